What follows belongs to an exercise in optimizing a design on an open flow for small area and a short achievable clock period; a production flow would make more cautious choices. At most, simulation tests tie the RTL to the original design; equivalence was not proved. Order is by start time. A run may have started before the one above it ended, and the first run may already hold edits. The series may have gaps, and a smaller design here may also do less where the tests do not look. Only the layout flow was run in runs 2 to 5, 10, 12 to 14, 29, 30 and 32 to 36; the RTL was not checked for function there. In runs 29 to 35, 37, 38 and 42 the design's own scripts or RTL, not TritonCTS, make the clock network. No driver is modelled on the clock port, so clock power and skew are understated where the tree is cut down; a real chip needs a root buffer or a tree. Power and IR drop assume default switching activity.

<file path="flow/run.sh">
#!/bin/bash
# synth_recipe.tcl (not shown) runs the flow's synth.tcl, then flattens the netlist and writes it again
# the make line also repeats each setting of config.mk as NAME=value (left out here)
make -C /OpenROAD-flow-scripts/flow DESIGN_CONFIG=/design/flow/config.mk WORK_HOME=/design/flow/orfs CLKGATE_MAP_FILE= SYNTH_SCRIPT=/design/flow/synth_recipe.tcl finish
</file>
<file path="flow/config.mk">
export PLATFORM = sky130hd
export DESIGN_NAME = dr_core
export DESIGN_NICKNAME = dr_core
export VERILOG_FILES = /design/flow/design.v
export SDC_FILE = /design/flow/constraint.sdc
export NUM_CORES = 4
export LEC_CHECK = 0
export CAP_MARGIN = 20
export CORE_MARGIN = 2
export CORE_UTILIZATION = 40
export PLACE_DENSITY = 0.6
export SLEW_MARGIN = 20
</file>
<file path="flow/constraint.sdc">
create_clock -name core_clock -period 3.3 [get_ports {clock_480}]
set_input_delay 0.6600 -clock core_clock [delete_from_list [all_inputs] [get_ports {clock_480}]]
set_output_delay 0.6600 -clock core_clock [all_outputs]
set_load 0.01 [all_outputs]
</file>
<file path="flow/design.v">
module CRD(
    input clock,
    input reset,
    input [4:0] data,
    output CRD,
    output ADD,
    output DROP
);
reg [4:0] data_r, data_w, data_2_r, data_2_w;
reg [4:0] flag_r, flag_w;
reg [2:0] ctrl_r, ctrl_w;
reg ADD_r, ADD_w, DROP_r, DROP_w;
assign CRD = data_2_r[ctrl_r];
assign ADD = ADD_r;
assign DROP = DROP_r;
always @(*) begin  
    data_w = data;
    data_2_w = data_r;
    flag_w = (data_w == data_r) ? flag_r: data_w ^ {5{data_r[4]}};
end
always @(*) begin  
    if (flag_r[0] == 1'b1) ctrl_w = 3'b010;  
    else if (flag_r[1] == 1'b1) ctrl_w = 3'b011;  
    else if (flag_r[2] == 1'b1) ctrl_w = 3'b100;  
    else if (flag_r[3] == 1'b1) ctrl_w = 3'b000;  
    else if (flag_r[4] == 1'b1) ctrl_w = 3'b001;  
    else ctrl_w = ctrl_r;   
end
always @(*) begin  
    if( (ctrl_r[1] == ctrl_w[1]) && (ctrl_r[0] == ctrl_w[0]) && (ctrl_r[2] != ctrl_w[2]) ) begin
        ADD_w = !ctrl_r[2];
        DROP_w = ctrl_r[2];
    end
    else begin
        ADD_w = 1'b0;
        DROP_w = 1'b0;
    end
end
always @(posedge clock) begin
    if(reset) begin
        data_r <= 5'b0;
        data_2_r <= 5'b0;
        flag_r <= 5'b0;
        ctrl_r <= 3'b0;
        ADD_r  <= 1'b0;
        DROP_r <= 1'b0;
    end
    else begin
        data_r <= data_w;
        data_2_r <= data_2_w;
        flag_r <= flag_w;
        ctrl_r <= ctrl_w;
        ADD_r  <= ADD_w;
        DROP_r <= DROP_w;
    end
end
endmodule
module token_control
(
    input clk, reset, add_left, drop_left, ptr_left, ptl_right,
    output reg add_right, drop_right, ptr_right, ptl_left, token,
    input has_token_rst
);
reg add_d, add_q;
reg drop_d, drop_q;
reg ptr_d, ptr_q;
reg ptl_d, ptl_q;
reg has_token_d, has_token_q;
assign add_d = add_left;
assign add_right = add_q;
assign drop_d = drop_left;
assign drop_right = drop_q;
assign ptr_right = ptr_q;
assign token = has_token_q | ptr_q;
always @* begin
    if ((has_token_q | ptl_right) & add_left) begin
        ptr_d = 1'b1;
    end else begin
        ptr_d = 1'b0;
    end
end
always @* begin
    if (has_token_q & drop_left) begin
        ptl_left = 1'b1;
    end else begin
        ptl_left = 1'b0;
    end
end
always @* begin
    if ((has_token_q & !add_left & !drop_left) | (ptl_right & !add_d) | ptr_left) begin
        has_token_d = 1'b1;
    end else begin
        has_token_d = 1'b0;
    end
end
always @(posedge clk) begin
    if (reset) begin
        add_q <= 0;
        drop_q <= 0;
        ptr_q <= 0;
        has_token_q <= has_token_rst;
    end else begin
        add_q <= add_d;
        drop_q <= drop_d;
        ptr_q <= ptr_d;
        has_token_q <= has_token_d;
    end
end
endmodule
module ad_fifo_cell
(
    input crd_left, add_left, drop_left, ptr_left, ptl_right, clk, reset,
    output crd_right, add_right, drop_right, ptr_right, ptl_left, token_out,
    output reg cell_output,
    input has_token_rst
);
wire token;
reg crd_d, crd_q;
assign crd_d = crd_left;
assign crd_right = crd_q;
assign token_out = token;
token_control TC(
    .clk(clk),
    .reset(reset),
    .add_left(add_left),
    .drop_left(drop_left),
    .ptr_left(ptr_left),
    .ptl_right(ptl_right),
    .add_right(add_right),
    .drop_right(drop_right),
    .ptr_right(ptr_right),
    .ptl_left(ptl_left),
    .token(token),
    .has_token_rst(has_token_rst)
);
always @* begin
    if (token == 1'b1) begin         
        if (ptr_right == 1'b0) begin
            cell_output = crd_q;     
        end else begin
            cell_output = !crd_q;    
        end
    end else begin                   
        cell_output = 1'b0;
    end
end
always @(posedge clk) begin
    if (reset) begin
        crd_q <= 0;
    end else begin
        crd_q <= crd_d;
    end
end
endmodule
module ad_fifo #(parameter N = 41)  
(
    input CRD, Add, Drop, Clock, Reset,
    output Underflow, Overflow, Data
);
wire [N:0] crd, add, drop, ptr, ptl;
wire clk, reset;
wire [N-1:0] cell_output;
wire [N-1:0] has_token_rst, token_out;
assign crd[0] = CRD;
assign add[0] = Add;
assign drop[0] = Drop;
assign clk = Clock;
assign reset = Reset;
assign Underflow = ptl[0];
assign Overflow = ptr[N];
assign Data = |cell_output;      
assign ptl[N] = 1'b0;             
assign ptr[0] = 1'b0;             
assign has_token_rst = {{(N/2){1'b0}}, 1'b1, {(N/2){1'b0}}};
genvar i;
generate
    for (i=0; i<N; i=i+1) begin : cell_instance
        ad_fifo_cell cell_inst (
            .crd_left(crd[i]),
            .add_left(add[i]),
            .drop_left(drop[i]),
            .ptr_left(ptr[i]),
            .ptl_right(ptl[i+1]),
            .clk(clk),
            .reset(reset),
            .crd_right(crd[i+1]),
            .add_right(add[i+1]),
            .drop_right(drop[i+1]),
            .ptr_right(ptr[i+1]),
            .ptl_left(ptl[i]),
            .cell_output(cell_output[i]),
            .has_token_rst(has_token_rst[i]),
            .token_out(token_out[i])
        );
    end
endgenerate
endmodule
module dr_core
(
    input        clock_480,
    input        reset,
    input  [4:0] data_in,
    output       data_out,
    output       underflow,
    output       overflow
);
wire dout_crd, add_crd, drop_crd;
CRD crd(
    .clock(clock_480),
    .reset(reset),
    .data(data_in),
    .CRD(dout_crd),
    .ADD(add_crd),
    .DROP(drop_crd)
);
ad_fifo #(.N(41)) fifo
(
    .CRD(dout_crd),
    .Add(add_crd),
    .Drop(drop_crd),
    .Clock(clock_480),
    .Reset(reset),
    .Underflow(underflow),
    .Overflow(overflow),
    .Data(data_out)
);
endmodule
</file>
==> implementation parameters, run 1 <==
Parameter                              Value

Routing
  First-iteration detailed-routing DRC count    209
  Number of iterations in the first detailed-routing pass    4
  Routed wire per std cell    14.1 um
  Length of routed wiring on met1    7740 um
  Number of remaining DRC errors    0
  Met2 layer wire length in the routed design    6740 um
  Antenna Violating Nets Remaining    0
  Total wirelength of the detailed-routed design    15500 um
  Met3 wire length    599 um
  Number of vias per cell    4.71
  Top routing layer used    met4
  Vias after detailed routing    5195

Worst setup path
  Worst stage delay on the critical path    580 ps
  Category of the most critical setup path    reg -> out
  Required time reported for the critical path endpoint    2640 ps
  Arrival time at the worst endpoint    2540 ps
  Largest delay share family, worst path    simple AND/OR/NAND/NOR gates
  Critical Path, Cell by Cell    and3b_1 -> a31oi_1 -> and4_1 -> nand4_1 -> or4_1 -> dlygate4sd2_1
  Worst path slowest cell    sky130_fd_sc_hd__or4_1
  Kind of start point of the critical path    flip-flop
  Maximum fanout along the worst path    3
  Sort of element at the end of the critical path    primary output
  Combined buffer and inverter count along the critical path    1

Floorplan
  # rows    50
  Core Footprint    18800 um^2
  Height of the chip    143 um
  Horiz. Die Dim    143 um
  Die Footprint    20400 um^2
  Initial core utilization    40.9%
  Top Ports    10

CTS
  Clock Root Buffer    sky130_fd_sc_hd__clkbuf_16
  CTS sink cnt    223
  Post-CTS setup buffers    0
  CTS Buf Count    23
  Insertion delay to the later sink of the worst-skew pair    500 ps
  CTS Hold Buffers Added    0
  CTS tree    yes
  Number of gates resized after cts    2
  Clock-pin slew on the worst setup and hold paths    60 ps
  Number of buffers between clock root and the deepest sink    3
  CTS H-tree depth    1

Yosys
  Count of cell types in the netlist    43
  FF+latch count, synth    223
  Area share of the leading cell type in the synthesized netlist    57.9%
  Proportion of synthesized chip area in sequential cells    57.9%
  Mapped Nets    819
  Top_reg_cell synth    sky130_fd_sc_hd__dfxtp_1
  Number of synthesized flops with an enable pin    0
  Mean area per synthesized cell    9.49 um^2
  Yosys top cell by area    sky130_fd_sc_hd__dfxtp_1
  Yosys synthesis warning count    10
  Leading cell types by total area after synthesis    sky130_fd_sc_hd__dfxtp_1 (58%), sky130_fd_sc_hd__nor2b_1 (13%), sky130_fd_sc_hd__a21oi_1 (5.2%)
  Post-Syn Instances    812
  Share of async-settable or async-resettable flops after synthesis    0%
  Post-synth design cell area    7710 um^2

Timing
  Max frequency    313 MHz
  Worst slew margin    63.7%
  Post-layout min period    3200 ps
  Number of endpoints with negative hold slack in the final report    0
  Final critical-path setup slack    100 ps
  Setup Viol. Count Final    0
  Unrepaired setup endpoints after global routing    false
  Post-route setup TNS    0 ps
  Maximum clock skew at final layout    10.6 ps
  Number of max-slew violations in the final report    0
  Share of the cycle needed by the critical path after routing    97.0%
  Worst-margin pin slew    544 ps

Layout
  Total inserted antenna cells    0
  # nets final    838
  Summed area of non-filler cells in the final layout    8830 um^2
  Layout-stage area growth over the synthesis result    14.6%
  Number of fill cells    1776
  Non-filler cells, final    1104
  Share of cells above drive strength 1    4.98%

Place
  Post-placement worst setup slack    368 ps
  Cell area after placement    8100 um^2
  Detailed placement HPWL    11000 um
  Count of port buffers added during placement    9
  GPL Wtd Cong    0.880
  Cell total after placement    1066

Global routing
  Total global-route track usage    15.5%
  Total overflow reported by the global router    0
  Initial antenna violation count    0
  Via count of the first global-routing pass    5001
  Maximum number of pins on one net before global-route repair    67
  First-pass GRT wire length    25300 um

Power
  Pwr Density    603 nW/um^2
  Switching portion of total power    20.0%
  Portion of total power attributed to the clock network    47.0%
  Leak    3.15 nW
  Switching Power    1.07 mW
  Gate power share    1.8%
  Fraction of power consumed by sequential logic    51.2%
  Internal power consumption    4.26 mW
  Total power of the final layout    5.32 mW
  Worst vdd rail ir drop    456 uV

Status
  Status    finished clean

Worst hold path
  Tightest Hold Check Type    reg -> reg

Run
  Count of max-cap constraint violations    0
==> layer usage <==
layer,track usage (%),up-vias
met5,0,-
met4,5.37,0
li1,-,2706
met3,2.52,36
met2,24.1,66
met1,21.9,2387
==> area by class of cell <==
| cell class | count | area (um^2) | area share, % |
|---|---|---|---|
| Clock buffer | 35 | 691 | 7.82 |
| Clock inverter | 3 | 43.8 | 0.496 |
| Inverter | 37 | 139 | 1.57 |
| Multi-Input combinational cell | 531 | 3020 | 34.2 |
| Sequential cell | 223 | 4460 | 50.5 |
| Tap cell | 260 | 325 | 3.68 |
| Timing Repair Buffer | 15 | 148 | 1.67 |
==> layout by cell type (no fill, tap or decap), drive strengths merged, types with 2 or more instances in the layout <==
cell	netlist	routed
nand2b	44	44
o21ai	2	2
nor3b	3	3
a31oi	12	12
nand3b	5	5
and4b	2	2
o22ai	12	12
clkdlybuf4s50	0	7
a32o	4	4
nor3	3	3
a21oi	80	80
a221oi	2	2
nand2	39	39
nor2	101	101
a311oi	2	2
dfxtp	223	223
a22oi	2	2
nor2b	165	165
nand4	5	5
and4	2	2
nand3	3	3
and3b	12	12
clkbuf	17	35
inv	37	38
xnor2	7	7
a211oi	4	4
buf	4	7
xor2	3	3
o2111ai	2	2
nor4	3	3
==> power by group through the flow <==
| stage | Combinational [mW] | Sequential (mW) | Clock (mW) |
|---|---|---|---|
| CTS | 0.0966 | 2.73 | 2.57 |
| detailed placement | 0.0963 | 2.79 | 0 |
| floorplan | 0.0699 | 2.78 | 0 |
| global route | 0.106 | 2.73 | 2.66 |
| global placement | 0.0969 | 2.79 | 0 |
| finish | 0.0950 | 2.73 | 2.50 |
==> cells in the mapped netlist (all sizes together) (2+ instances only) <==
| library cell | number |
|---|---|
| xnor2 | 7 |
| buf | 4 |
| nor2 | 101 |
| nor2b | 165 |
| nand2b | 44 |
| a31oi | 12 |
| a211oi | 4 |
| nand4 | 5 |
| a221oi | 2 |
| clkbuf | 17 |
| a311oi | 2 |
| nand3 | 3 |
| xor2 | 3 |
| nor3 | 3 |
| nand3b | 5 |
| a22oi | 2 |
| nor3b | 3 |
| and4 | 2 |
| a32o | 4 |
| a21oi | 80 |
| nand2 | 39 |
| o2111ai | 2 |
| nor4 | 3 |
| dfxtp | 223 |
| inv | 37 |
| o22ai | 12 |
| o21ai | 2 |
| and3b | 12 |
| and4b | 2 |
==> metrics by stage <==
| step | util [%] | hold WS (ps) |
|---|---|---|
| final | 46.9 | 414 |
| after global routing | 46.9 | 450 |
| after CTS | 46.9 | 423 |
| after detailed placement | 43.0 | 410 |
| after global placement | 43.0 | 405 |
| after floorplan | - | 393 |
==> kinds of logic (layout without fill, tap and decap cells) <==
| family | Yosys count | after routing | share of synthesized area [%] |
|---|---|---|---|
| xor+xnor | 10 | 10 | 1.14 |
| buf+inv | 58 | 90 | 2.84 |
| simple gates | 392 | 392 | 28.1 |
| flops | 223 | 223 | 57.9 |
| compound gates | 127 | 127 | 9.60 |
| mux | 2 | 2 | 0.422 |
==> flip-flops by register name, summed over array words and instances, names as in the netlist <==
register,count
fifo.cell_instance.cell_inst.TC.has_token_q,41
fifo.cell_instance.cell_inst.TC.add_q,40
fifo.cell_instance.cell_inst.TC.ptr_q,41
crd.ADD_r,1
crd.data_r,5
fifo.cell_instance.cell_inst.crd_q,41
crd.flag_r,5
crd.data_2_r,5
crd.DROP_r,1
fifo.cell_instance.cell_inst.TC.drop_q,40
crd.ctrl_r,3
==> worst reg2reg max path: cells and delay by family (launching register included) <==
family,cells,cell delay [ps]
simple gates,2,390
xor+xnor,1,190
compound gates,1,280
flops,1,480
==> path summary, 6_finish.rpt <==
check                                                 start                                              to  slack [ps]  cells after the start
setup reg to reg                              crd.data_r[4]                                   crd.flag_r[4]        1910                      4
setup / recovery  fifo.cell_instance[27].cell_inst.TC.ptr_q                                        data_out         100                      6
hold reg to reg                                   crd.ADD_r  fifo.cell_instance[0].cell_inst.TC.has_token_q         410                      1
hold / removal                                    crd.ADD_r  fifo.cell_instance[0].cell_inst.TC.has_token_q         410                      1
==> run 2: changes to the inputs <==
==> flow/design.v (replaced) <==
module CRD(
    input clock,
    input reset,
    input [4:0] data,
    output reg CRD,
    output reg ADD,
    output reg DROP,
    output DROP_w
);
reg [4:0] data_r, flag_r;
reg [2:0] ctrl_r;
reg [2:0] ctrl_w;
wire [4:0] flag_w = (data == data_r) ? flag_r : data ^ {5{data_r[4]}};
always @(*) begin
    if (flag_r[0]) ctrl_w = 3'd2;
    else if (flag_r[1]) ctrl_w = 3'd3;
    else if (flag_r[2]) ctrl_w = 3'd4;
    else if (flag_r[3]) ctrl_w = 3'd0;
    else if (flag_r[4]) ctrl_w = 3'd1;
    else ctrl_w = ctrl_r;
end
wire wrap = (ctrl_r[1:0] == ctrl_w[1:0]) && (ctrl_r[2] != ctrl_w[2]);
wire ADD_w = wrap & !ctrl_r[2];
assign DROP_w = wrap & ctrl_r[2];
always @(posedge clock) begin
    if (reset) begin
        data_r <= 5'b0;
        flag_r <= 5'b0;
        ctrl_r <= 3'b0;
        CRD <= 1'b0;
        ADD <= 1'b0;
        DROP <= 1'b0;
    end else begin
        data_r <= data;
        flag_r <= flag_w;
        ctrl_r <= ctrl_w;
        CRD <= data_r[ctrl_w];
        ADD <= ADD_w;
        DROP <= DROP_w;
    end
end
endmodule
module ad_fifo #(parameter N = 41)
(
    input  Clock, Reset,
    input  CRD, Add, Drop, DropNext,
    output reg Underflow, Overflow, Data
);
localparam M = N / 2;           
reg [N-1:0] c;                  
reg [N-1:1] a_q, d_q;           
reg [N-1:0] h;                  
reg T;                          
reg [4:0] cnt;
reg go;                         
wire [N-1:0] a = {a_q, Add};
wire [N-1:0] d0 = {d_q, Drop};
wire [N-1:0] d = d0 & ~({{(N-1){1'b0}}, ~go} << M);
wire [N-1:0] ag = a & ~({{(N-1){1'b0}}, ~go} << M);
wire [N:0] hx = {1'b0, h};                     
wire [N:0] dx = {1'b0, d};
wire [N-1:0] cp = {c[N-2:0], CRD};             
wire [N-1:0] h_n;
wire [N-1:0] add_hit;
genvar i;
generate
    for (i = 0; i < N; i = i + 1) begin : g_cell
        if (i == 0)
            assign h_n[i] = T ? 1'b0 : (h[i] & ~d[i]) | (hx[i+1] & dx[i+1]);
        else
            assign h_n[i] = T ? h[i-1] : (h[i] & ~d[i]) | (hx[i+1] & dx[i+1]);
        assign add_hit[i] = ag[i] & (h[i] | (hx[i+1] & dx[i+1]));
    end
endgenerate
wire T_n = ~T & (|add_hit);
wire data_n = go & (T_n ^ (|(h_n & cp)));
wire under_n = h_n[0] & DropNext & ~(~T & add_hit[0]);
wire over_n = ~T & h[N-1] & ag[N-1];
always @(posedge Clock) begin
    c <= cp;
    a_q <= a[N-2:0];
    d_q <= d0[N-2:0];
    if (Reset) begin
        h <= {{(N-1){1'b0}}, 1'b1} << M;
        T <= 1'b0;
        cnt <= 5'd0;
        go <= 1'b0;
        Data <= 1'b0;
        Underflow <= 1'b0;
        Overflow <= 1'b0;
    end else begin
        h <= h_n;
        T <= T_n;
        if (!go) cnt <= cnt + 5'd1;
        go <= go | (cnt == 5'd21);
        Data <= data_n;
        Underflow <= under_n;
        Overflow <= over_n;
    end
end
endmodule
module dr_core
(
    input        clock_480,
    input        reset,
    input  [4:0] data_in,
    output       data_out,
    output       underflow,
    output       overflow
);
wire dout_crd, add_crd, drop_crd, drop_next;
CRD crd(
    .clock(clock_480),
    .reset(reset),
    .data(data_in),
    .CRD(dout_crd),
    .ADD(add_crd),
    .DROP(drop_crd),
    .DROP_w(drop_next)
);
ad_fifo #(.N(41)) fifo
(
    .Clock(clock_480),
    .Reset(reset),
    .CRD(dout_crd),
    .Add(add_crd),
    .Drop(drop_crd),
    .DropNext(drop_next),
    .Underflow(underflow),
    .Overflow(overflow),
    .Data(data_out)
);
endmodule
==> run 2 against run 1 <==
  * Clock skew fell by 5.9 ps
  * Still clean on timing, DRC and antenna
  * Synthesized area fell by 19%
  * Highest routed layer unchanged
  * Final cell count is 24% lower
  * Sequential power is 7% lower
  * Maximum frequency up 20%
  * Worst hold slack got worse by 70 ps
  * Sequential share of layout area up 1.4 points
  * Register-to-register slack lost 1300 ps
  * Largest power group unchanged
==> implementation parameters, run 2 <==
Parameter                              Value

Yosys
  Number of synthesized flops with an enable pin    0 (unchanged)
  Commonest cells in the synthesized netlist    sky130_fd_sc_hd__dfxtp_1 (187), sky130_fd_sc_hd__nor2_1 (45), sky130_fd_sc_hd__nor2b_1 (42), sky130_fd_sc_hd__nand2b_1 (34), sky130_fd_sc_hd__inv_1 (32)
  Most frequent cell after synthesis    sky130_fd_sc_hd__dfxtp_1
  Share of async-settable or async-resettable flops after synthesis    0% (unchanged)
  Post-Syn Instances    605 (-25%)
  Proportion of synthesized chip area in sequential cells    59.6% (+1.7 points)
  Mean area per synthesized cell    10.4 um^2 (+9.3%)
  Top_reg_cell synth    sky130_fd_sc_hd__dfxtp_1
  Count of cell types in the netlist    50 (+16%)
  Yosys top cell by area    sky130_fd_sc_hd__dfxtp_1
  Post-synth design cell area    6280 um^2 (-19%)
  Yosys synthesis warning count    2 (-8)
  Leading cell types by total area after synthesis    sky130_fd_sc_hd__dfxtp_1 (60%), sky130_fd_sc_hd__nor2b_1 (4.2%), sky130_fd_sc_hd__nand2b_1 (3.4%)
  FF+latch count, synth    187 (-16%)
  Area share of the leading cell type in the synthesized netlist    59.6% (+1.7 points)
  Mapped Nets    614 (-25%)

Power
  Switching Power    1.12 mW (+5.0%)
  Fraction of power consumed by sequential logic    50.8% (-0.4 points)
  Pwr Density    690 nW/um^2 (+15%)
  Leak    2.68 nW (-15%)
  Switching portion of total power    22.5% (+2.5 points)
  Gate power share    6.1% (+4.3 points)
  Worst vdd rail ir drop    366 uV (-20%)
  Portion of total power attributed to the clock network    43.1% (-3.9 points)
  Internal power consumption    3.86 mW (-9.4%)

Worst setup path
  Category of the most critical setup path    reg -> reg
  Maximum fanout along the worst path    33 (+30)
  Worst path slowest cell    sky130_fd_sc_hd__dfxtp_2
  Arrival time at the worst endpoint    3010 ps (+470 ps)
  Worst stage delay on the critical path    750 ps (+170 ps)
  Sort of element at the end of the critical path    flip-flop
  Kind of start point of the critical path    flip-flop
  Critical Path, Cell by Cell    clkinv_1 -> o21ai_0 -> o22ai_1 -> nor4_1 -> nand4_1 -> xnor2_1 -> nor3b_1
  Required time reported for the critical path endpoint    3650 ps (+1010 ps)

Place
  Detailed placement HPWL    10500 um (-4.9%)
  GPL Wtd Cong    0.844 (-4.1%)
  Count of port buffers added during placement    9 (unchanged)
  Post-placement worst setup slack    668 ps (+300 ps)

Timing
  Unrepaired setup endpoints after global routing    false
  Worst slew margin    49.4% (-14 points)
  Post-layout min period    2660 ps (-540 ps)
  Setup Viol. Count Final    0 (unchanged)
  Post-route setup TNS    0 ps (unchanged)
  Worst-margin pin slew    749 ps (+205 ps)
  Maximum clock skew at final layout    4.62 ps (-5.94 ps)
  Final critical-path setup slack    640 ps (+540 ps)
  Share of the cycle needed by the critical path after routing    80.6% (-16 points)
  Number of endpoints with negative hold slack in the final report    0 (unchanged)
  Max frequency    376 MHz (+20%)
  Number of max-slew violations in the final report    0 (unchanged)

Routing
  Total wirelength of the detailed-routed design    14300 um (-7.8%)
  First-iteration detailed-routing DRC count    348 (+67%)
  Antenna Violating Nets Remaining    0 (unchanged)
  Routed wire per std cell    17.0 um (+21%)
  Number of remaining DRC errors    0 (unchanged)
  Number of vias per cell    5.20 (+11%)
  Vias after detailed routing    4391 (-15%)
  Number of iterations in the first detailed-routing pass    4 (unchanged)

Run
  Count of max-cap constraint violations    0 (unchanged)

Status
  Status    finished clean

Global routing
  Total global-route track usage    18.2% (+2.7 points)
  Via count of the first global-routing pass    4334 (-13%)
  Total overflow reported by the global router    0 (unchanged)
  First-pass GRT wire length    22800 um (-9.9%)
  Initial antenna violation count    0 (unchanged)
  Maximum number of pins on one net before global-route repair    38 (-43%)

CTS
  Post-CTS setup buffers    0 (unchanged)
  Number of buffers between clock root and the deepest sink    2 (-1)
  CTS H-tree depth    4 (+3)
  CTS Hold Buffers Added    0 (unchanged)
  CTS sink cnt    187 (-16%)
  Clock-pin slew on the worst setup and hold paths    60 ps (about the same)
  Number of gates resized after cts    0 (-2)
  CTS tree    yes
  Insertion delay to the later sink of the worst-skew pair    430 ps (-70 ps)
  CTS Buf Count    17 (-26%)
  Clock Root Buffer    sky130_fd_sc_hd__clkbuf_16

Floorplan
  Horiz. Die Dim    129 um (-9.5%)
  # rows    45 (-10%)
  Initial core utilization    41.1% (+0.22 points)
  Die Footprint    16700 um^2 (-18%)
  Top Ports    10 (unchanged)
  Core Footprint    15300 um^2 (-19%)
  Height of the chip    129 um (-9.5%)

Layout
  Largest register by flop count    fifo.h
  Layout-stage area growth over the synthesis result    14.9%
  Share of cells above drive strength 1    6.79% (+1.8 points)
  Total inserted antenna cells    0 (unchanged)
  Most frequent cells in the layout    sky130_fd_sc_hd__dfxtp_1 (186), sky130_fd_sc_hd__nor2_1 (45), sky130_fd_sc_hd__nor2b_1 (42)
  # nets final    629 (-25%)
  Number of flip-flops in the largest register    41
  Most common cell after layout, fill and taps aside    sky130_fd_sc_hd__dfxtp_1

Worst hold path
  Tightest Hold Check Type    reg -> reg
run 2: cell types whose count changed after synthesis, moves of 20 or more:
cell,before,now
sky130_fd_sc_hd__a21oi_1,80,17
sky130_fd_sc_hd__and2_1,1,24
sky130_fd_sc_hd__dfxtp_1,223,187
sky130_fd_sc_hd__nand2_1,39,18
sky130_fd_sc_hd__nor2_1,101,45
sky130_fd_sc_hd__nor2b_1,165,42
sky130_fd_sc_hd__o21ai_0,2,30
sky130_fd_sc_hd__o31ai_1,1,21
run 2: final timing paths:
| check | start | end | slack, ps | cells past startpoint |
|---|---|---|---|---|
| max | fifo.T | fifo.Data | 640 | 7 |
| min | crd.DROP | fifo.d_q[1] | 340 | 0 |
| max reg2reg | fifo.T | fifo.Data | 640 | 7 |
| min reg2reg | crd.DROP | fifo.d_q[1] | 340 | 0 |
run 2: logic make-up after synthesis:
group	after synthesis	synth area share [%]
and+or+nand+nor	206	18.0
xor gates and xnor gates	14	1.95
buffers and inverters	53	3.47
adders and majority gates	2	0.399
muxes	2	0.518
AOI/OAI and AO/OA	141	16.0
DFF	187	59.6
run 2: area by class of cell:
type,instances,area [um^2]
Fill cell,1399,8050
Clock buffer,21,460
Clock inverter,11,166
Inverter,33,124
Multi-Input combinational cell,365,2320
Sequential cell,187,3740
Tap cell,211,264
Timing Repair Buffer,16,138
run 2: per-stage QoR:
step / power (mW) / instance area [um^2] / std cells / util (%) / hold slack, ps
floorplan: 2.77 / 6280 / 605 / - / 322
global placement: 2.87 / 6590 / 812 / 43.2 / 328
detailed placement: 2.88 / 6590 / 812 / 43.2 / 330
CTS: 5.01 / 7210 / 844 / 47.3 / 345
global route: 5.16 / 7210 / 844 / 47.3 / 355
finish: 4.98 / 7210 / 844 / 47.3 / 345
run 2: critical path, delay by kind of cell (launching register included):
family | cells | cell delay [ps]
XOR/XNOR | 1 | 150
flip-flops | 1 | 750
buffers and inverters | 1 | 620
AO/OA/AOI/OAI | 2 | 430
AND/OR/NAND/NOR | 3 | 620
run 2: per-layer routing:
metal | routed length (um) | GRT usage (%) | part of all wire (%)
met1 | 6610 | 23.1 | 46
met2 | 6590 | 28.9 | 46
met3 | 727 | 4.79 | 5.1
met4 | 388 | 8.50 | 2.7
met5 | 0 | 0 | 0
run 2: power by group through the flow:
stage	Sequential [mW]	Combinational [mW]	Clock, mW
floorplan	2.52	0.247	0
global placement	2.57	0.299	0
detailed placement	2.58	0.304	0
CTS	2.53	0.306	2.18
global route	2.55	0.341	2.27
finish	2.53	0.305	2.14
==> run 3: changes to the inputs <==
--- a/flow/config.mk
+++ b/flow/config.mk
@@ -9,4 +9,6 @@
 export CORE_MARGIN = 2
 export CORE_UTILIZATION = 40
+export CTS_BUF_LIST = sky130_fd_sc_hd__clkbuf_8
 export PLACE_DENSITY = 0.6
+export SETUP_SLACK_MARGIN = 1.6
 export SLEW_MARGIN = 20
==> run 3 against run 2 <==
  * Sequential share of layout area fell by 1.2 points
  * Flip-flop and latch count stayed put
  * Cell area increased by 2.7%
  * Final cell count up 1.1%
  * Global-route usage rose by 1.3 points
  * Clock-buffer cell count rose by 1
  * Wire length rose by 9.4%
  * Maximum frequency grew 23%
  * Clock skew rose by 7.2 ps
  * Critical path depth increased by 2
  * Combinational power rose by 26%
  * Register-to-register slack improved by 490 ps
==> implementation parameters, run 3 <==
Parameter                              Value

Layout
  Layout-stage area growth over the synthesis result    18.0%
  Share of cells above drive strength 1    14.0% (+7.2 points)
  Summed area of non-filler cells in the final layout    7400 um^2 (+2.7%)
  Reg area    3760 um^2 (+0.30%)
  # nets final    638 (+1.4%)
  Number of fill cells    1420 (+1.5%)
  Most common cell after layout, fill and taps aside    sky130_fd_sc_hd__dfxtp_1
  Footprint of the multi-input gates    2540 um^2 (+9.5%)
  Total inserted antenna cells    0 (unchanged)
  Largest register by flop count    fifo.h
  Number of flip-flops in the largest register    41 (unchanged)
  Most frequent cells in the layout    sky130_fd_sc_hd__dfxtp_1 (183), sky130_fd_sc_hd__nor2_1 (44), sky130_fd_sc_hd__nor2b_1 (39)

Timing
  Final critical-path setup slack    1130 ps (+493 ps)
  Share of the cycle needed by the critical path after routing    65.7% (-15 points)
  Post-layout min period    2170 ps (-493 ps)
  Setup Viol. Count Final    0 (unchanged)
  Worst slew margin    58.2% (+8.8 points)
  Unrepaired setup endpoints after global routing    true
  Maximum clock skew at final layout    11.8 ps (+7.20 ps)
  Max frequency    462 MHz (+23%)
  Worst-margin pin slew    627 ps (-123 ps)
  Post-Route Hold Slack    347 ps (+1.79 ps)
  Post-route setup TNS    0 ps (unchanged)
  Number of endpoints with negative hold slack in the final report    0 (unchanged)
  Number of max-slew violations in the final report    0 (unchanged)

CTS
  CTS Hold Buffers Added    0 (unchanged)
  Insertion delay to the later sink of the worst-skew pair    460 ps (+30 ps)
  Clock-pin slew on the worst setup and hold paths    90 ps (+30 ps)
  Clock Root Buffer    sky130_fd_sc_hd__clkbuf_8
  CTS H-tree depth    4 (unchanged)
  CTS tree    yes
  Number of buffers between clock root and the deepest sink    2 (unchanged)
  CTS sink cnt    187 (unchanged)
  CTS Buf Count    17 (unchanged)

Worst setup path
  Category of the most critical setup path    reg -> reg
  Sort of element at the end of the critical path    flip-flop
  Required time reported for the critical path endpoint    3690 ps (+40 ps)
  Combined buffer and inverter count along the critical path    2 (+1)
  Maximum fanout along the worst path    9 (-73%)
  Critical Path, Cell by Cell    buf_16 -> buf_4 -> nor2b_1 -> a31oi_1 -> a32o_2 -> nor4_2 -> nand4_1 -> xnor2_1 -> nor3b_1
  Worst path slowest cell    sky130_fd_sc_hd__dfxtp_4
  Largest delay share family, worst path    simple AND/OR/NAND/NOR gates
  Arrival time at the worst endpoint    2560 ps (-450 ps)
  Worst stage delay on the critical path    500 ps (-250 ps)
  Kind of start point of the critical path    flip-flop

Yosys
  Mean area per synthesized cell    10.4 um^2 (unchanged)
  Post-Syn Instances    605 (unchanged)
  Commonest cells in the synthesized netlist    sky130_fd_sc_hd__dfxtp_1 (187), sky130_fd_sc_hd__nor2_1 (45), sky130_fd_sc_hd__nor2b_1 (42), sky130_fd_sc_hd__nand2b_1 (34), sky130_fd_sc_hd__inv_1 (32)
  FF+latch count, synth    187 (unchanged)
  Number of synthesized flops with an enable pin    0 (unchanged)
  Proportion of synthesized chip area in sequential cells    59.6% (unchanged)
  Most frequent cell after synthesis    sky130_fd_sc_hd__dfxtp_1
  Yosys synthesis warning count    2 (unchanged)
  Mapped Nets    614 (unchanged)
  Area share of the leading cell type in the synthesized netlist    59.6% (unchanged)
  Share of the synthesized netlist area taken by xor and xnor gates    1.95% (unchanged)
  Count of cell types in the netlist    50 (unchanged)
  Combinational family with the most area after synthesis    simple AND/OR/NAND/NOR gates
  Synthesized-area fraction occupied by ao, oa, aoi and oai cells    16.0% (unchanged)
  Post-synth design cell area    6280 um^2 (unchanged)
  Fraction of synthesized area in multiplexers    0.518% (unchanged)
  Yosys top cell by area    sky130_fd_sc_hd__dfxtp_1
  Share of synthesized cell area in full adder, half adder and majority cells    0.399% (unchanged)
  Top_reg_cell synth    sky130_fd_sc_hd__dfxtp_1
  Share of synthesized cell area in and, or, nand and nor gates    18.0% (unchanged)
  Leading cell types by total area after synthesis    sky130_fd_sc_hd__dfxtp_1 (60%), sky130_fd_sc_hd__nor2b_1 (4.2%), sky130_fd_sc_hd__nand2b_1 (3.4%)
  Share of async-settable or async-resettable flops after synthesis    0% (unchanged)

Routing
  Routed wire per std cell    18.3 um (+8.2%)
  Number of iterations in the first detailed-routing pass    5 (+1)
  Number of vias per cell    5.33 (+2.5%)
  Antenna Violating Nets Remaining    0 (unchanged)
  Total wirelength of the detailed-routed design    15600 um (+9.4%)
  Vias after detailed routing    4550 (+3.6%)
  Number of remaining DRC errors    0 (unchanged)
  First-iteration detailed-routing DRC count    311 (-11%)

Worst hold path
  Tightest Hold Check Type    reg -> reg

Floorplan
  Die Footprint    16700 um^2 (unchanged)
  Height of the chip    129 um (unchanged)
  Core Footprint    15300 um^2 (unchanged)
  Horiz. Die Dim    129 um (unchanged)
  Initial core utilization    41.1% (unchanged)
  # rows    45 (unchanged)
  Top Ports    10 (unchanged)

Global routing
  Maximum number of pins on one net before global-route repair    38 (unchanged)
  First-pass GRT wire length    24500 um (+7.5%)
  Via count of the first global-routing pass    4470 (+3.1%)
  Initial antenna violation count    0 (unchanged)
  Total overflow reported by the global router    0 (unchanged)
  Total global-route track usage    19.5% (+1.3 points)

Power
  Worst vdd rail ir drop    274 uV (-25%)
  Total power of the final layout    4.48 mW (-10%)
  Leak    2.71 nW (+1.2%)
  Pwr Density    605 nW/um^2 (-12%)

Status
  Status    finished clean

Place
  Detailed placement HPWL    10600 um (+0.88%)
  GPL Wtd Cong    0.911 (+8.0%)
  Count of port buffers added during placement    9 (unchanged)
  Post-placement worst setup slack    718 ps (+49.9 ps)
  Cell area after placement    6590 um^2 (about the same)

Run
  Count of max-cap constraint violations    0 (unchanged)
-- run 3: changes by cell type in the layout (fill, tap and decap cells not counted), sizes merged --
cell,before,now
clkinvlp,3,4
bufinv,4,2
clkbuf,21,24
bufbuf,0,1
buf,8,16
clkdlybuf4s15,0,1
inv,33,35
clkdlybuf4s50,8,5
clkinv,4,2
-- run 3: layer usage --
layer	up-vias	track usage [%]	part of all wire (%)
met5	-	0	0
met4	0	8.25	2.9
met3	34	4.42	5.1
met2	141	30.0	45
met1	2197	26.4	47
li1	2178	-	-
-- run 3: layout make-up --
class                   count  share of cell area [%]
clock buffers              22                    4.09
clock inverters            10                    1.55
inverters                  33                    1.69
multi-input cells         365                    34.3
flip-flops and latches    187                    50.7
well taps                 211                    3.57
repair buffers             25                    4.12
-- run 3: final timing paths --
check | endpoint | slack [ps] | start | depth (start not counted)
worst max register to register | fifo.Data | 1130 | fifo.T | 9
worst max-delay path | fifo.Data | 1130 | fifo.T | 9
worst min-delay path | fifo.c[1] | 350 | fifo.c[0] | 0
worst min register to register | fifo.c[1] | 350 | fifo.c[0] | 0
-- run 3: worst reg2reg max path: cells and delay by family (launching register included) --
family | cells | cell delay [ps]
compound gates | 2 | 350
buf+inv | 2 | 340
xor+xnor | 1 | 160
flops | 1 | 500
simple gates | 4 | 750
-- run 3: per-stage QoR --
stage	util, %	instances
after detailed placement	43.2	809
after global placement	43.2	809
final	48.5	853
after floorplan	-	605
after global routing	48.5	853
after CTS	47.6	850
-- run 3: cells by family after synthesis --
family | after synthesis
AO/OA/AOI/OAI | 141
XOR/XNOR | 14
adder cells (fa/ha/maj) | 2
buffers and inverters | 53
flip-flops | 187
multiplexers | 2
AND/OR/NAND/NOR | 206
-- run 3: timing repair --
action | in CTS | in global routing
gates resized for setup | 41 | 35
setup buffers | 6 | 3
pin swaps | 5 | 9
gates cloned | 3 | 0
endpoints found under the hold margin | 0 | 0
endpoints found under the setup margin | 6 | 12
-- run 3: power breakdown --
group / internal, mW / switching (mW)
clock: 0.773 / 0.786
sequential: 2.40 / 0.134
combinational: 0.188 / 0.195
==> run 4: changes to the inputs <==
==> flow/design.v (replaced) <==
module CRD(
    input clock,
    input reset,
    input [4:0] data,
    output reg Z,
    output reg ADD,
    output reg DROP,
    output DROP_w
);
reg [4:0] data_r, flag_r;
reg [2:0] ctrl_r;
reg [2:0] ctrl_w;
wire [4:0] flag_w = (data == data_r) ? flag_r : data ^ {5{data_r[4]}};
always @(*) begin
    if (flag_r[0]) ctrl_w = 3'd2;
    else if (flag_r[1]) ctrl_w = 3'd3;
    else if (flag_r[2]) ctrl_w = 3'd4;
    else if (flag_r[3]) ctrl_w = 3'd0;
    else if (flag_r[4]) ctrl_w = 3'd1;
    else ctrl_w = ctrl_r;
end
wire wrap = (ctrl_r[1:0] == ctrl_w[1:0]) && (ctrl_r[2] != ctrl_w[2]);
wire ADD_w = wrap & !ctrl_r[2];
assign DROP_w = wrap & ctrl_r[2];
always @(posedge clock) begin
    if (reset) begin
        data_r <= 5'b0;
        flag_r <= 5'b0;
        ctrl_r <= 3'b0;
    end else begin
        data_r <= data;
        flag_r <= flag_w;
        ctrl_r <= ctrl_w;
    end
    Z <= ADD_w ^ data_r[ctrl_w];
    ADD <= ADD_w;
    DROP <= DROP_w;
end
endmodule
module ad_fifo #(parameter N = 41)
(
    input  Clock, Reset,
    input  Z, Add, Drop, DropNext,
    output reg Underflow, Overflow, Data
);
localparam M = N / 2;           
reg [N-1:1] z_q;
reg [N-1:1] a_q, d_q;           
reg [N-1:0] h;                  
reg T;                          
reg [4:0] lf;                   
reg go;                         
wire [N-1:0] mask = ~({{(N-1){1'b0}}, ~go} << M);
wire [N-1:0] a = {a_q, Add} & mask;
wire [N-1:0] d = {d_q, Drop} & mask;
wire [N-1:0] z = {z_q, Z};
wire [N-1:0] hs = (h & ~d) | ({1'b0, h[N-1:1]} & {1'b0, d[N-1:1]});
wire [N-1:0] h_n = T ? {h[N-2:0], 1'b0} : hs;
wire T_n = ~T & (|(a & hs));
wire data_n = T ? ~Data & ~Overflow : go & (|(z & hs));
wire under_n = ~T & hs[0] & ~a[0] & DropNext;
wire over_n = ~T & h[N-1] & a[N-1];
always @(posedge Clock) begin
    z_q <= z[N-2:0];
    a_q <= {a_q[N-2:1], Add};
    d_q <= {d_q[N-2:1], Drop};
    if (Reset) begin
        h <= {{(N-1){1'b0}}, 1'b1} << M;
        T <= 1'b0;
        lf <= 5'b00001;
        go <= 1'b0;
        Data <= 1'b0;
        Underflow <= 1'b0;
        Overflow <= 1'b0;
    end else begin
        h <= h_n;
        T <= T_n;
        lf <= {lf[3:0], lf[4] ^ lf[2]};
        go <= go | (lf == LF21);
        Data <= data_n;
        Underflow <= under_n;
        Overflow <= over_n;
    end
end
localparam [4:0] LF21 = 5'b11011;
endmodule
module dr_core
(
    input        clock_480,
    input        reset,
    input  [4:0] data_in,
    output       data_out,
    output       underflow,
    output       overflow
);
wire z_crd, add_crd, drop_crd, drop_next;
CRD crd(
    .clock(clock_480),
    .reset(reset),
    .data(data_in),
    .Z(z_crd),
    .ADD(add_crd),
    .DROP(drop_crd),
    .DROP_w(drop_next)
);
ad_fifo #(.N(41)) fifo
(
    .Clock(clock_480),
    .Reset(reset),
    .Z(z_crd),
    .Add(add_crd),
    .Drop(drop_crd),
    .DropNext(drop_next),
    .Underflow(underflow),
    .Overflow(overflow),
    .Data(data_out)
);
endmodule
--- a/flow/config.mk
+++ b/flow/config.mk
@@ -11,4 +11,4 @@
 export CTS_BUF_LIST = sky130_fd_sc_hd__clkbuf_8
 export PLACE_DENSITY = 0.6
-export SETUP_SLACK_MARGIN = 1.6
+export SETUP_SLACK_MARGIN = 1.7
 export SLEW_MARGIN = 20
==> run 4 against run 3 <==
  * Still clean
  * Flip-flop and latch count unchanged
  * Sequential share of layout area increased by 4.2 points
  * Sequential power increased by 2%
  * Die area decreased by 4.1%
  * Global-route usage decreased by 2.6 points
  * Largest cell class unchanged
  * Combinational power decreased by 66%
  * Clock power decreased by 5%
  * Setup slack improved by 430 ps
==> implementation parameters, run 4 <==
Parameter                              Value

CTS
  CTS H-tree depth    4 (unchanged)
  CTS Hold Buffers Added    0 (unchanged)
  CTS sink cnt    187 (unchanged)
  Clock-pin slew on the worst setup and hold paths    90 ps (about the same)
  Insertion delay to the later sink of the worst-skew pair    470 ps (about the same)
  CTS tree    yes
  Number of buffers between clock root and the deepest sink    2 (unchanged)
  Clock Root Buffer    sky130_fd_sc_hd__clkbuf_8
  CTS Buf Count    17 (unchanged)

Global routing
  Via count of the first global-routing pass    4140 (-7.4%)
  Maximum number of pins on one net before global-route repair    49 (+29%)
  Total overflow reported by the global router    0 (unchanged)
  First-pass GRT wire length    20800 um (-15%)
  Total global-route track usage    16.8% (-2.6 points)
  Initial antenna violation count    0 (unchanged)

Yosys
  Post-synth design cell area    6010 um^2 (-4.2%)
  Fraction of synthesized area in multiplexers    0.562% (+0.044 points)
  Synthesized-area fraction occupied by ao, oa, aoi and oai cells    17.0% (+1.0 points)
  Number of synthesized flops with an enable pin    0 (unchanged)
  Area share of the leading cell type in the synthesized netlist    62.3% (+2.6 points)
  Yosys synthesis warning count    2 (unchanged)
  Commonest cells in the synthesized netlist    sky130_fd_sc_hd__dfxtp_1 (187), sky130_fd_sc_hd__o21ai_0 (69), sky130_fd_sc_hd__nor2b_1 (47), sky130_fd_sc_hd__nand2_1 (37)
  Mean area per synthesized cell    10.3 um^2 (-0.25%)
  Proportion of synthesized chip area in sequential cells    62.3% (+2.6 points)
  Share of synthesized cell area in and, or, nand and nor gates    16.4% (-1.6 points)
  Combinational family with the most area after synthesis    compound AO/OA/AOI/OAI gates
  Post-Syn Instances    581 (-4.0%)
  Count of cell types in the netlist    43 (-14%)
  Most frequent cell after synthesis    sky130_fd_sc_hd__dfxtp_1
  Share of async-settable or async-resettable flops after synthesis    0% (unchanged)
  Share of the synthesized netlist area taken by xor and xnor gates    1.60% (-0.35 points)
  Yosys top cell by area    sky130_fd_sc_hd__dfxtp_1
  Mapped Nets    588 (-4.2%)
  Share of synthesized cell area in full adder, half adder and majority cells    0% (-0.40 points)
  FF+latch count, synth    187 (unchanged)
  Leading cell types by total area after synthesis    sky130_fd_sc_hd__dfxtp_1 (62%), sky130_fd_sc_hd__o21ai_0 (5.7%), sky130_fd_sc_hd__nor2b_1 (4.9%)
  Top_reg_cell synth    sky130_fd_sc_hd__dfxtp_1

Worst setup path
  Worst path slowest cell    sky130_fd_sc_hd__or4b_4
  Largest delay share family, worst path    simple AND/OR/NAND/NOR gates
  Critical Path, Cell by Cell    or2_4 -> or4b_4 -> a31oi_4 -> xnor2_1 -> mux2_2
  Required time reported for the critical path endpoint    3660 ps (-30 ps)
  Category of the most critical setup path    reg -> reg
  Maximum fanout along the worst path    3 (-6)
  Depth of the worst register-to-register path    5 (-4)
  Kind of start point of the critical path    flip-flop
  Worst stage delay on the critical path    540 ps (+40 ps)
  Arrival time at the worst endpoint    2090 ps (-470 ps)
  Path length in cells of the critical path    5 (-4)
  Sort of element at the end of the critical path    flip-flop
  Combined buffer and inverter count along the critical path    0 (-2)

Timing
  Unrepaired setup endpoints after global routing    true
  Post-layout min period    1730 ps (-433 ps)
  Number of max-slew violations in the final report    0 (unchanged)
  Worst slew margin    68.5% (+10 points)
  Number of endpoints with negative hold slack in the final report    0 (unchanged)
  Max frequency    577 MHz (+25%)
  Share of the cycle needed by the critical path after routing    52.5% (-13 points)
  Setup Viol. Count Final    0 (unchanged)
  Worst-margin pin slew    473 ps (-154 ps)
  Final critical-path setup slack    1570 ps (+433 ps)
  Post-Route Hold Slack    344 ps (-2.44 ps)
  Maximum clock skew at final layout    9.98 ps (-1.84 ps)
  Post-route setup TNS    0 ps (unchanged)

Routing
  Number of vias per cell    5.09 (-4.6%)
  First-iteration detailed-routing DRC count    276 (-11%)
  Antenna Violating Nets Remaining    0 (unchanged)
  Routed wire per std cell    16.3 um (-11%)
  Number of remaining DRC errors    0 (unchanged)
  Total wirelength of the detailed-routed design    13100 um (-16%)
  Length of routed wiring on met1    6390 um (-12%)
  Vias after detailed routing    4091 (-10%)
  Top routing layer used    met4
  Met3 wire length    579 um (-28%)
  Met2 layer wire length in the routed design    5880 um (-17%)
  Number of iterations in the first detailed-routing pass    5 (unchanged)

Place
  Cell area after placement    6290 um^2 (-4.6%)
  Cell total after placement    760 (-6.1%)
  Detailed placement HPWL    9080 um (-14%)
  Post-placement worst setup slack    1100 ps (+381 ps)
  Count of port buffers added during placement    9 (unchanged)
  GPL Wtd Cong    0.831 (-8.8%)

Layout
  Summed area of non-filler cells in the final layout    6840 um^2 (-7.6%)
  Share of cells above drive strength 1    11.5% (-2.6 points)
  Number of flip-flops in the largest register    41 (unchanged)
  Most common cell after layout, fill and taps aside    sky130_fd_sc_hd__dfxtp_1
  Total inserted antenna cells    0 (unchanged)
  Post-layout util    46.9% (-1.6 points)
  Largest register by flop count    fifo.h
  Layout-stage area growth over the synthesis result    13.8%
  Non-filler cells, final    804 (-5.7%)
  # nets final    614 (-3.8%)
  Most frequent cells in the layout    sky130_fd_sc_hd__dfxtp_1 (179), sky130_fd_sc_hd__o21ai_0 (53), sky130_fd_sc_hd__nor2b_1 (47)

Floorplan
  Initial core utilization    41.2% (+0.078 points)
  # rows    44 (-2.2%)
  Top Ports    10 (unchanged)
  Height of the chip    127 um (-2.1%)
  Die Footprint    16000 um^2 (-4.1%)
  Horiz. Die Dim    127 um (-2.1%)
  Core Footprint    14600 um^2 (-4.4%)

Run
  Count of max-cap constraint violations    0 (unchanged)

Power
  Leak    2.60 nW (-4.4%)
  Pwr Density    612 nW/um^2 (+1.2%)
  Worst vdd rail ir drop    409 uV (+49%)
  Total power of the final layout    4.19 mW (-6.4%)

Worst hold path
  Tightest Hold Check Type    reg -> reg
  Number of cells on the worst hold path    0 (unchanged)

Status
  Status    finished clean
## run 4: changes by cell type in the layout (fill, tap and decap cells not counted), sizes merged, moves of 6 or more
| cell | change |
|---|---|
| nor2 | -26 |
| inv | -14 |
| a21o | -6 |
| nand2 | +19 |
| a221oi | -6 |
| nand4 | +8 |
| o21bai | +29 |
| o31ai | -21 |
| a21oi | +18 |
| o21ai | +43 |
| o311ai | -15 |
| and2 | +11 |
| nand2b | -32 |
## run 4: cells by family after synthesis
family	count (synthesis)
muxes	2
and+or+nand+nor	178
AOI/OAI and AO/OA	168
buffers and inverters	35
DFF	187
xor gates and xnor gates	11
## run 4: repair_timing
action	CTS	global route
resized for setup	24	29
endpoints found under the setup margin	33	21
buffers inserted	3	9
pin swaps	2	4
## run 4: final cells by class
type | count | area [um^2]
Timing Repair Buffer | 23 | 213
Fill cell | 1349 | 7740
Clock buffer | 19 | 262
Tap cell | 184 | 230
Inverter | 19 | 71.3
Clock inverter | 13 | 125
Sequential cell | 187 | 3760
Multi-Input combinational cell | 359 | 2180
## run 4: worst register-to-register path: cells and delay by family, from the launching register on
kind / cells / cell delay (ps)
XOR/XNOR: 1 / 70
multiplexers: 1 / 250
AND/OR/NAND/NOR: 2 / 790
flip-flops: 1 / 330
AO/OA/AOI/OAI: 1 / 190
## run 4: worst paths after layout
check / end / startpoint / slack, ps
worst max register to register: crd.Z / crd.flag_r[1] / 1570
worst min-delay path: fifo.a_q[33] / fifo.a_q[32] / 340
worst max-delay path: crd.Z / crd.flag_r[1] / 1570
worst min register to register: fifo.a_q[33] / fifo.a_q[32] / 340
## run 4: layer usage
metal  up-vias  global-route usage (%)
li1       2064                       -
met2        72                    26.2
met3        27                    4.85
met1      1928                    22.4
met4         0                    6.14
met5         -                       0
## run 4: report_power, final
group	switching [mW]	total, mW	leakage [nW]	internal, mW
registers	0.111	2.58	1.53	2.46
logic	0.0628	0.131	0.865	0.0684
clock network	0.782	1.48	0.199	0.703
total	0.956	4.19	2.60	3.24
==> run 5: changes to the inputs <==
--- a/flow/config.mk
+++ b/flow/config.mk
@@ -9,5 +9,6 @@
 export CORE_MARGIN = 2
 export CORE_UTILIZATION = 40
-export CTS_BUF_LIST = sky130_fd_sc_hd__clkbuf_8
+export CTS_BUF_LIST = sky130_fd_sc_hd__clkbuf_8 sky130_fd_sc_hd__clkbuf_4
+export CTS_CLUSTER_SIZE = 20
 export PLACE_DENSITY = 0.6
 export SETUP_SLACK_MARGIN = 1.7
==> run 5 against run 4 <==
  * Still clean
  * Worst hold slack worse by 0.68 ps
  * First-iteration DRC count is 0.36% higher
  * Die area stayed put
  * Maximum frequency hardly changed
  * Final cell count stayed put
  * Highest routed layer unchanged
==> implementation parameters, run 5 <==
Parameter                              Value

Worst setup path
  Critical Path, Cell by Cell    or2_4 -> or4b_4 -> a31oi_4 -> xnor2_1 -> mux2_2
  Category of the most critical setup path    reg -> reg
  Maximum fanout along the worst path    3 (unchanged)
  Arrival time at the worst endpoint    2090 ps (about the same)
  Worst path slowest cell    sky130_fd_sc_hd__or4b_4
  Worst stage delay on the critical path    540 ps (about the same)
  Kind of start point of the critical path    flip-flop
  Sort of element at the end of the critical path    flip-flop
  Required time reported for the critical path endpoint    3660 ps (about the same)

Global routing
  Total global-route track usage    16.8% (unchanged)
  Total overflow reported by the global router    0 (unchanged)
  First-pass GRT wire length    20800 um (unchanged)
  Maximum number of pins on one net before global-route repair    49 (unchanged)
  Via count of the first global-routing pass    4140 (unchanged)
  Initial antenna violation count    0 (unchanged)

Yosys
  Post-Syn Instances    581 (unchanged)
  Combinational family with the most area after synthesis    compound AO/OA/AOI/OAI gates
  Area share of the leading cell type in the synthesized netlist    62.3% (unchanged)
  Commonest cells in the synthesized netlist    sky130_fd_sc_hd__dfxtp_1 (187), sky130_fd_sc_hd__o21ai_0 (69), sky130_fd_sc_hd__nor2b_1 (47), sky130_fd_sc_hd__nand2_1 (37)
  Post-synth design cell area    6010 um^2 (unchanged)
  Share of async-settable or async-resettable flops after synthesis    0% (unchanged)
  Proportion of synthesized chip area in sequential cells    62.3% (unchanged)
  Synthesized-area fraction occupied by ao, oa, aoi and oai cells    17.0% (unchanged)
  Mapped Nets    588 (unchanged)
  Yosys synthesis warning count    2 (unchanged)
  Yosys top cell by area    sky130_fd_sc_hd__dfxtp_1
  Top_reg_cell synth    sky130_fd_sc_hd__dfxtp_1
  Share of the synthesized netlist area taken by xor and xnor gates    1.60% (unchanged)
  FF+latch count, synth    187 (unchanged)
  Share of synthesized cell area in and, or, nand and nor gates    16.4% (unchanged)
  Fraction of synthesized area in multiplexers    0.562% (unchanged)
  Mean area per synthesized cell    10.3 um^2 (unchanged)
  Share of synthesized cell area in full adder, half adder and majority cells    0% (unchanged)
  Leading cell types by total area after synthesis    sky130_fd_sc_hd__dfxtp_1 (62%), sky130_fd_sc_hd__o21ai_0 (5.7%), sky130_fd_sc_hd__nor2b_1 (4.9%)
  Number of synthesized flops with an enable pin    0 (unchanged)
  Most frequent cell after synthesis    sky130_fd_sc_hd__dfxtp_1
  Count of cell types in the netlist    43 (unchanged)

Place
  Detailed placement HPWL    9080 um (unchanged)
  Cell total after placement    760 (unchanged)
  GPL Wtd Cong    0.831 (unchanged)
  Count of port buffers added during placement    9 (unchanged)

CTS
  CTS sink cnt    187 (unchanged)
  Insertion delay to the later sink of the worst-skew pair    470 ps (about the same)
  CTS tree    yes
  Clock Root Buffer    sky130_fd_sc_hd__clkbuf_8
  CTS Buf Count    17 (unchanged)
  Number of buffers between clock root and the deepest sink    2 (unchanged)
  CTS Hold Buffers Added    0 (unchanged)
  Clock-pin slew on the worst setup and hold paths    90 ps (about the same)
  CTS H-tree depth    4 (unchanged)

Timing
  Maximum clock skew at final layout    11.0 ps (+0.989 ps)
  Number of endpoints with negative hold slack in the final report    0 (unchanged)
  Worst slew margin    68.6% (+0.087 points)
  Setup Viol. Count Final    0 (unchanged)
  Unrepaired setup endpoints after global routing    true
  Post-layout min period    1730 ps (-0.0100 ps)
  Post-Route Hold Slack    343 ps (-0.679 ps)
  Post-route setup TNS    0 ps (unchanged)
  Number of max-slew violations in the final report    0 (unchanged)
  Share of the cycle needed by the critical path after routing    52.5% (about the same)
  Worst-margin pin slew    472 ps (-1.30 ps)
  Max frequency    577 MHz (about the same)

Floorplan
  Die Footprint    16000 um^2 (unchanged)
  Height of the chip    127 um (unchanged)
  # rows    44 (unchanged)
  Horiz. Die Dim    127 um (unchanged)
  Core Footprint    14600 um^2 (unchanged)
  Top Ports    10 (unchanged)
  Initial core utilization    41.2% (unchanged)

Worst hold path
  Tightest Hold Check Type    reg -> reg

Power
  Pwr Density    614 nW/um^2 (+0.25%)
  Worst vdd rail ir drop    409 uV (about the same)
  Leak    2.59 nW (about the same)

Layout
  Most frequent cells in the layout    sky130_fd_sc_hd__dfxtp_1 (179), sky130_fd_sc_hd__o21ai_0 (53), sky130_fd_sc_hd__nor2b_1 (47)
  Share of cells above drive strength 1    11.6% (+0.16 points)
  # nets final    614 (unchanged)
  Largest register by flop count    fifo.h
  Most common cell after layout, fill and taps aside    sky130_fd_sc_hd__dfxtp_1
  Layout-stage area growth over the synthesis result    13.9% (about the same)
  Non-filler cells, final    804 (unchanged)
  Total inserted antenna cells    0 (unchanged)
  Number of flip-flops in the largest register    41 (unchanged)

Status
  Status    finished clean

Routing
  Total wirelength of the detailed-routed design    13100 um (-0.11%)
  Vias after detailed routing    4097 (+0.15%)
  Number of iterations in the first detailed-routing pass    5 (unchanged)
  First-iteration detailed-routing DRC count    277 (+0.36%)
  Routed wire per std cell    16.3 um (-0.11%)
  Number of vias per cell    5.10 (+0.15%)
  Antenna Violating Nets Remaining    0 (unchanged)
  Number of remaining DRC errors    0 (unchanged)

Run
  Count of max-cap constraint violations    0 (unchanged)
run 5: cell counts after synthesis:
Identical to the previous run, type by type.
run 5: metal layers:
layer  part of all wire [%]  global-route usage (%)  up-vias
li1                       -                       -     2064
met1                     49                    22.4     1930
met2                     45                    26.2       78
met3                    4.3                    4.85       25
met4                    1.9                    6.14        0
met5                      0                       0        -
run 5: logic make-up (layout without fill, tap and decap cells):
family,after synthesis,in the layout
buffers and inverters,35,74
and+or+nand+nor,178,178
AOI/OAI and AO/OA,168,168
xor gates and xnor gates,11,11
DFF,187,187
muxes,2,2
run 5: metrics by stage:
stage                     cell area (um^2)  utilization [%]  total power [mW]  setup WS (ps)
after floorplan                       6020                -              2.67           1590
after global placement                6290             43.1              2.73           1160
after detailed placement              6290             43.1              2.74           1100
after CTS                             6730             46.1              4.22           1540
after global routing                  6850             46.9              4.37           1500
final                                 6850             46.9              4.20           1570
run 5: critical path, delay by kind of cell, from the launching register on:
family,cells,cell delay (ps)
compound gates,1,190
xor+xnor,1,70
simple gates,2,790
mux,1,250
flops,1,330
run 5: what timing repair did:
action	4_1_cts	5_1_grt
setup buffers	3	9
setup endpoints to repair	33	21
resized for setup	24	29
pin swaps	2	4
gates cloned	0	0
run 5: area by class of cell:
class	instances	area (um^2)
Clock buffer	20	269
Clock inverter	12	121
Fill cell	1347	7740
Inverter	19	71.3
Multi-Input combinational cell	359	2180
Sequential cell	187	3760
Tap cell	184	230
Timing Repair Buffer	23	213
run 5: path summary, 6_finish.rpt:
kind | startpoint | to | slack [ps] | cells past startpoint
setup / recovery | crd.flag_r[1] | crd.Z | 1570 | 5
hold / removal | fifo.a_q[32] | fifo.a_q[33] | 340 | 0
setup reg to reg | crd.flag_r[1] | crd.Z | 1570 | 5
hold reg to reg | fifo.a_q[32] | fifo.a_q[33] | 340 | 0
run 5: power by group:
| group | switching, mW | internal [mW] |
|---|---|---|
| sequential | 0.111 | 2.46 |
| combinational | 0.0628 | 0.0684 |
| clock | 0.783 | 0.714 |
==> run 6: changes to the inputs <==
--- a/flow/design.v
+++ b/flow/design.v
@@ -8,30 +8,28 @@
     output DROP_w
 );
-reg [4:0] data_r, flag_r;
-reg [2:0] ctrl_r;
-reg [2:0] ctrl_w;
-wire [4:0] flag_w = (data == data_r) ? flag_r : data ^ {5{data_r[4]}};
-always @(*) begin
-    if (flag_r[0]) ctrl_w = 3'd2;
-    else if (flag_r[1]) ctrl_w = 3'd3;
-    else if (flag_r[2]) ctrl_w = 3'd4;
-    else if (flag_r[3]) ctrl_w = 3'd0;
-    else if (flag_r[4]) ctrl_w = 3'd1;
-    else ctrl_w = ctrl_r;
-end
-wire wrap = (ctrl_r[1:0] == ctrl_w[1:0]) && (ctrl_r[2] != ctrl_w[2]);
-wire ADD_w = wrap & !ctrl_r[2];
-assign DROP_w = wrap & ctrl_r[2];
+reg [4:0] data_r;
+reg [4:0] P;                    
+reg [4:0] ph;                   
+wire [4:0] flag_w = data ^ {5{data_r[4]}};
+wire [4:0] pick = {flag_w[2] & ~flag_w[1] & ~flag_w[0],
+                   flag_w[1] & ~flag_w[0],
+                   flag_w[0],
+                   flag_w[4] & ~flag_w[3] & ~flag_w[2] & ~flag_w[1] & ~flag_w[0],
+                   flag_w[3] & ~flag_w[2] & ~flag_w[1] & ~flag_w[0]};
+wire [4:0] P_w = (data == data_r) ? P : pick;
+wire [4:0] ph_w = (|P) ? P : ph;
+wire ADD_w = ph[0] & P[4];
+assign DROP_w = ph[4] & P[0];
 always @(posedge clock) begin
     if (reset) begin
         data_r <= 5'b0;
-        flag_r <= 5'b0;
-        ctrl_r <= 3'b0;
+        P <= 5'b0;
+        ph <= 5'b00001;
     end else begin
         data_r <= data;
-        flag_r <= flag_w;
-        ctrl_r <= ctrl_w;
+        P <= P_w;
+        ph <= ph_w;
     end
-    Z <= ADD_w ^ data_r[ctrl_w];
+    Z <= ADD_w ^ (|(data_r & ph_w));
     ADD <= ADD_w;
     DROP <= DROP_w;
--- a/flow/config.mk
+++ b/flow/config.mk
@@ -9,7 +9,6 @@
 export CORE_MARGIN = 2
 export CORE_UTILIZATION = 40
-export CTS_BUF_LIST = sky130_fd_sc_hd__clkbuf_8 sky130_fd_sc_hd__clkbuf_4
-export CTS_CLUSTER_SIZE = 20
+export CTS_BUF_LIST = sky130_fd_sc_hd__clkbuf_8
 export PLACE_DENSITY = 0.6
-export SETUP_SLACK_MARGIN = 1.7
+export SETUP_SLACK_MARGIN = 1.9
 export SLEW_MARGIN = 20
==> run 6 against run 5 <==
  * Core utilization up 0.44 points
  * Final cell count up 1.1%
  * Sequential share of layout area down 1.2 points
  * Via count down 0.22%
  * Critical path depth down 4
  * Cell area up 4.0%
  * Total power down 5.0%
  * Largest power group unchanged
  * Critical path type is now reg -> out
  * Flip-flop and latch count up 2
==> implementation parameters, run 6 <==
Parameter                              Value

Timing
  Post-route setup TNS    0 ps (unchanged)
  Max frequency    639 MHz (+11%)
  Maximum clock skew at final layout    11.7 ps (+0.715 ps)
  Share of the cycle needed by the critical path after routing    47.4% (-5.1 points)
  Number of max-slew violations in the final report    0 (unchanged)
  Worst-margin pin slew    497 ps (+24.9 ps)
  Worst slew margin    66.9% (-1.7 points)
  Unrepaired setup endpoints after global routing    true
  Setup Viol. Count Final    0 (unchanged)
  Post-Route Hold Slack    344 ps (+0.926 ps)
  Post-layout min period    1570 ps (-168 ps)
  Number of endpoints with negative hold slack in the final report    0 (unchanged)

CTS
  CTS sink cnt    189 (+1.1%)
  Clock-pin slew on the worst setup and hold paths    90 ps (about the same)
  CTS H-tree depth    4 (unchanged)
  Clock Root Buffer    sky130_fd_sc_hd__clkbuf_8
  CTS tree    yes
  Number of buffers between clock root and the deepest sink    2 (unchanged)
  CTS Buf Count    17 (unchanged)
  Insertion delay to the later sink of the worst-skew pair    460 ps (about the same)

Yosys
  Post-synth design cell area    6070 um^2 (+0.96%)
  Mapped Nets    599 (+1.9%)
  Number of synthesized flops with an enable pin    0 (unchanged)
  Yosys top cell by area    sky130_fd_sc_hd__dfxtp_1
  Commonest cells in the synthesized netlist    sky130_fd_sc_hd__dfxtp_1 (189), sky130_fd_sc_hd__o21ai_0 (73), sky130_fd_sc_hd__nor2b_1 (52), sky130_fd_sc_hd__nand2_1 (43), sky130_fd_sc_hd__a21oi_1 (34)
  Top_reg_cell synth    sky130_fd_sc_hd__dfxtp_1
  Proportion of synthesized chip area in sequential cells    62.3% (+0.069 points)
  Post-Syn Instances    592 (+1.9%)
  Most frequent cell after synthesis    sky130_fd_sc_hd__dfxtp_1
  Yosys synthesis warning count    2 (unchanged)
  Mean area per synthesized cell    10.3 um^2 (-0.92%)
  Share of async-settable or async-resettable flops after synthesis    0% (unchanged)
  Count of cell types in the netlist    44 (+2.3%)
  FF+latch count, synth    189 (+1.1%)
  Leading cell types by total area after synthesis    sky130_fd_sc_hd__dfxtp_1 (62%), sky130_fd_sc_hd__o21ai_0 (6.0%), sky130_fd_sc_hd__nor2b_1 (5.4%)
  Area share of the leading cell type in the synthesized netlist    62.3% (+0.069 points)

Floorplan
  Core Footprint    15000 um^2 (+3.0%)
  Horiz. Die Dim    127 um (+0.46%)
  Die Footprint    16200 um^2 (+0.93%)
  Initial core utilization    40.4% (-0.83 points)
  Top Ports    10 (unchanged)
  # rows    45 (+2.3%)
  Height of the chip    127 um (+0.46%)

Layout
  Number of fill cells    1405 (+4.3%)
  Most common cell after layout, fill and taps aside    sky130_fd_sc_hd__dfxtp_1
  Total inserted antenna cells    0 (unchanged)
  Most frequent cells in the layout    sky130_fd_sc_hd__dfxtp_1 (171), sky130_fd_sc_hd__nor2b_1 (49), sky130_fd_sc_hd__nand2_1 (42)
  Number of flip-flops in the largest register    41 (unchanged)
  Largest register by flop count    fifo.h
  Layout-stage area growth over the synthesis result    17.3%
  Non-filler cells, final    813 (+1.1%)
  Share of cells above drive strength 1    21.9% (+10 points)
  # nets final    619 (+0.81%)

Worst setup path
  Maximum fanout along the worst path    2 (-1)
  Worst stage delay on the critical path    340 ps (-200 ps)
  Category of the most critical setup path    reg -> out
  Kind of start point of the critical path    flip-flop
  Arrival time at the worst endpoint    910 ps (-1180 ps)
  Required time reported for the critical path endpoint    2640 ps (-1020 ps)
  Critical Path, Cell by Cell    buf_6
  Combined buffer and inverter count along the critical path    1 (+1)
  Sort of element at the end of the critical path    primary output
  Worst path slowest cell    sky130_fd_sc_hd__dfxtp_2
  Largest delay share family, worst path    flip-flops

Power
  Worst vdd rail ir drop    249 uV (-39%)
  Pwr Density    561 nW/um^2 (-8.7%)
  Leak    2.64 nW (+1.7%)
  Total power of the final layout    3.99 mW (-5.0%)

Global routing
  Initial antenna violation count    0 (unchanged)
  Maximum number of pins on one net before global-route repair    57 (+16%)
  Total global-route track usage    16.7% (-0.19 points)
  Via count of the first global-routing pass    4018 (-2.9%)
  Total overflow reported by the global router    0 (unchanged)
  First-pass GRT wire length    20700 um (-0.90%)

Routing
  Antenna Violating Nets Remaining    0 (unchanged)
  First-iteration detailed-routing DRC count    254 (-8.3%)
  Number of remaining DRC errors    0 (unchanged)
  Number of iterations in the first detailed-routing pass    5 (unchanged)
  Met2 layer wire length in the routed design    5900 um (+0.14%)
  Vias after detailed routing    4088 (-0.22%)
  Length of routed wiring on met1    6180 um (-3.2%)
  Top routing layer used    met4
  Met3 wire length    461 um (-18%)
  Number of vias per cell    5.03 (-1.3%)
  Total wirelength of the detailed-routed design    12700 um (-2.7%)
  Routed wire per std cell    15.7 um (-3.8%)

Place
  Cell total after placement    773 (+1.7%)
  Detailed placement HPWL    8850 um (-2.6%)
  GPL Wtd Cong    0.822 (-1.1%)
  Count of port buffers added during placement    9 (unchanged)

Run
  Count of max-cap constraint violations    0 (unchanged)

Worst hold path
  Tightest Hold Check Type    reg -> reg

Status
  Status    finished clean
-- run 6: stage by stage --
step / worst slack (ps) / util, % / area [um^2]
floorplan: 1780 / - / 6080
global placement: 1190 / 42.2 / 6340
detailed placement: 1130 / 42.2 / 6340
CTS: 1700 / 46.4 / 6970
global route: 1680 / 47.4 / 7120
finish: 1730 / 47.4 / 7120
-- run 6: logic make-up (layout without fill, tap and decap cells) --
group | after synthesis | after routing | share of synthesized area, %
AOI/OAI and AO/OA | 171 | 171 | 17.1
xor gates and xnor gates | 8 | 8 | 1.15
buffers and inverters | 44 | 77 | 2.82
DFF | 189 | 189 | 62.3
muxes | 2 | 2 | 0.330
and+or+nand+nor | 178 | 178 | 16.3
-- run 6: final timing paths --
check,start,to,slack [ps],depth (start not counted)
worst max register to register,fifo.h[31],fifo.T,1870,5
worst min-delay path,fifo.a_q[15],fifo.a_q[16],340,0
worst min register to register,fifo.a_q[15],fifo.a_q[16],340,0
worst max-delay path,fifo.Data,data_out,1730,1
-- run 6: where the power goes --
group          leakage, nW  switching (mW)  internal (mW)  total, mW
combinational        0.878          0.0545         0.0461      0.101
clock                0.212           0.738          0.660       1.40
sequential            1.55          0.0789           2.41       2.49
-- run 6: timing repair --
| action | in CTS | in global routing |
|---|---|---|
| buffers inserted | 4 | 4 |
| setup endpoints to repair | 40 | 27 |
| hold buffers | 0 | 0 |
| resized for setup | 121 | 60 |
| pin swaps | 22 | 25 |
-- run 6: per-layer routing --
layer / track usage, % / up-vias
li1: - / 2090
met2: 26.0 / 56
met4: 6.79 / 0
met1: 22.2 / 1925
met3: 4.23 / 17
met5: 0 / -
-- run 6: layout make-up --
cell class / count / area (um^2) / area share [%]
multi-input combinational: 359 / 2450 / 34.4
inverter: 25 / 93.8 / 1.32
sequential: 189 / 3820 / 53.6
clock buffer: 21 / 289 / 4.06
timing repair buffer: 20 / 156 / 2.20
tap: 188 / 235 / 3.30
clock inverter: 11 / 77.6 / 1.09
==> run 7: changes to the inputs <==
--- a/flow/config.mk
+++ b/flow/config.mk
@@ -8,7 +8,7 @@
 export CAP_MARGIN = 20
 export CORE_MARGIN = 2
-export CORE_UTILIZATION = 40
+export CORE_UTILIZATION = 60
 export CTS_BUF_LIST = sky130_fd_sc_hd__clkbuf_8
-export PLACE_DENSITY = 0.6
+export PLACE_DENSITY = 0.75
 export SETUP_SLACK_MARGIN = 1.9
 export SLEW_MARGIN = 20
==> run 7 against run 6 <==
  * Synthesized cell count did not move
  * Worst hold slack worse by 1.6 ps
  * Synthesized area stayed put
  * Register-to-register slack worse by 40 ps
  * Wire length decreased by 2.9%
  * Still clean on timing, DRC and antenna
  * Sequential power is essentially flat
==> implementation parameters, run 7 <==
Parameter                              Value

Status
  Status    finished clean

Global routing
  Initial antenna violation count    0 (unchanged)
  Total global-route track usage    23.4% (+6.7 points)
  First-pass GRT wire length    19900 um (-3.8%)
  Total overflow reported by the global router    0 (unchanged)
  Maximum number of pins on one net before global-route repair    40 (-30%)
  Via count of the first global-routing pass    4070 (+1.3%)

Worst hold path
  Tightest Hold Check Type    reg -> reg

Yosys
  Area share of the leading cell type in the synthesized netlist    62.3% (unchanged)
  Proportion of synthesized chip area in sequential cells    62.3% (unchanged)
  Count of cell types in the netlist    44 (unchanged)
  Commonest cells in the synthesized netlist    sky130_fd_sc_hd__dfxtp_1 (189), sky130_fd_sc_hd__o21ai_0 (73), sky130_fd_sc_hd__nor2b_1 (52), sky130_fd_sc_hd__nand2_1 (43), sky130_fd_sc_hd__a21oi_1 (34)
  Mean area per synthesized cell    10.3 um^2 (unchanged)
  Number of synthesized flops with an enable pin    0 (unchanged)
  Post-synth design cell area    6070 um^2 (unchanged)
  Top_reg_cell synth    sky130_fd_sc_hd__dfxtp_1
  Yosys synthesis warning count    2 (unchanged)
  Leading cell types by total area after synthesis    sky130_fd_sc_hd__dfxtp_1 (62%), sky130_fd_sc_hd__o21ai_0 (6.0%), sky130_fd_sc_hd__nor2b_1 (5.4%)
  Share of async-settable or async-resettable flops after synthesis    0% (unchanged)
  Yosys top cell by area    sky130_fd_sc_hd__dfxtp_1
  FF+latch count, synth    189 (unchanged)
  Most frequent cell after synthesis    sky130_fd_sc_hd__dfxtp_1
  Mapped Nets    599 (unchanged)
  Post-Syn Instances    592 (unchanged)

Timing
  Post-route setup TNS    0 ps (unchanged)
  Post-layout min period    1560 ps (-8.80 ps)
  Number of max-slew violations in the final report    0 (unchanged)
  Max frequency    642 MHz (+0.56%)
  Number of endpoints with negative hold slack in the final report    0 (unchanged)
  Worst slew margin    63.9% (-3.0 points)
  Share of the cycle needed by the critical path after routing    47.2% (-0.27 points)
  Unrepaired setup endpoints after global routing    true
  Setup Viol. Count Final    0 (unchanged)
  Worst-margin pin slew    541 ps (+44.4 ps)
  Maximum clock skew at final layout    10.3 ps (-1.39 ps)

Worst setup path
  RR Startpoint    fifo.d_q[11]
  Worst stage delay on the critical path    350 ps (about the same)
  Arrival time at the worst endpoint    900 ps (about the same)
  Category of the most critical setup path    reg -> out
  Crit path from    fifo.Data
  Path length in cells of the critical path    1 (unchanged)
  Sort of element at the end of the critical path    primary output
  Critical Path, Cell by Cell    buf_6
  Slack of the worst reg-to-reg path    1830 ps (-40 ps)
  Last element of the critical path    data_out
  Depth of the worst register-to-register path    5 (unchanged)
  Combined buffer and inverter count along the critical path    1 (unchanged)
  Kind of start point of the critical path    flip-flop
  Maximum fanout along the worst path    2 (unchanged)
  Largest delay share family, worst path    flip-flops
  Endpoint of the most critical register-to-register path    fifo.T
  Required time reported for the critical path endpoint    2640 ps (about the same)
  Worst path slowest cell    sky130_fd_sc_hd__dfxtp_2

Floorplan
  Core Footprint    9820 um^2 (-35%)
  # rows    36 (-20%)
  Die Footprint    10900 um^2 (-32%)
  Height of the chip    105 um (-18%)
  Horiz. Die Dim    105 um (-18%)
  Initial core utilization    61.8% (+21 points)
  Top Ports    10 (unchanged)

Routing
  Vias after detailed routing    4075 (-0.32%)
  Total wirelength of the detailed-routed design    12400 um (-2.9%)
  Routed wire per std cell    16.4 um (+5.0%)
  Number of vias per cell    5.42 (+7.8%)
  Number of iterations in the first detailed-routing pass    5 (unchanged)
  Number of remaining DRC errors    0 (unchanged)
  First-iteration detailed-routing DRC count    220 (-13%)
  Antenna Violating Nets Remaining    0 (unchanged)

CTS
  CTS H-tree depth    4 (unchanged)
  Clock-pin slew on the worst setup and hold paths    90 ps (about the same)
  Number of buffers between clock root and the deepest sink    2 (unchanged)
  CTS tree    yes
  CTS Hold Buffers Added    0 (unchanged)
  CTS Buf Count    17 (unchanged)
  Insertion delay to the later sink of the worst-skew pair    440 ps (-20 ps)
  Clock Root Buffer    sky130_fd_sc_hd__clkbuf_8
  CTS sink cnt    189 (unchanged)

Power
  Internal power consumption    3.20 mW (+2.4%)
  Gate power share    2.4% (about the same)
  Switching portion of total power    21.1% (-0.70 points)
  Total power of the final layout    4.05 mW (+1.5%)
  Worst vdd rail ir drop    451 uV (+81%)
  Switching Power    856 uW (-1.8%)
  Portion of total power attributed to the clock network    36.0% (+1.0 points)
  Pwr Density    584 nW/um^2 (+4.1%)
  Fraction of power consumed by sequential logic    61.6% (-0.9 points)
  Leak    2.59 nW (-2.1%)

Layout
  Non-filler cells, final    752 (-7.5%)
  Number of flip-flops in the largest register    41 (unchanged)
  Share of cells above drive strength 1    17.9% (-4.0 points)
  Layout-stage area growth over the synthesis result    14.3%
  Total inserted antenna cells    0 (unchanged)
  # nets final    615 (-0.65%)
  Most common cell after layout, fill and taps aside    sky130_fd_sc_hd__dfxtp_1
  Largest register by flop count    fifo.h
  Most frequent cells in the layout    sky130_fd_sc_hd__dfxtp_1 (172), sky130_fd_sc_hd__nor2b_1 (49), sky130_fd_sc_hd__nand2_1 (42)

Place
  Count of port buffers added during placement    9 (unchanged)
  Cell total after placement    718 (-7.1%)
  GPL Wtd Cong    0.900 (+9.5%)
  Detailed placement HPWL    8410 um (-5.0%)

Run
  Count of max-cap constraint violations    0 (unchanged)
-- run 7: cell counts after synthesis --
Identical to the previous run, type by type.
-- run 7: worst min path at each step --
stage / from / endpoint / slack (ps) / cells past startpoint
5_1_grt: fifo.z_q[3] / fifo.z_q[4] / 350 / 0
3_3_place_gp: fifo.a_q[28] / fifo.a_q[29] / 330 / 0
4_1_cts: fifo.a_q[12] / fifo.a_q[13] / 340 / 0
3_5_place_dp: fifo.a_q[32] / fifo.a_q[33] / 330 / 0
6_report: fifo.a_q[32] / fifo.a_q[33] / 340 / 0
2_1_floorplan: fifo.a_q[9] / fifo.a_q[10] / 320 / 0
-- run 7: power groups by stage --
stage | clock [mW] | combinational [mW] | sequential [mW]
3_5_place_dp | 0 | 0.0869 | 2.53
3_3_place_gp | 0 | 0.0830 | 2.53
5_1_grt | 1.59 | 0.107 | 2.51
4_1_cts | 1.49 | 0.0894 | 2.49
6_report | 1.46 | 0.0965 | 2.50
2_1_floorplan | 0 | 0.0657 | 2.51
-- run 7: kinds of logic after synthesis --
| logic type | after synthesis | share of synthesized area, % |
|---|---|---|
| compound gates | 171 | 17.1 |
| mux | 2 | 0.330 |
| buf+inv | 44 | 2.82 |
| simple gates | 178 | 16.3 |
| flops | 189 | 62.3 |
| xor+xnor | 8 | 1.15 |
-- run 7: stage by stage --
stage	worst slack [ps]	hold slack, ps	cell area (um^2)	util [%]
global placement	1220	327	6280	64.0
CTS	1730	344	6780	69.1
finish	1740	343	6940	70.7
floorplan	1780	325	6080	-
global route	1700	352	6940	70.7
detailed placement	1160	330	6280	64.0
-- run 7: what timing repair did --
action,in CTS,in global routing
buffers inserted,2,2
endpoints found under the setup margin,13,12
pin swaps,10,27
gates resized for setup,83,56
-- run 7: layout make-up --
type,count,area (um^2)
timing repair buffer,16,144
tap,133,166
inverter,25,93.8
multi-input combinational,359,2340
clock inverter,9,95.1
clock buffer,21,289
fill,764,2880
sequential,189,3820
-- run 7: per-layer routing --
| layer | track usage (%) | part of all wire [%] | wire length (um) |
|---|---|---|---|
| met1 | 31.6 | 48 | 5880 |
| met2 | 35.3 | 46 | 5710 |
| met3 | 6.30 | 4.5 | 551 |
| met4 | 10.4 | 1.8 | 227 |
| met5 | 0 | 0 | 0 |
==> run 8: changes to the inputs <==
--- a/flow/config.mk
+++ b/flow/config.mk
@@ -6,4 +6,5 @@
 export NUM_CORES = 4
 export LEC_CHECK = 0
+export ABC_AREA = 1
 export CAP_MARGIN = 20
 export CORE_MARGIN = 2
@@ -11,4 +12,4 @@
 export CTS_BUF_LIST = sky130_fd_sc_hd__clkbuf_8
 export PLACE_DENSITY = 0.75
-export SETUP_SLACK_MARGIN = 1.9
+export SETUP_SLACK_MARGIN = 1.8
 export SLEW_MARGIN = 20
==> run 8 against run 7 <==
  * Still clean on timing, DRC and antenna
  * Register-to-register slack better by 70 ps
  * Worst hold slack gained 6.5 ps
  * Maximum frequency shrank 0.60%
==> implementation parameters, run 8 <==
Parameter                              Value

Status
  Status    finished clean

Floorplan
  Core Footprint    9860 um^2 (+0.46%)
  Horiz. Die Dim    105 um (+0.47%)
  Top Ports    10 (unchanged)
  Height of the chip    105 um (+0.47%)
  # rows    36 (unchanged)
  Die Footprint    11000 um^2 (+0.95%)
  Initial core utilization    62.2% (+0.33 points)

Layout
  Non-filler cells, final    920 (+22%)
  Total inserted antenna cells    0 (unchanged)
  Reg area    3790 um^2 (-0.66%)
  Number of flip-flops in the largest register    41 (unchanged)
  Most common cell after layout, fill and taps aside    sky130_fd_sc_hd__nand2_1
  Share of cells above drive strength 1    8.01% (-9.9 points)
  Number of fill cells    786 (+2.9%)
  Footprint of the multi-input gates    1880 um^2 (-20%)
  # nets final    781 (+27%)
  Post-layout util    69.6% (-1.1 points)
  Largest register by flop count    fifo.h
  Most frequent cells in the layout    sky130_fd_sc_hd__nand2_1 (228), sky130_fd_sc_hd__dfxtp_1 (182), sky130_fd_sc_hd__inv_1 (112)
  Layout-stage area growth over the synthesis result    11.9%

Worst setup path
  Critical Path, Cell by Cell    buf_6
  Sort of element at the end of the critical path    primary output
  Category of the most critical setup path    reg -> out
  Kind of start point of the critical path    flip-flop
  Worst path slowest cell    sky130_fd_sc_hd__dfxtp_2
  Maximum fanout along the worst path    2 (unchanged)
  Crit path from    fifo.Overflow
  Depth of the worst register-to-register path    5 (unchanged)
  Slack of the worst reg-to-reg path    1900 ps (+70 ps)
  Largest delay share family, worst path    flip-flops
  Combined buffer and inverter count along the critical path    1 (unchanged)
  RR Startpoint    crd.data_r[4]
  Arrival time at the worst endpoint    910 ps (about the same)
  Worst stage delay on the critical path    340 ps (about the same)
  Endpoint of the most critical register-to-register path    crd.P[1]
  Required time reported for the critical path endpoint    2640 ps (about the same)

Yosys
  Top_reg_cell synth    sky130_fd_sc_hd__dfxtp_1
  Commonest cells in the synthesized netlist    sky130_fd_sc_hd__nand2_1 (228), sky130_fd_sc_hd__dfxtp_1 (189), sky130_fd_sc_hd__inv_1 (113), sky130_fd_sc_hd__nor2_1 (86), sky130_fd_sc_hd__o21ai_0 (56)
  Count of cell types in the netlist    20 (-55%)
  Proportion of synthesized chip area in sequential cells    61.7% (-0.61 points)
  Mapped Nets    763 (+27%)
  Area share of the leading cell type in the synthesized netlist    61.7% (-0.61 points)
  Yosys synthesis warning count    2 (unchanged)
  Share of synthesized cell area in and, or, nand and nor gates    22.0% (+5.7 points)
  Fraction of synthesized area in multiplexers    0% (-0.33 points)
  Post-synth design cell area    6130 um^2 (+0.99%)
  Number of synthesized flops with an enable pin    0 (unchanged)
  Combinational family with the most area after synthesis    simple AND/OR/NAND/NOR gates
  Yosys top cell by area    sky130_fd_sc_hd__dfxtp_1
  FF+latch count, synth    189 (unchanged)
  Leading cell types by total area after synthesis    sky130_fd_sc_hd__dfxtp_1 (62%), sky130_fd_sc_hd__nand2_1 (14%), sky130_fd_sc_hd__inv_1 (6.9%)
  Most frequent cell after synthesis    sky130_fd_sc_hd__nand2_1
  Mean area per synthesized cell    8.11 um^2 (-21%)
  Share of the synthesized netlist area taken by xor and xnor gates    1.00% (-0.15 points)
  Share of synthesized cell area in full adder, half adder and majority cells    0% (unchanged)
  Synthesized-area fraction occupied by ao, oa, aoi and oai cells    7.04% (-10 points)
  Share of async-settable or async-resettable flops after synthesis    0% (unchanged)
  Post-Syn Instances    756 (+28%)

Timing
  Number of max-slew violations in the final report    0 (unchanged)
  Post-route setup TNS    0 ps (unchanged)
  Maximum clock skew at final layout    8.81 ps (-1.48 ps)
  Final critical-path setup slack    1730 ps (-9.44 ps)
  Max frequency    638 MHz (-0.60%)
  Number of endpoints with negative hold slack in the final report    0 (unchanged)
  Worst-margin pin slew    528 ps (-12.4 ps)
  Share of the cycle needed by the critical path after routing    47.5% (+0.29 points)
  Unrepaired setup endpoints after global routing    true
  Worst slew margin    64.8% (+0.83 points)
  Setup Viol. Count Final    0 (unchanged)
  Post-layout min period    1570 ps (+9.44 ps)

Worst hold path
  Hold Crit Endpoint    fifo.z_q[25]
  Startpoint of the worst hold path    fifo.z_q[24]
  Number of cells on the worst hold path    0 (unchanged)
  Tightest Hold Check Type    reg -> reg

Power
  Worst vdd rail ir drop    364 uV (-19%)
  Pwr Density    626 nW/um^2 (+7.3%)
  Portion of total power attributed to the clock network    39.2% (+3.2 points)
  Gate power share    2.5% (about the same)
  Leak    3.38 nW (+31%)
  Internal power consumption    3.37 mW (+5.6%)
  Fraction of power consumed by sequential logic    58.3% (-3.3 points)
  Total power of the final layout    4.30 mW (+6.1%)
  Switching portion of total power    21.5% (+0.41 points)
  Switching Power    926 uW (+8.1%)

Global routing
  First-pass GRT wire length    19400 um (-2.4%)
  Initial antenna violation count    0 (unchanged)
  Total overflow reported by the global router    0 (unchanged)
  Maximum number of pins on one net before global-route repair    60 (+50%)
  Total global-route track usage    22.6% (-0.77 points)
  Via count of the first global-routing pass    4257 (+4.6%)

Place
  Post-placement worst setup slack    1240 ps (+86.5 ps)
  Count of port buffers added during placement    9 (unchanged)
  Detailed placement HPWL    8130 um (-3.3%)
  GPL Wtd Cong    0.877 (-2.5%)
  Cell total after placement    885 (+23%)

Routing
  Total wirelength of the detailed-routed design    11700 um (-5.8%)
  Vias after detailed routing    4488 (+10%)
  Routed wire per std cell    12.7 um (-23%)
  Met2 layer wire length in the routed design    5650 um (-0.96%)
  Top routing layer used    met4
  Length of routed wiring on met1    5310 um (-9.8%)
  Antenna Violating Nets Remaining    0 (unchanged)
  Number of vias per cell    4.88 (-10%)
  Met3 wire length    539 um (-2.2%)
  First-iteration detailed-routing DRC count    176 (-20%)
  Number of iterations in the first detailed-routing pass    5 (unchanged)
  Number of remaining DRC errors    0 (unchanged)

CTS
  CTS sink cnt    189 (unchanged)
  CTS Buf Count    17 (unchanged)
  CTS tree    yes
  Clock-pin slew on the worst setup and hold paths    90 ps (about the same)
  Clock Root Buffer    sky130_fd_sc_hd__clkbuf_8
  CTS Hold Buffers Added    0 (unchanged)
  Insertion delay to the later sink of the worst-skew pair    460 ps (+20 ps)
  CTS H-tree depth    4 (unchanged)
  Number of buffers between clock root and the deepest sink    2 (unchanged)

Run
  Count of max-cap constraint violations    0 (unchanged)
[run 8: cell types whose count changed after synthesis, moves of 31 or more]
cell                       previous run  this run
sky130_fd_sc_hd__nor2b_1             52         0
sky130_fd_sc_hd__nand2_1             43       228
sky130_fd_sc_hd__inv_1               25       113
sky130_fd_sc_hd__o21bai_1            31         0
sky130_fd_sc_hd__and2_1              32         0
sky130_fd_sc_hd__nor2_1              14        86
[run 8: worst max-delay path by stage]
stage	depth (start not counted)	end
detailed placement	8	crd.P[3]
finish	1	overflow
global placement	8	crd.P[3]
global route	1	overflow
floorplan	5	fifo.h[1]
CTS	1	data_out
[run 8: per-stage QoR]
stage | instance area, um^2 | hold WS, ps
after detailed placement | 6330 | 336
final | 6860 | 349
after CTS | 6810 | 352
after global placement | 6330 | 332
after floorplan | 6130 | 331
after global routing | 6860 | 358
[run 8: area by class of cell]
class	instances	share of cell area (%)
clock buffer	17	3.41
clock inverter	15	3.23
inverter	115	6.38
multi-input combinational	436	27.3
sequential	189	55.3
tap	133	2.42
timing repair buffer	15	1.97
[run 8: timing repair]
| action | CTS | global route |
|---|---|---|
| gates resized for setup | 20 | 27 |
| setup endpoints to repair | 7 | 30 |
| pin swaps | 2 | 3 |
| buffers inserted | 3 | 0 |
[run 8: routing by layer]
metal	vias to the layer above	global-route usage (%)
met1	2061	27.7
li1	2332	-
met2	83	37.5
met4	0	8.29
met3	12	6.99
met5	-	0
[run 8: cells by family after synthesis]
family,after synthesis
compound gates,85
xor+xnor,7
buf+inv,131
flops,189
simple gates,344
[run 8: power groups by stage]
stage / logic, mW / clock network, mW / registers (mW)
floorplan: 0.0777 / 0 / 2.53
global placement: 0.0979 / 0 / 2.55
detailed placement: 0.102 / 0 / 2.56
CTS: 0.104 / 1.72 / 2.51
global route: 0.124 / 1.81 / 2.52
finish: 0.109 / 1.69 / 2.50
==> run 9: changes to the inputs <==
--- a/flow/config.mk
+++ b/flow/config.mk
@@ -6,9 +6,10 @@
 export NUM_CORES = 4
 export LEC_CHECK = 0
-export ABC_AREA = 1
 export CAP_MARGIN = 20
 export CORE_MARGIN = 2
 export CORE_UTILIZATION = 60
-export CTS_BUF_LIST = sky130_fd_sc_hd__clkbuf_8
+export CTS_BUF_LIST = sky130_fd_sc_hd__clkbuf_16 sky130_fd_sc_hd__clkbuf_8
+export CTS_CLUSTER_DIAMETER = 60
+export CTS_CLUSTER_SIZE = 40
 export PLACE_DENSITY = 0.75
 export SETUP_SLACK_MARGIN = 1.8
==> run 9 against run 8 <==
  * Synthesized cell count fell by 22%
  * Combinational power is 15% lower
  * Non-clock buffer count down 1
  * Wire length up 8.6%
  * Synthesized area decreased by 0.98%
  * Sequential share of layout area fell by 1.9 points
  * Maximum frequency fell by 4.8%
  * Die area shrank 0.94%
  * Clock-buffer cell count up 3
  * Still clean
  * Clock power increased by about 30%
==> implementation parameters, run 9 <==
Parameter                              Value

Global routing
  Initial antenna violation count    0 (unchanged)
  Total global-route track usage    24.6% (+2.0 points)
  Maximum number of pins on one net before global-route repair    40 (-33%)
  Via count of the first global-routing pass    4081 (-4.1%)
  First-pass GRT wire length    20500 um (+5.9%)
  Total overflow reported by the global router    0 (unchanged)

Layout
  Most frequent cells in the layout    sky130_fd_sc_hd__dfxtp_1 (179), sky130_fd_sc_hd__nor2b_1 (51), sky130_fd_sc_hd__nand2_1 (43)
  Number of fill cells    744 (-5.3%)
  Layout-stage area growth over the synthesis result    17.3%
  Number of flip-flops in the largest register    41 (unchanged)
  Largest register by flop count    fifo.h
  Total inserted antenna cells    0 (unchanged)
  # nets final    613 (-22%)
  Most common cell after layout, fill and taps aside    sky130_fd_sc_hd__dfxtp_1
  Share of cells above drive strength 1    14.5% (+6.5 points)

CTS
  CTS Buf Count    17 (unchanged)
  Clock Root Buffer    sky130_fd_sc_hd__clkbuf_8
  CTS H-tree depth    4 (unchanged)
  CTS sink cnt    189 (unchanged)
  CTS tree    yes
  Clock-pin slew on the worst setup and hold paths    70 ps (-20 ps)
  Insertion delay to the later sink of the worst-skew pair    540 ps (+80 ps)
  CTS Hold Buffers Added    0 (unchanged)
  Number of buffers between clock root and the deepest sink    2 (unchanged)

Power
  Pwr Density    672 nW/um^2 (+7.3%)
  Portion of total power attributed to the clock network    45.9% (+6.7 points)
  Worst vdd rail ir drop    479 uV (+32%)
  Switching Power    963 uW (+4.0%)
  Switching portion of total power    20.1% (-1.4 points)
  Gate power share    1.9% (-0.6 points)
  Internal power consumption    3.82 mW (+13%)
  Leak    2.69 nW (-20%)
  Total power of the final layout    4.79 mW (+11%)
  Fraction of power consumed by sequential logic    52.2% (-6.1 points)

Routing
  Number of iterations in the first detailed-routing pass    4 (-1)
  Routed wire per std cell    16.8 um (+33%)
  Number of vias per cell    5.49 (+12%)
  First-iteration detailed-routing DRC count    270 (+53%)
  Number of remaining DRC errors    0 (unchanged)
  Antenna Violating Nets Remaining    0 (unchanged)
  Vias after detailed routing    4127 (-8.0%)
  Total wirelength of the detailed-routed design    12700 um (+8.6%)

Yosys
  Share of async-settable or async-resettable flops after synthesis    0% (unchanged)
  Mean area per synthesized cell    10.3 um^2 (+26%)
  Yosys top cell by area    sky130_fd_sc_hd__dfxtp_1
  Combinational family with the most area after synthesis    compound AO/OA/AOI/OAI gates
  Proportion of synthesized chip area in sequential cells    62.3% (+0.61 points)
  Number of synthesized flops with an enable pin    0 (unchanged)
  Share of the synthesized netlist area taken by xor and xnor gates    1.15% (+0.15 points)
  Post-synth design cell area    6070 um^2 (-0.98%)
  Fraction of synthesized area in multiplexers    0.330% (+0.33 points)
  Count of cell types in the netlist    44 (+120%)
  Commonest cells in the synthesized netlist    sky130_fd_sc_hd__dfxtp_1 (189), sky130_fd_sc_hd__o21ai_0 (73), sky130_fd_sc_hd__nor2b_1 (52), sky130_fd_sc_hd__nand2_1 (43), sky130_fd_sc_hd__a21oi_1 (34)
  Post-Syn Instances    592 (-22%)
  Top_reg_cell synth    sky130_fd_sc_hd__dfxtp_1
  Share of synthesized cell area in and, or, nand and nor gates    16.3% (-5.7 points)
  Most frequent cell after synthesis    sky130_fd_sc_hd__dfxtp_1
  Share of synthesized cell area in full adder, half adder and majority cells    0% (unchanged)
  Yosys synthesis warning count    2 (unchanged)
  Mapped Nets    599 (-21%)
  Area share of the leading cell type in the synthesized netlist    62.3% (+0.61 points)
  Leading cell types by total area after synthesis    sky130_fd_sc_hd__dfxtp_1 (62%), sky130_fd_sc_hd__o21ai_0 (6.0%), sky130_fd_sc_hd__nor2b_1 (5.4%)
  Synthesized-area fraction occupied by ao, oa, aoi and oai cells    17.1% (+10 points)
  FF+latch count, synth    189 (unchanged)

Worst setup path
  Depth of the worst register-to-register path    5 (unchanged)
  Critical Path, Cell by Cell    buf_6
  Endpoint of the most critical register-to-register path    fifo.T
  Last element of the critical path    data_out
  Worst path slowest cell    sky130_fd_sc_hd__dfxtp_2
  Required time reported for the critical path endpoint    2640 ps (about the same)
  Slack of the worst reg-to-reg path    1870 ps (-30 ps)
  RR Startpoint    fifo.d_q[3]
  Sort of element at the end of the critical path    primary output
  Worst stage delay on the critical path    330 ps (about the same)
  Kind of start point of the critical path    flip-flop
  Crit path from    fifo.Data
  Combined buffer and inverter count along the critical path    1 (unchanged)
  Arrival time at the worst endpoint    990 ps (+80 ps)
  Path length in cells of the critical path    1 (unchanged)
  Maximum fanout along the worst path    2 (unchanged)
  Largest delay share family, worst path    flip-flops
  Category of the most critical setup path    reg -> out

Timing
  Worst slew margin    63.9% (-0.83 points)
  Number of endpoints with negative hold slack in the final report    0 (unchanged)
  Post-route setup TNS    0 ps (unchanged)
  Post-Route Hold Slack    346 ps (-3.18 ps)
  Setup Viol. Count Final    0 (unchanged)
  Max frequency    607 MHz (-4.8%)
  Maximum clock skew at final layout    5.92 ps (-2.89 ps)
  Unrepaired setup endpoints after global routing    true
  Final critical-path setup slack    1650 ps (-79.8 ps)
  Number of max-slew violations in the final report    0 (unchanged)
  Post-layout min period    1650 ps (+79.8 ps)
  Worst-margin pin slew    541 ps (+12.5 ps)
  Share of the cycle needed by the critical path after routing    49.9% (+2.4 points)

Floorplan
  # rows    36 (unchanged)
  Horiz. Die Dim    105 um (-0.47%)
  Initial core utilization    61.8% (-0.33 points)
  Die Footprint    10900 um^2 (-0.94%)
  Core Footprint    9820 um^2 (-0.46%)
  Top Ports    10 (unchanged)
  Height of the chip    105 um (-0.47%)

Place
  Detailed placement HPWL    8380 um (+3.1%)
  Post-placement worst setup slack    1170 ps (-68.6 ps)
  Count of port buffers added during placement    9 (unchanged)
  GPL Wtd Cong    0.900 (+2.7%)

Status
  Status    finished clean

Run
  Count of max-cap constraint violations    0 (unchanged)

Worst hold path
  Tightest Hold Check Type    reg -> reg
-- run 9: cell types whose count changed after synthesis, moves of 5 or more --
cell / change
sky130_fd_sc_hd__nand2_1: -185
sky130_fd_sc_hd__nor2b_1: +52
sky130_fd_sc_hd__inv_1: -88
sky130_fd_sc_hd__and2_1: +32
sky130_fd_sc_hd__nor2_1: -72
sky130_fd_sc_hd__o21bai_1: +31
sky130_fd_sc_hd__nand3_1: -14
sky130_fd_sc_hd__nor4_1: +6
sky130_fd_sc_hd__o21ai_0: +17
sky130_fd_sc_hd__o2111ai_1: +8
sky130_fd_sc_hd__clkbuf_1: +5
sky130_fd_sc_hd__a21oi_1: +8
sky130_fd_sc_hd__a22oi_1: +7
-- run 9: worst min path at each step --
stage	to	cells past startpoint	slack [ps]	from
after floorplan	fifo.a_q[10]	0	320	fifo.a_q[9]
after global placement	fifo.a_q[29]	0	330	fifo.a_q[28]
after detailed placement	fifo.a_q[33]	0	330	fifo.a_q[32]
after CTS	fifo.a_q[33]	0	350	fifo.a_q[32]
after global routing	fifo.a_q[34]	0	350	fifo.a_q[33]
final	fifo.a_q[33]	0	350	fifo.a_q[32]
-- run 9: metal layers --
| metal | vias to the layer above | track usage [%] | routed length, um |
|---|---|---|---|
| met2 | 72 | 37.8 | 6030 |
| met1 | 1971 | 32.8 | 6010 |
| li1 | 2070 | - | - |
| met3 | 14 | 7.61 | 518 |
| met4 | 0 | 9.14 | 105 |
| met5 | - | 0 | 0 |
-- run 9: kinds of logic after synthesis --
family	Yosys count
XOR/XNOR	8
AND/OR/NAND/NOR	178
multiplexers	2
buffers and inverters	44
flip-flops	189
AO/OA/AOI/OAI	171
-- run 9: what timing repair did --
action                     in CTS  in global routing
setup endpoints to repair      11                 12
buffers inserted                1                  1
pin swaps                       1                 16
resized for setup              39                 62
-- run 9: cell type report --
cell class	instances	area [um^2]	share of cell area (%)
Inverter	25	93.8	1.32
Timing Repair Buffer	14	151	2.13
Clock inverter	12	190	2.67
Sequential cell	189	3800	53.4
Tap cell	133	166	2.34
Clock buffer	20	455	6.40
Multi-Input combinational cell	359	2260	31.8
-- run 9: power by group through the flow --
stage	sequential [mW]	combinational, mW	clock, mW
after floorplan	2.51	0.0657	0
after global placement	2.53	0.0830	0
after detailed placement	2.53	0.0868	0
after CTS	2.49	0.0875	2.21
after global routing	2.51	0.103	2.32
final	2.50	0.0929	2.20
-- run 9: stage by stage --
| stage | cells | instance area [um^2] | util, % |
|---|---|---|---|
| floorplan | 592 | 6080 | - |
| global placement | 718 | 6280 | 64.0 |
| detailed placement | 718 | 6280 | 64.0 |
| CTS | 751 | 6970 | 71.0 |
| global route | 752 | 7120 | 72.5 |
| finish | 752 | 7120 | 72.5 |
==> run 10: changes to the inputs <==
--- a/flow/design.v
+++ b/flow/design.v
@@ -43,8 +43,9 @@
 );
 localparam M = N / 2;           
-reg [N-1:1] z_q;
-reg [N-1:1] a_q, d_q;           
-reg [N-1:0] h;                  
-reg T;                          
+localparam NG = (N + 6) / 7;    
+reg [N-1:1] z_q, a_q, d_q;      
+reg [NG-1:0] G;
+reg [6:0] J;
+reg T;
 reg [4:0] lf;                   
 reg go;                         
@@ -53,10 +54,32 @@
 wire [N-1:0] d = {d_q, Drop} & mask;
 wire [N-1:0] z = {z_q, Z};
-wire [N-1:0] hs = (h & ~d) | ({1'b0, h[N-1:1]} & {1'b0, d[N-1:1]});
-wire [N-1:0] h_n = T ? {h[N-2:0], 1'b0} : hs;
-wire T_n = ~T & (|(a & hs));
-wire data_n = T ? ~Data & ~Overflow : go & (|(z & hs));
-wire under_n = ~T & hs[0] & ~a[0] & DropNext;
-wire over_n = ~T & h[N-1] & a[N-1];
+wire [N-1:0] e = a | ({a[N-2:0], 1'b0} & d);       
+wire [N-1:0] f = (d & {z[N-2:0], 1'b0}) | (~d & z);  
+function sel;
+    input [NG*7-1:0] v;
+    input [NG-1:0] g;
+    input [6:0] jj;
+    integer k;
+    reg [NG-1:0] s;
+    begin
+        for (k = 0; k < NG; k = k + 1)
+            s[k] = g[k] & (|(jj & v[7*k +: 7]));
+        sel = |s;
+    end
+endfunction
+wire [NG*7-1:0] ex = e, fx = f, dx = d;
+wire add_hit = sel(ex, G, J);
+wire drop_hit = sel(dx, G, J);
+wire out_bit = sel(fx, G, J);
+wire h0 = G[0] & J[0], h1 = G[0] & J[1];
+wire h40 = G[(N-1)/7] & J[(N-1)%7];
+wire T_n = ~T & add_hit;
+wire data_n = T ? ~Data & ~Overflow : go & out_bit;
+wire under_n = ~T & ((h0 & ~d[0]) | (h1 & d[1])) & ~a[0] & DropNext;
+wire over_n = ~T & h40 & a[N-1];
+wire right = T, left = ~T & drop_hit;
+wire [6:0] J_n = right ? {J[5:0], J[6]} : left ? {J[0], J[6:1]} : J;
+wire [NG-1:0] G_n = (right & J[6]) ? {G[NG-2:0], 1'b0} :
+                    (left & J[0]) ? {1'b0, G[NG-1:1]} : G;
 always @(posedge Clock) begin
     z_q <= z[N-2:0];
@@ -64,5 +87,6 @@
     d_q <= {d_q[N-2:1], Drop};
     if (Reset) begin
-        h <= {{(N-1){1'b0}}, 1'b1} << M;
+        G <= {{(NG-1){1'b0}}, 1'b1} << (M / 7);
+        J <= 7'b1 << (M % 7);
         T <= 1'b0;
         lf <= 5'b00001;
@@ -72,5 +96,6 @@
         Overflow <= 1'b0;
     end else begin
-        h <= h_n;
+        G <= G_n;
+        J <= J_n;
         T <= T_n;
         lf <= {lf[3:0], lf[4] ^ lf[2]};
--- a/flow/config.mk
+++ b/flow/config.mk
@@ -9,8 +9,6 @@
 export CORE_MARGIN = 2
 export CORE_UTILIZATION = 60
-export CTS_BUF_LIST = sky130_fd_sc_hd__clkbuf_16 sky130_fd_sc_hd__clkbuf_8
-export CTS_CLUSTER_DIAMETER = 60
-export CTS_CLUSTER_SIZE = 40
+export CTS_BUF_LIST = sky130_fd_sc_hd__clkbuf_8
 export PLACE_DENSITY = 0.75
-export SETUP_SLACK_MARGIN = 1.8
+export SETUP_SLACK_MARGIN = 1.9
 export SLEW_MARGIN = 20
==> run 10 against run 9 <==
  * Total power shrank 17%
  * Combinational power grew 89%
  * Sequential power shrank 12%
  * First-iteration DRC count grew 100%
  * Die area shrank 9.7%
==> implementation parameters, run 10 <==
Parameter                              Value

Status
  Status    finished clean

Worst setup path
  Worst path slowest cell    sky130_fd_sc_hd__a222oi_1
  Depth of the worst register-to-register path    7 (+2)
  Most common cell type on the critical path    sky130_fd_sc_hd__a222oi_1
  Category of the most critical setup path    reg -> reg
  Arrival time at the worst endpoint    2450 ps (+1460 ps)
  Slack of the worst reg-to-reg path    1190 ps (-680 ps)
  Worst stage delay on the critical path    460 ps (+130 ps)
  Sort of element at the end of the critical path    flip-flop
  Crit path from    fifo.J[1]
  RR Startpoint    fifo.J[1]
  Path length in cells of the critical path    7 (+6)
  Required time reported for the critical path endpoint    3650 ps (+1010 ps)
  Last element of the critical path    fifo.J[4]
  Combined buffer and inverter count along the critical path    2 (+1)
  Largest delay share family, worst path    compound AO/OA/AOI/OAI gates
  Endpoint of the most critical register-to-register path    fifo.J[4]
  Maximum fanout along the worst path    17 (+15)
  Critical Path, Cell by Cell    a222oi_1 -> nand4_1 -> a222oi_1 -> nand3_2 -> buf_6 -> buf_4 -> a2111oi_2
  Kind of start point of the critical path    flip-flop

Routing
  Total wirelength of the detailed-routed design    13600 um (+7.0%)
  Number of vias per cell    6.47 (+18%)
  Number of iterations in the first detailed-routing pass    8 (+4)
  Vias after detailed routing    4319 (+4.7%)
  Antenna Violating Nets Remaining    0 (unchanged)
  Routed wire per std cell    20.3 um (+20%)
  First-iteration detailed-routing DRC count    546 (+100%)
  Number of remaining DRC errors    0 (unchanged)

Place
  Detailed placement HPWL    8620 um (+2.8%)
  Count of port buffers added during placement    9 (unchanged)
  Post-placement worst setup slack    765 ps (-409 ps)
  Cell area after placement    5650 um^2 (-10%)
  GPL Wtd Cong    0.959 (+6.5%)

Timing
  Share of the cycle needed by the critical path after routing    63.8% (+14 points)
  Post-layout min period    2110 ps (+461 ps)
  Post-route setup TNS    0 ps (unchanged)
  Number of endpoints with negative hold slack in the final report    0 (unchanged)
  Unrepaired setup endpoints after global routing    true
  Worst-margin pin slew    429 ps (-112 ps)
  Maximum clock skew at final layout    12.4 ps (+6.49 ps)
  Worst slew margin    71.4% (+7.5 points)
  Setup Viol. Count Final    0 (unchanged)
  Max frequency    475 MHz (-22%)
  Number of max-slew violations in the final report    0 (unchanged)
  Final critical-path setup slack    1190 ps (-461 ps)

Floorplan
  Top Ports    10 (unchanged)
  Die Footprint    9880 um^2 (-9.7%)
  Horiz. Die Dim    99.4 um (-5.0%)
  # rows    34 (-5.6%)
  Height of the chip    99.4 um (-5.0%)
  Core Footprint    8760 um^2 (-11%)
  Initial core utilization    62.3% (+0.45 points)

Power
  Gate power share    4.4% (+2.5 points)
  Leak    2.44 nW (-9.6%)
  Fraction of power consumed by sequential logic    55.0% (+2.8 points)
  Worst vdd rail ir drop    481 uV (+0.35%)
  Pwr Density    613 nW/um^2 (-8.9%)
  Switching Power    968 uW (+0.59%)
  Internal power consumption    3.02 mW (-21%)
  Switching portion of total power    24.3% (+4.2 points)
  Portion of total power attributed to the clock network    40.6% (-5.3 points)

CTS
  Number of buffers between clock root and the deepest sink    2 (unchanged)
  Clock Root Buffer    sky130_fd_sc_hd__clkbuf_8
  Clock-pin slew on the worst setup and hold paths    90 ps (+20 ps)
  Insertion delay to the later sink of the worst-skew pair    450 ps (-90 ps)
  CTS tree    yes
  CTS sink cnt    161 (-15%)
  CTS Hold Buffers Added    0 (unchanged)
  CTS H-tree depth    4 (unchanged)
  CTS Buf Count    17 (unchanged)

Layout
  Reg area    3270 um^2 (-14%)
  # nets final    554 (-9.6%)
  Most common cell after layout, fill and taps aside    sky130_fd_sc_hd__dfxtp_1
  Layout-stage area growth over the synthesis result    19.2%
  Most frequent cells in the layout    sky130_fd_sc_hd__dfxtp_1 (142), sky130_fd_sc_hd__mux2i_1 (34), sky130_fd_sc_hd__nand2_1 (32)
  Summed area of non-filler cells in the final layout    6500 um^2 (-8.6%)
  Share of cells above drive strength 1    22.3% (+7.8 points)
  Number of fill cells    599 (-19%)
  Total inserted antenna cells    0 (unchanged)
  Largest registers in the final layout    fifo.a_q: 40 flops, fifo.d_q: 40 flops, fifo.z_q: 40 flops
  Footprint of the multi-input gates    2200 um^2 (-2.8%)

Yosys
  Yosys top cell by area    sky130_fd_sc_hd__dfxtp_1
  FF+latch count, synth    161 (-15%)
  Mean area per synthesized cell    10.6 um^2 (+3.7%)
  Top_reg_cell synth    sky130_fd_sc_hd__dfxtp_1
  Count of cell types in the netlist    51 (+16%)
  Post-synth design cell area    5460 um^2 (-10%)
  Post-Syn Instances    513 (-13%)
  Leading cell types by total area after synthesis    sky130_fd_sc_hd__dfxtp_1 (59%), sky130_fd_sc_hd__mux2i_1 (6.2%), sky130_fd_sc_hd__o22ai_1 (2.5%)
  Area share of the leading cell type in the synthesized netlist    59.1% (-3.3 points)
  Share of async-settable or async-resettable flops after synthesis    0% (unchanged)
  Most frequent cell after synthesis    sky130_fd_sc_hd__dfxtp_1
  Number of synthesized flops with an enable pin    0 (unchanged)
  Proportion of synthesized chip area in sequential cells    59.1% (-3.3 points)
  Commonest cells in the synthesized netlist    sky130_fd_sc_hd__dfxtp_1 (161), sky130_fd_sc_hd__mux2i_1 (34), sky130_fd_sc_hd__nand2_1 (33), sky130_fd_sc_hd__nor2_1 (32), sky130_fd_sc_hd__a21oi_1 (27)
  Mapped Nets    520 (-13%)
  Yosys synthesis warning count    2 (unchanged)

Run
  Count of max-cap constraint violations    0 (unchanged)

Global routing
  Total global-route track usage    28.1% (+3.6 points)
  Maximum number of pins on one net before global-route repair    19 (-53%)
  First-pass GRT wire length    21400 um (+4.1%)
  Initial antenna violation count    0 (unchanged)
  Via count of the first global-routing pass    4101 (+0.49%)
  Total overflow reported by the global router    0 (unchanged)

Worst hold path
  Tightest Hold Check Type    reg -> reg
[run 10: changes by cell type in the layout (fill, tap and decap cells not counted), moves of 16 or more]
| cell | previous run | this run |
|---|---|---|
| sky130_fd_sc_hd__nor2b_1 | 51 | 10 |
| sky130_fd_sc_hd__dfxtp_1 | 179 | 142 |
| sky130_fd_sc_hd__mux2i_1 | 2 | 34 |
| sky130_fd_sc_hd__o21bai_1 | 31 | 0 |
| sky130_fd_sc_hd__o21ai_0 | 37 | 9 |
| sky130_fd_sc_hd__and2_1 | 30 | 5 |
| sky130_fd_sc_hd__o22ai_1 | 0 | 22 |
| sky130_fd_sc_hd__buf_4 | 3 | 23 |
| sky130_fd_sc_hd__o21ai_1 | 22 | 2 |
| sky130_fd_sc_hd__clkbuf_16 | 16 | 0 |
| sky130_fd_sc_hd__nor2_1 | 13 | 29 |
[run 10: power by group through the flow]
| stage | Sequential, mW | Combinational (mW) | Clock [mW] |
|---|---|---|---|
| 2_1_floorplan | 2.20 | 0.124 | 0 |
| 3_3_place_gp | 2.23 | 0.155 | 0 |
| 3_5_place_dp | 2.24 | 0.157 | 0 |
| 4_1_cts | 2.19 | 0.169 | 1.63 |
| 5_1_grt | 2.21 | 0.191 | 1.72 |
| 6_report | 2.19 | 0.176 | 1.62 |
[run 10: through the flow]
step	power, mW	std cells	util (%)	hold WS, ps
after floorplan	2.32	513	-	325
after global placement	2.39	613	64.5	336
after detailed placement	2.39	613	64.5	335
after CTS	3.99	660	72.7	352
after global routing	4.12	668	74.2	355
final	3.98	668	74.2	352
[run 10: logic make-up after synthesis]
| group | after synthesis | share of synthesized area, % |
|---|---|---|
| buffers and inverters | 43 | 3.26 |
| AND/OR/NAND/NOR | 137 | 12.5 |
| multiplexers | 35 | 6.44 |
| flip-flops | 161 | 59.1 |
| XOR/XNOR | 8 | 1.28 |
| AO/OA/AOI/OAI | 129 | 17.4 |
[run 10: how the worst min path moves through the flow]
stage	startpoint	end	slack [ps]	cells past startpoint
2_1_floorplan	fifo.a_q[19]	fifo.a_q[20]	320	0
3_3_place_gp	fifo.a_q[29]	fifo.a_q[30]	340	0
3_5_place_dp	fifo.a_q[19]	fifo.a_q[20]	330	0
4_1_cts	fifo.a_q[37]	fifo.a_q[38]	350	0
5_1_grt	fifo.a_q[8]	fifo.a_q[9]	350	0
6_report	fifo.a_q[37]	fifo.a_q[38]	350	0
[run 10: layout make-up]
class | count | share of cell area [%]
clock inverters | 15 | 3.42
clock buffers | 17 | 3.60
repair buffers | 37 | 5.31
inverters | 20 | 1.58
well taps | 108 | 2.08
flip-flops and latches | 161 | 50.2
multi-input cells | 310 | 33.8
[run 10: what timing repair did]
action                                  CTS  global route
buffers inserted                         13             8
resized for setup                        62            24
endpoints found under the setup margin   30            27
gates cloned                              2             0
endpoints found under the hold margin     0             0
pin swaps                                 7            10
[run 10: metal layers]
| layer | up-vias | GRT usage [%] | wire, um | part of all wire [%] |
|---|---|---|---|---|
| met4 | 0 | 9.38 | 214 | 1.6 |
| met2 | 242 | 45.5 | 6580 | 49 |
| li1 | 1977 | - | - | - |
| met3 | 30 | 8.43 | 1230 | 9.1 |
| met5 | - | 0 | 0 | 0 |
| met1 | 2070 | 36.2 | 5530 | 41 |
==> run 11: changes to the inputs <==
--- a/flow/design.v
+++ b/flow/design.v
@@ -43,9 +43,8 @@
 );
 localparam M = N / 2;           
-localparam NG = (N + 6) / 7;    
-reg [N-1:1] z_q, a_q, d_q;      
-reg [NG-1:0] G;
-reg [6:0] J;
-reg T;
+reg [N-1:1] z_q;
+reg [N-1:1] a_q, d_q;           
+reg [N-1:0] h;                  
+reg T;                          
 reg [4:0] lf;                   
 reg go;                         
@@ -54,32 +53,10 @@
 wire [N-1:0] d = {d_q, Drop} & mask;
 wire [N-1:0] z = {z_q, Z};
-wire [N-1:0] e = a | ({a[N-2:0], 1'b0} & d);       
-wire [N-1:0] f = (d & {z[N-2:0], 1'b0}) | (~d & z);  
-function sel;
-    input [NG*7-1:0] v;
-    input [NG-1:0] g;
-    input [6:0] jj;
-    integer k;
-    reg [NG-1:0] s;
-    begin
-        for (k = 0; k < NG; k = k + 1)
-            s[k] = g[k] & (|(jj & v[7*k +: 7]));
-        sel = |s;
-    end
-endfunction
-wire [NG*7-1:0] ex = e, fx = f, dx = d;
-wire add_hit = sel(ex, G, J);
-wire drop_hit = sel(dx, G, J);
-wire out_bit = sel(fx, G, J);
-wire h0 = G[0] & J[0], h1 = G[0] & J[1];
-wire h40 = G[(N-1)/7] & J[(N-1)%7];
-wire T_n = ~T & add_hit;
-wire data_n = T ? ~Data & ~Overflow : go & out_bit;
-wire under_n = ~T & ((h0 & ~d[0]) | (h1 & d[1])) & ~a[0] & DropNext;
-wire over_n = ~T & h40 & a[N-1];
-wire right = T, left = ~T & drop_hit;
-wire [6:0] J_n = right ? {J[5:0], J[6]} : left ? {J[0], J[6:1]} : J;
-wire [NG-1:0] G_n = (right & J[6]) ? {G[NG-2:0], 1'b0} :
-                    (left & J[0]) ? {1'b0, G[NG-1:1]} : G;
+wire [N-1:0] hs = (h & ~d) | ({1'b0, h[N-1:1]} & {1'b0, d[N-1:1]});
+wire [N-1:0] h_n = T ? {h[N-2:0], 1'b0} : hs;
+wire T_n = ~T & (|(a & hs));
+wire data_n = T ? ~Data & ~Overflow : go & (|(z & hs));
+wire under_n = ~T & hs[0] & ~a[0] & DropNext;
+wire over_n = ~T & h[N-1] & a[N-1];
 always @(posedge Clock) begin
     z_q <= z[N-2:0];
@@ -87,6 +64,5 @@
     d_q <= {d_q[N-2:1], Drop};
     if (Reset) begin
-        G <= {{(NG-1){1'b0}}, 1'b1} << (M / 7);
-        J <= 7'b1 << (M % 7);
+        h <= {{(N-1){1'b0}}, 1'b1} << M;
         T <= 1'b0;
         lf <= 5'b00001;
@@ -96,6 +72,5 @@
         Overflow <= 1'b0;
     end else begin
-        G <= G_n;
-        J <= J_n;
+        h <= h_n;
         T <= T_n;
         lf <= {lf[3:0], lf[4] ^ lf[2]};
--- a/flow/config.mk
+++ b/flow/config.mk
@@ -11,4 +11,4 @@
 export CTS_BUF_LIST = sky130_fd_sc_hd__clkbuf_8
 export PLACE_DENSITY = 0.75
-export SETUP_SLACK_MARGIN = 1.9
+export SETUP_SLACK_MARGIN = 1.65
 export SLEW_MARGIN = 20
==> run 11 against run 10 <==
  * Synthesized area is 11% higher
  * Total power up 2.3%
  * Synthesized cell count is 15% higher
  * Flip-flop and latch count increased by 28
  * Clock-buffer cell count is 1 higher
  * Clock skew down 5.8 ps
  * Combinational power fell by 51%
  * Via count fell by 6.9%
  * Worst hold slack worse by 10 ps
  * Critical path type unchanged
==> implementation parameters, run 11 <==
Parameter                              Value

Status
  Status    finished clean

Worst setup path
  Depth of the worst register-to-register path    5 (-2)
  Arrival time at the worst endpoint    1980 ps (-470 ps)
  Required time reported for the critical path endpoint    3590 ps (-60 ps)
  Endpoint of the most critical register-to-register path    fifo.T
  Combined buffer and inverter count along the critical path    0 (-2)
  Slack of the worst reg-to-reg path    1610 ps (+420 ps)
  Largest delay share family, worst path    compound AO/OA/AOI/OAI gates
  Category of the most critical setup path    reg -> reg
  RR Startpoint    fifo.d_q[22]
  Critical Path, Cell by Cell    and2_1 -> o21ai_0 -> o2111ai_1 -> nor4_2 -> a311oi_1
  Worst path slowest cell    sky130_fd_sc_hd__nor4_2
  Maximum fanout along the worst path    3 (-14)
  Worst stage delay on the critical path    370 ps (-90 ps)
  Kind of start point of the critical path    flip-flop
  Sort of element at the end of the critical path    flip-flop

Layout
  Non-filler cells, final    750 (+12%)
  Share of cells above drive strength 1    8.43% (-14 points)
  Most frequent cells in the layout    sky130_fd_sc_hd__dfxtp_1 (185), sky130_fd_sc_hd__o21ai_0 (66), sky130_fd_sc_hd__nor2b_1 (52)
  Layout-stage area growth over the synthesis result    10.1%
  Largest register by flop count    fifo.h
  Total inserted antenna cells    0 (unchanged)
  Number of flip-flops in the largest register    41
  Most common cell after layout, fill and taps aside    sky130_fd_sc_hd__dfxtp_1
  # nets final    611 (+10%)

Routing
  Total wirelength of the detailed-routed design    11900 um (-12%)
  Number of iterations in the first detailed-routing pass    5 (-3)
  Number of remaining DRC errors    0 (unchanged)
  Vias after detailed routing    4022 (-6.9%)
  First-iteration detailed-routing DRC count    203 (-63%)
  Antenna Violating Nets Remaining    0 (unchanged)
  Number of vias per cell    5.36 (-17%)
  Routed wire per std cell    15.9 um (-22%)

Yosys
  Proportion of synthesized chip area in sequential cells    62.3% (+3.3 points)
  Area share of the leading cell type in the synthesized netlist    62.3% (+3.3 points)
  Post-Syn Instances    592 (+15%)
  Count of cell types in the netlist    44 (-14%)
  Mapped Nets    599 (+15%)
  Share of async-settable or async-resettable flops after synthesis    0% (unchanged)
  FF+latch count, synth    189 (+17%)
  Most frequent cell after synthesis    sky130_fd_sc_hd__dfxtp_1
  Yosys top cell by area    sky130_fd_sc_hd__dfxtp_1
  Post-synth design cell area    6070 um^2 (+11%)
  Fraction of synthesized area in multiplexers    0.330% (-6.1 points)
  Top_reg_cell synth    sky130_fd_sc_hd__dfxtp_1
  Leading cell types by total area after synthesis    sky130_fd_sc_hd__dfxtp_1 (62%), sky130_fd_sc_hd__o21ai_0 (6.0%), sky130_fd_sc_hd__nor2b_1 (5.4%)
  Number of synthesized flops with an enable pin    0 (unchanged)
  Yosys synthesis warning count    2 (unchanged)
  Mean area per synthesized cell    10.3 um^2 (-3.6%)
  Share of the synthesized netlist area taken by xor and xnor gates    1.15% (-0.13 points)
  Synthesized-area fraction occupied by ao, oa, aoi and oai cells    17.1% (-0.34 points)
  Share of synthesized cell area in and, or, nand and nor gates    16.3% (+3.7 points)
  Share of synthesized cell area in full adder, half adder and majority cells    0% (unchanged)
  Combinational family with the most area after synthesis    compound AO/OA/AOI/OAI gates
  Commonest cells in the synthesized netlist    sky130_fd_sc_hd__dfxtp_1 (189), sky130_fd_sc_hd__o21ai_0 (73), sky130_fd_sc_hd__nor2b_1 (52), sky130_fd_sc_hd__nand2_1 (43), sky130_fd_sc_hd__a21oi_1 (34)

Worst hold path
  Hold Crit Endpoint    fifo.z_q[26]
  Startpoint of the worst hold path    fifo.z_q[25]
  Tightest Hold Check Type    reg -> reg
  Number of cells on the worst hold path    0 (unchanged)

Power
  Fraction of power consumed by sequential logic    61.0% (+6.0 points)
  Worst vdd rail ir drop    360 uV (-25%)
  Gate power share    2.1% (-2.3 points)
  Internal power consumption    3.21 mW (+6.5%)
  Portion of total power attributed to the clock network    36.9% (-3.7 points)
  Pwr Density    610 nW/um^2 (-0.49%)
  Switching portion of total power    21.2% (-3.1 points)
  Switching Power    865 uW (-11%)
  Leak    2.50 nW (+2.7%)

Floorplan
  Horiz. Die Dim    105 um (+5.2%)
  Die Footprint    10900 um^2 (+11%)
  Height of the chip    105 um (+5.2%)
  Initial core utilization    61.8% (-0.45 points)
  Top Ports    10 (unchanged)
  Core Footprint    9820 um^2 (+12%)
  # rows    36 (+5.9%)

CTS
  Insertion delay to the later sink of the worst-skew pair    440 ps (about the same)
  CTS Buf Count    17 (unchanged)
  Clock Root Buffer    sky130_fd_sc_hd__clkbuf_8
  CTS tree    yes
  CTS H-tree depth    4 (unchanged)
  CTS sink cnt    189 (+17%)
  Clock-pin slew on the worst setup and hold paths    90 ps (about the same)
  Number of buffers between clock root and the deepest sink    2 (unchanged)
  CTS Hold Buffers Added    0 (unchanged)

Timing
  Worst-margin pin slew    772 ps (+343 ps)
  Worst slew margin    48.6% (-23 points)
  Post-route setup TNS    0 ps (unchanged)
  Unrepaired setup endpoints after global routing    true
  Setup Viol. Count Final    0 (unchanged)
  Post-layout min period    1690 ps (-419 ps)
  Number of endpoints with negative hold slack in the final report    0 (unchanged)
  Share of the cycle needed by the critical path after routing    51.1% (-13 points)
  Max frequency    593 MHz (+25%)
  Maximum clock skew at final layout    6.62 ps (-5.79 ps)
  Number of max-slew violations in the final report    0 (unchanged)

Global routing
  Total overflow reported by the global router    0 (unchanged)
  Via count of the first global-routing pass    3987 (-2.8%)
  Initial antenna violation count    0 (unchanged)
  Maximum number of pins on one net before global-route repair    51 (+32)
  Total global-route track usage    23.0% (-5.1 points)
  First-pass GRT wire length    19400 um (-9.1%)

Run
  Count of max-cap constraint violations    0 (unchanged)

Place
  Count of port buffers added during placement    9 (unchanged)
  Cell total after placement    718 (+17%)
  GPL Wtd Cong    0.883 (-7.9%)
  Detailed placement HPWL    8470 um (-1.7%)
run 11: cell types whose count changed after synthesis, moves of 10 or more:
cell / delta
sky130_fd_sc_hd__dfxtp_1: +28
sky130_fd_sc_hd__and2_1: +27
sky130_fd_sc_hd__o22ai_1: -22
sky130_fd_sc_hd__mux2i_1: -32
sky130_fd_sc_hd__nor2b_1: +42
sky130_fd_sc_hd__o21bai_1: +31
sky130_fd_sc_hd__nand3_1: -16
sky130_fd_sc_hd__nand2_1: +10
sky130_fd_sc_hd__nor2_1: -18
sky130_fd_sc_hd__o21ai_0: +62
run 11: kinds of logic after synthesis:
family / after synthesis
simple gates: 178
xor+xnor: 8
compound gates: 171
flops: 189
mux: 2
buf+inv: 44
run 11: layout make-up:
type                            count  area [um^2]
Sequential cell                   189         3790
Multi-Input combinational cell    359         2140
Clock inverter                     14          153
Timing Repair Buffer               12         97.6
Clock buffer                       18          248
Tap cell                          133          166
Fill cell                         809         3130
Inverter                           25         93.8
run 11: timing repair:
item / in CTS / in global routing
pin swaps: 0 / 2
buffers inserted: 0 / 0
endpoints found under the setup margin: 11 / 6
gates resized for setup: 18 / 12
run 11: how the worst max path moves through the flow:
stage / from / to / cells past startpoint
floorplan: data_in[0] / crd.P[0] / 6
global placement: data_in[0] / crd.P[0] / 6
detailed placement: data_in[0] / crd.P[0] / 6
CTS: fifo.Overflow / overflow / 1
global route: fifo.d_q[32] / fifo.T / 5
finish: fifo.d_q[22] / fifo.T / 5
run 11: power groups by stage:
| stage | logic (mW) | registers [mW] | clock network [mW] |
|---|---|---|---|
| 2_1_floorplan | 0.0642 | 2.51 | 0 |
| 3_3_place_gp | 0.0836 | 2.53 | 0 |
| 3_5_place_dp | 0.0857 | 2.54 | 0 |
| 4_1_cts | 0.0859 | 2.48 | 1.53 |
| 5_1_grt | 0.0945 | 2.50 | 1.63 |
| 6_report | 0.0862 | 2.48 | 1.51 |
run 11: through the flow:
step / setup slack (ps) / hold WS [ps] / utilization (%) / total power [mW] / cell area (um^2)
4_1_cts: 1580 / 344 / 67.9 / 4.10 / 6670
3_3_place_gp: 1180 / 326 / 63.8 / 2.61 / 6270
5_1_grt: 1570 / 355 / 68.1 / 4.23 / 6690
2_1_floorplan: 1660 / 325 / - / 2.57 / 6070
3_5_place_dp: 1140 / 329 / 63.8 / 2.62 / 6270
6_report: 1610 / 342 / 68.1 / 4.08 / 6690
run 11: per-layer routing:
metal | track usage [%] | vias to the layer above | wire, um
met5 | 0 | - | 0
met2 | 35.9 | 77 | 5390
met1 | 30.9 | 1857 | 5670
met4 | 9.24 | 0 | 300
li1 | - | 2066 | -
met3 | 5.55 | 22 | 574
==> run 12: changes to the inputs <==
--- a/flow/design.v
+++ b/flow/design.v
@@ -6,5 +6,7 @@
     output reg ADD,
     output reg DROP,
-    output DROP_w
+    output DROP_w,
+    output ADD_w,
+    output Z_w
 );
 reg [4:0] data_r;
@@ -19,5 +21,6 @@
 wire [4:0] P_w = (data == data_r) ? P : pick;
 wire [4:0] ph_w = (|P) ? P : ph;
-wire ADD_w = ph[0] & P[4];
+assign ADD_w = ph[0] & P[4];
+assign Z_w = ADD_w ^ (|(data_r & ph_w));
 assign DROP_w = ph[4] & P[0];
 always @(posedge clock) begin
@@ -31,5 +34,5 @@
         ph <= ph_w;
     end
-    Z <= ADD_w ^ (|(data_r & ph_w));
+    Z <= Z_w;
     ADD <= ADD_w;
     DROP <= DROP_w;
@@ -39,10 +42,9 @@
 (
     input  Clock, Reset,
-    input  Z, Add, Drop, DropNext,
+    input  Z, Add, Drop, DropNext, AddNext, ZNext,
     output reg Underflow, Overflow, Data
 );
 localparam M = N / 2;           
-reg [N-1:1] z_q;
-reg [N-1:1] a_q, d_q;           
+reg [N-1:1] e_q, f_q, d_q;      
 reg [N-1:0] h;                  
 reg T;                          
@@ -50,16 +52,18 @@
 reg go;                         
 wire [N-1:0] mask = ~({{(N-1){1'b0}}, ~go} << M);
-wire [N-1:0] a = {a_q, Add} & mask;
 wire [N-1:0] d = {d_q, Drop} & mask;
-wire [N-1:0] z = {z_q, Z};
+wire [N-1:0] e = {e_q, Add};            
+wire [N-1:0] f = {f_q, ~Drop & Z};      
+wire e0 = Add | (AddNext & Drop);       
+wire f0 = Drop ? ZNext : Z;             
 wire [N-1:0] hs = (h & ~d) | ({1'b0, h[N-1:1]} & {1'b0, d[N-1:1]});
 wire [N-1:0] h_n = T ? {h[N-2:0], 1'b0} : hs;
-wire T_n = ~T & (|(a & hs));
-wire data_n = T ? ~Data & ~Overflow : go & (|(z & hs));
-wire under_n = ~T & hs[0] & ~a[0] & DropNext;
-wire over_n = ~T & h[N-1] & a[N-1];
+wire T_n = go & ~T & (|(h & e));
+wire data_n = T ? ~Data & ~Overflow : go & (|(h & f));
+wire under_n = ~T & hs[0] & ~Add & DropNext;
+wire over_n = ~T & h[N-1] & e[N-1] & ~d[N-1];
 always @(posedge Clock) begin
-    z_q <= z[N-2:0];
-    a_q <= {a_q[N-2:1], Add};
+    e_q <= {e_q[N-2:1], e0};
+    f_q <= {f_q[N-2:1], f0};
     d_q <= {d_q[N-2:1], Drop};
     if (Reset) begin
@@ -92,5 +96,5 @@
     output       overflow
 );
-wire z_crd, add_crd, drop_crd, drop_next;
+wire z_crd, add_crd, drop_crd, drop_next, add_next, z_next;
 CRD crd(
     .clock(clock_480),
@@ -100,5 +104,7 @@
     .ADD(add_crd),
     .DROP(drop_crd),
-    .DROP_w(drop_next)
+    .DROP_w(drop_next),
+    .ADD_w(add_next),
+    .Z_w(z_next)
 );
 ad_fifo #(.N(41)) fifo
@@ -110,4 +116,6 @@
     .Drop(drop_crd),
     .DropNext(drop_next),
+    .AddNext(add_next),
+    .ZNext(z_next),
     .Underflow(underflow),
     .Overflow(overflow),
--- a/flow/config.mk
+++ b/flow/config.mk
@@ -11,4 +11,4 @@
 export CTS_BUF_LIST = sky130_fd_sc_hd__clkbuf_8
 export PLACE_DENSITY = 0.75
-export SETUP_SLACK_MARGIN = 1.65
+export SETUP_SLACK_MARGIN = 1.75
 export SLEW_MARGIN = 20
==> run 12 against run 11 <==
  * Still clean
  * Critical path depth shrank 4
  * Via count shrank 0.57%
  * Clock-buffer cell count shrank 1
  * Sequential share of layout area grew 2.1 points
  * Cell area shrank 2.7%
  * Critical endpoint is now overflow
  * Highest routed layer unchanged
==> implementation parameters, run 12 <==
Parameter                              Value

Timing
  Maximum clock skew at final layout    11.0 ps (+4.39 ps)
  Setup Viol. Count Final    0 (unchanged)
  Post-route setup TNS    0 ps (unchanged)
  Post-Route Hold Slack    348 ps (+6.13 ps)
  Unrepaired setup endpoints after global routing    true
  Number of max-slew violations in the final report    0 (unchanged)
  Worst slew margin    57.5% (+8.9 points)
  Number of endpoints with negative hold slack in the final report    0 (unchanged)
  Post-layout min period    1600 ps (-84.2 ps)
  Worst-margin pin slew    638 ps (-133 ps)
  Share of the cycle needed by the critical path after routing    48.6% (-2.6 points)
  Max frequency    624 MHz (+5.2%)

Layout
  Reg area    3820 um^2 (+0.89%)
  # nets final    570 (-6.7%)
  Number of fill cells    714 (-12%)
  Total inserted antenna cells    0 (unchanged)
  Footprint of the multi-input gates    1950 um^2 (-8.5%)
  Largest register by flop count    fifo.h
  Non-filler cells, final    705 (-6.0%)
  Share of cells above drive strength 1    15.3% (+6.8 points)
  Most frequent cells in the layout    sky130_fd_sc_hd__dfxtp_1 (168), sky130_fd_sc_hd__a21oi_1 (80), sky130_fd_sc_hd__nor2_1 (54)
  Layout-stage area growth over the synthesis result    13.6%
  Number of flip-flops in the largest register    41 (unchanged)
  Post-layout util    70.4% (+2.3 points)
  Most common cell after layout, fill and taps aside    sky130_fd_sc_hd__dfxtp_1

Place
  Detailed placement HPWL    8290 um (-2.1%)
  Count of port buffers added during placement    9 (unchanged)
  Cell total after placement    664 (-7.5%)
  GPL Wtd Cong    0.901 (+2.0%)

Yosys
  Count of cell types in the netlist    44 (unchanged)
  Mean area per synthesized cell    10.6 um^2 (+2.9%)
  Leading cell types by total area after synthesis    sky130_fd_sc_hd__dfxtp_1 (66%), sky130_fd_sc_hd__a21oi_1 (7.0%), sky130_fd_sc_hd__nand2b_1 (4.4%)
  Yosys synthesis warning count    2 (unchanged)
  Proportion of synthesized chip area in sequential cells    66.0% (+3.7 points)
  Mapped Nets    550 (-8.2%)
  Commonest cells in the synthesized netlist    sky130_fd_sc_hd__dfxtp_1 (189), sky130_fd_sc_hd__a21oi_1 (80), sky130_fd_sc_hd__nor2_1 (54), sky130_fd_sc_hd__nand2_1 (45), sky130_fd_sc_hd__nand2b_1 (40)
  Share of async-settable or async-resettable flops after synthesis    0% (unchanged)
  Share of synthesized cell area in and, or, nand and nor gates    15.7% (-0.58 points)
  Combinational family with the most area after synthesis    simple AND/OR/NAND/NOR gates
  FF+latch count, synth    189 (unchanged)
  Fraction of synthesized area in multiplexers    0.175% (-0.16 points)
  Share of the synthesized netlist area taken by xor and xnor gates    1.07% (-0.084 points)
  Area share of the leading cell type in the synthesized netlist    66.0% (+3.7 points)
  Yosys top cell by area    sky130_fd_sc_hd__dfxtp_1
  Number of synthesized flops with an enable pin    0 (unchanged)
  Most frequent cell after synthesis    sky130_fd_sc_hd__dfxtp_1
  Top_reg_cell synth    sky130_fd_sc_hd__dfxtp_1
  Post-synth design cell area    5730 um^2 (-5.6%)
  Synthesized-area fraction occupied by ao, oa, aoi and oai cells    15.4% (-1.7 points)
  Post-Syn Instances    543 (-8.3%)
  Share of synthesized cell area in full adder, half adder and majority cells    0% (unchanged)

Power
  Switching portion of total power    25.1% (+3.9 points)
  Total power of the final layout    4.02 mW (-1.3%)
  Switching Power    1.01 mW (+17%)
  Fraction of power consumed by sequential logic    61.9% (+0.9 points)
  Pwr Density    618 nW/um^2 (+1.4%)
  Leak    2.46 nW (-1.9%)
  Portion of total power attributed to the clock network    35.7% (-1.2 points)
  Worst vdd rail ir drop    383 uV (+6.4%)
  Internal power consumption    3.01 mW (-6.2%)
  Gate power share    2.3% (+0.2 points)

CTS
  CTS sink cnt    189 (unchanged)
  CTS Buf Count    17 (unchanged)
  Clock Root Buffer    sky130_fd_sc_hd__clkbuf_8
  Clock-pin slew on the worst setup and hold paths    110 ps (+20 ps)
  Insertion delay to the later sink of the worst-skew pair    450 ps (about the same)
  Number of buffers between clock root and the deepest sink    2 (unchanged)
  CTS tree    yes
  CTS H-tree depth    4 (unchanged)

Routing
  Number of remaining DRC errors    0 (unchanged)
  First-iteration detailed-routing DRC count    226 (+11%)
  Routed wire per std cell    17.6 um (+10%)
  Number of iterations in the first detailed-routing pass    6 (+1)
  Antenna Violating Nets Remaining    0 (unchanged)
  Total wirelength of the detailed-routed design    12400 um (+3.7%)
  Number of vias per cell    5.67 (+5.8%)
  Vias after detailed routing    3999 (-0.57%)

Floorplan
  Core Footprint    9240 um^2 (-5.9%)
  Top Ports    10 (unchanged)
  Height of the chip    102 um (-2.7%)
  Die Footprint    10300 um^2 (-5.4%)
  # rows    35 (-2.8%)
  Initial core utilization    62.0% (+0.19 points)
  Horiz. Die Dim    102 um (-2.7%)

Worst setup path
  Worst path slowest cell    sky130_fd_sc_hd__dfxtp_2
  Sort of element at the end of the critical path    primary output
  Required time reported for the critical path endpoint    2640 ps (-950 ps)
  Critical Path, Cell by Cell    clkbuf_2
  Maximum fanout along the worst path    2 (-1)
  Worst stage delay on the critical path    360 ps (about the same)
  Depth of the worst register-to-register path    5 (unchanged)
  Combined buffer and inverter count along the critical path    1 (+1)
  Category of the most critical setup path    reg -> out
  Kind of start point of the critical path    flip-flop
  Arrival time at the worst endpoint    940 ps (-1040 ps)
  Slack of the worst reg-to-reg path    1730 ps (+120 ps)
  RR Startpoint    crd.P[2]
  Largest delay share family, worst path    flip-flops
  Endpoint of the most critical register-to-register path    fifo.f_q[1]

Worst hold path
  Number of cells on the worst hold path    0 (unchanged)
  Tightest Hold Check Type    reg -> reg
  Hold Crit Endpoint    fifo.e_q[15]
  Startpoint of the worst hold path    fifo.e_q[14]

Global routing
  Via count of the first global-routing pass    3707 (-7.0%)
  Total global-route track usage    24.9% (+1.9 points)
  First-pass GRT wire length    19300 um (-0.78%)
  Total overflow reported by the global router    0 (unchanged)
  Initial antenna violation count    0 (unchanged)
  Maximum number of pins on one net before global-route repair    55 (+7.8%)

Run
  Count of max-cap constraint violations    0 (unchanged)

Status
  Status    finished clean
run 12: kinds of logic (layout without fill, tap and decap cells):
family	count (synthesis)	in the layout
AOI/OAI and AO/OA	140	140
xor gates and xnor gates	7	7
buffers and inverters	24	57
DFF	189	189
muxes	1	1
and+or+nand+nor	182	182
run 12: metrics by stage:
stage / cell area (um^2) / setup WS [ps]
2_1_floorplan: 5750 / 1730
3_3_place_gp: 5920 / 1170
3_5_place_dp: 5920 / 1120
4_1_cts: 6400 / 1540
5_1_grt: 6510 / 1650
6_report: 6510 / 1700
run 12: cell type report:
cell class / instances / area share (%)
Sequential cell: 189 / 58.8
Multi-Input combinational cell: 330 / 30.0
Clock buffer: 17 / 3.60
Timing Repair Buffer: 20 / 2.60
Tap cell: 129 / 2.48
Clock inverter: 15 / 2.23
Inverter: 5 / 0.288
run 12: power groups by stage:
stage | clock [mW] | sequential [mW] | combinational [mW]
after detailed placement | 0 | 2.54 | 0.0830
after CTS | 1.46 | 2.49 | 0.0909
after global placement | 0 | 2.54 | 0.0812
after floorplan | 0 | 2.51 | 0.0651
final | 1.44 | 2.49 | 0.0939
after global routing | 1.54 | 2.51 | 0.103
run 12: worst max path at each step:
stage	from	to	slack (ps)	cells after the start
after global routing	fifo.Overflow	overflow	1650	1
after floorplan	data_in[0]	crd.P[0]	1730	6
after CTS	fifo.Overflow	overflow	1540	1
after global placement	data_in[0]	crd.P[0]	1170	6
after detailed placement	data_in[0]	crd.P[0]	1120	6
final	fifo.Overflow	overflow	1700	1
run 12: what timing repair did:
item,in CTS,in global routing
pin swaps,9,6
setup buffers,5,4
hold buffers,0,0
resized for setup,37,25
endpoints found under the setup margin,28,27
run 12: per-layer routing:
metal	share of wire (%)	global-route usage, %	vias up
li1	-	-	1940
met1	45	33.5	1941
met2	49	40.6	111
met3	5.4	6.21	7
met4	0.56	6.34	0
met5	0	0	-
==> run 13: changes to the inputs <==
--- a/flow/config.mk
+++ b/flow/config.mk
@@ -11,4 +11,4 @@
 export CTS_BUF_LIST = sky130_fd_sc_hd__clkbuf_8
 export PLACE_DENSITY = 0.75
-export SETUP_SLACK_MARGIN = 1.75
+export SETUP_SLACK_MARGIN = 1.9
 export SLEW_MARGIN = 20
==> run 13 against run 12 <==
  * Clock-buffer cell count increased by 1
  * Global-route usage shrank 0.28 points
  * Via count decreased by 2.3%
  * Core utilization fell by 0.16 points
  * Flip-flop and latch count is the same
  * Worst hold slack gained 6.3 ps
  * Sequential power about the same
  * Register-to-register slack lost 40 ps
  * Synthesized cell count unchanged
  * First-iteration DRC count increased by 27%
  * Non-clock buffer count down 1
  * Critical endpoint is now fifo.f_q[1]
  * Largest power group unchanged
==> implementation parameters, run 13 <==
Parameter                              Value

Yosys
  Mean area per synthesized cell    10.6 um^2 (unchanged)
  Post-synth design cell area    5730 um^2 (unchanged)
  Area share of the leading cell type in the synthesized netlist    66.0% (unchanged)
  Post-Syn Instances    543 (unchanged)
  Commonest cells in the synthesized netlist    sky130_fd_sc_hd__dfxtp_1 (189), sky130_fd_sc_hd__a21oi_1 (80), sky130_fd_sc_hd__nor2_1 (54), sky130_fd_sc_hd__nand2_1 (45), sky130_fd_sc_hd__nand2b_1 (40)
  Share of async-settable or async-resettable flops after synthesis    0% (unchanged)
  Leading cell types by total area after synthesis    sky130_fd_sc_hd__dfxtp_1 (66%), sky130_fd_sc_hd__a21oi_1 (7.0%), sky130_fd_sc_hd__nand2b_1 (4.4%)
  FF+latch count, synth    189 (unchanged)
  Most frequent cell after synthesis    sky130_fd_sc_hd__dfxtp_1
  Number of synthesized flops with an enable pin    0 (unchanged)
  Proportion of synthesized chip area in sequential cells    66.0% (unchanged)
  Mapped Nets    550 (unchanged)
  Top_reg_cell synth    sky130_fd_sc_hd__dfxtp_1
  Count of cell types in the netlist    44 (unchanged)
  Yosys top cell by area    sky130_fd_sc_hd__dfxtp_1
  Yosys synthesis warning count    2 (unchanged)

Layout
  Most common cell after layout, fill and taps aside    sky130_fd_sc_hd__dfxtp_1
  Summed area of non-filler cells in the final layout    6490 um^2 (-0.23%)
  # nets final    569 (-0.18%)
  Largest register by flop count    fifo.h
  Total inserted antenna cells    0 (unchanged)
  Share of cells above drive strength 1    15.1% (-0.15 points)
  Number of flip-flops in the largest register    41 (unchanged)
  Layout-stage area growth over the synthesis result    13.3%
  Number of fill cells    687 (-3.8%)
  Most frequent cells in the layout    sky130_fd_sc_hd__dfxtp_1 (168), sky130_fd_sc_hd__a21oi_1 (80), sky130_fd_sc_hd__nor2_1 (54)

Floorplan
  Initial core utilization    62.0% (unchanged)
  Die Footprint    10300 um^2 (unchanged)
  # rows    35 (unchanged)
  Horiz. Die Dim    102 um (unchanged)
  Height of the chip    102 um (unchanged)
  Core Footprint    9240 um^2 (unchanged)
  Top Ports    10 (unchanged)

Global routing
  Total overflow reported by the global router    0 (unchanged)
  Initial antenna violation count    0 (unchanged)
  First-pass GRT wire length    19100 um (-1.1%)
  Maximum number of pins on one net before global-route repair    46 (-16%)
  Via count of the first global-routing pass    3786 (+2.1%)
  Total global-route track usage    24.7% (-0.28 points)

Power
  Fraction of power consumed by sequential logic    62.6% (+0.7 points)
  Leak    2.44 nW (-0.66%)
  Pwr Density    613 nW/um^2 (-0.82%)
  Internal power consumption    3.07 mW (+1.9%)
  Switching Power    911 uW (-9.8%)
  Portion of total power attributed to the clock network    35.0% (-0.7 points)
  Switching portion of total power    22.9% (-2.2 points)
  Worst vdd rail ir drop    336 uV (-12%)
  Gate power share    2.4% (about the same)
  Total power of the final layout    3.98 mW (-1.0%)

Place
  GPL Wtd Cong    0.887 (-1.5%)
  Count of port buffers added during placement    9 (unchanged)
  Cell area after placement    5930 um^2 (about the same)
  Detailed placement HPWL    8060 um (-2.8%)

CTS
  Clock-pin slew on the worst setup and hold paths    90 ps (-20 ps)
  Number of buffers between clock root and the deepest sink    2 (unchanged)
  CTS Buf Count    17 (unchanged)
  CTS sink cnt    189 (unchanged)
  CTS tree    yes
  CTS H-tree depth    4 (unchanged)
  Clock Root Buffer    sky130_fd_sc_hd__clkbuf_8
  Insertion delay to the later sink of the worst-skew pair    450 ps (about the same)

Routing
  Routed wire per std cell    16.9 um (-3.9%)
  Total wirelength of the detailed-routed design    11900 um (-4.0%)
  Antenna Violating Nets Remaining    0 (unchanged)
  First-iteration detailed-routing DRC count    287 (+27%)
  Number of remaining DRC errors    0 (unchanged)
  Number of iterations in the first detailed-routing pass    5 (-1)
  Vias after detailed routing    3908 (-2.3%)
  Number of vias per cell    5.55 (-2.1%)

Worst setup path
  RR Startpoint    crd.P[4]
  Crit path from    crd.P[4]
  Arrival time at the worst endpoint    1960 ps (+1020 ps)
  Most common cell type on the critical path    sky130_fd_sc_hd__a31o_1
  Maximum fanout along the worst path    5 (+3)
  Kind of start point of the critical path    flip-flop
  Sort of element at the end of the critical path    flip-flop
  Worst path slowest cell    sky130_fd_sc_hd__a222oi_1
  Category of the most critical setup path    reg -> reg
  Worst stage delay on the critical path    450 ps (+90 ps)
  Critical Path, Cell by Cell    nor2_4 -> a31o_1 -> a222oi_1 -> nand3_1 -> a31o_1
  Required time reported for the critical path endpoint    3640 ps (+1000 ps)

Timing
  Unrepaired setup endpoints after global routing    true
  Worst slew margin    69.5% (+12 points)
  Maximum clock skew at final layout    15.1 ps (+4.09 ps)
  Worst-margin pin slew    457 ps (-181 ps)
  Max frequency    620 MHz (-0.64%)
  Number of endpoints with negative hold slack in the final report    0 (unchanged)
  Share of the cycle needed by the critical path after routing    48.9% (+0.31 points)
  Post-Route Hold Slack    354 ps (+6.26 ps)
  Setup Viol. Count Final    0 (unchanged)
  Number of max-slew violations in the final report    0 (unchanged)
  Post-route setup TNS    0 ps (unchanged)
  Post-layout min period    1610 ps (+10.3 ps)

Worst hold path
  Startpoint of the worst hold path    fifo.f_q[26]
  Tightest Hold Check Type    reg -> reg

Status
  Status    finished clean

Run
  Count of max-cap constraint violations    0 (unchanged)
[run 13: cell counts after synthesis]
No cell type changed its count.
[run 13: path summary, 6_finish.rpt]
check | endpoint | slack (ps) | cells after the start
worst max-delay path | fifo.f_q[1] | 1690 | 5
worst min-delay path | fifo.f_q[27] | 350 | 0
worst max register to register | fifo.f_q[1] | 1690 | 5
worst min register to register | fifo.f_q[27] | 350 | 0
[run 13: routing by layer]
metal	vias up	track usage [%]	part of all wire, %
met5	-	0	0
met4	0	9.25	1.6
met3	17	6.35	5.4
met2	102	37.9	46
met1	1853	33.7	47
li1	1936	-	-
[run 13: logic make-up (layout without fill, tap and decap cells)]
group           Yosys count  count (layout)  synth area share (%)
simple gates            182             182                  15.7
compound gates          140             140                  15.4
buf+inv                  24              56                  1.62
flops                   189             189                  66.0
xor+xnor                  7               7                  1.07
mux                       1               1                 0.175
[run 13: area by class of cell]
| class | instances | area (um^2) | area share, % |
|---|---|---|---|
| Timing Repair Buffer | 19 | 158 | 2.43 |
| Clock buffer | 18 | 248 | 3.82 |
| Inverter | 5 | 18.8 | 0.289 |
| Sequential cell | 189 | 3830 | 59.0 |
| Clock inverter | 14 | 119 | 1.83 |
| Tap cell | 129 | 161 | 2.49 |
| Multi-Input combinational cell | 330 | 1960 | 30.2 |
[run 13: power by group through the flow]
| stage | Combinational (mW) | Sequential, mW | Clock [mW] |
|---|---|---|---|
| 2_1_floorplan | 0.0664 | 2.51 | 0 |
| 3_3_place_gp | 0.0814 | 2.54 | 0 |
| 3_5_place_dp | 0.0835 | 2.54 | 0 |
| 4_1_cts | 0.0874 | 2.49 | 1.42 |
| 5_1_grt | 0.104 | 2.50 | 1.52 |
| 6_report | 0.0941 | 2.49 | 1.39 |
[run 13: worst max-delay path, delay by kind of cell (launching register included)]
kind	cells	cell delay (ps)
AOI/OAI and AO/OA	3	900
DFF	1	390
and+or+nand+nor	2	220
[run 13: metrics by stage]
| stage | utilization (%) | setup slack, ps | instances |
|---|---|---|---|
| floorplan | - | 1730 | 543 |
| global placement | 64.1 | 1170 | 664 |
| detailed placement | 64.1 | 1120 | 664 |
| CTS | 69.4 | 1710 | 700 |
| global route | 70.3 | 1650 | 704 |
| finish | 70.3 | 1690 | 704 |
[run 13: repair_timing]
action	CTS	global route
buffers inserted	4	4
setup endpoints to repair	36	56
pin swaps	16	15
hold buffers	0	0
resized for setup	57	18
==> run 14: changes to the inputs <==
--- a/flow/design.v
+++ b/flow/design.v
@@ -46,21 +46,40 @@
 );
 localparam M = N / 2;           
+localparam NG = (N + 6) / 7;    
 reg [N-1:1] e_q, f_q, d_q;      
-reg [N-1:0] h;                  
+reg [NG-1:0] G;
+reg [6:0] J;
 reg T;                          
+reg dn;                         
 reg [4:0] lf;                   
 reg go;                         
-wire [N-1:0] mask = ~({{(N-1){1'b0}}, ~go} << M);
-wire [N-1:0] d = {d_q, Drop} & mask;
+wire [N-1:0] d = {d_q, Drop};
 wire [N-1:0] e = {e_q, Add};            
 wire [N-1:0] f = {f_q, ~Drop & Z};      
 wire e0 = Add | (AddNext & Drop);       
 wire f0 = Drop ? ZNext : Z;             
-wire [N-1:0] hs = (h & ~d) | ({1'b0, h[N-1:1]} & {1'b0, d[N-1:1]});
-wire [N-1:0] h_n = T ? {h[N-2:0], 1'b0} : hs;
-wire T_n = go & ~T & (|(h & e));
-wire data_n = T ? ~Data & ~Overflow : go & (|(h & f));
-wire under_n = ~T & hs[0] & ~Add & DropNext;
-wire over_n = ~T & h[N-1] & e[N-1] & ~d[N-1];
+wire [N-1:0] D;
+genvar i;
+generate
+    for (i = 0; i < N; i = i + 1) begin : g_dec
+        assign D[i] = G[i / 7] & J[i % 7];
+    end
+endgenerate
+wire go_n = go | (lf == LF21);
+wire add_hit = |(D & e);
+wire out_bit = |(D & f);
+wire d0 = |(D & d);                           
+wire d1 = |(D & {d[N-2:0], DropNext});             
+wire d2 = |(D[N-1:1] & {d[N-3:0], DropNext});       
+wire right = T, left = ~T & dn;
+wire T_n = go & ~T & add_hit;
+wire data_n = T ? ~Data & ~Overflow : go & out_bit;
+wire dn_n = go_n & (T ? d0 : dn ? d2 : d1);
+wire under_n = ~T & ((D[0] & ~dn) | (D[1] & dn)) & ~Add & DropNext;
+wire over_n = ~T & D[N-1] & add_hit & ~dn;
+wire [6:0] J_n = right ? {J[5:0], J[6]} : left ? {J[0], J[6:1]} : J;
+wire [NG-1:0] G_n = (right & D[N-1]) ? {NG{1'b0}} :
+                    (right & J[6]) ? {G[NG-2:0], 1'b0} :
+                    (left & J[0]) ? {1'b0, G[NG-1:1]} : G;
 always @(posedge Clock) begin
     e_q <= {e_q[N-2:1], e0};
@@ -68,6 +87,8 @@
     d_q <= {d_q[N-2:1], Drop};
     if (Reset) begin
-        h <= {{(N-1){1'b0}}, 1'b1} << M;
+        G <= {{(NG-1){1'b0}}, 1'b1} << (M / 7);
+        J <= 7'b1 << (M % 7);
         T <= 1'b0;
+        dn <= 1'b0;
         lf <= 5'b00001;
         go <= 1'b0;
@@ -76,8 +97,10 @@
         Overflow <= 1'b0;
     end else begin
-        h <= h_n;
+        G <= G_n;
+        J <= J_n;
         T <= T_n;
+        dn <= dn_n;
         lf <= {lf[3:0], lf[4] ^ lf[2]};
-        go <= go | (lf == LF21);
+        go <= go_n;
         Data <= data_n;
         Underflow <= under_n;
==> run 14 against run 13 <==
  * Total power is 4.3% lower
  * Clock power is 12% higher
  * Worst hold slack worse by 8.5 ps
  * Setup slack worse by 120 ps
  * Final cell count is 5.0% lower
  * First-iteration DRC count is 42% higher
  * Critical path depth is 1 higher
  * Sequential share of layout area is 9.2 points lower
  * Highest routed layer unchanged
  * Still clean on timing, DRC and antenna
  * Critical path type unchanged
==> implementation parameters, run 14 <==
Parameter                              Value

Place
  Detailed placement HPWL    8140 um (+1.1%)
  GPL Wtd Cong    0.936 (+5.5%)
  Cell area after placement    5610 um^2 (-5.4%)
  Cell total after placement    593 (-11%)
  Count of port buffers added during placement    9 (unchanged)

Worst setup path
  Sort of element at the end of the critical path    flip-flop
  Slack of the worst reg-to-reg path    1570 ps (-120 ps)
  Crit path from    fifo.J[6]
  Category of the most critical setup path    reg -> reg
  Maximum fanout along the worst path    13 (+8)
  Arrival time at the worst endpoint    2050 ps (+90 ps)
  Depth of the worst register-to-register path    6 (+1)
  Critical Path, Cell by Cell    buf_12 -> a22oi_1 -> nand2_1 -> a2111oi_4 -> nand4_1 -> and4_1
  Required time reported for the critical path endpoint    3620 ps (-20 ps)
  Worst path slowest cell    sky130_fd_sc_hd__a2111oi_4
  RR Startpoint    fifo.J[6]
  Worst stage delay on the critical path    400 ps (-50 ps)
  Kind of start point of the critical path    flip-flop

Yosys
  Top_reg_cell synth    sky130_fd_sc_hd__dfxtp_1
  Number of synthesized flops with an enable pin    0 (unchanged)
  Area share of the leading cell type in the synthesized netlist    58.9% (-7.1 points)
  Leading cell types by total area after synthesis    sky130_fd_sc_hd__dfxtp_1 (59%), sky130_fd_sc_hd__a22oi_1 (6.8%), sky130_fd_sc_hd__a22o_1 (4.8%)
  Yosys synthesis warning count    2 (unchanged)
  Share of async-settable or async-resettable flops after synthesis    0% (unchanged)
  Mapped Nets    518 (-5.8%)
  Post-Syn Instances    511 (-5.9%)
  Commonest cells in the synthesized netlist    sky130_fd_sc_hd__dfxtp_1 (162), sky130_fd_sc_hd__a22oi_1 (50), sky130_fd_sc_hd__a22o_1 (30), sky130_fd_sc_hd__nand3_1 (27), sky130_fd_sc_hd__nor2_1 (24)
  Post-synth design cell area    5510 um^2 (-3.9%)
  Yosys top cell by area    sky130_fd_sc_hd__dfxtp_1
  Proportion of synthesized chip area in sequential cells    58.9% (-7.1 points)
  Count of cell types in the netlist    54 (+23%)
  Most frequent cell after synthesis    sky130_fd_sc_hd__dfxtp_1
  FF+latch count, synth    162 (-14%)
  Mean area per synthesized cell    10.8 um^2 (+2.1%)

Layout
  Largest registers in the final layout    fifo.d_q: 40 flops, fifo.e_q: 40 flops, fifo.f_q: 40 flops
  Non-filler cells, final    669 (-5.0%)
  Most frequent cells in the layout    sky130_fd_sc_hd__dfxtp_1 (140), sky130_fd_sc_hd__a22oi_1 (48), sky130_fd_sc_hd__buf_4 (43)
  Most common cell after layout, fill and taps aside    sky130_fd_sc_hd__dfxtp_1
  Number of fill cells    555 (-19%)
  Layout-stage area growth over the synthesis result    20.9%
  Summed area of non-filler cells in the final layout    6660 um^2 (+2.5%)
  # nets final    555 (-2.5%)
  Share of cells above drive strength 1    25.3% (+10 points)
  Reg area    3320 um^2 (-13%)
  Footprint of the multi-input gates    2200 um^2 (+13%)
  Total inserted antenna cells    0 (unchanged)

Timing
  Unrepaired setup endpoints after global routing    true
  Number of endpoints with negative hold slack in the final report    0 (unchanged)
  Number of max-slew violations in the final report    0 (unchanged)
  Maximum clock skew at final layout    13.8 ps (-1.31 ps)
  Worst-margin pin slew    526 ps (+68.5 ps)
  Post-route setup TNS    0 ps (unchanged)
  Post-layout min period    1730 ps (+118 ps)
  Setup Viol. Count Final    0 (unchanged)
  Max frequency    577 MHz (-6.8%)
  Worst slew margin    65.0% (-4.6 points)
  Share of the cycle needed by the critical path after routing    52.5% (+3.6 points)

Routing
  Total wirelength of the detailed-routed design    15100 um (+27%)
  Antenna Violating Nets Remaining    0 (unchanged)
  Length of routed wiring on met1    5770 um (+3.8%)
  Top routing layer used    met4
  First-iteration detailed-routing DRC count    407 (+42%)
  Met3 wire length    1400 um (+120%)
  Number of remaining DRC errors    0 (unchanged)
  Routed wire per std cell    22.5 um (+33%)
  Vias after detailed routing    4550 (+16%)
  Number of vias per cell    6.80 (+23%)
  Met2 layer wire length in the routed design    6920 um (+26%)
  Number of iterations in the first detailed-routing pass    7 (+2)

Floorplan
  Core Footprint    8810 um^2 (-4.7%)
  Height of the chip    99.8 um (-1.9%)
  # rows    34 (-2.9%)
  Initial core utilization    62.5% (+0.53 points)
  Die Footprint    9960 um^2 (-3.7%)
  Horiz. Die Dim    99.8 um (-1.9%)
  Top Ports    10 (unchanged)

CTS
  CTS sink cnt    162 (-14%)
  Clock-pin slew on the worst setup and hold paths    90 ps (about the same)
  CTS Buf Count    17 (unchanged)
  Insertion delay to the later sink of the worst-skew pair    440 ps (about the same)
  CTS Hold Buffers Added    0 (unchanged)
  CTS tree    yes
  CTS H-tree depth    4 (unchanged)
  Clock Root Buffer    sky130_fd_sc_hd__clkbuf_8
  Number of buffers between clock root and the deepest sink    2 (unchanged)

Power
  Pwr Density    572 nW/um^2 (-6.7%)
  Total power of the final layout    3.81 mW (-4.3%)
  Leak    2.56 nW (+5.1%)
  Worst vdd rail ir drop    349 uV (+3.8%)

Global routing
  Maximum number of pins on one net before global-route repair    26 (-43%)
  First-pass GRT wire length    23200 um (+22%)
  Initial antenna violation count    0 (unchanged)
  Total global-route track usage    30.5% (+5.8 points)
  Total overflow reported by the global router    0 (unchanged)
  Via count of the first global-routing pass    4397 (+16%)

Worst hold path
  Startpoint of the worst hold path    fifo.f_q[39]
  Tightest Hold Check Type    reg -> reg
  Number of cells on the worst hold path    0 (unchanged)

Status
  Status    finished clean

Run
  Count of max-cap constraint violations    0 (unchanged)
run 14: kinds of logic after synthesis:
family,count (synthesis),synth area share (%)
AND/OR/NAND/NOR,123,11.4
multiplexers,13,2.39
XOR/XNOR,7,1.11
buffers and inverters,51,4.16
AO/OA/AOI/OAI,155,22.1
flip-flops,162,58.9
run 14: timing repair:
item,4_1_cts,5_1_grt
setup buffers,31,13
gates resized for setup,83,28
setup endpoints to repair,43,17
pin swaps,14,11
run 14: final cells by class:
type	instances	share of cell area (%)
clock buffer	18	3.72
clock inverter	14	2.89
inverter	10	0.564
multi-input combinational	298	33.1
sequential	162	49.8
tap	108	2.03
timing repair buffer	59	7.86
run 14: worst paths after layout:
path	end
max	fifo.dn
max reg2reg	fifo.dn
min reg2reg	fifo.f_q[40]
min	fifo.f_q[40]
run 14: power breakdown:
group	leakage, nW	total (mW)	switching, mW	internal, mW
sequential	1.34	2.15	0.0739	2.07
combinational	1.01	0.109	0.0536	0.0549
clock	0.217	1.55	0.760	0.794
total	2.56	3.81	0.887	2.92
run 14: stage by stage:
| step | util (%) | hold slack [ps] | setup WS, ps |
|---|---|---|---|
| after floorplan | - | 324 | 1730 |
| after global placement | 63.7 | 330 | 1190 |
| after detailed placement | 63.7 | 330 | 1080 |
| after CTS | 73.2 | 340 | 1640 |
| after global routing | 75.6 | 352 | 1430 |
| final | 75.6 | 346 | 1570 |
run 14: worst max-delay path: cells and delay by family (launching register included):
kind	cells	cell delay (ps)
AOI/OAI and AO/OA	2	600
buffers and inverters	1	150
DFF	1	370
and+or+nand+nor	3	510
run 14: routing by layer:
| layer | global-route usage (%) | up-vias |
|---|---|---|
| met1 | 38.2 | 2124 |
| met5 | 0 | - |
| li1 | - | 2000 |
| met2 | 48.3 | 328 |
| met3 | 6.75 | 98 |
| met4 | 18.4 | 0 |
==> run 15: changes to the inputs <==
==> flow/design.v (replaced) <==
module CRD(
    input clock,
    input reset,
    input [4:0] data,
    output reg Z,
    output reg ADD,
    output reg DROP,
    output DROP_w
);
reg [4:0] data_r;
reg [4:0] P;                    
reg [4:0] ph;                   
wire [4:0] flag_w = data ^ {5{data_r[4]}};
wire [4:0] pick = {flag_w[2] & ~flag_w[1] & ~flag_w[0],
                   flag_w[1] & ~flag_w[0],
                   flag_w[0],
                   flag_w[4] & ~flag_w[3] & ~flag_w[2] & ~flag_w[1] & ~flag_w[0],
                   flag_w[3] & ~flag_w[2] & ~flag_w[1] & ~flag_w[0]};
wire [4:0] P_w = (data == data_r) ? P : pick;
wire [4:0] ph_w = (|P) ? P : ph;
wire ADD_w = ph[0] & P[4];
assign DROP_w = ph[4] & P[0];
always @(posedge clock) begin
    if (reset) begin
        data_r <= 5'b0;
        P <= 5'b0;
        ph <= 5'b00001;
    end else begin
        data_r <= data;
        P <= P_w;
        ph <= ph_w;
    end
    Z <= ADD_w ^ (|(data_r & ph_w));
    ADD <= ADD_w;
    DROP <= DROP_w;
end
endmodule
module ad_fifo #(parameter N = 41)
(
    input  Clock, Reset,
    input  Z, Add, Drop, DropNext,
    output reg Underflow, Overflow, Data
);
localparam M = N / 2;           
reg [N-1:2] e_q, f_q;           
reg [N-1:1] d_q;
reg a1, z1;                     
reg [N-1:0] h;                  
reg T;                          
reg [4:0] lf;                   
reg go;                         
wire [N-1:0] mask = ~({{(N-1){1'b0}}, ~go} << M);
wire [N-1:0] d = {d_q, Drop} & mask;
wire [N-1:0] e = {e_q, a1 | (Add & d_q[1]), Add};
wire [N-1:0] f = {f_q, d_q[1] ? Z : z1, ~Drop & Z};
wire [N-1:0] hs = (h & ~d) | ({1'b0, h[N-1:1]} & {1'b0, d[N-1:1]});
wire [N-1:0] h_n = T ? {h[N-2:0], 1'b0} : hs;
wire T_n = go & ~T & (|(h & e));
wire data_n = T ? ~Data & ~Overflow : go & (|(h & f));
wire under_n = ~T & hs[0] & ~Add & DropNext;
wire over_n = ~T & h[N-1] & e[N-1] & ~d[N-1];
always @(posedge Clock) begin
    e_q <= e[N-2:1];
    f_q <= f[N-2:1];
    a1 <= Add;
    z1 <= Z;
    d_q <= {d_q[N-2:1], Drop};
    if (Reset) begin
        h <= {{(N-1){1'b0}}, 1'b1} << M;
        T <= 1'b0;
        lf <= 5'b00001;
        go <= 1'b0;
        Data <= 1'b0;
        Underflow <= 1'b0;
        Overflow <= 1'b0;
    end else begin
        h <= h_n;
        T <= T_n;
        lf <= {lf[3:0], lf[4] ^ lf[2]};
        go <= go | (lf == LF21);
        Data <= data_n;
        Underflow <= under_n;
        Overflow <= over_n;
    end
end
localparam [4:0] LF21 = 5'b11011;
endmodule
module dr_core
(
    input        clock_480,
    input        reset,
    input  [4:0] data_in,
    output       data_out,
    output       underflow,
    output       overflow
);
wire z_crd, add_crd, drop_crd, drop_next;
CRD crd(
    .clock(clock_480),
    .reset(reset),
    .data(data_in),
    .Z(z_crd),
    .ADD(add_crd),
    .DROP(drop_crd),
    .DROP_w(drop_next)
);
ad_fifo #(.N(41)) fifo
(
    .Clock(clock_480),
    .Reset(reset),
    .Z(z_crd),
    .Add(add_crd),
    .Drop(drop_crd),
    .DropNext(drop_next),
    .Underflow(underflow),
    .Overflow(overflow),
    .Data(data_out)
);
endmodule
--- a/flow/config.mk
+++ b/flow/config.mk
@@ -11,4 +11,4 @@
 export CTS_BUF_LIST = sky130_fd_sc_hd__clkbuf_8
 export PLACE_DENSITY = 0.75
-export SETUP_SLACK_MARGIN = 1.9
+export SETUP_SLACK_MARGIN = 1.75
 export SLEW_MARGIN = 20
==> run 15 against run 14 <==
  * Still clean
  * Synthesized area grew 4.5%
  * Wire length fell by 21%
  * Flip-flop and latch count is 27 higher
  * Largest power group unchanged
  * Highest routed layer unchanged
==> implementation parameters, run 15 <==
Parameter                              Value

Status
  Status    finished clean

Routing
  Antenna Violating Nets Remaining    0 (unchanged)
  Met2 layer wire length in the routed design    5570 um (-20%)
  Number of remaining DRC errors    0 (unchanged)
  Number of iterations in the first detailed-routing pass    5 (-2)
  Number of vias per cell    5.60 (-18%)
  Top routing layer used    met4
  Total wirelength of the detailed-routed design    11900 um (-21%)
  First-iteration detailed-routing DRC count    254 (-38%)
  Vias after detailed routing    3900 (-14%)
  Routed wire per std cell    17.0 um (-24%)
  Met3 wire length    590 um (-58%)
  Length of routed wiring on met1    5450 um (-5.4%)

Worst setup path
  Arrival time at the worst endpoint    900 ps (-1150 ps)
  Critical Path, Cell by Cell    buf_6
  Kind of start point of the critical path    flip-flop
  Combined buffer and inverter count along the critical path    1 (unchanged)
  Slack of the worst reg-to-reg path    1860 ps (+290 ps)
  Required time reported for the critical path endpoint    2640 ps (-980 ps)
  Maximum fanout along the worst path    2 (-11)
  Worst path slowest cell    sky130_fd_sc_hd__dfxtp_2
  Depth of the worst register-to-register path    3 (-3)
  RR Startpoint    fifo.T
  Largest delay share family, worst path    flip-flops
  Endpoint of the most critical register-to-register path    fifo.Data
  Worst stage delay on the critical path    350 ps (-50 ps)
  Sort of element at the end of the critical path    primary output
  Category of the most critical setup path    reg -> out

Timing
  Share of the cycle needed by the critical path after routing    47.4% (-5.1 points)
  Max frequency    640 MHz (+11%)
  Post-route setup TNS    0 ps (unchanged)
  Worst-margin pin slew    506 ps (-19.6 ps)
  Setup Viol. Count Final    0 (unchanged)
  Unrepaired setup endpoints after global routing    true
  Worst slew margin    66.3% (+1.3 points)
  Number of endpoints with negative hold slack in the final report    0 (unchanged)
  Maximum clock skew at final layout    14.2 ps (+0.402 ps)
  Number of max-slew violations in the final report    0 (unchanged)
  Post-layout min period    1560 ps (-168 ps)

CTS
  Number of buffers between clock root and the deepest sink    2 (unchanged)
  CTS tree    yes
  Clock Root Buffer    sky130_fd_sc_hd__clkbuf_8
  Clock-pin slew on the worst setup and hold paths    90 ps (about the same)
  Insertion delay to the later sink of the worst-skew pair    460 ps (+20 ps)
  CTS Buf Count    17 (unchanged)
  CTS H-tree depth    4 (unchanged)
  CTS sink cnt    189 (+17%)

Worst hold path
  Tightest Hold Check Type    reg -> reg
  Number of cells on the worst hold path    0 (unchanged)
  Hold Crit Endpoint    fifo.d_q[1]
  Startpoint of the worst hold path    crd.DROP

Floorplan
  Horiz. Die Dim    102 um (+2.1%)
  Top Ports    10 (unchanged)
  Initial core utilization    62.0% (-0.57 points)
  # rows    35 (+2.9%)
  Die Footprint    10400 um^2 (+4.3%)
  Core Footprint    9280 um^2 (+5.4%)
  Height of the chip    102 um (+2.1%)

Yosys
  FF+latch count, synth    189 (+17%)
  Post-synth design cell area    5750 um^2 (+4.5%)
  Commonest cells in the synthesized netlist    sky130_fd_sc_hd__dfxtp_1 (189), sky130_fd_sc_hd__a21oi_1 (86), sky130_fd_sc_hd__nand2_1 (50), sky130_fd_sc_hd__nor2_1 (50), sky130_fd_sc_hd__nand2b_1 (40)
  Area share of the leading cell type in the synthesized netlist    65.8% (+6.9 points)
  Most frequent cell after synthesis    sky130_fd_sc_hd__dfxtp_1
  Mapped Nets    549 (+6.0%)
  Yosys top cell by area    sky130_fd_sc_hd__dfxtp_1
  Number of synthesized flops with an enable pin    0 (unchanged)
  Share of async-settable or async-resettable flops after synthesis    0% (unchanged)
  Count of cell types in the netlist    38 (-30%)
  Mean area per synthesized cell    10.6 um^2 (-1.5%)
  Top_reg_cell synth    sky130_fd_sc_hd__dfxtp_1
  Post-Syn Instances    542 (+6.1%)
  Yosys synthesis warning count    2 (unchanged)
  Leading cell types by total area after synthesis    sky130_fd_sc_hd__dfxtp_1 (66%), sky130_fd_sc_hd__a21oi_1 (7.5%), sky130_fd_sc_hd__nand2b_1 (4.3%)
  Proportion of synthesized chip area in sequential cells    65.8% (+6.9 points)

Place
  Count of port buffers added during placement    9 (unchanged)
  GPL Wtd Cong    0.887 (-5.3%)
  Detailed placement HPWL    8130 um (-0.17%)

Global routing
  Total overflow reported by the global router    0 (unchanged)
  First-pass GRT wire length    18500 um (-20%)
  Maximum number of pins on one net before global-route repair    50 (+92%)
  Via count of the first global-routing pass    3600 (-18%)
  Total global-route track usage    23.8% (-6.6 points)
  Initial antenna violation count    0 (unchanged)

Layout
  Total inserted antenna cells    0 (unchanged)
  # nets final    561 (+1.1%)
  Reg area    3790 um^2 (+14%)
  Largest registers in the final layout    fifo.h: 41 flops, fifo.d_q: 40 flops
  Number of flip-flops in the largest register    41
  Largest register by flop count    fifo.h
  Most common cell after layout, fill and taps aside    sky130_fd_sc_hd__dfxtp_1
  Footprint of the multi-input gates    1900 um^2 (-14%)
  Share of cells above drive strength 1    9.17% (-16 points)
  Number of fill cells    717 (+29%)
  Post-layout util    69.2% (-6.4 points)
  Layout-stage area growth over the synthesis result    11.6%
  Most frequent cells in the layout    sky130_fd_sc_hd__dfxtp_1 (186), sky130_fd_sc_hd__a21oi_1 (86), sky130_fd_sc_hd__nor2_1 (50)

Power
  Worst vdd rail ir drop    410 uV (+18%)
  Leak    2.35 nW (-8.5%)
  Pwr Density    657 nW/um^2 (+15%)

Run
  Count of max-cap constraint violations    0 (unchanged)
## run 15: power by group
group | leakage, nW | total (mW) | internal [mW] | switching [mW]
combinational | 0.589 | 0.0869 | 0.0385 | 0.0484
sequential | 1.54 | 2.52 | 2.43 | 0.0920
clock | 0.215 | 1.61 | 0.808 | 0.803
## run 15: worst reg2reg max path, cell delays in order (launching register included)
cell and delay [ps]:
sky130_fd_sc_hd__dfxtp_4 570, sky130_fd_sc_hd__nor4b_1 460, sky130_fd_sc_hd__nor4_1 120, sky130_fd_sc_hd__a31oi_1 200
## run 15: area by class of cell
type                            count  share of cell area, %
Clock inverter                     13                   2.73
Multi-Input combinational cell    332                   29.6
Tap cell                          129                   2.51
Clock buffer                       19                   4.07
Timing Repair Buffer               12                   1.93
Inverter                            2                  0.117
Sequential cell                   189                   59.0
## run 15: logic make-up (layout without fill, tap and decap cells)
kind of cell	count (synthesis)	count (layout)	share of synthesized area, %
flip-flops	189	189	65.8
AND/OR/NAND/NOR	181	181	15.7
AO/OA/AOI/OAI	142	142	15.5
buffers and inverters	21	46	1.72
XOR/XNOR	8	8	1.22
multiplexers	1	1	0.196
## run 15: per-layer routing
layer  global-route usage, %  up-vias
met1                    32.0     1841
met2                    36.8      112
met3                    6.50       24
met4                    9.64        0
met5                       0        -
li1                        -     1923
## run 15: repair_timing
| item | 4_1_cts | 5_1_grt |
|---|---|---|
| gates cloned | 0 | 0 |
| hold buffers | 0 | 0 |
| endpoints found under the hold margin | 0 | 0 |
| buffers inserted | 0 | 1 |
| endpoints found under the setup margin | 27 | 25 |
| resized for setup | 15 | 12 |
## run 15: how the worst max path moves through the flow
stage / start / slack (ps) / endpoint / cells after the start
global route: fifo.Overflow / 1690 / overflow / 1
global placement: data_in[0] / 1200 / crd.P[4] / 3
finish: fifo.Overflow / 1740 / overflow / 1
floorplan: data_in[0] / 1700 / crd.P[4] / 3
detailed placement: data_in[0] / 1180 / crd.P[4] / 3
CTS: fifo.Overflow / 1520 / overflow / 1
## run 15: stage by stage
stage | hold slack, ps | power (mW) | cells | cell area (um^2) | setup WS [ps]
after detailed placement | 337 | 2.65 | 663 | 5930 | 1180
after floorplan | 323 | 2.60 | 542 | 5750 | 1700
after global routing | 354 | 4.36 | 696 | 6420 | 1690
final | 353 | 4.22 | 696 | 6420 | 1740
after global placement | 331 | 2.64 | 663 | 5930 | 1200
after CTS | 352 | 4.24 | 695 | 6360 | 1520
==> run 16: changes to the inputs <==
--- a/flow/design.v
+++ b/flow/design.v
@@ -26,12 +26,15 @@
         P <= 5'b0;
         ph <= 5'b00001;
+        Z <= 1'b0;
+        ADD <= 1'b0;
+        DROP <= 1'b0;
     end else begin
         data_r <= data;
         P <= P_w;
         ph <= ph_w;
+        Z <= ADD_w ^ (|(data_r & ph_w));
+        ADD <= ADD_w;
+        DROP <= DROP_w;
     end
-    Z <= ADD_w ^ (|(data_r & ph_w));
-    ADD <= ADD_w;
-    DROP <= DROP_w;
 end
 endmodule
@@ -48,15 +51,13 @@
 reg [N-1:0] h;                  
 reg T;                          
-reg [4:0] lf;                   
 reg go;                         
-wire [N-1:0] mask = ~({{(N-1){1'b0}}, ~go} << M);
-wire [N-1:0] d = {d_q, Drop} & mask;
+wire [N-1:0] d = {d_q, Drop};
 wire [N-1:0] e = {e_q, a1 | (Add & d_q[1]), Add};
 wire [N-1:0] f = {f_q, d_q[1] ? Z : z1, ~Drop & Z};
 wire [N-1:0] hs = (h & ~d) | ({1'b0, h[N-1:1]} & {1'b0, d[N-1:1]});
-wire [N-1:0] h_n = T ? {h[N-2:0], 1'b0} : hs;
+wire [N-1:0] h_n = (T | ~go) ? {h[N-2:0], 1'b0} : hs;
 wire T_n = go & ~T & (|(h & e));
 wire data_n = T ? ~Data & ~Overflow : go & (|(h & f));
-wire under_n = ~T & hs[0] & ~Add & DropNext;
+wire under_n = go & ~T & hs[0] & ~Add & DropNext;
 wire over_n = ~T & h[N-1] & e[N-1] & ~d[N-1];
 always @(posedge Clock) begin
@@ -67,7 +68,6 @@
     d_q <= {d_q[N-2:1], Drop};
     if (Reset) begin
-        h <= {{(N-1){1'b0}}, 1'b1} << M;
+        h <= {{(N-1){1'b0}}, 1'b1};
         T <= 1'b0;
-        lf <= 5'b00001;
         go <= 1'b0;
         Data <= 1'b0;
@@ -77,6 +77,5 @@
         h <= h_n;
         T <= T_n;
-        lf <= {lf[3:0], lf[4] ^ lf[2]};
-        go <= go | (lf == LF21);
+        go <= go | h[M-1];
         Data <= data_n;
         Underflow <= under_n;
@@ -84,5 +83,4 @@
     end
 end
-localparam [4:0] LF21 = 5'b11011;
 endmodule
 module dr_core
==> run 16 against run 15 <==
  * Largest power group unchanged
  * Final cell count decreased by 8.9%
  * Sequential power is essentially flat
  * Still clean
  * Cell area is 1.4% lower
==> implementation parameters, run 16 <==
Parameter                              Value

Global routing
  Via count of the first global-routing pass    3627 (+0.75%)
  Total global-route track usage    25.2% (+1.4 points)
  Total overflow reported by the global router    0 (unchanged)
  Initial antenna violation count    0 (unchanged)
  Maximum number of pins on one net before global-route repair    46 (-8.0%)
  First-pass GRT wire length    19100 um (+3.3%)

CTS
  CTS tree    yes
  CTS H-tree depth    4 (unchanged)
  Clock-pin slew on the worst setup and hold paths    90 ps (about the same)
  CTS sink cnt    184 (-2.6%)
  CTS Hold Buffers Added    0 (unchanged)
  Insertion delay to the later sink of the worst-skew pair    430 ps (-30 ps)
  CTS Buf Count    17 (unchanged)
  Number of buffers between clock root and the deepest sink    2 (unchanged)
  Clock Root Buffer    sky130_fd_sc_hd__clkbuf_8

Yosys
  Mean area per synthesized cell    11.0 um^2 (+3.6%)
  Mapped Nets    506 (-7.8%)
  Area share of the leading cell type in the synthesized netlist    67.1% (+1.3 points)
  Post-synth design cell area    5490 um^2 (-4.6%)
  Most frequent cell after synthesis    sky130_fd_sc_hd__dfxtp_1
  Top_reg_cell synth    sky130_fd_sc_hd__dfxtp_1
  Yosys top cell by area    sky130_fd_sc_hd__dfxtp_1
  Leading cell types by total area after synthesis    sky130_fd_sc_hd__dfxtp_1 (67%), sky130_fd_sc_hd__a221oi_1 (7.8%), sky130_fd_sc_hd__nor3_1 (3.9%)
  Commonest cells in the synthesized netlist    sky130_fd_sc_hd__dfxtp_1 (184), sky130_fd_sc_hd__nor2_1 (56), sky130_fd_sc_hd__a221oi_1 (49), sky130_fd_sc_hd__inv_1 (48), sky130_fd_sc_hd__nor3_1 (43)
  Post-Syn Instances    499 (-7.9%)
  Number of synthesized flops with an enable pin    0 (unchanged)
  Yosys synthesis warning count    2 (unchanged)
  Share of async-settable or async-resettable flops after synthesis    0% (unchanged)
  Proportion of synthesized chip area in sequential cells    67.1% (+1.3 points)
  Count of cell types in the netlist    41 (+7.9%)
  FF+latch count, synth    184 (-2.6%)

Layout
  Number of fill cells    609 (-15%)
  Largest registers in the final layout    fifo.h: 41 flops, fifo.d_q: 40 flops
  Total inserted antenna cells    0 (unchanged)
  Layout-stage area growth over the synthesis result    15.2%
  Most common cell after layout, fill and taps aside    sky130_fd_sc_hd__dfxtp_1
  Footprint of the multi-input gates    1720 um^2 (-9.3%)
  Post-layout util    71.9% (+2.7 points)
  Largest register by flop count    fifo.h
  # nets final    522 (-7.0%)
  Most frequent cells in the layout    sky130_fd_sc_hd__dfxtp_1 (152), sky130_fd_sc_hd__nor2_1 (56), sky130_fd_sc_hd__inv_1 (49)
  Number of flip-flops in the largest register    41 (unchanged)
  Share of cells above drive strength 1    20.2% (+11 points)
  Reg area    3750 um^2 (-1.0%)
  Non-filler cells, final    634 (-8.9%)

Timing
  Post-route setup TNS    0 ps (unchanged)
  Number of endpoints with negative hold slack in the final report    0 (unchanged)
  Worst slew margin    65.0% (-1.3 points)
  Number of max-slew violations in the final report    0 (unchanged)
  Maximum clock skew at final layout    11.8 ps (-2.37 ps)
  Share of the cycle needed by the critical path after routing    48.9% (+1.5 points)
  Post-layout min period    1610 ps (+48.6 ps)
  Max frequency    620 MHz (-3.0%)
  Unrepaired setup endpoints after global routing    true
  Worst-margin pin slew    525 ps (+18.8 ps)
  Setup Viol. Count Final    0 (unchanged)

Worst hold path
  Tightest Hold Check Type    reg -> reg

Worst setup path
  Category of the most critical setup path    reg -> reg
  Sort of element at the end of the critical path    flip-flop
  Worst stage delay on the critical path    540 ps (+190 ps)
  Critical Path, Cell by Cell    a22oi_2 -> nand4_1 -> or4_1 -> o21ai_2 -> a21oi_2
  Worst path slowest cell    sky130_fd_sc_hd__or4_1
  Maximum fanout along the worst path    5 (+3)
  Kind of start point of the critical path    flip-flop
  Required time reported for the critical path endpoint    3600 ps (+960 ps)
  Arrival time at the worst endpoint    1910 ps (+1010 ps)
  Combined buffer and inverter count along the critical path    0 (-1)
  Largest delay share family, worst path    simple AND/OR/NAND/NOR gates

Run
  Count of max-cap constraint violations    0 (unchanged)

Floorplan
  # rows    34 (-2.9%)
  Height of the chip    99.7 um (-2.2%)
  Core Footprint    8810 um^2 (-5.1%)
  Horiz. Die Dim    99.7 um (-2.2%)
  Initial core utilization    62.3% (+0.37 points)
  Die Footprint    9930 um^2 (-4.4%)
  Top Ports    10 (unchanged)

Power
  Leak    2.31 nW (-1.4%)
  Worst vdd rail ir drop    585 uV (+43%)
  Pwr Density    670 nW/um^2 (+2.1%)

Routing
  Number of vias per cell    5.94 (+6.1%)
  First-iteration detailed-routing DRC count    198 (-22%)
  Total wirelength of the detailed-routed design    11700 um (-1.1%)
  Vias after detailed routing    3768 (-3.4%)
  Number of remaining DRC errors    0 (unchanged)
  Routed wire per std cell    18.5 um (+8.6%)
  Number of iterations in the first detailed-routing pass    4 (-1)
  Antenna Violating Nets Remaining    0 (unchanged)

Place
  Count of port buffers added during placement    9 (unchanged)
  Cell total after placement    599 (-9.7%)
  Detailed placement HPWL    7850 um (-3.5%)
  GPL Wtd Cong    0.856 (-3.5%)

Status
  Status    finished clean
[run 16: cell types whose count changed after synthesis, sizes merged, moves of 38 or more]
cell,before,now
nor3,5,44
a221oi,10,49
inv,2,48
nand2b,40,2
nand2,50,11
a21oi,86,5
[run 16: path summary, 6_finish.rpt]
kind	slack [ps]	from	cells after the start	endpoint
worst min-delay path	340	fifo.e_q[18]	0	fifo.e_q[19]
worst max register to register	1690	fifo.h[12]	5	fifo.Data
worst max-delay path	1690	fifo.h[12]	5	fifo.Data
worst min register to register	340	fifo.e_q[18]	0	fifo.e_q[19]
[run 16: area by class of cell]
cell class / instances / share of cell area, %
repair buffers: 17 / 2.16
clock buffers: 18 / 3.92
multi-input cells: 247 / 27.2
flip-flops and latches: 184 / 59.3
well taps: 108 / 2.14
inverters: 48 / 2.85
clock inverters: 12 / 2.41
[run 16: repair_timing]
action | CTS | global route
gates resized for setup | 54 | 43
setup endpoints to repair | 51 | 11
pin swaps | 11 | 17
buffers inserted | 3 | 2
[run 16: power breakdown]
group          total [mW]  leakage, nW  internal, mW  switching [mW]
combinational       0.242        0.590         0.114           0.128
clock                1.50        0.210         0.762           0.743
sequential           2.49         1.51          2.35           0.144
[run 16: logic make-up (layout without fill, tap and decap cells)]
logic type,count (synthesis),count (layout),synth area share (%)
DFF,184,184,67.1
and+or+nand+nor,139,139,12.1
AOI/OAI and AO/OA,99,99,14.5
buffers and inverters,68,95,4.69
xor gates and xnor gates,6,6,0.957
muxes,3,3,0.661
[run 16: metrics by stage]
stage	total power, mW	hold slack (ps)	worst slack [ps]	instance area (um^2)
6_report	4.24	344	1690	6330
5_1_grt	4.41	341	1630	6330
4_1_cts	4.24	345	1660	6160
3_5_place_dp	2.74	335	1140	5660
3_3_place_gp	2.73	336	1150	5660
2_1_floorplan	2.64	323	1730	5500
[run 16: layer usage]
layer	vias to the layer above	routed length, um	track usage, %
met4	0	139	7.48
li1	1818	-	-
met2	80	5460	38.4
met1	1855	5570	35.8
met3	15	548	6.32
met5	-	0	0
==> run 17: changes to the inputs <==
--- a/flow/design.v
+++ b/flow/design.v
@@ -9,6 +9,6 @@
 );
 reg [4:0] data_r;
-reg [4:0] P;                    
-reg [4:0] ph;                   
+reg [4:0] Q;
+reg p0, p4;
 wire [4:0] flag_w = data ^ {5{data_r[4]}};
 wire [4:0] pick = {flag_w[2] & ~flag_w[1] & ~flag_w[0],
@@ -17,13 +17,13 @@
                    flag_w[4] & ~flag_w[3] & ~flag_w[2] & ~flag_w[1] & ~flag_w[0],
                    flag_w[3] & ~flag_w[2] & ~flag_w[1] & ~flag_w[0]};
-wire [4:0] P_w = (data == data_r) ? P : pick;
-wire [4:0] ph_w = (|P) ? P : ph;
-wire ADD_w = ph[0] & P[4];
-assign DROP_w = ph[4] & P[0];
+wire [4:0] Q_w = ((data != data_r) && (|pick)) ? pick : Q;
+wire ADD_w = p0 & Q[4];
+assign DROP_w = p4 & Q[0];
 always @(posedge clock) begin
     if (reset) begin
         data_r <= 5'b0;
-        P <= 5'b0;
-        ph <= 5'b00001;
+        Q <= 5'b00001;
+        p0 <= 1'b1;
+        p4 <= 1'b0;
         Z <= 1'b0;
         ADD <= 1'b0;
@@ -31,7 +31,8 @@
     end else begin
         data_r <= data;
-        P <= P_w;
-        ph <= ph_w;
-        Z <= ADD_w ^ (|(data_r & ph_w));
+        Q <= Q_w;
+        p0 <= Q[0];
+        p4 <= Q[4];
+        Z <= ADD_w ^ (|(data_r & Q));
         ADD <= ADD_w;
         DROP <= DROP_w;
==> run 17 against run 16 <==
  * Worst hold slack lost 0.50 ps
  * Maximum frequency shrank 11%
  * Synthesized cell count shrank 1.0%
  * Cell area grew 0.63%
  * Total power shrank 2.3%
  * Clock skew shrank 0.56 ps
  * Combinational power grew 2%
  * Final cell count grew 1.1%
  * Via count grew 0.11%
  * Largest cell class unchanged
  * Highest routed layer unchanged
==> implementation parameters, run 17 <==
Parameter                              Value

Status
  Status    finished clean

Routing
  Total wirelength of the detailed-routed design    11700 um (about the same)
  Routed wire per std cell    18.3 um (-1.1%)
  Antenna Violating Nets Remaining    0 (unchanged)
  First-iteration detailed-routing DRC count    186 (-6.1%)
  Number of remaining DRC errors    0 (unchanged)
  Number of vias per cell    5.88 (-0.99%)
  Number of iterations in the first detailed-routing pass    5 (+1)
  Vias after detailed routing    3772 (+0.11%)

Run
  Count of max-cap constraint violations    0 (unchanged)

Yosys
  Mapped Nets    501 (-0.99%)
  Yosys synthesis warning count    2 (unchanged)
  Share of async-settable or async-resettable flops after synthesis    0% (unchanged)
  Post-synth design cell area    5460 um^2 (-0.64%)
  Leading cell types by total area after synthesis    sky130_fd_sc_hd__dfxtp_1 (66%), sky130_fd_sc_hd__a221oi_1 (7.9%), sky130_fd_sc_hd__nor3_1 (3.9%)
  Most frequent cell after synthesis    sky130_fd_sc_hd__dfxtp_1
  Post-Syn Instances    494 (-1.0%)
  Proportion of synthesized chip area in sequential cells    66.4% (-0.67 points)
  FF+latch count, synth    181 (-1.6%)
  Number of synthesized flops with an enable pin    0 (unchanged)
  Mean area per synthesized cell    11.0 um^2 (+0.37%)
  Yosys top cell by area    sky130_fd_sc_hd__dfxtp_1
  Area share of the leading cell type in the synthesized netlist    66.4% (-0.67 points)
  Top_reg_cell synth    sky130_fd_sc_hd__dfxtp_1
  Count of cell types in the netlist    44 (+7.3%)
  Commonest cells in the synthesized netlist    sky130_fd_sc_hd__dfxtp_1 (181), sky130_fd_sc_hd__nor2_1 (52), sky130_fd_sc_hd__a221oi_1 (49), sky130_fd_sc_hd__inv_1 (42), sky130_fd_sc_hd__nor3_1 (42)

Timing
  Max frequency    550 MHz (-11%)
  Post-route setup TNS    0 ps (unchanged)
  Number of max-slew violations in the final report    0 (unchanged)
  Number of endpoints with negative hold slack in the final report    0 (unchanged)
  Setup Viol. Count Final    0 (unchanged)
  Worst-margin pin slew    679 ps (+154 ps)
  Share of the cycle needed by the critical path after routing    55.1% (+6.2 points)
  Post-layout min period    1820 ps (+205 ps)
  Unrepaired setup endpoints after global routing    true
  Maximum clock skew at final layout    11.3 ps (-0.558 ps)
  Worst slew margin    54.7% (-10 points)

Worst setup path
  Required time reported for the critical path endpoint    3620 ps (+20 ps)
  Sort of element at the end of the critical path    flip-flop
  Arrival time at the worst endpoint    2140 ps (+230 ps)
  Category of the most critical setup path    in -> reg
  Maximum fanout along the worst path    8 (+3)
  Kind of start point of the critical path    primary input

Global routing
  First-pass GRT wire length    18600 um (-2.6%)
  Via count of the first global-routing pass    3578 (-1.4%)
  Total global-route track usage    24.6% (-0.65 points)
  Maximum number of pins on one net before global-route repair    61 (+33%)
  Total overflow reported by the global router    0 (unchanged)
  Initial antenna violation count    0 (unchanged)

Layout
  Layout-stage area growth over the synthesis result    16.7%
  Number of flip-flops in the largest register    41 (unchanged)
  # nets final    527 (+0.96%)
  Total inserted antenna cells    0 (unchanged)
  Largest register by flop count    fifo.h
  Summed area of non-filler cells in the final layout    6370 um^2 (+0.63%)
  Share of cells above drive strength 1    23.8% (+3.7 points)
  Post-layout util    72.7% (+0.81 points)
  Largest registers in the final layout    fifo.h: 41 flops, fifo.d_q: 40 flops
  Most common cell after layout, fill and taps aside    sky130_fd_sc_hd__dfxtp_1
  Most frequent cells in the layout    sky130_fd_sc_hd__dfxtp_1 (148), sky130_fd_sc_hd__nor2_1 (52), sky130_fd_sc_hd__inv_1 (42), sky130_fd_sc_hd__nor3_1 (42), sky130_fd_sc_hd__a221oi_1 (41)

CTS
  CTS H-tree depth    4 (unchanged)
  Insertion delay to the later sink of the worst-skew pair    440 ps (about the same)
  CTS Buf Count    17 (unchanged)
  Clock-pin slew on the worst setup and hold paths    90 ps (about the same)
  CTS tree    yes
  Number of buffers between clock root and the deepest sink    2 (unchanged)
  CTS Hold Buffers Added    0 (unchanged)
  CTS sink cnt    181 (-1.6%)
  Clock Root Buffer    sky130_fd_sc_hd__clkbuf_8

Place
  Cell area after placement    5610 um^2 (-0.93%)
  GPL Wtd Cong    0.865 (+1.1%)
  Count of port buffers added during placement    9 (unchanged)
  Detailed placement HPWL    7720 um (-1.6%)

Floorplan
  Horiz. Die Dim    99.4 um (-0.31%)
  Core Footprint    8760 um^2 (-0.48%)
  # rows    34 (unchanged)
  Initial core utilization    62.3% (-0.097 points)
  Die Footprint    9870 um^2 (-0.61%)
  Height of the chip    99.4 um (-0.31%)
  Top Ports    10 (unchanged)

Power
  Pwr Density    651 nW/um^2 (-2.9%)
  Worst vdd rail ir drop    357 uV (-39%)
  Leak    2.36 nW (+1.8%)

Worst hold path
  Tightest Hold Check Type    reg -> reg
==> run 17: final cells by class <==
cell class / count / area (um^2)
inverter: 42 / 158
clock buffer: 18 / 248
timing repair buffer: 28 / 231
multi-input combinational: 250 / 1760
clock inverter: 14 / 151
fill: 612 / 2400
sequential: 181 / 3680
tap: 108 / 135
==> run 17: final timing paths <==
kind / cells past startpoint / slack (ps) / end / start
worst max-delay path: 6 / 1480 / crd.Q[3] / data_in[1]
worst min-delay path: 0 / 340 / fifo.e_q[25] / fifo.e_q[24]
worst max register to register: 5 / 1490 / crd.Q[3] / crd.data_r[4]
worst min register to register: 0 / 340 / fifo.e_q[25] / fifo.e_q[24]
==> run 17: routing by layer <==
layer / vias up / part of all wire [%] / track usage [%]
met1: 1855 / 45 / 34.3
li1: 1818 / - / -
met4: 0 / 1.6 / 7.17
met2: 84 / 48 / 38.7
met5: - / 0 / 0
met3: 15 / 5.1 / 5.41
==> run 17: kinds of logic after synthesis <==
group	share of synthesized area (%)
XOR/XNOR	0.963
flip-flops	66.4
multiplexers	0.665
buffers and inverters	4.66
AND/OR/NAND/NOR	12.3
AO/OA/AOI/OAI	15.0
==> run 17: critical path, cell delays in order <==
cell	delay, ps
sky130_fd_sc_hd__buf_6	110
sky130_fd_sc_hd__or4_4	570
sky130_fd_sc_hd__a21boi_2	180
sky130_fd_sc_hd__o21ba_4	170
sky130_fd_sc_hd__or2_4	140
sky130_fd_sc_hd__mux2_4	300
==> run 17: stage by stage <==
| stage | total power [mW] | hold slack (ps) | std cells | setup WS (ps) |
|---|---|---|---|---|
| after floorplan | 2.57 | 323 | 494 | 1160 |
| after global routing | 4.30 | 347 | 641 | 1470 |
| after global placement | 2.64 | 331 | 593 | 660 |
| after detailed placement | 2.65 | 336 | 593 | 606 |
| final | 4.14 | 344 | 641 | 1480 |
| after CTS | 4.13 | 346 | 634 | 1580 |
==> run 17: where the power goes <==
group | switching [mW] | leakage (nW) | internal, mW
logic | 0.129 | 0.667 | 0.119
registers | 0.123 | 1.49 | 2.29
clock network | 0.778 | 0.200 | 0.701
total | 1.03 | 2.36 | 3.11
==> run 17: what timing repair did <==
action,CTS,global route
setup endpoints to repair,35,10
resized for setup,93,16
setup buffers,9,7
pin swaps,13,7
==> run 18: changes to the inputs <==
--- a/flow/design.v
+++ b/flow/design.v
@@ -9,6 +9,6 @@
 );
 reg [4:0] data_r;
-reg [4:0] Q;
-reg p0, p4;
+reg [4:0] P;                    
+reg [4:0] ph;                   
 wire [4:0] flag_w = data ^ {5{data_r[4]}};
 wire [4:0] pick = {flag_w[2] & ~flag_w[1] & ~flag_w[0],
@@ -17,13 +17,13 @@
                    flag_w[4] & ~flag_w[3] & ~flag_w[2] & ~flag_w[1] & ~flag_w[0],
                    flag_w[3] & ~flag_w[2] & ~flag_w[1] & ~flag_w[0]};
-wire [4:0] Q_w = ((data != data_r) && (|pick)) ? pick : Q;
-wire ADD_w = p0 & Q[4];
-assign DROP_w = p4 & Q[0];
+wire [4:0] P_w = (data == data_r) ? P : pick;
+wire [4:0] ph_w = (|P) ? P : ph;
+wire ADD_w = ph[0] & P[4];
+assign DROP_w = ph[4] & P[0];
 always @(posedge clock) begin
     if (reset) begin
         data_r <= 5'b0;
-        Q <= 5'b00001;
-        p0 <= 1'b1;
-        p4 <= 1'b0;
+        P <= 5'b0;
+        ph <= 5'b00001;
         Z <= 1'b0;
         ADD <= 1'b0;
@@ -31,8 +31,7 @@
     end else begin
         data_r <= data;
-        Q <= Q_w;
-        p0 <= Q[0];
-        p4 <= Q[4];
-        Z <= ADD_w ^ (|(data_r & Q));
+        P <= P_w;
+        ph <= ph_w;
+        Z <= ADD_w ^ (|(data_r & ph_w));
         ADD <= ADD_w;
         DROP <= DROP_w;
--- a/flow/config.mk
+++ b/flow/config.mk
@@ -6,4 +6,5 @@
 export NUM_CORES = 4
 export LEC_CHECK = 0
+export ABC_CLOCK_PERIOD_IN_PS = 1200
 export CAP_MARGIN = 20
 export CORE_MARGIN = 2
==> run 18 against run 17 <==
  * Setup slack improved by 210 ps
  * Cell area is 0.63% lower
  * Combinational power decreased by 2%
  * Non-clock buffer count shrank 11
  * Register-to-register slack improved by 200 ps
  * Clock power hardly changed
  * Clock-buffer cell count stayed put
  * Global-route usage rose by 0.65 points
  * Die area is 0.61% higher
  * Worst hold slack better by 0.50 ps
  * Wire length is essentially flat
==> implementation parameters, run 18 <==
Parameter                              Value

Yosys
  FF+latch count, synth    184 (+1.7%)
  Number of synthesized flops with an enable pin    0 (unchanged)
  Mapped Nets    506 (+1.0%)
  Yosys synthesis warning count    2 (unchanged)
  Yosys top cell by area    sky130_fd_sc_hd__dfxtp_1
  Proportion of synthesized chip area in sequential cells    67.1% (+0.67 points)
  Most frequent cell after synthesis    sky130_fd_sc_hd__dfxtp_1
  Mean area per synthesized cell    11.0 um^2 (-0.37%)
  Post-synth design cell area    5490 um^2 (+0.64%)
  Commonest cells in the synthesized netlist    sky130_fd_sc_hd__dfxtp_1 (184), sky130_fd_sc_hd__nor2_1 (56), sky130_fd_sc_hd__a221oi_1 (49), sky130_fd_sc_hd__inv_1 (48), sky130_fd_sc_hd__nor3_1 (43)
  Leading cell types by total area after synthesis    sky130_fd_sc_hd__dfxtp_1 (67%), sky130_fd_sc_hd__a221oi_1 (7.8%), sky130_fd_sc_hd__nor3_1 (3.9%)
  Count of cell types in the netlist    41 (-6.8%)
  Top_reg_cell synth    sky130_fd_sc_hd__dfxtp_1
  Area share of the leading cell type in the synthesized netlist    67.1% (+0.67 points)
  Post-Syn Instances    499 (+1.0%)
  Share of async-settable or async-resettable flops after synthesis    0% (unchanged)

Worst setup path
  Worst stage delay on the critical path    540 ps (-30 ps)
  Arrival time at the worst endpoint    1910 ps (-230 ps)
  Required time reported for the critical path endpoint    3600 ps (-20 ps)
  Largest delay share family, worst path    simple AND/OR/NAND/NOR gates
  Worst path slowest cell    sky130_fd_sc_hd__or4_1
  Category of the most critical setup path    reg -> reg
  Maximum fanout along the worst path    5 (-3)
  Kind of start point of the critical path    flip-flop
  Critical Path, Cell by Cell    a22oi_2 -> nand4_1 -> or4_1 -> o21ai_2 -> a21oi_2
  Combined buffer and inverter count along the critical path    0 (-1)
  Sort of element at the end of the critical path    flip-flop

Status
  Status    finished clean

Timing
  Number of max-slew violations in the final report    0 (unchanged)
  Worst-margin pin slew    525 ps (-154 ps)
  Unrepaired setup endpoints after global routing    true
  Setup Viol. Count Final    0 (unchanged)
  Maximum clock skew at final layout    11.8 ps (+0.558 ps)
  Post-route setup TNS    0 ps (unchanged)
  Max frequency    620 MHz (+13%)
  Worst slew margin    65.0% (+10 points)
  Share of the cycle needed by the critical path after routing    48.9% (-6.2 points)
  Post-layout min period    1610 ps (-205 ps)
  Number of endpoints with negative hold slack in the final report    0 (unchanged)

Layout
  Post-layout util    71.9% (-0.81 points)
  # nets final    522 (-0.95%)
  Number of flip-flops in the largest register    41 (unchanged)
  Layout-stage area growth over the synthesis result    15.2%
  Share of cells above drive strength 1    20.2% (-3.7 points)
  Total inserted antenna cells    0 (unchanged)
  Non-filler cells, final    634 (-1.1%)
  Largest registers in the final layout    fifo.h: 41 flops, fifo.d_q: 40 flops
  Largest register by flop count    fifo.h
  Most frequent cells in the layout    sky130_fd_sc_hd__dfxtp_1 (152), sky130_fd_sc_hd__nor2_1 (56), sky130_fd_sc_hd__inv_1 (49)
  Most common cell after layout, fill and taps aside    sky130_fd_sc_hd__dfxtp_1

CTS
  Clock Root Buffer    sky130_fd_sc_hd__clkbuf_8
  Insertion delay to the later sink of the worst-skew pair    430 ps (about the same)
  Clock-pin slew on the worst setup and hold paths    90 ps (about the same)
  CTS Buf Count    17 (unchanged)
  CTS Hold Buffers Added    0 (unchanged)
  CTS sink cnt    184 (+1.7%)
  CTS H-tree depth    4 (unchanged)
  CTS tree    yes
  Number of buffers between clock root and the deepest sink    2 (unchanged)

Global routing
  Met1 Track Usage GR    35.8% (+1.5 points)
  Global-route track usage on met2    38.4% (-0.31 points)
  Initial antenna violation count    0 (unchanged)
  Routing layer with the top usage in global route    met2
  Met3 Usage GRT    6.32% (+0.91 points)
  First-pass GRT wire length    19100 um (+2.6%)
  Via count of the first global-routing pass    3627 (+1.4%)
  Total global-route track usage    25.2% (+0.65 points)
  Total overflow reported by the global router    0 (unchanged)
  Maximum number of pins on one net before global-route repair    46 (-25%)

Routing
  Routed wire per std cell    18.5 um (+1.1%)
  Number of vias per cell    5.94 (+1.0%)
  Total wirelength of the detailed-routed design    11700 um (about the same)
  Number of iterations in the first detailed-routing pass    4 (-1)
  Antenna Violating Nets Remaining    0 (unchanged)
  Number of remaining DRC errors    0 (unchanged)
  Vias after detailed routing    3768 (-0.11%)
  First-iteration detailed-routing DRC count    198 (+6.5%)

Place
  Count of port buffers added during placement    9 (unchanged)
  Cell total after placement    599 (+1.0%)
  Detailed placement HPWL    7850 um (+1.7%)
  GPL Wtd Cong    0.856 (-1.1%)

Power
  Leak    2.31 nW (-1.7%)
  Pwr Density    670 nW/um^2 (+3.0%)
  Worst vdd rail ir drop    585 uV (+64%)

Run
  Count of max-cap constraint violations    0 (unchanged)

Floorplan
  Initial core utilization    62.3% (+0.097 points)
  # rows    34 (unchanged)
  Height of the chip    99.7 um (+0.31%)
  Top Ports    10 (unchanged)
  Horiz. Die Dim    99.7 um (+0.31%)
  Die Footprint    9930 um^2 (+0.61%)
  Core Footprint    8810 um^2 (+0.49%)

Worst hold path
  Tightest Hold Check Type    reg -> reg
## run 18: cell types whose count changed in the layout (fill, tap and decap cells not counted), moves of 3 or more
cell | before | now
sky130_fd_sc_hd__inv_1 | 42 | 49
sky130_fd_sc_hd__a22oi_1 | 10 | 5
sky130_fd_sc_hd__nor2_1 | 52 | 56
sky130_fd_sc_hd__dfxtp_4 | 6 | 11
sky130_fd_sc_hd__dfxtp_1 | 148 | 152
sky130_fd_sc_hd__a221oi_1 | 41 | 47
sky130_fd_sc_hd__a22oi_2 | 9 | 12
sky130_fd_sc_hd__nor2b_1 | 8 | 4
sky130_fd_sc_hd__a221oi_2 | 8 | 2
sky130_fd_sc_hd__buf_4 | 19 | 8
sky130_fd_sc_hd__dfxtp_2 | 27 | 21
sky130_fd_sc_hd__nand2_1 | 16 | 11
## run 18: cell type report
type	count	area (um^2)
clock buffer	18	248
clock inverter	12	153
fill	609	2480
inverter	48	180
multi-input combinational	247	1720
sequential	184	3750
tap	108	135
timing repair buffer	17	136
## run 18: cells by family after synthesis
family | Yosys count | synth area share [%]
buffers and inverters | 68 | 4.69
multiplexers | 3 | 0.661
XOR/XNOR | 6 | 0.957
AO/OA/AOI/OAI | 99 | 14.5
AND/OR/NAND/NOR | 139 | 12.1
flip-flops | 184 | 67.1
## run 18: final timing paths
| kind | from | to | slack [ps] | cells after the start |
|---|---|---|---|---|
| worst max register to register | fifo.h[12] | fifo.Data | 1690 | 5 |
| worst min register to register | fifo.e_q[18] | fifo.e_q[19] | 340 | 0 |
| worst max-delay path | fifo.h[12] | fifo.Data | 1690 | 5 |
| worst min-delay path | fifo.e_q[18] | fifo.e_q[19] | 340 | 0 |
## run 18: repair_timing
item / in CTS / in global routing
hold endpoints to repair: 0 / 0
pin swaps: 11 / 17
endpoints found under the setup margin: 51 / 11
setup buffers: 3 / 2
resized for setup: 54 / 43
## run 18: power by group
group	internal, mW	total, mW	leakage [nW]	switching, mW
combinational	0.114	0.242	0.590	0.128
sequential	2.35	2.49	1.51	0.144
clock	0.762	1.50	0.210	0.743
## run 18: per-stage QoR
step	cell area (um^2)	hold slack (ps)	total power [mW]	setup slack, ps
CTS	6160	345	4.24	1660
detailed placement	5660	335	2.74	1140
global route	6330	341	4.41	1630
floorplan	5500	323	2.64	1730
global placement	5660	336	2.73	1150
finish	6330	344	4.24	1690
## run 18: layer usage
metal | vias to the layer above | wire [um]
met3 | 15 | 548
li1 | 1818 | -
met2 | 80 | 5460
met5 | - | 0
met1 | 1855 | 5570
met4 | 0 | 139
==> run 19: changes to the inputs <==
--- a/flow/config.mk
+++ b/flow/config.mk
@@ -6,9 +6,11 @@
 export NUM_CORES = 4
 export LEC_CHECK = 0
-export ABC_CLOCK_PERIOD_IN_PS = 1200
+export ABC_AREA = 1
 export CAP_MARGIN = 20
 export CORE_MARGIN = 2
 export CORE_UTILIZATION = 60
 export CTS_BUF_LIST = sky130_fd_sc_hd__clkbuf_8
+export CTS_CLUSTER_DIAMETER = 80
+export CTS_CLUSTER_SIZE = 24
 export PLACE_DENSITY = 0.75
 export SETUP_SLACK_MARGIN = 1.75
==> run 19 against run 18 <==
  * Still clean on timing, DRC and antenna
  * First-iteration DRC count fell by 19%
  * Core utilization decreased by 1.3 points
  * Critical path depth is 4 lower
  * Clock power up 3%
  * Synthesized cell count increased by 16%
  * Sequential power about the same
  * Via count rose by 5.5%
  * Final cell count increased by 17%
  * Worst hold slack gained 1.4 ps
  * Die area rose by 4.1%
==> implementation parameters, run 19 <==
Parameter                              Value

Worst setup path
  Largest delay share family, worst path    flip-flops
  Required time reported for the critical path endpoint    2640 ps (-960 ps)
  Category of the most critical setup path    reg -> out
  Combined buffer and inverter count along the critical path    1 (+1)
  Arrival time at the worst endpoint    880 ps (-1030 ps)
  Critical Path, Cell by Cell    buf_6
  Worst stage delay on the critical path    340 ps (-200 ps)
  Worst path slowest cell    sky130_fd_sc_hd__dfxtp_2
  Sort of element at the end of the critical path    primary output
  Maximum fanout along the worst path    2 (-3)
  Kind of start point of the critical path    flip-flop

Floorplan
  # rows    35 (+2.9%)
  Height of the chip    102 um (+2.0%)
  Core Footprint    9240 um^2 (+4.9%)
  Horiz. Die Dim    102 um (+2.0%)
  Initial core utilization    61.9% (-0.40 points)
  Die Footprint    10300 um^2 (+4.1%)
  Top Ports    10 (unchanged)

Timing
  Post-route setup TNS    0 ps (unchanged)
  Share of the cycle needed by the critical path after routing    46.6% (-2.2 points)
  Post-layout min period    1540 ps (-73.3 ps)
  Setup Viol. Count Final    0 (unchanged)
  Worst slew margin    66.2% (+1.2 points)
  Max frequency    650 MHz (+4.8%)
  Unrepaired setup endpoints after global routing    true
  Number of max-slew violations in the final report    0 (unchanged)
  Maximum clock skew at final layout    11.8 ps (-0.0211 ps)
  Worst-margin pin slew    506 ps (-18.6 ps)
  Number of endpoints with negative hold slack in the final report    0 (unchanged)

Yosys
  Share of the synthesized netlist area taken by xor and xnor gates    1.49% (+0.53 points)
  Share of synthesized cell area in full adder, half adder and majority cells    0% (unchanged)
  Share of async-settable or async-resettable flops after synthesis    0% (unchanged)
  Share of synthesized cell area in and, or, nand and nor gates    11.4% (-0.74 points)
  Synthesized-area fraction occupied by ao, oa, aoi and oai cells    17.0% (+2.6 points)
  FF+latch count, synth    184 (unchanged)
  Fraction of synthesized area in multiplexers    0% (-0.66 points)
  Number of synthesized flops with an enable pin    0 (unchanged)
  Proportion of synthesized chip area in sequential cells    64.3% (-2.7 points)
  Post-synth design cell area    5720 um^2 (+4.3%)
  Mapped Nets    585 (+16%)
  Count of cell types in the netlist    29 (-29%)
  Mean area per synthesized cell    9.90 um^2 (-10%)
  Yosys top cell by area    sky130_fd_sc_hd__dfxtp_1
  Area share of the leading cell type in the synthesized netlist    64.3% (-2.7 points)
  Combinational family with the most area after synthesis    compound AO/OA/AOI/OAI gates
  Top_reg_cell synth    sky130_fd_sc_hd__dfxtp_1
  Yosys synthesis warning count    2 (unchanged)
  Leading cell types by total area after synthesis    sky130_fd_sc_hd__dfxtp_1 (64%), sky130_fd_sc_hd__a22oi_1 (5.0%), sky130_fd_sc_hd__nand2_1 (5.0%)
  Post-Syn Instances    578 (+16%)
  Commonest cells in the synthesized netlist    sky130_fd_sc_hd__dfxtp_1 (184), sky130_fd_sc_hd__nand2_1 (76), sky130_fd_sc_hd__inv_1 (65), sky130_fd_sc_hd__a21oi_1 (49), sky130_fd_sc_hd__o21ai_0 (42)
  Most frequent cell after synthesis    sky130_fd_sc_hd__dfxtp_1

CTS
  Number of buffers between clock root and the deepest sink    2 (unchanged)
  CTS Buf Count    17 (unchanged)
  CTS sink cnt    184 (unchanged)
  CTS tree    yes
  Clock-pin slew on the worst setup and hold paths    100 ps (about the same)
  CTS H-tree depth    4 (unchanged)
  Clock Root Buffer    sky130_fd_sc_hd__clkbuf_8
  Insertion delay to the later sink of the worst-skew pair    440 ps (about the same)
  CTS Hold Buffers Added    0 (unchanged)

Layout
  Largest registers in the final layout    fifo.h: 41 flops, fifo.d_q: 40 flops
  Share of cells above drive strength 1    10.1% (-10 points)
  Most common cell after layout, fill and taps aside    sky130_fd_sc_hd__dfxtp_1
  # nets final    608 (+16%)
  Most frequent cells in the layout    sky130_fd_sc_hd__dfxtp_1 (182), sky130_fd_sc_hd__nand2_1 (76), sky130_fd_sc_hd__inv_1 (64)
  Largest register by flop count    fifo.h
  Total inserted antenna cells    0 (unchanged)
  Layout-stage area growth over the synthesis result    13.8%
  Number of flip-flops in the largest register    41 (unchanged)
  Number of fill cells    698 (+15%)

Place
  GPL Wtd Cong    0.863 (+0.82%)
  Count of port buffers added during placement    9 (unchanged)
  Detailed placement HPWL    7650 um (-2.5%)

Power
  Leak    2.60 nW (+12%)
  Total power of the final layout    4.34 mW (+2.3%)
  Pwr Density    666 nW/um^2 (-0.65%)
  Worst vdd rail ir drop    443 uV (-24%)

Run
  Count of max-cap constraint violations    0 (unchanged)

Routing
  Length of routed wiring on met1    5370 um (-3.6%)
  Total wirelength of the detailed-routed design    12200 um (+4.3%)
  Routed wire per std cell    16.5 um (-11%)
  Vias after detailed routing    3975 (+5.5%)
  Met2 layer wire length in the routed design    5830 um (+6.8%)
  Number of vias per cell    5.36 (-9.9%)
  Antenna Violating Nets Remaining    0 (unchanged)
  First-iteration detailed-routing DRC count    161 (-19%)
  Met3 wire length    676 um (+23%)
  Top routing layer used    met4
  Number of remaining DRC errors    0 (unchanged)
  Number of iterations in the first detailed-routing pass    5 (+1)

Status
  Status    finished clean

Global routing
  Initial antenna violation count    0 (unchanged)
  Via count of the first global-routing pass    3750 (+3.4%)
  First-pass GRT wire length    18400 um (-3.8%)
  Total global-route track usage    23.5% (-1.8 points)
  Maximum number of pins on one net before global-route repair    43 (-6.5%)
  Total overflow reported by the global router    0 (unchanged)

Worst hold path
  Tightest Hold Check Type    reg -> reg
## run 19: timing repair
action                     CTS  global route
setup endpoints to repair   48            48
gates cloned                 2             4
resized for setup           17            16
buffers inserted             0             1
pin swaps                    1             4
## run 19: cell families after synthesis
| kind of cell | Yosys count |
|---|---|
| AOI/OAI and AO/OA | 157 |
| buffers and inverters | 81 |
| xor gates and xnor gates | 8 |
| DFF | 184 |
| and+or+nand+nor | 148 |
## run 19: path summary, 6_finish.rpt
kind,startpoint,end,slack [ps],cells after the start
max,fifo.Data,data_out,1760,1
min,fifo.f_q[37],fifo.f_q[38],350,0
min reg2reg,fifo.f_q[37],fifo.f_q[38],350,0
max reg2reg,fifo.go,fifo.Underflow,1850,5
## run 19: where the power goes
group          internal (mW)  total, mW  switching, mW
clock                  0.773       1.55          0.782
combinational          0.117      0.272          0.155
sequential              2.38       2.51          0.136
## run 19: area by class of cell
cell class	instances	area [um^2]	area share [%]
timing repair buffer	17	259	3.98
clock inverter	13	171	2.63
inverter	66	251	3.86
clock buffer	18	248	3.80
multi-input combinational	315	1740	26.7
tap	129	161	2.48
sequential	184	3690	56.6
## run 19: routing by layer
metal	vias to the layer above	GRT usage, %
li1	1986	-
met4	0	9.77
met1	1850	30.8
met5	-	0
met2	116	37.3
met3	23	5.59
## run 19: through the flow
| stage | instance area [um^2] | hold WS, ps | setup slack [ps] | cells | utilization, % |
|---|---|---|---|---|---|
| 5_1_grt | 6520 | 355 | 1720 | 742 | 70.5 |
| 2_1_floorplan | 5720 | 331 | 1940 | 578 | - |
| 3_3_place_gp | 5920 | 332 | 1230 | 704 | 64.1 |
| 4_1_cts | 6350 | 350 | 1730 | 737 | 68.8 |
| 3_5_place_dp | 5920 | 336 | 1190 | 704 | 64.1 |
| 6_report | 6520 | 346 | 1760 | 742 | 70.5 |
==> run 20: changes to the inputs <==
--- a/flow/design.v
+++ b/flow/design.v
@@ -9,6 +9,6 @@
 );
 reg [4:0] data_r;
-reg [4:0] P;                    
-reg [4:0] ph;                   
+reg [4:0] Q;
+reg p0, p4;
 wire [4:0] flag_w = data ^ {5{data_r[4]}};
 wire [4:0] pick = {flag_w[2] & ~flag_w[1] & ~flag_w[0],
@@ -17,13 +17,13 @@
                    flag_w[4] & ~flag_w[3] & ~flag_w[2] & ~flag_w[1] & ~flag_w[0],
                    flag_w[3] & ~flag_w[2] & ~flag_w[1] & ~flag_w[0]};
-wire [4:0] P_w = (data == data_r) ? P : pick;
-wire [4:0] ph_w = (|P) ? P : ph;
-wire ADD_w = ph[0] & P[4];
-assign DROP_w = ph[4] & P[0];
+wire [4:0] Q_w = ((data != data_r) && (|pick)) ? pick : Q;
+wire ADD_w = p0 & Q[4];
+assign DROP_w = p4 & Q[0];
 always @(posedge clock) begin
     if (reset) begin
         data_r <= 5'b0;
-        P <= 5'b0;
-        ph <= 5'b00001;
+        Q <= 5'b00001;
+        p0 <= 1'b1;
+        p4 <= 1'b0;
         Z <= 1'b0;
         ADD <= 1'b0;
@@ -31,7 +31,8 @@
     end else begin
         data_r <= data;
-        P <= P_w;
-        ph <= ph_w;
-        Z <= ADD_w ^ (|(data_r & ph_w));
+        Q <= Q_w;
+        p0 <= Q[0];
+        p4 <= Q[4];
+        Z <= ADD_w ^ (|(data_r & Q));
         ADD <= ADD_w;
         DROP <= DROP_w;
--- a/flow/config.mk
+++ b/flow/config.mk
@@ -11,6 +11,4 @@
 export CORE_UTILIZATION = 60
 export CTS_BUF_LIST = sky130_fd_sc_hd__clkbuf_8
-export CTS_CLUSTER_DIAMETER = 80
-export CTS_CLUSTER_SIZE = 24
 export PLACE_DENSITY = 0.75
 export SETUP_SLACK_MARGIN = 1.75
==> run 20 against run 19 <==
  * Still clean on timing, DRC and antenna
  * Synthesized area decreased by 0.92%
  * Sequential power fell by 4%
  * First-iteration DRC count grew 23%
  * Clock skew is essentially flat
  * Total power decreased by 2.1%
  * Largest power group unchanged
  * Combinational power shrank 23%
  * Critical path depth is the same
  * Synthesized cell count increased by 8.3%
  * Clock power up 6%
  * Largest cell class unchanged
  * Register-to-register slack better by 40 ps
  * Non-clock buffer count down 5
  * Setup slack worse by 7.7 ps
==> implementation parameters, run 20 <==
Parameter                              Value

Worst setup path
  Maximum fanout along the worst path    2 (unchanged)
  Worst path slowest cell    sky130_fd_sc_hd__dfxtp_2
  Worst stage delay on the critical path    330 ps (about the same)
  Largest delay share family, worst path    flip-flops
  Category of the most critical setup path    reg -> out
  Arrival time at the worst endpoint    890 ps (about the same)
  Kind of start point of the critical path    flip-flop
  Combined buffer and inverter count along the critical path    1 (unchanged)
  Sort of element at the end of the critical path    primary output
  Required time reported for the critical path endpoint    2640 ps (about the same)
  Critical Path, Cell by Cell    buf_6

Global routing
  First-pass GRT wire length    18100 um (-1.2%)
  Via count of the first global-routing pass    3882 (+3.5%)
  Total overflow reported by the global router    0 (unchanged)
  Maximum number of pins on one net before global-route repair    79 (+84%)
  Total global-route track usage    23.1% (-0.33 points)
  Initial antenna violation count    0 (unchanged)

Yosys
  Top_reg_cell synth    sky130_fd_sc_hd__dfxtp_1
  Commonest cells in the synthesized netlist    sky130_fd_sc_hd__dfxtp_1 (181), sky130_fd_sc_hd__nand2_1 (166), sky130_fd_sc_hd__inv_1 (60), sky130_fd_sc_hd__a21oi_1 (47), sky130_fd_sc_hd__o21ai_0 (40)
  Mapped Nets    633 (+8.2%)
  Yosys synthesis warning count    2 (unchanged)
  Count of cell types in the netlist    30 (+3.4%)
  Yosys top cell by area    sky130_fd_sc_hd__dfxtp_1
  FF+latch count, synth    181 (-1.6%)
  Share of async-settable or async-resettable flops after synthesis    0% (unchanged)
  Mean area per synthesized cell    9.06 um^2 (-8.5%)
  Number of synthesized flops with an enable pin    0 (unchanged)
  Post-Syn Instances    626 (+8.3%)
  Post-synth design cell area    5670 um^2 (-0.92%)
  Leading cell types by total area after synthesis    sky130_fd_sc_hd__dfxtp_1 (64%), sky130_fd_sc_hd__nand2_1 (11%), sky130_fd_sc_hd__a22oi_1 (5.0%)
  Area share of the leading cell type in the synthesized netlist    63.9% (-0.46 points)
  Proportion of synthesized chip area in sequential cells    63.9% (-0.46 points)
  Most frequent cell after synthesis    sky130_fd_sc_hd__dfxtp_1

Status
  Status    finished clean

Routing
  Number of iterations in the first detailed-routing pass    4 (-1)
  Routed wire per std cell    14.8 um (-9.9%)
  First-iteration detailed-routing DRC count    198 (+23%)
  Vias after detailed routing    4051 (+1.9%)
  Antenna Violating Nets Remaining    0 (unchanged)
  Number of remaining DRC errors    0 (unchanged)
  Total wirelength of the detailed-routed design    11400 um (-7.0%)
  Number of vias per cell    5.29 (-1.3%)

Worst hold path
  Tightest Hold Check Type    reg -> reg

CTS
  Post-CTS setup buffers    0 (unchanged)
  CTS H-tree depth    4 (unchanged)
  Clock Root Buffer    sky130_fd_sc_hd__clkbuf_8
  Number of buffers between clock root and the deepest sink    2 (unchanged)
  CTS Buf Count    17 (unchanged)
  CTS tree    yes
  Insertion delay to the later sink of the worst-skew pair    450 ps (about the same)
  CTS sink cnt    181 (-1.6%)
  Clock-pin slew on the worst setup and hold paths    90 ps (about the same)

Floorplan
  Top Ports    10 (unchanged)
  # rows    35 (unchanged)
  Die Footprint    10200 um^2 (-0.88%)
  Core Footprint    9200 um^2 (-0.47%)
  Horiz. Die Dim    101 um (-0.44%)
  Height of the chip    101 um (-0.44%)
  Initial core utilization    61.7% (-0.28 points)

Run
  Count of max-cap constraint violations    0 (unchanged)

Power
  Worst vdd rail ir drop    469 uV (+5.8%)
  Total power of the final layout    4.25 mW (-2.1%)
  Pwr Density    669 nW/um^2 (+0.46%)
  Leak    2.69 nW (+3.5%)

Place
  Detailed placement HPWL    7460 um (-2.4%)
  Count of port buffers added during placement    9 (unchanged)
  Post-placement worst setup slack    1130 ps (-55.4 ps)
  GPL Wtd Cong    0.830 (-3.8%)

Layout
  Share of cells above drive strength 1    8.85% (-1.3 points)
  Most frequent cells in the layout    sky130_fd_sc_hd__dfxtp_1 (179), sky130_fd_sc_hd__nand2_1 (166), sky130_fd_sc_hd__inv_1 (60)
  Most common cell after layout, fill and taps aside    sky130_fd_sc_hd__dfxtp_1
  Largest register by flop count    fifo.h
  Largest registers in the final layout    fifo.h: 41 flops, fifo.d_q: 40 flops
  # nets final    650 (+6.9%)
  Number of flip-flops in the largest register    41 (unchanged)
  Layout-stage area growth over the synthesis result    12.0%
  Total inserted antenna cells    0 (unchanged)

Timing
  Setup Viol. Count Final    0 (unchanged)
  Worst-margin pin slew    415 ps (-91.2 ps)
  Share of the cycle needed by the critical path after routing    46.9% (+0.23 points)
  Unrepaired setup endpoints after global routing    true
  Post-route setup TNS    0 ps (unchanged)
  Max frequency    647 MHz (-0.50%)
  Number of endpoints with negative hold slack in the final report    0 (unchanged)
  Number of max-slew violations in the final report    0 (unchanged)
  Worst slew margin    72.1% (+5.9 points)
  Post-layout min period    1550 ps (+7.74 ps)
  Maximum clock skew at final layout    11.5 ps (-0.300 ps)
  Final critical-path setup slack    1750 ps (-7.74 ps)
## run 20: changes by cell type after synthesis, moves of 3 or more
cell and change:
sky130_fd_sc_hd__a22o_1 -22, sky130_fd_sc_hd__dfxtp_1 -3, sky130_fd_sc_hd__inv_1 -5, sky130_fd_sc_hd__nand2_1 +90, sky130_fd_sc_hd__nand2_2 +6, sky130_fd_sc_hd__nand3_1 +9, sky130_fd_sc_hd__nand3_2 -3, sky130_fd_sc_hd__nand4_1 -7
sky130_fd_sc_hd__o21ai_1 -3, sky130_fd_sc_hd__xor2_1 -4
## run 20: metrics by stage
step	cells	util [%]	hold WS (ps)	area, um^2
floorplan	626	-	331	5670
global placement	734	63.6	332	5840
detailed placement	734	63.6	335	5840
CTS	765	68.5	347	6300
global route	766	69.0	345	6350
finish	766	69.0	346	6350
## run 20: worst paths after layout
kind	endpoint	startpoint	cells past startpoint	slack, ps
min reg2reg	fifo.f_q[34]	fifo.f_q[33]	0	350
max reg2reg	crd.Q[4]	crd.data_r[4]	9	1890
min	fifo.f_q[34]	fifo.f_q[33]	0	350
max	overflow	fifo.Overflow	1	1750
## run 20: where the power goes
part	total [mW]	switching [mW]	leakage, nW	internal [mW]
Combinational	0.209	0.124	0.990	0.0849
Sequential	2.40	0.102	1.47	2.30
Clock	1.64	0.753	0.222	0.885
Total	4.25	0.980	2.69	3.27
## run 20: repair_timing
action                     4_1_cts  5_1_grt
gates resized for setup         24        7
pin swaps                        0        1
hold buffers                     0        0
setup endpoints to repair       49       35
gates cloned                     0        1
## run 20: cell families after synthesis
kind of cell    count (synthesis)  share of synthesized area (%)
buf+inv                        77                           5.47
compound gates                127                           13.0
simple gates                  240                           17.4
flops                         181                           63.9
xor+xnor                        1                          0.287
## run 20: final cells by class
class / count / area [um^2]
inverter: 63 / 249
timing repair buffer: 12 / 146
clock buffer: 20 / 275
multi-input combinational: 368 / 1740
tap: 111 / 139
sequential: 181 / 3630
fill: 741 / 2850
clock inverter: 11 / 171
## run 20: layer usage
layer,GRT usage (%),part of all wire (%)
met1,29.2,44
met2,37.4,49
met3,7.38,5.2
met4,8.42,1.6
met5,0,0
==> run 21: changes to the inputs <==
--- a/flow/design.v
+++ b/flow/design.v
@@ -9,6 +9,6 @@
 );
 reg [4:0] data_r;
-reg [4:0] Q;
-reg p0, p4;
+reg [4:0] P;                    
+reg [4:0] ph;                   
 wire [4:0] flag_w = data ^ {5{data_r[4]}};
 wire [4:0] pick = {flag_w[2] & ~flag_w[1] & ~flag_w[0],
@@ -17,13 +17,13 @@
                    flag_w[4] & ~flag_w[3] & ~flag_w[2] & ~flag_w[1] & ~flag_w[0],
                    flag_w[3] & ~flag_w[2] & ~flag_w[1] & ~flag_w[0]};
-wire [4:0] Q_w = ((data != data_r) && (|pick)) ? pick : Q;
-wire ADD_w = p0 & Q[4];
-assign DROP_w = p4 & Q[0];
+wire [4:0] P_w = (data == data_r) ? P : pick;
+wire [4:0] ph_w = (|P) ? P : ph;
+wire ADD_w = ph[0] & P[4];
+assign DROP_w = ph[4] & P[0];
 always @(posedge clock) begin
     if (reset) begin
         data_r <= 5'b0;
-        Q <= 5'b00001;
-        p0 <= 1'b1;
-        p4 <= 1'b0;
+        P <= 5'b0;
+        ph <= 5'b00001;
         Z <= 1'b0;
         ADD <= 1'b0;
@@ -31,8 +31,7 @@
     end else begin
         data_r <= data;
-        Q <= Q_w;
-        p0 <= Q[0];
-        p4 <= Q[4];
-        Z <= ADD_w ^ (|(data_r & Q));
+        P <= P_w;
+        ph <= ph_w;
+        Z <= ADD_w ^ (|(data_r & ph_w));
         ADD <= ADD_w;
         DROP <= DROP_w;
==> run 21 against run 20 <==
  * Still clean on timing, DRC and antenna
  * Via count down 1.9%
  * Clock skew barely moved
  * Critical path depth is the same
  * Synthesized cell count decreased by 7.7%
  * First-iteration DRC count down 19%
  * Total power up 2.1%
  * Non-clock buffer count rose by 5
  * Critical endpoint is now data_out
  * Largest cell class unchanged
==> implementation parameters, run 21 <==
Parameter                              Value

Timing
  Setup Viol. Count Final    0 (unchanged)
  Number of endpoints with negative hold slack in the final report    0 (unchanged)
  Post-Route Hold Slack    346 ps (-0.297 ps)
  Post-layout min period    1540 ps (-7.74 ps)
  Worst-margin pin slew    506 ps (+91.2 ps)
  Number of max-slew violations in the final report    0 (unchanged)
  Post-route setup TNS    0 ps (unchanged)
  Share of the cycle needed by the critical path after routing    46.6% (-0.23 points)
  Unrepaired setup endpoints after global routing    true
  Worst slew margin    66.2% (-5.9 points)
  Max frequency    650 MHz (+0.50%)
  Maximum clock skew at final layout    11.8 ps (+0.300 ps)
  Final critical-path setup slack    1760 ps (+7.74 ps)

Global routing
  Initial antenna violation count    0 (unchanged)
  Total global-route track usage    23.5% (+0.33 points)
  First-pass GRT wire length    18400 um (+1.3%)
  Via count of the first global-routing pass    3750 (-3.4%)
  Maximum number of pins on one net before global-route repair    43 (-46%)
  Total overflow reported by the global router    0 (unchanged)

Worst setup path
  Kind of start point of the critical path    flip-flop
  Combined buffer and inverter count along the critical path    1 (unchanged)
  Category of the most critical setup path    reg -> out
  Required time reported for the critical path endpoint    2640 ps (about the same)
  Depth of the worst register-to-register path    5 (-4)
  Largest delay share family, worst path    flip-flops
  Worst path slowest cell    sky130_fd_sc_hd__dfxtp_2
  Critical Path, Cell by Cell    buf_6
  Maximum fanout along the worst path    2 (unchanged)
  Slack of the worst reg-to-reg path    1850 ps (-40 ps)
  Sort of element at the end of the critical path    primary output
  Worst stage delay on the critical path    340 ps (about the same)
  Path length in cells of the critical path    1 (unchanged)
  Arrival time at the worst endpoint    880 ps (about the same)

Place
  Detailed placement HPWL    7650 um (+2.5%)
  Count of port buffers added during placement    9 (unchanged)
  Post-placement worst setup slack    1190 ps (+55.4 ps)
  Cell area after placement    5920 um^2 (+1.3%)
  GPL Wtd Cong    0.863 (+4.0%)
  Cell total after placement    704 (-4.1%)

Power
  Pwr Density    666 nW/um^2 (-0.46%)
  Worst vdd rail ir drop    443 uV (-5.4%)
  Switching Power    1.07 mW (+9.5%)
  Leak    2.60 nW (-3.4%)
  Fraction of power consumed by sequential logic    57.9% (+1.4 points)
  Gate power share    6.3% (+1.4 points)
  Portion of total power attributed to the clock network    35.8% (-2.8 points)
  Switching portion of total power    24.7% (+1.7 points)
  Total power of the final layout    4.34 mW (+2.1%)
  Internal power consumption    3.27 mW (about the same)

CTS
  Number of buffers between clock root and the deepest sink    2 (unchanged)
  CTS H-tree depth    4 (unchanged)
  CTS Buf Count    17 (unchanged)
  CTS Hold Buffers Added    0 (unchanged)
  Insertion delay to the later sink of the worst-skew pair    440 ps (about the same)
  Clock-pin slew on the worst setup and hold paths    100 ps (about the same)
  Clock Root Buffer    sky130_fd_sc_hd__clkbuf_8
  CTS sink cnt    184 (+1.7%)
  CTS tree    yes

Floorplan
  Core Footprint    9240 um^2 (+0.48%)
  Horiz. Die Dim    102 um (+0.44%)
  # rows    35 (unchanged)
  Height of the chip    102 um (+0.44%)
  Initial core utilization    61.9% (+0.28 points)
  Top Ports    10 (unchanged)
  Die Footprint    10300 um^2 (+0.89%)

Layout
  Post-layout util    70.5% (+1.5 points)
  Reg area    3690 um^2 (+1.7%)
  Footprint of the multi-input gates    1740 um^2 (-0.29%)
  Largest registers in the final layout    fifo.h: 41 flops, fifo.d_q: 40 flops
  # nets final    608 (-6.5%)
  Largest register by flop count    fifo.h
  Layout-stage area growth over the synthesis result    13.8%
  Share of cells above drive strength 1    10.1% (+1.3 points)
  Total inserted antenna cells    0 (unchanged)
  Summed area of non-filler cells in the final layout    6520 um^2 (+2.6%)
  Non-filler cells, final    742 (-3.1%)
  Number of fill cells    698 (-5.8%)
  Most common cell after layout, fill and taps aside    sky130_fd_sc_hd__dfxtp_1
  Most frequent cells in the layout    sky130_fd_sc_hd__dfxtp_1 (182), sky130_fd_sc_hd__nand2_1 (76), sky130_fd_sc_hd__inv_1 (64)
  Number of flip-flops in the largest register    41 (unchanged)

Routing
  Vias after detailed routing    3975 (-1.9%)
  Routed wire per std cell    16.5 um (+11%)
  First-iteration detailed-routing DRC count    161 (-19%)
  Number of remaining DRC errors    0 (unchanged)
  Number of vias per cell    5.36 (+1.3%)
  Antenna Violating Nets Remaining    0 (unchanged)
  Number of iterations in the first detailed-routing pass    5 (+1)
  Total wirelength of the detailed-routed design    12200 um (+7.5%)

Yosys
  Commonest cells in the synthesized netlist    sky130_fd_sc_hd__dfxtp_1 (184), sky130_fd_sc_hd__nand2_1 (76), sky130_fd_sc_hd__inv_1 (65), sky130_fd_sc_hd__a21oi_1 (49), sky130_fd_sc_hd__o21ai_0 (42)
  Count of cell types in the netlist    29 (-3.3%)
  Share of async-settable or async-resettable flops after synthesis    0% (unchanged)
  Post-Syn Instances    578 (-7.7%)
  Area share of the leading cell type in the synthesized netlist    64.3% (+0.46 points)
  Yosys top cell by area    sky130_fd_sc_hd__dfxtp_1
  FF+latch count, synth    184 (+1.7%)
  Mapped Nets    585 (-7.6%)
  Yosys synthesis warning count    2 (unchanged)
  Most frequent cell after synthesis    sky130_fd_sc_hd__dfxtp_1
  Top_reg_cell synth    sky130_fd_sc_hd__dfxtp_1
  Number of synthesized flops with an enable pin    0 (unchanged)
  Leading cell types by total area after synthesis    sky130_fd_sc_hd__dfxtp_1 (64%), sky130_fd_sc_hd__a22oi_1 (5.0%), sky130_fd_sc_hd__nand2_1 (5.0%)
  Proportion of synthesized chip area in sequential cells    64.3% (+0.46 points)
  Mean area per synthesized cell    9.90 um^2 (+9.3%)
  Post-synth design cell area    5720 um^2 (+0.93%)

Run
  Count of max-cap constraint violations    0 (unchanged)

Worst hold path
  Number of cells on the worst hold path    0 (unchanged)
  Tightest Hold Check Type    reg -> reg

Status
  Status    finished clean
[run 21: changes by cell type after synthesis, sizes merged, moves of 3 or more]
cell,change
a22o,+22
dfxtp,+3
inv,+4
nand2,-97
nand3,-6
nand4,+7
nor2,+5
o21ai,+5
xnor2,+3
xor2,+4
[run 21: kinds of logic (layout without fill, tap and decap cells)]
family | count (synthesis) | in the layout | share of synthesized area [%]
compound gates | 157 | 157 | 17.0
flops | 184 | 184 | 64.3
xor+xnor | 8 | 8 | 1.49
simple gates | 148 | 150 | 11.4
buf+inv | 81 | 114 | 5.75
[run 21: final cells by class]
type | instances | share of cell area, %
Clock buffer | 18 | 3.80
Inverter | 66 | 3.86
Sequential cell | 184 | 56.6
Clock inverter | 13 | 2.63
Timing Repair Buffer | 17 | 3.98
Multi-Input combinational cell | 315 | 26.7
Tap cell | 129 | 2.48
[run 21: repair_timing]
item                                    4_1_cts  5_1_grt
resized for setup                            17       16
endpoints found under the setup margin       48       48
endpoints found under the hold margin         0        0
pin swaps                                     1        4
gates cloned                                  2        4
setup buffers                                 0        1
[run 21: path summary, 6_finish.rpt]
kind,from,end
setup / recovery,fifo.Data,data_out
hold / removal,fifo.f_q[37],fifo.f_q[38]
setup reg to reg,fifo.go,fifo.Underflow
hold reg to reg,fifo.f_q[37],fifo.f_q[38]
[run 21: power groups by stage]
| stage | clock [mW] | combinational, mW | sequential, mW |
|---|---|---|---|
| 2_1_floorplan | 0 | 0.194 | 2.50 |
| 6_report | 1.55 | 0.272 | 2.51 |
| 4_1_cts | 1.57 | 0.246 | 2.51 |
| 5_1_grt | 1.66 | 0.306 | 2.53 |
| 3_3_place_gp | 0 | 0.229 | 2.55 |
| 3_5_place_dp | 0 | 0.238 | 2.56 |
[run 21: per-layer routing]
layer  up-vias  GRT usage [%]  part of all wire (%)
met5         -              0                     0
met1      1850           30.8                    44
li1       1986              -                     -
met3        23           5.59                   5.5
met2       116           37.3                    48
met4         0           9.77                   2.9
==> run 22: changes to the inputs <==
--- a/flow/config.mk
+++ b/flow/config.mk
@@ -12,4 +12,4 @@
 export CTS_BUF_LIST = sky130_fd_sc_hd__clkbuf_8
 export PLACE_DENSITY = 0.75
-export SETUP_SLACK_MARGIN = 1.75
+export SETUP_SLACK_MARGIN = 1.5
 export SLEW_MARGIN = 20
==> run 22 against run 21 <==
  * Setup slack got worse by 150 ps
  * Clock power about the same
  * Largest power group unchanged
  * Still clean on timing, DRC and antenna
  * Sequential power about the same
  * Worst hold slack improved by 1.6 ps
  * Critical path type unchanged
  * Register-to-register slack got worse by 140 ps
==> implementation parameters, run 22 <==
Parameter                              Value

Yosys
  Yosys synthesis warning count    2 (unchanged)
  Most frequent cell after synthesis    sky130_fd_sc_hd__dfxtp_1
  Post-synth design cell area    5720 um^2 (unchanged)
  Proportion of synthesized chip area in sequential cells    64.3% (unchanged)
  Yosys top cell by area    sky130_fd_sc_hd__dfxtp_1
  Leading cell types by total area after synthesis    sky130_fd_sc_hd__dfxtp_1 (64%), sky130_fd_sc_hd__a22oi_1 (5.0%), sky130_fd_sc_hd__nand2_1 (5.0%)
  Count of cell types in the netlist    29 (unchanged)
  Share of async-settable or async-resettable flops after synthesis    0% (unchanged)
  Commonest cells in the synthesized netlist    sky130_fd_sc_hd__dfxtp_1 (184), sky130_fd_sc_hd__nand2_1 (76), sky130_fd_sc_hd__inv_1 (65), sky130_fd_sc_hd__a21oi_1 (49), sky130_fd_sc_hd__o21ai_0 (42)
  Top_reg_cell synth    sky130_fd_sc_hd__dfxtp_1
  Mean area per synthesized cell    9.90 um^2 (unchanged)
  Area share of the leading cell type in the synthesized netlist    64.3% (unchanged)
  Post-Syn Instances    578 (unchanged)
  Mapped Nets    585 (unchanged)
  Number of synthesized flops with an enable pin    0 (unchanged)
  FF+latch count, synth    184 (unchanged)

Place
  Detailed placement HPWL    7650 um (unchanged)
  Count of port buffers added during placement    9 (unchanged)
  Cell area after placement    5920 um^2 (unchanged)
  Cell total after placement    704 (unchanged)
  GPL Wtd Cong    0.863 (unchanged)

Global routing
  Via count of the first global-routing pass    3714 (-0.96%)
  First-pass GRT wire length    17800 um (-2.9%)
  Total overflow reported by the global router    0 (unchanged)
  Maximum number of pins on one net before global-route repair    43 (unchanged)
  Global-route track usage on met2    35.8% (-1.5 points)
  Met1 Track Usage GR    29.9% (-0.89 points)
  Total global-route track usage    22.7% (-0.77 points)
  Met3 Usage GRT    5.52% (-0.069 points)
  Initial antenna violation count    0 (unchanged)
  Routing layer with the top usage in global route    met2

Timing
  Number of max-slew violations in the final report    0 (unchanged)
  Number of endpoints with negative hold slack in the final report    0 (unchanged)
  Unrepaired setup endpoints after global routing    false
  Maximum clock skew at final layout    10.3 ps (-1.56 ps)
  Worst slew margin    40.4% (-26 points)
  Post-route setup TNS    0 ps (unchanged)
  Worst-margin pin slew    892 ps (+386 ps)
  Share of the cycle needed by the critical path after routing    51.1% (+4.5 points)
  Max frequency    593 MHz (-8.7%)
  Post-layout min period    1690 ps (+147 ps)
  Setup Viol. Count Final    0 (unchanged)

Routing
  Number of remaining DRC errors    0 (unchanged)
  Antenna Violating Nets Remaining    0 (unchanged)
  Number of vias per cell    5.25 (-2.1%)
  First-iteration detailed-routing DRC count    134 (-17%)
  Number of iterations in the first detailed-routing pass    5 (unchanged)
  Vias after detailed routing    3861 (-2.9%)
  Routed wire per std cell    15.2 um (-7.7%)
  Total wirelength of the detailed-routed design    11200 um (-8.4%)

Floorplan
  Die Footprint    10300 um^2 (unchanged)
  Horiz. Die Dim    102 um (unchanged)
  # rows    35 (unchanged)
  Initial core utilization    61.9% (unchanged)
  Core Footprint    9240 um^2 (unchanged)
  Height of the chip    102 um (unchanged)
  Top Ports    10 (unchanged)

Worst setup path
  Last element of the critical path    overflow
  Combined buffer and inverter count along the critical path    1 (unchanged)
  Endpoint of the most critical register-to-register path    fifo.h[21]
  Sort of element at the end of the critical path    primary output
  Arrival time at the worst endpoint    1030 ps (+150 ps)
  Category of the most critical setup path    reg -> out
  Depth of the worst register-to-register path    5 (unchanged)
  Kind of start point of the critical path    flip-flop
  Worst stage delay on the critical path    330 ps (about the same)
  Slack of the worst reg-to-reg path    1710 ps (-140 ps)
  Worst path slowest cell    sky130_fd_sc_hd__dfxtp_1
  Crit path from    fifo.Overflow
  Path length in cells of the critical path    1 (unchanged)
  Required time reported for the critical path endpoint    2640 ps (about the same)
  Maximum fanout along the worst path    2 (unchanged)
  RR Startpoint    fifo.go
  Largest delay share family, worst path    flip-flops
  Critical Path, Cell by Cell    dlygate4sd2_1

Status
  Status    finished clean

Run
  Count of max-cap constraint violations    0 (unchanged)

Layout
  Largest register by flop count    fifo.h
  Most frequent cells in the layout    sky130_fd_sc_hd__dfxtp_1 (184), sky130_fd_sc_hd__nand2_1 (76), sky130_fd_sc_hd__inv_1 (65)
  Number of flip-flops in the largest register    41 (unchanged)
  Number of fill cells    712 (+2.0%)
  Total inserted antenna cells    0 (unchanged)
  Non-filler cells, final    736 (-0.81%)
  Largest registers in the final layout    fifo.h: 41 flops, fifo.d_q: 40 flops
  # nets final    602 (-0.99%)
  Most common cell after layout, fill and taps aside    sky130_fd_sc_hd__dfxtp_1
  Share of cells above drive strength 1    8.07% (-2.0 points)
  Summed area of non-filler cells in the final layout    6340 um^2 (-2.6%)
  Post-layout util    68.7% (-1.9 points)
  Layout-stage area growth over the synthesis result    10.8%

Power
  Fraction of power consumed by sequential logic    58.4% (+0.5 points)
  Switching Power    1.05 mW (-1.9%)
  Portion of total power attributed to the clock network    36.0% (+0.2 points)
  Internal power consumption    3.25 mW (-0.51%)
  Total power of the final layout    4.30 mW (-0.84%)
  Worst vdd rail ir drop    442 uV (-0.24%)
  Switching portion of total power    24.5% (-0.26 points)
  Leak    2.49 nW (-4.0%)
  Gate power share    5.6% (-0.7 points)
  Pwr Density    678 nW/um^2 (+1.8%)

CTS
  CTS sink cnt    184 (unchanged)
  Clock-pin slew on the worst setup and hold paths    90 ps (about the same)
  CTS H-tree depth    4 (unchanged)
  CTS tree    yes
  Insertion delay to the later sink of the worst-skew pair    440 ps (about the same)
  Post-CTS setup buffers    0 (unchanged)
  CTS Buf Count    17 (unchanged)
  Clock Root Buffer    sky130_fd_sc_hd__clkbuf_8
  Number of buffers between clock root and the deepest sink    2 (unchanged)

Worst hold path
  Tightest Hold Check Type    reg -> reg
## run 22: changes by cell type in the layout (fill, tap and decap cells not counted), sizes merged, moves of 3 or more
cell and change:
clkdlybuf4s50 +5, dlymetal6s2s -5, buf -4, clkbuf -4, dlygate4sd2 +3
## run 22: logic make-up after synthesis
| group | Yosys count | share of synthesized area (%) |
|---|---|---|
| buffers and inverters | 81 | 5.75 |
| AO/OA/AOI/OAI | 157 | 17.0 |
| XOR/XNOR | 8 | 1.49 |
| AND/OR/NAND/NOR | 148 | 11.4 |
| flip-flops | 184 | 64.3 |
## run 22: stage by stage
stage | hold WS [ps] | setup slack [ps]
after floorplan | 331 | 1940
after global placement | 332 | 1230
after detailed placement | 336 | 1190
after CTS | 350 | 1550
after global routing | 353 | 1500
final | 348 | 1610
## run 22: repair_timing
item,CTS,global route
pin swaps,0,1
setup endpoints to repair,3,24
gates resized for setup,3,0
hold buffers,0,0
cloned,0,1
## run 22: area by class of cell
class	instances	area [um^2]	share of cell area (%)
inverters	66	248	3.91
repair buffers	12	109	1.72
clock buffers	18	248	3.91
flip-flops and latches	184	3680	58.1
well taps	129	161	2.54
multi-input cells	314	1720	27.2
clock inverters	13	171	2.70
## run 22: how the worst min path moves through the flow
| stage | end | cells after the start | from |
|---|---|---|---|
| 5_1_grt | fifo.f_q[24] | 0 | fifo.f_q[23] |
| 3_5_place_dp | fifo.e_q[27] | 0 | fifo.e_q[26] |
| 6_report | fifo.f_q[24] | 0 | fifo.f_q[23] |
| 2_1_floorplan | fifo.d_q[1] | 0 | crd.DROP |
| 4_1_cts | fifo.e_q[7] | 0 | fifo.e_q[6] |
| 3_3_place_gp | fifo.e_q[11] | 0 | fifo.e_q[10] |
## run 22: layer usage
layer	vias up	wire, um
met1	1803	5210
met5	-	0
met4	0	251
li1	1969	-
met3	18	460
met2	71	5270
## run 22: power by group through the flow
stage / clock (mW) / combinational [mW] / sequential (mW)
2_1_floorplan: 0 / 0.194 / 2.50
3_3_place_gp: 0 / 0.229 / 2.55
3_5_place_dp: 0 / 0.238 / 2.56
4_1_cts: 1.57 / 0.239 / 2.51
5_1_grt: 1.66 / 0.279 / 2.53
6_report: 1.55 / 0.243 / 2.51
==> run 23: changes to the inputs <==
--- a/flow/design.v
+++ b/flow/design.v
@@ -9,6 +9,6 @@
 );
 reg [4:0] data_r;
-reg [4:0] P;                    
-reg [4:0] ph;                   
+reg [4:0] Q;
+reg p0, p4;
 wire [4:0] flag_w = data ^ {5{data_r[4]}};
 wire [4:0] pick = {flag_w[2] & ~flag_w[1] & ~flag_w[0],
@@ -17,13 +17,13 @@
                    flag_w[4] & ~flag_w[3] & ~flag_w[2] & ~flag_w[1] & ~flag_w[0],
                    flag_w[3] & ~flag_w[2] & ~flag_w[1] & ~flag_w[0]};
-wire [4:0] P_w = (data == data_r) ? P : pick;
-wire [4:0] ph_w = (|P) ? P : ph;
-wire ADD_w = ph[0] & P[4];
-assign DROP_w = ph[4] & P[0];
+wire [4:0] Q_w = ((data != data_r) && (|pick)) ? pick : Q;
+wire ADD_w = p0 & Q[4];
+assign DROP_w = p4 & Q[0];
 always @(posedge clock) begin
     if (reset) begin
         data_r <= 5'b0;
-        P <= 5'b0;
-        ph <= 5'b00001;
+        Q <= 5'b00001;
+        p0 <= 1'b1;
+        p4 <= 1'b0;
         Z <= 1'b0;
         ADD <= 1'b0;
@@ -31,7 +31,8 @@
     end else begin
         data_r <= data;
-        P <= P_w;
-        ph <= ph_w;
-        Z <= ADD_w ^ (|(data_r & ph_w));
+        Q <= Q_w;
+        p0 <= Q[0];
+        p4 <= Q[4];
+        Z <= ADD_w ^ (|(data_r & Q));
         ADD <= ADD_w;
         DROP <= DROP_w;
--- a/flow/config.mk
+++ b/flow/config.mk
@@ -9,7 +9,7 @@
 export CAP_MARGIN = 20
 export CORE_MARGIN = 2
-export CORE_UTILIZATION = 60
+export CORE_UTILIZATION = 70
 export CTS_BUF_LIST = sky130_fd_sc_hd__clkbuf_8
-export PLACE_DENSITY = 0.75
-export SETUP_SLACK_MARGIN = 1.5
+export PLACE_DENSITY = 0.85
+export SETUP_SLACK_MARGIN = 1.75
 export SLEW_MARGIN = 20
==> run 23 against run 22 <==
  * Still clean
  * Clock power is 3% lower
  * First-iteration DRC count is 43% higher
  * Non-clock buffer count is 6 higher
  * Critical endpoint is now data_out
  * Highest routed layer unchanged
==> implementation parameters, run 23 <==
Parameter                              Value

CTS
  Number of buffers between clock root and the deepest sink    2 (unchanged)
  Insertion delay to the later sink of the worst-skew pair    440 ps (about the same)
  CTS tree    yes
  CTS H-tree depth    4 (unchanged)
  CTS sink cnt    181 (-1.6%)
  CTS Buf Count    17 (unchanged)
  CTS Hold Buffers Added    0 (unchanged)
  Clock-pin slew on the worst setup and hold paths    90 ps (about the same)
  Clock Root Buffer    sky130_fd_sc_hd__clkbuf_8

Worst hold path
  Startpoint of the worst hold path    fifo.e_q[11]
  Tightest Hold Check Type    reg -> reg

Worst setup path
  Combined buffer and inverter count along the critical path    1 (unchanged)
  Worst path slowest cell    sky130_fd_sc_hd__dfxtp_2
  RR Startpoint    crd.data_r[4]
  Largest delay share family, worst path    flip-flops
  Crit path from    fifo.Data
  Required time reported for the critical path endpoint    2640 ps (about the same)
  Sort of element at the end of the critical path    primary output
  Worst stage delay on the critical path    340 ps (about the same)
  Critical Path, Cell by Cell    buf_6
  Kind of start point of the critical path    flip-flop
  Maximum fanout along the worst path    2 (unchanged)
  Category of the most critical setup path    reg -> out
  Arrival time at the worst endpoint    890 ps (-140 ps)

Timing
  Final critical-path setup slack    1750 ps (+141 ps)
  Post-route setup TNS    0 ps (unchanged)
  Unrepaired setup endpoints after global routing    true
  Max frequency    647 MHz (+9.1%)
  Post-layout min period    1550 ps (-141 ps)
  Worst slew margin    76.5% (+36 points)
  Worst-margin pin slew    353 ps (-540 ps)
  Share of the cycle needed by the critical path after routing    46.8% (-4.3 points)
  Maximum clock skew at final layout    12.7 ps (+2.47 ps)
  Number of endpoints with negative hold slack in the final report    0 (unchanged)
  Setup Viol. Count Final    0 (unchanged)
  Number of max-slew violations in the final report    0 (unchanged)

Yosys
  Mean area per synthesized cell    9.06 um^2 (-8.5%)
  Commonest cells in the synthesized netlist    sky130_fd_sc_hd__dfxtp_1 (181), sky130_fd_sc_hd__nand2_1 (166), sky130_fd_sc_hd__inv_1 (60), sky130_fd_sc_hd__a21oi_1 (47), sky130_fd_sc_hd__o21ai_0 (40)
  Area share of the leading cell type in the synthesized netlist    63.9% (-0.46 points)
  Number of synthesized flops with an enable pin    0 (unchanged)
  Count of cell types in the netlist    30 (+3.4%)
  Yosys top cell by area    sky130_fd_sc_hd__dfxtp_1
  Share of async-settable or async-resettable flops after synthesis    0% (unchanged)
  Leading cell types by total area after synthesis    sky130_fd_sc_hd__dfxtp_1 (64%), sky130_fd_sc_hd__nand2_1 (11%), sky130_fd_sc_hd__a22oi_1 (5.0%)
  Most frequent cell after synthesis    sky130_fd_sc_hd__dfxtp_1
  Yosys synthesis warning count    2 (unchanged)
  Mapped Nets    633 (+8.2%)
  Proportion of synthesized chip area in sequential cells    63.9% (-0.46 points)
  Post-synth design cell area    5670 um^2 (-0.92%)
  Post-Syn Instances    626 (+8.3%)
  FF+latch count, synth    181 (-1.6%)
  Top_reg_cell synth    sky130_fd_sc_hd__dfxtp_1

Power
  Fraction of power consumed by sequential logic    58.3% (about the same)
  Worst vdd rail ir drop    493 uV (+11%)
  Switching Power    1.01 mW (-3.7%)
  Internal power consumption    3.11 mW (-4.3%)
  Leak    2.69 nW (+7.8%)
  Switching portion of total power    24.6% (+0.11 points)
  Pwr Density    649 nW/um^2 (-4.3%)
  Gate power share    5.4% (-0.2 points)
  Portion of total power attributed to the clock network    36.3% (+0.3 points)

Layout
  Most common cell after layout, fill and taps aside    sky130_fd_sc_hd__dfxtp_1
  Largest register by flop count    fifo.h
  Number of flip-flops in the largest register    41 (unchanged)
  Largest registers in the final layout    fifo.h: 41 flops, fifo.d_q: 40 flops
  Share of cells above drive strength 1    10.3% (+2.2 points)
  # nets final    656 (+9.0%)
  Layout-stage area growth over the synthesis result    12.0%
  Most frequent cells in the layout    sky130_fd_sc_hd__dfxtp_1 (177), sky130_fd_sc_hd__nand2_1 (165), sky130_fd_sc_hd__inv_1 (60)
  Total inserted antenna cells    0 (unchanged)

Routing
  Antenna Violating Nets Remaining    0 (unchanged)
  Number of iterations in the first detailed-routing pass    5 (unchanged)
  Vias after detailed routing    4264 (+10%)
  First-iteration detailed-routing DRC count    192 (+43%)
  Routed wire per std cell    15.7 um (+3.3%)
  Total wirelength of the detailed-routed design    12000 um (+7.3%)
  Number of remaining DRC errors    0 (unchanged)
  Number of vias per cell    5.58 (+6.4%)

Floorplan
  Height of the chip    94.0 um (-7.5%)
  Horiz. Die Dim    94.0 um (-7.5%)
  Top Ports    10 (unchanged)
  Initial core utilization    72.6% (+11 points)
  Core Footprint    7810 um^2 (-16%)
  Die Footprint    8840 um^2 (-14%)
  # rows    32 (-8.6%)

Status
  Status    finished clean

Place
  Count of port buffers added during placement    9 (unchanged)
  GPL Wtd Cong    0.950 (+10%)
  Detailed placement HPWL    7740 um (+1.2%)
  Post-placement worst setup slack    1130 ps (-57.4 ps)

Global routing
  First-pass GRT wire length    19300 um (+8.4%)
  Total global-route track usage    28.7% (+6.0 points)
  Total overflow reported by the global router    0 (unchanged)
  Via count of the first global-routing pass    4219 (+14%)
  Initial antenna violation count    0 (unchanged)
  Global-route track usage on met2    48.7% (+13 points)
  Maximum number of pins on one net before global-route repair    79 (+84%)
  Routing layer with the top usage in global route    met2
  Met3 Usage GRT    6.10% (+0.58 points)
  Met1 Track Usage GR    34.9% (+5.0 points)

Run
  Count of max-cap constraint violations    0 (unchanged)
## run 23: kinds of logic after synthesis
logic type                synth area share, %
xor gates and xnor gates                0.287
DFF                                      63.9
AOI/OAI and AO/OA                        13.0
and+or+nand+nor                          17.4
buffers and inverters                    5.47
## run 23: what timing repair did
item                                    CTS  global route
endpoints found under the setup margin   49            48
resized for setup                        25            11
buffers inserted                          4             3
pin swaps                                 2             1
## run 23: final timing paths
| check | cells after the start | end | slack (ps) |
|---|---|---|---|
| worst max-delay path | 1 | data_out | 1750 |
| worst min-delay path | 0 | fifo.e_q[12] | 340 |
| worst max register to register | 8 | crd.Q[3] | 1950 |
| worst min register to register | 0 | fifo.e_q[12] | 340 |
## run 23: routing by layer
layer  part of all wire, %  up-vias  routed length, um
li1                      -     2077                  -
met1                    41     2029               4930
met2                    51      127               6150
met3                   5.0       31                595
met4                   2.8        0                336
met5                     0        -                  0
## run 23: per-stage QoR
stage	cells	hold slack, ps	power (mW)	util [%]	instance area, um^2
floorplan	626	331	2.57	-	5670
global placement	725	334	2.63	74.7	5830
detailed placement	725	335	2.65	74.7	5830
CTS	761	348	4.12	80.4	6280
global route	764	347	4.28	81.3	6350
finish	764	345	4.12	81.3	6350
## run 23: cell type report
class,count,area [um^2]
sequential,181,3630
timing repair buffer,18,176
fill,444,1460
clock inverter,13,146
inverter,63,248
tap,102,128
clock buffer,19,262
multi-input combinational,368,1760
## run 23: power groups by stage
stage / Sequential, mW / Combinational (mW) / Clock (mW)
after detailed placement: 2.45 / 0.199 / 0
after global routing: 2.42 / 0.251 / 1.61
after CTS: 2.40 / 0.208 / 1.51
after floorplan: 2.41 / 0.160 / 0
final: 2.41 / 0.222 / 1.50
after global placement: 2.44 / 0.188 / 0
==> run 24: changes to the inputs <==
==> flow/flow/run.sh (new file) <==
#!/bin/bash
# The standard layout, with clock tree synthesis told not to add dummy load
# cells for balancing (they are cell area that drives nothing).
set -euo pipefail
CTS="-sink_clustering_enable -repair_clock_nets -buf_list sky130_fd_sc_hd__clkbuf_8 -dont_use_dummy_load"
bash standard.sh finish "CTS_ARGS=$CTS" > standard.log 2>&1
==> flow/standard.sh (new file) <==
#!/bin/bash
# synth_recipe.tcl (not shown) runs the flow's synth.tcl, then flattens the netlist and writes it again
# the make line also repeats each setting of config.mk as NAME=value (left out here)
make -C /OpenROAD-flow-scripts/flow DESIGN_CONFIG=/design/flow/config.mk WORK_HOME=/design/flow/orfs CLKGATE_MAP_FILE= SYNTH_SCRIPT=/design/flow/synth_recipe.tcl "${@:-finish}"
--- a/flow/config.mk
+++ b/flow/config.mk
@@ -9,7 +9,7 @@
 export CAP_MARGIN = 20
 export CORE_MARGIN = 2
-export CORE_UTILIZATION = 70
+export CORE_UTILIZATION = 60
 export CTS_BUF_LIST = sky130_fd_sc_hd__clkbuf_8
-export PLACE_DENSITY = 0.85
+export PLACE_DENSITY = 0.75
 export SETUP_SLACK_MARGIN = 1.75
 export SLEW_MARGIN = 20
removed: flow/run.sh
==> run 24 against run 23 <==
  * Synthesized cell count stayed put
  * Global-route usage shrank 6.1 points
  * First-iteration DRC count is 6.8% higher
  * Critical path depth did not move
  * Largest power group unchanged
  * Register-to-register slack gained 20 ps
  * Total power is 10% lower
  * Non-clock buffer count down 5
  * Setup slack improved by 14 ps
  * Flip-flop and latch count stayed put
  * Core utilization shrank 15 points
==> implementation parameters, run 24 <==
Parameter                              Value

Status
  Status    finished clean

Place
  Post-placement worst setup slack    1130 ps (+2.07 ps)
  Detailed placement HPWL    7460 um (-3.5%)
  GPL Wtd Cong    0.830 (-13%)
  Count of port buffers added during placement    9 (unchanged)

Power
  Switching portion of total power    23.2% (-1.4 points)
  Leak    2.57 nW (-4.3%)
  Internal power consumption    2.84 mW (-8.7%)
  Pwr Density    603 nW/um^2 (-7.2%)
  Fraction of power consumed by sequential logic    65.0% (+6.7 points)
  Switching Power    856 uW (-15%)
  Portion of total power attributed to the clock network    29.4% (-6.9 points)
  Gate power share    5.6% (+0.2 points)
  Worst vdd rail ir drop    426 uV (-14%)

Layout
  Most frequent cells in the layout    sky130_fd_sc_hd__dfxtp_1 (178), sky130_fd_sc_hd__nand2_1 (165), sky130_fd_sc_hd__inv_1 (60)
  Largest register by flop count    fifo.h
  Total inserted antenna cells    0 (unchanged)
  Number of fill cells    775 (+75%)
  Reg area    3630 um^2 (about the same)
  Largest registers in the final layout    fifo.h: 41 flops, fifo.d_q: 40 flops
  Share of cells above drive strength 1    7.32% (-3.0 points)
  # nets final    651 (-0.76%)
  Most common cell after layout, fill and taps aside    sky130_fd_sc_hd__dfxtp_1
  Footprint of the multi-input gates    1760 um^2 (-0.28%)
  Number of flip-flops in the largest register    41 (unchanged)
  Layout-stage area growth over the synthesis result    8.14%

CTS
  Number of buffers between clock root and the deepest sink    2 (unchanged)
  CTS sink cnt    181 (unchanged)
  Insertion delay to the later sink of the worst-skew pair    430 ps (about the same)
  CTS Buf Count    17 (unchanged)
  Clock-pin slew on the worst setup and hold paths    80 ps (about the same)
  CTS H-tree depth    4 (unchanged)
  Clock Root Buffer    sky130_fd_sc_hd__clkbuf_8
  CTS tree    yes

Routing
  First-iteration detailed-routing DRC count    205 (+6.8%)
  Number of iterations in the first detailed-routing pass    4 (-1)
  Vias after detailed routing    3971 (-6.9%)
  Number of remaining DRC errors    0 (unchanged)
  Total wirelength of the detailed-routed design    10800 um (-10%)
  Routed wire per std cell    14.4 um (-8.7%)
  Antenna Violating Nets Remaining    0 (unchanged)
  Number of vias per cell    5.27 (-5.5%)

Floorplan
  Die Footprint    10200 um^2 (+16%)
  Height of the chip    101 um (+7.7%)
  Top Ports    10 (unchanged)
  Initial core utilization    61.7% (-11 points)
  # rows    35 (+9.4%)
  Core Footprint    9200 um^2 (+18%)
  Horiz. Die Dim    101 um (+7.7%)

Yosys
  Most frequent cell after synthesis    sky130_fd_sc_hd__dfxtp_1
  Yosys synthesis warning count    2 (unchanged)
  Post-synth design cell area    5670 um^2 (unchanged)
  Leading cell types by total area after synthesis    sky130_fd_sc_hd__dfxtp_1 (64%), sky130_fd_sc_hd__nand2_1 (11%), sky130_fd_sc_hd__a22oi_1 (5.0%)
  Number of synthesized flops with an enable pin    0 (unchanged)
  Proportion of synthesized chip area in sequential cells    63.9% (unchanged)
  Area share of the leading cell type in the synthesized netlist    63.9% (unchanged)
  Mapped Nets    633 (unchanged)
  Commonest cells in the synthesized netlist    sky130_fd_sc_hd__dfxtp_1 (181), sky130_fd_sc_hd__nand2_1 (166), sky130_fd_sc_hd__inv_1 (60), sky130_fd_sc_hd__a21oi_1 (47), sky130_fd_sc_hd__o21ai_0 (40)
  Yosys top cell by area    sky130_fd_sc_hd__dfxtp_1
  Count of cell types in the netlist    30 (unchanged)
  Mean area per synthesized cell    9.06 um^2 (unchanged)
  FF+latch count, synth    181 (unchanged)
  Post-Syn Instances    626 (unchanged)
  Share of async-settable or async-resettable flops after synthesis    0% (unchanged)
  Top_reg_cell synth    sky130_fd_sc_hd__dfxtp_1

Worst hold path
  Startpoint of the worst hold path    fifo.f_q[5]
  Number of cells on the worst hold path    0 (unchanged)
  Tightest Hold Check Type    reg -> reg

Timing
  Share of the cycle needed by the critical path after routing    46.4% (-0.41 points)
  Unrepaired setup endpoints after global routing    true
  Number of endpoints with negative hold slack in the final report    0 (unchanged)
  Worst slew margin    73.7% (-2.8 points)
  Post-route setup TNS    0 ps (unchanged)
  Worst-margin pin slew    391 ps (+38.7 ps)
  Final critical-path setup slack    1770 ps (+13.6 ps)
  Maximum clock skew at final layout    21.9 ps (+9.15 ps)
  Max frequency    653 MHz (+0.89%)
  Setup Viol. Count Final    0 (unchanged)
  Number of max-slew violations in the final report    0 (unchanged)
  Post-layout min period    1530 ps (-13.6 ps)

Worst setup path
  Combined buffer and inverter count along the critical path    1 (unchanged)
  Path length in cells of the critical path    1 (unchanged)
  Maximum fanout along the worst path    2 (unchanged)
  Critical Path, Cell by Cell    buf_6
  Arrival time at the worst endpoint    870 ps (-20 ps)
  Sort of element at the end of the critical path    primary output
  Category of the most critical setup path    reg -> out
  Worst path slowest cell    sky130_fd_sc_hd__dfxtp_2
  Kind of start point of the critical path    flip-flop
  Depth of the worst register-to-register path    9 (+1)
  Required time reported for the critical path endpoint    2640 ps (about the same)
  Worst stage delay on the critical path    330 ps (about the same)
  Crit path from    fifo.Overflow
  RR Startpoint    crd.data_r[4]
  Largest delay share family, worst path    flip-flops

Global routing
  Initial antenna violation count    0 (unchanged)
  Via count of the first global-routing pass    3871 (-8.2%)
  Total overflow reported by the global router    0 (unchanged)
  First-pass GRT wire length    18100 um (-6.6%)
  Maximum number of pins on one net before global-route repair    79 (unchanged)
  Total global-route track usage    22.6% (-6.1 points)

Run
  Count of max-cap constraint violations    0 (unchanged)
-- run 24: worst register-to-register path, cell delays in order, from the launching register on --
cell and delay [ps]:
sky130_fd_sc_hd__dfxtp_2 470, sky130_fd_sc_hd__inv_4 70, sky130_fd_sc_hd__nand2_1 60, sky130_fd_sc_hd__nand2_1 80, sky130_fd_sc_hd__nor2_2 160, sky130_fd_sc_hd__nand2_2 80, sky130_fd_sc_hd__nand2_4 90, sky130_fd_sc_hd__nand2_1 80
sky130_fd_sc_hd__nand3_1 80, sky130_fd_sc_hd__nand2_1 60
-- run 24: power by group through the flow --
stage                     sequential (mW)  clock (mW)  combinational (mW)
after floorplan                      2.41           0               0.160
after global placement               2.45           0               0.191
after detailed placement             2.45           0               0.199
after CTS                            2.40        1.11               0.203
after global routing                 2.42        1.20               0.239
final                                2.40        1.09               0.208
-- run 24: metrics by stage --
stage	cells	instance area, um^2	hold slack [ps]	utilization [%]	total power [mW]
floorplan	626	5670	331	-	2.57
global route	753	6130	326	66.7	3.86
CTS	752	6090	330	66.3	3.72
finish	753	6130	330	66.7	3.70
detailed placement	734	5840	335	63.6	2.65
global placement	734	5840	332	63.6	2.64
-- run 24: routing by layer --
layer,GRT usage [%],vias up,routed length [um]
met1,29.3,1866,4990
met5,0,-,0
met2,37.4,56,5310
li1,-,2039,-
met3,6.97,10,396
met4,5.41,0,111
-- run 24: cell families (layout without fill, tap and decap cells) --
kind of cell / count (synthesis) / in the layout / share of synthesized area (%)
xor+xnor: 1 / 1 / 0.287
buf+inv: 77 / 93 / 5.47
simple gates: 240 / 240 / 17.4
flops: 181 / 181 / 63.9
compound gates: 127 / 127 / 13.0
-- run 24: layout make-up --
class                   count  share of cell area (%)
flip-flops and latches    181                    59.1
multi-input cells         368                    28.6
inverters                  63                    4.04
clock buffers              17                    3.81
well taps                 111                    2.26
repair buffers             13                    2.10
-- run 24: final timing paths --
kind	slack [ps]	to
hold / removal	330	fifo.f_q[6]
setup / recovery	1770	overflow
setup reg to reg	1970	crd.Q[4]
hold reg to reg	330	fifo.f_q[6]
-- run 24: repair_timing --
item	4_1_cts	5_1_grt
buffers inserted	1	1
gates cloned	0	0
setup endpoints to repair	49	43
pin swaps	3	0
resized for setup	26	7
hold buffers	0	0
==> run 25: changes to the inputs <==
==> flow/flow/run.sh (replaced) <==
#!/bin/bash
# The standard layout, with clock tree synthesis told not to add dummy load
# cells for balancing (they are cell area that drives nothing) and to use a
# stronger buffer at the root of the tree.
set -euo pipefail
CTS="-sink_clustering_enable -repair_clock_nets -buf_list sky130_fd_sc_hd__clkbuf_8 -root_buf sky130_fd_sc_hd__clkbuf_16 -dont_use_dummy_load"
bash standard.sh finish "CTS_ARGS=$CTS" > standard.log 2>&1
==> run 25 against run 24 <==
  * Clock skew down 2.1 ps
  * Global-route usage about the same
  * Combinational power up 5%
  * Flip-flop and latch count unchanged
==> implementation parameters, run 25 <==
Parameter                              Value

Layout
  Layout-stage area growth over the synthesis result    8.98%
  # nets final    653 (+0.31%)
  Number of flip-flops in the largest register    41 (unchanged)
  Most common cell after layout, fill and taps aside    sky130_fd_sc_hd__dfxtp_1
  Total inserted antenna cells    0 (unchanged)
  Share of cells above drive strength 1    7.45% (+0.13 points)
  Summed area of non-filler cells in the final layout    6180 um^2 (+0.78%)
  Most frequent cells in the layout    sky130_fd_sc_hd__dfxtp_1 (179), sky130_fd_sc_hd__nand2_1 (165), sky130_fd_sc_hd__inv_1 (60)
  Largest register by flop count    fifo.h
  Number of fill cells    759 (-2.1%)
  Largest registers in the final layout    fifo.h: 41 flops, fifo.d_q: 40 flops

CTS
  Clock-pin slew on the worst setup and hold paths    80 ps (about the same)
  CTS H-tree depth    4 (unchanged)
  CTS sink cnt    181 (unchanged)
  Insertion delay to the later sink of the worst-skew pair    370 ps (-60 ps)
  Number of buffers between clock root and the deepest sink    2 (unchanged)
  Clock Root Buffer    sky130_fd_sc_hd__clkbuf_16
  CTS tree    yes
  CTS Buf Count    17 (unchanged)

Worst setup path
  Arrival time at the worst endpoint    830 ps (-40 ps)
  Critical Path, Cell by Cell    clkbuf_2
  Combined buffer and inverter count along the critical path    1 (unchanged)
  Maximum fanout along the worst path    2 (unchanged)
  Worst stage delay on the critical path    340 ps (about the same)
  Category of the most critical setup path    reg -> out
  Largest delay share family, worst path    flip-flops
  Sort of element at the end of the critical path    primary output
  Kind of start point of the critical path    flip-flop
  Worst path slowest cell    sky130_fd_sc_hd__dfxtp_1
  Required time reported for the critical path endpoint    2640 ps (about the same)

Floorplan
  Horiz. Die Dim    101 um (unchanged)
  Core Footprint    9200 um^2 (unchanged)
  Top Ports    10 (unchanged)
  Initial core utilization    61.7% (unchanged)
  Height of the chip    101 um (unchanged)
  Die Footprint    10200 um^2 (unchanged)
  # rows    35 (unchanged)

Yosys
  Yosys top cell by area    sky130_fd_sc_hd__dfxtp_1
  Number of synthesized flops with an enable pin    0 (unchanged)
  Yosys synthesis warning count    2 (unchanged)
  Leading cell types by total area after synthesis    sky130_fd_sc_hd__dfxtp_1 (64%), sky130_fd_sc_hd__nand2_1 (11%), sky130_fd_sc_hd__a22oi_1 (5.0%)
  Proportion of synthesized chip area in sequential cells    63.9% (unchanged)
  Share of async-settable or async-resettable flops after synthesis    0% (unchanged)
  Commonest cells in the synthesized netlist    sky130_fd_sc_hd__dfxtp_1 (181), sky130_fd_sc_hd__nand2_1 (166), sky130_fd_sc_hd__inv_1 (60), sky130_fd_sc_hd__a21oi_1 (47), sky130_fd_sc_hd__o21ai_0 (40)
  Count of cell types in the netlist    30 (unchanged)
  Most frequent cell after synthesis    sky130_fd_sc_hd__dfxtp_1
  Mean area per synthesized cell    9.06 um^2 (unchanged)
  Top_reg_cell synth    sky130_fd_sc_hd__dfxtp_1
  Post-synth design cell area    5670 um^2 (unchanged)
  Post-Syn Instances    626 (unchanged)
  FF+latch count, synth    181 (unchanged)
  Mapped Nets    633 (unchanged)
  Area share of the leading cell type in the synthesized netlist    63.9% (unchanged)

Place
  Detailed placement HPWL    7460 um (unchanged)
  Cell area after placement    5840 um^2 (unchanged)
  GPL Wtd Cong    0.830 (unchanged)
  Count of port buffers added during placement    9 (unchanged)

Routing
  Number of vias per cell    5.41 (+2.6%)
  Antenna Violating Nets Remaining    0 (unchanged)
  Number of iterations in the first detailed-routing pass    4 (unchanged)
  Total wirelength of the detailed-routed design    11200 um (+4.0%)
  Number of remaining DRC errors    0 (unchanged)
  First-iteration detailed-routing DRC count    229 (+12%)
  Vias after detailed routing    4085 (+2.9%)
  Routed wire per std cell    14.9 um (+3.7%)
  Length of routed wiring on met1    5120 um (+2.5%)
  Top routing layer used    met4
  Met2 layer wire length in the routed design    5370 um (+1.2%)
  Met3 wire length    567 um (+43%)

Timing
  Maximum clock skew at final layout    19.8 ps (-2.07 ps)
  Worst-margin pin slew    398 ps (+6.52 ps)
  Number of endpoints with negative hold slack in the final report    0 (unchanged)
  Post-route setup TNS    0 ps (unchanged)
  Share of the cycle needed by the critical path after routing    45.3% (-1.1 points)
  Setup Viol. Count Final    0 (unchanged)
  Unrepaired setup endpoints after global routing    false
  Post-layout min period    1490 ps (-36.6 ps)
  Max frequency    669 MHz (+2.4%)
  Number of max-slew violations in the final report    0 (unchanged)
  Worst slew margin    73.2% (-0.44 points)

Power
  Pwr Density    605 nW/um^2 (+0.41%)
  Leak    2.60 nW (+1.2%)
  Worst vdd rail ir drop    426 uV (about the same)

Run
  Count of max-cap constraint violations    0 (unchanged)

Global routing
  Total global-route track usage    22.7% (+0.044 points)
  Initial antenna violation count    0 (unchanged)
  Via count of the first global-routing pass    3877 (+0.15%)
  Total overflow reported by the global router    0 (unchanged)
  First-pass GRT wire length    18100 um (+0.12%)
  Maximum number of pins on one net before global-route repair    79 (unchanged)

Status
  Status    finished clean

Worst hold path
  Tightest Hold Check Type    reg -> reg
run 25: area by class of cell:
| cell class | instances | area (um^2) | area share, % |
|---|---|---|---|
| Sequential cell | 181 | 3630 | 58.7 |
| Multi-Input combinational cell | 369 | 1780 | 28.8 |
| Inverter | 63 | 249 | 4.03 |
| Clock buffer | 17 | 245 | 3.97 |
| Timing Repair Buffer | 14 | 144 | 2.33 |
| Tap cell | 111 | 139 | 2.25 |
run 25: per-stage QoR:
step	worst slack, ps	instances	total power [mW]	hold WS (ps)	utilization [%]
global placement	1160	734	2.64	332	63.6
floorplan	1880	626	2.57	331	-
global route	1770	755	3.90	326	67.2
CTS	1680	753	3.75	330	66.6
finish	1810	755	3.74	333	67.2
detailed placement	1130	734	2.65	335	63.6
run 25: layer usage:
layer	vias up	GRT usage (%)
li1	2050	-
met1	1916	29.1
met2	102	37.3
met3	17	6.63
met4	0	6.86
met5	-	0
run 25: final timing paths:
path / depth (start not counted) / slack (ps) / to / from
max: 1 / 1810 / data_out / fifo.Data
min: 0 / 330 / fifo.f_q[6] / fifo.f_q[5]
max reg2reg: 9 / 1940 / crd.Q[4] / crd.data_r[4]
min reg2reg: 0 / 330 / fifo.f_q[6] / fifo.f_q[5]
run 25: kinds of logic (layout without fill, tap and decap cells):
logic type | Yosys count | in the layout | share of synthesized area, %
xor+xnor | 1 | 2 | 0.287
simple gates | 240 | 240 | 17.4
compound gates | 127 | 127 | 13.0
flops | 181 | 181 | 63.9
buf+inv | 77 | 94 | 5.47
run 25: power breakdown:
group	total (mW)	switching (mW)	internal, mW
Sequential	2.40	0.103	2.30
Clock	1.12	0.633	0.488
Combinational	0.218	0.129	0.0892
run 25: timing repair:
item	4_1_cts	5_1_grt
endpoints found under the hold margin	0	0
pin swaps	3	2
resized for setup	25	7
cloned	0	2
hold buffers	0	0
endpoints found under the setup margin	49	8
setup buffers	2	0
==> run 26: changes to the inputs <==
==> flow/flow/run.sh (replaced) <==
#!/bin/bash
# The standard layout, with clock tree synthesis told not to add dummy load
# cells for balancing (they are cell area that drives nothing), to use a
# stronger buffer at the root of the tree and larger sink clusters.
set -euo pipefail
CTS="-sink_clustering_enable -repair_clock_nets -buf_list sky130_fd_sc_hd__clkbuf_8 -root_buf sky130_fd_sc_hd__clkbuf_16 -sink_clustering_size 20 -sink_clustering_max_diameter 100 -dont_use_dummy_load"
bash standard.sh finish "CTS_ARGS=$CTS" > standard.log 2>&1
==> run 26 against run 25 <==
  * Cell area stayed put
  * Clock power hardly changed
  * Clock-buffer cell count stayed put
  * Sequential share of layout area stayed put
  * Total power stayed put
  * Final cell count stayed put
  * Critical endpoint unchanged
  * Largest cell class unchanged
  * Largest power group unchanged
  * Highest routed layer unchanged
==> implementation parameters, run 26 <==
Parameter                              Value

Status
  Status    finished clean

Routing
  Number of remaining DRC errors    0 (unchanged)
  First-iteration detailed-routing DRC count    229 (unchanged)
  Antenna Violating Nets Remaining    0 (unchanged)
  Number of vias per cell    5.41 (unchanged)
  Total wirelength of the detailed-routed design    11200 um (unchanged)
  Routed wire per std cell    14.9 um (unchanged)
  Number of iterations in the first detailed-routing pass    4 (unchanged)
  Vias after detailed routing    4085 (unchanged)

Place
  Detailed placement HPWL    7460 um (unchanged)
  GPL Wtd Cong    0.830 (unchanged)
  Cell total after placement    734 (unchanged)
  Count of port buffers added during placement    9 (unchanged)

Worst setup path
  Arrival time at the worst endpoint    830 ps (about the same)
  Slack of the worst reg-to-reg path    1940 ps (about the same)
  Category of the most critical setup path    reg -> out
  Maximum fanout along the worst path    2 (unchanged)
  Largest delay share family, worst path    flip-flops
  Worst stage delay on the critical path    340 ps (about the same)
  Depth of the worst register-to-register path    9 (unchanged)
  Kind of start point of the critical path    flip-flop
  Critical Path, Cell by Cell    clkbuf_2
  Required time reported for the critical path endpoint    2640 ps (about the same)
  Endpoint of the most critical register-to-register path    crd.Q[4]
  Worst path slowest cell    sky130_fd_sc_hd__dfxtp_1
  Sort of element at the end of the critical path    primary output
  RR Startpoint    crd.data_r[4]
  Combined buffer and inverter count along the critical path    1 (unchanged)

Worst hold path
  Hold Crit Endpoint    fifo.f_q[6]
  Number of cells on the worst hold path    0 (unchanged)
  Tightest Hold Check Type    reg -> reg
  Startpoint of the worst hold path    fifo.f_q[5]

Timing
  Maximum clock skew at final layout    19.8 ps (unchanged)
  Setup Viol. Count Final    0 (unchanged)
  Worst-margin pin slew    398 ps (unchanged)
  Share of the cycle needed by the critical path after routing    45.3% (unchanged)
  Max frequency    669 MHz (unchanged)
  Worst slew margin    73.2% (unchanged)
  Unrepaired setup endpoints after global routing    false
  Post-route setup TNS    0 ps (unchanged)
  Number of endpoints with negative hold slack in the final report    0 (unchanged)
  Number of max-slew violations in the final report    0 (unchanged)
  Post-layout min period    1490 ps (unchanged)

Global routing
  Total overflow reported by the global router    0 (unchanged)
  Maximum number of pins on one net before global-route repair    79 (unchanged)
  Total global-route track usage    22.7% (unchanged)
  Via count of the first global-routing pass    3877 (unchanged)
  Global-route track usage on met2    37.3% (unchanged)
  Met1 Track Usage GR    29.1% (unchanged)
  Routing layer with the top usage in global route    met2
  Met3 Usage GRT    6.63% (unchanged)
  First-pass GRT wire length    18100 um (unchanged)
  Initial antenna violation count    0 (unchanged)

Layout
  # nets final    653 (unchanged)
  Layout-stage area growth over the synthesis result    8.98% (unchanged)
  Share of cells above drive strength 1    7.45% (unchanged)
  Most frequent cells in the layout    sky130_fd_sc_hd__dfxtp_1 (179), sky130_fd_sc_hd__nand2_1 (165), sky130_fd_sc_hd__inv_1 (60)
  Non-filler cells, final    755 (unchanged)
  Largest registers in the final layout    fifo.h: 41 flops, fifo.d_q: 40 flops
  Total inserted antenna cells    0 (unchanged)
  Number of flip-flops in the largest register    41 (unchanged)
  Most common cell after layout, fill and taps aside    sky130_fd_sc_hd__dfxtp_1
  Largest register by flop count    fifo.h

Yosys
  Area share of the leading cell type in the synthesized netlist    63.9% (unchanged)
  Mean area per synthesized cell    9.06 um^2 (unchanged)
  Top_reg_cell synth    sky130_fd_sc_hd__dfxtp_1
  Proportion of synthesized chip area in sequential cells    63.9% (unchanged)
  Number of synthesized flops with an enable pin    0 (unchanged)
  Yosys synthesis warning count    2 (unchanged)
  Yosys top cell by area    sky130_fd_sc_hd__dfxtp_1
  Most frequent cell after synthesis    sky130_fd_sc_hd__dfxtp_1
  Post-Syn Instances    626 (unchanged)
  Mapped Nets    633 (unchanged)
  FF+latch count, synth    181 (unchanged)
  Count of cell types in the netlist    30 (unchanged)
  Commonest cells in the synthesized netlist    sky130_fd_sc_hd__dfxtp_1 (181), sky130_fd_sc_hd__nand2_1 (166), sky130_fd_sc_hd__inv_1 (60), sky130_fd_sc_hd__a21oi_1 (47), sky130_fd_sc_hd__o21ai_0 (40)
  Share of async-settable or async-resettable flops after synthesis    0% (unchanged)
  Leading cell types by total area after synthesis    sky130_fd_sc_hd__dfxtp_1 (64%), sky130_fd_sc_hd__nand2_1 (11%), sky130_fd_sc_hd__a22oi_1 (5.0%)
  Post-synth design cell area    5670 um^2 (unchanged)

CTS
  Clock Root Buffer    sky130_fd_sc_hd__clkbuf_16
  Clock-pin slew on the worst setup and hold paths    80 ps (about the same)
  CTS Buf Count    17 (unchanged)
  CTS tree    yes
  CTS sink cnt    181 (unchanged)
  Number of buffers between clock root and the deepest sink    2 (unchanged)
  Insertion delay to the later sink of the worst-skew pair    370 ps (about the same)
  CTS H-tree depth    4 (unchanged)

Run
  Count of max-cap constraint violations    0 (unchanged)

Floorplan
  Initial core utilization    61.7% (unchanged)
  # rows    35 (unchanged)
  Core Footprint    9200 um^2 (unchanged)
  Height of the chip    101 um (unchanged)
  Top Ports    10 (unchanged)
  Die Footprint    10200 um^2 (unchanged)
  Horiz. Die Dim    101 um (unchanged)

Power
  Leak    2.60 nW (unchanged)
  Total power of the final layout    3.74 mW (unchanged)
  Worst vdd rail ir drop    426 uV (unchanged)
  Pwr Density    605 nW/um^2 (unchanged)
[run 26: cell families after synthesis]
group	Yosys count	share of synthesized area, %
compound gates	127	13.0
xor+xnor	1	0.287
buf+inv	77	5.47
flops	181	63.9
simple gates	240	17.4
[run 26: where the power goes]
part           internal, mW  leakage (nW)  switching [mW]  total (mW)
sequential             2.30          1.47           0.103        2.40
clock                 0.488         0.127           0.633        1.12
combinational        0.0892          1.00           0.129       0.218
[run 26: repair_timing]
| item | CTS | global route |
|---|---|---|
| hold endpoints to repair | 0 | 0 |
| gates resized for setup | 25 | 7 |
| buffers inserted | 2 | 0 |
| pin swaps | 3 | 2 |
| gates cloned | 0 | 2 |
| hold buffers | 0 | 0 |
| endpoints found under the setup margin | 49 | 8 |
[run 26: cell type report]
class / instances / area (um^2)
clock buffer: 17 / 245
fill: 759 / 3020
inverter: 63 / 249
multi-input combinational: 369 / 1780
sequential: 181 / 3630
tap: 111 / 139
timing repair buffer: 14 / 144
[run 26: worst max path at each step]
| stage | slack (ps) | endpoint | startpoint | cells past startpoint |
|---|---|---|---|---|
| after floorplan | 1880 | crd.Q[0] | data_in[0] | 9 |
| after global placement | 1160 | fifo.h[20] | reset | 6 |
| after detailed placement | 1130 | fifo.h[20] | reset | 6 |
| after CTS | 1680 | data_out | fifo.Data | 1 |
| after global routing | 1770 | crd.Q[0] | data_in[3] | 10 |
| final | 1810 | data_out | fifo.Data | 1 |
[run 26: metrics by stage]
step	hold WS [ps]	util, %	cell area (um^2)	setup WS, ps
floorplan	331	-	5670	1880
finish	333	67.2	6180	1810
global placement	332	63.6	5840	1160
global route	326	67.2	6180	1770
CTS	330	66.6	6120	1680
detailed placement	335	63.6	5840	1130
[run 26: per-layer routing]
metal | up-vias | share of wire, %
met3 | 17 | 5.0
met2 | 102 | 48
li1 | 2050 | -
met5 | - | 0
met1 | 1916 | 46
met4 | 0 | 1.6
==> run 27: changes to the inputs <==
==> flow/flow/run.sh (replaced) <==
#!/bin/bash
# The standard layout, with clock tree synthesis told not to add dummy load
# cells for balancing (they are cell area that drives nothing) and to use a
# stronger buffer at the root of the tree.
set -euo pipefail
CTS="-sink_clustering_enable -repair_clock_nets -buf_list sky130_fd_sc_hd__clkbuf_8 -root_buf sky130_fd_sc_hd__clkbuf_16 -dont_use_dummy_load"
bash standard.sh finish "CTS_ARGS=$CTS" > standard.log 2>&1
--- a/flow/config.mk
+++ b/flow/config.mk
@@ -12,4 +12,4 @@
 export CTS_BUF_LIST = sky130_fd_sc_hd__clkbuf_8
 export PLACE_DENSITY = 0.75
-export SETUP_SLACK_MARGIN = 1.75
+export SETUP_SLACK_MARGIN = 1.85
 export SLEW_MARGIN = 20
==> run 27 against run 26 <==
  * Still clean on timing, DRC and antenna
  * Core utilization up 1.1 points
  * Clock-buffer cell count unchanged
  * Clock power is essentially flat
  * Maximum frequency is 1.6% higher
  * Global-route usage increased by 0.12 points
  * Synthesized area unchanged
  * Clock skew is 2.9 ps higher
  * Highest routed layer unchanged
==> implementation parameters, run 27 <==
Parameter                              Value

Worst hold path
  Number of cells on the worst hold path    0 (unchanged)
  Tightest Hold Check Type    reg -> reg
  Hold Crit Endpoint    fifo.f_q[6]
  Startpoint of the worst hold path    fifo.f_q[5]

Place
  Detailed placement HPWL    7460 um (unchanged)
  GPL Wtd Cong    0.830 (unchanged)
  Count of port buffers added during placement    9 (unchanged)
  Cell area after placement    5840 um^2 (unchanged)
  Post-placement worst setup slack    1130 ps (unchanged)
  Cell total after placement    734 (unchanged)

Layout
  Post-layout util    68.3% (+1.1 points)
  Largest registers in the final layout    fifo.h: 41 flops, fifo.d_q: 40 flops
  Most frequent cells in the layout    sky130_fd_sc_hd__dfxtp_1 (178), sky130_fd_sc_hd__nand2_1 (164), sky130_fd_sc_hd__inv_1 (59)
  Most common cell after layout, fill and taps aside    sky130_fd_sc_hd__dfxtp_1
  Largest register by flop count    fifo.h
  Number of flip-flops in the largest register    41 (unchanged)
  Non-filler cells, final    760 (+0.66%)
  Number of fill cells    741 (-2.4%)
  Layout-stage area growth over the synthesis result    10.8%
  # nets final    658 (+0.77%)
  Share of cells above drive strength 1    8.94% (+1.5 points)
  Summed area of non-filler cells in the final layout    6280 um^2 (+1.6%)
  Total inserted antenna cells    0 (unchanged)

Floorplan
  Die Footprint    10200 um^2 (unchanged)
  # rows    35 (unchanged)
  Horiz. Die Dim    101 um (unchanged)
  Height of the chip    101 um (unchanged)
  Core Footprint    9200 um^2 (unchanged)
  Initial core utilization    61.7% (unchanged)
  Top Ports    10 (unchanged)

Routing
  Total wirelength of the detailed-routed design    11800 um (+5.3%)
  Vias after detailed routing    4171 (+2.1%)
  First-iteration detailed-routing DRC count    208 (-9.2%)
  Number of remaining DRC errors    0 (unchanged)
  Antenna Violating Nets Remaining    0 (unchanged)
  Routed wire per std cell    15.6 um (+4.6%)
  Number of vias per cell    5.49 (+1.4%)
  Number of iterations in the first detailed-routing pass    5 (+1)

Worst setup path
  Sort of element at the end of the critical path    primary output
  Worst path slowest cell    sky130_fd_sc_hd__dfxtp_2
  Arrival time at the worst endpoint    810 ps (-20 ps)
  Required time reported for the critical path endpoint    2640 ps (about the same)
  Largest delay share family, worst path    flip-flops
  Depth of the worst register-to-register path    8 (-1)
  Maximum fanout along the worst path    2 (unchanged)
  Crit path from    fifo.Overflow
  Kind of start point of the critical path    flip-flop
  Slack of the worst reg-to-reg path    1990 ps (+50 ps)
  RR Startpoint    crd.data_r[4]
  Critical Path, Cell by Cell    buf_6
  Endpoint of the most critical register-to-register path    crd.Q[1]
  Combined buffer and inverter count along the critical path    1 (unchanged)
  Category of the most critical setup path    reg -> out
  Worst stage delay on the critical path    330 ps (about the same)

Yosys
  Leading cell types by total area after synthesis    sky130_fd_sc_hd__dfxtp_1 (64%), sky130_fd_sc_hd__nand2_1 (11%), sky130_fd_sc_hd__a22oi_1 (5.0%)
  Share of async-settable or async-resettable flops after synthesis    0% (unchanged)
  Count of cell types in the netlist    30 (unchanged)
  Top_reg_cell synth    sky130_fd_sc_hd__dfxtp_1
  Yosys synthesis warning count    2 (unchanged)
  Most frequent cell after synthesis    sky130_fd_sc_hd__dfxtp_1
  Area share of the leading cell type in the synthesized netlist    63.9% (unchanged)
  Yosys top cell by area    sky130_fd_sc_hd__dfxtp_1
  FF+latch count, synth    181 (unchanged)
  Post-synth design cell area    5670 um^2 (unchanged)
  Mean area per synthesized cell    9.06 um^2 (unchanged)
  Number of synthesized flops with an enable pin    0 (unchanged)
  Mapped Nets    633 (unchanged)
  Proportion of synthesized chip area in sequential cells    63.9% (unchanged)
  Commonest cells in the synthesized netlist    sky130_fd_sc_hd__dfxtp_1 (181), sky130_fd_sc_hd__nand2_1 (166), sky130_fd_sc_hd__inv_1 (60), sky130_fd_sc_hd__a21oi_1 (47), sky130_fd_sc_hd__o21ai_0 (40)
  Post-Syn Instances    626 (unchanged)

Global routing
  Total overflow reported by the global router    0 (unchanged)
  Initial antenna violation count    0 (unchanged)
  Total global-route track usage    22.8% (+0.12 points)
  First-pass GRT wire length    18200 um (+0.57%)
  Via count of the first global-routing pass    3899 (+0.57%)
  Maximum number of pins on one net before global-route repair    79 (unchanged)

Timing
  Setup Viol. Count Final    0 (unchanged)
  Share of the cycle needed by the critical path after routing    44.6% (-0.72 points)
  Maximum clock skew at final layout    22.7 ps (+2.94 ps)
  Worst slew margin    75.3% (+2.0 points)
  Unrepaired setup endpoints after global routing    true
  Post-Route Hold Slack    328 ps (-4.73 ps)
  Number of max-slew violations in the final report    0 (unchanged)
  Final critical-path setup slack    1830 ps (+23.6 ps)
  Number of endpoints with negative hold slack in the final report    0 (unchanged)
  Max frequency    680 MHz (+1.6%)
  Post-route setup TNS    0 ps (unchanged)
  Worst-margin pin slew    368 ps (-30.3 ps)
  Post-layout min period    1470 ps (-23.6 ps)

CTS
  CTS tree    yes
  Number of buffers between clock root and the deepest sink    2 (unchanged)
  Clock-pin slew on the worst setup and hold paths    80 ps (about the same)
  Clock Root Buffer    sky130_fd_sc_hd__clkbuf_16
  Insertion delay to the later sink of the worst-skew pair    370 ps (about the same)
  CTS sink cnt    181 (unchanged)
  CTS H-tree depth    4 (unchanged)
  CTS Buf Count    17 (unchanged)

Status
  Status    finished clean

Run
  Count of max-cap constraint violations    0 (unchanged)

Power
  Total power of the final layout    3.77 mW (+0.63%)
  Worst vdd rail ir drop    425 uV (-0.27%)
  Pwr Density    599 nW/um^2 (-1.0%)
  Leak    2.64 nW (+1.4%)
## run 27: worst max path at each step
stage | depth (start not counted) | slack [ps] | end
final | 1 | 1830 | overflow
after global routing | 1 | 1800 | overflow
after CTS | 1 | 1810 | data_out
after detailed placement | 6 | 1130 | fifo.h[20]
after global placement | 6 | 1160 | fifo.h[20]
after floorplan | 9 | 1880 | crd.Q[0]
## run 27: per-layer routing
metal  vias to the layer above  wire length, um  track usage, %
met5                         -                0               0
li1                       2059                -               -
met3                        20              724            6.63
met1                      1968             5240            29.2
met2                       124             5660            37.9
met4                         0              211            6.34
## run 27: cell type report
cell class | count | area, um^2 | area share [%]
Tap cell | 111 | 139 | 2.21
Inverter | 63 | 259 | 4.12
Multi-Input combinational cell | 369 | 1780 | 28.3
Clock buffer | 17 | 245 | 3.90
Sequential cell | 181 | 3630 | 57.7
Timing Repair Buffer | 19 | 231 | 3.68
## run 27: logic make-up after synthesis
kind of cell	Yosys count	synth area share [%]
flip-flops	181	63.9
AO/OA/AOI/OAI	127	13.0
XOR/XNOR	1	0.287
buffers and inverters	77	5.47
AND/OR/NAND/NOR	240	17.4
## run 27: power breakdown
group | switching (mW) | total [mW] | internal (mW)
logic | 0.137 | 0.237 | 0.0998
registers | 0.103 | 2.40 | 2.30
clock network | 0.637 | 1.12 | 0.488
## run 27: repair_timing
action / 4_1_cts / 5_1_grt
pin swaps: 4 / 3
setup endpoints to repair: 49 / 50
buffers inserted: 2 / 2
cloned: 1 / 4
gates resized for setup: 33 / 16
hold buffers: 0 / 0
==> run 28: changes to the inputs <==
==> flow/flow/run.sh (replaced) <==
#!/bin/bash
# The standard layout, with clock tree synthesis told not to add dummy load
# cells for balancing (they are cell area that drives nothing), to use a
# stronger buffer at the root of the tree and larger sink clusters.
set -euo pipefail
CTS="-sink_clustering_enable -repair_clock_nets -buf_list sky130_fd_sc_hd__clkbuf_16 -root_buf sky130_fd_sc_hd__clkbuf_16 -sink_clustering_size 30 -sink_clustering_max_diameter 120 -dont_use_dummy_load"
bash standard.sh finish "CTS_ARGS=$CTS" > standard.log 2>&1
--- a/flow/config.mk
+++ b/flow/config.mk
@@ -12,4 +12,4 @@
 export CTS_BUF_LIST = sky130_fd_sc_hd__clkbuf_8
 export PLACE_DENSITY = 0.75
-export SETUP_SLACK_MARGIN = 1.85
+export SETUP_SLACK_MARGIN = 1.75
 export SLEW_MARGIN = 20
==> run 28 against run 27 <==
  * Still clean
  * Clock skew is 8.8 ps lower
  * Clock power is 41% higher
  * Non-clock buffer count is 5 lower
  * Register-to-register slack worse by 30 ps
  * Wire length is 5.5% lower
  * Die area stayed put
==> implementation parameters, run 28 <==
Parameter                              Value

Status
  Status    finished clean

Timing
  Post-layout min period    1510 ps (+40.6 ps)
  Unrepaired setup endpoints after global routing    false
  Post-route setup TNS    0 ps (unchanged)
  Final critical-path setup slack    1790 ps (-40.6 ps)
  Post-Route Hold Slack    341 ps (+13.4 ps)
  Setup Viol. Count Final    0 (unchanged)
  Worst slew margin    73.1% (-2.2 points)
  Worst-margin pin slew    400 ps (+32.7 ps)
  Maximum clock skew at final layout    13.9 ps (-8.80 ps)
  Number of endpoints with negative hold slack in the final report    0 (unchanged)
  Share of the cycle needed by the critical path after routing    45.8% (+1.2 points)
  Number of max-slew violations in the final report    0 (unchanged)
  Max frequency    661 MHz (-2.7%)

Layout
  Layout-stage area growth over the synthesis result    11.5%
  Number of flip-flops in the largest register    41 (unchanged)
  Non-filler cells, final    754 (-0.79%)
  Largest registers in the final layout    fifo.h: 41 flops, fifo.d_q: 40 flops
  Most frequent cells in the layout    sky130_fd_sc_hd__dfxtp_1 (178), sky130_fd_sc_hd__nand2_1 (165), sky130_fd_sc_hd__inv_1 (60)
  Largest register by flop count    fifo.h
  Most common cell after layout, fill and taps aside    sky130_fd_sc_hd__dfxtp_1
  # nets final    652 (-0.91%)
  Share of cells above drive strength 1    7.47% (-1.5 points)
  Total inserted antenna cells    0 (unchanged)

Worst hold path
  Tightest Hold Check Type    reg -> reg
  Number of cells on the worst hold path    0 (unchanged)

CTS
  Clock Root Buffer    sky130_fd_sc_hd__clkbuf_16
  Number of buffers between clock root and the deepest sink    2 (unchanged)
  CTS sink cnt    181 (unchanged)
  Clock-pin slew on the worst setup and hold paths    60 ps (-20 ps)
  CTS tree    yes
  CTS Hold Buffers Added    0 (unchanged)
  Insertion delay to the later sink of the worst-skew pair    410 ps (+40 ps)
  CTS H-tree depth    4 (unchanged)
  CTS Buf Count    17 (unchanged)

Global routing
  Via count of the first global-routing pass    3964 (+1.7%)
  Initial antenna violation count    0 (unchanged)
  Maximum number of pins on one net before global-route repair    79 (unchanged)
  Total overflow reported by the global router    0 (unchanged)
  First-pass GRT wire length    18700 um (+2.7%)
  Total global-route track usage    23.6% (+0.79 points)

Routing
  Number of iterations in the first detailed-routing pass    6 (+1)
  Number of vias per cell    5.40 (-1.6%)
  Routed wire per std cell    14.8 um (-4.8%)
  Number of remaining DRC errors    0 (unchanged)
  First-iteration detailed-routing DRC count    181 (-13%)
  Total wirelength of the detailed-routed design    11200 um (-5.5%)
  Vias after detailed routing    4070 (-2.4%)
  Antenna Violating Nets Remaining    0 (unchanged)

Worst setup path
  Depth of the worst register-to-register path    9 (+1)
  Combined buffer and inverter count along the critical path    1 (unchanged)
  Largest delay share family, worst path    flip-flops
  Arrival time at the worst endpoint    850 ps (+40 ps)
  Maximum fanout along the worst path    2 (unchanged)
  Critical Path, Cell by Cell    buf_2
  Kind of start point of the critical path    flip-flop
  Worst path slowest cell    sky130_fd_sc_hd__dfxtp_2
  RR Startpoint    crd.data_r[4]
  Required time reported for the critical path endpoint    2640 ps (about the same)
  Category of the most critical setup path    reg -> out
  Path length in cells of the critical path    1 (unchanged)
  Last element of the critical path    data_out
  Slack of the worst reg-to-reg path    1960 ps (-30 ps)
  Worst stage delay on the critical path    320 ps (about the same)
  Crit path from    fifo.Data
  Sort of element at the end of the critical path    primary output
  Endpoint of the most critical register-to-register path    crd.Q[4]

Yosys
  Mean area per synthesized cell    9.06 um^2 (unchanged)
  FF+latch count, synth    181 (unchanged)
  Yosys synthesis warning count    2 (unchanged)
  Commonest cells in the synthesized netlist    sky130_fd_sc_hd__dfxtp_1 (181), sky130_fd_sc_hd__nand2_1 (166), sky130_fd_sc_hd__inv_1 (60), sky130_fd_sc_hd__a21oi_1 (47), sky130_fd_sc_hd__o21ai_0 (40)
  Area share of the leading cell type in the synthesized netlist    63.9% (unchanged)
  Mapped Nets    633 (unchanged)
  Count of cell types in the netlist    30 (unchanged)
  Post-Syn Instances    626 (unchanged)
  Most frequent cell after synthesis    sky130_fd_sc_hd__dfxtp_1
  Post-synth design cell area    5670 um^2 (unchanged)
  Yosys top cell by area    sky130_fd_sc_hd__dfxtp_1
  Number of synthesized flops with an enable pin    0 (unchanged)
  Top_reg_cell synth    sky130_fd_sc_hd__dfxtp_1
  Share of async-settable or async-resettable flops after synthesis    0% (unchanged)
  Proportion of synthesized chip area in sequential cells    63.9% (unchanged)
  Leading cell types by total area after synthesis    sky130_fd_sc_hd__dfxtp_1 (64%), sky130_fd_sc_hd__nand2_1 (11%), sky130_fd_sc_hd__a22oi_1 (5.0%)

Floorplan
  Horiz. Die Dim    101 um (unchanged)
  Core Footprint    9200 um^2 (unchanged)
  # rows    35 (unchanged)
  Top Ports    10 (unchanged)
  Height of the chip    101 um (unchanged)
  Die Footprint    10200 um^2 (unchanged)
  Initial core utilization    61.7% (unchanged)

Run
  Count of max-cap constraint violations    0 (unchanged)

Place
  Cell total after placement    734 (unchanged)
  Count of port buffers added during placement    9 (unchanged)
  GPL Wtd Cong    0.830 (unchanged)
  Detailed placement HPWL    7460 um (unchanged)
  Post-placement worst setup slack    1130 ps (unchanged)

Power
  Worst vdd rail ir drop    580 uV (+36%)
  Gate power share    5.0% (-1.3 points)
  Switching Power    918 uW (+4.6%)
  Pwr Density    664 nW/um^2 (+11%)
  Leak    2.66 nW (+0.88%)
  Fraction of power consumed by sequential logic    57.3% (-6.5 points)
  Internal power consumption    3.28 mW (+14%)
  Portion of total power attributed to the clock network    37.6% (+7.7 points)
  Switching portion of total power    21.8% (-1.5 points)
run 28: worst min path at each step:
stage	startpoint	endpoint	slack [ps]
after global placement	fifo.e_q[25]	fifo.e_q[26]	330
after floorplan	crd.DROP	fifo.d_q[1]	330
final	fifo.f_q[5]	fifo.f_q[6]	340
after detailed placement	fifo.f_q[13]	fifo.f_q[14]	330
after global routing	fifo.f_q[5]	fifo.f_q[6]	340
after CTS	fifo.f_q[5]	fifo.f_q[6]	340
run 28: per-layer routing:
| layer | track usage [%] | routed length [um] |
|---|---|---|
| met1 | 29.8 | 5100 |
| met2 | 39.7 | 5490 |
| met3 | 6.28 | 422 |
| met4 | 7.28 | 166 |
| met5 | 0 | 0 |
run 28: final cells by class:
| cell class | count | area [um^2] |
|---|---|---|
| tap | 111 | 139 |
| clock buffer | 17 | 425 |
| fill | 736 | 2870 |
| sequential | 181 | 3630 |
| multi-input combinational | 368 | 1760 |
| timing repair buffer | 14 | 130 |
| inverter | 63 | 248 |
run 28: what timing repair did:
item,4_1_cts,5_1_grt
setup endpoints to repair,49,44
pin swaps,3,0
gates cloned,0,0
buffers inserted,1,2
gates resized for setup,24,8
run 28: kinds of logic (layout without fill, tap and decap cells):
kind of cell / count (synthesis) / in the layout / synth area share, %
AO/OA/AOI/OAI: 127 / 127 / 13.0
XOR/XNOR: 1 / 1 / 0.287
flip-flops: 181 / 181 / 63.9
buffers and inverters: 77 / 94 / 5.47
AND/OR/NAND/NOR: 240 / 240 / 17.4
run 28: through the flow:
stage               cell area [um^2]  total power [mW]  util [%]
floorplan                       5670              2.57         -
global placement                5840              2.64      63.6
detailed placement              5840              2.65      63.6
CTS                             6280              4.23      68.3
global route                    6330              4.37      68.8
finish                          6330              4.20      68.8
run 28: power groups by stage:
stage                     clock network, mW  registers [mW]  logic, mW
after CTS                              1.61            2.40      0.206
after global routing                   1.71            2.42      0.240
after floorplan                           0            2.41      0.160
final                                  1.58            2.41      0.212
after global placement                    0            2.45      0.191
after detailed placement                  0            2.45      0.199
==> run 29: changes to the inputs <==
--- a/flow/design.v
+++ b/flow/design.v
@@ -8,31 +8,29 @@
     output DROP_w
 );
-reg [4:0] data_r;
-reg [4:0] Q;
-reg p0, p4;
-wire [4:0] flag_w = data ^ {5{data_r[4]}};
-wire [4:0] pick = {flag_w[2] & ~flag_w[1] & ~flag_w[0],
-                   flag_w[1] & ~flag_w[0],
-                   flag_w[0],
-                   flag_w[4] & ~flag_w[3] & ~flag_w[2] & ~flag_w[1] & ~flag_w[0],
-                   flag_w[3] & ~flag_w[2] & ~flag_w[1] & ~flag_w[0]};
-wire [4:0] Q_w = ((data != data_r) && (|pick)) ? pick : Q;
-wire ADD_w = p0 & Q[4];
-assign DROP_w = p4 & Q[0];
+reg [4:0] d1, d2;
+reg [4:0] Qp;
+wire [4:0] flag = d1 ^ {5{d2[4]}};
+wire [4:0] pick = {flag[2] & ~flag[1] & ~flag[0],
+                   flag[1] & ~flag[0],
+                   flag[0],
+                   flag[4] & ~flag[3] & ~flag[2] & ~flag[1] & ~flag[0],
+                   flag[3] & ~flag[2] & ~flag[1] & ~flag[0]};
+wire sel = (d1 != d2) && (|flag);
+wire [4:0] Qc = sel ? pick : Qp;
+wire ADD_w = Qp[0] & Qc[4];
+assign DROP_w = Qp[4] & Qc[0];
 always @(posedge clock) begin
     if (reset) begin
-        data_r <= 5'b0;
-        Q <= 5'b00001;
-        p0 <= 1'b1;
-        p4 <= 1'b0;
+        d1 <= 5'b0;
+        d2 <= 5'b0;
+        Qp <= 5'b00001;
         Z <= 1'b0;
         ADD <= 1'b0;
         DROP <= 1'b0;
     end else begin
-        data_r <= data;
-        Q <= Q_w;
-        p0 <= Q[0];
-        p4 <= Q[4];
-        Z <= ADD_w ^ (|(data_r & Q));
+        d1 <= data;
+        d2 <= d1;
+        Qp <= Qc;
+        Z <= ADD_w ^ (|(d1 & Qc));
         ADD <= ADD_w;
         DROP <= DROP_w;
@@ -57,5 +55,8 @@
 wire [N-1:0] f = {f_q, d_q[1] ? Z : z1, ~Drop & Z};
 wire [N-1:0] hs = (h & ~d) | ({1'b0, h[N-1:1]} & {1'b0, d[N-1:1]});
-wire [N-1:0] h_n = (T | ~go) ? {h[N-2:0], 1'b0} : hs;
+wire sh = ~Reset & (T | ~go);
+wire st = ~Reset & go & ~T;
+wire [N-1:0] h_n = ({N{sh}} & {h[N-2:0], 1'b0}) | ({N{st}} & hs) |
+                   {{(N-1){1'b0}}, Reset};
 wire T_n = go & ~T & (|(h & e));
 wire data_n = T ? ~Data & ~Overflow : go & (|(h & f));
@@ -68,6 +69,6 @@
     z1 <= Z;
     d_q <= {d_q[N-2:1], Drop};
+    h <= h_n;
     if (Reset) begin
-        h <= {{(N-1){1'b0}}, 1'b1};
         T <= 1'b0;
         go <= 1'b0;
@@ -76,5 +77,4 @@
         Overflow <= 1'b0;
     end else begin
-        h <= h_n;
         T <= T_n;
         go <= go | h[M-1];
==> flow/flow/run.sh (replaced) <==
#!/bin/bash
# The standard layout, except that the clock tree is built by
# flow/clock_tree.tcl (a two-level tree of inverters) instead of ORFS's CTS.
# Each tool's output goes to a log of its own in this folder.
set -euo pipefail
bash standard.sh place > standard_place.log 2>&1
bash standard.sh run "RUN_SCRIPT=$PWD/flow/clock_tree.tcl" RUN_LOG_NAME_STEM=4_1_cts > clock_tree.log 2>&1
bash standard.sh finish > standard_finish.log 2>&1
==> flow/flow/clock_tree.tcl (new file) <==
# Clock tree step in place of ORFS's CTS: a two-level tree of inverters.
# The flip-flops are split into eight groups of equal count by location
# (by x, then y, then x); each group is driven by an inv_12 in its middle,
# and each pair of neighbouring groups' inverters by an inv_8 that the clock
# port drives. Two inversions keep every flip-flop on the rising edge.
# The rest of the step is ORFS's cts.tcl: timing repair and legalisation.
utl::set_metrics_stage "cts__{}"
source $::env(SCRIPTS_DIR)/load.tcl
erase_non_stage_variables cts
load_design 3_place.odb 3_place.sdc

set block [ord::get_db_block]
set db [ord::get_db]
set clk_port [get_name [lindex [get_property [lindex [all_clocks] 0] sources] 0]]
set clk_net [[$block findBTerm $clk_port] getNet]

proc loc_x { it } { return [lindex [[$it getInst] getLocation] 0] }
proc loc_y { it } { return [lindex [[$it getInst] getLocation] 1] }
proc by_x { a b } { return [expr {[loc_x $a] - [loc_x $b]}] }
proc by_y { a b } { return [expr {[loc_y $a] - [loc_y $b]}] }

# split the sinks into 8 groups of equal count by recursive bisection,
# alternately by x and by y
proc bisect { items depth } {
  if { $depth == 0 } { return [list $items] }
  if { $depth % 2 } {
    set items [lsort -command by_x $items]
  } else {
    set items [lsort -command by_y $items]
  }
  set m [expr {[llength $items] / 2}]
  return [concat [bisect [lrange $items 0 [expr {$m - 1}]] [expr {$depth - 1}]] \
                 [bisect [lrange $items $m end] [expr {$depth - 1}]]]
}
set groups [bisect [$clk_net getITerms] 3]

# the clock port drives four inverters, one per pair of neighbouring groups;
# each drives one inverter per group, which drives the group's flip-flops
set m_trunk [$db findMaster sky130_fd_sc_hd__inv_8]
set m_leaf [$db findMaster sky130_fd_sc_hd__inv_12]
proc centre { pts } {
  set sx 0
  set sy 0
  foreach p $pts {
    set sx [expr {$sx + [lindex $p 0]}]
    set sy [expr {$sy + [lindex $p 1]}]
  }
  set n [llength $pts]
  return [list [expr {$sx / $n}] [expr {$sy / $n}]]
}
proc add_cell { master name in_net out_net xy } {
  set block [ord::get_db_block]
  set inst [odb::dbInst_create $block $master $name]
  [$inst findITerm A] connect $in_net
  [$inst findITerm Y] connect $out_net
  $inst setLocation [lindex $xy 0] [lindex $xy 1]
  $inst setPlacementStatus PLACED
  return $inst
}
for {set t 0} {$t < 4} {incr t} {
  set trunk [odb::dbNet_create $block "clknet_t${t}_$clk_port"]
  $trunk setSigType CLOCK
  set leaf_xy {}
  foreach k [list [expr {2 * $t}] [expr {2 * $t + 1}]] {
    set g [lindex $groups $k]
    set pts {}
    foreach it $g { lappend pts [list [loc_x $it] [loc_y $it]] }
    set xy [centre $pts]
    lappend leaf_xy $xy
    set leaf [odb::dbNet_create $block "clknet_l${k}_$clk_port"]
    $leaf setSigType CLOCK
    foreach it $g {
      $it disconnect
      $it connect $leaf
    }
    add_cell $m_leaf "clkinv_l${k}_$clk_port" $trunk $leaf $xy
    puts "clock leaf $k: [llength $g] sinks at $xy"
  }
  add_cell $m_trunk "clkinv_t${t}_$clk_port" $clk_net $trunk [centre $leaf_xy]
}
global_connect
set_propagated_clock [all_clocks]

set_placement_padding -global \
  -left $::env(CELL_PAD_IN_SITES_DETAIL_PLACEMENT) \
  -right $::env(CELL_PAD_IN_SITES_DETAIL_PLACEMENT)
detailed_placement
estimate_parasitics -placement
report_clock_skew
report_clock_latency

if { !$::env(SKIP_CTS_REPAIR_TIMING) } {
  repair_timing_helper
  detailed_placement
  check_placement -verbose
}

report_metrics 4 "cts final"
orfs_write_db $::env(RESULTS_DIR)/4_1_cts.odb
orfs_write_sdc $::env(RESULTS_DIR)/4_cts.sdc
--- a/flow/config.mk
+++ b/flow/config.mk
@@ -12,4 +12,4 @@
 export CTS_BUF_LIST = sky130_fd_sc_hd__clkbuf_8
 export PLACE_DENSITY = 0.75
-export SETUP_SLACK_MARGIN = 1.75
+export SETUP_SLACK_MARGIN = 2.0
 export SLEW_MARGIN = 20
==> run 29 against run 28 <==
  * Setup slack got worse by 140 ps
  * Register-to-register slack got worse by 320 ps
  * Highest routed layer unchanged
  * Final cell count rose by 2.9%
  * Maximum frequency fell by 8.7%
  * Synthesized area fell by 1.1%
  * Die area fell by 1.0%
  * Still clean
  * Cell area rose by 7.9%
==> implementation parameters, run 29 <==
Parameter                              Value

Timing
  Number of endpoints with negative hold slack in the final report    0 (unchanged)
  Setup Viol. Count Final    0 (unchanged)
  Max frequency    604 MHz (-8.7%)
  Worst slew margin    42.7% (-30 points)
  Share of the cycle needed by the critical path after routing    50.2% (+4.4 points)
  Post-route setup TNS    0 ps (unchanged)
  Unrepaired setup endpoints after global routing    true
  Worst-margin pin slew    860 ps (+459 ps)
  Post-layout min period    1660 ps (+144 ps)
  Maximum clock skew at final layout    5.08 ps (-8.87 ps)
  Number of max-slew violations in the final report    0 (unchanged)

CTS
  CTS Hold Buffers Added    0 (unchanged)
  Clock-pin slew on the worst setup and hold paths    80 ps (+20 ps)
  Insertion delay to the later sink of the worst-skew pair    120 ps (-290 ps)

Yosys
  Mapped Nets    634 (+0.16%)
  Yosys top cell by area    sky130_fd_sc_hd__dfxtp_1
  Count of cell types in the netlist    25 (-17%)
  Mean area per synthesized cell    8.95 um^2 (-1.2%)
  Top_reg_cell synth    sky130_fd_sc_hd__dfxtp_1
  Number of synthesized flops with an enable pin    0 (unchanged)
  Proportion of synthesized chip area in sequential cells    65.6% (+1.8 points)
  Commonest cells in the synthesized netlist    sky130_fd_sc_hd__nand2_1 (203), sky130_fd_sc_hd__dfxtp_1 (184), sky130_fd_sc_hd__o21ai_0 (79), sky130_fd_sc_hd__inv_1 (63), sky130_fd_sc_hd__nor2_1 (23)
  Most frequent cell after synthesis    sky130_fd_sc_hd__nand2_1
  FF+latch count, synth    184 (+1.7%)
  Share of async-settable or async-resettable flops after synthesis    0% (unchanged)
  Leading cell types by total area after synthesis    sky130_fd_sc_hd__dfxtp_1 (66%), sky130_fd_sc_hd__nand2_1 (14%), sky130_fd_sc_hd__o21ai_0 (7.0%)
  Yosys synthesis warning count    2 (unchanged)
  Post-Syn Instances    627 (+0.16%)
  Post-synth design cell area    5610 um^2 (-1.1%)
  Area share of the leading cell type in the synthesized netlist    65.6% (+1.8 points)

Status
  Status    finished clean

Worst setup path
  Combined buffer and inverter count along the critical path    1 (unchanged)
  Largest delay share family, worst path    simple AND/OR/NAND/NOR gates
  Critical Path, Cell by Cell    buf_12 -> xnor2_4 -> nand3_1 -> nand3_1 -> nand3_1 -> nand2_1 -> nor2_2 -> a21oi_2 -> nor2_1
  Depth of the worst register-to-register path    9 (unchanged)
  Worst stage delay on the critical path    380 ps (+60 ps)
  Required time reported for the critical path endpoint    3320 ps (+680 ps)
  Kind of start point of the critical path    flip-flop
  Sort of element at the end of the critical path    flip-flop
  Worst path slowest cell    sky130_fd_sc_hd__dfxtp_4
  Most common cell type on the critical path    sky130_fd_sc_hd__nand3_1
  Maximum fanout along the worst path    7 (+5)
  Category of the most critical setup path    reg -> reg
  Path length in cells of the critical path    9 (+8)
  Arrival time at the worst endpoint    1680 ps (+830 ps)

Power
  Internal power consumption    2.68 mW (-18%)
  Leak    2.95 nW (+11%)
  Gate power share    5.0% (about the same)
  Fraction of power consumed by sequential logic    69.4% (+12 points)
  Switching portion of total power    26.5% (+4.6 points)
  Portion of total power attributed to the clock network    25.7% (-12 points)
  Switching Power    964 uW (+5.1%)
  Pwr Density    534 nW/um^2 (-20%)
  Worst vdd rail ir drop    441 uV (-24%)

Floorplan
  # rows    35 (unchanged)
  Die Footprint    10100 um^2 (-1.0%)
  Height of the chip    101 um (-0.51%)
  Core Footprint    9150 um^2 (-0.48%)
  Initial core utilization    61.3% (-0.36 points)
  Horiz. Die Dim    101 um (-0.51%)
  Top Ports    10 (unchanged)

Routing
  Total wirelength of the detailed-routed design    13400 um (+20%)
  Number of iterations in the first detailed-routing pass    5 (-1)
  Number of remaining DRC errors    0 (unchanged)
  First-iteration detailed-routing DRC count    231 (+28%)
  Antenna Violating Nets Remaining    0 (unchanged)
  Vias after detailed routing    4339 (+6.6%)
  Number of vias per cell    5.59 (+3.6%)
  Routed wire per std cell    17.2 um (+16%)

Global routing
  Via count of the first global-routing pass    4110 (+3.7%)
  Initial antenna violation count    0 (unchanged)
  First-pass GRT wire length    20500 um (+9.6%)
  Total overflow reported by the global router    0 (unchanged)
  Total global-route track usage    25.4% (+1.8 points)
  Maximum number of pins on one net before global-route repair    24 (-70%)

Place
  Cell area after placement    5850 um^2 (about the same)
  Count of port buffers added during placement    9 (unchanged)
  GPL Wtd Cong    0.910 (+9.7%)
  Detailed placement HPWL    7900 um (+5.8%)

Layout
  Share of cells above drive strength 1    21.4% (+14 points)
  Summed area of non-filler cells in the final layout    6820 um^2 (+7.9%)
  Most frequent cells in the layout    sky130_fd_sc_hd__dfxtp_1 (176), sky130_fd_sc_hd__nand2_1 (156), sky130_fd_sc_hd__inv_1 (60)
  Most common cell after layout, fill and taps aside    sky130_fd_sc_hd__dfxtp_1
  Number of flip-flops in the largest register    41 (unchanged)
  Largest register by flop count    fifo.h
  Total inserted antenna cells    0 (unchanged)
  Layout-stage area growth over the synthesis result    21.6%
  # nets final    674 (+3.4%)
  Number of fill cells    646 (-12%)
  Largest registers in the final layout    fifo.h: 41 flops, fifo.d_q: 40 flops

Worst hold path
  Tightest Hold Check Type    reg -> reg
  Number of cells on the worst hold path    0 (unchanged)

Run
  Count of max-cap constraint violations    0 (unchanged)
==> run 29: changes by cell type after synthesis, sizes merged, moves of 5 or more <==
cell and change:
a21oi -43, a22oi -38, buf -7, nand2 +37, nand3 -5, nand4 +19
nor2 -15, o21ai +39
==> run 29: worst register-to-register path, cell delays in order, from the launching register on <==
cell and delay (ps):
sky130_fd_sc_hd__dfxtp_4 380, sky130_fd_sc_hd__buf_12 130, sky130_fd_sc_hd__xnor2_4 260, sky130_fd_sc_hd__nand3_1 200, sky130_fd_sc_hd__nand3_1 160, sky130_fd_sc_hd__nand3_1 120, sky130_fd_sc_hd__nand2_1 90, sky130_fd_sc_hd__nor2_2 50
sky130_fd_sc_hd__a21oi_2 120, sky130_fd_sc_hd__nor2_1 50
==> run 29: path summary, 6_finish.rpt <==
path | from | end | slack [ps]
max | crd.d2[4] | crd.Z | 1640
min | fifo.f_q[7] | fifo.f_q[8] | 350
max reg2reg | crd.d2[4] | crd.Z | 1640
min reg2reg | fifo.f_q[7] | fifo.f_q[8] | 350
==> run 29: power by group through the flow <==
| stage | combinational (mW) | clock (mW) | sequential [mW] |
|---|---|---|---|
| 3_3_place_gp | 0.125 | 0 | 2.56 |
| 5_1_grt | 0.197 | 1.04 | 2.54 |
| 3_5_place_dp | 0.128 | 0 | 2.56 |
| 4_1_cts | 0.146 | 0.961 | 2.52 |
| 2_1_floorplan | 0.102 | 0 | 2.53 |
| 6_report | 0.181 | 0.936 | 2.53 |
==> run 29: layout make-up <==
| class | count | area [um^2] | share of cell area (%) |
|---|---|---|---|
| inverters | 77 | 427 | 6.25 |
| well taps | 111 | 139 | 2.04 |
| multi-input cells | 369 | 2050 | 30.1 |
| flip-flops and latches | 184 | 3700 | 54.3 |
| repair buffers | 35 | 503 | 7.37 |
==> run 29: cells by family (layout without fill, tap and decap cells) <==
group / Yosys count / after routing / synth area share [%]
buffers and inverters: 75 / 112 / 5.15
XOR/XNOR: 1 / 1 / 0.156
multiplexers: 1 / 1 / 0.201
AND/OR/NAND/NOR: 279 / 279 / 20.9
flip-flops: 184 / 184 / 65.6
AO/OA/AOI/OAI: 87 / 88 / 7.96
==> run 29: routing by layer <==
metal / up-vias / wire, um / GRT usage [%]
met4: 0 / 462 / 5.48
met2: 151 / 6640 / 43.5
li1: 2084 / - / -
met3: 37 / 800 / 2.57
met5: - / 0 / 0
met1: 2067 / 5480 / 35.1
==> run 29: metrics by stage <==
stage / std cells / power [mW] / utilization (%) / hold WS (ps) / worst slack, ps
after floorplan: 627 / 2.63 / - / 331 / 1880
after global placement: 740 / 2.68 / 63.9 / 333 / 1050
after detailed placement: 740 / 2.69 / 63.9 / 335 / 1020
after global routing: 776 / 3.78 / 74.5 / 354 / 1520
final: 776 / 3.64 / 74.5 / 347 / 1640
==> run 29: timing repair <==
| action | in CTS | in global routing |
|---|---|---|
| resized for setup | 88 | 70 |
| pin swaps | 4 | 7 |
| setup endpoints to repair | 66 | 53 |
| setup buffers | 10 | 6 |
| cloned | 7 | 1 |
==> run 30: changes to the inputs <==
--- a/flow/config.mk
+++ b/flow/config.mk
@@ -12,4 +12,4 @@
 export CTS_BUF_LIST = sky130_fd_sc_hd__clkbuf_8
 export PLACE_DENSITY = 0.75
-export SETUP_SLACK_MARGIN = 2.0
+export SETUP_SLACK_MARGIN = 1.9
 export SLEW_MARGIN = 20
==> run 30 against run 29 <==
  * Flip-flop and latch count stayed put
  * Clock skew is 4.9 ps higher
  * Synthesized area stayed put
  * Cell area is 6.8% lower
  * Synthesized cell count stayed put
  * Sequential share of layout area is 3.9 points higher
  * Clock power hardly changed
  * Wire length is 13% lower
  * Via count is 5.6% lower
  * Setup slack better by 82 ps
  * Critical endpoint unchanged
==> implementation parameters, run 30 <==
Parameter                              Value

Power
  Switching Power    944 uW (-2.1%)
  Leak    2.47 nW (-16%)
  Switching portion of total power    26.1% (-0.39 points)
  Pwr Density    569 nW/um^2 (+6.6%)
  Fraction of power consumed by sequential logic    69.7% (+0.3 points)
  Gate power share    4.5% (-0.5 points)
  Portion of total power attributed to the clock network    25.9% (+0.2 points)
  Internal power consumption    2.67 mW (-0.13%)
  Worst vdd rail ir drop    277 uV (-37%)
  Total power of the final layout    3.62 mW (-0.66%)

Floorplan
  Core Footprint    9150 um^2 (unchanged)
  Height of the chip    101 um (unchanged)
  Horiz. Die Dim    101 um (unchanged)
  # rows    35 (unchanged)
  Initial core utilization    61.3% (unchanged)
  Top Ports    10 (unchanged)
  Die Footprint    10100 um^2 (unchanged)

Global routing
  Total global-route track usage    22.6% (-2.8 points)
  Maximum number of pins on one net before global-route repair    41 (+71%)
  Initial antenna violation count    0 (unchanged)
  Via count of the first global-routing pass    3957 (-3.7%)
  Total overflow reported by the global router    0 (unchanged)
  First-pass GRT wire length    18600 um (-9.2%)

Place
  Post-placement worst setup slack    1090 ps (+65.5 ps)
  Cell area after placement    5850 um^2 (unchanged)
  Count of port buffers added during placement    9 (unchanged)
  Detailed placement HPWL    7460 um (-5.5%)
  GPL Wtd Cong    0.897 (-1.4%)

Routing
  Antenna Violating Nets Remaining    0 (unchanged)
  Total wirelength of the detailed-routed design    11600 um (-13%)
  Number of remaining DRC errors    0 (unchanged)
  Number of iterations in the first detailed-routing pass    4 (-1)
  First-iteration detailed-routing DRC count    140 (-39%)
  Vias after detailed routing    4098 (-5.6%)
  Number of vias per cell    5.34 (-4.4%)
  Routed wire per std cell    15.1 um (-12%)

Yosys
  Share of async-settable or async-resettable flops after synthesis    0% (unchanged)
  Mapped Nets    634 (unchanged)
  Most frequent cell after synthesis    sky130_fd_sc_hd__nand2_1
  Area share of the leading cell type in the synthesized netlist    65.6% (unchanged)
  Top_reg_cell synth    sky130_fd_sc_hd__dfxtp_1
  FF+latch count, synth    184 (unchanged)
  Yosys synthesis warning count    2 (unchanged)
  Commonest cells in the synthesized netlist    sky130_fd_sc_hd__nand2_1 (203), sky130_fd_sc_hd__dfxtp_1 (184), sky130_fd_sc_hd__o21ai_0 (79), sky130_fd_sc_hd__inv_1 (63), sky130_fd_sc_hd__nor2_1 (23)
  Yosys top cell by area    sky130_fd_sc_hd__dfxtp_1
  Proportion of synthesized chip area in sequential cells    65.6% (unchanged)
  Count of cell types in the netlist    25 (unchanged)
  Leading cell types by total area after synthesis    sky130_fd_sc_hd__dfxtp_1 (66%), sky130_fd_sc_hd__nand2_1 (14%), sky130_fd_sc_hd__o21ai_0 (7.0%)
  Number of synthesized flops with an enable pin    0 (unchanged)
  Mean area per synthesized cell    8.95 um^2 (unchanged)
  Post-Syn Instances    627 (unchanged)
  Post-synth design cell area    5610 um^2 (unchanged)

Timing
  Share of the cycle needed by the critical path after routing    47.7% (-2.5 points)
  Number of max-slew violations in the final report    0 (unchanged)
  Number of endpoints with negative hold slack in the final report    0 (unchanged)
  Worst slew margin    79.7% (+37 points)
  Worst-margin pin slew    302 ps (-558 ps)
  Final critical-path setup slack    1730 ps (+82.1 ps)
  Maximum clock skew at final layout    9.97 ps (+4.89 ps)
  Post-route setup TNS    0 ps (unchanged)
  Setup Viol. Count Final    0 (unchanged)
  Unrepaired setup endpoints after global routing    true
  Max frequency    635 MHz (+5.2%)
  Post-layout min period    1570 ps (-82.1 ps)

CTS
  CTS Hold Buffers Added    0 (unchanged)
  Insertion delay to the later sink of the worst-skew pair    130 ps (about the same)
  Clock-pin slew on the worst setup and hold paths    80 ps (about the same)

Worst setup path
  Kind of start point of the critical path    flip-flop
  Sort of element at the end of the critical path    flip-flop
  Depth of the worst register-to-register path    13 (+4)
  Endpoint of the most critical register-to-register path    crd.Z
  Arrival time at the worst endpoint    1600 ps (-80 ps)
  Required time reported for the critical path endpoint    3330 ps (about the same)
  Maximum fanout along the worst path    6 (-1)
  RR Startpoint    crd.d2[4]
  Crit path from    crd.d2[4]
  Slack of the worst reg-to-reg path    1730 ps (+80 ps)
  Category of the most critical setup path    reg -> reg

Worst hold path
  Tightest Hold Check Type    reg -> reg
  Hold Crit Endpoint    fifo.f_q[34]
  Startpoint of the worst hold path    fifo.f_q[33]
  Number of cells on the worst hold path    0 (unchanged)

Layout
  Summed area of non-filler cells in the final layout    6360 um^2 (-6.8%)
  Most common cell after layout, fill and taps aside    sky130_fd_sc_hd__nand2_1
  Total inserted antenna cells    0 (unchanged)
  Largest registers in the final layout    fifo.h: 41 flops, fifo.d_q: 40 flops
  Share of cells above drive strength 1    10.8% (-11 points)
  Largest register by flop count    fifo.h
  Layout-stage area growth over the synthesis result    13.3%
  # nets final    665 (-1.3%)
  Post-layout util    69.5% (-5.1 points)
  Number of flip-flops in the largest register    41 (unchanged)
  Most frequent cells in the layout    sky130_fd_sc_hd__nand2_1 (197), sky130_fd_sc_hd__dfxtp_1 (178), sky130_fd_sc_hd__o21ai_0 (75)

Status
  Status    finished clean

Run
  Count of max-cap constraint violations    0 (unchanged)
[run 30: worst max path at each step]
| stage | slack [ps] | cells past startpoint | end |
|---|---|---|---|
| floorplan | 1880 | 12 | crd.Z |
| global placement | 1170 | 5 | fifo.Data |
| detailed placement | 1090 | 5 | fifo.h[4] |
| CTS | 1760 | 10 | crd.Z |
| global route | 1570 | 13 | crd.Z |
| finish | 1730 | 13 | crd.Z |
[run 30: metrics by stage]
stage,hold WS (ps),instances
global placement,332,740
detailed placement,335,740
finish,347,767
floorplan,331,627
global route,354,767
[run 30: kinds of logic after synthesis]
logic type	after synthesis	synth area share (%)
xor gates and xnor gates	1	0.156
muxes	1	0.201
AOI/OAI and AO/OA	87	7.96
buffers and inverters	75	5.15
and+or+nand+nor	279	20.9
DFF	184	65.6
[run 30: layout make-up]
cell class                 instances  area, um^2
inverter                          77         422
multi-input combinational        368        1750
timing repair buffer              27         348
fill                             676        2800
sequential                       184        3700
tap                              111         139
[run 30: worst max-delay path, stage by stage, from the launching register on]
cell,delay (ps)
sky130_fd_sc_hd__dfxtp_4,410
sky130_fd_sc_hd__inv_4,60
sky130_fd_sc_hd__nand2_2,60
sky130_fd_sc_hd__nand2_2,60
sky130_fd_sc_hd__nor2_4,150
sky130_fd_sc_hd__nand2_2,90
sky130_fd_sc_hd__nand2_4,90
sky130_fd_sc_hd__nand3_1,90
sky130_fd_sc_hd__nand3_1,90
sky130_fd_sc_hd__nand2_1,60
sky130_fd_sc_hd__nor2_2,120
sky130_fd_sc_hd__nand3_1,70
sky130_fd_sc_hd__nand2_1,70
sky130_fd_sc_hd__nor2_1,40
[run 30: power by group through the flow]
| stage | clock network [mW] | registers [mW] | logic (mW) |
|---|---|---|---|
| final | 0.935 | 2.52 | 0.161 |
| after global routing | 1.06 | 2.54 | 0.179 |
| after CTS | 0.964 | 2.52 | 0.146 |
| after detailed placement | 0 | 2.56 | 0.125 |
| after global placement | 0 | 2.55 | 0.123 |
| after floorplan | 0 | 2.53 | 0.0978 |
[run 30: repair_timing]
action                     CTS  global route
pin swaps                   11            12
setup endpoints to repair   67            16
cloned                       2             3
setup buffers                8             2
gates resized for setup     33            20
[run 30: metal layers]
layer / GRT usage, % / share of wire, %
met1: 30.1 / 44
met2: 39.9 / 49
met3: 2.84 / 4.9
met4: 4.53 / 1.5
met5: 0 / 0
==> run 31: changes to the inputs <==
--- a/flow/design.v
+++ b/flow/design.v
@@ -8,29 +8,31 @@
     output DROP_w
 );
-reg [4:0] d1, d2;
-reg [4:0] Qp;
-wire [4:0] flag = d1 ^ {5{d2[4]}};
-wire [4:0] pick = {flag[2] & ~flag[1] & ~flag[0],
-                   flag[1] & ~flag[0],
-                   flag[0],
-                   flag[4] & ~flag[3] & ~flag[2] & ~flag[1] & ~flag[0],
-                   flag[3] & ~flag[2] & ~flag[1] & ~flag[0]};
-wire sel = (d1 != d2) && (|flag);
-wire [4:0] Qc = sel ? pick : Qp;
-wire ADD_w = Qp[0] & Qc[4];
-assign DROP_w = Qp[4] & Qc[0];
+reg [4:0] data_r;
+reg [4:0] Q;
+reg p0, p4;
+wire [4:0] flag_w = data ^ {5{data_r[4]}};
+wire [4:0] pick = {flag_w[2] & ~flag_w[1] & ~flag_w[0],
+                   flag_w[1] & ~flag_w[0],
+                   flag_w[0],
+                   flag_w[4] & ~flag_w[3] & ~flag_w[2] & ~flag_w[1] & ~flag_w[0],
+                   flag_w[3] & ~flag_w[2] & ~flag_w[1] & ~flag_w[0]};
+wire [4:0] Q_w = ((data != data_r) && (|pick)) ? pick : Q;
+wire ADD_w = p0 & Q[4];
+assign DROP_w = p4 & Q[0];
 always @(posedge clock) begin
     if (reset) begin
-        d1 <= 5'b0;
-        d2 <= 5'b0;
-        Qp <= 5'b00001;
+        data_r <= 5'b0;
+        Q <= 5'b00001;
+        p0 <= 1'b1;
+        p4 <= 1'b0;
         Z <= 1'b0;
         ADD <= 1'b0;
         DROP <= 1'b0;
     end else begin
-        d1 <= data;
-        d2 <= d1;
-        Qp <= Qc;
-        Z <= ADD_w ^ (|(d1 & Qc));
+        data_r <= data;
+        Q <= Q_w;
+        p0 <= Q[0];
+        p4 <= Q[4];
+        Z <= ADD_w ^ (|(data_r & Q));
         ADD <= ADD_w;
         DROP <= DROP_w;
@@ -55,8 +57,5 @@
 wire [N-1:0] f = {f_q, d_q[1] ? Z : z1, ~Drop & Z};
 wire [N-1:0] hs = (h & ~d) | ({1'b0, h[N-1:1]} & {1'b0, d[N-1:1]});
-wire sh = ~Reset & (T | ~go);
-wire st = ~Reset & go & ~T;
-wire [N-1:0] h_n = ({N{sh}} & {h[N-2:0], 1'b0}) | ({N{st}} & hs) |
-                   {{(N-1){1'b0}}, Reset};
+wire [N-1:0] h_n = (T | ~go) ? {h[N-2:0], 1'b0} : hs;
 wire T_n = go & ~T & (|(h & e));
 wire data_n = T ? ~Data & ~Overflow : go & (|(h & f));
@@ -69,6 +68,6 @@
     z1 <= Z;
     d_q <= {d_q[N-2:1], Drop};
-    h <= h_n;
     if (Reset) begin
+        h <= {{(N-1){1'b0}}, 1'b1};
         T <= 1'b0;
         go <= 1'b0;
@@ -77,4 +76,5 @@
         Overflow <= 1'b0;
     end else begin
+        h <= h_n;
         T <= T_n;
         go <= go | h[M-1];
--- a/flow/config.mk
+++ b/flow/config.mk
@@ -12,4 +12,4 @@
 export CTS_BUF_LIST = sky130_fd_sc_hd__clkbuf_8
 export PLACE_DENSITY = 0.75
-export SETUP_SLACK_MARGIN = 1.9
+export SETUP_SLACK_MARGIN = 1.75
 export SLEW_MARGIN = 20
==> run 31 against run 30 <==
  * Still clean on timing, DRC and antenna
  * Synthesized area grew 1.1%
  * Wire length hardly changed
  * Total power fell by 1.1%
  * Clock power shrank 0.5%
  * First-iteration DRC count up 3.6%
  * Critical path type is now in -> reg
==> implementation parameters, run 31 <==
Parameter                              Value

Floorplan
  # rows    35 (unchanged)
  Top Ports    10 (unchanged)
  Height of the chip    101 um (+0.51%)
  Core Footprint    9200 um^2 (+0.48%)
  Horiz. Die Dim    101 um (+0.51%)
  Initial core utilization    61.7% (+0.36 points)
  Die Footprint    10200 um^2 (+1.0%)

Global routing
  Total overflow reported by the global router    0 (unchanged)
  First-pass GRT wire length    19300 um (+4.0%)
  Via count of the first global-routing pass    4049 (+2.3%)
  Maximum number of pins on one net before global-route repair    79 (+93%)
  Total global-route track usage    23.2% (+0.50 points)
  Initial antenna violation count    1 (+1)

Worst setup path
  Maximum fanout along the worst path    7 (+1)
  Kind of start point of the critical path    primary input
  Worst stage delay on the critical path    150 ps (-260 ps)
  Required time reported for the critical path endpoint    3320 ps (about the same)
  Arrival time at the worst endpoint    1490 ps (-110 ps)
  Worst path slowest cell    sky130_fd_sc_hd__nor2_2
  Sort of element at the end of the critical path    flip-flop
  Largest delay share family, worst path    simple AND/OR/NAND/NOR gates
  Combined buffer and inverter count along the critical path    2 (+1)
  Category of the most critical setup path    in -> reg
  Critical Path, Cell by Cell    buf_2 -> inv_2 -> nand2_1 -> nand2_1 -> nor2_2 -> nand2_2 -> nand2_4 -> nand3_2 -> nand2_2 -> nor2_1

CTS
  Clock-pin slew on the worst setup and hold paths    80 ps (about the same)
  Insertion delay to the later sink of the worst-skew pair    120 ps (about the same)

Routing
  Vias after detailed routing    4099 (+0.024%)
  Total wirelength of the detailed-routed design    11600 um (about the same)
  Number of vias per cell    5.43 (+1.6%)
  First-iteration detailed-routing DRC count    145 (+3.6%)
  Antenna Violating Nets Remaining    0 (unchanged)
  Routed wire per std cell    15.3 um (+1.6%)
  Number of remaining DRC errors    0 (unchanged)
  Number of iterations in the first detailed-routing pass    5 (+1)

Power
  Pwr Density    575 nW/um^2 (+1.1%)
  Leak    2.60 nW (+5.4%)
  Worst vdd rail ir drop    379 uV (+37%)

Yosys
  Yosys synthesis warning count    2 (unchanged)
  Yosys top cell by area    sky130_fd_sc_hd__dfxtp_1
  Mapped Nets    633 (-0.16%)
  Area share of the leading cell type in the synthesized netlist    63.9% (-1.8 points)
  Number of synthesized flops with an enable pin    0 (unchanged)
  FF+latch count, synth    181 (-1.6%)
  Post-synth design cell area    5670 um^2 (+1.1%)
  Top_reg_cell synth    sky130_fd_sc_hd__dfxtp_1
  Leading cell types by total area after synthesis    sky130_fd_sc_hd__dfxtp_1 (64%), sky130_fd_sc_hd__nand2_1 (11%), sky130_fd_sc_hd__a22oi_1 (5.0%)
  Mean area per synthesized cell    9.06 um^2 (+1.2%)
  Post-Syn Instances    626 (-0.16%)
  Share of async-settable or async-resettable flops after synthesis    0% (unchanged)
  Count of cell types in the netlist    30 (+20%)
  Proportion of synthesized chip area in sequential cells    63.9% (-1.8 points)
  Commonest cells in the synthesized netlist    sky130_fd_sc_hd__dfxtp_1 (181), sky130_fd_sc_hd__nand2_1 (166), sky130_fd_sc_hd__inv_1 (60), sky130_fd_sc_hd__a21oi_1 (47), sky130_fd_sc_hd__o21ai_0 (40)
  Most frequent cell after synthesis    sky130_fd_sc_hd__dfxtp_1

Layout
  Most common cell after layout, fill and taps aside    sky130_fd_sc_hd__dfxtp_1
  Total inserted antenna cells    0 (unchanged)
  Share of cells above drive strength 1    9.32% (-1.5 points)
  Most frequent cells in the layout    sky130_fd_sc_hd__dfxtp_1 (180), sky130_fd_sc_hd__nand2_1 (160), sky130_fd_sc_hd__inv_1 (56)
  # nets final    653 (-1.8%)
  Number of flip-flops in the largest register    41 (unchanged)
  Largest register by flop count    fifo.h
  Layout-stage area growth over the synthesis result    9.62%
  Largest registers in the final layout    fifo.h: 41 flops, fifo.d_q: 40 flops

Timing
  Maximum clock skew at final layout    7.17 ps (-2.81 ps)
  Post-layout min period    1470 ps (-100 ps)
  Share of the cycle needed by the critical path after routing    44.7% (-3.0 points)
  Max frequency    678 MHz (+6.8%)
  Final critical-path setup slack    1830 ps (+100 ps)
  Number of endpoints with negative hold slack in the final report    0 (unchanged)
  Unrepaired setup endpoints after global routing    false
  Worst slew margin    73.0% (-6.6 points)
  Setup Viol. Count Final    0 (unchanged)
  Number of max-slew violations in the final report    0 (unchanged)
  Worst-margin pin slew    401 ps (+98.7 ps)
  Post-route setup TNS    0 ps (unchanged)

Run
  Count of max-cap constraint violations    0 (unchanged)

Place
  GPL Wtd Cong    0.830 (-7.5%)
  Post-placement worst setup slack    1130 ps (+43.6 ps)
  Count of port buffers added during placement    9 (unchanged)
  Detailed placement HPWL    7460 um (about the same)

Worst hold path
  Tightest Hold Check Type    reg -> reg

Status
  Status    finished clean
run 31: changes by cell type in the layout (fill, tap and decap cells not counted), sizes merged, moves of 4 or more:
cell and change:
nand4 -19, a22oi +38, clkdlybuf4s50 -5, nor2 +15
nand3 +5, o21ai -39, clkbuf -4, nand2 -37
a21oi +43
run 31: logic make-up after synthesis:
logic type / after synthesis / synth area share (%)
XOR/XNOR: 1 / 0.287
buffers and inverters: 77 / 5.47
flip-flops: 181 / 63.9
AO/OA/AOI/OAI: 127 / 13.0
AND/OR/NAND/NOR: 240 / 17.4
run 31: where the power goes:
part | switching (mW) | internal (mW) | total [mW]
clock | 0.742 | 0.188 | 0.930
combinational | 0.140 | 0.101 | 0.241
sequential | 0.102 | 2.30 | 2.41
total | 0.985 | 2.59 | 3.58
run 31: layer usage:
metal | routed length [um] | vias to the layer above | global-route usage [%] | part of all wire [%]
met5 | 13 | - | 0 | 0.11
met1 | 5070 | 1910 | 30.6 | 44
met3 | 581 | 25 | 2.48 | 5.0
met4 | 283 | 2 | 5.72 | 2.4
met2 | 5640 | 97 | 40.9 | 49
li1 | - | 2065 | - | -
run 31: path summary, 6_finish.rpt:
check,from,endpoint,slack [ps],depth (start not counted)
max,data_in[2],crd.Q[2],1830,10
min,fifo.e_q[16],fifo.e_q[17],350,0
max reg2reg,crd.data_r[4],crd.Q[2],1920,9
min reg2reg,fifo.e_q[16],fifo.e_q[17],350,0
run 31: timing repair:
action	in CTS	in global routing
gates cloned	4	0
pin swaps	7	9
gates resized for setup	38	19
hold buffers	0	0
setup buffers	3	2
setup endpoints to repair	51	44
run 31: layout make-up:
class	instances	area, um^2
sequential	181	3620
fill	752	2980
multi-input combinational	369	1800
inverter	75	434
timing repair buffer	19	215
tap	111	139
run 31: metrics by stage:
step | hold slack (ps) | util (%) | cells | area [um^2] | power, mW
2_1_floorplan | 331 | - | 626 | 5670 | 2.57
3_5_place_dp | 335 | 63.6 | 734 | 5840 | 2.65
5_1_grt | 353 | 67.6 | 755 | 6220 | 3.73
3_3_place_gp | 332 | 63.6 | 734 | 5840 | 2.64
6_report | 348 | 67.6 | 755 | 6220 | 3.58
==> run 32: changes to the inputs <==
--- a/flow/design.v
+++ b/flow/design.v
@@ -8,31 +8,32 @@
     output DROP_w
 );
-reg [4:0] data_r;
-reg [4:0] Q;
-reg p0, p4;
-wire [4:0] flag_w = data ^ {5{data_r[4]}};
-wire [4:0] pick = {flag_w[2] & ~flag_w[1] & ~flag_w[0],
-                   flag_w[1] & ~flag_w[0],
-                   flag_w[0],
-                   flag_w[4] & ~flag_w[3] & ~flag_w[2] & ~flag_w[1] & ~flag_w[0],
-                   flag_w[3] & ~flag_w[2] & ~flag_w[1] & ~flag_w[0]};
-wire [4:0] Q_w = ((data != data_r) && (|pick)) ? pick : Q;
-wire ADD_w = p0 & Q[4];
-assign DROP_w = p4 & Q[0];
+reg [4:0] d1, d2;
+reg [4:0] Qp;
+wire [4:0] flag = d1 ^ {5{d2[4]}};
+wire [4:0] pick = {flag[2] & ~flag[1] & ~flag[0],
+                   flag[1] & ~flag[0],
+                   flag[0],
+                   flag[4] & ~flag[3] & ~flag[2] & ~flag[1] & ~flag[0],
+                   flag[3] & ~flag[2] & ~flag[1] & ~flag[0]};
+wire sel = (d1 != d2) && (|flag);
+wire [4:0] Qc = sel ? pick : Qp;
+wire ADD_w = Qp[0] & sel & pick[4];
+wire z_pick = (Qp[0] & pick[4]) ^ (|(d1 & pick));
+wire z_hold = |(d1 & Qp);
+wire z_w = sel ? z_pick : z_hold;
+assign DROP_w = Qp[4] & Qc[0];
 always @(posedge clock) begin
     if (reset) begin
-        data_r <= 5'b0;
-        Q <= 5'b00001;
-        p0 <= 1'b1;
-        p4 <= 1'b0;
+        d1 <= 5'b0;
+        d2 <= 5'b0;
+        Qp <= 5'b00001;
         Z <= 1'b0;
         ADD <= 1'b0;
         DROP <= 1'b0;
     end else begin
-        data_r <= data;
-        Q <= Q_w;
-        p0 <= Q[0];
-        p4 <= Q[4];
-        Z <= ADD_w ^ (|(data_r & Q));
+        d1 <= data;
+        d2 <= d1;
+        Qp <= Qc;
+        Z <= z_w;
         ADD <= ADD_w;
         DROP <= DROP_w;
@@ -57,5 +58,8 @@
 wire [N-1:0] f = {f_q, d_q[1] ? Z : z1, ~Drop & Z};
 wire [N-1:0] hs = (h & ~d) | ({1'b0, h[N-1:1]} & {1'b0, d[N-1:1]});
-wire [N-1:0] h_n = (T | ~go) ? {h[N-2:0], 1'b0} : hs;
+wire sh = ~Reset & (T | ~go);
+wire st = ~Reset & go & ~T;
+wire [N-1:0] h_n = ({N{sh}} & {h[N-2:0], 1'b0}) | ({N{st}} & hs) |
+                   {{(N-1){1'b0}}, Reset};
 wire T_n = go & ~T & (|(h & e));
 wire data_n = T ? ~Data & ~Overflow : go & (|(h & f));
@@ -68,6 +72,6 @@
     z1 <= Z;
     d_q <= {d_q[N-2:1], Drop};
+    h <= h_n;
     if (Reset) begin
-        h <= {{(N-1){1'b0}}, 1'b1};
         T <= 1'b0;
         go <= 1'b0;
@@ -76,5 +80,4 @@
         Overflow <= 1'b0;
     end else begin
-        h <= h_n;
         T <= T_n;
         go <= go | h[M-1];
--- a/flow/config.mk
+++ b/flow/config.mk
@@ -10,6 +10,5 @@
 export CORE_MARGIN = 2
 export CORE_UTILIZATION = 60
-export CTS_BUF_LIST = sky130_fd_sc_hd__clkbuf_8
 export PLACE_DENSITY = 0.75
-export SETUP_SLACK_MARGIN = 1.75
+export SETUP_SLACK_MARGIN = 1.85
 export SLEW_MARGIN = 20
==> run 32 against run 31 <==
  * Synthesized area rose by 1.1%
  * Total power fell by 2.4%
  * Final cell count rose by 9.1%
  * Die area rose by 1.1%
  * Worst hold slack improved by 1.5 ps
  * Core utilization rose by 4.5 points
  * Via count rose by 3.1%
  * Highest routed layer is now met4
==> implementation parameters, run 32 <==
Parameter                              Value

Status
  Status    finished clean

Timing
  Worst-margin pin slew    521 ps (+121 ps)
  Share of the cycle needed by the critical path after routing    46.5% (+1.8 points)
  Number of endpoints with negative hold slack in the final report    0 (unchanged)
  Worst slew margin    65.1% (-7.9 points)
  Maximum clock skew at final layout    8.30 ps (+1.14 ps)
  Number of max-slew violations in the final report    0 (unchanged)
  Post-route setup TNS    0 ps (unchanged)
  Max frequency    652 MHz (-4.0%)
  Setup Viol. Count Final    0 (unchanged)
  Post-Route Hold Slack    349 ps (+1.45 ps)
  Post-layout min period    1530 ps (+60.9 ps)
  Unrepaired setup endpoints after global routing    true

Worst setup path
  Maximum fanout along the worst path    7 (unchanged)
  RR Startpoint    fifo.T
  Depth of the worst register-to-register path    7 (-2)
  Required time reported for the critical path endpoint    3300 ps (-20 ps)
  Last element of the critical path    fifo.h[2]
  Endpoint of the most critical register-to-register path    fifo.h[2]
  Kind of start point of the critical path    primary input
  Category of the most critical setup path    in -> reg
  Slack of the worst reg-to-reg path    1870 ps (-50 ps)
  Sort of element at the end of the critical path    flip-flop
  Arrival time at the worst endpoint    1540 ps (+50 ps)
  Crit path from    reset

Routing
  Antenna Violating Nets Remaining    0 (unchanged)
  First-iteration detailed-routing DRC count    147 (+1.4%)
  Number of iterations in the first detailed-routing pass    5 (unchanged)
  Routed wire per std cell    14.3 um (-6.9%)
  Vias after detailed routing    4225 (+3.1%)
  Number of vias per cell    5.13 (-5.6%)
  Total wirelength of the detailed-routed design    11800 um (+1.6%)
  Number of remaining DRC errors    0 (unchanged)

Yosys
  Mapped Nets    669 (+5.7%)
  Number of synthesized flops with an enable pin    0 (unchanged)
  Top_reg_cell synth    sky130_fd_sc_hd__dfxtp_1
  Leading cell types by total area after synthesis    sky130_fd_sc_hd__dfxtp_1 (64%), sky130_fd_sc_hd__nand2_1 (14%), sky130_fd_sc_hd__o21ai_0 (7.2%)
  Post-synth design cell area    5730 um^2 (+1.1%)
  Share of async-settable or async-resettable flops after synthesis    0% (unchanged)
  Count of cell types in the netlist    26 (-13%)
  Area share of the leading cell type in the synthesized netlist    64.2% (+0.35 points)
  Most frequent cell after synthesis    sky130_fd_sc_hd__nand2_1
  Yosys synthesis warning count    2 (unchanged)
  Post-Syn Instances    662 (+5.8%)
  Proportion of synthesized chip area in sequential cells    64.2% (+0.35 points)
  Mean area per synthesized cell    8.66 um^2 (-4.4%)
  Commonest cells in the synthesized netlist    sky130_fd_sc_hd__nand2_1 (216), sky130_fd_sc_hd__dfxtp_1 (184), sky130_fd_sc_hd__o21ai_0 (82), sky130_fd_sc_hd__inv_1 (69), sky130_fd_sc_hd__nor2_1 (37)
  Yosys top cell by area    sky130_fd_sc_hd__dfxtp_1
  FF+latch count, synth    184 (+1.7%)

Global routing
  Initial antenna violation count    0 (-1)
  Total global-route track usage    22.9% (-0.23 points)
  Via count of the first global-routing pass    4059 (+0.25%)
  Maximum number of pins on one net before global-route repair    24 (-70%)
  First-pass GRT wire length    19200 um (-0.85%)
  Total overflow reported by the global router    0 (unchanged)

Floorplan
  Height of the chip    102 um (+0.53%)
  Horiz. Die Dim    102 um (+0.53%)
  Top Ports    10 (unchanged)
  # rows    35 (unchanged)
  Die Footprint    10400 um^2 (+1.1%)
  Core Footprint    9240 um^2 (+0.48%)
  Initial core utilization    62.1% (+0.38 points)

Place
  Count of port buffers added during placement    9 (unchanged)
  GPL Wtd Cong    0.867 (+4.5%)
  Detailed placement HPWL    7530 um (+0.95%)

Power
  Worst vdd rail ir drop    476 uV (+26%)
  Leak    2.83 nW (+8.9%)
  Pwr Density    524 nW/um^2 (-8.9%)

CTS
  CTS Hold Buffers Added    0 (unchanged)
  Clock-pin slew on the worst setup and hold paths    80 ps (about the same)
  Insertion delay to the later sink of the worst-skew pair    120 ps (about the same)

Layout
  Number of flip-flops in the largest register    41 (unchanged)
  Largest register by flop count    fifo.h
  Total inserted antenna cells    0 (unchanged)
  Most frequent cells in the layout    sky130_fd_sc_hd__dfxtp_1 (179), sky130_fd_sc_hd__nand2_1 (174), sky130_fd_sc_hd__inv_1 (65)
  # nets final    704 (+7.8%)
  Share of cells above drive strength 1    16.7% (+7.4 points)
  Largest registers in the final layout    fifo.h: 41 flops, fifo.d_q: 40 flops
  Layout-stage area growth over the synthesis result    16.1%
  Most common cell after layout, fill and taps aside    sky130_fd_sc_hd__dfxtp_1

Worst hold path
  Tightest Hold Check Type    reg -> reg

Run
  Count of max-cap constraint violations    0 (unchanged)
[run 32: cell count changes in the layout (fill, tap and decap cells not counted), sizes merged, moves of 4 or more]
cell,before,now
clkdlybuf4s50,0,5
nand4,2,10
nand3,17,13
inv,74,82
buf,14,23
a21oi,47,10
nand2,173,224
o21ai,40,85
a22oi,38,0
[run 32: through the flow]
step	area (um^2)	setup WS [ps]	util, %	instances	power, mW
final	6660	1770	72.1	824	3.49
after global routing	6660	1750	72.1	824	3.64
after detailed placement	5960	821	64.5	792	2.56
after global placement	5960	915	64.5	792	2.55
after floorplan	5740	1820	-	662	2.52
[run 32: layer usage]
metal | global-route usage, % | wire [um] | vias to the layer above
li1 | - | - | 2146
met1 | 32.0 | 5400 | 1961
met2 | 40.1 | 5690 | 100
met3 | 1.73 | 484 | 18
met4 | 3.12 | 201 | 0
met5 | 0 | 0 | -
[run 32: worst min path at each step]
| stage | from | to | depth (start not counted) |
|---|---|---|---|
| 2_1_floorplan | crd.Z | fifo.z1 | 0 |
| 3_3_place_gp | fifo.f_q[9] | fifo.f_q[10] | 0 |
| 3_5_place_dp | fifo.f_q[9] | fifo.f_q[10] | 0 |
| 4_1_cts | fifo.f_q[19] | fifo.f_q[20] | 0 |
| 5_1_grt | fifo.e_q[2] | fifo.e_q[3] | 0 |
| 6_report | fifo.f_q[22] | fifo.f_q[23] | 0 |
[run 32: final cells by class]
class	count	area, um^2
Multi-Input combinational cell	396	1980
Tap cell	129	161
Fill cell	672	2580
Sequential cell	184	3690
Timing Repair Buffer	31	365
Inverter	84	458
[run 32: logic make-up (layout without fill, tap and decap cells)]
family	count (synthesis)	in the layout	share of synthesized area, %
flip-flops	184	184	64.2
AO/OA/AOI/OAI	100	101	9.06
buffers and inverters	84	115	5.87
XOR/XNOR	1	1	0.153
AND/OR/NAND/NOR	293	294	20.7
[run 32: where the power goes]
group	switching, mW	total, mW	leakage, nW	internal (mW)
clock	0.746	0.934	0.0826	0.188
sequential	0.0683	2.41	1.50	2.35
combinational	0.0854	0.143	1.25	0.0574
total	0.900	3.49	2.83	2.59
[run 32: worst max-delay path, cell delays in order]
cell,delay [ps]
sky130_fd_sc_hd__buf_6,70
sky130_fd_sc_hd__buf_6,110
sky130_fd_sc_hd__nor2_4,40
sky130_fd_sc_hd__nand2_2,110
sky130_fd_sc_hd__clkinvlp_4,140
sky130_fd_sc_hd__buf_8,160
sky130_fd_sc_hd__buf_8,140
sky130_fd_sc_hd__nand2_2,50
sky130_fd_sc_hd__o21ai_1,60
[run 32: repair_timing]
action	CTS	global route
endpoints found under the setup margin	55	50
gates cloned	4	1
buffers inserted	8	7
pin swaps	3	5
gates resized for setup	105	46
==> run 33: changes to the inputs <==
--- a/flow/config.mk
+++ b/flow/config.mk
@@ -6,5 +6,4 @@
 export NUM_CORES = 4
 export LEC_CHECK = 0
-export ABC_AREA = 1
 export CAP_MARGIN = 20
 export CORE_MARGIN = 2
==> run 33 against run 32 <==
  * Still clean
  * Core utilization down 1.4 points
  * Synthesized cell count down 25%
  * Total power up 9.2%
  * Via count down 9.3%
  * Maximum frequency down 3.7%
  * Largest power group unchanged
==> implementation parameters, run 33 <==
Parameter                              Value

Status
  Status    finished clean

Routing
  Vias after detailed routing    3833 (-9.3%)
  Met3 wire length    735 um (+52%)
  Length of routed wiring on met1    5870 um (+8.7%)
  Top routing layer used    met4
  Number of iterations in the first detailed-routing pass    4 (-1)
  Antenna Violating Nets Remaining    0 (unchanged)
  Total wirelength of the detailed-routed design    12600 um (+7.3%)
  Number of vias per cell    6.02 (+17%)
  First-iteration detailed-routing DRC count    242 (+65%)
  Met2 layer wire length in the routed design    5760 um (+1.2%)
  Number of remaining DRC errors    0 (unchanged)
  Routed wire per std cell    19.8 um (+39%)

Global routing
  Initial antenna violation count    0 (unchanged)
  Maximum number of pins on one net before global-route repair    29 (+21%)
  First-pass GRT wire length    19400 um (+1.3%)
  Total global-route track usage    24.6% (+1.6 points)
  Via count of the first global-routing pass    3697 (-8.9%)
  Total overflow reported by the global router    0 (unchanged)

Run
  Count of max-cap constraint violations    0 (unchanged)

Place
  Post-placement worst setup slack    1350 ps (+533 ps)
  Count of port buffers added during placement    9 (unchanged)
  GPL Wtd Cong    0.974 (+12%)
  Detailed placement HPWL    8310 um (+10%)

Yosys
  Mean area per synthesized cell    11.2 um^2 (+30%)
  Share of async-settable or async-resettable flops after synthesis    0% (unchanged)
  Mapped Nets    501 (-25%)
  FF+latch count, synth    184 (unchanged)
  Yosys top cell by area    sky130_fd_sc_hd__dfxtp_1
  Commonest cells in the synthesized netlist    sky130_fd_sc_hd__dfxtp_1 (184), sky130_fd_sc_hd__a221oi_1 (50), sky130_fd_sc_hd__nor2_1 (49), sky130_fd_sc_hd__inv_1 (42), sky130_fd_sc_hd__nor3_1 (40)
  Proportion of synthesized chip area in sequential cells    66.4% (+2.2 points)
  Count of cell types in the netlist    41 (+58%)
  Leading cell types by total area after synthesis    sky130_fd_sc_hd__dfxtp_1 (66%), sky130_fd_sc_hd__a221oi_1 (7.9%), sky130_fd_sc_hd__nor3_1 (3.6%)
  Most frequent cell after synthesis    sky130_fd_sc_hd__dfxtp_1
  Top_reg_cell synth    sky130_fd_sc_hd__dfxtp_1
  Post-Syn Instances    494 (-25%)
  Post-synth design cell area    5550 um^2 (-3.3%)
  Number of synthesized flops with an enable pin    0 (unchanged)
  Area share of the leading cell type in the synthesized netlist    66.4% (+2.2 points)
  Yosys synthesis warning count    2 (unchanged)

Worst setup path
  Sort of element at the end of the critical path    flip-flop
  Required time reported for the critical path endpoint    3310 ps (about the same)
  Critical Path, Cell by Cell    or4_4 -> o22ai_4 -> o21bai_4 -> buf_6 -> mux2i_1 -> nor2_1
  Worst path slowest cell    sky130_fd_sc_hd__or4_4
  Category of the most critical setup path    reg -> reg
  Arrival time at the worst endpoint    1600 ps (+60 ps)
  Worst stage delay on the critical path    550 ps (+390 ps)
  Kind of start point of the critical path    flip-flop
  Maximum fanout along the worst path    6 (-1)

Timing
  Setup Viol. Count Final    0 (unchanged)
  Number of endpoints with negative hold slack in the final report    0 (unchanged)
  Worst-margin pin slew    432 ps (-89.0 ps)
  Post-route setup TNS    0 ps (unchanged)
  Unrepaired setup endpoints after global routing    true
  Share of the cycle needed by the critical path after routing    48.3% (+1.8 points)
  Number of max-slew violations in the final report    0 (unchanged)
  Post-layout min period    1590 ps (+58.4 ps)
  Final critical-path setup slack    1710 ps (-58.4 ps)
  Worst slew margin    71.1% (+6.0 points)
  Maximum clock skew at final layout    7.37 ps (-0.930 ps)
  Max frequency    628 MHz (-3.7%)

Floorplan
  Height of the chip    100 um (-1.6%)
  # rows    35 (unchanged)
  Die Footprint    10000 um^2 (-3.1%)
  Top Ports    10 (unchanged)
  Initial core utilization    60.9% (-1.2 points)
  Core Footprint    9110 um^2 (-1.4%)
  Horiz. Die Dim    100 um (-1.6%)

Layout
  Most common cell after layout, fill and taps aside    sky130_fd_sc_hd__dfxtp_1
  Layout-stage area growth over the synthesis result    16.0%
  Most frequent cells in the layout    sky130_fd_sc_hd__dfxtp_1 (144), sky130_fd_sc_hd__nor2_1 (47), sky130_fd_sc_hd__inv_1 (42), sky130_fd_sc_hd__a221oi_1 (42), sky130_fd_sc_hd__nor3_1 (40)
  Number of flip-flops in the largest register    41 (unchanged)
  Largest register by flop count    fifo.h
  Largest registers in the final layout    fifo.h: 41 flops, fifo.d_q: 40 flops
  # nets final    535 (-24%)
  Share of cells above drive strength 1    24.9% (+8.2 points)
  Total inserted antenna cells    0 (unchanged)

Power
  Leak    2.34 nW (-17%)
  Pwr Density    593 nW/um^2 (+13%)
  Worst vdd rail ir drop    467 uV (-1.9%)

CTS
  Clock-pin slew on the worst setup and hold paths    80 ps (about the same)
  Insertion delay to the later sink of the worst-skew pair    120 ps (about the same)

Worst hold path
  Tightest Hold Check Type    reg -> reg
[run 33: layout make-up]
type / instances / area [um^2]
Timing Repair Buffer: 41 / 350
Fill cell: 646 / 2680
Inverter: 54 / 333
Tap cell: 111 / 139
Sequential cell: 184 / 3770
Multi-Input combinational cell: 247 / 1840
[run 33: metrics by stage]
stage,util [%],power [mW],cells,cell area (um^2),hold slack (ps)
floorplan,-,2.69,494,5550,323
global placement,62.7,2.79,596,5710,331
detailed placement,62.7,2.81,596,5710,338
global route,70.6,3.96,637,6430,361
finish,70.6,3.81,637,6430,352
[run 33: path summary, 6_finish.rpt]
kind | cells after the start | startpoint | endpoint | slack [ps]
hold / removal | 0 | fifo.f_q[5] | fifo.f_q[6] | 350
setup / recovery | 6 | crd.d2[4] | crd.Qp[4] | 1710
hold reg to reg | 0 | fifo.f_q[5] | fifo.f_q[6] | 350
setup reg to reg | 6 | crd.d2[4] | crd.Qp[4] | 1710
[run 33: kinds of logic after synthesis]
kind of cell | after synthesis | synth area share [%]
mux | 5 | 0.925
flops | 184 | 66.4
compound gates | 97 | 14.8
buf+inv | 64 | 4.56
simple gates | 137 | 12.2
xor+xnor | 7 | 1.11
[run 33: where the power goes]
part	leakage [nW]	internal (mW)	switching, mW
combinational	0.739	0.167	0.164
sequential	1.52	2.38	0.166
clock	0.0826	0.189	0.748
[run 33: what timing repair did]
item                                    CTS  global route
hold buffers                              0             0
pin swaps                                12            15
gates resized for setup                  86            23
gates cloned                              0             1
endpoints found under the setup margin   55            46
setup buffers                            18            10
[run 33: worst max-delay path, delay by kind of cell, from the launching register on]
family / cells / cell delay [ps]
buf+inv: 1 / 150
simple gates: 2 / 600
mux: 1 / 140
flops: 1 / 350
compound gates: 2 / 240
[run 33: metal layers]
layer	track usage, %	vias up
met1	37.2	1881
met2	38.3	97
met4	5.37	0
met3	2.72	22
met5	0	-
li1	-	1833
==> run 34: changes to the inputs <==
--- a/flow/design.v
+++ b/flow/design.v
@@ -58,8 +58,5 @@
 wire [N-1:0] f = {f_q, d_q[1] ? Z : z1, ~Drop & Z};
 wire [N-1:0] hs = (h & ~d) | ({1'b0, h[N-1:1]} & {1'b0, d[N-1:1]});
-wire sh = ~Reset & (T | ~go);
-wire st = ~Reset & go & ~T;
-wire [N-1:0] h_n = ({N{sh}} & {h[N-2:0], 1'b0}) | ({N{st}} & hs) |
-                   {{(N-1){1'b0}}, Reset};
+wire [N-1:0] h_n = (T | ~go) ? {h[N-2:0], 1'b0} : hs;
 wire T_n = go & ~T & (|(h & e));
 wire data_n = T ? ~Data & ~Overflow : go & (|(h & f));
@@ -72,6 +69,6 @@
     z1 <= Z;
     d_q <= {d_q[N-2:1], Drop};
-    h <= h_n;
     if (Reset) begin
+        h <= {{(N-1){1'b0}}, 1'b1};
         T <= 1'b0;
         go <= 1'b0;
@@ -80,4 +77,5 @@
         Overflow <= 1'b0;
     end else begin
+        h <= h_n;
         T <= T_n;
         go <= go | h[M-1];
--- a/flow/config.mk
+++ b/flow/config.mk
@@ -6,4 +6,5 @@
 export NUM_CORES = 4
 export LEC_CHECK = 0
+export ABC_AREA = 1
 export CAP_MARGIN = 20
 export CORE_MARGIN = 2
==> run 34 against run 33 <==
  * Sequential share of layout area down 2.1 points
  * Sequential power barely moved
  * Clock skew about the same
  * Worst hold slack lost 5.9 ps
  * Critical path type is now in -> reg
  * Critical endpoint is now fifo.h[21]
  * Largest cell class unchanged
  * Largest power group unchanged
==> implementation parameters, run 34 <==
Parameter                              Value

Yosys
  Mapped Nets    635 (+27%)
  Post-Syn Instances    628 (+27%)
  Proportion of synthesized chip area in sequential cells    63.9% (-2.5 points)
  Count of cell types in the netlist    26 (-37%)
  Leading cell types by total area after synthesis    sky130_fd_sc_hd__dfxtp_1 (64%), sky130_fd_sc_hd__nand2_1 (8.8%), sky130_fd_sc_hd__a22oi_1 (4.8%)
  Yosys synthesis warning count    2 (unchanged)
  Area share of the leading cell type in the synthesized netlist    63.9% (-2.5 points)
  Most frequent cell after synthesis    sky130_fd_sc_hd__dfxtp_1
  Top_reg_cell synth    sky130_fd_sc_hd__dfxtp_1
  Commonest cells in the synthesized netlist    sky130_fd_sc_hd__dfxtp_1 (184), sky130_fd_sc_hd__nand2_1 (135), sky130_fd_sc_hd__inv_1 (74), sky130_fd_sc_hd__a21oi_1 (49), sky130_fd_sc_hd__o21ai_0 (44)
  Share of async-settable or async-resettable flops after synthesis    0% (unchanged)
  Number of synthesized flops with an enable pin    0 (unchanged)
  Mean area per synthesized cell    9.17 um^2 (-18%)
  Yosys top cell by area    sky130_fd_sc_hd__dfxtp_1
  Post-synth design cell area    5760 um^2 (+3.9%)
  FF+latch count, synth    184 (unchanged)

Status
  Status    finished clean

Place
  Detailed placement HPWL    7640 um (-8.0%)
  Cell area after placement    5970 um^2 (+4.5%)
  Post-placement worst setup slack    804 ps (-549 ps)
  Count of port buffers added during placement    9 (unchanged)
  Cell total after placement    753 (+26%)
  GPL Wtd Cong    0.913 (-6.3%)

Worst setup path
  RR Startpoint    crd.d2[4]
  Crit path from    reset
  Depth of the worst register-to-register path    12 (+6)
  Largest delay share family, worst path    buffers and inverters
  Worst path slowest cell    sky130_fd_sc_hd__buf_12
  Kind of start point of the critical path    primary input
  Required time reported for the critical path endpoint    3350 ps (+40 ps)
  Critical Path, Cell by Cell    buf_4 -> buf_12 -> clkinvlp_4 -> buf_12 -> buf_8 -> o21ai_1 -> a21oi_1
  Last element of the critical path    fifo.h[21]
  Category of the most critical setup path    in -> reg
  Slack of the worst reg-to-reg path    1860 ps (+150 ps)
  Most common cell type on the critical path    sky130_fd_sc_hd__buf_12
  Path length in cells of the critical path    7 (+1)
  Sort of element at the end of the critical path    flip-flop
  Combined buffer and inverter count along the critical path    5 (+4)
  Arrival time at the worst endpoint    1500 ps (-100 ps)
  Endpoint of the most critical register-to-register path    crd.Z
  Worst stage delay on the critical path    140 ps (-410 ps)
  Maximum fanout along the worst path    6 (unchanged)

Global routing
  First-pass GRT wire length    18700 um (-3.7%)
  Total overflow reported by the global router    0 (unchanged)
  Via count of the first global-routing pass    3949 (+6.8%)
  Total global-route track usage    22.3% (-2.3 points)
  Maximum number of pins on one net before global-route repair    41 (+41%)
  Initial antenna violation count    0 (unchanged)

Power
  Worst vdd rail ir drop    405 uV (-13%)
  Internal power consumption    2.73 mW (-0.11%)
  Switching Power    1.06 mW (-1.7%)
  Pwr Density    579 nW/um^2 (-2.4%)
  Gate power share    8.6% (about the same)
  Switching portion of total power    27.9% (-0.32 points)
  Leak    2.61 nW (+12%)
  Fraction of power consumed by sequential logic    66.7% (about the same)
  Portion of total power attributed to the clock network    24.7% (about the same)

Floorplan
  Initial core utilization    62.1% (+1.2 points)
  Top Ports    10 (unchanged)
  Die Footprint    10400 um^2 (+3.7%)
  Core Footprint    9280 um^2 (+1.9%)
  Horiz. Die Dim    102 um (+1.8%)
  Height of the chip    102 um (+1.8%)
  # rows    35 (unchanged)

Timing
  Worst-margin pin slew    617 ps (+184 ps)
  Worst slew margin    58.9% (-12 points)
  Maximum clock skew at final layout    7.58 ps (+0.207 ps)
  Number of max-slew violations in the final report    0 (unchanged)
  Setup Viol. Count Final    0 (unchanged)
  Post-layout min period    1450 ps (-144 ps)
  Unrepaired setup endpoints after global routing    true
  Max frequency    690 MHz (+9.9%)
  Post-route setup TNS    0 ps (unchanged)
  Final critical-path setup slack    1850 ps (+144 ps)
  Share of the cycle needed by the critical path after routing    43.9% (-4.4 points)
  Number of endpoints with negative hold slack in the final report    0 (unchanged)

Routing
  Total wirelength of the detailed-routed design    12200 um (-3.3%)
  Antenna Violating Nets Remaining    0 (unchanged)
  Routed wire per std cell    15.5 um (-22%)
  Number of vias per cell    5.43 (-9.7%)
  Number of iterations in the first detailed-routing pass    5 (+1)
  First-iteration detailed-routing DRC count    180 (-26%)
  Number of remaining DRC errors    0 (unchanged)
  Vias after detailed routing    4277 (+12%)

Layout
  Total inserted antenna cells    0 (unchanged)
  Most common cell after layout, fill and taps aside    sky130_fd_sc_hd__dfxtp_1
  Number of fill cells    712 (+10%)
  Non-filler cells, final    787 (+24%)
  Most frequent cells in the layout    sky130_fd_sc_hd__dfxtp_1 (178), sky130_fd_sc_hd__nand2_1 (127), sky130_fd_sc_hd__inv_1 (68)
  # nets final    667 (+25%)
  Largest registers in the final layout    fifo.h: 41 flops, fifo.d_q: 40 flops
  Share of cells above drive strength 1    13.1% (-12 points)
  Post-layout util    70.6% (about the same)
  Number of flip-flops in the largest register    41 (unchanged)
  Largest register by flop count    fifo.h
  Summed area of non-filler cells in the final layout    6550 um^2 (+1.8%)
  Layout-stage area growth over the synthesis result    13.7%

Run
  Count of max-cap constraint violations    0 (unchanged)

CTS
  CTS Hold Buffers Added    0 (unchanged)
  Insertion delay to the later sink of the worst-skew pair    120 ps (about the same)
  Clock-pin slew on the worst setup and hold paths    80 ps (about the same)

Worst hold path
  Tightest Hold Check Type    reg -> reg
run 34: logic make-up after synthesis:
logic type,Yosys count,share of synthesized area [%]
AND/OR/NAND/NOR,213,15.6
buffers and inverters,92,6.36
AO/OA/AOI/OAI,138,13.9
flip-flops,184,63.9
XOR/XNOR,1,0.152
run 34: cell type report:
| class | count | area [um^2] | area share [%] |
|---|---|---|---|
| inverters | 88 | 469 | 7.16 |
| multi-input cells | 354 | 1810 | 27.6 |
| flip-flops and latches | 184 | 3700 | 56.5 |
| well taps | 129 | 161 | 2.46 |
| repair buffers | 31 | 402 | 6.13 |
| repair inverters | 1 | 7.51 | 0.115 |
run 34: timing repair:
action | CTS | global route
hold endpoints to repair | 0 | 0
endpoints found under the setup margin | 55 | 48
cloned | 5 | 3
gates resized for setup | 30 | 52
pin swaps | 2 | 12
buffers inserted | 6 | 8
run 34: routing by layer:
layer | GRT usage (%) | vias up | wire length (um)
li1 | - | 2112 | -
met1 | 30.8 | 2049 | 5400
met2 | 38.4 | 100 | 6060
met3 | 2.60 | 16 | 590
met4 | 4.21 | 0 | 172
met5 | 0 | - | 0
run 34: worst min-delay path by stage:
stage | from | endpoint | slack (ps) | cells past startpoint
3_3_place_gp | fifo.f_q[21] | fifo.f_q[22] | 330 | 0
5_1_grt | crd.DROP | fifo.d_q[1] | 350 | 0
6_report | crd.DROP | fifo.d_q[1] | 350 | 0
4_1_cts | fifo.f_q[12] | fifo.f_q[13] | 350 | 0
3_5_place_dp | fifo.e_q[10] | fifo.e_q[11] | 340 | 0
2_1_floorplan | crd.DROP | fifo.d_q[1] | 330 | 0
run 34: through the flow:
stage               hold slack (ps)  power (mW)
floorplan                       331        2.71
global placement                332        2.79
detailed placement              335        2.80
global route                    350        3.96
finish                          346        3.79
run 34: power by group through the flow:
stage	logic [mW]	clock network (mW)	registers (mW)
after floorplan	0.190	0	2.52
after global placement	0.225	0	2.56
after detailed placement	0.235	0	2.57
after CTS	0.280	0.955	2.52
after global routing	0.364	1.05	2.55
final	0.328	0.936	2.53
==> run 35: changes to the inputs <==
--- a/flow/config.mk
+++ b/flow/config.mk
@@ -11,4 +11,4 @@
 export CORE_UTILIZATION = 60
 export PLACE_DENSITY = 0.75
-export SETUP_SLACK_MARGIN = 1.85
+export SETUP_SLACK_MARGIN = 1.75
 export SLEW_MARGIN = 20
==> run 35 against run 34 <==
  * Flip-flop and latch count is the same
  * Register-to-register slack worse by 40 ps
  * First-iteration DRC count shrank 2.2%
  * Critical endpoint is now fifo.h[37]
  * Combinational power down 17%
  * Critical path type unchanged
  * Via count down 4.0%
==> implementation parameters, run 35 <==
Parameter                              Value

Global routing
  Met3 Usage GRT    2.53% (-0.068 points)
  Maximum number of pins on one net before global-route repair    41 (unchanged)
  Initial antenna violation count    0 (unchanged)
  Met1 Track Usage GR    29.9% (-0.93 points)
  First-pass GRT wire length    18300 um (-2.1%)
  Total overflow reported by the global router    0 (unchanged)
  Routing layer with the top usage in global route    met2
  Via count of the first global-routing pass    3882 (-1.7%)
  Global-route track usage on met2    37.5% (-0.91 points)
  Total global-route track usage    21.8% (-0.51 points)

Worst setup path
  Worst stage delay on the critical path    230 ps (+90 ps)
  Required time reported for the critical path endpoint    3350 ps (about the same)
  Kind of start point of the critical path    primary input
  Critical Path, Cell by Cell    clkdlybuf4s15_2 -> buf_12 -> clkinvlp_4 -> buf_6 -> o21ai_0 -> a21oi_1
  Arrival time at the worst endpoint    1560 ps (+60 ps)
  Maximum fanout along the worst path    12 (+6)
  Worst path slowest cell    sky130_fd_sc_hd__clkdlybuf4s15_2
  Category of the most critical setup path    in -> reg
  Sort of element at the end of the critical path    flip-flop

Timing
  Worst-margin pin slew    505 ps (-112 ps)
  Max frequency    662 MHz (-4.1%)
  Post-route setup TNS    0 ps (unchanged)
  Final critical-path setup slack    1790 ps (-62.0 ps)
  Maximum clock skew at final layout    5.76 ps (-1.82 ps)
  Setup Viol. Count Final    0 (unchanged)
  Post-layout min period    1510 ps (+62.0 ps)
  Worst slew margin    66.3% (+7.4 points)
  Number of max-slew violations in the final report    0 (unchanged)
  Share of the cycle needed by the critical path after routing    45.8% (+1.9 points)
  Number of endpoints with negative hold slack in the final report    0 (unchanged)
  Unrepaired setup endpoints after global routing    true

Place
  Count of port buffers added during placement    9 (unchanged)
  Detailed placement HPWL    7640 um (unchanged)
  GPL Wtd Cong    0.913 (unchanged)
  Post-placement worst setup slack    804 ps (unchanged)

Yosys
  Share of async-settable or async-resettable flops after synthesis    0% (unchanged)
  Commonest cells in the synthesized netlist    sky130_fd_sc_hd__dfxtp_1 (184), sky130_fd_sc_hd__nand2_1 (135), sky130_fd_sc_hd__inv_1 (74), sky130_fd_sc_hd__a21oi_1 (49), sky130_fd_sc_hd__o21ai_0 (44)
  Number of synthesized flops with an enable pin    0 (unchanged)
  Most frequent cell after synthesis    sky130_fd_sc_hd__dfxtp_1
  Mapped Nets    635 (unchanged)
  Yosys top cell by area    sky130_fd_sc_hd__dfxtp_1
  Post-synth design cell area    5760 um^2 (unchanged)
  Mean area per synthesized cell    9.17 um^2 (unchanged)
  Count of cell types in the netlist    26 (unchanged)
  Top_reg_cell synth    sky130_fd_sc_hd__dfxtp_1
  Yosys synthesis warning count    2 (unchanged)
  Post-Syn Instances    628 (unchanged)
  Area share of the leading cell type in the synthesized netlist    63.9% (unchanged)
  FF+latch count, synth    184 (unchanged)
  Leading cell types by total area after synthesis    sky130_fd_sc_hd__dfxtp_1 (64%), sky130_fd_sc_hd__nand2_1 (8.8%), sky130_fd_sc_hd__a22oi_1 (4.8%)
  Proportion of synthesized chip area in sequential cells    63.9% (unchanged)

Power
  Worst vdd rail ir drop    385 uV (-5.0%)
  Switching portion of total power    27.7% (-0.26 points)
  Portion of total power attributed to the clock network    25.1% (+0.4 points)
  Fraction of power consumed by sequential logic    67.6% (+0.9 points)
  Internal power consumption    2.70 mW (-1.2%)
  Gate power share    7.3% (-1.3 points)
  Switching Power    1.03 mW (-2.5%)
  Leak    2.52 nW (-3.7%)
  Pwr Density    592 nW/um^2 (+2.3%)

Floorplan
  Top Ports    10 (unchanged)
  # rows    35 (unchanged)
  Die Footprint    10400 um^2 (unchanged)
  Initial core utilization    62.1% (unchanged)
  Horiz. Die Dim    102 um (unchanged)
  Core Footprint    9280 um^2 (unchanged)
  Height of the chip    102 um (unchanged)

Routing
  Antenna Violating Nets Remaining    0 (unchanged)
  Total wirelength of the detailed-routed design    11100 um (-9.0%)
  Vias after detailed routing    4104 (-4.0%)
  First-iteration detailed-routing DRC count    176 (-2.2%)
  Number of vias per cell    5.28 (-2.8%)
  Number of iterations in the first detailed-routing pass    4 (-1)
  Routed wire per std cell    14.3 um (-7.9%)
  Number of remaining DRC errors    0 (unchanged)

Run
  Count of max-cap constraint violations    0 (unchanged)

CTS
  Insertion delay to the later sink of the worst-skew pair    120 ps (about the same)
  Clock-pin slew on the worst setup and hold paths    80 ps (about the same)
  CTS Hold Buffers Added    0 (unchanged)

Layout
  Share of cells above drive strength 1    7.56% (-5.5 points)
  Number of flip-flops in the largest register    41 (unchanged)
  Largest registers in the final layout    fifo.h: 41 flops, fifo.d_q: 40 flops
  Layout-stage area growth over the synthesis result    9.45%
  Most frequent cells in the layout    sky130_fd_sc_hd__dfxtp_1 (180), sky130_fd_sc_hd__nand2_1 (135), sky130_fd_sc_hd__inv_1 (72)
  Most common cell after layout, fill and taps aside    sky130_fd_sc_hd__dfxtp_1
  Total inserted antenna cells    0 (unchanged)
  Largest register by flop count    fifo.h
  Number of fill cells    751 (+5.5%)
  # nets final    657 (-1.5%)

Worst hold path
  Tightest Hold Check Type    reg -> reg

Status
  Status    finished clean
[run 35: cell counts after synthesis]
Identical to the previous run, type by type.
[run 35: power groups by stage]
stage | registers, mW | logic [mW] | clock network, mW
floorplan | 2.52 | 0.190 | 0
CTS | 2.52 | 0.256 | 0.955
finish | 2.52 | 0.272 | 0.939
global placement | 2.56 | 0.225 | 0
global route | 2.54 | 0.309 | 1.05
detailed placement | 2.57 | 0.235 | 0
[run 35: path summary, 6_finish.rpt]
| check | depth (start not counted) | end | slack [ps] | start |
|---|---|---|---|---|
| setup / recovery | 6 | fifo.h[37] | 1790 | reset |
| hold / removal | 0 | fifo.e_q[11] | 340 | fifo.e_q[10] |
| setup reg to reg | 12 | crd.Z | 1820 | crd.d1[2] |
| hold reg to reg | 0 | fifo.e_q[11] | 340 | fifo.e_q[10] |
[run 35: area by class of cell]
class | instances | area, um^2 | area share (%)
Multi-Input combinational cell | 354 | 1740 | 27.6
Inverter | 88 | 469 | 7.44
Timing Repair Buffer | 21 | 235 | 3.73
Tap cell | 129 | 161 | 2.56
Timing Repair inverter | 1 | 7.51 | 0.119
Sequential cell | 184 | 3690 | 58.5
[run 35: cells by family (layout without fill, tap and decap cells)]
group | after synthesis | after routing | share of synthesized area (%)
simple gates | 213 | 215 | 15.6
flops | 184 | 184 | 63.9
compound gates | 138 | 138 | 13.9
buf+inv | 92 | 110 | 6.36
xor+xnor | 1 | 1 | 0.152
[run 35: through the flow]
step / cells / total power, mW / area, um^2 / util [%] / hold slack (ps)
after global routing: 777 / 3.90 / 6310 / 67.9 / 357
after detailed placement: 753 / 2.80 / 5970 / 64.3 / 335
final: 777 / 3.73 / 6310 / 67.9 / 345
after global placement: 753 / 2.79 / 5970 / 64.3 / 332
after floorplan: 628 / 2.71 / 5760 / - / 331
[run 35: repair_timing]
action                                  4_1_cts  5_1_grt
pin swaps                                     1        1
cloned                                        4        0
endpoints found under the setup margin       52       32
resized for setup                            16        9
buffers inserted                              1        7
[run 35: worst max-delay path, delay by kind of cell]
kind | cells | cell delay, ps
buffers and inverters | 4 | 640
AOI/OAI and AO/OA | 2 | 260
[run 35: metal layers]
layer | up-vias | share of wire (%)
li1 | 2084 | -
met1 | 1944 | 46
met2 | 58 | 48
met3 | 18 | 4.1
met4 | 0 | 1.8
met5 | - | 0
==> run 36: changes to the inputs <==
==> flow/flow/run.sh (replaced) <==
#!/bin/bash
# The standard layout, with clock tree synthesis told not to add dummy load
# cells for balancing (they are cell area that drives nothing) and to use a
# stronger buffer at the root of the tree.
set -euo pipefail
CTS="-sink_clustering_enable -repair_clock_nets -buf_list sky130_fd_sc_hd__clkbuf_8 -root_buf sky130_fd_sc_hd__clkbuf_16 -dont_use_dummy_load"
bash standard.sh finish "CTS_ARGS=$CTS" > standard.log 2>&1
--- a/flow/config.mk
+++ b/flow/config.mk
@@ -10,4 +10,5 @@
 export CORE_MARGIN = 2
 export CORE_UTILIZATION = 60
+export CTS_BUF_LIST = sky130_fd_sc_hd__clkbuf_8
 export PLACE_DENSITY = 0.75
 export SETUP_SLACK_MARGIN = 1.75
removed: flow/flow/clock_tree.tcl
==> run 36 against run 35 <==
  * Register-to-register slack better by 30 ps
  * Global-route usage up 2.0 points
  * Wire length up 2.2%
  * Core utilization up 0.13 points
  * Sequential share of layout area down 0.076 points
  * Flip-flop and latch count unchanged
  * Critical path depth down 5
  * Setup slack better by 22 ps
  * Sequential power about the same
  * Worst hold slack worse by 19 ps
==> implementation parameters, run 36 <==
Parameter                              Value

Global routing
  Total overflow reported by the global router    0 (unchanged)
  Maximum number of pins on one net before global-route repair    41 (unchanged)
  First-pass GRT wire length    18700 um (+2.1%)
  Total global-route track usage    23.8% (+2.0 points)
  Initial antenna violation count    0 (unchanged)
  Via count of the first global-routing pass    3972 (+2.3%)

Worst setup path
  Required time reported for the critical path endpoint    2640 ps (-710 ps)
  Maximum fanout along the worst path    2 (-10)
  Arrival time at the worst endpoint    830 ps (-730 ps)
  Worst stage delay on the critical path    330 ps (+100 ps)
  Sort of element at the end of the critical path    primary output
  Kind of start point of the critical path    flip-flop
  Category of the most critical setup path    reg -> out
  Combined buffer and inverter count along the critical path    1 (-3)
  Worst path slowest cell    sky130_fd_sc_hd__dfxtp_1
  Critical Path, Cell by Cell    buf_2
  Largest delay share family, worst path    flip-flops

Floorplan
  Initial core utilization    62.1% (unchanged)
  Core Footprint    9280 um^2 (unchanged)
  Horiz. Die Dim    102 um (unchanged)
  # rows    35 (unchanged)
  Height of the chip    102 um (unchanged)
  Top Ports    10 (unchanged)
  Die Footprint    10400 um^2 (unchanged)

Timing
  Number of endpoints with negative hold slack in the final report    0 (unchanged)
  Final critical-path setup slack    1810 ps (+21.7 ps)
  Worst slew margin    65.6% (-0.67 points)
  Share of the cycle needed by the critical path after routing    45.1% (-0.66 points)
  Unrepaired setup endpoints after global routing    true
  Post-layout min period    1490 ps (-21.7 ps)
  Maximum clock skew at final layout    23.2 ps (+17.4 ps)
  Setup Viol. Count Final    0 (unchanged)
  Worst-margin pin slew    515 ps (+10.0 ps)
  Max frequency    671 MHz (+1.5%)
  Post-route setup TNS    0 ps (unchanged)
  Number of max-slew violations in the final report    0 (unchanged)

CTS
  Clock-pin slew on the worst setup and hold paths    90 ps (about the same)
  CTS sink cnt    184
  CTS Buf Count    17
  CTS H-tree depth    4
  Number of buffers between clock root and the deepest sink    2
  Insertion delay to the later sink of the worst-skew pair    370 ps (+250 ps)
  CTS tree    yes
  Clock Root Buffer    sky130_fd_sc_hd__clkbuf_16

Layout
  # nets final    658 (+0.15%)
  Largest registers in the final layout    fifo.h: 41 flops, fifo.d_q: 40 flops
  Largest register by flop count    fifo.h
  Number of fill cells    755 (+0.53%)
  Layout-stage area growth over the synthesis result    9.66%
  Most common cell after layout, fill and taps aside    sky130_fd_sc_hd__dfxtp_1
  Most frequent cells in the layout    sky130_fd_sc_hd__dfxtp_1 (178), sky130_fd_sc_hd__nand2_1 (135), sky130_fd_sc_hd__inv_1 (71)
  Total inserted antenna cells    0 (unchanged)
  Number of flip-flops in the largest register    41 (unchanged)
  Share of cells above drive strength 1    8.47% (+0.91 points)

Run
  Count of max-cap constraint violations    0 (unchanged)

Place
  GPL Wtd Cong    0.913 (unchanged)
  Count of port buffers added during placement    9 (unchanged)
  Post-placement worst setup slack    804 ps (unchanged)
  Detailed placement HPWL    7640 um (unchanged)

Yosys
  Mapped Nets    635 (unchanged)
  Leading cell types by total area after synthesis    sky130_fd_sc_hd__dfxtp_1 (64%), sky130_fd_sc_hd__nand2_1 (8.8%), sky130_fd_sc_hd__a22oi_1 (4.8%)
  Post-Syn Instances    628 (unchanged)
  Number of synthesized flops with an enable pin    0 (unchanged)
  Yosys top cell by area    sky130_fd_sc_hd__dfxtp_1
  Top_reg_cell synth    sky130_fd_sc_hd__dfxtp_1
  Yosys synthesis warning count    2 (unchanged)
  Mean area per synthesized cell    9.17 um^2 (unchanged)
  FF+latch count, synth    184 (unchanged)
  Proportion of synthesized chip area in sequential cells    63.9% (unchanged)
  Area share of the leading cell type in the synthesized netlist    63.9% (unchanged)
  Post-synth design cell area    5760 um^2 (unchanged)
  Share of async-settable or async-resettable flops after synthesis    0% (unchanged)
  Commonest cells in the synthesized netlist    sky130_fd_sc_hd__dfxtp_1 (184), sky130_fd_sc_hd__nand2_1 (135), sky130_fd_sc_hd__inv_1 (74), sky130_fd_sc_hd__a21oi_1 (49), sky130_fd_sc_hd__o21ai_0 (44)
  Count of cell types in the netlist    26 (unchanged)
  Most frequent cell after synthesis    sky130_fd_sc_hd__dfxtp_1

Routing
  Number of vias per cell    5.33 (+0.97%)
  Routed wire per std cell    14.6 um (+2.1%)
  Number of iterations in the first detailed-routing pass    5 (+1)
  Vias after detailed routing    4149 (+1.1%)
  Antenna Violating Nets Remaining    0 (unchanged)
  Number of remaining DRC errors    0 (unchanged)
  Total wirelength of the detailed-routed design    11400 um (+2.2%)
  First-iteration detailed-routing DRC count    262 (+49%)

Power
  Worst vdd rail ir drop    507 uV (+32%)
  Pwr Density    619 nW/um^2 (+4.6%)
  Leak    2.53 nW (+0.49%)

Status
  Status    finished clean

Worst hold path
  Tightest Hold Check Type    reg -> reg
==> run 36: cell counts after synthesis <==
Identical to the previous run, type by type.
==> run 36: repair_timing <==
action                                 CTS  global route
setup buffers                            1             3
pin swaps                                1             1
hold buffers                             0             0
setup endpoints to repair               51            24
gates resized for setup                 22             9
cloned                                   4             0
endpoints found under the hold margin    0             0
==> run 36: final cells by class <==
type                    count  area (um^2)  share of cell area, %
clock buffers              17          245                   3.88
flip-flops and latches    184         3690                   58.5
multi-input cells         354         1740                   27.6
inverters                  76          294                   4.65
repair buffers             17          175                   2.77
repair inverters            1         7.51                  0.119
well taps                 129          161                   2.55
==> run 36: per-layer routing <==
| metal | global-route usage (%) | vias to the layer above | share of wire [%] |
|---|---|---|---|
| met5 | 0 | - | 0 |
| met2 | 38.9 | 81 | 48 |
| li1 | - | 2082 | - |
| met3 | 6.43 | 13 | 4.0 |
| met1 | 30.7 | 1973 | 47 |
| met4 | 7.90 | 0 | 1.0 |
==> run 36: worst paths after layout <==
kind	startpoint	end	slack (ps)	cells past startpoint
max	fifo.Overflow	overflow	1810	1
min reg2reg	fifo.e_q[10]	fifo.e_q[11]	330	0
min	fifo.e_q[10]	fifo.e_q[11]	330	0
max reg2reg	crd.d1[0]	fifo.Underflow	1850	11
==> run 36: cells by family after synthesis <==
group	Yosys count	share of synthesized area, %
AO/OA/AOI/OAI	138	13.9
XOR/XNOR	1	0.152
buffers and inverters	92	6.36
flip-flops	184	63.9
AND/OR/NAND/NOR	213	15.6
==> run 36: worst register-to-register path: cells and delay by family (launching register included) <==
family,cells,cell delay [ps]
buf+inv,1,110
simple gates,9,780
compound gates,1,130
flops,1,360
==> run 36: stage by stage <==
step,instances,hold slack [ps],util (%),power [mW],area [um^2]
detailed placement,753,335,64.3,2.80,5970
global route,778,333,68.1,4.08,6320
CTS,775,329,67.7,3.91,6280
floorplan,628,331,-,2.71,5760
finish,778,326,68.1,3.91,6320
global placement,753,332,64.3,2.79,5970
==> run 36: report_power, final <==
part	switching [mW]	internal [mW]	leakage, nW	total, mW
combinational	0.156	0.111	0.898	0.266
clock	0.637	0.488	0.127	1.12
sequential	0.130	2.39	1.50	2.52
total	0.922	2.99	2.53	3.91
==> run 37: changes to the inputs <==
--- a/flow/design.v
+++ b/flow/design.v
@@ -8,32 +8,31 @@
     output DROP_w
 );
-reg [4:0] d1, d2;
-reg [4:0] Qp;
-wire [4:0] flag = d1 ^ {5{d2[4]}};
-wire [4:0] pick = {flag[2] & ~flag[1] & ~flag[0],
-                   flag[1] & ~flag[0],
-                   flag[0],
-                   flag[4] & ~flag[3] & ~flag[2] & ~flag[1] & ~flag[0],
-                   flag[3] & ~flag[2] & ~flag[1] & ~flag[0]};
-wire sel = (d1 != d2) && (|flag);
-wire [4:0] Qc = sel ? pick : Qp;
-wire ADD_w = Qp[0] & sel & pick[4];
-wire z_pick = (Qp[0] & pick[4]) ^ (|(d1 & pick));
-wire z_hold = |(d1 & Qp);
-wire z_w = sel ? z_pick : z_hold;
-assign DROP_w = Qp[4] & Qc[0];
+reg [4:0] data_r;
+reg [4:0] Q;
+reg p0, p4;
+wire [4:0] flag_w = data ^ {5{data_r[4]}};
+wire [4:0] pick = {flag_w[2] & ~flag_w[1] & ~flag_w[0],
+                   flag_w[1] & ~flag_w[0],
+                   flag_w[0],
+                   flag_w[4] & ~flag_w[3] & ~flag_w[2] & ~flag_w[1] & ~flag_w[0],
+                   flag_w[3] & ~flag_w[2] & ~flag_w[1] & ~flag_w[0]};
+wire [4:0] Q_w = ((data != data_r) && (|pick)) ? pick : Q;
+wire ADD_w = p0 & Q[4];
+assign DROP_w = p4 & Q[0];
 always @(posedge clock) begin
     if (reset) begin
-        d1 <= 5'b0;
-        d2 <= 5'b0;
-        Qp <= 5'b00001;
+        data_r <= 5'b0;
+        Q <= 5'b00001;
+        p0 <= 1'b1;
+        p4 <= 1'b0;
         Z <= 1'b0;
         ADD <= 1'b0;
         DROP <= 1'b0;
     end else begin
-        d1 <= data;
-        d2 <= d1;
-        Qp <= Qc;
-        Z <= z_w;
+        data_r <= data;
+        Q <= Q_w;
+        p0 <= Q[0];
+        p4 <= Q[4];
+        Z <= ADD_w ^ (|(data_r & Q));
         ADD <= ADD_w;
         DROP <= DROP_w;
==> flow/flow/run.sh (replaced) <==
#!/bin/bash
# The standard layout, except that the clock tree is built by
# flow/clock_tree.tcl (a two-level tree of inverters) instead of ORFS's CTS.
# Each tool's output goes to a log of its own in this folder.
set -euo pipefail
bash standard.sh place > standard_place.log 2>&1
bash standard.sh run "RUN_SCRIPT=$PWD/flow/clock_tree.tcl" RUN_LOG_NAME_STEM=4_1_cts > clock_tree.log 2>&1
bash standard.sh finish > standard_finish.log 2>&1
==> flow/flow/clock_tree.tcl (new file) <==
# Clock tree step in place of ORFS's CTS: a two-level tree of inverters.
# The flip-flops are split into eight groups of equal count by location
# (by x, then y, then x); each group is driven by an inv_8 in its middle,
# and each pair of neighbouring groups' inverters by an inv_4 that the clock
# port drives. Two inversions keep every flip-flop on the rising edge.
# The rest of the step is ORFS's cts.tcl: timing repair and legalisation.
utl::set_metrics_stage "cts__{}"
source $::env(SCRIPTS_DIR)/load.tcl
erase_non_stage_variables cts
load_design 3_place.odb 3_place.sdc

set block [ord::get_db_block]
set db [ord::get_db]
set clk_port [get_name [lindex [get_property [lindex [all_clocks] 0] sources] 0]]
set clk_net [[$block findBTerm $clk_port] getNet]

proc loc_x { it } { return [lindex [[$it getInst] getLocation] 0] }
proc loc_y { it } { return [lindex [[$it getInst] getLocation] 1] }
proc by_x { a b } { return [expr {[loc_x $a] - [loc_x $b]}] }
proc by_y { a b } { return [expr {[loc_y $a] - [loc_y $b]}] }

# split the sinks into 8 groups of equal count by recursive bisection,
# alternately by x and by y
proc bisect { items depth } {
  if { $depth == 0 } { return [list $items] }
  if { $depth % 2 } {
    set items [lsort -command by_x $items]
  } else {
    set items [lsort -command by_y $items]
  }
  set m [expr {[llength $items] / 2}]
  return [concat [bisect [lrange $items 0 [expr {$m - 1}]] [expr {$depth - 1}]] \
                 [bisect [lrange $items $m end] [expr {$depth - 1}]]]
}
set groups [bisect [$clk_net getITerms] 3]

# the clock port drives four inverters, one per pair of neighbouring groups;
# each drives one inverter per group, which drives the group's flip-flops
set m_trunk [$db findMaster sky130_fd_sc_hd__inv_4]
set m_leaf [$db findMaster sky130_fd_sc_hd__inv_8]
proc centre { pts } {
  set sx 0
  set sy 0
  foreach p $pts {
    set sx [expr {$sx + [lindex $p 0]}]
    set sy [expr {$sy + [lindex $p 1]}]
  }
  set n [llength $pts]
  return [list [expr {$sx / $n}] [expr {$sy / $n}]]
}
proc add_cell { master name in_net out_net xy } {
  set block [ord::get_db_block]
  set inst [odb::dbInst_create $block $master $name]
  [$inst findITerm A] connect $in_net
  [$inst findITerm Y] connect $out_net
  $inst setLocation [lindex $xy 0] [lindex $xy 1]
  $inst setPlacementStatus PLACED
  return $inst
}
for {set t 0} {$t < 4} {incr t} {
  set trunk [odb::dbNet_create $block "clknet_t${t}_$clk_port"]
  $trunk setSigType CLOCK
  set leaf_xy {}
  foreach k [list [expr {2 * $t}] [expr {2 * $t + 1}]] {
    set g [lindex $groups $k]
    set pts {}
    foreach it $g { lappend pts [list [loc_x $it] [loc_y $it]] }
    set xy [centre $pts]
    lappend leaf_xy $xy
    set leaf [odb::dbNet_create $block "clknet_l${k}_$clk_port"]
    $leaf setSigType CLOCK
    foreach it $g {
      $it disconnect
      $it connect $leaf
    }
    add_cell $m_leaf "clkinv_l${k}_$clk_port" $trunk $leaf $xy
    puts "clock leaf $k: [llength $g] sinks at $xy"
  }
  add_cell $m_trunk "clkinv_t${t}_$clk_port" $clk_net $trunk [centre $leaf_xy]
}
global_connect
set_propagated_clock [all_clocks]

set_placement_padding -global \
  -left $::env(CELL_PAD_IN_SITES_DETAIL_PLACEMENT) \
  -right $::env(CELL_PAD_IN_SITES_DETAIL_PLACEMENT)
detailed_placement
estimate_parasitics -placement
report_clock_skew
report_clock_latency

if { !$::env(SKIP_CTS_REPAIR_TIMING) } {
  repair_timing_helper
  detailed_placement
  check_placement -verbose
}

report_metrics 4 "cts final"
orfs_write_db $::env(RESULTS_DIR)/4_1_cts.odb
orfs_write_sdc $::env(RESULTS_DIR)/4_cts.sdc
==> run 37 against run 36 <==
  * Still clean on timing, DRC and antenna
  * First-iteration DRC count down 27%
  * Worst hold slack better by 24 ps
  * Final cell count fell by 2.7%
  * Largest cell class unchanged
  * Highest routed layer unchanged
==> implementation parameters, run 37 <==
Parameter                              Value

Global routing
  Total global-route track usage    22.9% (-0.89 points)
  Routing layer with the top usage in global route    met2
  Initial antenna violation count    0 (unchanged)
  Total overflow reported by the global router    0 (unchanged)
  Global-route track usage on met2    40.7% (+1.8 points)
  Met3 Usage GRT    2.42% (-4.0 points)
  Maximum number of pins on one net before global-route repair    79 (+93%)
  First-pass GRT wire length    19000 um (+1.8%)
  Met1 Track Usage GR    30.6% (-0.093 points)
  Via count of the first global-routing pass    3977 (+0.13%)

CTS
  CTS Hold Buffers Added    0 (unchanged)
  Clock-pin slew on the worst setup and hold paths    110 ps (+20 ps)
  Insertion delay to the later sink of the worst-skew pair    160 ps (-210 ps)

Floorplan
  # rows    35 (unchanged)
  Top Ports    10 (unchanged)
  Die Footprint    10200 um^2 (-1.5%)
  Core Footprint    9200 um^2 (-0.94%)
  Initial core utilization    61.7% (-0.39 points)
  Height of the chip    101 um (-0.75%)
  Horiz. Die Dim    101 um (-0.75%)

Power
  Leak    2.61 nW (+3.1%)
  Switching Power    916 uW (-0.59%)
  Worst vdd rail ir drop    442 uV (-13%)
  Fraction of power consumed by sequential logic    69.9% (+5.5 points)
  Pwr Density    557 nW/um^2 (-10%)
  Portion of total power attributed to the clock network    23.1% (-5.6 points)
  Internal power consumption    2.52 mW (-16%)
  Total power of the final layout    3.44 mW (-12%)
  Switching portion of total power    26.6% (+3.1 points)
  Gate power share    7.1% (+0.3 points)

Layout
  Largest registers in the final layout    fifo.h: 41 flops, fifo.d_q: 40 flops
  Number of flip-flops in the largest register    41 (unchanged)
  Summed area of non-filler cells in the final layout    6180 um^2 (-2.2%)
  Layout-stage area growth over the synthesis result    8.96%
  Number of fill cells    754 (-0.13%)
  Share of cells above drive strength 1    8.98% (+0.50 points)
  Most common cell after layout, fill and taps aside    sky130_fd_sc_hd__dfxtp_1
  # nets final    655 (-0.46%)
  Total inserted antenna cells    0 (unchanged)
  Largest register by flop count    fifo.h
  Most frequent cells in the layout    sky130_fd_sc_hd__dfxtp_1 (180), sky130_fd_sc_hd__nand2_1 (162), sky130_fd_sc_hd__inv_1 (56)
  Reg area    3620 um^2 (-1.9%)
  Footprint of the multi-input gates    1790 um^2 (+2.7%)

Yosys
  Leading cell types by total area after synthesis    sky130_fd_sc_hd__dfxtp_1 (64%), sky130_fd_sc_hd__nand2_1 (11%), sky130_fd_sc_hd__a22oi_1 (5.0%)
  Share of async-settable or async-resettable flops after synthesis    0% (unchanged)
  Mapped Nets    633 (-0.31%)
  Yosys top cell by area    sky130_fd_sc_hd__dfxtp_1
  Count of cell types in the netlist    30 (+15%)
  Most frequent cell after synthesis    sky130_fd_sc_hd__dfxtp_1
  Commonest cells in the synthesized netlist    sky130_fd_sc_hd__dfxtp_1 (181), sky130_fd_sc_hd__nand2_1 (166), sky130_fd_sc_hd__inv_1 (60), sky130_fd_sc_hd__a21oi_1 (47), sky130_fd_sc_hd__o21ai_0 (40)
  Area share of the leading cell type in the synthesized netlist    63.9% (about the same)
  Proportion of synthesized chip area in sequential cells    63.9% (about the same)
  FF+latch count, synth    181 (-1.6%)
  Post-synth design cell area    5670 um^2 (-1.6%)
  Top_reg_cell synth    sky130_fd_sc_hd__dfxtp_1
  Number of synthesized flops with an enable pin    0 (unchanged)
  Post-Syn Instances    626 (-0.32%)
  Mean area per synthesized cell    9.06 um^2 (-1.2%)
  Yosys synthesis warning count    2 (unchanged)

Routing
  Vias after detailed routing    4072 (-1.9%)
  Antenna Violating Nets Remaining    0 (unchanged)
  Routed wire per std cell    15.3 um (+4.6%)
  Number of iterations in the first detailed-routing pass    5 (unchanged)
  Total wirelength of the detailed-routed design    11600 um (+1.8%)
  First-iteration detailed-routing DRC count    191 (-27%)
  Number of vias per cell    5.38 (+0.87%)
  Number of remaining DRC errors    0 (unchanged)

Status
  Status    finished clean

Worst setup path
  Kind of start point of the critical path    primary input
  Maximum fanout along the worst path    5 (+3)
  Required time reported for the critical path endpoint    3350 ps (+710 ps)
  Category of the most critical setup path    in -> reg
  Arrival time at the worst endpoint    1540 ps (+710 ps)
  Sort of element at the end of the critical path    flip-flop

Run
  Count of max-cap constraint violations    0 (unchanged)

Timing
  Setup Viol. Count Final    0 (unchanged)
  Post-layout min period    1490 ps (-2.03 ps)
  Post-route setup TNS    0 ps (unchanged)
  Number of max-slew violations in the final report    0 (unchanged)
  Post-Route Hold Slack    350 ps (+24.3 ps)
  Worst slew margin    74.0% (+8.4 points)
  Share of the cycle needed by the critical path after routing    45.1% (-0.062 points)
  Number of endpoints with negative hold slack in the final report    0 (unchanged)
  Max frequency    672 MHz (+0.14%)
  Worst-margin pin slew    386 ps (-128 ps)
  Unrepaired setup endpoints after global routing    false
  Maximum clock skew at final layout    9.11 ps (-14.1 ps)

Place
  GPL Wtd Cong    0.830 (-9.1%)
  Detailed placement HPWL    7460 um (-2.3%)
  Count of port buffers added during placement    9 (unchanged)
  Cell area after placement    5840 um^2 (-2.1%)

Worst hold path
  Tightest Hold Check Type    reg -> reg
==> run 37: cell count changes after synthesis, sizes merged, moves of 2 or more <==
cell	change
dfxtp	-3
nand2	+31
nor3	-2
a21oi	-2
o21ai	-6
nand3	+7
buf	+5
nand4	-11
clkbuf	-7
a22o	-4
inv	-14
==> run 37: kinds of logic after synthesis <==
family / Yosys count / share of synthesized area [%]
xor+xnor: 1 / 0.287
compound gates: 127 / 13.0
simple gates: 240 / 17.4
flops: 181 / 63.9
buf+inv: 77 / 5.47
==> run 37: worst paths after layout <==
| check | depth (start not counted) | slack, ps | start | to |
|---|---|---|---|---|
| setup reg to reg | 9 | 1900 | crd.data_r[4] | crd.Q[2] |
| setup / recovery | 5 | 1810 | data_in[4] | crd.Q[2] |
| hold / removal | 0 | 350 | fifo.e_q[4] | fifo.e_q[5] |
| hold reg to reg | 0 | 350 | fifo.e_q[4] | fifo.e_q[5] |
==> run 37: cell type report <==
type | count | share of cell area [%]
Sequential cell | 181 | 58.7
Tap cell | 111 | 2.25
Timing Repair Buffer | 21 | 4.09
Multi-Input combinational cell | 369 | 29.0
Inverter | 75 | 6.05
==> run 37: routing by layer <==
layer / part of all wire (%) / wire length (um)
met2: 49 / 5650
met1: 45 / 5190
met3: 4.2 / 490
met5: 0 / 0
met4: 2.0 / 231
==> run 37: power groups by stage <==
stage | Combinational [mW] | Clock [mW] | Sequential (mW)
2_1_floorplan | 0.160 | 0 | 2.41
3_3_place_gp | 0.191 | 0 | 2.45
3_5_place_dp | 0.199 | 0 | 2.45
4_1_cts | 0.234 | 0.820 | 2.40
5_1_grt | 0.273 | 0.897 | 2.42
6_report | 0.243 | 0.794 | 2.40
==> run 37: metrics by stage <==
step / std cells / utilization, % / worst slack, ps
floorplan: 626 / - / 1880
global placement: 734 / 63.6 / 1160
detailed placement: 734 / 63.6 / 1130
global route: 757 / 67.2 / 1750
finish: 757 / 67.2 / 1810
==> run 37: timing repair <==
action,CTS,global route
cloned,4,0
resized for setup,31,16
pin swaps,7,6
setup buffers,4,3
endpoints found under the setup margin,50,43
==> run 37: worst max-delay path, stage by stage <==
cell and delay, ps:
sky130_fd_sc_hd__dlygate4sd2_1 340, sky130_fd_sc_hd__xnor2_4 280, sky130_fd_sc_hd__nand3_1 130, sky130_fd_sc_hd__nand2_1 90, sky130_fd_sc_hd__nor2_1 50
==> run 38: changes to the inputs <==
--- a/flow/flow/clock_tree.tcl
+++ b/flow/flow/clock_tree.tcl
@@ -2,5 +2,5 @@
 # The flip-flops are split into eight groups of equal count by location
 # (by x, then y, then x); each group is driven by an inv_8 in its middle,
-# and each pair of neighbouring groups' inverters by an inv_4 that the clock
+# and each pair of neighbouring groups' inverters by an inv_8 that the clock
 # port drives. Two inversions keep every flip-flop on the rising edge.
 # The rest of the step is ORFS's cts.tcl: timing repair and legalisation.
@@ -37,5 +37,5 @@
 # the clock port drives four inverters, one per pair of neighbouring groups;
 # each drives one inverter per group, which drives the group's flip-flops
-set m_trunk [$db findMaster sky130_fd_sc_hd__inv_4]
+set m_trunk [$db findMaster sky130_fd_sc_hd__inv_8]
 set m_leaf [$db findMaster sky130_fd_sc_hd__inv_8]
 proc centre { pts } {
==> run 38 against run 37 <==
  * Flip-flop and latch count is the same
  * Final cell count unchanged
  * Sequential share of layout area fell by 0.19 points
  * Still clean
  * Total power increased by 1.0%
  * Synthesized area is the same
  * Register-to-register slack gained 30 ps
  * Largest cell class unchanged
  * Sequential power about the same
  * Worst hold slack got worse by 1.9 ps
  * Global-route usage shrank 0.062 points
  * Critical endpoint is now fifo.h[40]
  * Wire length up 0.68%
==> implementation parameters, run 38 <==
Parameter                              Value

Timing
  Setup Viol. Count Final    0 (unchanged)
  Share of the cycle needed by the critical path after routing    45.7% (+0.61 points)
  Number of endpoints with negative hold slack in the final report    0 (unchanged)
  Unrepaired setup endpoints after global routing    false
  Post-layout min period    1510 ps (+20.0 ps)
  Post-route setup TNS    0 ps (unchanged)
  Maximum clock skew at final layout    9.26 ps (+0.150 ps)
  Max frequency    663 MHz (-1.3%)
  Worst-margin pin slew    381 ps (-5.77 ps)
  Number of max-slew violations in the final report    0 (unchanged)
  Worst slew margin    74.4% (+0.39 points)

Routing
  Total wirelength of the detailed-routed design    11600 um (+0.68%)
  Number of vias per cell    5.39 (+0.20%)
  Antenna Violating Nets Remaining    0 (unchanged)
  Number of remaining DRC errors    0 (unchanged)
  Routed wire per std cell    15.4 um (+0.68%)
  First-iteration detailed-routing DRC count    162 (-15%)
  Vias after detailed routing    4080 (+0.20%)
  Number of iterations in the first detailed-routing pass    5 (unchanged)

Worst setup path
  Depth of the worst register-to-register path    9 (unchanged)
  Required time reported for the critical path endpoint    3380 ps (+30 ps)
  Maximum fanout along the worst path    14 (+9)
  Endpoint of the most critical register-to-register path    crd.Q[2]
  Arrival time at the worst endpoint    1580 ps (+40 ps)
  Sort of element at the end of the critical path    flip-flop
  Kind of start point of the critical path    primary input
  Slack of the worst reg-to-reg path    1930 ps (+30 ps)
  RR Startpoint    crd.data_r[4]
  Category of the most critical setup path    in -> reg

Worst hold path
  Number of cells on the worst hold path    0 (unchanged)
  Startpoint of the worst hold path    fifo.e_q[4]
  Tightest Hold Check Type    reg -> reg
  Hold Crit Endpoint    fifo.e_q[5]

Yosys
  Yosys top cell by area    sky130_fd_sc_hd__dfxtp_1
  Mean area per synthesized cell    9.06 um^2 (unchanged)
  Commonest cells in the synthesized netlist    sky130_fd_sc_hd__dfxtp_1 (181), sky130_fd_sc_hd__nand2_1 (166), sky130_fd_sc_hd__inv_1 (60), sky130_fd_sc_hd__a21oi_1 (47), sky130_fd_sc_hd__o21ai_0 (40)
  Post-synth design cell area    5670 um^2 (unchanged)
  Post-Syn Instances    626 (unchanged)
  Top_reg_cell synth    sky130_fd_sc_hd__dfxtp_1
  Count of cell types in the netlist    30 (unchanged)
  Most frequent cell after synthesis    sky130_fd_sc_hd__dfxtp_1
  Proportion of synthesized chip area in sequential cells    63.9% (unchanged)
  Yosys synthesis warning count    2 (unchanged)
  Share of async-settable or async-resettable flops after synthesis    0% (unchanged)
  Area share of the leading cell type in the synthesized netlist    63.9% (unchanged)
  Mapped Nets    633 (unchanged)
  FF+latch count, synth    181 (unchanged)
  Leading cell types by total area after synthesis    sky130_fd_sc_hd__dfxtp_1 (64%), sky130_fd_sc_hd__nand2_1 (11%), sky130_fd_sc_hd__a22oi_1 (5.0%)
  Number of synthesized flops with an enable pin    0 (unchanged)

Layout
  Total inserted antenna cells    0 (unchanged)
  Largest register by flop count    fifo.h
  Number of flip-flops in the largest register    41 (unchanged)
  Share of cells above drive strength 1    8.98% (unchanged)
  Layout-stage area growth over the synthesis result    9.31%
  # nets final    655 (unchanged)
  Largest registers in the final layout    fifo.h: 41 flops, fifo.d_q: 40 flops
  Most frequent cells in the layout    sky130_fd_sc_hd__dfxtp_1 (180), sky130_fd_sc_hd__nand2_1 (162), sky130_fd_sc_hd__inv_1 (56)
  Most common cell after layout, fill and taps aside    sky130_fd_sc_hd__dfxtp_1

Floorplan
  Core Footprint    9200 um^2 (unchanged)
  # rows    35 (unchanged)
  Top Ports    10 (unchanged)
  Initial core utilization    61.7% (unchanged)
  Height of the chip    101 um (unchanged)
  Horiz. Die Dim    101 um (unchanged)
  Die Footprint    10200 um^2 (unchanged)

Run
  Count of max-cap constraint violations    0 (unchanged)

Place
  Count of port buffers added during placement    9 (unchanged)
  Detailed placement HPWL    7460 um (unchanged)
  GPL Wtd Cong    0.830 (unchanged)

Global routing
  Total global-route track usage    22.8% (-0.062 points)
  Initial antenna violation count    0 (unchanged)
  Total overflow reported by the global router    0 (unchanged)
  Via count of the first global-routing pass    4047 (+1.8%)
  Maximum number of pins on one net before global-route repair    79 (unchanged)
  First-pass GRT wire length    19100 um (+0.29%)

CTS
  Clock-pin slew on the worst setup and hold paths    100 ps (about the same)
  Insertion delay to the later sink of the worst-skew pair    130 ps (-30 ps)
  CTS Hold Buffers Added    0 (unchanged)

Power
  Leak    2.61 nW (about the same)
  Pwr Density    561 nW/um^2 (+0.70%)
  Worst vdd rail ir drop    434 uV (-1.9%)
  Total power of the final layout    3.48 mW (+1.0%)

Status
  Status    finished clean
==> run 38: critical path, stage by stage <==
cell and delay (ps):
sky130_fd_sc_hd__dlygate4sd2_1 240, sky130_fd_sc_hd__buf_6 130, sky130_fd_sc_hd__buf_4 180, sky130_fd_sc_hd__nor2_1 210, sky130_fd_sc_hd__nand3b_1 100, sky130_fd_sc_hd__nand2_1 60
==> run 38: how the worst max path moves through the flow <==
stage               start    endpoint  slack [ps]  cells after the start
3_3_place_gp        reset  fifo.h[20]        1160                      6
6_report            reset  fifo.h[40]        1790                      6
2_1_floorplan  data_in[0]    crd.Q[0]        1880                      9
5_1_grt             reset  fifo.h[23]        1760                      6
3_5_place_dp        reset  fifo.h[20]        1130                      6
4_1_cts        data_in[3]    crd.Q[0]        1750                     10
==> run 38: what timing repair did <==
item	4_1_cts	5_1_grt
gates cloned	4	0
pin swaps	7	5
buffers inserted	3	4
endpoints found under the setup margin	51	44
gates resized for setup	34	17
==> run 38: kinds of logic (layout without fill, tap and decap cells) <==
kind of cell | after synthesis | in the layout | share of synthesized area (%)
XOR/XNOR | 1 | 2 | 0.287
AO/OA/AOI/OAI | 127 | 127 | 13.0
flip-flops | 181 | 181 | 63.9
AND/OR/NAND/NOR | 240 | 240 | 17.4
buffers and inverters | 77 | 96 | 5.47
==> run 38: area by class of cell <==
| type | instances | area, um^2 |
|---|---|---|
| tap | 111 | 139 |
| sequential | 181 | 3620 |
| multi-input combinational | 369 | 1790 |
| inverter | 75 | 394 |
| timing repair buffer | 21 | 248 |
| fill | 762 | 3000 |
==> run 38: layer usage <==
layer	up-vias	GRT usage [%]	share of wire, %
li1	2063	-	-
met1	1901	29.7	44
met2	93	40.3	49
met3	23	2.90	5.0
met4	0	5.82	2.3
met5	-	0	0
==> run 38: power breakdown <==
group | internal (mW) | leakage [nW] | switching [mW] | total, mW
combinational | 0.105 | 1.06 | 0.138 | 0.243
clock | 0.150 | 0.0726 | 0.676 | 0.826
sequential | 2.30 | 1.47 | 0.104 | 2.41
total | 2.56 | 2.61 | 0.918 | 3.48
==> run 38: through the flow <==
| stage | instances | hold slack (ps) | setup WS, ps | cell area, um^2 | utilization, % |
|---|---|---|---|---|---|
| final | 757 | 348 | 1790 | 6200 | 67.4 |
| after global routing | 757 | 359 | 1760 | 6200 | 67.4 |
| after detailed placement | 734 | 335 | 1130 | 5840 | 63.6 |
| after global placement | 734 | 332 | 1160 | 5840 | 63.6 |
| after floorplan | 626 | 331 | 1880 | 5670 | - |
==> run 39: changes to the inputs <==
==> flow/flow/run.sh (replaced) <==
#!/bin/bash
# The standard layout, with clock tree synthesis told not to add dummy load
# cells for balancing (they are cell area that drives nothing) and to use a
# stronger buffer at the root of the tree.
set -euo pipefail
CTS="-sink_clustering_enable -repair_clock_nets -buf_list sky130_fd_sc_hd__clkbuf_8 -root_buf sky130_fd_sc_hd__clkbuf_16 -dont_use_dummy_load"
bash standard.sh finish "CTS_ARGS=$CTS" > standard.log 2>&1
--- a/flow/config.mk
+++ b/flow/config.mk
@@ -9,7 +9,6 @@
 export CAP_MARGIN = 20
 export CORE_MARGIN = 2
-export CORE_UTILIZATION = 60
-export CTS_BUF_LIST = sky130_fd_sc_hd__clkbuf_8
-export PLACE_DENSITY = 0.75
+export CORE_UTILIZATION = 75
+export PLACE_DENSITY = 0.9
 export SETUP_SLACK_MARGIN = 1.75
 export SLEW_MARGIN = 20
removed: flow/flow/clock_tree.tcl
==> run 39 against run 38 <==
  * Core utilization grew 17 points
  * Sequential share of layout area grew 0.38 points
  * Maximum frequency grew 0.49%
  * Synthesized cell count is the same
  * Clock skew grew 14 ps
  * Synthesized area is the same
  * Sequential power is essentially flat
  * Cell area shrank 0.65%
  * Wire length grew 1.9%
  * Register-to-register slack lost 60 ps
  * Critical endpoint is now fifo.h[18]
  * Highest routed layer unchanged
==> implementation parameters, run 39 <==
Parameter                              Value

Status
  Status    finished clean

CTS
  CTS H-tree depth    4
  Clock-pin slew on the worst setup and hold paths    80 ps (-20 ps)
  CTS sink cnt    181
  Insertion delay to the later sink of the worst-skew pair    380 ps (+250 ps)
  CTS Buf Count    17
  CTS tree    yes
  Clock Root Buffer    sky130_fd_sc_hd__clkbuf_16
  Number of buffers between clock root and the deepest sink    2

Worst setup path
  Worst path slowest cell    sky130_fd_sc_hd__clkdlybuf4s50_1
  Worst stage delay on the critical path    410 ps (+170 ps)
  Required time reported for the critical path endpoint    3580 ps (+200 ps)
  Maximum fanout along the worst path    41 (+27)
  Largest delay share family, worst path    buffers and inverters
  Crit path from    reset
  Sort of element at the end of the critical path    flip-flop
  Arrival time at the worst endpoint    1780 ps (+200 ps)
  Critical Path, Cell by Cell    clkdlybuf4s50_1 -> buf_6 -> clkinv_4 -> buf_12 -> o21ai_0 -> a21oi_1
  RR Startpoint    crd.data_r[4]
  Category of the most critical setup path    in -> reg
  Kind of start point of the critical path    primary input
  Combined buffer and inverter count along the critical path    4 (+1)

Timing
  Post-layout min period    1500 ps (-7.39 ps)
  Maximum clock skew at final layout    23.0 ps (+13.7 ps)
  Share of the cycle needed by the critical path after routing    45.5% (-0.22 points)
  Post-route setup TNS    0 ps (unchanged)
  Max frequency    667 MHz (+0.49%)
  Worst-margin pin slew    471 ps (+90.4 ps)
  Number of max-slew violations in the final report    0 (unchanged)
  Unrepaired setup endpoints after global routing    true
  Worst slew margin    68.6% (-5.8 points)
  Number of endpoints with negative hold slack in the final report    0 (unchanged)
  Setup Viol. Count Final    0 (unchanged)

Layout
  Most common cell after layout, fill and taps aside    sky130_fd_sc_hd__dfxtp_1
  Layout-stage area growth over the synthesis result    8.60%
  Most frequent cells in the layout    sky130_fd_sc_hd__dfxtp_1 (180), sky130_fd_sc_hd__nand2_1 (163), sky130_fd_sc_hd__inv_1 (60)
  Share of cells above drive strength 1    7.76% (-1.2 points)
  Largest registers in the final layout    fifo.h: 41 flops, fifo.d_q: 40 flops
  # nets final    653 (-0.31%)
  Largest register by flop count    fifo.h
  Number of flip-flops in the largest register    41 (unchanged)
  Summed area of non-filler cells in the final layout    6160 um^2 (-0.65%)
  Total inserted antenna cells    0 (unchanged)
  Post-layout util    84.5% (+17 points)

Yosys
  Count of cell types in the netlist    30 (unchanged)
  Yosys synthesis warning count    2 (unchanged)
  Post-synth design cell area    5670 um^2 (unchanged)
  Share of async-settable or async-resettable flops after synthesis    0% (unchanged)
  Most frequent cell after synthesis    sky130_fd_sc_hd__dfxtp_1
  Mapped Nets    633 (unchanged)
  Mean area per synthesized cell    9.06 um^2 (unchanged)
  Number of synthesized flops with an enable pin    0 (unchanged)
  FF+latch count, synth    181 (unchanged)
  Proportion of synthesized chip area in sequential cells    63.9% (unchanged)
  Commonest cells in the synthesized netlist    sky130_fd_sc_hd__dfxtp_1 (181), sky130_fd_sc_hd__nand2_1 (166), sky130_fd_sc_hd__inv_1 (60), sky130_fd_sc_hd__a21oi_1 (47), sky130_fd_sc_hd__o21ai_0 (40)
  Area share of the leading cell type in the synthesized netlist    63.9% (unchanged)
  Yosys top cell by area    sky130_fd_sc_hd__dfxtp_1
  Post-Syn Instances    626 (unchanged)
  Leading cell types by total area after synthesis    sky130_fd_sc_hd__dfxtp_1 (64%), sky130_fd_sc_hd__nand2_1 (11%), sky130_fd_sc_hd__a22oi_1 (5.0%)
  Top_reg_cell synth    sky130_fd_sc_hd__dfxtp_1

Global routing
  Maximum number of pins on one net before global-route repair    79 (unchanged)
  Initial antenna violation count    0 (unchanged)
  Via count of the first global-routing pass    4074 (+0.67%)
  First-pass GRT wire length    19000 um (-0.65%)
  Total global-route track usage    29.2% (+6.4 points)
  Total overflow reported by the global router    0 (unchanged)

Worst hold path
  Startpoint of the worst hold path    fifo.f_q[35]
  Tightest Hold Check Type    reg -> reg

Floorplan
  # rows    31 (-11%)
  Height of the chip    91.0 um (-10%)
  Top Ports    10 (unchanged)
  Horiz. Die Dim    91.0 um (-10%)
  Die Footprint    8270 um^2 (-19%)
  Core Footprint    7290 um^2 (-21%)
  Initial core utilization    77.8% (+16 points)

Power
  Leak    2.59 nW (-0.58%)
  Pwr Density    607 nW/um^2 (+8.3%)
  Worst vdd rail ir drop    524 uV (+21%)

Run
  Count of max-cap constraint violations    0 (unchanged)

Place
  Count of port buffers added during placement    9 (unchanged)
  GPL Wtd Cong    0.909 (+9.6%)
  Cell area after placement    5830 um^2 (-0.26%)
  Detailed placement HPWL    7660 um (+2.7%)

Routing
  Total wirelength of the detailed-routed design    11900 um (+1.9%)
  Number of iterations in the first detailed-routing pass    5 (unchanged)
  First-iteration detailed-routing DRC count    327 (+100%)
  Vias after detailed routing    4236 (+3.8%)
  Number of remaining DRC errors    0 (unchanged)
  Routed wire per std cell    16.0 um (+3.8%)
  Number of vias per cell    5.70 (+5.8%)
  Antenna Violating Nets Remaining    0 (unchanged)
==> run 39: worst paths after layout <==
path | endpoint | slack [ps] | cells after the start
hold reg to reg | fifo.f_q[36] | 330 | 0
setup reg to reg | crd.Q[0] | 1870 | 9
hold / removal | fifo.f_q[36] | 330 | 0
setup / recovery | fifo.h[18] | 1800 | 6
==> run 39: power breakdown <==
part / total [mW] / internal, mW / switching (mW) / leakage (nW)
Clock: 1.11 / 0.488 / 0.624 / 0.127
Combinational: 0.225 / 0.0884 / 0.136 / 0.991
Sequential: 2.40 / 2.30 / 0.103 / 1.47
==> run 39: layout make-up <==
cell class,instances,area (um^2)
clock buffer,17,245
fill,396,1130
inverter,63,249
multi-input combinational,369,1790
sequential,181,3620
tap,99,124
timing repair buffer,14,129
==> run 39: timing repair <==
action	4_1_cts	5_1_grt
gates cloned	0	1
gates resized for setup	26	9
hold buffers	0	0
setup endpoints to repair	49	44
pin swaps	3	3
buffers inserted	1	2
==> run 39: logic make-up after synthesis <==
logic type                count (synthesis)  share of synthesized area, %
xor gates and xnor gates                  1                         0.287
and+or+nand+nor                         240                          17.4
AOI/OAI and AO/OA                       127                          13.0
DFF                                     181                          63.9
buffers and inverters                    77                          5.47
==> run 39: layer usage <==
layer	up-vias	wire length, um	GRT usage (%)
li1	2050	-	-
met2	181	5990	51.0
met3	31	799	6.80
met5	-	0	0
met4	0	294	9.47
met1	1974	4790	35.7
==> run 39: metrics by stage <==
| step | power, mW | setup WS, ps | hold WS, ps | cells |
|---|---|---|---|---|
| 2_1_floorplan | 2.57 | 1880 | 331 | 626 |
| 4_1_cts | 3.73 | 1680 | 331 | 740 |
| 6_report | 3.74 | 1800 | 333 | 743 |
| 5_1_grt | 3.86 | 1700 | 344 | 743 |
| 3_3_place_gp | 2.63 | 1230 | 334 | 722 |
| 3_5_place_dp | 2.65 | 1100 | 335 | 722 |
==> run 40: changes to the inputs <==
--- a/flow/config.mk
+++ b/flow/config.mk
@@ -6,9 +6,9 @@
 export NUM_CORES = 4
 export LEC_CHECK = 0
-export ABC_AREA = 1
 export CAP_MARGIN = 20
 export CORE_MARGIN = 2
-export CORE_UTILIZATION = 75
-export PLACE_DENSITY = 0.9
+export CORE_UTILIZATION = 60
+export GPL_TIMING_DRIVEN = 0
+export PLACE_DENSITY = 0.75
 export SETUP_SLACK_MARGIN = 1.75
 export SLEW_MARGIN = 20
==> run 40 against run 39 <==
  * Highest routed layer unchanged
  * Non-clock buffer count increased by 22
  * Via count decreased by 9.8%
  * Register-to-register slack got worse by 360 ps
  * Still clean on timing, DRC and antenna
  * Sequential power about the same
  * Synthesized area decreased by 3.8%
  * Maximum frequency decreased by 20%
==> implementation parameters, run 40 <==
Parameter                              Value

Yosys
  Yosys synthesis warning count    2 (unchanged)
  Most frequent cell after synthesis    sky130_fd_sc_hd__dfxtp_1
  Mapped Nets    501 (-21%)
  FF+latch count, synth    181 (unchanged)
  Post-Syn Instances    494 (-21%)
  Share of async-settable or async-resettable flops after synthesis    0% (unchanged)
  Leading cell types by total area after synthesis    sky130_fd_sc_hd__dfxtp_1 (66%), sky130_fd_sc_hd__a221oi_1 (7.9%), sky130_fd_sc_hd__nor3_1 (3.9%)
  Proportion of synthesized chip area in sequential cells    66.4% (+2.5 points)
  Count of cell types in the netlist    44 (+47%)
  Top_reg_cell synth    sky130_fd_sc_hd__dfxtp_1
  Number of synthesized flops with an enable pin    0 (unchanged)
  Yosys top cell by area    sky130_fd_sc_hd__dfxtp_1
  Commonest cells in the synthesized netlist    sky130_fd_sc_hd__dfxtp_1 (181), sky130_fd_sc_hd__nor2_1 (52), sky130_fd_sc_hd__a221oi_1 (49), sky130_fd_sc_hd__inv_1 (42), sky130_fd_sc_hd__nor3_1 (42)
  Mean area per synthesized cell    11.0 um^2 (+22%)
  Post-synth design cell area    5460 um^2 (-3.8%)
  Area share of the leading cell type in the synthesized netlist    66.4% (+2.5 points)

Worst setup path
  Worst path slowest cell    sky130_fd_sc_hd__or4_4
  Required time reported for the critical path endpoint    3540 ps (-40 ps)
  Arrival time at the worst endpoint    2110 ps (+330 ps)
  Critical Path, Cell by Cell    buf_8 -> or4_4 -> a21boi_2 -> o21ba_4 -> or2_1 -> buf_6 -> mux2_4
  Worst stage delay on the critical path    550 ps (+140 ps)
  RR Startpoint    crd.data_r[4]
  Maximum fanout along the worst path    4 (-90%)
  Largest delay share family, worst path    simple AND/OR/NAND/NOR gates
  Sort of element at the end of the critical path    flip-flop
  Combined buffer and inverter count along the critical path    2 (-2)
  Crit path from    data_in[1]
  Slack of the worst reg-to-reg path    1510 ps (-360 ps)
  Endpoint of the most critical register-to-register path    crd.Q[3]
  Depth of the worst register-to-register path    6 (-3)
  Kind of start point of the critical path    primary input
  Category of the most critical setup path    in -> reg

Floorplan
  Height of the chip    99.4 um (+9.2%)
  Initial core utilization    62.3% (-16 points)
  Core Footprint    8760 um^2 (+20%)
  Top Ports    10 (unchanged)
  Die Footprint    9870 um^2 (+19%)
  Horiz. Die Dim    99.4 um (+9.2%)
  # rows    34 (+9.7%)

Global routing
  Initial antenna violation count    0 (unchanged)
  First-pass GRT wire length    19100 um (+0.80%)
  Via count of the first global-routing pass    3652 (-10%)
  Total global-route track usage    25.3% (-3.9 points)
  Total overflow reported by the global router    0 (unchanged)
  Maximum number of pins on one net before global-route repair    17 (-78%)

Routing
  Met3 wire length    737 um (-7.8%)
  Antenna Violating Nets Remaining    0 (unchanged)
  First-iteration detailed-routing DRC count    217 (-34%)
  Number of vias per cell    6.02 (+5.7%)
  Top routing layer used    met4
  Vias after detailed routing    3819 (-9.8%)
  Number of remaining DRC errors    0 (unchanged)
  Total wirelength of the detailed-routed design    11800 um (-0.37%)
  Met2 layer wire length in the routed design    5540 um (-7.5%)
  Number of iterations in the first detailed-routing pass    5 (unchanged)
  Length of routed wiring on met1    5340 um (+12%)
  Routed wire per std cell    18.6 um (+17%)

Layout
  Largest registers in the final layout    fifo.h: 41 flops, fifo.d_q: 40 flops
  Number of fill cells    647 (+63%)
  Reg area    3670 um^2 (+1.1%)
  Total inserted antenna cells    0 (unchanged)
  Most common cell after layout, fill and taps aside    sky130_fd_sc_hd__dfxtp_1
  Largest register by flop count    fifo.h
  # nets final    535 (-18%)
  Number of flip-flops in the largest register    41 (unchanged)
  Share of cells above drive strength 1    19.2% (+11 points)
  Footprint of the multi-input gates    1740 um^2 (-2.9%)
  Most frequent cells in the layout    sky130_fd_sc_hd__dfxtp_1 (159), sky130_fd_sc_hd__nor2_1 (52), sky130_fd_sc_hd__inv_1 (42), sky130_fd_sc_hd__nor3_1 (42), sky130_fd_sc_hd__a221oi_1 (42)
  Post-layout util    70.5% (-14 points)
  Layout-stage area growth over the synthesis result    13.3%

Timing
  Number of max-slew violations in the final report    0 (unchanged)
  Max frequency    536 MHz (-20%)
  Setup Viol. Count Final    0 (unchanged)
  Worst slew margin    65.5% (-3.1 points)
  Post-route setup TNS    0 ps (unchanged)
  Unrepaired setup endpoints after global routing    true
  Number of endpoints with negative hold slack in the final report    0 (unchanged)
  Post-layout min period    1870 ps (+366 ps)
  Maximum clock skew at final layout    28.2 ps (+5.27 ps)
  Worst-margin pin slew    517 ps (+46.0 ps)
  Share of the cycle needed by the critical path after routing    56.5% (+11 points)

Worst hold path
  Number of cells on the worst hold path    0 (unchanged)
  Tightest Hold Check Type    reg -> reg
  Startpoint of the worst hold path    fifo.e_q[13]
  Hold Crit Endpoint    fifo.e_q[14]

CTS
  CTS Buf Count    17 (unchanged)
  Number of buffers between clock root and the deepest sink    2 (unchanged)
  CTS H-tree depth    4 (unchanged)
  Clock-pin slew on the worst setup and hold paths    90 ps (about the same)
  CTS sink cnt    181 (unchanged)
  CTS tree    yes
  Clock Root Buffer    sky130_fd_sc_hd__clkbuf_16
  Insertion delay to the later sink of the worst-skew pair    370 ps (about the same)

Power
  Leak    2.29 nW (-12%)
  Worst vdd rail ir drop    365 uV (-30%)
  Pwr Density    611 nW/um^2 (+0.58%)

Status
  Status    finished clean

Place
  Count of port buffers added during placement    6 (-3)
  Detailed placement HPWL    8070 um (+5.3%)
  GPL Wtd Cong    0.898 (-1.2%)

Run
  Count of max-cap constraint violations    0 (unchanged)
[run 40: cell count changes after synthesis, sizes merged, moves of 10 or more]
cell	previous run	this run
a21oi	47	7
nand2	173	16
inv	62	42
o21ai	40	3
nor2	40	52
nor3	1	42
a221oi	0	49
a22oi	38	19
nand3	17	2
a22o	0	10
[run 40: final cells by class]
| type | instances | share of cell area (%) |
|---|---|---|
| Buffer | 21 | 2.19 |
| Inverter | 42 | 2.55 |
| Timing Repair Buffer | 15 | 1.70 |
| Clock buffer | 17 | 3.97 |
| Multi-Input combinational cell | 250 | 28.1 |
| Sequential cell | 181 | 59.3 |
| Tap cell | 108 | 2.19 |
[run 40: kinds of logic (layout without fill, tap and decap cells)]
| group | Yosys count | after routing | synth area share [%] |
|---|---|---|---|
| AOI/OAI and AO/OA | 100 | 100 | 15.0 |
| xor gates and xnor gates | 6 | 6 | 0.963 |
| buffers and inverters | 63 | 95 | 4.66 |
| DFF | 181 | 181 | 66.4 |
| muxes | 3 | 3 | 0.665 |
| and+or+nand+nor | 141 | 141 | 12.3 |
[run 40: stage by stage]
stage	instance area, um^2	power, mW	std cells	hold WS (ps)	setup slack (ps)
final	6180	3.78	634	320	1430
after global routing	6180	3.93	634	328	1410
after CTS	6110	3.77	633	318	1450
after detailed placement	5670	2.66	608	330	618
after global placement	5670	2.65	608	332	632
after floorplan	5470	2.57	494	323	1160
[run 40: power breakdown]
part           switching [mW]  internal, mW  leakage (nW)  total (mW)
clock network           0.627         0.488         0.127        1.11
registers               0.124          2.29          1.48        2.42
logic                   0.131         0.112         0.677       0.243
[run 40: layer usage]
metal  vias up  GRT usage [%]
li1       1813              -
met1      1857           36.0
met2       130           38.9
met3        19           5.41
met4         0           7.90
met5         -              0
[run 40: how the worst max path moves through the flow]
stage | end | slack (ps) | depth (start not counted)
global placement | crd.Q[3] | 630 | 7
detailed placement | crd.Q[3] | 620 | 7
CTS | crd.Q[3] | 1450 | 7
global route | crd.Q[3] | 1410 | 7
floorplan | crd.Q[3] | 1160 | 7
finish | crd.Q[3] | 1430 | 7
[run 40: repair_timing]
action,CTS,global route
pin swaps,10,4
resized for setup,74,24
buffers inserted,8,1
hold buffers,0,0
setup endpoints to repair,60,43
hold endpoints to repair,0,0
==> run 41: changes to the inputs <==
--- a/flow/config.mk
+++ b/flow/config.mk
@@ -6,4 +6,5 @@
 export NUM_CORES = 4
 export LEC_CHECK = 0
+export ABC_AREA = 1
 export CAP_MARGIN = 20
 export CORE_MARGIN = 2
==> run 41 against run 40 <==
  * Critical path depth is 6 lower
  * Sequential share of layout area shrank 0.55 points
  * Register-to-register slack improved by 340 ps
  * Clock skew fell by 4.0 ps
  * Synthesized cell count is 27% higher
  * Via count rose by 5.6%
  * Final cell count rose by 21%
  * Combinational power fell by 11%
  * Die area increased by 3.8%
  * Flip-flop and latch count is the same
  * Critical path type is now reg -> out
  * Critical endpoint is now underflow
==> implementation parameters, run 41 <==
Parameter                              Value

Status
  Status    finished clean

Layout
  Number of flip-flops in the largest register    41 (unchanged)
  Share of cells above drive strength 1    8.73% (-10 points)
  Total inserted antenna cells    0 (unchanged)
  Largest registers in the final layout    fifo.h: 41 flops, fifo.d_q: 40 flops
  Largest register by flop count    fifo.h
  Footprint of the multi-input gates    1760 um^2 (+1.6%)
  Most frequent cells in the layout    sky130_fd_sc_hd__dfxtp_1 (179), sky130_fd_sc_hd__nand2_1 (164), sky130_fd_sc_hd__inv_1 (59)
  Most common cell after layout, fill and taps aside    sky130_fd_sc_hd__dfxtp_1
  Reg area    3630 um^2 (-1.1%)
  Layout-stage area growth over the synthesis result    8.80%
  # nets final    662 (+24%)
  Number of fill cells    739 (+14%)

Global routing
  Maximum number of pins on one net before global-route repair    17 (unchanged)
  Initial antenna violation count    0 (unchanged)
  Total overflow reported by the global router    0 (unchanged)
  Via count of the first global-routing pass    3822 (+4.7%)
  First-pass GRT wire length    17800 um (-6.9%)
  Total global-route track usage    22.9% (-2.4 points)

Timing
  Worst-margin pin slew    480 ps (-37.3 ps)
  Max frequency    676 MHz (+26%)
  Post-layout min period    1480 ps (-388 ps)
  Number of max-slew violations in the final report    0 (unchanged)
  Share of the cycle needed by the critical path after routing    44.8% (-12 points)
  Final critical-path setup slack    1820 ps (+388 ps)
  Setup Viol. Count Final    0 (unchanged)
  Unrepaired setup endpoints after global routing    false
  Post-route setup TNS    0 ps (unchanged)
  Number of endpoints with negative hold slack in the final report    0 (unchanged)
  Maximum clock skew at final layout    24.2 ps (-3.98 ps)
  Worst slew margin    68.0% (+2.5 points)

Worst setup path
  Kind of start point of the critical path    flip-flop
  Arrival time at the worst endpoint    820 ps (-1290 ps)
  Endpoint of the most critical register-to-register path    fifo.h[22]
  Depth of the worst register-to-register path    6 (unchanged)
  Slack of the worst reg-to-reg path    1850 ps (+340 ps)
  Required time reported for the critical path endpoint    2640 ps (-900 ps)
  Sort of element at the end of the critical path    primary output
  Critical Path, Cell by Cell    buf_2
  Category of the most critical setup path    reg -> out
  Combined buffer and inverter count along the critical path    1 (-1)
  Worst stage delay on the critical path    320 ps (-230 ps)
  Worst path slowest cell    sky130_fd_sc_hd__dfxtp_1
  RR Startpoint    fifo.go
  Largest delay share family, worst path    flip-flops
  Maximum fanout along the worst path    1 (-3)

Worst hold path
  Number of cells on the worst hold path    0 (unchanged)
  Startpoint of the worst hold path    fifo.f_q[5]
  Hold Crit Endpoint    fifo.f_q[6]
  Tightest Hold Check Type    reg -> reg

Routing
  First-iteration detailed-routing DRC count    162 (-25%)
  Number of iterations in the first detailed-routing pass    6 (+1)
  Routed wire per std cell    14.0 um (-25%)
  Vias after detailed routing    4032 (+5.6%)
  Number of vias per cell    5.28 (-12%)
  Number of remaining DRC errors    0 (unchanged)
  Antenna Violating Nets Remaining    0 (unchanged)
  Total wirelength of the detailed-routed design    10700 um (-9.6%)

Place
  GPL Wtd Cong    0.914 (+1.7%)
  Detailed placement HPWL    7880 um (-2.3%)
  Post-placement worst setup slack    1060 ps (+438 ps)
  Count of port buffers added during placement    9 (+3)

Power
  Worst vdd rail ir drop    433 uV (+19%)
  Leak    2.62 nW (+14%)
  Pwr Density    605 nW/um^2 (-1.0%)

Yosys
  Top_reg_cell synth    sky130_fd_sc_hd__dfxtp_1
  Mapped Nets    633 (+26%)
  Post-Syn Instances    626 (+27%)
  Post-synth design cell area    5670 um^2 (+4.0%)
  Yosys top cell by area    sky130_fd_sc_hd__dfxtp_1
  Leading cell types by total area after synthesis    sky130_fd_sc_hd__dfxtp_1 (64%), sky130_fd_sc_hd__nand2_1 (11%), sky130_fd_sc_hd__a22oi_1 (5.0%)
  Proportion of synthesized chip area in sequential cells    63.9% (-2.5 points)
  Most frequent cell after synthesis    sky130_fd_sc_hd__dfxtp_1
  Number of synthesized flops with an enable pin    0 (unchanged)
  Yosys synthesis warning count    2 (unchanged)
  Share of async-settable or async-resettable flops after synthesis    0% (unchanged)
  FF+latch count, synth    181 (unchanged)
  Count of cell types in the netlist    30 (-32%)
  Commonest cells in the synthesized netlist    sky130_fd_sc_hd__dfxtp_1 (181), sky130_fd_sc_hd__nand2_1 (166), sky130_fd_sc_hd__inv_1 (60), sky130_fd_sc_hd__a21oi_1 (47), sky130_fd_sc_hd__o21ai_0 (40)
  Mean area per synthesized cell    9.06 um^2 (-18%)
  Area share of the leading cell type in the synthesized netlist    63.9% (-2.5 points)

CTS
  CTS H-tree depth    4 (unchanged)
  Number of buffers between clock root and the deepest sink    2 (unchanged)
  Insertion delay to the later sink of the worst-skew pair    380 ps (about the same)
  Clock Root Buffer    sky130_fd_sc_hd__clkbuf_16
  CTS Hold Buffers Added    0 (unchanged)
  CTS sink cnt    181 (unchanged)
  CTS Buf Count    17 (unchanged)
  Clock-pin slew on the worst setup and hold paths    80 ps (about the same)
  CTS tree    yes

Floorplan
  Top Ports    10 (unchanged)
  Horiz. Die Dim    101 um (+1.9%)
  Initial core utilization    61.7% (-0.58 points)
  # rows    35 (+2.9%)
  Die Footprint    10200 um^2 (+3.8%)
  Height of the chip    101 um (+1.9%)
  Core Footprint    9200 um^2 (+4.9%)

Run
  Count of max-cap constraint violations    0 (unchanged)
## run 41: changes by cell type after synthesis, moves of 10 or more
cell and delta:
sky130_fd_sc_hd__inv_1 +18, sky130_fd_sc_hd__nor2_1 -14, sky130_fd_sc_hd__o21ai_0 +37, sky130_fd_sc_hd__nand3_1 +15, sky130_fd_sc_hd__a221oi_1 -49, sky130_fd_sc_hd__a22oi_1 +19
sky130_fd_sc_hd__nor3_1 -41, sky130_fd_sc_hd__nand2_1 +150, sky130_fd_sc_hd__a21oi_1 +41, sky130_fd_sc_hd__a22o_1 -10
## run 41: cell type report
type / count / area share [%]
flip-flops and latches: 181 / 58.8
multi-input cells: 368 / 28.6
clock buffers: 17 / 3.97
inverters: 63 / 3.95
well taps: 111 / 2.25
repair buffers: 10 / 1.24
plain buffers: 14 / 1.24
## run 41: worst max path at each step
| stage | startpoint | endpoint | slack [ps] | cells after the start |
|---|---|---|---|---|
| 2_1_floorplan | data_in[0] | crd.Q[0] | 1880 | 9 |
| 3_3_place_gp | reset | crd.Q[4] | 1080 | 5 |
| 3_5_place_dp | reset | fifo.h[28] | 1060 | 5 |
| 4_1_cts | fifo.Overflow | overflow | 1710 | 1 |
| 5_1_grt | fifo.go | fifo.h[23] | 1750 | 6 |
| 6_report | fifo.Underflow | underflow | 1820 | 1 |
## run 41: kinds of logic after synthesis
kind of cell	Yosys count	synth area share, %
simple gates	240	17.4
flops	181	63.9
compound gates	127	13.0
buf+inv	77	5.47
xor+xnor	1	0.287
## run 41: layer usage
metal	up-vias	GRT usage (%)	share of wire, %
met5	-	0	0
met4	0	8.11	1.2
met3	13	7.04	3.6
met2	60	36.9	47
met1	1880	29.3	49
li1	2079	-	-
## run 41: power by group
| part | leakage (nW) | switching, mW | internal (mW) | total (mW) |
|---|---|---|---|---|
| combinational | 1.02 | 0.128 | 0.0888 | 0.217 |
| clock | 0.127 | 0.630 | 0.488 | 1.12 |
| sequential | 1.47 | 0.0960 | 2.30 | 2.40 |
| total | 2.62 | 0.854 | 2.88 | 3.73 |
## run 41: what timing repair did
item | CTS | global route
resized for setup | 30 | 2
buffers inserted | 1 | 0
endpoints found under the setup margin | 50 | 5
pin swaps | 3 | 0
## run 41: per-stage QoR
stage	cell area [um^2]	power [mW]	utilization, %	hold slack (ps)	instances
3_5_place_dp	5900	2.66	64.2	336	746
2_1_floorplan	5670	2.57	-	331	626
6_report	6170	3.73	67.1	328	764
5_1_grt	6170	3.88	67.1	324	764
3_3_place_gp	5900	2.65	64.2	333	746
4_1_cts	6170	3.75	67.0	330	764
==> run 42: changes to the inputs <==
==> flow/flow/run.sh (replaced) <==
#!/bin/bash
# The standard layout, except that the clock tree is built by
# flow/clock_tree.tcl (a two-level tree of inverters) instead of ORFS's CTS.
# Each tool's output goes to a log of its own in this folder.
set -euo pipefail
bash standard.sh place > standard_place.log 2>&1
bash standard.sh run "RUN_SCRIPT=$PWD/flow/clock_tree.tcl" RUN_LOG_NAME_STEM=4_1_cts > clock_tree.log 2>&1
bash standard.sh finish > standard_finish.log 2>&1
==> flow/flow/clock_tree.tcl: back to that of run 37 <==
==> run 42 against run 41 <==
  * Still clean
  * Sequential share of layout area rose by 0.99 points
  * Setup slack got worse by 32 ps
  * Global-route usage fell by 1.9 points
  * Total power fell by 8.9%
  * Core utilization fell by 1.2 points
  * Final cell count fell by 0.39%
  * Via count barely moved
  * Critical path depth rose by 8
  * Synthesized area did not move
  * Critical path type is now in -> reg
==> implementation parameters, run 42 <==
Parameter                              Value

Floorplan
  # rows    35 (unchanged)
  Height of the chip    101 um (unchanged)
  Initial core utilization    61.7% (unchanged)
  Core Footprint    9200 um^2 (unchanged)
  Die Footprint    10200 um^2 (unchanged)
  Top Ports    10 (unchanged)
  Horiz. Die Dim    101 um (unchanged)

CTS
  Insertion delay to the later sink of the worst-skew pair    150 ps (-230 ps)
  Clock-pin slew on the worst setup and hold paths    100 ps (+20 ps)
  CTS Hold Buffers Added    0 (unchanged)

Worst setup path
  Largest delay share family, worst path    simple AND/OR/NAND/NOR gates
  Maximum fanout along the worst path    3 (+2)
  Kind of start point of the critical path    primary input
  Combined buffer and inverter count along the critical path    3 (+2)
  Sort of element at the end of the critical path    flip-flop
  Category of the most critical setup path    in -> reg
  Critical Path, Cell by Cell    clkdlybuf4s15_2 -> inv_1 -> nand2_1 -> nand2_2 -> nor2_4 -> buf_4 -> and2_2 -> nand3_1 -> nand2_1
  Worst path slowest cell    sky130_fd_sc_hd__clkdlybuf4s15_2
  Most common cell type on the critical path    sky130_fd_sc_hd__nand2_1
  Required time reported for the critical path endpoint    3360 ps (+720 ps)
  Arrival time at the worst endpoint    1570 ps (+750 ps)
  Worst stage delay on the critical path    200 ps (-120 ps)

Yosys
  Share of async-settable or async-resettable flops after synthesis    0% (unchanged)
  FF+latch count, synth    181 (unchanged)
  Mapped Nets    633 (unchanged)
  Mean area per synthesized cell    9.06 um^2 (unchanged)
  Proportion of synthesized chip area in sequential cells    63.9% (unchanged)
  Yosys top cell by area    sky130_fd_sc_hd__dfxtp_1
  Count of cell types in the netlist    30 (unchanged)
  Area share of the leading cell type in the synthesized netlist    63.9% (unchanged)
  Most frequent cell after synthesis    sky130_fd_sc_hd__dfxtp_1
  Post-synth design cell area    5670 um^2 (unchanged)
  Post-Syn Instances    626 (unchanged)
  Commonest cells in the synthesized netlist    sky130_fd_sc_hd__dfxtp_1 (181), sky130_fd_sc_hd__nand2_1 (166), sky130_fd_sc_hd__inv_1 (60), sky130_fd_sc_hd__a21oi_1 (47), sky130_fd_sc_hd__o21ai_0 (40)
  Top_reg_cell synth    sky130_fd_sc_hd__dfxtp_1
  Leading cell types by total area after synthesis    sky130_fd_sc_hd__dfxtp_1 (64%), sky130_fd_sc_hd__nand2_1 (11%), sky130_fd_sc_hd__a22oi_1 (5.0%)
  Number of synthesized flops with an enable pin    0 (unchanged)
  Yosys synthesis warning count    2 (unchanged)

Global routing
  Met3 Usage GRT    2.83% (-4.2 points)
  Met1 Track Usage GR    28.2% (-1.1 points)
  Total overflow reported by the global router    0 (unchanged)
  First-pass GRT wire length    17600 um (-1.3%)
  Global-route track usage on met2    36.9% (unchanged)
  Initial antenna violation count    0 (unchanged)
  Via count of the first global-routing pass    3802 (-0.52%)
  Routing layer with the top usage in global route    met2
  Maximum number of pins on one net before global-route repair    24 (+7)
  Total global-route track usage    21.0% (-1.9 points)

Timing
  Post-layout min period    1510 ps (+31.7 ps)
  Number of max-slew violations in the final report    0 (unchanged)
  Worst-margin pin slew    495 ps (+15.5 ps)
  Unrepaired setup endpoints after global routing    false
  Worst slew margin    67.0% (-1.0 points)
  Share of the cycle needed by the critical path after routing    45.8% (+0.96 points)
  Setup Viol. Count Final    0 (unchanged)
  Number of endpoints with negative hold slack in the final report    0 (unchanged)
  Max frequency    662 MHz (-2.1%)
  Maximum clock skew at final layout    11.2 ps (-13.0 ps)
  Post-route setup TNS    0 ps (unchanged)

Layout
  Layout-stage area growth over the synthesis result    6.93%
  Total inserted antenna cells    0 (unchanged)
  Most frequent cells in the layout    sky130_fd_sc_hd__dfxtp_1 (181), sky130_fd_sc_hd__nand2_1 (164), sky130_fd_sc_hd__inv_1 (57)
  Reg area    3620 um^2 (about the same)
  Non-filler cells, final    761 (-0.39%)
  Summed area of non-filler cells in the final layout    6060 um^2 (-1.7%)
  Largest registers in the final layout    fifo.h: 41 flops, fifo.d_q: 40 flops
  Most common cell after layout, fill and taps aside    sky130_fd_sc_hd__dfxtp_1
  Footprint of the multi-input gates    1780 um^2 (+0.92%)
  Number of fill cells    763 (+3.2%)
  Largest register by flop count    fifo.h
  Number of flip-flops in the largest register    41 (unchanged)
  Share of cells above drive strength 1    8.62% (-0.11 points)
  # nets final    659 (-0.45%)

Place
  Cell total after placement    746 (unchanged)
  Count of port buffers added during placement    9 (unchanged)
  Cell area after placement    5900 um^2 (unchanged)
  Detailed placement HPWL    7880 um (unchanged)
  GPL Wtd Cong    0.914 (unchanged)

Routing
  Antenna Violating Nets Remaining    0 (unchanged)
  Number of iterations in the first detailed-routing pass    6 (unchanged)
  Number of remaining DRC errors    0 (unchanged)
  Vias after detailed routing    4028 (-0.099%)
  First-iteration detailed-routing DRC count    133 (-18%)
  Routed wire per std cell    13.8 um (-1.3%)
  Total wirelength of the detailed-routed design    10500 um (-1.6%)
  Number of vias per cell    5.29 (+0.29%)

Worst hold path
  Tightest Hold Check Type    reg -> reg

Power
  Fraction of power consumed by sequential logic    70.5% (+6.3 points)
  Portion of total power attributed to the clock network    23.0% (-6.9 points)
  Switching Power    890 uW (+4.3%)
  Pwr Density    560 nW/um^2 (-7.3%)
  Internal power consumption    2.51 mW (-13%)
  Worst vdd rail ir drop    440 uV (+1.5%)
  Leak    2.57 nW (-1.9%)
  Switching portion of total power    26.2% (+3.3 points)
  Gate power share    6.5% (+0.7 points)

Status
  Status    finished clean

Run
  Count of max-cap constraint violations    0 (unchanged)
run 42: cell counts after synthesis:
Identical to the previous run, type by type.
run 42: area by class of cell:
type | count | area share, %
Inverter | 75 | 5.92
Multi-Input combinational cell | 369 | 29.4
Buffer | 14 | 1.34
Sequential cell | 181 | 59.7
Tap cell | 111 | 2.29
Timing Repair Buffer | 11 | 1.34
run 42: routing by layer:
layer / vias up / wire (um) / part of all wire [%]
met1: 1876 / 4940 / 47
met2: 57 / 4960 / 47
met5: - / 0 / 0
met4: 0 / 192 / 1.8
met3: 18 / 414 / 3.9
li1: 2077 / - / -
run 42: final timing paths:
path	slack, ps	startpoint	to	cells after the start
max reg2reg	1880	fifo.go	fifo.h[22]	6
min	350	fifo.f_q[5]	fifo.f_q[6]	0
min reg2reg	350	fifo.f_q[5]	fifo.f_q[6]	0
max	1790	data_in[0]	crd.Q[4]	9
run 42: cell families after synthesis:
group           count (synthesis)  share of synthesized area, %
flops                         181                          63.9
compound gates                127                          13.0
simple gates                  240                          17.4
buf+inv                        77                          5.47
xor+xnor                        1                         0.287
run 42: per-stage QoR:
step / hold slack, ps / util, % / setup slack (ps) / total power [mW]
after floorplan: 331 / - / 1880 / 2.57
after global placement: 333 / 64.2 / 1080 / 2.65
after detailed placement: 336 / 64.2 / 1060 / 2.66
after global routing: 356 / 65.9 / 1750 / 3.55
final: 349 / 65.9 / 1790 / 3.40
run 42: what timing repair did:
| action | in CTS | in global routing |
|---|---|---|
| pin swaps | 5 | 5 |
| buffers inserted | 1 | 1 |
| gates resized for setup | 27 | 10 |
| endpoints found under the setup margin | 59 | 49 |
| cloned | 1 | 0 |
run 42: power groups by stage:
stage / registers (mW) / logic, mW / clock network (mW)
2_1_floorplan: 2.41 / 0.160 / 0
3_3_place_gp: 2.44 / 0.205 / 0
3_5_place_dp: 2.45 / 0.212 / 0
4_1_cts: 2.39 / 0.221 / 0.808
5_1_grt: 2.41 / 0.254 / 0.883
6_report: 2.40 / 0.221 / 0.783
==> run 43: changes to the inputs <==
==> flow/flow/run.sh (replaced) <==
#!/bin/bash
# The standard layout, with clock tree synthesis told not to add dummy load
# cells for balancing (they are cell area that drives nothing) and to use a
# stronger buffer at the root of the tree.
set -euo pipefail
CTS="-sink_clustering_enable -repair_clock_nets -buf_list sky130_fd_sc_hd__clkbuf_8 -root_buf sky130_fd_sc_hd__clkbuf_16 -dont_use_dummy_load"
bash standard.sh finish "CTS_ARGS=$CTS" > standard.log 2>&1
--- a/flow/config.mk
+++ b/flow/config.mk
@@ -9,7 +9,7 @@
 export CAP_MARGIN = 20
 export CORE_MARGIN = 2
-export CORE_UTILIZATION = 60
+export CORE_UTILIZATION = 50
 export GPL_TIMING_DRIVEN = 0
-export PLACE_DENSITY = 0.75
+export PLACE_DENSITY = 0.7
 export SETUP_SLACK_MARGIN = 1.75
 export SLEW_MARGIN = 20
removed: flow/flow/clock_tree.tcl
==> run 43 against run 42 <==
  * Largest cell class unchanged
  * Die area grew 19%
  * Sequential share of layout area shrank 1.4 points
  * Combinational power is essentially flat
  * Flip-flop and latch count is the same
  * Via count grew 0.82%
  * Critical endpoint is now data_out
  * Register-to-register slack lost 50 ps
  * Maximum frequency grew 1.3%
  * Clock skew grew 15 ps
  * Largest power group unchanged
  * Still clean
  * Critical path depth shrank 8
  * Synthesized area is the same
  * Total power grew 10%
==> implementation parameters, run 43 <==
Parameter                              Value

Worst setup path
  Worst stage delay on the critical path    330 ps (+130 ps)
  Largest delay share family, worst path    flip-flops
  Critical Path, Cell by Cell    buf_2
  Category of the most critical setup path    reg -> out
  Endpoint of the most critical register-to-register path    fifo.h[22]
  RR Startpoint    fifo.go
  Worst path slowest cell    sky130_fd_sc_hd__dfxtp_1
  Slack of the worst reg-to-reg path    1830 ps (-50 ps)
  Kind of start point of the critical path    flip-flop
  Combined buffer and inverter count along the critical path    1 (-2)
  Sort of element at the end of the critical path    primary output
  Maximum fanout along the worst path    2 (-1)
  Arrival time at the worst endpoint    830 ps (-740 ps)
  Required time reported for the critical path endpoint    2640 ps (-720 ps)
  Depth of the worst register-to-register path    6 (unchanged)

Timing
  Number of endpoints with negative hold slack in the final report    0 (unchanged)
  Max frequency    671 MHz (+1.3%)
  Setup Viol. Count Final    0 (unchanged)
  Share of the cycle needed by the critical path after routing    45.2% (-0.61 points)
  Post-route setup TNS    0 ps (unchanged)
  Post-layout min period    1490 ps (-20.0 ps)
  Worst slew margin    66.8% (-0.21 points)
  Worst-margin pin slew    498 ps (+3.19 ps)
  Number of max-slew violations in the final report    0 (unchanged)
  Maximum clock skew at final layout    26.1 ps (+14.9 ps)
  Unrepaired setup endpoints after global routing    false

Routing
  Vias after detailed routing    4061 (+0.82%)
  Number of vias per cell    5.11 (-3.4%)
  Antenna Violating Nets Remaining    0 (unchanged)
  Number of remaining DRC errors    0 (unchanged)
  Total wirelength of the detailed-routed design    11200 um (+6.6%)
  Routed wire per std cell    14.1 um (+2.1%)
  First-iteration detailed-routing DRC count    356 (+170%)
  Number of iterations in the first detailed-routing pass    5 (-1)

Power
  Total power of the final layout    3.75 mW (+10%)
  Worst vdd rail ir drop    323 uV (-27%)
  Pwr Density    603 nW/um^2 (+7.6%)
  Leak    2.63 nW (+2.5%)

Global routing
  First-pass GRT wire length    18700 um (+6.2%)
  Initial antenna violation count    0 (unchanged)
  Total overflow reported by the global router    0 (unchanged)
  Maximum number of pins on one net before global-route repair    17 (-29%)
  Total global-route track usage    19.2% (-1.8 points)
  Via count of the first global-routing pass    3966 (+4.3%)

Run
  Count of max-cap constraint violations    0 (unchanged)

Worst hold path
  Startpoint of the worst hold path    fifo.f_q[38]
  Tightest Hold Check Type    reg -> reg
  Number of cells on the worst hold path    0 (unchanged)
  Hold Crit Endpoint    fifo.f_q[39]

Yosys
  Most frequent cell after synthesis    sky130_fd_sc_hd__dfxtp_1
  Mapped Nets    633 (unchanged)
  Share of synthesized cell area in full adder, half adder and majority cells    0% (unchanged)
  Leading cell types by total area after synthesis    sky130_fd_sc_hd__dfxtp_1 (64%), sky130_fd_sc_hd__nand2_1 (11%), sky130_fd_sc_hd__a22oi_1 (5.0%)
  Post-Syn Instances    626 (unchanged)
  Area share of the leading cell type in the synthesized netlist    63.9% (unchanged)
  Top_reg_cell synth    sky130_fd_sc_hd__dfxtp_1
  Fraction of synthesized area in multiplexers    0% (unchanged)
  Share of synthesized cell area in and, or, nand and nor gates    17.4% (unchanged)
  Proportion of synthesized chip area in sequential cells    63.9% (unchanged)
  Count of cell types in the netlist    30 (unchanged)
  Post-synth design cell area    5670 um^2 (unchanged)
  Number of synthesized flops with an enable pin    0 (unchanged)
  Share of the synthesized netlist area taken by xor and xnor gates    0.287% (unchanged)
  Yosys synthesis warning count    2 (unchanged)
  Share of async-settable or async-resettable flops after synthesis    0% (unchanged)
  Synthesized-area fraction occupied by ao, oa, aoi and oai cells    13.0% (unchanged)
  Commonest cells in the synthesized netlist    sky130_fd_sc_hd__dfxtp_1 (181), sky130_fd_sc_hd__nand2_1 (166), sky130_fd_sc_hd__inv_1 (60), sky130_fd_sc_hd__a21oi_1 (47), sky130_fd_sc_hd__o21ai_0 (40)
  Yosys top cell by area    sky130_fd_sc_hd__dfxtp_1
  Mean area per synthesized cell    9.06 um^2 (unchanged)
  FF+latch count, synth    181 (unchanged)
  Combinational family with the most area after synthesis    simple AND/OR/NAND/NOR gates

CTS
  Clock-pin slew on the worst setup and hold paths    80 ps (-20 ps)
  Number of buffers between clock root and the deepest sink    2
  Clock Root Buffer    sky130_fd_sc_hd__clkbuf_16
  CTS H-tree depth    4
  CTS tree    yes
  CTS sink cnt    181
  CTS Buf Count    17
  Insertion delay to the later sink of the worst-skew pair    380 ps (+230 ps)
  CTS Hold Buffers Added    0 (unchanged)

Place
  Count of port buffers added during placement    9 (unchanged)
  Detailed placement HPWL    7960 um (+0.94%)
  Cell area after placement    5940 um^2 (+0.61%)
  GPL Wtd Cong    0.869 (-5.0%)

Layout
  Largest register by flop count    fifo.h
  Summed area of non-filler cells in the final layout    6210 um^2 (+2.5%)
  Most common cell after layout, fill and taps aside    sky130_fd_sc_hd__dfxtp_1
  Total inserted antenna cells    0 (unchanged)
  Most frequent cells in the layout    sky130_fd_sc_hd__dfxtp_1 (180), sky130_fd_sc_hd__nand2_1 (166), sky130_fd_sc_hd__inv_1 (60)
  # nets final    663 (+0.61%)
  Share of cells above drive strength 1    8.26% (-0.36 points)
  Layout-stage area growth over the synthesis result    9.57%
  Number of fill cells    1030 (+35%)
  Number of flip-flops in the largest register    41 (unchanged)
  Largest registers in the final layout    fifo.h: 41 flops, fifo.d_q: 40 flops

Floorplan
  Top Ports    10 (unchanged)
  Die Footprint    12200 um^2 (+19%)
  Height of the chip    111 um (+9.2%)
  Initial core utilization    51.9% (-9.8 points)
  Core Footprint    10900 um^2 (+19%)
  Horiz. Die Dim    111 um (+9.2%)
  # rows    38 (+8.6%)

Status
  Status    finished clean
## run 43: cell types whose count changed in the layout (fill, tap and decap cells not counted), sizes merged
cell           change
buf                +3
inv               -12
dlymetal6s2s       +1
dlygate4sd2        +1
clkbuf            +12
clkdlybuf4s15      -1
## run 43: per-stage QoR
| stage | cells | util [%] | hold slack (ps) | worst slack, ps |
|---|---|---|---|---|
| detailed placement | 775 | 54.3 | 336 | 1030 |
| floorplan | 626 | - | 331 | 1880 |
| global route | 794 | 56.8 | 346 | 1760 |
| finish | 794 | 56.8 | 340 | 1810 |
| CTS | 793 | 56.7 | 337 | 1690 |
| global placement | 775 | 54.3 | 332 | 1070 |
## run 43: area by class of cell
type | instances | area [um^2] | area share (%)
Inverter | 63 | 244 | 3.93
Multi-Input combinational cell | 369 | 1770 | 28.5
Sequential cell | 181 | 3620 | 58.3
Timing Repair Buffer | 10 | 78.8 | 1.27
Clock buffer | 17 | 245 | 3.95
Tap cell | 140 | 175 | 2.82
Buffer | 14 | 76.3 | 1.23
## run 43: timing repair
action | in CTS | in global routing
cloned | 0 | 1
setup buffers | 1 | 0
pin swaps | 2 | 1
gates resized for setup | 23 | 5
endpoints found under the setup margin | 51 | 7
## run 43: kinds of logic after synthesis
| family | Yosys count |
|---|---|
| flip-flops | 181 |
| AND/OR/NAND/NOR | 240 |
| buffers and inverters | 77 |
| AO/OA/AOI/OAI | 127 |
| XOR/XNOR | 1 |
## run 43: metal layers
layer / vias to the layer above / wire, um / global-route usage [%]
met5: - / 0 / 0
met1: 1916 / 5230 / 24.7
li1: 2068 / - / -
met2: 58 / 5310 / 30.5
met3: 19 / 465 / 5.54
met4: 0 / 194 / 7.50
## run 43: worst max-delay path by stage
stage | endpoint | cells past startpoint | slack (ps) | from
floorplan | crd.Q[0] | 9 | 1880 | data_in[0]
global placement | fifo.h[39] | 5 | 1070 | reset
detailed placement | fifo.h[36] | 5 | 1030 | reset
CTS | data_out | 1 | 1690 | fifo.Data
global route | data_out | 1 | 1760 | fifo.Data
finish | data_out | 1 | 1810 | fifo.Data
## run 43: where the power goes
group,total [mW],switching (mW),internal (mW)
combinational,0.221,0.132,0.0893
clock,1.13,0.641,0.488
sequential,2.40,0.0980,2.30

-- what the ideal ports hide --
In the flow no input, the clock included, has a driving cell. The finished layouts below were timed again as built, in two steps.
Step 1 assumes that a clkbuf_16 drives the clock port and a buf_2 every other input.
Step 2 moves the port delays by t, midway between the first and last clock arrival at a register: inputs arrive t later, outputs are due t later. That takes back most of the time a late clock gives input paths.
Slacks: ideal / step 1 / step 2; pairs: ideal / step 1.
run | shift t [ns] | slack for setup (ns) | slew at the worst register clock pin (ns)
run 1 | 0.540 | 0.100 / 0.056 / 0.597 | 0.06 / 0.06
run 2 | 0.469 | 0.640 / 0.640 / 0.640 | 0.07 / 0.07
run 3 | 0.493 | 1.133 / 1.133 / 1.133 | 0.09 / 0.09
run 4 | 0.499 | 1.566 / 1.566 / 1.310 | 0.09 / 0.09
run 5 | 0.499 | 1.566 / 1.566 / 1.309 | 0.09 / 0.09
run 6 | 0.487 | 1.734 / 1.698 / 1.554 | 0.09 / 0.09
run 7 | 0.472 | 1.743 / 1.709 / 1.476 | 0.09 / 0.09
run 8 | 0.489 | 1.734 / 1.695 / 1.434 | 0.09 / 0.09
run 9 | 0.575 | 1.654 / 1.619 / 1.392 | 0.07 / 0.07
run 10 | 0.480 | 1.193 / 1.193 / 1.193 | 0.09 / 0.09
run 11 | 0.474 | 1.612 / 1.612 / 1.299 | 0.09 / 0.09
run 12 | 0.478 | 1.697 / 1.663 / 1.466 | 0.11 / 0.11
run 13 | 0.479 | 1.686 / 1.685 / 1.520 | 0.09 / 0.09
run 14 | 0.464 | 1.568 / 1.568 / 1.490 | 0.09 / 0.09
run 15 | 0.484 | 1.736 / 1.701 / 1.269 | 0.10 / 0.10
run 16 | 0.459 | 1.688 / 1.688 / 1.383 | 0.09 / 0.09
run 17 | 0.462 | 1.483 / 1.482 / 1.020 | 0.10 / 0.10
run 18 | 0.459 | 1.688 / 1.688 / 1.383 | 0.09 / 0.09
run 19 | 0.468 | 1.761 / 1.725 / 1.415 | 0.10 / 0.10
run 20 | 0.477 | 1.753 / 1.720 / 1.365 | 0.09 / 0.09
run 21 | 0.468 | 1.761 / 1.725 / 1.415 | 0.10 / 0.10
run 22 | 0.466 | 1.614 / 1.579 / 1.166 | 0.10 / 0.10
run 23 | 0.464 | 1.755 / 1.724 / 1.393 | 0.09 / 0.09
run 24 | 0.454 | 1.769 / 1.736 / 1.442 | 0.09 / 0.09
run 25 | 0.401 | 1.805 / 1.764 / 1.464 | 0.09 / 0.09
run 26 | 0.401 | 1.805 / 1.764 / 1.464 | 0.09 / 0.09
run 27 | 0.398 | 1.829 / 1.790 / 1.479 | 0.09 / 0.09
run 28 | 0.441 | 1.788 / 1.748 / 1.431 | 0.06 / 0.06
run 29 | 0.246 | 1.644 / 1.644 / 1.519 | 0.08 / 0.08
run 30 | 0.251 | 1.726 / 1.726 / 1.726 | 0.09 / 0.09
run 31 | 0.247 | 1.826 / 1.790 / 1.683 | 0.08 / 0.08
run 32 | 0.248 | 1.765 / 1.778 / 1.608 | 0.08 / 0.08
run 33 | 0.246 | 1.707 / 1.707 / 1.707 | 0.08 / 0.08
run 34 | 0.248 | 1.851 / 1.773 / 1.709 | 0.08 / 0.08
run 35 | 0.246 | 1.789 / 1.777 / 1.649 | 0.08 / 0.08
run 36 | 0.398 | 1.810 / 1.772 / 1.542 | 0.09 / 0.09
run 37 | 0.240 | 1.812 / 1.787 / 1.646 | 0.11 / 0.11
run 38 | 0.250 | 1.792 / 1.780 / 1.651 | 0.11 / 0.11
run 39 | 0.398 | 1.800 / 1.782 / 1.420 | 0.10 / 0.10
run 40 | 0.391 | 1.434 / 1.434 / 1.043 | 0.09 / 0.09
run 41 | 0.402 | 1.822 / 1.784 / 1.468 | 0.09 / 0.09
run 42 | 0.234 | 1.790 / 1.779 / 1.620 | 0.10 / 0.10
run 43 | 0.414 | 1.810 / 1.767 / 1.468 | 0.09 / 0.09
After both steps setup and hold are still met in every run listed. The setup slack of run 15, which loses most, moves by -0.035 ns with the drivers and by -0.467 ns with both steps.
